This design comes from an exercise in tuning for small area, a short achievable clock period and few clock cycles per item on the open sky130 flow, not from production work. At most, simulation tests tie the RTL to the original design; equivalence was not proved. Order is by start time. A run may have started before the one above it ended, and the first run may already hold edits. The series may have gaps, and a smaller design here may also do less where the tests do not look. Function not checked in runs 1, 2, 15, 16, 20 and 21: the RTL went through the layout flow alone. Power is estimated from default activity; no workload was simulated.

--- flow/config.mk ---
export PLATFORM = sky130hd
export DESIGN_NAME = seq_mult_16bit
export DESIGN_NICKNAME = seq_mult_16bit
export VERILOG_FILES = /design/flow/design.v
export SDC_FILE = /design/flow/constraint.sdc
export NUM_CORES = 4
export LEC_CHECK = 0
export CAP_MARGIN = 20
export CORE_MARGIN = 2
export CORE_UTILIZATION = 40
export SLEW_MARGIN = 20
--- flow/constraint.sdc ---
create_clock -name core_clock -period 4.5 [get_ports {clk}]
set_input_delay 0.9000 -clock core_clock [delete_from_list [all_inputs] [get_ports {clk}]]
set_output_delay 0.9000 -clock core_clock [all_outputs]
set_load 0.01 [all_outputs]
--- flow/design.v ---
`timescale 1ns / 1ps
module seq_mult_16bit (
    input  wire         clk,
    input  wire         rst_n,
    input  wire         start,
    input  wire [15:0]  a_in,
    input  wire [15:0]  b_in,
    output reg  [31:0]  p_out,
    output reg          done
);
    always @(posedge clk) begin
        p_out <= $signed(a_in) * $signed(b_in);
    end
    always @(posedge clk or negedge rst_n) begin
        if (!rst_n) done <= 1'b0;
        else        done <= start;
    end
endmodule
--- flow/run.sh ---
#!/bin/bash
# synth_recipe.tcl (not shown) runs the flow's synth.tcl, then flattens the netlist and writes it again
# the make line also repeats each setting of config.mk as NAME=value (left out here)
make -C /OpenROAD-flow-scripts/flow DESIGN_CONFIG=/design/flow/config.mk WORK_HOME=/design/flow/orfs CLKGATE_MAP_FILE= SYNTH_SCRIPT=/design/flow/synth_recipe.tcl finish
==> metrics.yaml, run 1 <==
so.violations: "negative setup slack"
synth-seq-cells: 33
synth_xor_area_frac: 0.0290
area_delta_synth_final_pct: 36.1
crit_start: "a_in[15]"
worst_slack_ps: -1590
core_area_mm2: 0.0260
required_ps: 4670
cp_slowest_stage_delay_ps: 620
place.gp.congestion: 0.808
firstDrtPassIters: 4
ant_nets: 0
worst_pin_slew_ps: 399
synth.distinct_cells: 50
dieHeight_um: 167
crit_chain: "buf_2, buf_6, nand2_4, inv_4, fa_2, buf_12, buf_12, fa_2, fa_1, fa_1, fa_1, inv_1, fa_1, inv_2, ha_4, inv_1, nor2_1, o21a_1, or4_4, o2111ai_2, nand2b_1, a21oi_2, xnor2_1"
synthMuxAreaShare: 0
final_core_util: 0.554
die_w_um: 167
dieArea_mm2: 0.0278
synth_top_family_by_area: "adder cells"
fillers: 2278
placementRows: 59
clock.fmax_ghz: 0.164
tns_ps: -29310
hp-class: "primary input to async pin"
worstSetupEndpoint: "p_out[29]"
timing.critical_path.mode_cell: "fa_1"
num_antenna_cells: 0
final_nets: 1769
avgSynthCellArea_um2: 9.38
ctsHoldBuffers: 0
cts.clk_slew.worst_paths_ps: 60
routedWlPerCell_um: 15.8
start_util: 0.407
grt_pass1_vias: 9470
arrival_ps: 6260
tritoncts: "done"
grt_max_degree: 13
crit_path_end_kind: "register"
cts.sinks: 33
mappedNetlistNets: 1507
critical_path_class: "primary input to register"
regArea_um2: 666
drive_gt1_frac: 0.310
slew_headroom: 0.732
hpwlAfterDp_um: 22700
cts_buffers: 5
ys_warn_count: 1
synth-simple-area-share: 0.147
clk_path_buf_depth: 2
hold_viol_final: 0
path_delay_family: "adder cells"
drv_cap: 0
worstPathMaxFanout: 3
dr_total_vias: 8268
crit_slowest_cell: "fa_2"
root_buffer: "clkbuf_16"
synthArstFlopShare: 0.0303
synth_top_flop_cell: "dfxtp_1"
routed_wl_um: 27300
overflow: 0
crit_cells: 23
syn_inst: 1128
globalRouteTotalUtil: 0.211
finalCritPeriodShare: 1.35
rsz0062_at_grt: "yes"
outcome: "failed layout checks"
fin_hold_ws_ps: 754
antenna_found_initial: 0
synth-seq-area-share: 0.0629
critPathBufInv: 8
grt_pass1_wl_um: 46400
io_pins: 68
finalSetupViolations: 24
netlist_area_mm2: 0.0106
synth_edf_count: 0
port_buffers: 67
multi_input_area_mm2: 0.00944
synth-compound-area-share: 0.0505
fin_crit_ps: 6090
final_max_slew_viol_count: 0
cp-start-kind: "primary input"
route.detailed.drc: 0
htree_levels: 2
synth-adder-area-share: 0.593
drtIter0Drc: 289
routed_via_density: 4.79
synth_stat cells, drive strengths merged (2+ instances only):
| master | number | area [um2] |
|---|---|---|
| a21oi | 26 | 130 |
| o211a | 2 | 20.0 |
| a41o | 2 | 20.0 |
| nand3b | 2 | 15.0 |
| xor2 | 4 | 35.0 |
| buf | 4 | 25.0 |
| o31ai | 3 | 22.5 |
| or3 | 3 | 23.8 |
| a21o | 7 | 53.8 |
| fa | 262 | 5250 |
| clkbuf | 32 | 124 |
| nand2b | 4 | 25.0 |
| xnor2 | 31 | 272 |
| o21bai | 4 | 30.0 |
| a211oi | 2 | 20.0 |
| inv | 292 | 1100 |
| nand3 | 8 | 40.0 |
| nand2 | 132 | 495 |
| ha | 82 | 1030 |
| nor3 | 4 | 20.0 |
| o21a | 4 | 30.0 |
| o211ai | 6 | 45.0 |
| o21ai | 13 | 68.8 |
| and2 | 124 | 777 |
| nand4 | 2 | 12.5 |
| a311oi | 2 | 17.5 |
| nor2 | 25 | 93.8 |
| dfxtp | 32 | 641 |
state kept, by name, summed over array words and instances, names as in the netlist:
signal,count
done,1
p_out,32
metrics by stage:
step	cell area (um2)	setup WS [ps]	instances
2_1_floorplan	11000	-1520	1128
3_3_place_gp	13000	-2400	1654
3_5_place_dp	13000	-2470	1654
4_1_cts	14100	-1620	1718
5_1_grt	14400	-1780	1726
6_report	14400	-1590	1726
cell families (layout without fill, tap and decap cells):
kind of cell               after synthesis  in the layout
adders and majority gates              344            344
buffers and inverters                  328            591
and+or+nand+nor                        311            311
AOI/OAI and AO/OA                       77             77
xor gates and xnor gates                35             35
DFF                                     33             33
worst min-delay path by stage:
stage	startpoint	end	slack, ps	cells after the start
final	rst_n	done	750	1
after detailed placement	rst_n	done	1050	1
after global routing	rst_n	done	750	1
after floorplan	rst_n	done	600	0
after CTS	rst_n	done	750	1
after global placement	rst_n	done	1050	1
layout make-up:
class,count,share of cell area
multi-input combinational,767,0.655
clock buffer,5,0.00868
tap,335,0.0291
sequential,33,0.0462
timing repair buffer,291,0.183
inverter,292,0.0764
clock inverter,3,0.00122
metal layers:
layer,GRT usage,vias to the layer above,part of all wire
met4,0.0521,0,0.030
met3,0.0252,45,0.038
met5,0,-,0
li1,-,3818,-
met1,0.252,4243,0.39
met2,0.401,162,0.54
cells in the final DEF, fill, tap and decap left out, types with 4 or more instances in the layout:
cell	count
a21o_1	6
a21oi_1	10
a21oi_2	11
a21oi_4	5
and2_1	96
and2_4	28
buf_12	11
buf_2	17
buf_4	164
buf_6	57
clkbuf_16	5
clkdlybuf4s50_1	36
dfxtp_1	32
fa_1	244
fa_2	18
ha_1	64
ha_4	16
inv_1	268
inv_2	22
nand2_1	111
nand2_2	16
nand2_4	5
nand2b_1	4
nor2_1	18
nor2_2	4
o211ai_1	6
o21a_1	4
o21ai_0	5
o21ai_2	4
xnor2_1	25
xnor2_2	5
repair_timing:
item                       in CTS  in global routing
setup endpoints to repair      26                 25
setup buffers                  56                 18
gates resized for setup       299                 62
cloned                          3                  0
pin swaps                     129                 82
Power of run 1 is left out: the tool's default activity adds up to more than one toggle a clock period on the data nets, which glitch-free logic cannot reach.
==> inputs of run 2 (changes only) <==
==> flow/design.v (replaced) <==
`timescale 1ns / 1ps
module seq_mult_16bit (
    input  wire         clk,
    input  wire         rst_n,
    input  wire         start,
    input  wire [15:0]  a_in,
    input  wire [15:0]  b_in,
    output wire [31:0]  p_out,
    output reg          done
);
    reg [15:0] a_r, b_r;
    always @(posedge clk) begin
        a_r <= a_in;
        b_r <= b_in;
    end
    assign p_out = $signed(a_r) * $signed(b_r);
    always @(posedge clk or negedge rst_n) begin
        if (!rst_n) done <= 1'b0;
        else        done <= start;
    end
endmodule
==> metrics.yaml, run 2 <==
so.violations: "negative setup slack"
arrival_ps: 6010  # -250 ps
worstPathMaxFanout: 8  # +5
fin_area_mm2: 0.0142  # -1.6%
antenna_found_initial: 0  # unchanged
fin_crit_ps: 6910  # +812 ps
largestRegisters: "a_r x16, b_r x16, done x1"
synthArstFlopShare: 0.0303  # unchanged
tns_ps: -48400  # -19100 ps
cp-start-kind: "register"
synth_edf_count: 0  # unchanged
die_w_um: 166  # -0.29%
drv_cap: 0  # unchanged
synth-seq-cells: 33  # unchanged
cts_buffers: 5  # unchanged
grt_pass1_vias: 8859  # -6.5%
final_max_slew_viol_count: 0  # unchanged
cts.clk_slew.worst_paths_ps: 50  # about the same
core_area_mm2: 0.0259  # -0.28%
port_buffers: 67  # unchanged
crit_path_end_kind: "output pin"
hp-class: "primary input to async pin"
drtIter0Drc: 366  # +27%
worst_pin_slew_ps: 577  # +178 ps
final_nets: 1736  # -1.9%
hpwlAfterDp_um: 22900  # +1.1%
syn_inst: 1113  # -1.3%
cts.sinks: 33  # unchanged
place.gp.congestion: 0.877  # +8.5%
grt_pass1_wl_um: 45400  # -2.3%
pre_cts_slack_ps: -2690  # -212 ps
critical_path_class: "register to output pin"
area_delta_synth_final_pct: 34.8
place_area_mm2: 0.0131  # +0.54%
hold_viol_final: 0  # unchanged
worst_slack_ps: -2410  # -812 ps
ys_warn_count: 1  # unchanged
finalCritPeriodShare: 1.53  # +0.180
routed_via_density: 4.74  # -1.1%
placementRows: 59  # unchanged
ctsHoldBuffers: 0  # unchanged
globalRouteTotalUtil: 0.203  # -0.00745
yosys-top-cells-count: "inv_1, fa_1, nand2_1, and2_1, ha_1"
routedWlPerCell_um: 16.1  # +2.0%
avgSynthCellArea_um2: 9.45  # +0.74%
outcome: "failed layout checks"
start_util: 0.406  # -0.00130
netlist_area_mm2: 0.0105  # -0.60%
synth_top_flop_cell: "dfxtp_1"
mappedNetlistNets: 1492  # -1.0%
firstDrtPassIters: 5  # +1
grt_max_degree: 17  # +4
routed_wl_um: 27300  # about the same
clock.fmax_ghz: 0.145  # -12%
clk_path_buf_depth: 2  # unchanged
yosysMostFrequentCell: "inv_1"
overflow: 0  # unchanged
io_pins: 68  # unchanged
most-common-layout-cells: "inv_1, fa_1, buf_4"
dieArea_mm2: 0.0276  # -0.59%
fillers: 2254  # -1.1%
synth-seq-area-share: 0.0633  # +0.000382
route.detailed.drc: 0  # unchanged
synth_top_area_frac: 0.499  # +0.00301
drive_gt1_frac: 0.314  # +0.00458
num_antenna_cells: 0  # unchanged
dr_total_vias: 8019  # -3.0%
synth.distinct_cells: 46  # -8.0%
rsz0062_at_grt: "yes"
finalSetupViolations: 27  # +13%
htree_levels: 2  # unchanged
root_buffer: "clkbuf_16"
mostFrequentLayoutCell: "inv_1"
slew_headroom: 0.606  # -0.127
yosysTopAreaCell: "fa_1"
dieHeight_um: 166  # -0.29%
ys_top_cells_by_area: "fa_1, inv_1, ha_1"
ant_nets: 0  # unchanged
required_ps: 3600  # -1070 ps
tritoncts: "done"
run 2: cell count changes in the layout (fill, tap and decap cells not counted), sizes merged, moves of 5 or more:
| cell | before | now |
|---|---|---|
| xnor2 | 31 | 25 |
| nor2 | 25 | 20 |
| nand2 | 132 | 127 |
| a21o | 7 | 15 |
| inv | 292 | 287 |
| buf | 254 | 231 |
| a31oi | 0 | 5 |
| a21oi | 26 | 19 |
run 2: logic make-up (layout without fill, tap and decap cells):
kind of cell,after synthesis,in the layout,synth area share
adder cells (fa/ha/maj),344,344,0.596
buffers and inverters,323,568,0.116
AND/OR/NAND/NOR,301,301,0.144
AO/OA/AOI/OAI,79,79,0.0526
XOR/XNOR,33,33,0.0275
flip-flops,33,33,0.0633
run 2: metal layers:
layer	vias to the layer above	wire, um	track usage
met5	-	0	0
met4	0	331	0.0355
met3	21	1260	0.0162
li1	3746	-	-
met1	4071	12800	0.294
met2	181	12900	0.341
run 2: worst paths after layout:
kind,startpoint,end,slack [ps],cells after the start
min,rst_n,done,760,1
max in group asynchronous,rst_n,done,3640,1
max,b_r[4],p_out[25],-2410,18
min in group core_clock,a_in[2],a_r[2],1060,1
run 2: what timing repair did:
action / CTS / global route
setup endpoints to repair: 28 / 27
pin swaps: 67 / 45
gates resized for setup: 252 / 64
buffers inserted: 23 / 21
cloned: 0 / 1
run 2: critical path, cell delays in order, from the launching register on:
cell	delay, ps
dfxtp_4	370
and2_4	160
fa_1	560
inv_2	50
fa_2	540
fa_2	470
fa_1	560
inv_2	40
fa_1	450
fa_1	560
ha_4	220
a21o_1	180
a221o_1	350
a21oi_2	190
o211ai_4	160
or2_4	270
a2111o_1	370
o211ai_2	80
buf_2	150
run 2: layout make-up:
type,instances,area (um2),area share
clock buffers,8,146,0.0103
inverters,288,1080,0.0765
multi-input cells,757,9450,0.666
flip-flops and latches,33,751,0.0529
well taps,335,419,0.0296
repair buffers,271,2320,0.164
repair inverters,1,5.00,0.000353
run 2: metrics by stage:
stage          hold WS (ps)  std cells  utilization
6_report                763       1693        0.547
5_1_grt                 754       1693        0.547
4_1_cts                 759       1673        0.533
3_5_place_dp           1050       1643        0.505
3_3_place_gp           1050       1643        0.505
2_1_floorplan           604       1113            -
Power of run 2 is left out for the same reason.
==> inputs of run 3 (changes only) <==
==> flow/design.v (replaced) <==
`timescale 1ns / 1ps
module seq_mult_16bit (
    input  wire         clk,
    input  wire         rst_n,
    input  wire         start,
    input  wire [15:0]  a_in,
    input  wire [15:0]  b_in,
    output wire [31:0]  p_out,
    output reg          done
);
    wire bo0;
    wire bt0;
    wire bn0;
    wire pp1;
    wire pp2;
    wire pp3;
    wire pp4;
    wire pp5;
    wire pp6;
    wire pp7;
    wire pp8;
    wire pp9;
    wire pp10;
    wire pp11;
    wire pp12;
    wire pp13;
    wire pp14;
    wire pp15;
    wire pp16;
    wire pp17;
    wire bo1;
    wire bt1;
    wire bn1;
    wire pp18;
    wire pp19;
    wire pp20;
    wire pp21;
    wire pp22;
    wire pp23;
    wire pp24;
    wire pp25;
    wire pp26;
    wire pp27;
    wire pp28;
    wire pp29;
    wire pp30;
    wire pp31;
    wire pp32;
    wire pp33;
    wire pp34;
    wire bo2;
    wire bt2;
    wire bn2;
    wire pp35;
    wire pp36;
    wire pp37;
    wire pp38;
    wire pp39;
    wire pp40;
    wire pp41;
    wire pp42;
    wire pp43;
    wire pp44;
    wire pp45;
    wire pp46;
    wire pp47;
    wire pp48;
    wire pp49;
    wire pp50;
    wire pp51;
    wire bo3;
    wire bt3;
    wire bn3;
    wire pp52;
    wire pp53;
    wire pp54;
    wire pp55;
    wire pp56;
    wire pp57;
    wire pp58;
    wire pp59;
    wire pp60;
    wire pp61;
    wire pp62;
    wire pp63;
    wire pp64;
    wire pp65;
    wire pp66;
    wire pp67;
    wire pp68;
    wire bo4;
    wire bt4;
    wire bn4;
    wire pp69;
    wire pp70;
    wire pp71;
    wire pp72;
    wire pp73;
    wire pp74;
    wire pp75;
    wire pp76;
    wire pp77;
    wire pp78;
    wire pp79;
    wire pp80;
    wire pp81;
    wire pp82;
    wire pp83;
    wire pp84;
    wire pp85;
    wire bo5;
    wire bt5;
    wire bn5;
    wire pp86;
    wire pp87;
    wire pp88;
    wire pp89;
    wire pp90;
    wire pp91;
    wire pp92;
    wire pp93;
    wire pp94;
    wire pp95;
    wire pp96;
    wire pp97;
    wire pp98;
    wire pp99;
    wire pp100;
    wire pp101;
    wire pp102;
    wire bo6;
    wire bt6;
    wire bn6;
    wire pp103;
    wire pp104;
    wire pp105;
    wire pp106;
    wire pp107;
    wire pp108;
    wire pp109;
    wire pp110;
    wire pp111;
    wire pp112;
    wire pp113;
    wire pp114;
    wire pp115;
    wire pp116;
    wire pp117;
    wire pp118;
    wire pp119;
    wire bo7;
    wire bt7;
    wire bn7;
    wire pp120;
    wire pp121;
    wire pp122;
    wire pp123;
    wire pp124;
    wire pp125;
    wire pp126;
    wire pp127;
    wire pp128;
    wire pp129;
    wire pp130;
    wire pp131;
    wire pp132;
    wire pp133;
    wire pp134;
    wire pp135;
    wire pp136;
    wire s137;
    wire c138;
    wire s139;
    wire c140;
    wire s141;
    wire c142;
    wire s143;
    wire c144;
    wire s145;
    wire c146;
    wire s147;
    wire c148;
    wire s149;
    wire c150;
    wire s151;
    wire c152;
    wire s153;
    wire c154;
    wire s155;
    wire c156;
    wire s157;
    wire c158;
    wire s159;
    wire c160;
    wire s161;
    wire c162;
    wire s163;
    wire c164;
    wire s165;
    wire c166;
    wire s167;
    wire c168;
    wire s169;
    wire c170;
    wire s171;
    wire c172;
    wire s173;
    wire c174;
    wire s175;
    wire c176;
    wire s177;
    wire c178;
    wire s179;
    wire c180;
    wire s181;
    wire c182;
    wire s183;
    wire c184;
    wire s185;
    wire c186;
    wire s187;
    wire c188;
    wire s189;
    wire c190;
    wire s191;
    wire c192;
    wire s193;
    wire c194;
    wire s195;
    wire c196;
    wire s197;
    wire c198;
    wire s199;
    wire c200;
    wire s201;
    wire c202;
    wire s203;
    wire c204;
    wire s205;
    wire c206;
    wire s207;
    wire c208;
    wire s209;
    wire c210;
    wire s211;
    wire c212;
    wire s213;
    wire c214;
    wire s215;
    wire c216;
    wire s217;
    wire c218;
    wire s219;
    wire c220;
    wire s221;
    wire c222;
    wire s223;
    wire c224;
    wire s225;
    wire c226;
    wire s227;
    wire c228;
    wire s229;
    wire c230;
    wire s231;
    wire c232;
    wire s233;
    wire c234;
    wire s235;
    wire c236;
    wire s237;
    wire c238;
    wire s239;
    wire c240;
    wire s241;
    wire c242;
    wire s243;
    wire c244;
    wire s245;
    wire c246;
    wire s247;
    wire c248;
    wire s249;
    wire c250;
    wire s251;
    wire c252;
    wire s253;
    wire c254;
    wire s255;
    wire c256;
    wire s257;
    wire c258;
    wire s259;
    wire c260;
    wire s261;
    wire c262;
    wire s263;
    wire c264;
    wire s265;
    wire c266;
    wire s267;
    wire c268;
    wire s269;
    wire c270;
    wire s271;
    wire c272;
    wire s273;
    wire c274;
    wire s275;
    wire c276;
    wire s277;
    wire c278;
    wire s279;
    wire c280;
    wire s281;
    wire c282;
    wire s283;
    wire c284;
    wire s285;
    wire c286;
    wire s287;
    wire c288;
    wire s289;
    wire c290;
    wire s291;
    wire c292;
    wire s293;
    wire c294;
    wire s295;
    wire c296;
    wire s297;
    wire c298;
    wire s299;
    wire c300;
    wire s301;
    wire c302;
    wire s303;
    wire c304;
    wire s305;
    wire c306;
    wire s307;
    wire c308;
    wire s309;
    wire c310;
    wire s311;
    wire c312;
    wire s313;
    wire c314;
    wire s315;
    wire c316;
    wire s317;
    wire c318;
    wire s319;
    wire c320;
    wire s321;
    wire c322;
    wire s323;
    wire c324;
    wire s325;
    wire c326;
    wire s327;
    wire c328;
    wire s329;
    wire c330;
    wire s331;
    wire c332;
    wire s333;
    wire c334;
    wire s335;
    wire c336;
    wire s337;
    wire c338;
    wire s339;
    wire c340;
    wire s341;
    wire c342;
    wire s343;
    wire c344;
    wire s345;
    wire c346;
    wire s347;
    wire c348;
    wire s349;
    wire c350;
    wire s351;
    wire c352;
    wire s353;
    wire c354;
    wire s355;
    wire c356;
    wire s357;
    wire c358;
    wire s359;
    wire c360;
    reg  [31:0] sx_r, sy_r;
    assign bo0 = b_in[0] ^ 1'b0;
    assign bt0 = (b_in[1] & ~b_in[0] & ~1'b0) | (~b_in[1] & b_in[0] & 1'b0);
    assign bn0 = b_in[1];
    assign pp1 = ((bo0 & a_in[0]) | (bt0 & 1'b0)) ^ bn0;
    assign pp2 = ((bo0 & a_in[1]) | (bt0 & a_in[0])) ^ bn0;
    assign pp3 = ((bo0 & a_in[2]) | (bt0 & a_in[1])) ^ bn0;
    assign pp4 = ((bo0 & a_in[3]) | (bt0 & a_in[2])) ^ bn0;
    assign pp5 = ((bo0 & a_in[4]) | (bt0 & a_in[3])) ^ bn0;
    assign pp6 = ((bo0 & a_in[5]) | (bt0 & a_in[4])) ^ bn0;
    assign pp7 = ((bo0 & a_in[6]) | (bt0 & a_in[5])) ^ bn0;
    assign pp8 = ((bo0 & a_in[7]) | (bt0 & a_in[6])) ^ bn0;
    assign pp9 = ((bo0 & a_in[8]) | (bt0 & a_in[7])) ^ bn0;
    assign pp10 = ((bo0 & a_in[9]) | (bt0 & a_in[8])) ^ bn0;
    assign pp11 = ((bo0 & a_in[10]) | (bt0 & a_in[9])) ^ bn0;
    assign pp12 = ((bo0 & a_in[11]) | (bt0 & a_in[10])) ^ bn0;
    assign pp13 = ((bo0 & a_in[12]) | (bt0 & a_in[11])) ^ bn0;
    assign pp14 = ((bo0 & a_in[13]) | (bt0 & a_in[12])) ^ bn0;
    assign pp15 = ((bo0 & a_in[14]) | (bt0 & a_in[13])) ^ bn0;
    assign pp16 = ((bo0 & a_in[15]) | (bt0 & a_in[14])) ^ bn0;
    assign pp17 = ~(((bo0 & a_in[15]) | (bt0 & a_in[15])) ^ bn0);
    assign bo1 = b_in[2] ^ b_in[1];
    assign bt1 = (b_in[3] & ~b_in[2] & ~b_in[1]) | (~b_in[3] & b_in[2] & b_in[1]);
    assign bn1 = b_in[3];
    assign pp18 = ((bo1 & a_in[0]) | (bt1 & 1'b0)) ^ bn1;
    assign pp19 = ((bo1 & a_in[1]) | (bt1 & a_in[0])) ^ bn1;
    assign pp20 = ((bo1 & a_in[2]) | (bt1 & a_in[1])) ^ bn1;
    assign pp21 = ((bo1 & a_in[3]) | (bt1 & a_in[2])) ^ bn1;
    assign pp22 = ((bo1 & a_in[4]) | (bt1 & a_in[3])) ^ bn1;
    assign pp23 = ((bo1 & a_in[5]) | (bt1 & a_in[4])) ^ bn1;
    assign pp24 = ((bo1 & a_in[6]) | (bt1 & a_in[5])) ^ bn1;
    assign pp25 = ((bo1 & a_in[7]) | (bt1 & a_in[6])) ^ bn1;
    assign pp26 = ((bo1 & a_in[8]) | (bt1 & a_in[7])) ^ bn1;
    assign pp27 = ((bo1 & a_in[9]) | (bt1 & a_in[8])) ^ bn1;
    assign pp28 = ((bo1 & a_in[10]) | (bt1 & a_in[9])) ^ bn1;
    assign pp29 = ((bo1 & a_in[11]) | (bt1 & a_in[10])) ^ bn1;
    assign pp30 = ((bo1 & a_in[12]) | (bt1 & a_in[11])) ^ bn1;
    assign pp31 = ((bo1 & a_in[13]) | (bt1 & a_in[12])) ^ bn1;
    assign pp32 = ((bo1 & a_in[14]) | (bt1 & a_in[13])) ^ bn1;
    assign pp33 = ((bo1 & a_in[15]) | (bt1 & a_in[14])) ^ bn1;
    assign pp34 = ~(((bo1 & a_in[15]) | (bt1 & a_in[15])) ^ bn1);
    assign bo2 = b_in[4] ^ b_in[3];
    assign bt2 = (b_in[5] & ~b_in[4] & ~b_in[3]) | (~b_in[5] & b_in[4] & b_in[3]);
    assign bn2 = b_in[5];
    assign pp35 = ((bo2 & a_in[0]) | (bt2 & 1'b0)) ^ bn2;
    assign pp36 = ((bo2 & a_in[1]) | (bt2 & a_in[0])) ^ bn2;
    assign pp37 = ((bo2 & a_in[2]) | (bt2 & a_in[1])) ^ bn2;
    assign pp38 = ((bo2 & a_in[3]) | (bt2 & a_in[2])) ^ bn2;
    assign pp39 = ((bo2 & a_in[4]) | (bt2 & a_in[3])) ^ bn2;
    assign pp40 = ((bo2 & a_in[5]) | (bt2 & a_in[4])) ^ bn2;
    assign pp41 = ((bo2 & a_in[6]) | (bt2 & a_in[5])) ^ bn2;
    assign pp42 = ((bo2 & a_in[7]) | (bt2 & a_in[6])) ^ bn2;
    assign pp43 = ((bo2 & a_in[8]) | (bt2 & a_in[7])) ^ bn2;
    assign pp44 = ((bo2 & a_in[9]) | (bt2 & a_in[8])) ^ bn2;
    assign pp45 = ((bo2 & a_in[10]) | (bt2 & a_in[9])) ^ bn2;
    assign pp46 = ((bo2 & a_in[11]) | (bt2 & a_in[10])) ^ bn2;
    assign pp47 = ((bo2 & a_in[12]) | (bt2 & a_in[11])) ^ bn2;
    assign pp48 = ((bo2 & a_in[13]) | (bt2 & a_in[12])) ^ bn2;
    assign pp49 = ((bo2 & a_in[14]) | (bt2 & a_in[13])) ^ bn2;
    assign pp50 = ((bo2 & a_in[15]) | (bt2 & a_in[14])) ^ bn2;
    assign pp51 = ~(((bo2 & a_in[15]) | (bt2 & a_in[15])) ^ bn2);
    assign bo3 = b_in[6] ^ b_in[5];
    assign bt3 = (b_in[7] & ~b_in[6] & ~b_in[5]) | (~b_in[7] & b_in[6] & b_in[5]);
    assign bn3 = b_in[7];
    assign pp52 = ((bo3 & a_in[0]) | (bt3 & 1'b0)) ^ bn3;
    assign pp53 = ((bo3 & a_in[1]) | (bt3 & a_in[0])) ^ bn3;
    assign pp54 = ((bo3 & a_in[2]) | (bt3 & a_in[1])) ^ bn3;
    assign pp55 = ((bo3 & a_in[3]) | (bt3 & a_in[2])) ^ bn3;
    assign pp56 = ((bo3 & a_in[4]) | (bt3 & a_in[3])) ^ bn3;
    assign pp57 = ((bo3 & a_in[5]) | (bt3 & a_in[4])) ^ bn3;
    assign pp58 = ((bo3 & a_in[6]) | (bt3 & a_in[5])) ^ bn3;
    assign pp59 = ((bo3 & a_in[7]) | (bt3 & a_in[6])) ^ bn3;
    assign pp60 = ((bo3 & a_in[8]) | (bt3 & a_in[7])) ^ bn3;
    assign pp61 = ((bo3 & a_in[9]) | (bt3 & a_in[8])) ^ bn3;
    assign pp62 = ((bo3 & a_in[10]) | (bt3 & a_in[9])) ^ bn3;
    assign pp63 = ((bo3 & a_in[11]) | (bt3 & a_in[10])) ^ bn3;
    assign pp64 = ((bo3 & a_in[12]) | (bt3 & a_in[11])) ^ bn3;
    assign pp65 = ((bo3 & a_in[13]) | (bt3 & a_in[12])) ^ bn3;
    assign pp66 = ((bo3 & a_in[14]) | (bt3 & a_in[13])) ^ bn3;
    assign pp67 = ((bo3 & a_in[15]) | (bt3 & a_in[14])) ^ bn3;
    assign pp68 = ~(((bo3 & a_in[15]) | (bt3 & a_in[15])) ^ bn3);
    assign bo4 = b_in[8] ^ b_in[7];
    assign bt4 = (b_in[9] & ~b_in[8] & ~b_in[7]) | (~b_in[9] & b_in[8] & b_in[7]);
    assign bn4 = b_in[9];
    assign pp69 = ((bo4 & a_in[0]) | (bt4 & 1'b0)) ^ bn4;
    assign pp70 = ((bo4 & a_in[1]) | (bt4 & a_in[0])) ^ bn4;
    assign pp71 = ((bo4 & a_in[2]) | (bt4 & a_in[1])) ^ bn4;
    assign pp72 = ((bo4 & a_in[3]) | (bt4 & a_in[2])) ^ bn4;
    assign pp73 = ((bo4 & a_in[4]) | (bt4 & a_in[3])) ^ bn4;
    assign pp74 = ((bo4 & a_in[5]) | (bt4 & a_in[4])) ^ bn4;
    assign pp75 = ((bo4 & a_in[6]) | (bt4 & a_in[5])) ^ bn4;
    assign pp76 = ((bo4 & a_in[7]) | (bt4 & a_in[6])) ^ bn4;
    assign pp77 = ((bo4 & a_in[8]) | (bt4 & a_in[7])) ^ bn4;
    assign pp78 = ((bo4 & a_in[9]) | (bt4 & a_in[8])) ^ bn4;
    assign pp79 = ((bo4 & a_in[10]) | (bt4 & a_in[9])) ^ bn4;
    assign pp80 = ((bo4 & a_in[11]) | (bt4 & a_in[10])) ^ bn4;
    assign pp81 = ((bo4 & a_in[12]) | (bt4 & a_in[11])) ^ bn4;
    assign pp82 = ((bo4 & a_in[13]) | (bt4 & a_in[12])) ^ bn4;
    assign pp83 = ((bo4 & a_in[14]) | (bt4 & a_in[13])) ^ bn4;
    assign pp84 = ((bo4 & a_in[15]) | (bt4 & a_in[14])) ^ bn4;
    assign pp85 = ~(((bo4 & a_in[15]) | (bt4 & a_in[15])) ^ bn4);
    assign bo5 = b_in[10] ^ b_in[9];
    assign bt5 = (b_in[11] & ~b_in[10] & ~b_in[9]) | (~b_in[11] & b_in[10] & b_in[9]);
    assign bn5 = b_in[11];
    assign pp86 = ((bo5 & a_in[0]) | (bt5 & 1'b0)) ^ bn5;
    assign pp87 = ((bo5 & a_in[1]) | (bt5 & a_in[0])) ^ bn5;
    assign pp88 = ((bo5 & a_in[2]) | (bt5 & a_in[1])) ^ bn5;
    assign pp89 = ((bo5 & a_in[3]) | (bt5 & a_in[2])) ^ bn5;
    assign pp90 = ((bo5 & a_in[4]) | (bt5 & a_in[3])) ^ bn5;
    assign pp91 = ((bo5 & a_in[5]) | (bt5 & a_in[4])) ^ bn5;
    assign pp92 = ((bo5 & a_in[6]) | (bt5 & a_in[5])) ^ bn5;
    assign pp93 = ((bo5 & a_in[7]) | (bt5 & a_in[6])) ^ bn5;
    assign pp94 = ((bo5 & a_in[8]) | (bt5 & a_in[7])) ^ bn5;
    assign pp95 = ((bo5 & a_in[9]) | (bt5 & a_in[8])) ^ bn5;
    assign pp96 = ((bo5 & a_in[10]) | (bt5 & a_in[9])) ^ bn5;
    assign pp97 = ((bo5 & a_in[11]) | (bt5 & a_in[10])) ^ bn5;
    assign pp98 = ((bo5 & a_in[12]) | (bt5 & a_in[11])) ^ bn5;
    assign pp99 = ((bo5 & a_in[13]) | (bt5 & a_in[12])) ^ bn5;
    assign pp100 = ((bo5 & a_in[14]) | (bt5 & a_in[13])) ^ bn5;
    assign pp101 = ((bo5 & a_in[15]) | (bt5 & a_in[14])) ^ bn5;
    assign pp102 = ~(((bo5 & a_in[15]) | (bt5 & a_in[15])) ^ bn5);
    assign bo6 = b_in[12] ^ b_in[11];
    assign bt6 = (b_in[13] & ~b_in[12] & ~b_in[11]) | (~b_in[13] & b_in[12] & b_in[11]);
    assign bn6 = b_in[13];
    assign pp103 = ((bo6 & a_in[0]) | (bt6 & 1'b0)) ^ bn6;
    assign pp104 = ((bo6 & a_in[1]) | (bt6 & a_in[0])) ^ bn6;
    assign pp105 = ((bo6 & a_in[2]) | (bt6 & a_in[1])) ^ bn6;
    assign pp106 = ((bo6 & a_in[3]) | (bt6 & a_in[2])) ^ bn6;
    assign pp107 = ((bo6 & a_in[4]) | (bt6 & a_in[3])) ^ bn6;
    assign pp108 = ((bo6 & a_in[5]) | (bt6 & a_in[4])) ^ bn6;
    assign pp109 = ((bo6 & a_in[6]) | (bt6 & a_in[5])) ^ bn6;
    assign pp110 = ((bo6 & a_in[7]) | (bt6 & a_in[6])) ^ bn6;
    assign pp111 = ((bo6 & a_in[8]) | (bt6 & a_in[7])) ^ bn6;
    assign pp112 = ((bo6 & a_in[9]) | (bt6 & a_in[8])) ^ bn6;
    assign pp113 = ((bo6 & a_in[10]) | (bt6 & a_in[9])) ^ bn6;
    assign pp114 = ((bo6 & a_in[11]) | (bt6 & a_in[10])) ^ bn6;
    assign pp115 = ((bo6 & a_in[12]) | (bt6 & a_in[11])) ^ bn6;
    assign pp116 = ((bo6 & a_in[13]) | (bt6 & a_in[12])) ^ bn6;
    assign pp117 = ((bo6 & a_in[14]) | (bt6 & a_in[13])) ^ bn6;
    assign pp118 = ((bo6 & a_in[15]) | (bt6 & a_in[14])) ^ bn6;
    assign pp119 = ~(((bo6 & a_in[15]) | (bt6 & a_in[15])) ^ bn6);
    assign bo7 = b_in[14] ^ b_in[13];
    assign bt7 = (b_in[15] & ~b_in[14] & ~b_in[13]) | (~b_in[15] & b_in[14] & b_in[13]);
    assign bn7 = b_in[15];
    assign pp120 = ((bo7 & a_in[0]) | (bt7 & 1'b0)) ^ bn7;
    assign pp121 = ((bo7 & a_in[1]) | (bt7 & a_in[0])) ^ bn7;
    assign pp122 = ((bo7 & a_in[2]) | (bt7 & a_in[1])) ^ bn7;
    assign pp123 = ((bo7 & a_in[3]) | (bt7 & a_in[2])) ^ bn7;
    assign pp124 = ((bo7 & a_in[4]) | (bt7 & a_in[3])) ^ bn7;
    assign pp125 = ((bo7 & a_in[5]) | (bt7 & a_in[4])) ^ bn7;
    assign pp126 = ((bo7 & a_in[6]) | (bt7 & a_in[5])) ^ bn7;
    assign pp127 = ((bo7 & a_in[7]) | (bt7 & a_in[6])) ^ bn7;
    assign pp128 = ((bo7 & a_in[8]) | (bt7 & a_in[7])) ^ bn7;
    assign pp129 = ((bo7 & a_in[9]) | (bt7 & a_in[8])) ^ bn7;
    assign pp130 = ((bo7 & a_in[10]) | (bt7 & a_in[9])) ^ bn7;
    assign pp131 = ((bo7 & a_in[11]) | (bt7 & a_in[10])) ^ bn7;
    assign pp132 = ((bo7 & a_in[12]) | (bt7 & a_in[11])) ^ bn7;
    assign pp133 = ((bo7 & a_in[13]) | (bt7 & a_in[12])) ^ bn7;
    assign pp134 = ((bo7 & a_in[14]) | (bt7 & a_in[13])) ^ bn7;
    assign pp135 = ((bo7 & a_in[15]) | (bt7 & a_in[14])) ^ bn7;
    assign pp136 = ~(((bo7 & a_in[15]) | (bt7 & a_in[15])) ^ bn7);
    assign s137 = bn1 ^ pp18;
    assign c138 = bn1 & pp18;
    assign s139 = pp19 ^ pp4;
    assign c140 = pp19 & pp4;
    assign s141 = bn2 ^ pp20 ^ pp35;
    assign c142 = (bn2 & pp20) | (pp35 & (bn2 ^ pp20));
    assign s143 = pp5 ^ c140;
    assign c144 = pp5 & c140;
    assign s145 = pp21 ^ pp36 ^ pp6;
    assign c146 = (pp21 & pp36) | (pp6 & (pp21 ^ pp36));
    assign s147 = c142 ^ c144;
    assign c148 = c142 & c144;
    assign s149 = bn3 ^ pp22 ^ pp37;
    assign c150 = (bn3 & pp22) | (pp37 & (bn3 ^ pp22));
    assign s151 = pp52 ^ pp7 ^ c146;
    assign c152 = (pp52 & pp7) | (c146 & (pp52 ^ pp7));
    assign s153 = s149 ^ c148;
    assign c154 = s149 & c148;
    assign s155 = pp23 ^ pp38 ^ pp53;
    assign c156 = (pp23 & pp38) | (pp53 & (pp23 ^ pp38));
    assign s157 = pp8 ^ c150 ^ s155;
    assign c158 = (pp8 & c150) | (s155 & (pp8 ^ c150));
    assign s159 = c152 ^ c154;
    assign c160 = c152 & c154;
    assign s161 = bn4 ^ pp24 ^ pp39;
    assign c162 = (bn4 & pp24) | (pp39 & (bn4 ^ pp24));
    assign s163 = pp54 ^ pp69 ^ pp9;
    assign c164 = (pp54 & pp69) | (pp9 & (pp54 ^ pp69));
    assign s165 = c156 ^ s161 ^ s163;
    assign c166 = (c156 & s161) | (s163 & (c156 ^ s161));
    assign s167 = c158 ^ s165;
    assign c168 = c158 & s165;
    assign s169 = pp10 ^ pp25 ^ pp40;
    assign c170 = (pp10 & pp25) | (pp40 & (pp10 ^ pp25));
    assign s171 = pp55 ^ pp70 ^ c162;
    assign c172 = (pp55 & pp70) | (c162 & (pp55 ^ pp70));
    assign s173 = c164 ^ s169 ^ c166;
    assign c174 = (c164 & s169) | (c166 & (c164 ^ s169));
    assign s175 = s171 ^ c168;
    assign c176 = s171 & c168;
    assign s177 = bn5 ^ pp11 ^ pp26;
    assign c178 = (bn5 & pp11) | (pp26 & (bn5 ^ pp11));
    assign s179 = pp41 ^ pp56 ^ pp71;
    assign c180 = (pp41 & pp56) | (pp71 & (pp41 ^ pp56));
    assign s181 = pp86 ^ c170 ^ s177;
    assign c182 = (pp86 & c170) | (s177 & (pp86 ^ c170));
    assign s183 = s179 ^ c172 ^ s181;
    assign c184 = (s179 & c172) | (s181 & (s179 ^ c172));
    assign s185 = c174 ^ c176;
    assign c186 = c174 & c176;
    assign s187 = pp12 ^ pp27 ^ pp42;
    assign c188 = (pp12 & pp27) | (pp42 & (pp12 ^ pp27));
    assign s189 = pp57 ^ pp72 ^ pp87;
    assign c190 = (pp57 & pp72) | (pp87 & (pp57 ^ pp72));
    assign s191 = c178 ^ c180 ^ s187;
    assign c192 = (c178 & c180) | (s187 & (c178 ^ c180));
    assign s193 = s189 ^ c182 ^ s191;
    assign c194 = (s189 & c182) | (s191 & (s189 ^ c182));
    assign s195 = c184 ^ s193;
    assign c196 = c184 & s193;
    assign s197 = bn6 ^ pp103 ^ pp13;
    assign c198 = (bn6 & pp103) | (pp13 & (bn6 ^ pp103));
    assign s199 = pp28 ^ pp43 ^ pp58;
    assign c200 = (pp28 & pp43) | (pp58 & (pp28 ^ pp43));
    assign s201 = pp73 ^ pp88 ^ c188;
    assign c202 = (pp73 & pp88) | (c188 & (pp73 ^ pp88));
    assign s203 = c190 ^ s197 ^ s199;
    assign c204 = (c190 & s197) | (s199 & (c190 ^ s197));
    assign s205 = c192 ^ s201 ^ s203;
    assign c206 = (c192 & s201) | (s203 & (c192 ^ s201));
    assign s207 = c194 ^ s205;
    assign c208 = c194 & s205;
    assign s209 = pp104 ^ pp14 ^ pp29;
    assign c210 = (pp104 & pp14) | (pp29 & (pp104 ^ pp14));
    assign s211 = pp44 ^ pp59 ^ pp74;
    assign c212 = (pp44 & pp59) | (pp74 & (pp44 ^ pp59));
    assign s213 = pp89 ^ c198 ^ c200;
    assign c214 = (pp89 & c198) | (c200 & (pp89 ^ c198));
    assign s215 = s209 ^ s211 ^ c202;
    assign c216 = (s209 & s211) | (c202 & (s209 ^ s211));
    assign s217 = c204 ^ s213 ^ s215;
    assign c218 = (c204 & s213) | (s215 & (c204 ^ s213));
    assign s219 = c206 ^ c208;
    assign c220 = c206 & c208;
    assign s221 = bn7 ^ pp105 ^ pp120;
    assign c222 = (bn7 & pp105) | (pp120 & (bn7 ^ pp105));
    assign s223 = pp15 ^ pp30 ^ pp45;
    assign c224 = (pp15 & pp30) | (pp45 & (pp15 ^ pp30));
    assign s225 = pp60 ^ pp75 ^ pp90;
    assign c226 = (pp60 & pp75) | (pp90 & (pp60 ^ pp75));
    assign s227 = c210 ^ c212 ^ s221;
    assign c228 = (c210 & c212) | (s221 & (c210 ^ c212));
    assign s229 = s223 ^ s225 ^ c214;
    assign c230 = (s223 & s225) | (c214 & (s223 ^ s225));
    assign s231 = s227 ^ c216 ^ s229;
    assign c232 = (s227 & c216) | (s229 & (s227 ^ c216));
    assign s233 = c218 ^ s231;
    assign c234 = c218 & s231;
    assign s235 = pp106 ^ pp121 ^ pp16;
    assign c236 = (pp106 & pp121) | (pp16 & (pp106 ^ pp121));
    assign s237 = pp31 ^ pp46 ^ pp61;
    assign c238 = (pp31 & pp46) | (pp61 & (pp31 ^ pp46));
    assign s239 = pp76 ^ pp91 ^ c222;
    assign c240 = (pp76 & pp91) | (c222 & (pp76 ^ pp91));
    assign s241 = c224 ^ c226 ^ s235;
    assign c242 = (c224 & c226) | (s235 & (c224 ^ c226));
    assign s243 = s237 ^ c228 ^ s239;
    assign c244 = (s237 & c228) | (s239 & (s237 ^ c228));
    assign s245 = s241 ^ c230 ^ s243;
    assign c246 = (s241 & c230) | (s243 & (s241 ^ c230));
    assign s247 = c232 ^ s245;
    assign c248 = c232 & s245;
    assign s249 = 1'b1 ^ pp107 ^ pp122;
    assign c250 = (1'b1 & pp107) | (pp122 & (1'b1 ^ pp107));
    assign s251 = pp17 ^ pp32 ^ pp47;
    assign c252 = (pp17 & pp32) | (pp47 & (pp17 ^ pp32));
    assign s253 = pp62 ^ pp77 ^ pp92;
    assign c254 = (pp62 & pp77) | (pp92 & (pp62 ^ pp77));
    assign s255 = c236 ^ c238 ^ s249;
    assign c256 = (c236 & c238) | (s249 & (c236 ^ c238));
    assign s257 = s251 ^ s253 ^ c240;
    assign c258 = (s251 & s253) | (c240 & (s251 ^ s253));
    assign s259 = c242 ^ s255 ^ c244;
    assign c260 = (c242 & s255) | (c244 & (c242 ^ s255));
    assign s261 = s257 ^ c246 ^ s259;
    assign c262 = (s257 & c246) | (s259 & (s257 ^ c246));
    assign s263 = 1'b1 ^ pp108 ^ pp123;
    assign c264 = (1'b1 & pp108) | (pp123 & (1'b1 ^ pp108));
    assign s265 = pp33 ^ pp48 ^ pp63;
    assign c266 = (pp33 & pp48) | (pp63 & (pp33 ^ pp48));
    assign s267 = pp78 ^ pp93 ^ c250;
    assign c268 = (pp78 & pp93) | (c250 & (pp78 ^ pp93));
    assign s269 = c252 ^ c254 ^ s263;
    assign c270 = (c252 & c254) | (s263 & (c252 ^ c254));
    assign s271 = s265 ^ c256 ^ s267;
    assign c272 = (s265 & c256) | (s267 & (s265 ^ c256));
    assign s273 = s269 ^ c258 ^ s271;
    assign c274 = (s269 & c258) | (s271 & (s269 ^ c258));
    assign s275 = c260 ^ s273;
    assign c276 = c260 & s273;
    assign s277 = pp109 ^ pp124 ^ pp34;
    assign c278 = (pp109 & pp124) | (pp34 & (pp109 ^ pp124));
    assign s279 = pp49 ^ pp64 ^ pp79;
    assign c280 = (pp49 & pp64) | (pp79 & (pp49 ^ pp64));
    assign s281 = pp94 ^ c264 ^ c266;
    assign c282 = (pp94 & c264) | (c266 & (pp94 ^ c264));
    assign s283 = s277 ^ s279 ^ c268;
    assign c284 = (s277 & s279) | (c268 & (s277 ^ s279));
    assign s285 = c270 ^ s281 ^ c272;
    assign c286 = (c270 & s281) | (c272 & (c270 ^ s281));
    assign s287 = s283 ^ c274 ^ s285;
    assign c288 = (s283 & c274) | (s285 & (s283 ^ c274));
    assign s289 = 1'b1 ^ pp110 ^ pp125;
    assign c290 = (1'b1 & pp110) | (pp125 & (1'b1 ^ pp110));
    assign s291 = pp50 ^ pp65 ^ pp80;
    assign c292 = (pp50 & pp65) | (pp80 & (pp50 ^ pp65));
    assign s293 = pp95 ^ c278 ^ c280;
    assign c294 = (pp95 & c278) | (c280 & (pp95 ^ c278));
    assign s295 = s289 ^ s291 ^ c282;
    assign c296 = (s289 & s291) | (c282 & (s289 ^ s291));
    assign s297 = s293 ^ c284 ^ s295;
    assign c298 = (s293 & c284) | (s295 & (s293 ^ c284));
    assign s299 = c286 ^ s297;
    assign c300 = c286 & s297;
    assign s301 = pp111 ^ pp126 ^ pp51;
    assign c302 = (pp111 & pp126) | (pp51 & (pp111 ^ pp126));
    assign s303 = pp66 ^ pp81 ^ pp96;
    assign c304 = (pp66 & pp81) | (pp96 & (pp66 ^ pp81));
    assign s305 = c290 ^ c292 ^ s301;
    assign c306 = (c290 & c292) | (s301 & (c290 ^ c292));
    assign s307 = s303 ^ c294 ^ s305;
    assign c308 = (s303 & c294) | (s305 & (s303 ^ c294));
    assign s309 = c296 ^ s307 ^ c298;
    assign c310 = (c296 & s307) | (c298 & (c296 ^ s307));
    assign s311 = 1'b1 ^ pp112 ^ pp127;
    assign c312 = (1'b1 & pp112) | (pp127 & (1'b1 ^ pp112));
    assign s313 = pp67 ^ pp82 ^ pp97;
    assign c314 = (pp67 & pp82) | (pp97 & (pp67 ^ pp82));
    assign s315 = c302 ^ c304 ^ s311;
    assign c316 = (c302 & c304) | (s311 & (c302 ^ c304));
    assign s317 = s313 ^ c306 ^ s315;
    assign c318 = (s313 & c306) | (s315 & (s313 ^ c306));
    assign s319 = c308 ^ s317;
    assign c320 = c308 & s317;
    assign s321 = pp113 ^ pp128 ^ pp68;
    assign c322 = (pp113 & pp128) | (pp68 & (pp113 ^ pp128));
    assign s323 = pp83 ^ pp98 ^ c312;
    assign c324 = (pp83 & pp98) | (c312 & (pp83 ^ pp98));
    assign s325 = c314 ^ s321 ^ c316;
    assign c326 = (c314 & s321) | (c316 & (c314 ^ s321));
    assign s327 = s323 ^ c318 ^ s325;
    assign c328 = (s323 & c318) | (s325 & (s323 ^ c318));
    assign s329 = 1'b1 ^ pp114 ^ pp129;
    assign c330 = (1'b1 & pp114) | (pp129 & (1'b1 ^ pp114));
    assign s331 = pp84 ^ pp99 ^ c322;
    assign c332 = (pp84 & pp99) | (c322 & (pp84 ^ pp99));
    assign s333 = s329 ^ c324 ^ s331;
    assign c334 = (s329 & c324) | (s331 & (s329 ^ c324));
    assign s335 = c326 ^ s333;
    assign c336 = c326 & s333;
    assign s337 = pp100 ^ pp115 ^ pp130;
    assign c338 = (pp100 & pp115) | (pp130 & (pp100 ^ pp115));
    assign s339 = pp85 ^ c330 ^ s337;
    assign c340 = (pp85 & c330) | (s337 & (pp85 ^ c330));
    assign s341 = c332 ^ s339 ^ c334;
    assign c342 = (c332 & s339) | (c334 & (c332 ^ s339));
    assign s343 = 1'b1 ^ pp101 ^ pp116;
    assign c344 = (1'b1 & pp101) | (pp116 & (1'b1 ^ pp101));
    assign s345 = pp131 ^ c338 ^ s343;
    assign c346 = (pp131 & c338) | (s343 & (pp131 ^ c338));
    assign s347 = c340 ^ s345;
    assign c348 = c340 & s345;
    assign s349 = pp102 ^ pp117 ^ pp132;
    assign c350 = (pp102 & pp117) | (pp132 & (pp102 ^ pp117));
    assign s351 = c344 ^ s349 ^ c346;
    assign c352 = (c344 & s349) | (c346 & (c344 ^ s349));
    assign s353 = 1'b1 ^ pp118 ^ pp133;
    assign c354 = (1'b1 & pp118) | (pp133 & (1'b1 ^ pp118));
    assign s355 = c350 ^ s353;
    assign c356 = c350 & s353;
    assign s357 = pp119 ^ pp134 ^ c354;
    assign c358 = (pp119 & pp134) | (c354 & (pp119 ^ pp134));
    assign s359 = 1'b1 ^ pp135;
    assign c360 = 1'b1 & pp135;
    wire [31:0] sx_d, sy_d;
    assign sx_d = {1'b1, pp136, s359, c356, s355, c348, s347, c336, s335, c320, s319, c300, s299, c276, c262, c248, c234, c220, s217, c196, c186, s183, s173, c160, s157, s151, s145, s141, c138, pp3, pp2, bn0};
    assign sy_d = {1'b0, c360, c358, s357, c352, s351, c342, s341, c328, s327, c310, s309, c288, s287, s275, s261, s247, s233, s219, s207, s195, s185, s175, s167, s159, s153, s147, s143, s139, s137, 1'b0, pp1};
    always @(posedge clk) begin
        sx_r <= sx_d;
        sy_r <= sy_d;
    end
    wire [31:0] g0, p0, sum;
    assign g0 = sx_r & sy_r;
    assign p0 = sx_r ^ sy_r;
    wire gg1;
    wire pp_1;
    wire gg2;
    wire pp_2;
    wire gg3;
    wire pp_3;
    wire gg4;
    wire pp_4;
    wire gg5;
    wire pp_5;
    wire gg6;
    wire pp_6;
    wire gg7;
    wire pp_7;
    wire gg8;
    wire pp_8;
    wire gg9;
    wire pp_9;
    wire gg10;
    wire pp_10;
    wire gg11;
    wire pp_11;
    wire gg12;
    wire pp_12;
    wire gg13;
    wire pp_13;
    wire gg14;
    wire pp_14;
    wire gg15;
    wire pp_15;
    wire gg16;
    wire pp_16;
    wire gg17;
    wire pp_17;
    wire gg18;
    wire pp_18;
    wire gg19;
    wire pp_19;
    wire gg20;
    wire pp_20;
    wire gg21;
    wire pp_21;
    wire gg22;
    wire pp_22;
    wire gg23;
    wire pp_23;
    wire gg24;
    wire pp_24;
    wire gg25;
    wire pp_25;
    wire gg26;
    wire pp_26;
    wire gg27;
    wire pp_27;
    wire gg28;
    wire pp_28;
    wire gg29;
    wire pp_29;
    wire gg30;
    wire pp_30;
    wire gg31;
    wire pp_31;
    wire gg32;
    wire pp_32;
    wire gg33;
    wire pp_33;
    wire gg34;
    wire pp_34;
    wire gg35;
    wire pp_35;
    wire gg36;
    wire pp_36;
    wire gg37;
    wire pp_37;
    wire gg38;
    wire pp_38;
    wire gg39;
    wire pp_39;
    wire gg40;
    wire pp_40;
    wire gg41;
    wire pp_41;
    wire gg42;
    wire pp_42;
    wire gg43;
    wire pp_43;
    wire gg44;
    wire pp_44;
    wire gg45;
    wire pp_45;
    wire gg46;
    wire pp_46;
    wire gg47;
    wire pp_47;
    wire gg48;
    wire pp_48;
    wire gg49;
    wire pp_49;
    wire gg50;
    wire pp_50;
    wire gg51;
    wire pp_51;
    wire gg52;
    wire pp_52;
    wire gg53;
    wire pp_53;
    wire gg54;
    wire pp_54;
    wire gg55;
    wire pp_55;
    wire gg56;
    wire pp_56;
    wire gg57;
    wire pp_57;
    assign gg1 = g0[1] | (p0[1] & g0[0]);
    assign pp_1 = p0[1] & p0[0];
    assign gg2 = g0[3] | (p0[3] & g0[2]);
    assign pp_2 = p0[3] & p0[2];
    assign gg3 = g0[5] | (p0[5] & g0[4]);
    assign pp_3 = p0[5] & p0[4];
    assign gg4 = g0[7] | (p0[7] & g0[6]);
    assign pp_4 = p0[7] & p0[6];
    assign gg5 = g0[9] | (p0[9] & g0[8]);
    assign pp_5 = p0[9] & p0[8];
    assign gg6 = g0[11] | (p0[11] & g0[10]);
    assign pp_6 = p0[11] & p0[10];
    assign gg7 = g0[13] | (p0[13] & g0[12]);
    assign pp_7 = p0[13] & p0[12];
    assign gg8 = g0[15] | (p0[15] & g0[14]);
    assign pp_8 = p0[15] & p0[14];
    assign gg9 = g0[17] | (p0[17] & g0[16]);
    assign pp_9 = p0[17] & p0[16];
    assign gg10 = g0[19] | (p0[19] & g0[18]);
    assign pp_10 = p0[19] & p0[18];
    assign gg11 = g0[21] | (p0[21] & g0[20]);
    assign pp_11 = p0[21] & p0[20];
    assign gg12 = g0[23] | (p0[23] & g0[22]);
    assign pp_12 = p0[23] & p0[22];
    assign gg13 = g0[25] | (p0[25] & g0[24]);
    assign pp_13 = p0[25] & p0[24];
    assign gg14 = g0[27] | (p0[27] & g0[26]);
    assign pp_14 = p0[27] & p0[26];
    assign gg15 = g0[29] | (p0[29] & g0[28]);
    assign pp_15 = p0[29] & p0[28];
    assign gg16 = g0[31] | (p0[31] & g0[30]);
    assign pp_16 = p0[31] & p0[30];
    assign gg17 = gg2 | (pp_2 & gg1);
    assign pp_17 = pp_2 & pp_1;
    assign gg18 = gg4 | (pp_4 & gg3);
    assign pp_18 = pp_4 & pp_3;
    assign gg19 = gg6 | (pp_6 & gg5);
    assign pp_19 = pp_6 & pp_5;
    assign gg20 = gg8 | (pp_8 & gg7);
    assign pp_20 = pp_8 & pp_7;
    assign gg21 = gg10 | (pp_10 & gg9);
    assign pp_21 = pp_10 & pp_9;
    assign gg22 = gg12 | (pp_12 & gg11);
    assign pp_22 = pp_12 & pp_11;
    assign gg23 = gg14 | (pp_14 & gg13);
    assign pp_23 = pp_14 & pp_13;
    assign gg24 = gg16 | (pp_16 & gg15);
    assign pp_24 = pp_16 & pp_15;
    assign gg25 = gg18 | (pp_18 & gg17);
    assign pp_25 = pp_18 & pp_17;
    assign gg26 = gg20 | (pp_20 & gg19);
    assign pp_26 = pp_20 & pp_19;
    assign gg27 = gg22 | (pp_22 & gg21);
    assign pp_27 = pp_22 & pp_21;
    assign gg28 = gg24 | (pp_24 & gg23);
    assign pp_28 = pp_24 & pp_23;
    assign gg29 = gg26 | (pp_26 & gg25);
    assign pp_29 = pp_26 & pp_25;
    assign gg30 = gg28 | (pp_28 & gg27);
    assign pp_30 = pp_28 & pp_27;
    assign gg31 = gg30 | (pp_30 & gg29);
    assign pp_31 = pp_30 & pp_29;
    assign gg32 = gg27 | (pp_27 & gg29);
    assign pp_32 = pp_27 & pp_29;
    assign gg33 = gg19 | (pp_19 & gg25);
    assign pp_33 = pp_19 & pp_25;
    assign gg34 = gg21 | (pp_21 & gg29);
    assign pp_34 = pp_21 & pp_29;
    assign gg35 = gg23 | (pp_23 & gg32);
    assign pp_35 = pp_23 & pp_32;
    assign gg36 = gg3 | (pp_3 & gg17);
    assign pp_36 = pp_3 & pp_17;
    assign gg37 = gg5 | (pp_5 & gg25);
    assign pp_37 = pp_5 & pp_25;
    assign gg38 = gg7 | (pp_7 & gg33);
    assign pp_38 = pp_7 & pp_33;
    assign gg39 = gg9 | (pp_9 & gg29);
    assign pp_39 = pp_9 & pp_29;
    assign gg40 = gg11 | (pp_11 & gg34);
    assign pp_40 = pp_11 & pp_34;
    assign gg41 = gg13 | (pp_13 & gg32);
    assign pp_41 = pp_13 & pp_32;
    assign gg42 = gg15 | (pp_15 & gg35);
    assign pp_42 = pp_15 & pp_35;
    assign gg43 = g0[2] | (p0[2] & gg1);
    assign pp_43 = p0[2] & pp_1;
    assign gg44 = g0[4] | (p0[4] & gg17);
    assign pp_44 = p0[4] & pp_17;
    assign gg45 = g0[6] | (p0[6] & gg36);
    assign pp_45 = p0[6] & pp_36;
    assign gg46 = g0[8] | (p0[8] & gg25);
    assign pp_46 = p0[8] & pp_25;
    assign gg47 = g0[10] | (p0[10] & gg37);
    assign pp_47 = p0[10] & pp_37;
    assign gg48 = g0[12] | (p0[12] & gg33);
    assign pp_48 = p0[12] & pp_33;
    assign gg49 = g0[14] | (p0[14] & gg38);
    assign pp_49 = p0[14] & pp_38;
    assign gg50 = g0[16] | (p0[16] & gg29);
    assign pp_50 = p0[16] & pp_29;
    assign gg51 = g0[18] | (p0[18] & gg39);
    assign pp_51 = p0[18] & pp_39;
    assign gg52 = g0[20] | (p0[20] & gg34);
    assign pp_52 = p0[20] & pp_34;
    assign gg53 = g0[22] | (p0[22] & gg40);
    assign pp_53 = p0[22] & pp_40;
    assign gg54 = g0[24] | (p0[24] & gg32);
    assign pp_54 = p0[24] & pp_32;
    assign gg55 = g0[26] | (p0[26] & gg41);
    assign pp_55 = p0[26] & pp_41;
    assign gg56 = g0[28] | (p0[28] & gg35);
    assign pp_56 = p0[28] & pp_35;
    assign gg57 = g0[30] | (p0[30] & gg42);
    assign pp_57 = p0[30] & pp_42;
    assign sum[0] = p0[0] ^ 1'b0;
    assign sum[1] = p0[1] ^ g0[0];
    assign sum[2] = p0[2] ^ gg1;
    assign sum[3] = p0[3] ^ gg43;
    assign sum[4] = p0[4] ^ gg17;
    assign sum[5] = p0[5] ^ gg44;
    assign sum[6] = p0[6] ^ gg36;
    assign sum[7] = p0[7] ^ gg45;
    assign sum[8] = p0[8] ^ gg25;
    assign sum[9] = p0[9] ^ gg46;
    assign sum[10] = p0[10] ^ gg37;
    assign sum[11] = p0[11] ^ gg47;
    assign sum[12] = p0[12] ^ gg33;
    assign sum[13] = p0[13] ^ gg48;
    assign sum[14] = p0[14] ^ gg38;
    assign sum[15] = p0[15] ^ gg49;
    assign sum[16] = p0[16] ^ gg29;
    assign sum[17] = p0[17] ^ gg50;
    assign sum[18] = p0[18] ^ gg39;
    assign sum[19] = p0[19] ^ gg51;
    assign sum[20] = p0[20] ^ gg34;
    assign sum[21] = p0[21] ^ gg52;
    assign sum[22] = p0[22] ^ gg40;
    assign sum[23] = p0[23] ^ gg53;
    assign sum[24] = p0[24] ^ gg32;
    assign sum[25] = p0[25] ^ gg54;
    assign sum[26] = p0[26] ^ gg41;
    assign sum[27] = p0[27] ^ gg55;
    assign sum[28] = p0[28] ^ gg35;
    assign sum[29] = p0[29] ^ gg56;
    assign sum[30] = p0[30] ^ gg42;
    assign sum[31] = p0[31] ^ gg57;
    assign p_out = sum;
    always @(posedge clk or negedge rst_n) begin
        if (!rst_n) done <= 1'b0;
        else        done <= start;
    end
endmodule
==> metrics.yaml, run 3 <==
drv_cap: 0  # unchanged
post-cts-setup-buffers: 0  # -100%
critical_path_class: "primary input to register"
tritoncts: "done"
synth.distinct_cells: 54  # +17%
antenna_found_initial: 0  # unchanged
most-common-layout-cells: "a21oi_1, nand2_1, inv_1"
synthArstFlopShare: 0.0161  # -0.0142
mappedNetlistNets: 1485  # -0.47%
final_nets: 1544  # -11%
power_uw: 5400
worstPathMaxFanout: 10  # +2
yosysMostFrequentCell: "a21oi_1"
crit_slowest_cell: "clkdlybuf4s50_1"
largest_register_ffs: 31
clk_path_buf_depth: 2  # unchanged
drive_gt1_frac: 0.118  # -0.196
globalRouteTotalUtil: 0.230  # +0.0267
irDropWorstVdd_mv: 0.426
outcome: "complete, no violations"
critPathBufInv: 4  # +1
grt_max_degree: 89  # +72
ant_nets: 0  # unchanged
crit_cells: 13  # -5
hp-class: "primary input to async pin"
avgSynthCellArea_um2: 7.56  # -20%
io_pins: 68  # unchanged
area_delta_synth_final_pct: 19.4
hpwlAfterDp_um: 23300  # +1.4%
hold_viol_final: 0  # unchanged
yosys-top-cells-count: "a21oi_1, nand2_1, inv_1, fa_1, clkbuf_1"
ys_top_cells_by_area: "fa_1, dfxtp_1, ha_1"
synth_edf_count: 0  # unchanged
dieHeight_um: 161  # -3.3%
arrival_ps: 4510  # -1500 ps
cts_buffers: 9  # +4
htree_levels: 3  # +1
syn_inst: 1297  # +17%
die_w_um: 161  # -3.3%
required_ps: 4710  # +1110 ps
leakagePower_uw: 0.00495
clock.fmax_ghz: 0.233  # +61%
port_buffers: 67  # unchanged
firstDrtPassIters: 6  # +1
cts.sinks: 62  # +88%
yosysTopAreaCell: "fa_1"
routedWlPerCell_um: 17.6  # +9.2%
grt_pass1_wl_um: 47800  # +5.4%
final_max_slew_viol_count: 0  # unchanged
synth-seq-cells: 62  # +88%
cp_slowest_stage_delay_ps: 670  # +110 ps
placementRows: 57  # -3.4%
dieArea_mm2: 0.0258  # -6.6%
fin_crit_ps: 4300  # -2600 ps
num_antenna_cells: 0  # unchanged
dr_total_vias: 9641  # +20%
grt_pass1_vias: 8712  # -1.7%
worst_pin_slew_ps: 665  # +87.7 ps
rsz0062_at_grt: "no"
synth-seq-area-share: 0.127  # +0.0637
start_util: 0.406  # about the same
pwr_density_cell_mw_per_mm2: 461
path_delay_family: "adder cells"
finalCritPeriodShare: 0.956  # -0.579
drtIter0Drc: 909  # +150%
crit_path_end_kind: "register"
overflow: 0  # unchanged
crit_chain: "clkdlybuf4s50_1, xor2_1, and2_1, a22oi_1, o21ai_0, fa_1, fa_1, inv_1, fa_1, inv_1, fa_1, inv_1, ha_1"
slew_headroom: 0.557  # -0.0485
finalSetupViolations: 0  # -100%
root_buffer: "clkbuf_16"
routed_wl_um: 29700  # +8.7%
ys_warn_count: 1  # unchanged
synth_top_area_frac: 0.196  # -0.303
mostFrequentLayoutCell: "a21oi_1"
cp-start-kind: "primary input"
largestRegisters: "sx_r x31, sy_r x30, done x1"
timing.critical_path.mode_cell: "fa_1"
netlist_area_mm2: 0.00981  # -6.7%
final_core_util: 0.484  # -0.0629
synth_top_flop_cell: "dfxtp_1"
top_register: "sx_r"
core_area_mm2: 0.0242  # -6.7%
route.detailed.drc: 0  # unchanged
cts.clk_slew.worst_paths_ps: 50  # about the same
routed_via_density: 5.72  # +21%
place.gp.congestion: 0.936  # +6.8%
-- run 3: kinds of logic after synthesis --
kind of cell | after synthesis | share of synthesized area
AOI/OAI and AO/OA | 448 | 0.291
xor gates and xnor gates | 44 | 0.0393
adders and majority gates | 189 | 0.305
buffers and inverters | 275 | 0.111
DFF | 62 | 0.127
muxes | 3 | 0.00332
and+or+nand+nor | 276 | 0.123
-- run 3: per-layer routing --
metal,share of wire,up-vias,GRT usage,wire length [um]
li1,-,4626,-,-
met1,0.49,4591,0.352,14400
met2,0.43,398,0.348,12900
met3,0.066,26,0.0256,1950
met4,0.015,0,0.0516,450
met5,0,-,0,0
-- run 3: worst max path at each step --
| stage | from | endpoint | slack, ps |
|---|---|---|---|
| 4_1_cts | sx_r[0] | p_out[23] | 100 |
| 3_3_place_gp | b_in[6] | sy_r[17] | -70 |
| 5_1_grt | b_in[2] | sy_r[16] | 3 |
| 3_5_place_dp | b_in[2] | sy_r[17] | -120 |
| 6_report | b_in[2] | sy_r[17] | 200 |
| 2_1_floorplan | b_in[6] | sy_r[16] | 330 |
-- run 3: layout make-up --
type / instances / area, um2
Inverter: 126 / 473
Tap cell: 324 / 405
Timing Repair Buffer: 197 / 1800
Multi-Input combinational cell: 960 / 7480
Sequential cell: 62 / 1250
Clock inverter: 5 / 58.8
Clock buffer: 11 / 243
Fill cell: 2353 / 12500
-- run 3: power by group --
part	internal [uW]	switching, uW	leakage [uW]	total, uW
logic	1860	1940	0.00429	3800
registers	796	116	0.000524	913
clock network	443	238	0.000142	681
total	3100	2290	0.00495	5400
-- run 3: timing repair --
item / CTS / global route
setup endpoints to repair: 0 / 4
hold buffers: 0 / 0
gates resized for setup: 0 / 3
-- run 3: metrics by stage --
stage / hold slack (ps) / std cells / setup slack, ps / area (um2) / setup TNS [ps]
after floorplan: 604 / 1297 / 327 / 9810 / 0
after global placement: 1050 / 1669 / -68.9 / 11400 / -245
after detailed placement: 1050 / 1669 / -124 / 11400 / -750
after CTS: 708 / 1685 / 98.9 / 11700 / 0
after global routing: 715 / 1685 / 2.78 / 11700 / 0
final: 716 / 1685 / 199 / 11700 / 0
Testbench counts for the RTL of run 3, summed over its fixed seeds: cycles 2,400, items 2,400.
==> inputs of run 4 (changes only) <==
==> flow/design.v (replaced) <==
`timescale 1ns / 1ps
module seq_mult_16bit (
    input  wire         clk,
    input  wire         rst_n,
    input  wire         start,
    input  wire [15:0]  a_in,
    input  wire [15:0]  b_in,
    output wire [31:0]  p_out,
    output reg          done
);
    wire bo0;
    wire bt0;
    wire bn0;
    wire pp1;
    wire pp2;
    wire pp3;
    wire pp4;
    wire pp5;
    wire pp6;
    wire pp7;
    wire pp8;
    wire pp9;
    wire pp10;
    wire pp11;
    wire pp12;
    wire pp13;
    wire pp14;
    wire pp15;
    wire pp16;
    wire sg17;
    wire sn18;
    wire bo1;
    wire bt1;
    wire bn1;
    wire pp19;
    wire pp20;
    wire pp21;
    wire pp22;
    wire pp23;
    wire pp24;
    wire pp25;
    wire pp26;
    wire pp27;
    wire pp28;
    wire pp29;
    wire pp30;
    wire pp31;
    wire pp32;
    wire pp33;
    wire pp34;
    wire sn35;
    wire bo2;
    wire bt2;
    wire bn2;
    wire pp36;
    wire pp37;
    wire pp38;
    wire pp39;
    wire pp40;
    wire pp41;
    wire pp42;
    wire pp43;
    wire pp44;
    wire pp45;
    wire pp46;
    wire pp47;
    wire pp48;
    wire pp49;
    wire pp50;
    wire pp51;
    wire sn52;
    wire bo3;
    wire bt3;
    wire bn3;
    wire pp53;
    wire pp54;
    wire pp55;
    wire pp56;
    wire pp57;
    wire pp58;
    wire pp59;
    wire pp60;
    wire pp61;
    wire pp62;
    wire pp63;
    wire pp64;
    wire pp65;
    wire pp66;
    wire pp67;
    wire pp68;
    wire sn69;
    wire bo4;
    wire bt4;
    wire bn4;
    wire pp70;
    wire pp71;
    wire pp72;
    wire pp73;
    wire pp74;
    wire pp75;
    wire pp76;
    wire pp77;
    wire pp78;
    wire pp79;
    wire pp80;
    wire pp81;
    wire pp82;
    wire pp83;
    wire pp84;
    wire pp85;
    wire sn86;
    wire bo5;
    wire bt5;
    wire bn5;
    wire pp87;
    wire pp88;
    wire pp89;
    wire pp90;
    wire pp91;
    wire pp92;
    wire pp93;
    wire pp94;
    wire pp95;
    wire pp96;
    wire pp97;
    wire pp98;
    wire pp99;
    wire pp100;
    wire pp101;
    wire pp102;
    wire sn103;
    wire bo6;
    wire bt6;
    wire bn6;
    wire pp104;
    wire pp105;
    wire pp106;
    wire pp107;
    wire pp108;
    wire pp109;
    wire pp110;
    wire pp111;
    wire pp112;
    wire pp113;
    wire pp114;
    wire pp115;
    wire pp116;
    wire pp117;
    wire pp118;
    wire pp119;
    wire sn120;
    wire bo7;
    wire bt7;
    wire bn7;
    wire pp121;
    wire pp122;
    wire pp123;
    wire pp124;
    wire pp125;
    wire pp126;
    wire pp127;
    wire pp128;
    wire pp129;
    wire pp130;
    wire pp131;
    wire pp132;
    wire pp133;
    wire pp134;
    wire pp135;
    wire pp136;
    wire sn137;
    wire s138;
    wire c139;
    wire s140;
    wire c141;
    wire s142;
    wire c143;
    wire s144;
    wire c145;
    wire s146;
    wire c147;
    wire s148;
    wire c149;
    wire s150;
    wire c151;
    wire s152;
    wire c153;
    wire s154;
    wire c155;
    wire s156;
    wire c157;
    wire s158;
    wire c159;
    wire s160;
    wire c161;
    wire s162;
    wire c163;
    wire s164;
    wire c165;
    wire s166;
    wire c167;
    wire s168;
    wire c169;
    wire s170;
    wire c171;
    wire s172;
    wire c173;
    wire s174;
    wire c175;
    wire s176;
    wire c177;
    wire s178;
    wire c179;
    wire s180;
    wire c181;
    wire s182;
    wire c183;
    wire s184;
    wire c185;
    wire s186;
    wire c187;
    wire s188;
    wire c189;
    wire s190;
    wire c191;
    wire s192;
    wire c193;
    wire s194;
    wire c195;
    wire s196;
    wire c197;
    wire s198;
    wire c199;
    wire s200;
    wire c201;
    wire s202;
    wire c203;
    wire s204;
    wire c205;
    wire s206;
    wire c207;
    wire s208;
    wire c209;
    wire s210;
    wire c211;
    wire s212;
    wire c213;
    wire s214;
    wire c215;
    wire s216;
    wire c217;
    wire s218;
    wire c219;
    wire s220;
    wire c221;
    wire s222;
    wire c223;
    wire s224;
    wire c225;
    wire s226;
    wire c227;
    wire s228;
    wire c229;
    wire s230;
    wire c231;
    wire s232;
    wire c233;
    wire s234;
    wire c235;
    wire s236;
    wire c237;
    wire s238;
    wire c239;
    wire s240;
    wire c241;
    wire s242;
    wire c243;
    wire s244;
    wire c245;
    wire s246;
    wire c247;
    wire s248;
    wire c249;
    wire s250;
    wire c251;
    wire s252;
    wire c253;
    wire s254;
    wire c255;
    wire s256;
    wire c257;
    wire s258;
    wire c259;
    wire s260;
    wire c261;
    wire s262;
    wire c263;
    wire s264;
    wire c265;
    wire s266;
    wire c267;
    wire s268;
    wire c269;
    wire s270;
    wire c271;
    wire s272;
    wire c273;
    wire s274;
    wire c275;
    wire s276;
    wire c277;
    wire s278;
    wire c279;
    wire s280;
    wire c281;
    wire s282;
    wire c283;
    wire s284;
    wire c285;
    wire s286;
    wire c287;
    wire s288;
    wire c289;
    wire s290;
    wire c291;
    wire s292;
    wire c293;
    wire s294;
    wire c295;
    wire s296;
    wire c297;
    wire s298;
    wire c299;
    wire s300;
    wire c301;
    wire s302;
    wire c303;
    wire s304;
    wire c305;
    wire s306;
    wire c307;
    wire s308;
    wire c309;
    wire s310;
    wire c311;
    wire s312;
    wire c313;
    wire s314;
    wire c315;
    wire s316;
    wire c317;
    wire s318;
    wire c319;
    wire s320;
    wire c321;
    wire s322;
    wire c323;
    wire s324;
    wire c325;
    wire s326;
    wire c327;
    wire s328;
    wire c329;
    wire s330;
    wire c331;
    wire s332;
    wire c333;
    wire s334;
    wire c335;
    wire s336;
    wire c337;
    wire s338;
    wire c339;
    wire s340;
    wire c341;
    wire s342;
    wire c343;
    wire s344;
    wire c345;
    wire s346;
    wire c347;
    wire s348;
    wire c349;
    wire s350;
    wire c351;
    wire s352;
    wire c353;
    wire s354;
    wire c355;
    wire s356;
    wire c357;
    wire s358;
    wire c359;
    wire s360;
    wire c361;
    wire s362;
    wire c363;
    assign bo0 = b_in[0] ^ 1'b0;
    assign bt0 = (b_in[1] & ~b_in[0] & ~1'b0) | (~b_in[1] & b_in[0] & 1'b0);
    assign bn0 = b_in[1];
    assign pp1 = ((bo0 & a_in[0]) | (bt0 & 1'b0)) ^ bn0;
    assign pp2 = ((bo0 & a_in[1]) | (bt0 & a_in[0])) ^ bn0;
    assign pp3 = ((bo0 & a_in[2]) | (bt0 & a_in[1])) ^ bn0;
    assign pp4 = ((bo0 & a_in[3]) | (bt0 & a_in[2])) ^ bn0;
    assign pp5 = ((bo0 & a_in[4]) | (bt0 & a_in[3])) ^ bn0;
    assign pp6 = ((bo0 & a_in[5]) | (bt0 & a_in[4])) ^ bn0;
    assign pp7 = ((bo0 & a_in[6]) | (bt0 & a_in[5])) ^ bn0;
    assign pp8 = ((bo0 & a_in[7]) | (bt0 & a_in[6])) ^ bn0;
    assign pp9 = ((bo0 & a_in[8]) | (bt0 & a_in[7])) ^ bn0;
    assign pp10 = ((bo0 & a_in[9]) | (bt0 & a_in[8])) ^ bn0;
    assign pp11 = ((bo0 & a_in[10]) | (bt0 & a_in[9])) ^ bn0;
    assign pp12 = ((bo0 & a_in[11]) | (bt0 & a_in[10])) ^ bn0;
    assign pp13 = ((bo0 & a_in[12]) | (bt0 & a_in[11])) ^ bn0;
    assign pp14 = ((bo0 & a_in[13]) | (bt0 & a_in[12])) ^ bn0;
    assign pp15 = ((bo0 & a_in[14]) | (bt0 & a_in[13])) ^ bn0;
    assign pp16 = ((bo0 & a_in[15]) | (bt0 & a_in[14])) ^ bn0;
    assign sg17 = ((bo0 & a_in[15]) | (bt0 & a_in[15])) ^ bn0;
    assign sn18 = ~sg17;
    assign bo1 = b_in[2] ^ b_in[1];
    assign bt1 = (b_in[3] & ~b_in[2] & ~b_in[1]) | (~b_in[3] & b_in[2] & b_in[1]);
    assign bn1 = b_in[3];
    assign pp19 = ((bo1 & a_in[0]) | (bt1 & 1'b0)) ^ bn1;
    assign pp20 = ((bo1 & a_in[1]) | (bt1 & a_in[0])) ^ bn1;
    assign pp21 = ((bo1 & a_in[2]) | (bt1 & a_in[1])) ^ bn1;
    assign pp22 = ((bo1 & a_in[3]) | (bt1 & a_in[2])) ^ bn1;
    assign pp23 = ((bo1 & a_in[4]) | (bt1 & a_in[3])) ^ bn1;
    assign pp24 = ((bo1 & a_in[5]) | (bt1 & a_in[4])) ^ bn1;
    assign pp25 = ((bo1 & a_in[6]) | (bt1 & a_in[5])) ^ bn1;
    assign pp26 = ((bo1 & a_in[7]) | (bt1 & a_in[6])) ^ bn1;
    assign pp27 = ((bo1 & a_in[8]) | (bt1 & a_in[7])) ^ bn1;
    assign pp28 = ((bo1 & a_in[9]) | (bt1 & a_in[8])) ^ bn1;
    assign pp29 = ((bo1 & a_in[10]) | (bt1 & a_in[9])) ^ bn1;
    assign pp30 = ((bo1 & a_in[11]) | (bt1 & a_in[10])) ^ bn1;
    assign pp31 = ((bo1 & a_in[12]) | (bt1 & a_in[11])) ^ bn1;
    assign pp32 = ((bo1 & a_in[13]) | (bt1 & a_in[12])) ^ bn1;
    assign pp33 = ((bo1 & a_in[14]) | (bt1 & a_in[13])) ^ bn1;
    assign pp34 = ((bo1 & a_in[15]) | (bt1 & a_in[14])) ^ bn1;
    assign sn35 = ~(((bo1 & a_in[15]) | (bt1 & a_in[15])) ^ bn1);
    assign bo2 = b_in[4] ^ b_in[3];
    assign bt2 = (b_in[5] & ~b_in[4] & ~b_in[3]) | (~b_in[5] & b_in[4] & b_in[3]);
    assign bn2 = b_in[5];
    assign pp36 = ((bo2 & a_in[0]) | (bt2 & 1'b0)) ^ bn2;
    assign pp37 = ((bo2 & a_in[1]) | (bt2 & a_in[0])) ^ bn2;
    assign pp38 = ((bo2 & a_in[2]) | (bt2 & a_in[1])) ^ bn2;
    assign pp39 = ((bo2 & a_in[3]) | (bt2 & a_in[2])) ^ bn2;
    assign pp40 = ((bo2 & a_in[4]) | (bt2 & a_in[3])) ^ bn2;
    assign pp41 = ((bo2 & a_in[5]) | (bt2 & a_in[4])) ^ bn2;
    assign pp42 = ((bo2 & a_in[6]) | (bt2 & a_in[5])) ^ bn2;
    assign pp43 = ((bo2 & a_in[7]) | (bt2 & a_in[6])) ^ bn2;
    assign pp44 = ((bo2 & a_in[8]) | (bt2 & a_in[7])) ^ bn2;
    assign pp45 = ((bo2 & a_in[9]) | (bt2 & a_in[8])) ^ bn2;
    assign pp46 = ((bo2 & a_in[10]) | (bt2 & a_in[9])) ^ bn2;
    assign pp47 = ((bo2 & a_in[11]) | (bt2 & a_in[10])) ^ bn2;
    assign pp48 = ((bo2 & a_in[12]) | (bt2 & a_in[11])) ^ bn2;
    assign pp49 = ((bo2 & a_in[13]) | (bt2 & a_in[12])) ^ bn2;
    assign pp50 = ((bo2 & a_in[14]) | (bt2 & a_in[13])) ^ bn2;
    assign pp51 = ((bo2 & a_in[15]) | (bt2 & a_in[14])) ^ bn2;
    assign sn52 = ~(((bo2 & a_in[15]) | (bt2 & a_in[15])) ^ bn2);
    assign bo3 = b_in[6] ^ b_in[5];
    assign bt3 = (b_in[7] & ~b_in[6] & ~b_in[5]) | (~b_in[7] & b_in[6] & b_in[5]);
    assign bn3 = b_in[7];
    assign pp53 = ((bo3 & a_in[0]) | (bt3 & 1'b0)) ^ bn3;
    assign pp54 = ((bo3 & a_in[1]) | (bt3 & a_in[0])) ^ bn3;
    assign pp55 = ((bo3 & a_in[2]) | (bt3 & a_in[1])) ^ bn3;
    assign pp56 = ((bo3 & a_in[3]) | (bt3 & a_in[2])) ^ bn3;
    assign pp57 = ((bo3 & a_in[4]) | (bt3 & a_in[3])) ^ bn3;
    assign pp58 = ((bo3 & a_in[5]) | (bt3 & a_in[4])) ^ bn3;
    assign pp59 = ((bo3 & a_in[6]) | (bt3 & a_in[5])) ^ bn3;
    assign pp60 = ((bo3 & a_in[7]) | (bt3 & a_in[6])) ^ bn3;
    assign pp61 = ((bo3 & a_in[8]) | (bt3 & a_in[7])) ^ bn3;
    assign pp62 = ((bo3 & a_in[9]) | (bt3 & a_in[8])) ^ bn3;
    assign pp63 = ((bo3 & a_in[10]) | (bt3 & a_in[9])) ^ bn3;
    assign pp64 = ((bo3 & a_in[11]) | (bt3 & a_in[10])) ^ bn3;
    assign pp65 = ((bo3 & a_in[12]) | (bt3 & a_in[11])) ^ bn3;
    assign pp66 = ((bo3 & a_in[13]) | (bt3 & a_in[12])) ^ bn3;
    assign pp67 = ((bo3 & a_in[14]) | (bt3 & a_in[13])) ^ bn3;
    assign pp68 = ((bo3 & a_in[15]) | (bt3 & a_in[14])) ^ bn3;
    assign sn69 = ~(((bo3 & a_in[15]) | (bt3 & a_in[15])) ^ bn3);
    assign bo4 = b_in[8] ^ b_in[7];
    assign bt4 = (b_in[9] & ~b_in[8] & ~b_in[7]) | (~b_in[9] & b_in[8] & b_in[7]);
    assign bn4 = b_in[9];
    assign pp70 = ((bo4 & a_in[0]) | (bt4 & 1'b0)) ^ bn4;
    assign pp71 = ((bo4 & a_in[1]) | (bt4 & a_in[0])) ^ bn4;
    assign pp72 = ((bo4 & a_in[2]) | (bt4 & a_in[1])) ^ bn4;
    assign pp73 = ((bo4 & a_in[3]) | (bt4 & a_in[2])) ^ bn4;
    assign pp74 = ((bo4 & a_in[4]) | (bt4 & a_in[3])) ^ bn4;
    assign pp75 = ((bo4 & a_in[5]) | (bt4 & a_in[4])) ^ bn4;
    assign pp76 = ((bo4 & a_in[6]) | (bt4 & a_in[5])) ^ bn4;
    assign pp77 = ((bo4 & a_in[7]) | (bt4 & a_in[6])) ^ bn4;
    assign pp78 = ((bo4 & a_in[8]) | (bt4 & a_in[7])) ^ bn4;
    assign pp79 = ((bo4 & a_in[9]) | (bt4 & a_in[8])) ^ bn4;
    assign pp80 = ((bo4 & a_in[10]) | (bt4 & a_in[9])) ^ bn4;
    assign pp81 = ((bo4 & a_in[11]) | (bt4 & a_in[10])) ^ bn4;
    assign pp82 = ((bo4 & a_in[12]) | (bt4 & a_in[11])) ^ bn4;
    assign pp83 = ((bo4 & a_in[13]) | (bt4 & a_in[12])) ^ bn4;
    assign pp84 = ((bo4 & a_in[14]) | (bt4 & a_in[13])) ^ bn4;
    assign pp85 = ((bo4 & a_in[15]) | (bt4 & a_in[14])) ^ bn4;
    assign sn86 = ~(((bo4 & a_in[15]) | (bt4 & a_in[15])) ^ bn4);
    assign bo5 = b_in[10] ^ b_in[9];
    assign bt5 = (b_in[11] & ~b_in[10] & ~b_in[9]) | (~b_in[11] & b_in[10] & b_in[9]);
    assign bn5 = b_in[11];
    assign pp87 = ((bo5 & a_in[0]) | (bt5 & 1'b0)) ^ bn5;
    assign pp88 = ((bo5 & a_in[1]) | (bt5 & a_in[0])) ^ bn5;
    assign pp89 = ((bo5 & a_in[2]) | (bt5 & a_in[1])) ^ bn5;
    assign pp90 = ((bo5 & a_in[3]) | (bt5 & a_in[2])) ^ bn5;
    assign pp91 = ((bo5 & a_in[4]) | (bt5 & a_in[3])) ^ bn5;
    assign pp92 = ((bo5 & a_in[5]) | (bt5 & a_in[4])) ^ bn5;
    assign pp93 = ((bo5 & a_in[6]) | (bt5 & a_in[5])) ^ bn5;
    assign pp94 = ((bo5 & a_in[7]) | (bt5 & a_in[6])) ^ bn5;
    assign pp95 = ((bo5 & a_in[8]) | (bt5 & a_in[7])) ^ bn5;
    assign pp96 = ((bo5 & a_in[9]) | (bt5 & a_in[8])) ^ bn5;
    assign pp97 = ((bo5 & a_in[10]) | (bt5 & a_in[9])) ^ bn5;
    assign pp98 = ((bo5 & a_in[11]) | (bt5 & a_in[10])) ^ bn5;
    assign pp99 = ((bo5 & a_in[12]) | (bt5 & a_in[11])) ^ bn5;
    assign pp100 = ((bo5 & a_in[13]) | (bt5 & a_in[12])) ^ bn5;
    assign pp101 = ((bo5 & a_in[14]) | (bt5 & a_in[13])) ^ bn5;
    assign pp102 = ((bo5 & a_in[15]) | (bt5 & a_in[14])) ^ bn5;
    assign sn103 = ~(((bo5 & a_in[15]) | (bt5 & a_in[15])) ^ bn5);
    assign bo6 = b_in[12] ^ b_in[11];
    assign bt6 = (b_in[13] & ~b_in[12] & ~b_in[11]) | (~b_in[13] & b_in[12] & b_in[11]);
    assign bn6 = b_in[13];
    assign pp104 = ((bo6 & a_in[0]) | (bt6 & 1'b0)) ^ bn6;
    assign pp105 = ((bo6 & a_in[1]) | (bt6 & a_in[0])) ^ bn6;
    assign pp106 = ((bo6 & a_in[2]) | (bt6 & a_in[1])) ^ bn6;
    assign pp107 = ((bo6 & a_in[3]) | (bt6 & a_in[2])) ^ bn6;
    assign pp108 = ((bo6 & a_in[4]) | (bt6 & a_in[3])) ^ bn6;
    assign pp109 = ((bo6 & a_in[5]) | (bt6 & a_in[4])) ^ bn6;
    assign pp110 = ((bo6 & a_in[6]) | (bt6 & a_in[5])) ^ bn6;
    assign pp111 = ((bo6 & a_in[7]) | (bt6 & a_in[6])) ^ bn6;
    assign pp112 = ((bo6 & a_in[8]) | (bt6 & a_in[7])) ^ bn6;
    assign pp113 = ((bo6 & a_in[9]) | (bt6 & a_in[8])) ^ bn6;
    assign pp114 = ((bo6 & a_in[10]) | (bt6 & a_in[9])) ^ bn6;
    assign pp115 = ((bo6 & a_in[11]) | (bt6 & a_in[10])) ^ bn6;
    assign pp116 = ((bo6 & a_in[12]) | (bt6 & a_in[11])) ^ bn6;
    assign pp117 = ((bo6 & a_in[13]) | (bt6 & a_in[12])) ^ bn6;
    assign pp118 = ((bo6 & a_in[14]) | (bt6 & a_in[13])) ^ bn6;
    assign pp119 = ((bo6 & a_in[15]) | (bt6 & a_in[14])) ^ bn6;
    assign sn120 = ~(((bo6 & a_in[15]) | (bt6 & a_in[15])) ^ bn6);
    assign bo7 = b_in[14] ^ b_in[13];
    assign bt7 = (b_in[15] & ~b_in[14] & ~b_in[13]) | (~b_in[15] & b_in[14] & b_in[13]);
    assign bn7 = b_in[15];
    assign pp121 = ((bo7 & a_in[0]) | (bt7 & 1'b0)) ^ bn7;
    assign pp122 = ((bo7 & a_in[1]) | (bt7 & a_in[0])) ^ bn7;
    assign pp123 = ((bo7 & a_in[2]) | (bt7 & a_in[1])) ^ bn7;
    assign pp124 = ((bo7 & a_in[3]) | (bt7 & a_in[2])) ^ bn7;
    assign pp125 = ((bo7 & a_in[4]) | (bt7 & a_in[3])) ^ bn7;
    assign pp126 = ((bo7 & a_in[5]) | (bt7 & a_in[4])) ^ bn7;
    assign pp127 = ((bo7 & a_in[6]) | (bt7 & a_in[5])) ^ bn7;
    assign pp128 = ((bo7 & a_in[7]) | (bt7 & a_in[6])) ^ bn7;
    assign pp129 = ((bo7 & a_in[8]) | (bt7 & a_in[7])) ^ bn7;
    assign pp130 = ((bo7 & a_in[9]) | (bt7 & a_in[8])) ^ bn7;
    assign pp131 = ((bo7 & a_in[10]) | (bt7 & a_in[9])) ^ bn7;
    assign pp132 = ((bo7 & a_in[11]) | (bt7 & a_in[10])) ^ bn7;
    assign pp133 = ((bo7 & a_in[12]) | (bt7 & a_in[11])) ^ bn7;
    assign pp134 = ((bo7 & a_in[13]) | (bt7 & a_in[12])) ^ bn7;
    assign pp135 = ((bo7 & a_in[14]) | (bt7 & a_in[13])) ^ bn7;
    assign pp136 = ((bo7 & a_in[15]) | (bt7 & a_in[14])) ^ bn7;
    assign sn137 = ~(((bo7 & a_in[15]) | (bt7 & a_in[15])) ^ bn7);
    assign s138 = bn5 ^ pp11;
    assign c139 = bn5 & pp11;
    assign s140 = pp12 ^ pp28;
    assign c141 = pp12 & pp28;
    assign s142 = bn6 ^ pp104 ^ pp13;
    assign c143 = (bn6 & pp104) | (pp13 & (bn6 ^ pp104));
    assign s144 = pp29 ^ pp44;
    assign c145 = pp29 & pp44;
    assign s146 = pp105 ^ pp14 ^ pp30;
    assign c147 = (pp105 & pp14) | (pp30 & (pp105 ^ pp14));
    assign s148 = pp45 ^ pp60;
    assign c149 = pp45 & pp60;
    assign s150 = bn7 ^ pp106 ^ pp121;
    assign c151 = (bn7 & pp106) | (pp121 & (bn7 ^ pp106));
    assign s152 = pp15 ^ pp31 ^ pp46;
    assign c153 = (pp15 & pp31) | (pp46 & (pp15 ^ pp31));
    assign s154 = pp61 ^ pp76;
    assign c155 = pp61 & pp76;
    assign s156 = pp107 ^ pp122 ^ pp16;
    assign c157 = (pp107 & pp122) | (pp16 & (pp107 ^ pp122));
    assign s158 = pp32 ^ pp47 ^ pp62;
    assign c159 = (pp32 & pp47) | (pp62 & (pp32 ^ pp47));
    assign s160 = pp77 ^ pp92;
    assign c161 = pp77 & pp92;
    assign s162 = pp108 ^ pp123 ^ pp33;
    assign c163 = (pp108 & pp123) | (pp33 & (pp108 ^ pp123));
    assign s164 = pp48 ^ pp63 ^ pp78;
    assign c165 = (pp48 & pp63) | (pp78 & (pp48 ^ pp63));
    assign s166 = pp93 ^ sg17;
    assign c167 = pp93 & sg17;
    assign s168 = pp109 ^ pp124 ^ pp34;
    assign c169 = (pp109 & pp124) | (pp34 & (pp109 ^ pp124));
    assign s170 = pp49 ^ pp64 ^ pp79;
    assign c171 = (pp49 & pp64) | (pp79 & (pp49 ^ pp64));
    assign s172 = pp94 ^ sg17;
    assign c173 = pp94 & sg17;
    assign s174 = pp110 ^ pp125 ^ pp50;
    assign c175 = (pp110 & pp125) | (pp50 & (pp110 ^ pp125));
    assign s176 = pp65 ^ pp80 ^ pp95;
    assign c177 = (pp65 & pp80) | (pp95 & (pp65 ^ pp80));
    assign s178 = sn35 ^ sn18;
    assign c179 = sn35 & sn18;
    assign s180 = 1'b1 ^ pp111 ^ pp126;
    assign c181 = (1'b1 & pp111) | (pp126 & (1'b1 ^ pp111));
    assign s182 = pp51 ^ pp66 ^ pp81;
    assign c183 = (pp51 & pp66) | (pp81 & (pp51 ^ pp66));
    assign s184 = pp112 ^ pp127 ^ pp67;
    assign c185 = (pp112 & pp127) | (pp67 & (pp112 ^ pp127));
    assign s186 = 1'b1 ^ pp113;
    assign c187 = 1'b1 & pp113;
    assign s188 = bn3 ^ pp23;
    assign c189 = bn3 & pp23;
    assign s190 = pp24 ^ pp39;
    assign c191 = pp24 & pp39;
    assign s192 = bn4 ^ pp25 ^ pp40;
    assign c193 = (bn4 & pp25) | (pp40 & (bn4 ^ pp25));
    assign s194 = pp55 ^ pp70;
    assign c195 = pp55 & pp70;
    assign s196 = pp10 ^ pp26 ^ pp41;
    assign c197 = (pp10 & pp26) | (pp41 & (pp10 ^ pp26));
    assign s198 = pp56 ^ pp71;
    assign c199 = pp56 & pp71;
    assign s200 = pp27 ^ pp42 ^ pp57;
    assign c201 = (pp27 & pp42) | (pp57 & (pp27 ^ pp42));
    assign s202 = pp72 ^ pp87 ^ s138;
    assign c203 = (pp72 & pp87) | (s138 & (pp72 ^ pp87));
    assign s204 = pp43 ^ pp58 ^ pp73;
    assign c205 = (pp43 & pp58) | (pp73 & (pp43 ^ pp58));
    assign s206 = pp88 ^ c139 ^ s140;
    assign c207 = (pp88 & c139) | (s140 & (pp88 ^ c139));
    assign s208 = pp59 ^ pp74 ^ pp89;
    assign c209 = (pp59 & pp74) | (pp89 & (pp59 ^ pp74));
    assign s210 = c141 ^ s144 ^ s142;
    assign c211 = (c141 & s144) | (s142 & (c141 ^ s144));
    assign s212 = pp75 ^ pp90 ^ c145;
    assign c213 = (pp75 & pp90) | (c145 & (pp75 ^ pp90));
    assign s214 = s148 ^ c143 ^ s146;
    assign c215 = (s148 & c143) | (s146 & (s148 ^ c143));
    assign s216 = pp91 ^ c149 ^ s154;
    assign c217 = (pp91 & c149) | (s154 & (pp91 ^ c149));
    assign s218 = c147 ^ s150 ^ s152;
    assign c219 = (c147 & s150) | (s152 & (c147 ^ s150));
    assign s220 = c155 ^ s160 ^ c151;
    assign c221 = (c155 & s160) | (c151 & (c155 ^ s160));
    assign s222 = c153 ^ s156 ^ s158;
    assign c223 = (c153 & s156) | (s158 & (c153 ^ s156));
    assign s224 = c161 ^ s166 ^ c157;
    assign c225 = (c161 & s166) | (c157 & (c161 ^ s166));
    assign s226 = c159 ^ s162 ^ s164;
    assign c227 = (c159 & s162) | (s164 & (c159 ^ s162));
    assign s228 = c167 ^ s172 ^ c163;
    assign c229 = (c167 & s172) | (c163 & (c167 ^ s172));
    assign s230 = c165 ^ s168 ^ s170;
    assign c231 = (c165 & s168) | (s170 & (c165 ^ s168));
    assign s232 = c173 ^ s178 ^ c169;
    assign c233 = (c173 & s178) | (c169 & (c173 ^ s178));
    assign s234 = c171 ^ s174 ^ s176;
    assign c235 = (c171 & s174) | (s176 & (c171 ^ s174));
    assign s236 = pp96 ^ c179 ^ c175;
    assign c237 = (pp96 & c179) | (c175 & (pp96 ^ c179));
    assign s238 = c177 ^ s180 ^ s182;
    assign c239 = (c177 & s180) | (s182 & (c177 ^ s180));
    assign s240 = pp82 ^ pp97 ^ sn52;
    assign c241 = (pp82 & pp97) | (sn52 & (pp82 ^ pp97));
    assign s242 = c181 ^ c183 ^ s184;
    assign c243 = (c181 & c183) | (s184 & (c181 ^ c183));
    assign s244 = pp128 ^ pp68 ^ pp83;
    assign c245 = (pp128 & pp68) | (pp83 & (pp128 ^ pp68));
    assign s246 = pp98 ^ s186 ^ c185;
    assign c247 = (pp98 & s186) | (c185 & (pp98 ^ s186));
    assign s248 = pp114 ^ pp129 ^ pp84;
    assign c249 = (pp114 & pp129) | (pp84 & (pp114 ^ pp129));
    assign s250 = pp99 ^ sn69 ^ c187;
    assign c251 = (pp99 & sn69) | (c187 & (pp99 ^ sn69));
    assign s252 = 1'b1 ^ pp100 ^ pp115;
    assign c253 = (1'b1 & pp100) | (pp115 & (1'b1 ^ pp100));
    assign s254 = pp130 ^ pp85;
    assign c255 = pp130 & pp85;
    assign s256 = pp101 ^ pp116 ^ pp131;
    assign c257 = (pp101 & pp116) | (pp131 & (pp101 ^ pp116));
    assign s258 = 1'b1 ^ pp102;
    assign c259 = 1'b1 & pp102;
    assign s260 = bn2 ^ pp21;
    assign c261 = bn2 & pp21;
    assign s262 = pp22 ^ pp37;
    assign c263 = pp22 & pp37;
    assign s264 = pp38 ^ pp53 ^ pp7;
    assign c265 = (pp38 & pp53) | (pp7 & (pp38 ^ pp53));
    assign s266 = pp54 ^ pp8 ^ c189;
    assign c267 = (pp54 & pp8) | (c189 & (pp54 ^ pp8));
    assign s268 = pp9 ^ c191 ^ s194;
    assign c269 = (pp9 & c191) | (s194 & (pp9 ^ c191));
    assign s270 = c195 ^ s198 ^ c193;
    assign c271 = (c195 & s198) | (c193 & (c195 ^ s198));
    assign s272 = c199 ^ c197 ^ s200;
    assign c273 = (c199 & c197) | (s200 & (c199 ^ c197));
    assign s274 = c201 ^ s204 ^ c203;
    assign c275 = (c201 & s204) | (c203 & (c201 ^ s204));
    assign s276 = c205 ^ s208 ^ c207;
    assign c277 = (c205 & s208) | (c207 & (c205 ^ s208));
    assign s278 = c209 ^ s212 ^ c211;
    assign c279 = (c209 & s212) | (c211 & (c209 ^ s212));
    assign s280 = c213 ^ s216 ^ c215;
    assign c281 = (c213 & s216) | (c215 & (c213 ^ s216));
    assign s282 = c217 ^ c219 ^ s220;
    assign c283 = (c217 & c219) | (s220 & (c217 ^ c219));
    assign s284 = c221 ^ c223 ^ s224;
    assign c285 = (c221 & c223) | (s224 & (c221 ^ c223));
    assign s286 = c225 ^ c227 ^ s228;
    assign c287 = (c225 & c227) | (s228 & (c225 ^ c227));
    assign s288 = c229 ^ c231 ^ s232;
    assign c289 = (c229 & c231) | (s232 & (c229 ^ c231));
    assign s290 = c233 ^ c235 ^ s236;
    assign c291 = (c233 & c235) | (s236 & (c233 ^ c235));
    assign s292 = s240 ^ c237 ^ c239;
    assign c293 = (s240 & c237) | (c239 & (s240 ^ c237));
    assign s294 = c241 ^ s244 ^ c243;
    assign c295 = (c241 & s244) | (c243 & (c241 ^ s244));
    assign s296 = c245 ^ s248 ^ s250;
    assign c297 = (c245 & s248) | (s250 & (c245 ^ s248));
    assign s298 = s254 ^ c249 ^ s252;
    assign c299 = (s254 & c249) | (s252 & (s254 ^ c249));
    assign s300 = sn86 ^ c255 ^ c253;
    assign c301 = (sn86 & c255) | (c253 & (sn86 ^ c255));
    assign s302 = pp117 ^ pp132 ^ s258;
    assign c303 = (pp117 & pp132) | (s258 & (pp117 ^ pp132));
    assign s304 = pp118 ^ pp133 ^ sn103;
    assign c305 = (pp118 & pp133) | (sn103 & (pp118 ^ pp133));
    assign s306 = 1'b1 ^ pp119;
    assign c307 = 1'b1 & pp119;
    assign s308 = bn1 ^ pp19;
    assign c309 = bn1 & pp19;
    assign s310 = pp20 ^ pp4;
    assign c311 = pp20 & pp4;
    assign s312 = pp36 ^ pp5 ^ s260;
    assign c313 = (pp36 & pp5) | (s260 & (pp36 ^ pp5));
    assign s314 = pp6 ^ c261 ^ s262;
    assign c315 = (pp6 & c261) | (s262 & (pp6 ^ c261));
    assign s316 = c263 ^ s188 ^ s264;
    assign c317 = (c263 & s188) | (s264 & (c263 ^ s188));
    assign s318 = s190 ^ c265 ^ s266;
    assign c319 = (s190 & c265) | (s266 & (s190 ^ c265));
    assign s320 = s192 ^ c267 ^ s268;
    assign c321 = (s192 & c267) | (s268 & (s192 ^ c267));
    assign s322 = s196 ^ c269 ^ s270;
    assign c323 = (s196 & c269) | (s270 & (s196 ^ c269));
    assign s324 = s202 ^ c271 ^ s272;
    assign c325 = (s202 & c271) | (s272 & (s202 ^ c271));
    assign s326 = s206 ^ c273 ^ s274;
    assign c327 = (s206 & c273) | (s274 & (s206 ^ c273));
    assign s328 = s210 ^ c275 ^ s276;
    assign c329 = (s210 & c275) | (s276 & (s210 ^ c275));
    assign s330 = s214 ^ c277 ^ s278;
    assign c331 = (s214 & c277) | (s278 & (s214 ^ c277));
    assign s332 = s218 ^ c279 ^ s280;
    assign c333 = (s218 & c279) | (s280 & (s218 ^ c279));
    assign s334 = s222 ^ c281 ^ s282;
    assign c335 = (s222 & c281) | (s282 & (s222 ^ c281));
    assign s336 = s226 ^ c283 ^ s284;
    assign c337 = (s226 & c283) | (s284 & (s226 ^ c283));
    assign s338 = s230 ^ c285 ^ s286;
    assign c339 = (s230 & c285) | (s286 & (s230 ^ c285));
    assign s340 = s234 ^ c287 ^ s288;
    assign c341 = (s234 & c287) | (s288 & (s234 ^ c287));
    assign s342 = s238 ^ c289 ^ s290;
    assign c343 = (s238 & c289) | (s290 & (s238 ^ c289));
    assign s344 = s242 ^ c291 ^ s292;
    assign c345 = (s242 & c291) | (s292 & (s242 ^ c291));
    assign s346 = s246 ^ c293 ^ s294;
    assign c347 = (s246 & c293) | (s294 & (s246 ^ c293));
    assign s348 = c247 ^ s296 ^ c295;
    assign c349 = (c247 & s296) | (c295 & (c247 ^ s296));
    assign s350 = c251 ^ s298 ^ c297;
    assign c351 = (c251 & s298) | (c297 & (c251 ^ s298));
    assign s352 = s256 ^ c299 ^ s300;
    assign c353 = (s256 & c299) | (s300 & (s256 ^ c299));
    assign s354 = c257 ^ s302 ^ c301;
    assign c355 = (c257 & s302) | (c301 & (c257 ^ s302));
    assign s356 = c259 ^ s304 ^ c303;
    assign c357 = (c259 & s304) | (c303 & (c259 ^ s304));
    assign s358 = pp134 ^ s306 ^ c305;
    assign c359 = (pp134 & s306) | (c305 & (pp134 ^ s306));
    assign s360 = pp135 ^ sn120 ^ c307;
    assign c361 = (pp135 & sn120) | (c307 & (pp135 ^ sn120));
    assign s362 = 1'b1 ^ pp136;
    assign c363 = 1'b1 & pp136;
    reg  [31:0] r0_q;    
    reg  [31:0] r1_q;    
    always @(posedge clk) begin
        r0_q[0] <= bn0;
        r0_q[1] <= pp2;
        r0_q[2] <= pp3;
        r0_q[3] <= c309;
        r0_q[4] <= c311;
        r0_q[5] <= c313;
        r0_q[6] <= c315;
        r0_q[7] <= c317;
        r0_q[8] <= c319;
        r0_q[9] <= c321;
        r0_q[10] <= c323;
        r0_q[11] <= c325;
        r0_q[12] <= c327;
        r0_q[13] <= c329;
        r0_q[14] <= c331;
        r0_q[15] <= c333;
        r0_q[16] <= c335;
        r0_q[17] <= c337;
        r0_q[18] <= c339;
        r0_q[19] <= c341;
        r0_q[20] <= c343;
        r0_q[21] <= c345;
        r0_q[22] <= c347;
        r0_q[23] <= s350;
        r0_q[24] <= s352;
        r0_q[25] <= c353;
        r0_q[26] <= s356;
        r0_q[27] <= s358;
        r0_q[28] <= s360;
        r0_q[29] <= s362;
        r0_q[30] <= sn137;
        r1_q[0] <= pp1;
        r1_q[2] <= s308;
        r1_q[3] <= s310;
        r1_q[4] <= s312;
        r1_q[5] <= s314;
        r1_q[6] <= s316;
        r1_q[7] <= s318;
        r1_q[8] <= s320;
        r1_q[9] <= s322;
        r1_q[10] <= s324;
        r1_q[11] <= s326;
        r1_q[12] <= s328;
        r1_q[13] <= s330;
        r1_q[14] <= s332;
        r1_q[15] <= s334;
        r1_q[16] <= s336;
        r1_q[17] <= s338;
        r1_q[18] <= s340;
        r1_q[19] <= s342;
        r1_q[20] <= s344;
        r1_q[21] <= s346;
        r1_q[22] <= s348;
        r1_q[23] <= c349;
        r1_q[24] <= c351;
        r1_q[25] <= s354;
        r1_q[26] <= c355;
        r1_q[27] <= c357;
        r1_q[28] <= c359;
        r1_q[29] <= c361;
        r1_q[30] <= c363;
    end
    wire [31:0] xs, ys, g0, p0;
    assign xs = {1'b1, r0_q[30], r0_q[29], r0_q[28], r0_q[27], r0_q[26], r0_q[25], r0_q[24], r0_q[23], r0_q[22], r0_q[21], r0_q[20], r0_q[19], r0_q[18], r0_q[17], r0_q[16], r0_q[15], r0_q[14], r0_q[13], r0_q[12], r0_q[11], r0_q[10], r0_q[9], r0_q[8], r0_q[7], r0_q[6], r0_q[5], r0_q[4], r0_q[3], r0_q[2], r0_q[1], r0_q[0]};
    assign ys = {1'b0, r1_q[30], r1_q[29], r1_q[28], r1_q[27], r1_q[26], r1_q[25], r1_q[24], r1_q[23], r1_q[22], r1_q[21], r1_q[20], r1_q[19], r1_q[18], r1_q[17], r1_q[16], r1_q[15], r1_q[14], r1_q[13], r1_q[12], r1_q[11], r1_q[10], r1_q[9], r1_q[8], r1_q[7], r1_q[6], r1_q[5], r1_q[4], r1_q[3], r1_q[2], 1'b0, r1_q[0]};
    assign g0 = xs & ys;
    assign p0 = xs ^ ys;
    wire gg1;
    wire gp1;
    wire gg2;
    wire gp2;
    wire gg3;
    wire gp3;
    wire gg4;
    wire gp4;
    wire gg5;
    wire gp5;
    wire gg6;
    wire gp6;
    wire gg7;
    wire gp7;
    wire gg8;
    wire gp8;
    wire gg9;
    wire gp9;
    wire gg10;
    wire gp10;
    wire gg11;
    wire gp11;
    wire gg12;
    wire gp12;
    wire gg13;
    wire gp13;
    wire gg14;
    wire gp14;
    wire gg15;
    wire gp15;
    wire gg16;
    wire gp16;
    wire gg17;
    wire gp17;
    wire gg18;
    wire gp18;
    wire gg19;
    wire gp19;
    wire gg20;
    wire gp20;
    wire gg21;
    wire gp21;
    wire gg22;
    wire gp22;
    wire gg23;
    wire gp23;
    wire gg24;
    wire gp24;
    wire gg25;
    wire gp25;
    wire gg26;
    wire gp26;
    wire gg27;
    wire gp27;
    wire gg28;
    wire gp28;
    wire gg29;
    wire gp29;
    wire gg30;
    wire gp30;
    wire gg31;
    wire gp31;
    wire gg32;
    wire gp32;
    wire gg33;
    wire gp33;
    wire gg34;
    wire gp34;
    wire gg35;
    wire gp35;
    wire gg36;
    wire gp36;
    wire gg37;
    wire gp37;
    wire gg38;
    wire gp38;
    wire gg39;
    wire gp39;
    wire gg40;
    wire gp40;
    wire gg41;
    wire gp41;
    wire gg42;
    wire gp42;
    wire gg43;
    wire gp43;
    wire gg44;
    wire gp44;
    wire gg45;
    wire gp45;
    wire gg46;
    wire gp46;
    wire gg47;
    wire gp47;
    wire gg48;
    wire gp48;
    wire gg49;
    wire gp49;
    wire gg50;
    wire gp50;
    wire gg51;
    wire gp51;
    wire gg52;
    wire gp52;
    wire gg53;
    wire gp53;
    wire gg54;
    wire gp54;
    wire gg55;
    wire gp55;
    wire gg56;
    wire gp56;
    wire gg57;
    wire gp57;
    assign gg1 = g0[1] | (p0[1] & g0[0]);
    assign gp1 = p0[1] & p0[0];
    assign gg2 = g0[3] | (p0[3] & g0[2]);
    assign gp2 = p0[3] & p0[2];
    assign gg3 = g0[5] | (p0[5] & g0[4]);
    assign gp3 = p0[5] & p0[4];
    assign gg4 = g0[7] | (p0[7] & g0[6]);
    assign gp4 = p0[7] & p0[6];
    assign gg5 = g0[9] | (p0[9] & g0[8]);
    assign gp5 = p0[9] & p0[8];
    assign gg6 = g0[11] | (p0[11] & g0[10]);
    assign gp6 = p0[11] & p0[10];
    assign gg7 = g0[13] | (p0[13] & g0[12]);
    assign gp7 = p0[13] & p0[12];
    assign gg8 = g0[15] | (p0[15] & g0[14]);
    assign gp8 = p0[15] & p0[14];
    assign gg9 = g0[17] | (p0[17] & g0[16]);
    assign gp9 = p0[17] & p0[16];
    assign gg10 = g0[19] | (p0[19] & g0[18]);
    assign gp10 = p0[19] & p0[18];
    assign gg11 = g0[21] | (p0[21] & g0[20]);
    assign gp11 = p0[21] & p0[20];
    assign gg12 = g0[23] | (p0[23] & g0[22]);
    assign gp12 = p0[23] & p0[22];
    assign gg13 = g0[25] | (p0[25] & g0[24]);
    assign gp13 = p0[25] & p0[24];
    assign gg14 = g0[27] | (p0[27] & g0[26]);
    assign gp14 = p0[27] & p0[26];
    assign gg15 = g0[29] | (p0[29] & g0[28]);
    assign gp15 = p0[29] & p0[28];
    assign gg16 = g0[31] | (p0[31] & g0[30]);
    assign gp16 = p0[31] & p0[30];
    assign gg17 = gg2 | (gp2 & gg1);
    assign gp17 = gp2 & gp1;
    assign gg18 = gg4 | (gp4 & gg3);
    assign gp18 = gp4 & gp3;
    assign gg19 = gg6 | (gp6 & gg5);
    assign gp19 = gp6 & gp5;
    assign gg20 = gg8 | (gp8 & gg7);
    assign gp20 = gp8 & gp7;
    assign gg21 = gg10 | (gp10 & gg9);
    assign gp21 = gp10 & gp9;
    assign gg22 = gg12 | (gp12 & gg11);
    assign gp22 = gp12 & gp11;
    assign gg23 = gg14 | (gp14 & gg13);
    assign gp23 = gp14 & gp13;
    assign gg24 = gg16 | (gp16 & gg15);
    assign gp24 = gp16 & gp15;
    assign gg25 = gg18 | (gp18 & gg17);
    assign gp25 = gp18 & gp17;
    assign gg26 = gg20 | (gp20 & gg19);
    assign gp26 = gp20 & gp19;
    assign gg27 = gg22 | (gp22 & gg21);
    assign gp27 = gp22 & gp21;
    assign gg28 = gg24 | (gp24 & gg23);
    assign gp28 = gp24 & gp23;
    assign gg29 = gg26 | (gp26 & gg25);
    assign gp29 = gp26 & gp25;
    assign gg30 = gg28 | (gp28 & gg27);
    assign gp30 = gp28 & gp27;
    assign gg31 = gg30 | (gp30 & gg29);
    assign gp31 = gp30 & gp29;
    assign gg32 = gg27 | (gp27 & gg29);
    assign gp32 = gp27 & gp29;
    assign gg33 = gg19 | (gp19 & gg25);
    assign gp33 = gp19 & gp25;
    assign gg34 = gg21 | (gp21 & gg29);
    assign gp34 = gp21 & gp29;
    assign gg35 = gg23 | (gp23 & gg32);
    assign gp35 = gp23 & gp32;
    assign gg36 = gg3 | (gp3 & gg17);
    assign gp36 = gp3 & gp17;
    assign gg37 = gg5 | (gp5 & gg25);
    assign gp37 = gp5 & gp25;
    assign gg38 = gg7 | (gp7 & gg33);
    assign gp38 = gp7 & gp33;
    assign gg39 = gg9 | (gp9 & gg29);
    assign gp39 = gp9 & gp29;
    assign gg40 = gg11 | (gp11 & gg34);
    assign gp40 = gp11 & gp34;
    assign gg41 = gg13 | (gp13 & gg32);
    assign gp41 = gp13 & gp32;
    assign gg42 = gg15 | (gp15 & gg35);
    assign gp42 = gp15 & gp35;
    assign gg43 = g0[2] | (p0[2] & gg1);
    assign gp43 = p0[2] & gp1;
    assign gg44 = g0[4] | (p0[4] & gg17);
    assign gp44 = p0[4] & gp17;
    assign gg45 = g0[6] | (p0[6] & gg36);
    assign gp45 = p0[6] & gp36;
    assign gg46 = g0[8] | (p0[8] & gg25);
    assign gp46 = p0[8] & gp25;
    assign gg47 = g0[10] | (p0[10] & gg37);
    assign gp47 = p0[10] & gp37;
    assign gg48 = g0[12] | (p0[12] & gg33);
    assign gp48 = p0[12] & gp33;
    assign gg49 = g0[14] | (p0[14] & gg38);
    assign gp49 = p0[14] & gp38;
    assign gg50 = g0[16] | (p0[16] & gg29);
    assign gp50 = p0[16] & gp29;
    assign gg51 = g0[18] | (p0[18] & gg39);
    assign gp51 = p0[18] & gp39;
    assign gg52 = g0[20] | (p0[20] & gg34);
    assign gp52 = p0[20] & gp34;
    assign gg53 = g0[22] | (p0[22] & gg40);
    assign gp53 = p0[22] & gp40;
    assign gg54 = g0[24] | (p0[24] & gg32);
    assign gp54 = p0[24] & gp32;
    assign gg55 = g0[26] | (p0[26] & gg41);
    assign gp55 = p0[26] & gp41;
    assign gg56 = g0[28] | (p0[28] & gg35);
    assign gp56 = p0[28] & gp35;
    assign gg57 = g0[30] | (p0[30] & gg42);
    assign gp57 = p0[30] & gp42;
    assign p_out[0] = p0[0];
    assign p_out[1] = p0[1] ^ g0[0];
    assign p_out[2] = p0[2] ^ gg1;
    assign p_out[3] = p0[3] ^ gg43;
    assign p_out[4] = p0[4] ^ gg17;
    assign p_out[5] = p0[5] ^ gg44;
    assign p_out[6] = p0[6] ^ gg36;
    assign p_out[7] = p0[7] ^ gg45;
    assign p_out[8] = p0[8] ^ gg25;
    assign p_out[9] = p0[9] ^ gg46;
    assign p_out[10] = p0[10] ^ gg37;
    assign p_out[11] = p0[11] ^ gg47;
    assign p_out[12] = p0[12] ^ gg33;
    assign p_out[13] = p0[13] ^ gg48;
    assign p_out[14] = p0[14] ^ gg38;
    assign p_out[15] = p0[15] ^ gg49;
    assign p_out[16] = p0[16] ^ gg29;
    assign p_out[17] = p0[17] ^ gg50;
    assign p_out[18] = p0[18] ^ gg39;
    assign p_out[19] = p0[19] ^ gg51;
    assign p_out[20] = p0[20] ^ gg34;
    assign p_out[21] = p0[21] ^ gg52;
    assign p_out[22] = p0[22] ^ gg40;
    assign p_out[23] = p0[23] ^ gg53;
    assign p_out[24] = p0[24] ^ gg32;
    assign p_out[25] = p0[25] ^ gg54;
    assign p_out[26] = p0[26] ^ gg41;
    assign p_out[27] = p0[27] ^ gg55;
    assign p_out[28] = p0[28] ^ gg35;
    assign p_out[29] = p0[29] ^ gg56;
    assign p_out[30] = p0[30] ^ gg42;
    assign p_out[31] = p0[31] ^ gg57;
    always @(posedge clk or negedge rst_n) begin
        if (!rst_n) done <= 1'b0;
        else        done <= start;
    end
endmodule
==> flow/flow/run.sh (new file) <==
#!/bin/bash
set -euo pipefail
cd "$(dirname "$0")/.."
bash standard.sh \
  "BUFFER_PORTS_ARGS=-buffer_cell sky130_fd_sc_hd__buf_4" \
  "SYNTH_ARGS=-noabc" \
  finish > flow_make.log 2>&1
==> flow/standard.sh (new file) <==
#!/bin/bash
# synth_recipe.tcl (not shown) runs the flow's synth.tcl, then flattens the netlist and writes it again
# the make line also repeats each setting of config.mk as NAME=value (left out here)
make -C /OpenROAD-flow-scripts/flow DESIGN_CONFIG=/design/flow/config.mk WORK_HOME=/design/flow/orfs CLKGATE_MAP_FILE= SYNTH_SCRIPT=/design/flow/synth_recipe.tcl "${@:-finish}"
--- a/flow/config.mk
+++ b/flow/config.mk
@@ -5,7 +5,9 @@
 export SDC_FILE = /design/flow/constraint.sdc
 export NUM_CORES = 4
 export LEC_CHECK = 0
+export ABC_AREA = 1
 export CAP_MARGIN = 20
 export CORE_MARGIN = 2
 export CORE_UTILIZATION = 40
+export SETUP_SLACK_MARGIN = 1.0
 export SLEW_MARGIN = 20
removed: flow/run.sh
==> metrics.yaml, run 4 <==
io_pins: 68  # unchanged
hpwlAfterDp_um: 14300  # -38%
synth_top_area_frac: 0.285  # +0.0894
yosysTopAreaCell: "fa_1"
dieHeight_um: 139  # -13%
htree_levels: 3  # unchanged
leakagePower_uw: 0.00414  # -16%
routedWlPerCell_um: 18.2  # +3.3%
synth-seq-cells: 62  # unchanged
outcome: "complete, no violations"
routed_via_density: 5.30  # -7.3%
overflow: 0  # unchanged
synthArstFlopShare: 0.0161  # unchanged
port_buffers: 67  # unchanged
final_max_slew_viol_count: 0  # unchanged
tritoncts: "done"
syn_inst: 727  # -44%
top_register: "r0_q"
dieArea_mm2: 0.0193  # -25%
antenna_found_initial: 0  # unchanged
power_uw: 5900  # +9.4%
grt_busiest_layer: "met2"
firstDrtPassIters: 5  # -1
yosysMostFrequentCell: "xor2_1"
grt_pass1_wl_um: 30100  # -37%
dr_total_vias: 5637  # -42%
place.gp.congestion: 0.854  # -8.8%
clock.fmax_ghz: 0.284  # +22%
area_delta_synth_final_pct: 29.9
placementRows: 49  # -14%
required_ps: 4710  # about the same
mappedNetlistNets: 918  # -38%
synth.distinct_cells: 33  # -39%
critical_path_class: "primary input to register"
drive_gt1_frac: 0.387  # +0.269
synth_top_flop_cell: "dfxtp_1"
slew_headroom: 0.597  # +0.0401
finalCritPeriodShare: 0.782  # -0.173
arrival_ps: 3730  # -780 ps
num_antenna_cells: 0  # unchanged
final_core_util: 0.530  # +0.0454
ant_nets: 0  # unchanged
irDropWorstVdd_mv: 0.533  # +25%
grt_max_degree: 22  # -75%
rsz0062_at_grt: "yes"
cp_slowest_stage_delay_ps: 580  # -90 ps
die_w_um: 139  # -13%
globalRouteTotalUtil: 0.198  # -0.0323
met2_usage: 0.317  # -0.0309
grt_pass1_vias: 5669  # -35%
fin_crit_ps: 3520  # -780 ps
root_buffer: "clkbuf_16"
routed_wl_um: 19300  # -35%
yosys-top-cells-count: "xor2_1, fa_1, o22ai_1, inv_1, dfxtp_1"
regArea_mm2: 0.00127  # +2.0%
crit_path_end_kind: "register"
clk_path_buf_depth: 2  # unchanged
tns_ps: 0  # unchanged
crit_slowest_cell: "fa_2"
fillers: 1607  # -32%
route.detailed.drc: 0  # unchanged
finalSetupViolations: 0  # unchanged
crit_chain: "buf_4, inv_1, o21ai_0, inv_1, ha_1, fa_2, fa_1, fa_1"
hp-class: "primary input to async pin"
largestRegisters: "r0_q x31, r1_q x30, done x1"
cts.clk_slew.worst_paths_ps: 60  # about the same
cts_buffers: 9  # unchanged
met1_usage: 0.271  # -0.0809
avgSynthCellArea_um2: 10.0  # +33%
fin_hold_ws_ps: 317  # -399 ps
met3_usage: 0.0376  # +0.0121
most-common-layout-cells: "xor2_1, buf_4, o22ai_1"
cp-start-kind: "primary input"
ctsHoldBuffers: 0  # unchanged
netlist_area_mm2: 0.00730  # -26%
mostFrequentLayoutCell: "xor2_1"
drtIter0Drc: 306  # -66%
drv_cap: 0  # unchanged
ys_top_cells_by_area: "fa_1, xor2_1, dfxtp_1"
synth_edf_count: 0  # unchanged
pwr_density_cell_mw_per_mm2: 622  # +35%
largest_register_ffs: 31  # unchanged
worst_pin_slew_ps: 598  # -66.5 ps
worstPathMaxFanout: 6  # -4
start_util: 0.408  # +0.00189
multi_input_area_mm2: 0.00613  # -18%
core_area_mm2: 0.0179  # -26%
final_nets: 1020  # -34%
ys_warn_count: 1  # unchanged
synth-seq-area-share: 0.171  # +0.0437
crit_start: "a_in[15]"
hold_viol_final: 0  # unchanged
cts.sinks: 62  # unchanged
==> run 4: cell count changes after synthesis, moves of 26 or more <==
cell,before,now
a21oi_1,139,15
xor2_1,31,142
nand2_1,134,54
o21ai_0,83,4
clkbuf_1,86,15
inv_1,122,63
a22oi_1,58,0
nor2_1,68,16
o22ai_1,47,98
maj3_1,36,0
buf_2,39,11
a211oi_1,28,2
==> run 4: per-layer routing <==
metal	vias up	routed length, um	part of all wire
met2	191	9140	0.47
met3	34	1150	0.059
li1	2635	-	-
met5	-	0	0
met1	2777	8560	0.44
met4	0	479	0.025
==> run 4: cells by family (layout without fill, tap and decap cells) <==
logic type | count (synthesis) | after routing | share of synthesized area
compound gates | 152 | 152 | 0.150
xor+xnor | 143 | 143 | 0.173
fa+ha+maj | 156 | 156 | 0.374
buf+inv | 116 | 223 | 0.0729
flops | 62 | 62 | 0.171
mux | 1 | 1 | 0.00206
simple gates | 97 | 97 | 0.0573
==> run 4: stage by stage <==
stage               cell area (um2)  std cells  worst slack (ps)
CTS                            8790       1035               998
floorplan                      7430        727               810
global route                   9480       1063               917
global placement               8110       1002               349
detailed placement             8110       1002               282
finish                         9480       1063               980
==> run 4: area by class of cell <==
type / count / share of cell area
Multi-Input combinational cell: 549 / 0.647
Timing Repair Buffer: 140 / 0.127
Sequential cell: 62 / 0.134
Clock buffer: 10 / 0.0241
Clock inverter: 6 / 0.00647
Inverter: 67 / 0.0313
Tap cell: 229 / 0.0302
==> run 4: repair_timing <==
| item | 4_1_cts | 5_1_grt |
|---|---|---|
| endpoints found under the setup margin | 35 | 29 |
| endpoints found under the hold margin | 0 | 0 |
| pin swaps | 15 | 50 |
| setup buffers | 17 | 27 |
| gates cloned | 0 | 1 |
| resized for setup | 53 | 99 |
==> run 4: critical path, delay by kind of cell <==
kind / cells / cell delay (ps)
buf+inv: 3 / 480
fa+ha+maj: 4 / 1810
compound gates: 1 / 540
==> run 4: report_power, final <==
| part | total (uW) | leakage, uW | switching, uW | internal [uW] |
|---|---|---|---|---|
| Sequential | 1040 | 0.000527 | 194 | 850 |
| Combinational | 4160 | 0.00347 | 2070 | 2090 |
| Clock | 693 | 0.000143 | 266 | 427 |
==> run 4: worst max path at each step <==
stage               cells after the start         to  slack, ps
floorplan                              11   r1_q[19]        810
global placement                       10   r1_q[17]        350
detailed placement                     10   r1_q[17]        280
CTS                                    16  p_out[30]       1000
global route                            8   r1_q[17]        920
finish                                  8   r1_q[17]        980
Testbench counts for the RTL of run 4, summed over its fixed seeds: cycles 2,400, items 2,400.
==> inputs of run 5 (changes only) <==
==> flow/flow/run.sh (replaced) <==
#!/bin/bash
set -euo pipefail
cd "$(dirname "$0")/.."
bash standard.sh \
  "BUFFER_PORTS_ARGS=-buffer_cell sky130_fd_sc_hd__buf_2" \
  "SYNTH_ARGS=-noabc" \
  finish > flow_make.log 2>&1
--- a/flow/config.mk
+++ b/flow/config.mk
@@ -8,6 +8,6 @@
 export ABC_AREA = 1
 export CAP_MARGIN = 20
 export CORE_MARGIN = 2
-export CORE_UTILIZATION = 40
+export CORE_UTILIZATION = 65
 export SETUP_SLACK_MARGIN = 1.0
 export SLEW_MARGIN = 20
==> metrics.yaml, run 5 <==
critical_path_class: "register to output pin"
placementRows: 38  # -22%
pwr_density_cell_mw_per_mm2: 615  # -1.3%
antenna_found_initial: 0  # unchanged
critPathBufInv: 2  # -1
num_antenna_cells: 0  # unchanged
worst_pin_slew_ps: 620  # +22.0 ps
synth-adder-area-share: 0.374  # unchanged
worstPathMaxFanout: 4  # -2
synthMuxAreaShare: 0.00206  # unchanged
crit_slowest_cell: "fa_1"
ant_nets: 0  # unchanged
largestRegisters: "r0_q x31, r1_q x30, done x1"
regArea_mm2: 0.00126  # -0.59%
dr_total_vias: 5947  # +5.5%
fin_area_mm2: 0.00905  # -4.5%
ys_top_cells_by_area: "fa_1, xor2_1, dfxtp_1"
route.detailed.drc: 0  # unchanged
place_area_mm2: 0.00784  # -3.3%
top_register: "r0_q"
timing.critical_path.mode_cell: "nand2_4"
yosys-top-cells-count: "xor2_1, fa_1, o22ai_1, inv_1, dfxtp_1"
cp_slowest_stage_delay_ps: 510  # -70 ps
slew_headroom: 0.586  # -0.0109
synth-simple-area-share: 0.0573  # unchanged
synth_xor_area_frac: 0.173  # unchanged
mostFrequentLayoutCell: "xor2_1"
yosysMostFrequentCell: "xor2_1"
most-common-layout-cells: "xor2_1, o22ai_1, fa_1"
avgSynthCellArea_um2: 10.0  # unchanged
grt_max_degree: 18  # -18%
synth_top_family_by_area: "adder cells"
grt_pass1_vias: 5902  # +4.1%
synth_top_area_frac: 0.285  # unchanged
cts_buffers: 9  # unchanged
crit_chain: "ha_4, nand2_4, inv_2, a21oi_4, nand2_4, nand2_4, nand2_4, nand2_4, nand2_4, nand2_2, nand2_2, nand2_2, nand2_2, fa_1, buf_2"
routed_via_density: 6.12  # +15%
io_pins: 68  # unchanged
rsz0062_at_grt: "yes"
ctsHoldBuffers: 0  # unchanged
final_max_slew_viol_count: 0  # unchanged
fin_crit_ps: 3560  # +36.9 ps
drtIter0Drc: 421  # +38%
path_delay_family: "adder cells"
globalRouteTotalUtil: 0.337  # +0.139
root_buffer: "clkbuf_8"
cts.clk_slew.worst_paths_ps: 70  # about the same
drv_cap: 0  # unchanged
largest_register_ffs: 31  # unchanged
hp-class: "primary input to async pin"
tns_ps: 0  # unchanged
crit_path_end_kind: "output pin"
synthArstFlopShare: 0.0161  # unchanged
ys_warn_count: 1  # unchanged
grt_pass1_wl_um: 30200  # +0.37%
place.gp.congestion: 0.956  # +12%
mappedNetlistNets: 918  # unchanged
area_delta_synth_final_pct: 24.1
synth_top_flop_cell: "dfxtp_1"
clk_path_buf_depth: 2  # unchanged
yosysTopAreaCell: "fa_1"
hpwlAfterDp_um: 14400  # +0.54%
die_w_um: 110  # -21%
cp-start-kind: "register"
synth.distinct_cells: 33  # unchanged
start_util: 0.670  # +0.263
hold_viol_final: 0  # unchanged
synth-seq-cells: 62  # unchanged
cts.sinks: 62  # unchanged
leakagePower_uw: 0.00402  # -2.9%
drive_gt1_frac: 0.383  # -0.00388
tritoncts: "done"
synth-seq-area-share: 0.171  # unchanged
required_ps: 3600  # -1110 ps
overflow: 0  # unchanged
synth_edf_count: 0  # unchanged
irDropWorstVdd_mv: 0.681  # +28%
syn_inst: 727  # unchanged
dieHeight_um: 110  # -21%
routedWlPerCell_um: 20.8  # +15%
firstDrtPassIters: 7  # +2
dieArea_mm2: 0.0121  # -37%
port_buffers: 67  # unchanged
clock.fmax_ghz: 0.281  # -1.0%
multi_input_area_mm2: 0.00614  # +0.18%
routed_wl_um: 20200  # +4.8%
arrival_ps: 2660  # -1070 ps
htree_levels: 3  # unchanged
finalCritPeriodShare: 0.790  # +0.00820
fillers: 645  # -60%
final_nets: 1018  # -0.20%
outcome: "complete, no violations"
core_area_mm2: 0.0109  # -39%
netlist_area_mm2: 0.00730  # unchanged
synth-compound-area-share: 0.150  # unchanged
finalSetupViolations: 0  # unchanged
run 5: what timing repair did:
item,CTS,global route
gates cloned,0,1
buffers inserted,22,19
pin swaps,20,38
resized for setup,58,88
endpoints found under the setup margin,36,35
run 5: report_power, final:
| group | total, uW | internal (uW) | switching, uW | leakage (uW) |
|---|---|---|---|---|
| logic | 4030 | 1870 | 2160 | 0.00339 |
| registers | 1030 | 845 | 184 | 0.000527 |
| clock network | 501 | 283 | 218 | 0.000106 |
run 5: area by class of cell:
type,count,share of cell area
repair buffers,137,0.108
clock buffers,12,0.0171
well taps,140,0.0193
repair inverters,1,0.000553
clock inverters,4,0.00498
flip-flops and latches,62,0.140
multi-input cells,549,0.679
inverters,67,0.0321
run 5: per-layer routing:
metal | vias to the layer above | global-route usage | wire, um
met5 | - | 0 | 0
met4 | 0 | 0.161 | 766
met3 | 64 | 0.0717 | 1640
met2 | 306 | 0.527 | 9820
met1 | 2947 | 0.446 | 8020
li1 | 2630 | - | -
run 5: worst paths after layout:
kind                         start        end  slack, ps  cells after the start
max                        r0_q[6]  p_out[30]        940                     15
min                          rst_n       done        290                      1
min in group core_clock      start       done        640                      1
max in group asynchronous    rst_n       done       4130                      1
run 5: logic make-up (layout without fill, tap and decap cells):
kind of cell,Yosys count,after routing
DFF,62,62
AOI/OAI and AO/OA,152,152
adders and majority gates,156,156
and+or+nand+nor,97,97
muxes,1,1
buffers and inverters,116,221
xor gates and xnor gates,143,143
run 5: metrics by stage:
stage                     hold WS [ps]  total power [uW]   util  setup slack, ps  cells
after floorplan                    604              3420      -              810    727
after global placement             675              4260  0.720              416    914
after detailed placement           675              4470  0.720              292    914
after CTS                          275              5330  0.781              969    952
after global routing               280              6110  0.832              854    972
final                              292              5560  0.832              943    972
==> inputs of run 6 (changes only) <==
==> flow/design.v (replaced) <==
`timescale 1ns / 1ps
module seq_mult_16bit (
    input  wire         clk,
    input  wire         rst_n,
    input  wire         start,
    input  wire [15:0]  a_in,
    input  wire [15:0]  b_in,
    output wire [31:0]  p_out,
    output reg          done
);
    wire bo0;
    wire bt0;
    wire bn0;
    wire ax0_0;
    wire ax0_1;
    wire ax0_2;
    wire ax0_3;
    wire ax0_4;
    wire ax0_5;
    wire ax0_6;
    wire ax0_7;
    wire ax0_8;
    wire ax0_9;
    wire ax0_10;
    wire ax0_11;
    wire ax0_12;
    wire ax0_13;
    wire ax0_14;
    wire ax0_15;
    wire pp1;
    wire pp2;
    wire pp3;
    wire pp4;
    wire pp5;
    wire pp6;
    wire pp7;
    wire pp8;
    wire pp9;
    wire pp10;
    wire pp11;
    wire pp12;
    wire pp13;
    wire pp14;
    wire pp15;
    wire pp16;
    wire sg17;
    wire sn18;
    wire bo1;
    wire bt1;
    wire bn1;
    wire ax1_0;
    wire ax1_1;
    wire ax1_2;
    wire ax1_3;
    wire ax1_4;
    wire ax1_5;
    wire ax1_6;
    wire ax1_7;
    wire ax1_8;
    wire ax1_9;
    wire ax1_10;
    wire ax1_11;
    wire ax1_12;
    wire ax1_13;
    wire ax1_14;
    wire ax1_15;
    wire pp19;
    wire pp20;
    wire pp21;
    wire pp22;
    wire pp23;
    wire pp24;
    wire pp25;
    wire pp26;
    wire pp27;
    wire pp28;
    wire pp29;
    wire pp30;
    wire pp31;
    wire pp32;
    wire pp33;
    wire pp34;
    wire sn35;
    wire bo2;
    wire bt2;
    wire bn2;
    wire ax2_0;
    wire ax2_1;
    wire ax2_2;
    wire ax2_3;
    wire ax2_4;
    wire ax2_5;
    wire ax2_6;
    wire ax2_7;
    wire ax2_8;
    wire ax2_9;
    wire ax2_10;
    wire ax2_11;
    wire ax2_12;
    wire ax2_13;
    wire ax2_14;
    wire ax2_15;
    wire pp36;
    wire pp37;
    wire pp38;
    wire pp39;
    wire pp40;
    wire pp41;
    wire pp42;
    wire pp43;
    wire pp44;
    wire pp45;
    wire pp46;
    wire pp47;
    wire pp48;
    wire pp49;
    wire pp50;
    wire pp51;
    wire sn52;
    wire bo3;
    wire bt3;
    wire bn3;
    wire ax3_0;
    wire ax3_1;
    wire ax3_2;
    wire ax3_3;
    wire ax3_4;
    wire ax3_5;
    wire ax3_6;
    wire ax3_7;
    wire ax3_8;
    wire ax3_9;
    wire ax3_10;
    wire ax3_11;
    wire ax3_12;
    wire ax3_13;
    wire ax3_14;
    wire ax3_15;
    wire pp53;
    wire pp54;
    wire pp55;
    wire pp56;
    wire pp57;
    wire pp58;
    wire pp59;
    wire pp60;
    wire pp61;
    wire pp62;
    wire pp63;
    wire pp64;
    wire pp65;
    wire pp66;
    wire pp67;
    wire pp68;
    wire sn69;
    wire bo4;
    wire bt4;
    wire bn4;
    wire ax4_0;
    wire ax4_1;
    wire ax4_2;
    wire ax4_3;
    wire ax4_4;
    wire ax4_5;
    wire ax4_6;
    wire ax4_7;
    wire ax4_8;
    wire ax4_9;
    wire ax4_10;
    wire ax4_11;
    wire ax4_12;
    wire ax4_13;
    wire ax4_14;
    wire ax4_15;
    wire pp70;
    wire pp71;
    wire pp72;
    wire pp73;
    wire pp74;
    wire pp75;
    wire pp76;
    wire pp77;
    wire pp78;
    wire pp79;
    wire pp80;
    wire pp81;
    wire pp82;
    wire pp83;
    wire pp84;
    wire pp85;
    wire sn86;
    wire bo5;
    wire bt5;
    wire bn5;
    wire ax5_0;
    wire ax5_1;
    wire ax5_2;
    wire ax5_3;
    wire ax5_4;
    wire ax5_5;
    wire ax5_6;
    wire ax5_7;
    wire ax5_8;
    wire ax5_9;
    wire ax5_10;
    wire ax5_11;
    wire ax5_12;
    wire ax5_13;
    wire ax5_14;
    wire ax5_15;
    wire pp87;
    wire pp88;
    wire pp89;
    wire pp90;
    wire pp91;
    wire pp92;
    wire pp93;
    wire pp94;
    wire pp95;
    wire pp96;
    wire pp97;
    wire pp98;
    wire pp99;
    wire pp100;
    wire pp101;
    wire pp102;
    wire sn103;
    wire bo6;
    wire bt6;
    wire bn6;
    wire ax6_0;
    wire ax6_1;
    wire ax6_2;
    wire ax6_3;
    wire ax6_4;
    wire ax6_5;
    wire ax6_6;
    wire ax6_7;
    wire ax6_8;
    wire ax6_9;
    wire ax6_10;
    wire ax6_11;
    wire ax6_12;
    wire ax6_13;
    wire ax6_14;
    wire ax6_15;
    wire pp104;
    wire pp105;
    wire pp106;
    wire pp107;
    wire pp108;
    wire pp109;
    wire pp110;
    wire pp111;
    wire pp112;
    wire pp113;
    wire pp114;
    wire pp115;
    wire pp116;
    wire pp117;
    wire pp118;
    wire pp119;
    wire sn120;
    wire bo7;
    wire bt7;
    wire bn7;
    wire ax7_0;
    wire ax7_1;
    wire ax7_2;
    wire ax7_3;
    wire ax7_4;
    wire ax7_5;
    wire ax7_6;
    wire ax7_7;
    wire ax7_8;
    wire ax7_9;
    wire ax7_10;
    wire ax7_11;
    wire ax7_12;
    wire ax7_13;
    wire ax7_14;
    wire ax7_15;
    wire pp121;
    wire pp122;
    wire pp123;
    wire pp124;
    wire pp125;
    wire pp126;
    wire pp127;
    wire pp128;
    wire pp129;
    wire pp130;
    wire pp131;
    wire pp132;
    wire pp133;
    wire pp134;
    wire pp135;
    wire pp136;
    wire sn137;
    wire s138;
    wire c139;
    wire s140;
    wire c141;
    wire s142;
    wire c143;
    wire s144;
    wire c145;
    wire s146;
    wire c147;
    wire s148;
    wire c149;
    wire s150;
    wire c151;
    wire s152;
    wire c153;
    wire s154;
    wire c155;
    wire s156;
    wire c157;
    wire s158;
    wire c159;
    wire s160;
    wire c161;
    wire s162;
    wire c163;
    wire s164;
    wire c165;
    wire s166;
    wire c167;
    wire s168;
    wire c169;
    wire s170;
    wire c171;
    wire s172;
    wire c173;
    wire s174;
    wire c175;
    wire s176;
    wire c177;
    wire s178;
    wire c179;
    wire s180;
    wire c181;
    wire s182;
    wire c183;
    wire s184;
    wire c185;
    wire s186;
    wire c187;
    wire s188;
    wire c189;
    wire s190;
    wire c191;
    wire s192;
    wire c193;
    wire s194;
    wire c195;
    wire s196;
    wire c197;
    wire s198;
    wire c199;
    wire s200;
    wire c201;
    wire s202;
    wire c203;
    wire s204;
    wire c205;
    wire s206;
    wire c207;
    wire s208;
    wire c209;
    wire s210;
    wire c211;
    wire s212;
    wire c213;
    wire s214;
    wire c215;
    wire s216;
    wire c217;
    wire s218;
    wire c219;
    wire s220;
    wire c221;
    wire s222;
    wire c223;
    wire s224;
    wire c225;
    wire s226;
    wire c227;
    wire s228;
    wire c229;
    wire s230;
    wire c231;
    wire s232;
    wire c233;
    wire s234;
    wire c235;
    wire s236;
    wire c237;
    wire s238;
    wire c239;
    wire s240;
    wire c241;
    wire s242;
    wire c243;
    wire s244;
    wire c245;
    wire s246;
    wire c247;
    wire s248;
    wire c249;
    wire s250;
    wire c251;
    wire s252;
    wire c253;
    wire s254;
    wire c255;
    wire s256;
    wire c257;
    wire s258;
    wire c259;
    wire s260;
    wire c261;
    wire s262;
    wire c263;
    wire s264;
    wire c265;
    wire s266;
    wire c267;
    wire s268;
    wire c269;
    wire s270;
    wire c271;
    wire s272;
    wire c273;
    wire s274;
    wire c275;
    wire s276;
    wire c277;
    wire s278;
    wire c279;
    wire s280;
    wire c281;
    wire s282;
    wire c283;
    wire s284;
    wire c285;
    wire s286;
    wire c287;
    wire s288;
    wire c289;
    wire s290;
    wire c291;
    wire s292;
    wire c293;
    wire s294;
    wire c295;
    wire s296;
    wire c297;
    wire s298;
    wire c299;
    wire s300;
    wire c301;
    wire s302;
    wire c303;
    wire s304;
    wire c305;
    wire s306;
    wire c307;
    wire s308;
    wire c309;
    wire s310;
    wire c311;
    wire s312;
    wire c313;
    wire s314;
    wire c315;
    wire s316;
    wire c317;
    wire s318;
    wire c319;
    wire s320;
    wire c321;
    wire s322;
    wire c323;
    wire s324;
    wire c325;
    wire s326;
    wire c327;
    wire s328;
    wire c329;
    wire s330;
    wire c331;
    wire s332;
    wire c333;
    wire s334;
    wire c335;
    wire s336;
    wire c337;
    wire s338;
    wire c339;
    wire s340;
    wire c341;
    wire s342;
    wire c343;
    wire s344;
    wire c345;
    wire s346;
    wire c347;
    wire s348;
    wire c349;
    wire s350;
    wire c351;
    wire s352;
    wire c353;
    wire s354;
    wire c355;
    wire s356;
    wire c357;
    wire s358;
    wire c359;
    wire s360;
    wire c361;
    wire s362;
    wire c363;
    assign bo0 = b_in[0] ^ 1'b0;
    assign bt0 = (b_in[1] & ~b_in[0] & ~1'b0) | (~b_in[1] & b_in[0] & 1'b0);
    assign bn0 = b_in[1] & ~(b_in[0] & 1'b0);
    assign ax0_0 = a_in[0] ^ b_in[1];
    assign ax0_1 = a_in[1] ^ b_in[1];
    assign ax0_2 = a_in[2] ^ b_in[1];
    assign ax0_3 = a_in[3] ^ b_in[1];
    assign ax0_4 = a_in[4] ^ b_in[1];
    assign ax0_5 = a_in[5] ^ b_in[1];
    assign ax0_6 = a_in[6] ^ b_in[1];
    assign ax0_7 = a_in[7] ^ b_in[1];
    assign ax0_8 = a_in[8] ^ b_in[1];
    assign ax0_9 = a_in[9] ^ b_in[1];
    assign ax0_10 = a_in[10] ^ b_in[1];
    assign ax0_11 = a_in[11] ^ b_in[1];
    assign ax0_12 = a_in[12] ^ b_in[1];
    assign ax0_13 = a_in[13] ^ b_in[1];
    assign ax0_14 = a_in[14] ^ b_in[1];
    assign ax0_15 = a_in[15] ^ b_in[1];
    assign pp1 = ((bo0 & ax0_0) | (bt0 & b_in[1]));
    assign pp2 = ((bo0 & ax0_1) | (bt0 & ax0_0));
    assign pp3 = ((bo0 & ax0_2) | (bt0 & ax0_1));
    assign pp4 = ((bo0 & ax0_3) | (bt0 & ax0_2));
    assign pp5 = ((bo0 & ax0_4) | (bt0 & ax0_3));
    assign pp6 = ((bo0 & ax0_5) | (bt0 & ax0_4));
    assign pp7 = ((bo0 & ax0_6) | (bt0 & ax0_5));
    assign pp8 = ((bo0 & ax0_7) | (bt0 & ax0_6));
    assign pp9 = ((bo0 & ax0_8) | (bt0 & ax0_7));
    assign pp10 = ((bo0 & ax0_9) | (bt0 & ax0_8));
    assign pp11 = ((bo0 & ax0_10) | (bt0 & ax0_9));
    assign pp12 = ((bo0 & ax0_11) | (bt0 & ax0_10));
    assign pp13 = ((bo0 & ax0_12) | (bt0 & ax0_11));
    assign pp14 = ((bo0 & ax0_13) | (bt0 & ax0_12));
    assign pp15 = ((bo0 & ax0_14) | (bt0 & ax0_13));
    assign pp16 = ((bo0 & ax0_15) | (bt0 & ax0_14));
    assign sg17 = ((bo0 & ax0_15) | (bt0 & ax0_15));
    assign sn18 = ~sg17;
    assign bo1 = b_in[2] ^ b_in[1];
    assign bt1 = (b_in[3] & ~b_in[2] & ~b_in[1]) | (~b_in[3] & b_in[2] & b_in[1]);
    assign bn1 = b_in[3] & ~(b_in[2] & b_in[1]);
    assign ax1_0 = a_in[0] ^ b_in[3];
    assign ax1_1 = a_in[1] ^ b_in[3];
    assign ax1_2 = a_in[2] ^ b_in[3];
    assign ax1_3 = a_in[3] ^ b_in[3];
    assign ax1_4 = a_in[4] ^ b_in[3];
    assign ax1_5 = a_in[5] ^ b_in[3];
    assign ax1_6 = a_in[6] ^ b_in[3];
    assign ax1_7 = a_in[7] ^ b_in[3];
    assign ax1_8 = a_in[8] ^ b_in[3];
    assign ax1_9 = a_in[9] ^ b_in[3];
    assign ax1_10 = a_in[10] ^ b_in[3];
    assign ax1_11 = a_in[11] ^ b_in[3];
    assign ax1_12 = a_in[12] ^ b_in[3];
    assign ax1_13 = a_in[13] ^ b_in[3];
    assign ax1_14 = a_in[14] ^ b_in[3];
    assign ax1_15 = a_in[15] ^ b_in[3];
    assign pp19 = ((bo1 & ax1_0) | (bt1 & b_in[3]));
    assign pp20 = ((bo1 & ax1_1) | (bt1 & ax1_0));
    assign pp21 = ((bo1 & ax1_2) | (bt1 & ax1_1));
    assign pp22 = ((bo1 & ax1_3) | (bt1 & ax1_2));
    assign pp23 = ((bo1 & ax1_4) | (bt1 & ax1_3));
    assign pp24 = ((bo1 & ax1_5) | (bt1 & ax1_4));
    assign pp25 = ((bo1 & ax1_6) | (bt1 & ax1_5));
    assign pp26 = ((bo1 & ax1_7) | (bt1 & ax1_6));
    assign pp27 = ((bo1 & ax1_8) | (bt1 & ax1_7));
    assign pp28 = ((bo1 & ax1_9) | (bt1 & ax1_8));
    assign pp29 = ((bo1 & ax1_10) | (bt1 & ax1_9));
    assign pp30 = ((bo1 & ax1_11) | (bt1 & ax1_10));
    assign pp31 = ((bo1 & ax1_12) | (bt1 & ax1_11));
    assign pp32 = ((bo1 & ax1_13) | (bt1 & ax1_12));
    assign pp33 = ((bo1 & ax1_14) | (bt1 & ax1_13));
    assign pp34 = ((bo1 & ax1_15) | (bt1 & ax1_14));
    assign sn35 = ~(((bo1 & ax1_15) | (bt1 & ax1_15)));
    assign bo2 = b_in[4] ^ b_in[3];
    assign bt2 = (b_in[5] & ~b_in[4] & ~b_in[3]) | (~b_in[5] & b_in[4] & b_in[3]);
    assign bn2 = b_in[5] & ~(b_in[4] & b_in[3]);
    assign ax2_0 = a_in[0] ^ b_in[5];
    assign ax2_1 = a_in[1] ^ b_in[5];
    assign ax2_2 = a_in[2] ^ b_in[5];
    assign ax2_3 = a_in[3] ^ b_in[5];
    assign ax2_4 = a_in[4] ^ b_in[5];
    assign ax2_5 = a_in[5] ^ b_in[5];
    assign ax2_6 = a_in[6] ^ b_in[5];
    assign ax2_7 = a_in[7] ^ b_in[5];
    assign ax2_8 = a_in[8] ^ b_in[5];
    assign ax2_9 = a_in[9] ^ b_in[5];
    assign ax2_10 = a_in[10] ^ b_in[5];
    assign ax2_11 = a_in[11] ^ b_in[5];
    assign ax2_12 = a_in[12] ^ b_in[5];
    assign ax2_13 = a_in[13] ^ b_in[5];
    assign ax2_14 = a_in[14] ^ b_in[5];
    assign ax2_15 = a_in[15] ^ b_in[5];
    assign pp36 = ((bo2 & ax2_0) | (bt2 & b_in[5]));
    assign pp37 = ((bo2 & ax2_1) | (bt2 & ax2_0));
    assign pp38 = ((bo2 & ax2_2) | (bt2 & ax2_1));
    assign pp39 = ((bo2 & ax2_3) | (bt2 & ax2_2));
    assign pp40 = ((bo2 & ax2_4) | (bt2 & ax2_3));
    assign pp41 = ((bo2 & ax2_5) | (bt2 & ax2_4));
    assign pp42 = ((bo2 & ax2_6) | (bt2 & ax2_5));
    assign pp43 = ((bo2 & ax2_7) | (bt2 & ax2_6));
    assign pp44 = ((bo2 & ax2_8) | (bt2 & ax2_7));
    assign pp45 = ((bo2 & ax2_9) | (bt2 & ax2_8));
    assign pp46 = ((bo2 & ax2_10) | (bt2 & ax2_9));
    assign pp47 = ((bo2 & ax2_11) | (bt2 & ax2_10));
    assign pp48 = ((bo2 & ax2_12) | (bt2 & ax2_11));
    assign pp49 = ((bo2 & ax2_13) | (bt2 & ax2_12));
    assign pp50 = ((bo2 & ax2_14) | (bt2 & ax2_13));
    assign pp51 = ((bo2 & ax2_15) | (bt2 & ax2_14));
    assign sn52 = ~(((bo2 & ax2_15) | (bt2 & ax2_15)));
    assign bo3 = b_in[6] ^ b_in[5];
    assign bt3 = (b_in[7] & ~b_in[6] & ~b_in[5]) | (~b_in[7] & b_in[6] & b_in[5]);
    assign bn3 = b_in[7] & ~(b_in[6] & b_in[5]);
    assign ax3_0 = a_in[0] ^ b_in[7];
    assign ax3_1 = a_in[1] ^ b_in[7];
    assign ax3_2 = a_in[2] ^ b_in[7];
    assign ax3_3 = a_in[3] ^ b_in[7];
    assign ax3_4 = a_in[4] ^ b_in[7];
    assign ax3_5 = a_in[5] ^ b_in[7];
    assign ax3_6 = a_in[6] ^ b_in[7];
    assign ax3_7 = a_in[7] ^ b_in[7];
    assign ax3_8 = a_in[8] ^ b_in[7];
    assign ax3_9 = a_in[9] ^ b_in[7];
    assign ax3_10 = a_in[10] ^ b_in[7];
    assign ax3_11 = a_in[11] ^ b_in[7];
    assign ax3_12 = a_in[12] ^ b_in[7];
    assign ax3_13 = a_in[13] ^ b_in[7];
    assign ax3_14 = a_in[14] ^ b_in[7];
    assign ax3_15 = a_in[15] ^ b_in[7];
    assign pp53 = ((bo3 & ax3_0) | (bt3 & b_in[7]));
    assign pp54 = ((bo3 & ax3_1) | (bt3 & ax3_0));
    assign pp55 = ((bo3 & ax3_2) | (bt3 & ax3_1));
    assign pp56 = ((bo3 & ax3_3) | (bt3 & ax3_2));
    assign pp57 = ((bo3 & ax3_4) | (bt3 & ax3_3));
    assign pp58 = ((bo3 & ax3_5) | (bt3 & ax3_4));
    assign pp59 = ((bo3 & ax3_6) | (bt3 & ax3_5));
    assign pp60 = ((bo3 & ax3_7) | (bt3 & ax3_6));
    assign pp61 = ((bo3 & ax3_8) | (bt3 & ax3_7));
    assign pp62 = ((bo3 & ax3_9) | (bt3 & ax3_8));
    assign pp63 = ((bo3 & ax3_10) | (bt3 & ax3_9));
    assign pp64 = ((bo3 & ax3_11) | (bt3 & ax3_10));
    assign pp65 = ((bo3 & ax3_12) | (bt3 & ax3_11));
    assign pp66 = ((bo3 & ax3_13) | (bt3 & ax3_12));
    assign pp67 = ((bo3 & ax3_14) | (bt3 & ax3_13));
    assign pp68 = ((bo3 & ax3_15) | (bt3 & ax3_14));
    assign sn69 = ~(((bo3 & ax3_15) | (bt3 & ax3_15)));
    assign bo4 = b_in[8] ^ b_in[7];
    assign bt4 = (b_in[9] & ~b_in[8] & ~b_in[7]) | (~b_in[9] & b_in[8] & b_in[7]);
    assign bn4 = b_in[9] & ~(b_in[8] & b_in[7]);
    assign ax4_0 = a_in[0] ^ b_in[9];
    assign ax4_1 = a_in[1] ^ b_in[9];
    assign ax4_2 = a_in[2] ^ b_in[9];
    assign ax4_3 = a_in[3] ^ b_in[9];
    assign ax4_4 = a_in[4] ^ b_in[9];
    assign ax4_5 = a_in[5] ^ b_in[9];
    assign ax4_6 = a_in[6] ^ b_in[9];
    assign ax4_7 = a_in[7] ^ b_in[9];
    assign ax4_8 = a_in[8] ^ b_in[9];
    assign ax4_9 = a_in[9] ^ b_in[9];
    assign ax4_10 = a_in[10] ^ b_in[9];
    assign ax4_11 = a_in[11] ^ b_in[9];
    assign ax4_12 = a_in[12] ^ b_in[9];
    assign ax4_13 = a_in[13] ^ b_in[9];
    assign ax4_14 = a_in[14] ^ b_in[9];
    assign ax4_15 = a_in[15] ^ b_in[9];
    assign pp70 = ((bo4 & ax4_0) | (bt4 & b_in[9]));
    assign pp71 = ((bo4 & ax4_1) | (bt4 & ax4_0));
    assign pp72 = ((bo4 & ax4_2) | (bt4 & ax4_1));
    assign pp73 = ((bo4 & ax4_3) | (bt4 & ax4_2));
    assign pp74 = ((bo4 & ax4_4) | (bt4 & ax4_3));
    assign pp75 = ((bo4 & ax4_5) | (bt4 & ax4_4));
    assign pp76 = ((bo4 & ax4_6) | (bt4 & ax4_5));
    assign pp77 = ((bo4 & ax4_7) | (bt4 & ax4_6));
    assign pp78 = ((bo4 & ax4_8) | (bt4 & ax4_7));
    assign pp79 = ((bo4 & ax4_9) | (bt4 & ax4_8));
    assign pp80 = ((bo4 & ax4_10) | (bt4 & ax4_9));
    assign pp81 = ((bo4 & ax4_11) | (bt4 & ax4_10));
    assign pp82 = ((bo4 & ax4_12) | (bt4 & ax4_11));
    assign pp83 = ((bo4 & ax4_13) | (bt4 & ax4_12));
    assign pp84 = ((bo4 & ax4_14) | (bt4 & ax4_13));
    assign pp85 = ((bo4 & ax4_15) | (bt4 & ax4_14));
    assign sn86 = ~(((bo4 & ax4_15) | (bt4 & ax4_15)));
    assign bo5 = b_in[10] ^ b_in[9];
    assign bt5 = (b_in[11] & ~b_in[10] & ~b_in[9]) | (~b_in[11] & b_in[10] & b_in[9]);
    assign bn5 = b_in[11] & ~(b_in[10] & b_in[9]);
    assign ax5_0 = a_in[0] ^ b_in[11];
    assign ax5_1 = a_in[1] ^ b_in[11];
    assign ax5_2 = a_in[2] ^ b_in[11];
    assign ax5_3 = a_in[3] ^ b_in[11];
    assign ax5_4 = a_in[4] ^ b_in[11];
    assign ax5_5 = a_in[5] ^ b_in[11];
    assign ax5_6 = a_in[6] ^ b_in[11];
    assign ax5_7 = a_in[7] ^ b_in[11];
    assign ax5_8 = a_in[8] ^ b_in[11];
    assign ax5_9 = a_in[9] ^ b_in[11];
    assign ax5_10 = a_in[10] ^ b_in[11];
    assign ax5_11 = a_in[11] ^ b_in[11];
    assign ax5_12 = a_in[12] ^ b_in[11];
    assign ax5_13 = a_in[13] ^ b_in[11];
    assign ax5_14 = a_in[14] ^ b_in[11];
    assign ax5_15 = a_in[15] ^ b_in[11];
    assign pp87 = ((bo5 & ax5_0) | (bt5 & b_in[11]));
    assign pp88 = ((bo5 & ax5_1) | (bt5 & ax5_0));
    assign pp89 = ((bo5 & ax5_2) | (bt5 & ax5_1));
    assign pp90 = ((bo5 & ax5_3) | (bt5 & ax5_2));
    assign pp91 = ((bo5 & ax5_4) | (bt5 & ax5_3));
    assign pp92 = ((bo5 & ax5_5) | (bt5 & ax5_4));
    assign pp93 = ((bo5 & ax5_6) | (bt5 & ax5_5));
    assign pp94 = ((bo5 & ax5_7) | (bt5 & ax5_6));
    assign pp95 = ((bo5 & ax5_8) | (bt5 & ax5_7));
    assign pp96 = ((bo5 & ax5_9) | (bt5 & ax5_8));
    assign pp97 = ((bo5 & ax5_10) | (bt5 & ax5_9));
    assign pp98 = ((bo5 & ax5_11) | (bt5 & ax5_10));
    assign pp99 = ((bo5 & ax5_12) | (bt5 & ax5_11));
    assign pp100 = ((bo5 & ax5_13) | (bt5 & ax5_12));
    assign pp101 = ((bo5 & ax5_14) | (bt5 & ax5_13));
    assign pp102 = ((bo5 & ax5_15) | (bt5 & ax5_14));
    assign sn103 = ~(((bo5 & ax5_15) | (bt5 & ax5_15)));
    assign bo6 = b_in[12] ^ b_in[11];
    assign bt6 = (b_in[13] & ~b_in[12] & ~b_in[11]) | (~b_in[13] & b_in[12] & b_in[11]);
    assign bn6 = b_in[13] & ~(b_in[12] & b_in[11]);
    assign ax6_0 = a_in[0] ^ b_in[13];
    assign ax6_1 = a_in[1] ^ b_in[13];
    assign ax6_2 = a_in[2] ^ b_in[13];
    assign ax6_3 = a_in[3] ^ b_in[13];
    assign ax6_4 = a_in[4] ^ b_in[13];
    assign ax6_5 = a_in[5] ^ b_in[13];
    assign ax6_6 = a_in[6] ^ b_in[13];
    assign ax6_7 = a_in[7] ^ b_in[13];
    assign ax6_8 = a_in[8] ^ b_in[13];
    assign ax6_9 = a_in[9] ^ b_in[13];
    assign ax6_10 = a_in[10] ^ b_in[13];
    assign ax6_11 = a_in[11] ^ b_in[13];
    assign ax6_12 = a_in[12] ^ b_in[13];
    assign ax6_13 = a_in[13] ^ b_in[13];
    assign ax6_14 = a_in[14] ^ b_in[13];
    assign ax6_15 = a_in[15] ^ b_in[13];
    assign pp104 = ((bo6 & ax6_0) | (bt6 & b_in[13]));
    assign pp105 = ((bo6 & ax6_1) | (bt6 & ax6_0));
    assign pp106 = ((bo6 & ax6_2) | (bt6 & ax6_1));
    assign pp107 = ((bo6 & ax6_3) | (bt6 & ax6_2));
    assign pp108 = ((bo6 & ax6_4) | (bt6 & ax6_3));
    assign pp109 = ((bo6 & ax6_5) | (bt6 & ax6_4));
    assign pp110 = ((bo6 & ax6_6) | (bt6 & ax6_5));
    assign pp111 = ((bo6 & ax6_7) | (bt6 & ax6_6));
    assign pp112 = ((bo6 & ax6_8) | (bt6 & ax6_7));
    assign pp113 = ((bo6 & ax6_9) | (bt6 & ax6_8));
    assign pp114 = ((bo6 & ax6_10) | (bt6 & ax6_9));
    assign pp115 = ((bo6 & ax6_11) | (bt6 & ax6_10));
    assign pp116 = ((bo6 & ax6_12) | (bt6 & ax6_11));
    assign pp117 = ((bo6 & ax6_13) | (bt6 & ax6_12));
    assign pp118 = ((bo6 & ax6_14) | (bt6 & ax6_13));
    assign pp119 = ((bo6 & ax6_15) | (bt6 & ax6_14));
    assign sn120 = ~(((bo6 & ax6_15) | (bt6 & ax6_15)));
    assign bo7 = b_in[14] ^ b_in[13];
    assign bt7 = (b_in[15] & ~b_in[14] & ~b_in[13]) | (~b_in[15] & b_in[14] & b_in[13]);
    assign bn7 = b_in[15] & ~(b_in[14] & b_in[13]);
    assign ax7_0 = a_in[0] ^ b_in[15];
    assign ax7_1 = a_in[1] ^ b_in[15];
    assign ax7_2 = a_in[2] ^ b_in[15];
    assign ax7_3 = a_in[3] ^ b_in[15];
    assign ax7_4 = a_in[4] ^ b_in[15];
    assign ax7_5 = a_in[5] ^ b_in[15];
    assign ax7_6 = a_in[6] ^ b_in[15];
    assign ax7_7 = a_in[7] ^ b_in[15];
    assign ax7_8 = a_in[8] ^ b_in[15];
    assign ax7_9 = a_in[9] ^ b_in[15];
    assign ax7_10 = a_in[10] ^ b_in[15];
    assign ax7_11 = a_in[11] ^ b_in[15];
    assign ax7_12 = a_in[12] ^ b_in[15];
    assign ax7_13 = a_in[13] ^ b_in[15];
    assign ax7_14 = a_in[14] ^ b_in[15];
    assign ax7_15 = a_in[15] ^ b_in[15];
    assign pp121 = ((bo7 & ax7_0) | (bt7 & b_in[15]));
    assign pp122 = ((bo7 & ax7_1) | (bt7 & ax7_0));
    assign pp123 = ((bo7 & ax7_2) | (bt7 & ax7_1));
    assign pp124 = ((bo7 & ax7_3) | (bt7 & ax7_2));
    assign pp125 = ((bo7 & ax7_4) | (bt7 & ax7_3));
    assign pp126 = ((bo7 & ax7_5) | (bt7 & ax7_4));
    assign pp127 = ((bo7 & ax7_6) | (bt7 & ax7_5));
    assign pp128 = ((bo7 & ax7_7) | (bt7 & ax7_6));
    assign pp129 = ((bo7 & ax7_8) | (bt7 & ax7_7));
    assign pp130 = ((bo7 & ax7_9) | (bt7 & ax7_8));
    assign pp131 = ((bo7 & ax7_10) | (bt7 & ax7_9));
    assign pp132 = ((bo7 & ax7_11) | (bt7 & ax7_10));
    assign pp133 = ((bo7 & ax7_12) | (bt7 & ax7_11));
    assign pp134 = ((bo7 & ax7_13) | (bt7 & ax7_12));
    assign pp135 = ((bo7 & ax7_14) | (bt7 & ax7_13));
    assign pp136 = ((bo7 & ax7_15) | (bt7 & ax7_14));
    assign sn137 = ~(((bo7 & ax7_15) | (bt7 & ax7_15)));
    assign s138 = bn5 ^ pp11;
    assign c139 = bn5 & pp11;
    assign s140 = pp12 ^ pp28;
    assign c141 = pp12 & pp28;
    assign s142 = bn6 ^ pp104 ^ pp13;
    assign c143 = (bn6 & pp104) | (pp13 & (bn6 ^ pp104));
    assign s144 = pp29 ^ pp44;
    assign c145 = pp29 & pp44;
    assign s146 = pp105 ^ pp14 ^ pp30;
    assign c147 = (pp105 & pp14) | (pp30 & (pp105 ^ pp14));
    assign s148 = pp45 ^ pp60;
    assign c149 = pp45 & pp60;
    assign s150 = bn7 ^ pp106 ^ pp121;
    assign c151 = (bn7 & pp106) | (pp121 & (bn7 ^ pp106));
    assign s152 = pp15 ^ pp31 ^ pp46;
    assign c153 = (pp15 & pp31) | (pp46 & (pp15 ^ pp31));
    assign s154 = pp61 ^ pp76;
    assign c155 = pp61 & pp76;
    assign s156 = pp107 ^ pp122 ^ pp16;
    assign c157 = (pp107 & pp122) | (pp16 & (pp107 ^ pp122));
    assign s158 = pp32 ^ pp47 ^ pp62;
    assign c159 = (pp32 & pp47) | (pp62 & (pp32 ^ pp47));
    assign s160 = pp77 ^ pp92;
    assign c161 = pp77 & pp92;
    assign s162 = pp108 ^ pp123 ^ pp33;
    assign c163 = (pp108 & pp123) | (pp33 & (pp108 ^ pp123));
    assign s164 = pp48 ^ pp63 ^ pp78;
    assign c165 = (pp48 & pp63) | (pp78 & (pp48 ^ pp63));
    assign s166 = pp93 ^ sg17;
    assign c167 = pp93 & sg17;
    assign s168 = pp109 ^ pp124 ^ pp34;
    assign c169 = (pp109 & pp124) | (pp34 & (pp109 ^ pp124));
    assign s170 = pp49 ^ pp64 ^ pp79;
    assign c171 = (pp49 & pp64) | (pp79 & (pp49 ^ pp64));
    assign s172 = pp94 ^ sg17;
    assign c173 = pp94 & sg17;
    assign s174 = pp110 ^ pp125 ^ pp50;
    assign c175 = (pp110 & pp125) | (pp50 & (pp110 ^ pp125));
    assign s176 = pp65 ^ pp80 ^ pp95;
    assign c177 = (pp65 & pp80) | (pp95 & (pp65 ^ pp80));
    assign s178 = sn35 ^ sn18;
    assign c179 = sn35 & sn18;
    assign s180 = 1'b1 ^ pp111 ^ pp126;
    assign c181 = (1'b1 & pp111) | (pp126 & (1'b1 ^ pp111));
    assign s182 = pp51 ^ pp66 ^ pp81;
    assign c183 = (pp51 & pp66) | (pp81 & (pp51 ^ pp66));
    assign s184 = pp112 ^ pp127 ^ pp67;
    assign c185 = (pp112 & pp127) | (pp67 & (pp112 ^ pp127));
    assign s186 = 1'b1 ^ pp113;
    assign c187 = 1'b1 & pp113;
    assign s188 = bn3 ^ pp23;
    assign c189 = bn3 & pp23;
    assign s190 = pp24 ^ pp39;
    assign c191 = pp24 & pp39;
    assign s192 = bn4 ^ pp25 ^ pp40;
    assign c193 = (bn4 & pp25) | (pp40 & (bn4 ^ pp25));
    assign s194 = pp55 ^ pp70;
    assign c195 = pp55 & pp70;
    assign s196 = pp10 ^ pp26 ^ pp41;
    assign c197 = (pp10 & pp26) | (pp41 & (pp10 ^ pp26));
    assign s198 = pp56 ^ pp71;
    assign c199 = pp56 & pp71;
    assign s200 = pp27 ^ pp42 ^ pp57;
    assign c201 = (pp27 & pp42) | (pp57 & (pp27 ^ pp42));
    assign s202 = pp72 ^ pp87 ^ s138;
    assign c203 = (pp72 & pp87) | (s138 & (pp72 ^ pp87));
    assign s204 = pp43 ^ pp58 ^ pp73;
    assign c205 = (pp43 & pp58) | (pp73 & (pp43 ^ pp58));
    assign s206 = pp88 ^ c139 ^ s140;
    assign c207 = (pp88 & c139) | (s140 & (pp88 ^ c139));
    assign s208 = pp59 ^ pp74 ^ pp89;
    assign c209 = (pp59 & pp74) | (pp89 & (pp59 ^ pp74));
    assign s210 = c141 ^ s144 ^ s142;
    assign c211 = (c141 & s144) | (s142 & (c141 ^ s144));
    assign s212 = pp75 ^ pp90 ^ c145;
    assign c213 = (pp75 & pp90) | (c145 & (pp75 ^ pp90));
    assign s214 = s148 ^ c143 ^ s146;
    assign c215 = (s148 & c143) | (s146 & (s148 ^ c143));
    assign s216 = pp91 ^ c149 ^ s154;
    assign c217 = (pp91 & c149) | (s154 & (pp91 ^ c149));
    assign s218 = c147 ^ s150 ^ s152;
    assign c219 = (c147 & s150) | (s152 & (c147 ^ s150));
    assign s220 = c155 ^ s160 ^ c151;
    assign c221 = (c155 & s160) | (c151 & (c155 ^ s160));
    assign s222 = c153 ^ s156 ^ s158;
    assign c223 = (c153 & s156) | (s158 & (c153 ^ s156));
    assign s224 = c161 ^ s166 ^ c157;
    assign c225 = (c161 & s166) | (c157 & (c161 ^ s166));
    assign s226 = c159 ^ s162 ^ s164;
    assign c227 = (c159 & s162) | (s164 & (c159 ^ s162));
    assign s228 = c167 ^ s172 ^ c163;
    assign c229 = (c167 & s172) | (c163 & (c167 ^ s172));
    assign s230 = c165 ^ s168 ^ s170;
    assign c231 = (c165 & s168) | (s170 & (c165 ^ s168));
    assign s232 = c173 ^ s178 ^ c169;
    assign c233 = (c173 & s178) | (c169 & (c173 ^ s178));
    assign s234 = c171 ^ s174 ^ s176;
    assign c235 = (c171 & s174) | (s176 & (c171 ^ s174));
    assign s236 = pp96 ^ c179 ^ c175;
    assign c237 = (pp96 & c179) | (c175 & (pp96 ^ c179));
    assign s238 = c177 ^ s180 ^ s182;
    assign c239 = (c177 & s180) | (s182 & (c177 ^ s180));
    assign s240 = pp82 ^ pp97 ^ sn52;
    assign c241 = (pp82 & pp97) | (sn52 & (pp82 ^ pp97));
    assign s242 = c181 ^ c183 ^ s184;
    assign c243 = (c181 & c183) | (s184 & (c181 ^ c183));
    assign s244 = pp128 ^ pp68 ^ pp83;
    assign c245 = (pp128 & pp68) | (pp83 & (pp128 ^ pp68));
    assign s246 = pp98 ^ s186 ^ c185;
    assign c247 = (pp98 & s186) | (c185 & (pp98 ^ s186));
    assign s248 = pp114 ^ pp129 ^ pp84;
    assign c249 = (pp114 & pp129) | (pp84 & (pp114 ^ pp129));
    assign s250 = pp99 ^ sn69 ^ c187;
    assign c251 = (pp99 & sn69) | (c187 & (pp99 ^ sn69));
    assign s252 = 1'b1 ^ pp100 ^ pp115;
    assign c253 = (1'b1 & pp100) | (pp115 & (1'b1 ^ pp100));
    assign s254 = pp130 ^ pp85;
    assign c255 = pp130 & pp85;
    assign s256 = pp101 ^ pp116 ^ pp131;
    assign c257 = (pp101 & pp116) | (pp131 & (pp101 ^ pp116));
    assign s258 = 1'b1 ^ pp102;
    assign c259 = 1'b1 & pp102;
    assign s260 = bn2 ^ pp21;
    assign c261 = bn2 & pp21;
    assign s262 = pp22 ^ pp37;
    assign c263 = pp22 & pp37;
    assign s264 = pp38 ^ pp53 ^ pp7;
    assign c265 = (pp38 & pp53) | (pp7 & (pp38 ^ pp53));
    assign s266 = pp54 ^ pp8 ^ c189;
    assign c267 = (pp54 & pp8) | (c189 & (pp54 ^ pp8));
    assign s268 = pp9 ^ c191 ^ s194;
    assign c269 = (pp9 & c191) | (s194 & (pp9 ^ c191));
    assign s270 = c195 ^ s198 ^ c193;
    assign c271 = (c195 & s198) | (c193 & (c195 ^ s198));
    assign s272 = c199 ^ c197 ^ s200;
    assign c273 = (c199 & c197) | (s200 & (c199 ^ c197));
    assign s274 = c201 ^ s204 ^ c203;
    assign c275 = (c201 & s204) | (c203 & (c201 ^ s204));
    assign s276 = c205 ^ s208 ^ c207;
    assign c277 = (c205 & s208) | (c207 & (c205 ^ s208));
    assign s278 = c209 ^ s212 ^ c211;
    assign c279 = (c209 & s212) | (c211 & (c209 ^ s212));
    assign s280 = c213 ^ s216 ^ c215;
    assign c281 = (c213 & s216) | (c215 & (c213 ^ s216));
    assign s282 = c217 ^ c219 ^ s220;
    assign c283 = (c217 & c219) | (s220 & (c217 ^ c219));
    assign s284 = c221 ^ c223 ^ s224;
    assign c285 = (c221 & c223) | (s224 & (c221 ^ c223));
    assign s286 = c225 ^ c227 ^ s228;
    assign c287 = (c225 & c227) | (s228 & (c225 ^ c227));
    assign s288 = c229 ^ c231 ^ s232;
    assign c289 = (c229 & c231) | (s232 & (c229 ^ c231));
    assign s290 = c233 ^ c235 ^ s236;
    assign c291 = (c233 & c235) | (s236 & (c233 ^ c235));
    assign s292 = s240 ^ c237 ^ c239;
    assign c293 = (s240 & c237) | (c239 & (s240 ^ c237));
    assign s294 = c241 ^ s244 ^ c243;
    assign c295 = (c241 & s244) | (c243 & (c241 ^ s244));
    assign s296 = c245 ^ s248 ^ s250;
    assign c297 = (c245 & s248) | (s250 & (c245 ^ s248));
    assign s298 = s254 ^ c249 ^ s252;
    assign c299 = (s254 & c249) | (s252 & (s254 ^ c249));
    assign s300 = sn86 ^ c255 ^ c253;
    assign c301 = (sn86 & c255) | (c253 & (sn86 ^ c255));
    assign s302 = pp117 ^ pp132 ^ s258;
    assign c303 = (pp117 & pp132) | (s258 & (pp117 ^ pp132));
    assign s304 = pp118 ^ pp133 ^ sn103;
    assign c305 = (pp118 & pp133) | (sn103 & (pp118 ^ pp133));
    assign s306 = 1'b1 ^ pp119;
    assign c307 = 1'b1 & pp119;
    assign s308 = bn1 ^ pp19;
    assign c309 = bn1 & pp19;
    assign s310 = pp20 ^ pp4;
    assign c311 = pp20 & pp4;
    assign s312 = pp36 ^ pp5 ^ s260;
    assign c313 = (pp36 & pp5) | (s260 & (pp36 ^ pp5));
    assign s314 = pp6 ^ c261 ^ s262;
    assign c315 = (pp6 & c261) | (s262 & (pp6 ^ c261));
    assign s316 = c263 ^ s188 ^ s264;
    assign c317 = (c263 & s188) | (s264 & (c263 ^ s188));
    assign s318 = s190 ^ c265 ^ s266;
    assign c319 = (s190 & c265) | (s266 & (s190 ^ c265));
    assign s320 = s192 ^ c267 ^ s268;
    assign c321 = (s192 & c267) | (s268 & (s192 ^ c267));
    assign s322 = s196 ^ c269 ^ s270;
    assign c323 = (s196 & c269) | (s270 & (s196 ^ c269));
    assign s324 = s202 ^ c271 ^ s272;
    assign c325 = (s202 & c271) | (s272 & (s202 ^ c271));
    assign s326 = s206 ^ c273 ^ s274;
    assign c327 = (s206 & c273) | (s274 & (s206 ^ c273));
    assign s328 = s210 ^ c275 ^ s276;
    assign c329 = (s210 & c275) | (s276 & (s210 ^ c275));
    assign s330 = s214 ^ c277 ^ s278;
    assign c331 = (s214 & c277) | (s278 & (s214 ^ c277));
    assign s332 = s218 ^ c279 ^ s280;
    assign c333 = (s218 & c279) | (s280 & (s218 ^ c279));
    assign s334 = s222 ^ c281 ^ s282;
    assign c335 = (s222 & c281) | (s282 & (s222 ^ c281));
    assign s336 = s226 ^ c283 ^ s284;
    assign c337 = (s226 & c283) | (s284 & (s226 ^ c283));
    assign s338 = s230 ^ c285 ^ s286;
    assign c339 = (s230 & c285) | (s286 & (s230 ^ c285));
    assign s340 = s234 ^ c287 ^ s288;
    assign c341 = (s234 & c287) | (s288 & (s234 ^ c287));
    assign s342 = s238 ^ c289 ^ s290;
    assign c343 = (s238 & c289) | (s290 & (s238 ^ c289));
    assign s344 = s242 ^ c291 ^ s292;
    assign c345 = (s242 & c291) | (s292 & (s242 ^ c291));
    assign s346 = s246 ^ c293 ^ s294;
    assign c347 = (s246 & c293) | (s294 & (s246 ^ c293));
    assign s348 = c247 ^ s296 ^ c295;
    assign c349 = (c247 & s296) | (c295 & (c247 ^ s296));
    assign s350 = c251 ^ s298 ^ c297;
    assign c351 = (c251 & s298) | (c297 & (c251 ^ s298));
    assign s352 = s256 ^ c299 ^ s300;
    assign c353 = (s256 & c299) | (s300 & (s256 ^ c299));
    assign s354 = c257 ^ s302 ^ c301;
    assign c355 = (c257 & s302) | (c301 & (c257 ^ s302));
    assign s356 = c259 ^ s304 ^ c303;
    assign c357 = (c259 & s304) | (c303 & (c259 ^ s304));
    assign s358 = pp134 ^ s306 ^ c305;
    assign c359 = (pp134 & s306) | (c305 & (pp134 ^ s306));
    assign s360 = pp135 ^ sn120 ^ c307;
    assign c361 = (pp135 & sn120) | (c307 & (pp135 ^ sn120));
    assign s362 = 1'b1 ^ pp136;
    assign c363 = 1'b1 & pp136;
    reg [31:0] r0_q, r1_q;
    always @(posedge clk) begin
        r0_q[0] <= bn0;
        r1_q[0] <= pp1;
        r0_q[1] <= pp2;
        r0_q[2] <= pp3;
        r1_q[2] <= s308;
        r0_q[3] <= c309;
        r1_q[3] <= s310;
        r0_q[4] <= c311;
        r1_q[4] <= s312;
        r0_q[5] <= c313;
        r1_q[5] <= s314;
        r0_q[6] <= c315;
        r1_q[6] <= s316;
        r0_q[7] <= c317;
        r1_q[7] <= s318;
        r0_q[8] <= c319;
        r1_q[8] <= s320;
        r0_q[9] <= c321;
        r1_q[9] <= s322;
        r0_q[10] <= c323;
        r1_q[10] <= s324;
        r0_q[11] <= c325;
        r1_q[11] <= s326;
        r0_q[12] <= c327;
        r1_q[12] <= s328;
        r0_q[13] <= c329;
        r1_q[13] <= s330;
        r0_q[14] <= c331;
        r1_q[14] <= s332;
        r0_q[15] <= c333;
        r1_q[15] <= s334;
        r0_q[16] <= c335;
        r1_q[16] <= s336;
        r0_q[17] <= c337;
        r1_q[17] <= s338;
        r0_q[18] <= c339;
        r1_q[18] <= s340;
        r0_q[19] <= c341;
        r1_q[19] <= s342;
        r0_q[20] <= c343;
        r1_q[20] <= s344;
        r0_q[21] <= c345;
        r1_q[21] <= s346;
        r0_q[22] <= c347;
        r1_q[22] <= s348;
        r0_q[23] <= s350;
        r1_q[23] <= c349;
        r0_q[24] <= s352;
        r1_q[24] <= c351;
        r0_q[25] <= c353;
        r1_q[25] <= s354;
        r0_q[26] <= s356;
        r1_q[26] <= c355;
        r0_q[27] <= s358;
        r1_q[27] <= c357;
        r0_q[28] <= s360;
        r1_q[28] <= c359;
        r0_q[29] <= s362;
        r1_q[29] <= c361;
        r0_q[30] <= sn137;
        r1_q[30] <= c363;
    end
    wire hg0;
    wire hg1;
    wire hg2;
    wire hg3;
    wire hg4;
    wire hg5;
    wire hg6;
    wire hg7;
    wire hg8;
    wire hg9;
    wire hg10;
    wire hg11;
    wire hg12;
    wire hg13;
    wire hg14;
    wire hg15;
    wire hg16;
    wire hg17;
    wire hg18;
    wire hg19;
    wire hg20;
    wire hg21;
    wire hg22;
    wire hg23;
    wire hg24;
    wire hg25;
    wire hg26;
    wire hg27;
    wire hg28;
    wire hg29;
    wire hg30;
    wire hg31;
    wire hp0;
    wire hp1;
    wire hp2;
    wire hp3;
    wire hp4;
    wire hp5;
    wire hp6;
    wire hp7;
    wire hp8;
    wire hp9;
    wire hp10;
    wire hp11;
    wire hp12;
    wire hp13;
    wire hp14;
    wire hp15;
    wire hp16;
    wire hp17;
    wire hp18;
    wire hp19;
    wire hp20;
    wire hp21;
    wire hp22;
    wire hp23;
    wire hp24;
    wire hp25;
    wire hp26;
    wire hp27;
    wire hp28;
    wire hp29;
    wire hp30;
    wire hp31;
    wire hG1;
    wire hP1;
    wire hG2;
    wire hP2;
    wire hG3;
    wire hP3;
    wire hG4;
    wire hP4;
    wire hG5;
    wire hP5;
    wire hG6;
    wire hP6;
    wire hG7;
    wire hP7;
    wire hG8;
    wire hP8;
    wire hG9;
    wire hP9;
    wire hG10;
    wire hP10;
    wire hG11;
    wire hP11;
    wire hG12;
    wire hP12;
    wire hG13;
    wire hP13;
    wire hG14;
    wire hP14;
    wire hG15;
    wire hP15;
    wire hG16;
    wire hP16;
    wire hG17;
    wire hP17;
    wire hG18;
    wire hP18;
    wire hG19;
    wire hP19;
    wire hG20;
    wire hP20;
    wire hG21;
    wire hP21;
    wire hG22;
    wire hP22;
    wire hG23;
    wire hP23;
    wire hG24;
    wire hP24;
    wire hG25;
    wire hP25;
    wire hG26;
    wire hP26;
    wire hG27;
    wire hP27;
    wire hG28;
    wire hP28;
    wire hG29;
    wire hP29;
    wire hG30;
    wire hP30;
    wire hG31;
    wire hP31;
    wire hG32;
    wire hP32;
    wire hG33;
    wire hP33;
    wire hG34;
    wire hP34;
    wire hG35;
    wire hP35;
    wire hG36;
    wire hP36;
    wire hG37;
    wire hP37;
    wire hG38;
    wire hP38;
    wire hG39;
    wire hP39;
    wire hG40;
    wire hP40;
    wire hG41;
    wire hP41;
    wire hG42;
    wire hP42;
    wire hG43;
    wire hP43;
    wire hG44;
    wire hP44;
    wire hG45;
    wire hP45;
    wire hG46;
    wire hP46;
    wire hG47;
    wire hP47;
    wire hG48;
    wire hP48;
    wire hG49;
    wire hP49;
    wire hG50;
    wire hP50;
    wire hG51;
    wire hP51;
    wire hG52;
    wire hP52;
    wire hG53;
    wire hP53;
    wire hG54;
    wire hP54;
    wire hG55;
    wire hP55;
    wire hG56;
    wire hP56;
    wire hG57;
    wire hP57;
    wire hs0;
    wire hs1;
    wire hs2;
    wire hs3;
    wire hs4;
    wire hs5;
    wire hs6;
    wire hs7;
    wire hs8;
    wire hs9;
    wire hs10;
    wire hs11;
    wire hs12;
    wire hs13;
    wire hs14;
    wire hs15;
    wire hs16;
    wire hs17;
    wire hs18;
    wire hs19;
    wire hs20;
    wire hs21;
    wire hs22;
    wire hs23;
    wire hs24;
    wire hs25;
    wire hs26;
    wire hs27;
    wire hs28;
    wire hs29;
    wire hs30;
    wire hs31;
    assign hg0 = r0_q[0] & r1_q[0];
    assign hp0 = r0_q[0] ^ r1_q[0];
    assign hg1 = r0_q[1] & 1'b0;
    assign hp1 = r0_q[1] ^ 1'b0;
    assign hg2 = r0_q[2] & r1_q[2];
    assign hp2 = r0_q[2] ^ r1_q[2];
    assign hg3 = r0_q[3] & r1_q[3];
    assign hp3 = r0_q[3] ^ r1_q[3];
    assign hg4 = r0_q[4] & r1_q[4];
    assign hp4 = r0_q[4] ^ r1_q[4];
    assign hg5 = r0_q[5] & r1_q[5];
    assign hp5 = r0_q[5] ^ r1_q[5];
    assign hg6 = r0_q[6] & r1_q[6];
    assign hp6 = r0_q[6] ^ r1_q[6];
    assign hg7 = r0_q[7] & r1_q[7];
    assign hp7 = r0_q[7] ^ r1_q[7];
    assign hg8 = r0_q[8] & r1_q[8];
    assign hp8 = r0_q[8] ^ r1_q[8];
    assign hg9 = r0_q[9] & r1_q[9];
    assign hp9 = r0_q[9] ^ r1_q[9];
    assign hg10 = r0_q[10] & r1_q[10];
    assign hp10 = r0_q[10] ^ r1_q[10];
    assign hg11 = r0_q[11] & r1_q[11];
    assign hp11 = r0_q[11] ^ r1_q[11];
    assign hg12 = r0_q[12] & r1_q[12];
    assign hp12 = r0_q[12] ^ r1_q[12];
    assign hg13 = r0_q[13] & r1_q[13];
    assign hp13 = r0_q[13] ^ r1_q[13];
    assign hg14 = r0_q[14] & r1_q[14];
    assign hp14 = r0_q[14] ^ r1_q[14];
    assign hg15 = r0_q[15] & r1_q[15];
    assign hp15 = r0_q[15] ^ r1_q[15];
    assign hg16 = r0_q[16] & r1_q[16];
    assign hp16 = r0_q[16] ^ r1_q[16];
    assign hg17 = r0_q[17] & r1_q[17];
    assign hp17 = r0_q[17] ^ r1_q[17];
    assign hg18 = r0_q[18] & r1_q[18];
    assign hp18 = r0_q[18] ^ r1_q[18];
    assign hg19 = r0_q[19] & r1_q[19];
    assign hp19 = r0_q[19] ^ r1_q[19];
    assign hg20 = r0_q[20] & r1_q[20];
    assign hp20 = r0_q[20] ^ r1_q[20];
    assign hg21 = r0_q[21] & r1_q[21];
    assign hp21 = r0_q[21] ^ r1_q[21];
    assign hg22 = r0_q[22] & r1_q[22];
    assign hp22 = r0_q[22] ^ r1_q[22];
    assign hg23 = r0_q[23] & r1_q[23];
    assign hp23 = r0_q[23] ^ r1_q[23];
    assign hg24 = r0_q[24] & r1_q[24];
    assign hp24 = r0_q[24] ^ r1_q[24];
    assign hg25 = r0_q[25] & r1_q[25];
    assign hp25 = r0_q[25] ^ r1_q[25];
    assign hg26 = r0_q[26] & r1_q[26];
    assign hp26 = r0_q[26] ^ r1_q[26];
    assign hg27 = r0_q[27] & r1_q[27];
    assign hp27 = r0_q[27] ^ r1_q[27];
    assign hg28 = r0_q[28] & r1_q[28];
    assign hp28 = r0_q[28] ^ r1_q[28];
    assign hg29 = r0_q[29] & r1_q[29];
    assign hp29 = r0_q[29] ^ r1_q[29];
    assign hg30 = r0_q[30] & r1_q[30];
    assign hp30 = r0_q[30] ^ r1_q[30];
    assign hg31 = 1'b1 & 1'b0;
    assign hp31 = 1'b1 ^ 1'b0;
    assign hG1 = hg1 | (hp1 & hg0);
    assign hP1 = hp1 & hp0;
    assign hG2 = hg3 | (hp3 & hg2);
    assign hP2 = hp3 & hp2;
    assign hG3 = hg5 | (hp5 & hg4);
    assign hP3 = hp5 & hp4;
    assign hG4 = hg7 | (hp7 & hg6);
    assign hP4 = hp7 & hp6;
    assign hG5 = hg9 | (hp9 & hg8);
    assign hP5 = hp9 & hp8;
    assign hG6 = hg11 | (hp11 & hg10);
    assign hP6 = hp11 & hp10;
    assign hG7 = hg13 | (hp13 & hg12);
    assign hP7 = hp13 & hp12;
    assign hG8 = hg15 | (hp15 & hg14);
    assign hP8 = hp15 & hp14;
    assign hG9 = hg17 | (hp17 & hg16);
    assign hP9 = hp17 & hp16;
    assign hG10 = hg19 | (hp19 & hg18);
    assign hP10 = hp19 & hp18;
    assign hG11 = hg21 | (hp21 & hg20);
    assign hP11 = hp21 & hp20;
    assign hG12 = hg23 | (hp23 & hg22);
    assign hP12 = hp23 & hp22;
    assign hG13 = hg25 | (hp25 & hg24);
    assign hP13 = hp25 & hp24;
    assign hG14 = hg27 | (hp27 & hg26);
    assign hP14 = hp27 & hp26;
    assign hG15 = hg29 | (hp29 & hg28);
    assign hP15 = hp29 & hp28;
    assign hG16 = hg31 | (hp31 & hg30);
    assign hP16 = hp31 & hp30;
    assign hG17 = hG2 | (hP2 & hG1);
    assign hP17 = hP2 & hP1;
    assign hG18 = hG4 | (hP4 & hG3);
    assign hP18 = hP4 & hP3;
    assign hG19 = hG6 | (hP6 & hG5);
    assign hP19 = hP6 & hP5;
    assign hG20 = hG8 | (hP8 & hG7);
    assign hP20 = hP8 & hP7;
    assign hG21 = hG10 | (hP10 & hG9);
    assign hP21 = hP10 & hP9;
    assign hG22 = hG12 | (hP12 & hG11);
    assign hP22 = hP12 & hP11;
    assign hG23 = hG14 | (hP14 & hG13);
    assign hP23 = hP14 & hP13;
    assign hG24 = hG16 | (hP16 & hG15);
    assign hP24 = hP16 & hP15;
    assign hG25 = hG18 | (hP18 & hG17);
    assign hP25 = hP18 & hP17;
    assign hG26 = hG20 | (hP20 & hG19);
    assign hP26 = hP20 & hP19;
    assign hG27 = hG22 | (hP22 & hG21);
    assign hP27 = hP22 & hP21;
    assign hG28 = hG24 | (hP24 & hG23);
    assign hP28 = hP24 & hP23;
    assign hG29 = hG26 | (hP26 & hG25);
    assign hP29 = hP26 & hP25;
    assign hG30 = hG28 | (hP28 & hG27);
    assign hP30 = hP28 & hP27;
    assign hG31 = hG30 | (hP30 & hG29);
    assign hP31 = hP30 & hP29;
    assign hG32 = hG27 | (hP27 & hG29);
    assign hP32 = hP27 & hP29;
    assign hG33 = hG19 | (hP19 & hG25);
    assign hP33 = hP19 & hP25;
    assign hG34 = hG21 | (hP21 & hG29);
    assign hP34 = hP21 & hP29;
    assign hG35 = hG23 | (hP23 & hG32);
    assign hP35 = hP23 & hP32;
    assign hG36 = hG3 | (hP3 & hG17);
    assign hP36 = hP3 & hP17;
    assign hG37 = hG5 | (hP5 & hG25);
    assign hP37 = hP5 & hP25;
    assign hG38 = hG7 | (hP7 & hG33);
    assign hP38 = hP7 & hP33;
    assign hG39 = hG9 | (hP9 & hG29);
    assign hP39 = hP9 & hP29;
    assign hG40 = hG11 | (hP11 & hG34);
    assign hP40 = hP11 & hP34;
    assign hG41 = hG13 | (hP13 & hG32);
    assign hP41 = hP13 & hP32;
    assign hG42 = hG15 | (hP15 & hG35);
    assign hP42 = hP15 & hP35;
    assign hG43 = hg2 | (hp2 & hG1);
    assign hP43 = hp2 & hP1;
    assign hG44 = hg4 | (hp4 & hG17);
    assign hP44 = hp4 & hP17;
    assign hG45 = hg6 | (hp6 & hG36);
    assign hP45 = hp6 & hP36;
    assign hG46 = hg8 | (hp8 & hG25);
    assign hP46 = hp8 & hP25;
    assign hG47 = hg10 | (hp10 & hG37);
    assign hP47 = hp10 & hP37;
    assign hG48 = hg12 | (hp12 & hG33);
    assign hP48 = hp12 & hP33;
    assign hG49 = hg14 | (hp14 & hG38);
    assign hP49 = hp14 & hP38;
    assign hG50 = hg16 | (hp16 & hG29);
    assign hP50 = hp16 & hP29;
    assign hG51 = hg18 | (hp18 & hG39);
    assign hP51 = hp18 & hP39;
    assign hG52 = hg20 | (hp20 & hG34);
    assign hP52 = hp20 & hP34;
    assign hG53 = hg22 | (hp22 & hG40);
    assign hP53 = hp22 & hP40;
    assign hG54 = hg24 | (hp24 & hG32);
    assign hP54 = hp24 & hP32;
    assign hG55 = hg26 | (hp26 & hG41);
    assign hP55 = hp26 & hP41;
    assign hG56 = hg28 | (hp28 & hG35);
    assign hP56 = hp28 & hP35;
    assign hG57 = hg30 | (hp30 & hG42);
    assign hP57 = hp30 & hP42;
    assign hs0 = hp0;
    assign hs1 = hp1 ^ hg0;
    assign hs2 = hp2 ^ hG1;
    assign hs3 = hp3 ^ hG43;
    assign hs4 = hp4 ^ hG17;
    assign hs5 = hp5 ^ hG44;
    assign hs6 = hp6 ^ hG36;
    assign hs7 = hp7 ^ hG45;
    assign hs8 = hp8 ^ hG25;
    assign hs9 = hp9 ^ hG46;
    assign hs10 = hp10 ^ hG37;
    assign hs11 = hp11 ^ hG47;
    assign hs12 = hp12 ^ hG33;
    assign hs13 = hp13 ^ hG48;
    assign hs14 = hp14 ^ hG38;
    assign hs15 = hp15 ^ hG49;
    assign hs16 = hp16 ^ hG29;
    assign hs17 = hp17 ^ hG50;
    assign hs18 = hp18 ^ hG39;
    assign hs19 = hp19 ^ hG51;
    assign hs20 = hp20 ^ hG34;
    assign hs21 = hp21 ^ hG52;
    assign hs22 = hp22 ^ hG40;
    assign hs23 = hp23 ^ hG53;
    assign hs24 = hp24 ^ hG32;
    assign hs25 = hp25 ^ hG54;
    assign hs26 = hp26 ^ hG41;
    assign hs27 = hp27 ^ hG55;
    assign hs28 = hp28 ^ hG35;
    assign hs29 = hp29 ^ hG56;
    assign hs30 = hp30 ^ hG42;
    assign hs31 = hp31 ^ hG57;
    assign p_out = {hs31, hs30, hs29, hs28, hs27, hs26, hs25, hs24, hs23, hs22, hs21, hs20, hs19, hs18, hs17, hs16, hs15, hs14, hs13, hs12, hs11, hs10, hs9, hs8, hs7, hs6, hs5, hs4, hs3, hs2, hs1, hs0};
    always @(posedge clk or negedge rst_n) begin
        if (!rst_n) done <= 1'b0;
        else        done <= start;
    end
endmodule
==> metrics.yaml, run 6 <==
finalSetupViolations: 0  # unchanged
dieArea_mm2: 0.0123  # +1.7%
grt_pass1_wl_um: 30200  # about the same
overflow: 0  # unchanged
tritoncts: "done"
switchingPower_uw: 2350  # -8.3%
yosysMostFrequentCell: "fa_1"
htree_levels: 3  # unchanged
largestRegisters: "r0_q x31, r1_q x30, done x1"
crit_chain: "clkbuf_4, inv_1, nand3_1, nand2_2, clkinvlp_4, o22ai_2, fa_2, fa_2, fa_1, fa_1"
dieHeight_um: 111  # +0.86%
placementRows: 39  # +2.6%
p_int_uw: 2980  # -0.66%
cp_slowest_stage_delay_ps: 560  # +50 ps
avgSynthCellArea_um2: 9.71  # -3.3%
mappedNetlistNets: 961  # +4.7%
dr_total_vias: 5720  # -3.8%
irDropWorstVdd_mv: 0.552  # -19%
port_buffers: 67  # unchanged
place.gp.congestion: 0.991  # +3.7%
switching_share: 0.441  # -0.0198
critical_path_class: "primary input to register"
worstPathMaxFanout: 12  # +8
arrival_ps: 3690  # +1030 ps
ys_top_cells_by_area: "fa_1, dfxtp_1, xnor2_1"
slew_headroom: 0.564  # -0.0218
yosys-top-cells-count: "fa_1, xnor2_1, o22ai_1, dfxtp_1, ha_1"
hp-class: "primary input to async pin"
power_frac_comb: 0.665  # -0.060
io_pins: 68  # unchanged
synthArstFlopShare: 0.0161  # unchanged
cts.clk_slew.worst_paths_ps: 50  # -20 ps
instances_no_fill: 945  # -2.8%
hold_viol_final: 0  # unchanged
drive_gt1_frac: 0.315  # -0.0680
root_buffer: "clkbuf_16"
clk_path_buf_depth: 2  # unchanged
cp-start-kind: "primary input"
fin_crit_ps: 3480  # -81.0 ps
netlist_area_mm2: 0.00743  # +1.8%
placed_cells: 908  # -0.66%
pwr-share-seq: 0.189  # +0.004
route.detailed.drc: 0  # unchanged
rsz0062_at_grt: "yes"
clock.fmax_ghz: 0.288  # +2.3%
tns_ps: 0  # unchanged
pwr_density_cell_mw_per_mm2: 604  # -1.8%
synth-seq-cells: 62  # unchanged
synth_top_flop_cell: "dfxtp_1"
synth_top_area_frac: 0.280  # -0.00500
area_delta_synth_final_pct: 18.9
firstDrtPassIters: 5  # -2
crit_path_end_kind: "register"
grt_pass1_vias: 5790  # -1.9%
hpwlAfterDp_um: 14600  # +1.4%
core_area_mm2: 0.0113  # +3.5%
syn_inst: 765  # +5.2%
synth-seq-area-share: 0.168  # -0.00299
yosysTopAreaCell: "fa_1"
final_nets: 993  # -2.5%
most-common-layout-cells: "xnor2_1, fa_1, o22ai_1"
routed_via_density: 6.05  # -1.1%
synth_edf_count: 0  # unchanged
ant_nets: 0  # unchanged
antenna_found_initial: 0  # unchanged
ys_warn_count: 1  # unchanged
required_ps: 4710  # +1110 ps
die_w_um: 111  # +0.86%
final_max_slew_viol_count: 0  # unchanged
pre_cts_slack_ps: 459  # +168 ps
drtIter0Drc: 383  # -9.0%
grt_max_degree: 19  # +1
worst_pin_slew_ps: 647  # +26.6 ps
finalCritPeriodShare: 0.772  # -0.0180
fin_hold_ws_ps: 323  # +30.2 ps
ctsHoldBuffers: 0  # unchanged
drv_cap: 0  # unchanged
globalRouteTotalUtil: 0.319  # -0.0177
cts_buffers: 9  # unchanged
num_antenna_cells: 0  # unchanged
top_register: "r0_q"
outcome: "complete, no violations"
worst_slack_ps: 1020  # +81.0 ps
routed_wl_um: 19300  # -4.7%
cts.sinks: 62  # unchanged
synth.distinct_cells: 31  # -6.1%
crit_slowest_cell: "fa_1"
start_util: 0.659  # -0.0113
mostFrequentLayoutCell: "xnor2_1"
leakagePower_uw: 0.00381  # -5.3%
largest_register_ffs: 31  # unchanged
routedWlPerCell_um: 20.4  # -2.0%
clkPwrFrac: 0.146  # +0.056
[run 6: cell types whose count changed after synthesis, moves of 7 or more]
cell / change
buf_4: +33
xor2_1: -103
xnor2_1: +103
inv_1: -7
o21ai_0: +16
o22ai_2: -21
a22oi_1: +8
buf_2: +14
[run 6: kinds of logic (layout without fill, tap and decap cells)]
family,count (synthesis),in the layout,share of synthesized area
adder cells (fa/ha/maj),161,161,0.376
AO/OA/AOI/OAI,151,151,0.124
flip-flops,62,62,0.168
XOR/XNOR,142,142,0.167
buffers and inverters,143,180,0.0992
AND/OR/NAND/NOR,106,106,0.0652
[run 6: metal layers]
metal | vias to the layer above | part of all wire | wire [um] | GRT usage
met1 | 2848 | 0.43 | 8250 | 0.457
li1 | 2589 | - | - | -
met5 | - | 0 | 0 | 0
met4 | 0 | 0.022 | 415 | 0.0858
met2 | 252 | 0.46 | 8890 | 0.495
met3 | 31 | 0.090 | 1740 | 0.0700
[run 6: stage by stage]
step	power (uW)	area, um2	utilization
after floorplan	3740	7700	-
after global placement	4010	7760	0.689
after detailed placement	4140	7760	0.689
after CTS	5010	8300	0.736
after global routing	5820	8830	0.784
final	5330	8830	0.784
[run 6: area by class of cell]
class / count / area [um2]
clock buffers: 13 / 270
flip-flops and latches: 62 / 1260
repair buffers: 99 / 657
clock inverters: 3 / 65.1
repair inverters: 1 / 5.00
multi-input cells: 560 / 6110
inverters: 64 / 280
well taps: 143 / 179
fillers: 717 / 2440
[run 6: path summary, 6_finish.rpt]
| kind | startpoint | end | slack, ps | cells after the start |
|---|---|---|---|---|
| max in group asynchronous | rst_n | done | 4090 | 1 |
| hold / removal | rst_n | done | 320 | 1 |
| setup / recovery | b_in[5] | r1_q[15] | 1020 | 10 |
| min in group core_clock | start | done | 660 | 1 |
[run 6: worst max-delay path, delay by kind of cell]
kind / cells / cell delay (ps)
AND/OR/NAND/NOR: 2 / 210
buffers and inverters: 3 / 530
adder cells (fa/ha/maj): 4 / 1830
AO/OA/AOI/OAI: 1 / 200
[run 6: power groups by stage]
stage	Clock (uW)	Sequential (uW)	Combinational, uW
5_1_grt	815	1040	3970
4_1_cts	790	962	3260
2_1_floorplan	0	928	2810
3_3_place_gp	0	951	3050
3_5_place_dp	0	962	3180
6_report	779	1010	3550
[run 6: timing repair]
item | in CTS | in global routing
pin swaps | 6 | 23
resized for setup | 34 | 86
buffers inserted | 6 | 14
endpoints found under the hold margin | 0 | 0
gates cloned | 0 | 1
setup endpoints to repair | 29 | 25
Testbench counts for the RTL of run 6, summed over its fixed seeds: cycles 2,400, items 2,400.
==> inputs of run 7 (changes only) <==
--- a/flow/config.mk
+++ b/flow/config.mk
@@ -9,5 +9,5 @@
 export CAP_MARGIN = 20
 export CORE_MARGIN = 2
 export CORE_UTILIZATION = 65
-export SETUP_SLACK_MARGIN = 1.0
+export SETUP_SLACK_MARGIN = 0.8
 export SLEW_MARGIN = 20
==> metrics.yaml, run 7 <==
outcome: "complete, no violations"
final_nets: 1003  # +1.0%
timing.critical_path.mode_cell: "fa_1"
htree_levels: 3  # unchanged
clock.fmax_ghz: 0.273  # -5.1%
synth_xor_area_frac: 0.167  # unchanged
arrival_ps: 3880  # +190 ps
drive_gt1_frac: 0.219  # -0.0962
yosysMostFrequentCell: "fa_1"
switching_share: 0.454  # +0.0130
synth-compound-area-share: 0.124  # unchanged
path_delay_family: "adder cells"
tns_ps: 0  # unchanged
mostFrequentLayoutCell: "fa_1"
dr_total_vias: 5721  # +0.017%
finalSetupViolations: 0  # unchanged
num_antenna_cells: 0  # unchanged
netlist_area_mm2: 0.00743  # unchanged
synth_edf_count: 0  # unchanged
cts_buffers: 9  # unchanged
tritoncts: "done"
routedWlPerCell_um: 20.2  # -1.2%
synth.distinct_cells: 31  # unchanged
clkPwrFrac: 0.126  # -0.020
drtIter0Drc: 438  # +14%
power_uw: 4790  # -10%
cp-start-kind: "primary input"
synthArstFlopShare: 0.0161  # unchanged
required_ps: 4710  # about the same
rsz0062_at_grt: "yes"
pre_cts_slack_ps: 259  # -200 ps
worst_pin_slew_ps: 730  # +83.1 ps
top_register: "r0_q"
routed_wl_um: 19300  # -0.11%
hpwlAfterDp_um: 14700  # +0.91%
synth_top_flop_cell: "dfxtp_1"
drv_cap: 0  # unchanged
mappedNetlistNets: 961  # unchanged
synth-seq-cells: 62  # unchanged
synth_top_area_frac: 0.280  # unchanged
crit_chain: "buf_6, ha_2, clkinv_2, o22ai_1, fa_1, fa_1, fa_1, fa_1"
root_buffer: "clkbuf_16"
ys_top_cells_by_area: "fa_1, dfxtp_1, xnor2_1"
antenna_found_initial: 0  # unchanged
critPathBufInv: 2  # -1
fin_crit_ps: 3660  # +185 ps
routed_via_density: 5.99  # -1.0%
multi_input_area_mm2: 0.00559  # -8.5%
worst_slack_ps: 839  # -185 ps
syn_inst: 765  # unchanged
pwr-share-seq: 0.199  # +0.010
core_area_mm2: 0.0113  # unchanged
irDropWorstVdd_mv: 0.657  # +19%
crit_path_end_kind: "register"
worstPathMaxFanout: 19  # +7
slew_headroom: 0.508  # -0.0560
final_max_slew_viol_count: 0  # unchanged
power_frac_comb: 0.675  # +0.010
route.detailed.drc: 0  # unchanged
switchingPower_uw: 2170  # -7.6%
ant_nets: 0  # unchanged
most-common-layout-cells: "fa_1, xnor2_1, o22ai_1"
synth_top_family_by_area: "adder cells"
globalRouteTotalUtil: 0.314  # -0.00487
synth-seq-area-share: 0.168  # unchanged
placementRows: 39  # unchanged
ctsHoldBuffers: 0  # unchanged
grt_max_degree: 20  # +1
grt_pass1_vias: 5904  # +2.0%
cts.clk_slew.worst_paths_ps: 50  # about the same
firstDrtPassIters: 5  # unchanged
synth-adder-area-share: 0.376  # unchanged
hold_viol_final: 0  # unchanged
cp_slowest_stage_delay_ps: 530  # -30 ps
p_int_uw: 2610  # -12%
die_w_um: 111  # unchanged
hp-class: "primary input to async pin"
avgSynthCellArea_um2: 9.71  # unchanged
finalCritPeriodShare: 0.814  # +0.0411
dieArea_mm2: 0.0123  # unchanged
overflow: 0  # unchanged
clk_path_buf_depth: 2  # unchanged
yosys-top-cells-count: "fa_1, xnor2_1, o22ai_1, dfxtp_1, ha_1"
largest_register_ffs: 31  # unchanged
port_buffers: 67  # unchanged
regArea_mm2: 0.00125  # -1.4%
place_area_mm2: 0.00758  # -2.4%
ys_warn_count: 1  # unchanged
fin_area_mm2: 0.00822  # -6.9%
leakagePower_uw: 0.00363  # -4.6%
synth-simple-area-share: 0.0652  # unchanged
grt_pass1_wl_um: 29900  # -1.2%
yosysTopAreaCell: "fa_1"
critical_path_class: "primary input to register"
io_pins: 68  # unchanged
dieHeight_um: 111  # unchanged
place.gp.congestion: 0.972  # -2.0%
start_util: 0.659  # unchanged
area_delta_synth_final_pct: 10.7
pwr_density_cell_mw_per_mm2: 582  # -3.6%
crit_slowest_cell: "fa_1"
fillers: 809  # +13%
cts.sinks: 62  # unchanged
largestRegisters: "r0_q x31, r1_q x30, done x1"
synthMuxAreaShare: 0  # unchanged
## run 7: changes by cell type in the layout (fill, tap and decap cells not counted), moves of 14 or more
cell / before / now
ha_4: 16 / 1
dfxtp_1: 47 / 61
dfxtp_2: 14 / 0
fa_1: 90 / 104
fa_2: 14 / 0
## run 7: cells by family after synthesis
family,count (synthesis)
xor+xnor,142
simple gates,106
flops,62
compound gates,151
fa+ha+maj,161
buf+inv,143
## run 7: power by group through the flow
stage	Clock (uW)	Combinational [uW]	Sequential [uW]
floorplan	0	2760	928
global placement	0	3000	949
detailed placement	0	3130	962
CTS	614	3160	952
global route	637	3640	981
finish	604	3230	952
## run 7: layout make-up
cell class                      instances  share of cell area
Inverter                               64              0.0332
Timing Repair Buffer                  107              0.0806
Sequential cell                        62               0.152
Tap cell                              143              0.0218
Clock buffer                           14              0.0297
Multi-Input combinational cell        560               0.680
Timing Repair inverter                  3             0.00213
Clock inverter                          2             0.00122
## run 7: per-stage QoR
step	hold slack, ps	std cells	util
after floorplan	604	765	-
after global placement	675	914	0.673
after detailed placement	676	914	0.673
after CTS	313	930	0.698
after global routing	320	955	0.730
final	323	955	0.730
## run 7: per-layer routing
layer	part of all wire	track usage	vias up
met5	0	0	-
met4	0.029	0.113	0
met3	0.090	0.0722	44
met2	0.46	0.506	284
met1	0.42	0.420	2780
li1	-	-	2613
## run 7: worst max path at each step
stage                  start        to  slack, ps  cells after the start
floorplan           b_in[13]  r1_q[15]        810                      8
global placement    b_in[13]  r1_q[21]        330                      8
detailed placement  b_in[13]  r1_q[21]        260                      8
CTS                  b_in[7]  r1_q[19]        810                      8
global route         b_in[7]  r1_q[19]        750                     12
finish              b_in[13]  r1_q[17]        840                      8
## run 7: what timing repair did
item | in CTS | in global routing
pin swaps | 0 | 3
setup buffers | 0 | 22
cloned | 0 | 3
resized for setup | 9 | 39
endpoints found under the hold margin | 0 | 0
endpoints found under the setup margin | 18 | 27
==> inputs of run 8 (changes only) <==
==> flow/flow/run.sh (replaced) <==
#!/bin/bash
set -euo pipefail
cd "$(dirname "$0")/.."
GRT_SETUP_MARGIN=0.6
bash standard.sh \
  "BUFFER_PORTS_ARGS=-buffer_cell sky130_fd_sc_hd__buf_2" \
  "SYNTH_ARGS=-noabc" \
  cts > flow_make_cts.log 2>&1
bash standard.sh \
  "BUFFER_PORTS_ARGS=-buffer_cell sky130_fd_sc_hd__buf_2" \
  "SYNTH_ARGS=-noabc" \
  "SETUP_SLACK_MARGIN=$GRT_SETUP_MARGIN" \
  finish > flow_make.log 2>&1
--- a/flow/config.mk
+++ b/flow/config.mk
@@ -9,5 +9,5 @@
 export CAP_MARGIN = 20
 export CORE_MARGIN = 2
 export CORE_UTILIZATION = 65
-export SETUP_SLACK_MARGIN = 0.8
+export SETUP_SLACK_MARGIN = 1.0
 export SLEW_MARGIN = 20
==> metrics.yaml, run 8 <==
outcome: "complete, no violations"
worstPathMaxFanout: 16  # -3
rsz0062_at_grt: "no"
arrival_ps: 3770  # -110 ps
routed_wl_um: 18400  # -4.7%
irDropWorstVdd_mv: 0.532  # -19%
cts_buffers: 9  # unchanged
hp-class: "primary input to async pin"
pwr_density_cell_mw_per_mm2: 602  # +3.5%
final_max_slew_viol_count: 0  # unchanged
regArea_mm2: 0.00125  # +0.20%
synthArstFlopShare: 0.0161  # unchanged
crit_path_end_kind: "register"
ys_warn_count: 1  # unchanged
firstDrtPassIters: 5  # unchanged
grt_pass1_wl_um: 30200  # +1.2%
largest_register_ffs: 31  # unchanged
routedWlPerCell_um: 19.8  # -2.1%
hold_viol_final: 0  # unchanged
yosys-top-cells-count: "fa_1, xnor2_1, o22ai_1, dfxtp_1, ha_1"
htree_levels: 3  # unchanged
avgSynthCellArea_um2: 9.71  # unchanged
syn_inst: 765  # unchanged
dieArea_mm2: 0.0123  # unchanged
fin_area_mm2: 0.00830  # +0.90%
switchingPower_uw: 2200  # +1.3%
p_int_uw: 2800  # +7.0%
largestRegisters: "r0_q x31, r1_q x30, done x1"
finalCritPeriodShare: 0.790  # -0.0238
leakagePower_uw: 0.00365  # +0.61%
hpwlAfterDp_um: 14600  # -0.90%
ys_top_cells_by_area: "fa_1, dfxtp_1, xnor2_1"
drv_cap: 0  # unchanged
core_area_mm2: 0.0113  # unchanged
num_antenna_cells: 0  # unchanged
synth.distinct_cells: 31  # unchanged
overflow: 0  # unchanged
tritoncts: "done"
synth_edf_count: 0  # unchanged
cts.clk_slew.worst_paths_ps: 50  # about the same
drtIter0Drc: 323  # -26%
fin_crit_ps: 3550  # -107 ps
start_util: 0.659  # unchanged
drive_gt1_frac: 0.239  # +0.0197
switching_share: 0.440  # -0.0135
dieHeight_um: 111  # unchanged
placementRows: 39  # unchanged
antenna_found_initial: 0  # unchanged
place.gp.congestion: 0.991  # +2.0%
mappedNetlistNets: 961  # unchanged
synth-seq-cells: 62  # unchanged
most-common-layout-cells: "xnor2_1, fa_1, o22ai_1"
clkPwrFrac: 0.156  # +0.030
worst_pin_slew_ps: 629  # -100 ps
multi_input_area_mm2: 0.00578  # +3.3%
globalRouteTotalUtil: 0.319  # +0.00487
port_buffers: 67  # unchanged
power_frac_comb: 0.652  # -0.023
clk_path_buf_depth: 2  # unchanged
cts.sinks: 62  # unchanged
netlist_area_mm2: 0.00743  # unchanged
route.detailed.drc: 0  # unchanged
die_w_um: 111  # unchanged
area_delta_synth_final_pct: 11.7
finalSetupViolations: 0  # unchanged
synth_top_area_frac: 0.280  # unchanged
cp-start-kind: "primary input"
fin_hold_ws_ps: 319  # -3.72 ps
synth_top_flop_cell: "dfxtp_1"
tns_ps: 0  # unchanged
yosysTopAreaCell: "fa_1"
routed_via_density: 6.03  # +0.61%
dr_total_vias: 5605  # -2.0%
synth-seq-area-share: 0.168  # unchanged
clock.fmax_ghz: 0.281  # +3.0%
fillers: 814  # +0.62%
slew_headroom: 0.576  # +0.0676
io_pins: 68  # unchanged
grt_pass1_vias: 5790  # -1.9%
ant_nets: 0  # unchanged
required_ps: 4720  # about the same
critical_path_class: "primary input to register"
grt_max_degree: 19  # -5.0%
final_nets: 978  # -2.5%
root_buffer: "clkbuf_16"
place_area_mm2: 0.00776  # +2.4%
yosysMostFrequentCell: "fa_1"
ctsHoldBuffers: 0  # unchanged
pwr-share-seq: 0.192  # -0.007
top_register: "r0_q"
[run 8: cell types whose count changed in the layout (fill, tap and decap cells not counted), moves of 6 or more]
cell        change
fa_1           -11
xnor2_1        -10
buf_4          -19
fa_2           +11
xnor2_2        +10
clkinvlp_4      -6
[run 8: cell type report]
| cell class | instances | share of cell area |
|---|---|---|
| clock inverters | 3 | 0.00784 |
| clock buffers | 13 | 0.0326 |
| multi-input cells | 560 | 0.696 |
| inverters | 64 | 0.0315 |
| well taps | 143 | 0.0216 |
| flip-flops and latches | 62 | 0.150 |
| repair buffers | 85 | 0.0597 |
[run 8: per-stage QoR]
step                utilization  worst slack, ps  cells  total power, uW
finish                    0.736              946    930             5000
global route              0.736              769    930             5500
CTS                       0.736              957    930             5010
detailed placement        0.689              459    908             4140
global placement          0.689              506    908             4010
floorplan                     -              983    765             3740
[run 8: cell families (layout without fill, tap and decap cells)]
| logic type | count (synthesis) | in the layout | share of synthesized area |
|---|---|---|---|
| adders and majority gates | 161 | 161 | 0.376 |
| DFF | 62 | 62 | 0.168 |
| buffers and inverters | 143 | 165 | 0.0992 |
| and+or+nand+nor | 106 | 106 | 0.0652 |
| AOI/OAI and AO/OA | 151 | 151 | 0.124 |
| xor gates and xnor gates | 142 | 142 | 0.167 |
[run 8: critical path, cell delays in order]
cell and delay, ps:
buf_2 150, inv_1 130, nand3_1 90, nand2_1 120, clkinvlp_4 280, o22ai_1 310
fa_2 490, fa_2 360, fa_1 530, fa_1 400
[run 8: power groups by stage]
stage | logic, uW | clock network [uW] | registers (uW)
floorplan | 2810 | 0 | 928
global placement | 3050 | 0 | 951
detailed placement | 3180 | 0 | 962
CTS | 3260 | 790 | 962
global route | 3690 | 816 | 992
finish | 3260 | 781 | 958
[run 8: layer usage]
layer  routed length [um]  vias up  share of wire  track usage
li1                     -     2555              -            -
met1                 8090     2788           0.44        0.457
met2                 8370      242           0.46        0.495
met3                 1630       20          0.089       0.0700
met4                  280        0          0.015       0.0858
met5                    0        -              0            0
[run 8: path summary, 6_finish.rpt]
kind | slack [ps] | from | cells after the start | end
max in group asynchronous | 4100 | rst_n | 1 | done
worst min-delay path | 320 | rst_n | 1 | done
worst max-delay path | 950 | b_in[7] | 10 | r1_q[19]
min in group core_clock | 660 | start | 1 | done
[run 8: timing repair]
action	CTS	global route
endpoints found under the setup margin	29	0
resized for setup	34	0
setup buffers	6	0
==> inputs of run 9 (changes only) <==
==> flow/flow/run.sh (replaced) <==
#!/bin/bash
set -euo pipefail
cd "$(dirname "$0")/.."
bash standard.sh \
  "BUFFER_PORTS_ARGS=-buffer_cell sky130_fd_sc_hd__buf_2" \
  "SYNTH_ARGS=-noabc" \
  finish > flow_make.log 2>&1
--- a/flow/config.mk
+++ b/flow/config.mk
@@ -9,5 +9,5 @@
 export CAP_MARGIN = 20
 export CORE_MARGIN = 2
 export CORE_UTILIZATION = 65
-export SETUP_SLACK_MARGIN = 1.0
+export SETUP_SLACK_MARGIN = 0.6
 export SLEW_MARGIN = 20
==> metrics.yaml, run 9 <==
worst_pin_slew_ps: 581  # -48.3 ps
drive_gt1_frac: 0.162  # -0.0767
synth-seq-area-share: 0.168  # unchanged
placementRows: 39  # unchanged
drv_cap: 0  # unchanged
critical_path_class: "primary input to register"
switchingPower_uw: 2130  # -3.4%
clock.fmax_ghz: 0.263  # -6.6%
overflow: 0  # unchanged
critPathBufInv: 2  # -1
grt_pass1_vias: 5640  # -2.6%
arrival_ps: 4020  # +250 ps
cp_slowest_stage_delay_ps: 570  # +40 ps
dr_total_vias: 5524  # -1.4%
fin_crit_ps: 3800  # +250 ps
crit_path_end_kind: "register"
yosysTopAreaCell: "fa_1"
num_antenna_cells: 0  # unchanged
route.detailed.drc: 0  # unchanged
ctsHoldBuffers: 0  # unchanged
yosysMostFrequentCell: "fa_1"
netlist_area_mm2: 0.00743  # unchanged
ys_top_cells_by_area: "fa_1, dfxtp_1, xnor2_1"
hp-class: "primary input to async pin"
tns_ps: 0  # unchanged
placed_cells: 915  # +0.77%
htree_levels: 3  # unchanged
irDropWorstVdd_mv: 0.548  # +3.1%
worstPathMaxFanout: 9  # -7
crit_slowest_cell: "fa_1"
crit_chain: "buf_2, ha_1, clkinvlp_4, o22ai_1, fa_1, fa_1, fa_1, fa_1"
p_int_uw: 2610  # -6.6%
grt_pass1_wl_um: 29400  # -2.8%
root_buffer: "clkbuf_16"
leakagePower_uw: 0.00353  # -3.3%
worst_slack_ps: 696  # -250 ps
clk_path_buf_depth: 2  # unchanged
cts.clk_slew.worst_paths_ps: 50  # about the same
mostFrequentLayoutCell: "fa_1"
pwr_density_cell_mw_per_mm2: 600  # -0.46%
cts_buffers: 9  # unchanged
drtIter0Drc: 359  # +11%
largest_register_ffs: 31  # unchanged
routed_via_density: 5.93  # -1.7%
die_w_um: 111  # unchanged
io_pins: 68  # unchanged
hold_viol_final: 0  # unchanged
cts.sinks: 62  # unchanged
timing.critical_path.mode_cell: "fa_1"
synthArstFlopShare: 0.0161  # unchanged
dieArea_mm2: 0.0123  # unchanged
avgSynthCellArea_um2: 9.71  # unchanged
required_ps: 4720  # about the same
final_nets: 980  # +0.20%
place.gp.congestion: 1.02  # +3.3%
outcome: "complete, no violations"
dieHeight_um: 111  # unchanged
final_max_slew_viol_count: 0  # unchanged
synth-seq-cells: 62  # unchanged
most-common-layout-cells: "fa_1, xnor2_1, o22ai_1"
synth.distinct_cells: 31  # unchanged
globalRouteTotalUtil: 0.311  # -0.00791
mappedNetlistNets: 961  # unchanged
core_area_mm2: 0.0113  # unchanged
slew_headroom: 0.609  # +0.0326
power_frac_comb: 0.658  # +0.006
routedWlPerCell_um: 19.4  # -1.6%
path_delay_family: "adder cells"
cp-start-kind: "primary input"
firstDrtPassIters: 5  # unchanged
pre_cts_slack_ps: 357  # -103 ps
clkPwrFrac: 0.141  # -0.015
finalSetupViolations: 0  # unchanged
switching_share: 0.449  # +0.00836
synth_top_area_frac: 0.280  # unchanged
grt_max_degree: 20  # +1
synth_edf_count: 0  # unchanged
ant_nets: 0  # unchanged
ys_warn_count: 1  # unchanged
largestRegisters: "r0_q x31, r1_q x30, done x1"
tritoncts: "done"
start_util: 0.659  # unchanged
hpwlAfterDp_um: 14500  # -0.55%
area_delta_synth_final_pct: 6.42
top_register: "r0_q"
routed_wl_um: 18100  # -1.4%
synth_top_flop_cell: "dfxtp_1"
rsz0062_at_grt: "yes"
finalCritPeriodShare: 0.845  # +0.0555
pwr-share-seq: 0.201  # +0.009
syn_inst: 765  # unchanged
port_buffers: 67  # unchanged
antenna_found_initial: 0  # unchanged
instances_no_fill: 932  # +0.22%
yosys-top-cells-count: "fa_1, xnor2_1, o22ai_1, dfxtp_1, ha_1"
## run 9: cell families (layout without fill, tap and decap cells)
kind of cell | after synthesis | count (layout) | share of synthesized area
DFF | 62 | 62 | 0.168
xor gates and xnor gates | 142 | 142 | 0.167
AOI/OAI and AO/OA | 151 | 151 | 0.124
buffers and inverters | 143 | 167 | 0.0992
adders and majority gates | 161 | 161 | 0.376
and+or+nand+nor | 106 | 106 | 0.0652
## run 9: final cells by class
| class | count | area (um2) |
|---|---|---|
| Clock inverter | 5 | 50.0 |
| Clock buffer | 11 | 233 |
| Tap cell | 143 | 179 |
| Sequential cell | 62 | 1250 |
| Inverter | 64 | 248 |
| Multi-Input combinational cell | 560 | 5460 |
| Fill cell | 898 | 3370 |
| Timing Repair Buffer | 87 | 489 |
## run 9: worst paths after layout
path,start,endpoint,slack [ps],depth (start not counted)
setup / recovery,b_in[13],r1_q[18],700,8
hold / removal,rst_n,done,320,1
min in group core_clock,start,done,660,1
max in group asynchronous,rst_n,done,4100,1
## run 9: power groups by stage
stage	logic (uW)	registers [uW]	clock network, uW
6_report	3120	951	669
5_1_grt	3530	982	710
4_1_cts	3150	955	683
3_5_place_dp	3140	964	0
3_3_place_gp	3020	953	0
2_1_floorplan	2760	928	0
## run 9: timing repair
action	4_1_cts	5_1_grt
endpoints found under the setup margin	0	14
buffers inserted	0	1
resized for setup	0	6
## run 9: layer usage
layer	global-route usage	part of all wire
met1	0.436	0.44
met2	0.487	0.46
met3	0.0733	0.087
met4	0.0925	0.020
met5	0	0
## run 9: metrics by stage
stage	total power (uW)	cell area [um2]	util	hold slack, ps
2_1_floorplan	3690	7430	-	604
6_report	4740	7910	0.701	322
3_5_place_dp	4100	7590	0.673	675
5_1_grt	5220	7910	0.701	314
4_1_cts	4790	7870	0.698	311
3_3_place_gp	3970	7590	0.673	675
==> inputs of run 10 (changes only) <==
==> flow/flow/run.sh (replaced) <==
#!/bin/bash
set -euo pipefail
cd "$(dirname "$0")/.."
GRT_SETUP_MARGIN=0.6
bash standard.sh \
  "BUFFER_PORTS_ARGS=-buffer_cell sky130_fd_sc_hd__buf_2" \
  "SYNTH_ARGS=-noabc" \
  cts > flow_make_cts.log 2>&1
bash standard.sh \
  "BUFFER_PORTS_ARGS=-buffer_cell sky130_fd_sc_hd__buf_2" \
  "SYNTH_ARGS=-noabc" \
  "SETUP_SLACK_MARGIN=$GRT_SETUP_MARGIN" \
  finish > flow_make.log 2>&1
--- a/flow/config.mk
+++ b/flow/config.mk
@@ -9,5 +9,6 @@
 export CAP_MARGIN = 20
 export CORE_MARGIN = 2
 export CORE_UTILIZATION = 65
-export SETUP_SLACK_MARGIN = 0.6
+export SETUP_SLACK_MARGIN = 1.0
 export SLEW_MARGIN = 20
+export TNS_END_PERCENT = 0
==> metrics.yaml, run 10 <==
dieArea_mm2: 0.0123  # unchanged
ant_nets: 0  # unchanged
synthArstFlopShare: 0.0161  # unchanged
synth_edf_count: 0  # unchanged
grt_max_degree: 19  # -5.0%
routed_wl_um: 18800  # +3.6%
ys_warn_count: 1  # unchanged
tns_ps: 0  # unchanged
final_nets: 986  # +0.61%
cts_buffers: 9  # unchanged
ys_top_cells_by_area: "fa_1, dfxtp_1, xnor2_1"
pwr_density_cell_mw_per_mm2: 587  # -2.2%
netlist_area_mm2: 0.00743  # unchanged
mappedNetlistNets: 961  # unchanged
route.detailed.drc: 0  # unchanged
clk_path_buf_depth: 2  # unchanged
core_area_mm2: 0.0113  # unchanged
place.gp.congestion: 0.928  # -9.4%
most-common-layout-cells: "xnor2_1, fa_1, o22ai_1"
crit_path_end_kind: "register"
io_pins: 68  # unchanged
yosysMostFrequentCell: "fa_1"
arrival_ps: 3770  # -250 ps
num_antenna_cells: 0  # unchanged
final_core_util: 0.729  # +0.0281
drtIter0Drc: 345  # -3.9%
port_buffers: 67  # unchanged
avgSynthCellArea_um2: 9.71  # unchanged
cts.clk_slew.worst_paths_ps: 50  # about the same
syn_inst: 765  # unchanged
yosys-top-cells-count: "fa_1, xnor2_1, o22ai_1, dfxtp_1, ha_1"
irDropWorstVdd_mv: 0.713  # +30%
hold_viol_final: 0  # unchanged
synth.distinct_cells: 31  # unchanged
crit_chain: "buf_2, buf_6, nor2_1, nand2_1, nand2_1, clkinvlp_4, o22ai_2, fa_1, fa_1, fa_1, fa_1"
area_delta_synth_final_pct: 10.7
cp_slowest_stage_delay_ps: 550  # -20 ps
antenna_found_initial: 0  # unchanged
dieHeight_um: 111  # unchanged
rsz0062_at_grt: "no"
hpwlAfterDp_um: 14900  # +2.8%
final_max_slew_viol_count: 0  # unchanged
path_delay_family: "adder cells"
synth-seq-cells: 62  # unchanged
top_register: "r0_q"
worst_pin_slew_ps: 723  # +141 ps
finalSetupViolations: 0  # unchanged
drv_cap: 0  # unchanged
required_ps: 4710  # about the same
routedWlPerCell_um: 20.0  # +2.9%
ctsHoldBuffers: 0  # unchanged
routed_via_density: 5.97  # +0.67%
drive_gt1_frac: 0.226  # +0.0642
synth_top_flop_cell: "dfxtp_1"
clock.fmax_ghz: 0.281  # +6.9%
slew_headroom: 0.513  # -0.0953
fin_crit_ps: 3560  # -247 ps
worst_slack_ps: 943  # +247 ps
critical_path_class: "primary input to register"
leakagePower_uw: 0.00363  # +2.9%
synth-seq-area-share: 0.168  # unchanged
grt_pass1_vias: 6029  # +6.9%
worstPathMaxFanout: 16  # +7
outcome: "complete, no violations"
globalRouteTotalUtil: 0.326  # +0.0150
start_util: 0.659  # unchanged
fin_area_mm2: 0.00822  # +4.0%
yosysTopAreaCell: "fa_1"
timing.critical_path.mode_cell: "fa_1"
grt_pass1_wl_um: 30800  # +4.9%
die_w_um: 111  # unchanged
cp-start-kind: "primary input"
overflow: 0  # unchanged
crit_slowest_cell: "fa_1"
firstDrtPassIters: 5  # unchanged
placementRows: 39  # unchanged
root_buffer: "clkbuf_16"
critPathBufInv: 3  # +1
htree_levels: 3  # unchanged
cts.sinks: 62  # unchanged
tritoncts: "done"
dr_total_vias: 5597  # +1.3%
finalCritPeriodShare: 0.790  # -0.0549
pre_cts_slack_ps: 406  # +49.4 ps
hp-class: "primary input to async pin"
synth_top_area_frac: 0.280  # unchanged
largest_register_ffs: 31  # unchanged
place_area_mm2: 0.00774  # +2.0%
largestRegisters: "r0_q x31, r1_q x30, done x1"
==> run 10: cells by family (layout without fill, tap and decap cells) <==
family	after synthesis	in the layout	synth area share
adder cells (fa/ha/maj)	161	161	0.376
AO/OA/AOI/OAI	151	151	0.124
buffers and inverters	143	173	0.0992
XOR/XNOR	142	142	0.167
AND/OR/NAND/NOR	106	106	0.0652
flip-flops	62	62	0.168
==> run 10: through the flow <==
| step | std cells | power [uW] | hold slack [ps] |
|---|---|---|---|
| after floorplan | 765 | 3730 | 604 |
| after global placement | 912 | 3980 | 675 |
| after detailed placement | 912 | 4150 | 676 |
| after CTS | 938 | 4870 | 314 |
| after global routing | 938 | 5320 | 324 |
| final | 938 | 4820 | 323 |
==> run 10: worst max-delay path by stage <==
| stage | cells after the start | from | endpoint |
|---|---|---|---|
| after global placement | 12 | b_in[11] | r1_q[19] |
| after global routing | 14 | r0_q[9] | p_out[23] |
| after CTS | 13 | r0_q[15] | p_out[30] |
| after detailed placement | 11 | b_in[11] | r1_q[14] |
| final | 11 | b_in[5] | r1_q[20] |
| after floorplan | 8 | b_in[13] | r1_q[15] |
==> run 10: layout make-up <==
class | instances | area (um2)
sequential | 62 | 1250
multi-input combinational | 560 | 5700
clock buffer | 14 | 244
clock inverter | 2 | 10.0
tap | 143 | 179
timing repair buffer | 93 | 567
fill | 835 | 3050
inverter | 64 | 273
==> run 10: per-layer routing <==
metal	vias up	share of wire	track usage
li1	2573	-	-
met1	2727	0.42	0.448
met2	260	0.46	0.508
met3	37	0.096	0.0749
met4	0	0.026	0.123
met5	-	0	0
==> run 10: power breakdown <==
part | switching, uW | internal [uW]
clock | 236 | 371
sequential | 144 | 813
combinational | 1810 | 1450
total | 2190 | 2630
==> run 10: repair_timing <==
item	in CTS	in global routing
setup endpoints to repair	32	0
setup buffers	10	0
gates resized for setup	36	0
==> inputs of run 11 (changes only) <==
--- a/flow/config.mk
+++ b/flow/config.mk
@@ -8,7 +8,6 @@
 export ABC_AREA = 1
 export CAP_MARGIN = 20
 export CORE_MARGIN = 2
-export CORE_UTILIZATION = 65
+export CORE_UTILIZATION = 55
 export SETUP_SLACK_MARGIN = 1.0
 export SLEW_MARGIN = 20
-export TNS_END_PERCENT = 0
==> metrics.yaml, run 11 <==
slew_headroom: 0.562  # +0.0491
worst_slack_ps: 991  # +47.9 ps
fin_crit_ps: 3510  # -47.9 ps
cp_slowest_stage_delay_ps: 530  # -20 ps
routed_wl_um: 18400  # -2.1%
top_register: "r0_q"
hp-class: "primary input to async pin"
mostFrequentLayoutCell: "fa_1"
finalCritPeriodShare: 0.780  # -0.0106
leakagePower_uw: 0.00363  # -0.12%
rsz0062_at_grt: "no"
die_w_um: 120  # +8.4%
firstDrtPassIters: 5  # unchanged
grt_pass1_vias: 5650  # -6.3%
route.detailed.drc: 0  # unchanged
synthArstFlopShare: 0.0161  # unchanged
yosysMostFrequentCell: "fa_1"
fin_hold_ws_ps: 322  # -0.622 ps
port_buffers: 67  # unchanged
synth.distinct_cells: 31  # unchanged
cp-start-kind: "primary input"
clk_path_buf_depth: 2  # unchanged
dieArea_mm2: 0.0145  # +17%
htree_levels: 3  # unchanged
ctsHoldBuffers: 0  # unchanged
mappedNetlistNets: 961  # unchanged
largestRegisters: "r0_q x31, r1_q x30, done x1"
ant_nets: 0  # unchanged
yosysTopAreaCell: "fa_1"
dr_total_vias: 5425  # -3.1%
cts_buffers: 9  # unchanged
hpwlAfterDp_um: 14800  # -0.73%
io_pins: 68  # unchanged
worst_pin_slew_ps: 650  # -72.9 ps
synth_top_area_frac: 0.280  # unchanged
crit_slowest_cell: "fa_1"
arrival_ps: 3730  # -40 ps
yosys-top-cells-count: "fa_1, xnor2_1, o22ai_1, dfxtp_1, ha_1"
required_ps: 4720  # about the same
place.gp.congestion: 0.946  # +2.0%
globalRouteTotalUtil: 0.272  # -0.0539
num_antenna_cells: 0  # unchanged
finalSetupViolations: 0  # unchanged
irDropWorstVdd_mv: 0.320  # -55%
drv_cap: 0  # unchanged
routed_via_density: 5.63  # -5.6%
synth-seq-cells: 62  # unchanged
synth-seq-area-share: 0.168  # unchanged
grt_max_degree: 18  # -1
final_max_slew_viol_count: 0  # unchanged
cts.clk_slew.worst_paths_ps: 50  # about the same
synth_edf_count: 0  # unchanged
drtIter0Drc: 242  # -30%
syn_inst: 765  # unchanged
pre_cts_slack_ps: 389  # -16.9 ps
tritoncts: "done"
routedWlPerCell_um: 19.1  # -4.6%
root_buffer: "clkbuf_16"
tns_ps: 0  # unchanged
hold_viol_final: 0  # unchanged
netlist_area_mm2: 0.00743  # unchanged
placed_cells: 943  # +3.4%
timing.critical_path.mode_cell: "fa_1"
start_util: 0.563  # -0.0958
worstPathMaxFanout: 15  # -1
critical_path_class: "primary input to register"
ys_warn_count: 1  # unchanged
core_area_mm2: 0.0132  # +17%
synth_top_flop_cell: "dfxtp_1"
cts.sinks: 62  # unchanged
pwr_density_cell_mw_per_mm2: 590  # +0.65%
clock.fmax_ghz: 0.285  # +1.4%
crit_path_end_kind: "register"
largest_register_ffs: 31  # unchanged
instances_no_fill: 963  # +2.7%
ys_top_cells_by_area: "fa_1, dfxtp_1, xnor2_1"
overflow: 0  # unchanged
most-common-layout-cells: "fa_1, xnor2_1, o22ai_1"
crit_chain: "buf_2, nand2_1, nand2_1, clkinvlp_4, o22ai_1, fa_1, fa_2, fa_1, fa_1"
power_uw: 4880  # +1.1%
area_delta_synth_final_pct: 11.2
dieHeight_um: 120  # +8.4%
drive_gt1_frac: 0.229  # +0.00230
outcome: "complete, no violations"
placementRows: 42  # +7.7%
grt_pass1_wl_um: 29500  # -4.2%
final_nets: 978  # -0.81%
antenna_found_initial: 0  # unchanged
avgSynthCellArea_um2: 9.71  # unchanged
## run 11: worst max path at each step
stage                         from        end  slack, ps  cells after the start
after floorplan           b_in[13]   r1_q[15]        980                      8
after global placement     b_in[3]   r1_q[20]        490                      8
after detailed placement   b_in[3]   r1_q[20]        390                      8
after CTS                  b_in[5]   r1_q[19]       1000                      9
after global routing       r0_q[9]  p_out[23]        810                     14
final                      b_in[5]   r1_q[19]        990                      9
## run 11: repair_timing
action                                  4_1_cts  5_1_grt
resized for setup                            20        0
endpoints found under the setup margin       27        0
setup buffers                                 4        0
## run 11: routing by layer
metal  global-route usage  routed length [um]
met2                0.419                8220
met1                0.383                8500
met5                    0                   0
met3               0.0613                1160
met4               0.0908                 489
## run 11: final cells by class
cell class                      count  area, um2
Clock buffer                       14        284
Clock inverter                      2       37.5
Fill cell                        1112       4930
Inverter                           64        262
Multi-Input combinational cell    560       5730
Sequential cell                    62       1250
Tap cell                          176        220
Timing Repair Buffer               85        475
## run 11: cell families after synthesis
group                    count (synthesis)  synth area share
AO/OA/AOI/OAI                          151             0.124
XOR/XNOR                               142             0.167
adder cells (fa/ha/maj)                161             0.376
flip-flops                              62             0.168
buffers and inverters                  143            0.0992
AND/OR/NAND/NOR                        106            0.0652
## run 11: critical path: cells and delay by family
family | cells | cell delay (ps)
fa+ha+maj | 4 | 1770
compound gates | 1 | 270
buf+inv | 2 | 520
simple gates | 2 | 250
## run 11: report_power, final
part | total [uW] | switching [uW] | internal (uW)
clock | 734 | 246 | 489
sequential | 954 | 142 | 812
combinational | 3190 | 1770 | 1420
## run 11: metrics by stage
stage	util	instance area [um2]
after global routing	0.626	8260
after CTS	0.626	8260
after detailed placement	0.593	7820
after global placement	0.593	7820
after floorplan	-	7700
final	0.626	8260
==> inputs of run 12 (changes only) <==
--- a/flow/flow/run.sh
+++ b/flow/flow/run.sh
@@ -1,7 +1,7 @@
 #!/bin/bash
 set -euo pipefail
 cd "$(dirname "$0")/.."
-GRT_SETUP_MARGIN=0.6
+GRT_SETUP_MARGIN=0.8
 bash standard.sh \
   "BUFFER_PORTS_ARGS=-buffer_cell sky130_fd_sc_hd__buf_2" \
   "SYNTH_ARGS=-noabc" \
==> metrics.yaml, run 12 <==
clock.fmax_ghz: 0.285  # unchanged
hold_viol_final: 0  # unchanged
final_nets: 978  # unchanged
instances_no_fill: 963  # unchanged
cts.sinks: 62  # unchanged
ctsHoldBuffers: 0  # unchanged
synth_top_area_frac: 0.280  # unchanged
finalCritPeriodShare: 0.780  # unchanged
critical_path_class: "primary input to register"
placementRows: 42  # unchanged
tns_ps: 0  # unchanged
mappedNetlistNets: 961  # unchanged
ant_nets: 0  # unchanged
cp-start-kind: "primary input"
core_area_mm2: 0.0132  # unchanged
hp-class: "primary input to async pin"
synth_edf_count: 0  # unchanged
synthArstFlopShare: 0.0161  # unchanged
drv_cap: 0  # unchanged
met1_usage: 0.383  # unchanged
die_w_um: 120  # unchanged
arrival_ps: 3730  # about the same
area_delta_synth_final_pct: 11.2  # unchanged
dr_total_vias: 5425  # unchanged
start_util: 0.563  # unchanged
dieHeight_um: 120  # unchanged
route.detailed.drc: 0  # unchanged
syn_inst: 765  # unchanged
antenna_found_initial: 0  # unchanged
met2_usage: 0.419  # unchanged
routed_wl_um: 18400  # unchanged
drive_gt1_frac: 0.229  # unchanged
netlist_area_mm2: 0.00743  # unchanged
mostFrequentLayoutCell: "fa_1"
synth_top_flop_cell: "dfxtp_1"
placed_cells: 943  # unchanged
drtIter0Drc: 242  # unchanged
clk_path_buf_depth: 2  # unchanged
hpwlAfterDp_um: 14800  # unchanged
met3_usage: 0.0613  # unchanged
synth-seq-cells: 62  # unchanged
required_ps: 4720  # about the same
grt_pass1_wl_um: 29500  # unchanged
routed_via_density: 5.63  # unchanged
yosys-top-cells-count: "fa_1, xnor2_1, o22ai_1, dfxtp_1, ha_1"
synth.distinct_cells: 31  # unchanged
root_buffer: "clkbuf_16"
place.gp.congestion: 0.946  # unchanged
tritoncts: "done"
yosysMostFrequentCell: "fa_1"
largest_register_ffs: 31  # unchanged
ys_warn_count: 1  # unchanged
crit_path_end_kind: "register"
largestRegisters: "r0_q x31, r1_q x30, done x1"
pwr_density_cell_mw_per_mm2: 590  # unchanged
grt_max_degree: 18  # unchanged
port_buffers: 67  # unchanged
irDropWorstVdd_mv: 0.320  # unchanged
grt_pass1_vias: 5650  # unchanged
routedWlPerCell_um: 19.1  # unchanged
top_register: "r0_q"
avgSynthCellArea_um2: 9.71  # unchanged
overflow: 0  # unchanged
fillers: 1112  # unchanged
grt_busiest_layer: "met2"
slew_headroom: 0.562  # unchanged
io_pins: 68  # unchanged
rsz0062_at_grt: "no"
htree_levels: 3  # unchanged
num_antenna_cells: 0  # unchanged
finalSetupViolations: 0  # unchanged
worstPathMaxFanout: 15  # unchanged
yosysTopAreaCell: "fa_1"
final_max_slew_viol_count: 0  # unchanged
globalRouteTotalUtil: 0.272  # unchanged
cts.clk_slew.worst_paths_ps: 50  # about the same
synth-seq-area-share: 0.168  # unchanged
fin_crit_ps: 3510  # unchanged
outcome: "complete, no violations"
leakagePower_uw: 0.00363  # unchanged
worst_pin_slew_ps: 650  # unchanged
ys_top_cells_by_area: "fa_1, dfxtp_1, xnor2_1"
most-common-layout-cells: "fa_1, xnor2_1, o22ai_1"
dieArea_mm2: 0.0145  # unchanged
cts_buffers: 9  # unchanged
firstDrtPassIters: 5  # unchanged
-- run 12: cell counts after synthesis --
No cell type changed its count.
-- run 12: what timing repair did --
action	4_1_cts	5_1_grt
gates resized for setup	20	0
endpoints found under the setup margin	27	0
buffers inserted	4	0
-- run 12: worst max-delay path, cell delays in order --
cell and delay (ps):
buf_2 260, nand2_1 120, nand2_1 130, clkinvlp_4 260
o22ai_1 270, fa_1 460, fa_2 380, fa_1 530
fa_1 400
-- run 12: cells by family after synthesis --
family,share of synthesized area
flip-flops,0.168
AND/OR/NAND/NOR,0.0652
XOR/XNOR,0.167
AO/OA/AOI/OAI,0.124
buffers and inverters,0.0992
adder cells (fa/ha/maj),0.376
-- run 12: final timing paths --
path / from / end / cells after the start
max: b_in[5] / r1_q[19] / 9
min: rst_n / done / 1
max in group asynchronous: rst_n / done / 1
min in group core_clock: start / done / 1
-- run 12: where the power goes --
part | internal (uW) | leakage (uW) | switching, uW
Clock | 489 | 0.000155 | 246
Sequential | 812 | 0.000525 | 142
Combinational | 1420 | 0.00295 | 1770
Total | 2720 | 0.00363 | 2160
-- run 12: per-layer routing --
metal | wire length (um) | up-vias
met4 | 489 | 0
met3 | 1160 | 38
met5 | 0 | -
met2 | 8220 | 186
li1 | - | 2555
met1 | 8500 | 2646
-- run 12: metrics by stage --
step	power (uW)	setup WS, ps	hold WS [ps]	util	area (um2)
2_1_floorplan	3740	983	604	-	7700
3_3_place_gp	4010	493	675	0.593	7820
3_5_place_dp	4140	389	678	0.593	7820
4_1_cts	4950	1000	316	0.626	8260
5_1_grt	5410	806	306	0.626	8260
6_report	4880	991	322	0.626	8260
-- run 12: final cells by class --
cell class | count | area (um2) | share of cell area
Multi-Input combinational cell | 560 | 5730 | 0.694
Sequential cell | 62 | 1250 | 0.151
Inverter | 64 | 262 | 0.0317
Clock inverter | 2 | 37.5 | 0.00455
Tap cell | 176 | 220 | 0.0267
Timing Repair Buffer | 85 | 475 | 0.0576
Clock buffer | 14 | 284 | 0.0344
==> inputs of run 13 (changes only) <==
--- a/flow/flow/run.sh
+++ b/flow/flow/run.sh
@@ -1,7 +1,7 @@
 #!/bin/bash
 set -euo pipefail
 cd "$(dirname "$0")/.."
-GRT_SETUP_MARGIN=0.8
+GRT_SETUP_MARGIN=0.6
 bash standard.sh \
   "BUFFER_PORTS_ARGS=-buffer_cell sky130_fd_sc_hd__buf_2" \
   "SYNTH_ARGS=-noabc" \
--- a/flow/config.mk
+++ b/flow/config.mk
@@ -9,5 +9,9 @@
 export CAP_MARGIN = 20
 export CORE_MARGIN = 2
 export CORE_UTILIZATION = 55
+export CTS_BUF_LIST = sky130_fd_sc_hd__clkbuf_4 sky130_fd_sc_hd__clkbuf_8
+export CTS_CLUSTER_DIAMETER = 100
+export CTS_CLUSTER_SIZE = 32
 export SETUP_SLACK_MARGIN = 1.0
 export SLEW_MARGIN = 20
+export TNS_END_PERCENT = 0
==> metrics.yaml, run 13 <==
firstDrtPassIters: 5  # unchanged
route.detailed.drc: 0  # unchanged
leakagePower_uw: 0.00360  # -0.93%
power_frac_comb: 0.692  # +0.038
placementRows: 42  # unchanged
critical_path_class: "primary input to register"
ys_warn_count: 1  # unchanged
crit_path_end_kind: "register"
hpwlAfterDp_um: 15200  # +2.8%
rsz0062_at_grt: "no"
fin_crit_ps: 3580  # +66.3 ps
place.gp.congestion: 0.973  # +2.8%
hold_viol_final: 0  # unchanged
overflow: 0  # unchanged
port_buffers: 67  # unchanged
mappedNetlistNets: 961  # unchanged
ant_nets: 0  # unchanged
io_pins: 68  # unchanged
finalCritPeriodShare: 0.795  # +0.0147
top_register: "r0_q"
grt_max_degree: 19  # +1
num_antenna_cells: 0  # unchanged
yosys-top-cells-count: "fa_1, xnor2_1, o22ai_1, dfxtp_1, ha_1"
final_max_slew_viol_count: 0  # unchanged
grt_pass1_wl_um: 30400  # +2.8%
worstPathMaxFanout: 12  # -3
cts.sinks: 62  # unchanged
cp-start-kind: "primary input"
die_w_um: 120  # unchanged
drtIter0Drc: 285  # +18%
tns_ps: 0  # unchanged
syn_inst: 765  # unchanged
clk_path_buf_depth: 2  # unchanged
drive_gt1_frac: 0.247  # +0.0184
finalSetupViolations: 0  # unchanged
drv_cap: 0  # unchanged
yosysTopAreaCell: "fa_1"
mostFrequentLayoutCell: "fa_1"
routed_via_density: 5.69  # +0.92%
switchingPower_uw: 2190  # +1.6%
pwr_density_cell_mw_per_mm2: 579  # -2.0%
synthArstFlopShare: 0.0161  # unchanged
htree_levels: 3  # unchanged
synth.distinct_cells: 31  # unchanged
synth_top_area_frac: 0.280  # unchanged
synth-seq-cells: 62  # unchanged
yosysMostFrequentCell: "fa_1"
most-common-layout-cells: "fa_1, xnor2_1, o22ai_1"
hp-class: "primary input to async pin"
ctsHoldBuffers: 0  # unchanged
largest_register_ffs: 31  # unchanged
pwr-share-seq: 0.204  # +0.008
required_ps: 4740  # +20 ps
tritoncts: "done"
avgSynthCellArea_um2: 9.71  # unchanged
netlist_area_mm2: 0.00743  # unchanged
globalRouteTotalUtil: 0.280  # +0.00733
power_uw: 4760  # -2.4%
start_util: 0.563  # unchanged
cts_buffers: 9  # unchanged
outcome: "complete, no violations"
grt_pass1_vias: 5838  # +3.3%
final_nets: 985  # +0.72%
p_int_uw: 2570  # -5.6%
dr_total_vias: 5509  # +1.5%
clkPwrFrac: 0.104  # -0.047
synth-seq-area-share: 0.168  # unchanged
largestRegisters: "r0_q x31, r1_q x30, done x1"
irDropWorstVdd_mv: 0.293  # -8.5%
synth_edf_count: 0  # unchanged
ys_top_cells_by_area: "fa_1, dfxtp_1, xnor2_1"
switching_share: 0.460  # +0.0183
root_buffer: "clkbuf_8"
clock.fmax_ghz: 0.280  # -1.9%
worstSetupEndpoint: "r1_q[15]"
routed_wl_um: 18900  # +2.8%
routedWlPerCell_um: 19.5  # +2.1%
cts.clk_slew.worst_paths_ps: 70  # +20 ps
antenna_found_initial: 0  # unchanged
crit_start: "b_in[5]"
worst_pin_slew_ps: 723  # +73.5 ps
slew_headroom: 0.513  # -0.0495
core_area_mm2: 0.0132  # unchanged
synth_top_flop_cell: "dfxtp_1"
dieHeight_um: 120  # unchanged
arrival_ps: 3810  # +80 ps
dieArea_mm2: 0.0145  # unchanged
area_delta_synth_final_pct: 10.6
-- run 13: cell counts after synthesis --
Identical to the previous run, type by type.
-- run 13: cell type report --
type,count,area (um2)
Tap cell,176,220
Clock inverter,4,47.5
Clock buffer,11,145
Timing Repair Buffer,92,537
Fill cell,1157,4970
Sequential cell,62,1250
Multi-Input combinational cell,560,5750
Inverter,64,262
-- run 13: power groups by stage --
stage / Clock (uW) / Combinational, uW / Sequential (uW)
2_1_floorplan: 0 / 2810 / 928
3_3_place_gp: 0 / 3060 / 955
3_5_place_dp: 0 / 3210 / 964
4_1_cts: 513 / 3330 / 973
5_1_grt: 532 / 3740 / 996
6_report: 495 / 3290 / 969
-- run 13: cell families after synthesis --
group / Yosys count / share of synthesized area
and+or+nand+nor: 106 / 0.0652
AOI/OAI and AO/OA: 151 / 0.124
DFF: 62 / 0.168
buffers and inverters: 143 / 0.0992
adders and majority gates: 161 / 0.376
xor gates and xnor gates: 142 / 0.167
-- run 13: how the worst min path moves through the flow --
stage          startpoint    to  slack (ps)  cells after the start
2_1_floorplan       rst_n  done         600                      0
3_3_place_gp        rst_n  done         670                      1
3_5_place_dp        rst_n  done         670                      1
4_1_cts             rst_n  done         270                      1
5_1_grt             rst_n  done         280                      1
6_report            rst_n  done         290                      1
-- run 13: per-stage QoR --
| stage | hold WS (ps) | instance area [um2] | worst slack [ps] | cells | utilization |
|---|---|---|---|---|---|
| after floorplan | 604 | 7640 | 983 | 765 | - |
| after global routing | 277 | 8220 | 762 | 969 | 0.623 |
| after global placement | 674 | 7770 | 460 | 944 | 0.589 |
| after detailed placement | 675 | 7770 | 438 | 944 | 0.589 |
| after CTS | 268 | 8220 | 974 | 969 | 0.623 |
| final | 290 | 8220 | 925 | 969 | 0.623 |
-- run 13: layer usage --
metal	wire length (um)	track usage	up-vias
met3	1280	0.0519	36
met5	0	0	-
met1	8620	0.391	2721
met2	8440	0.435	176
met4	540	0.105	0
li1	-	-	2576
-- run 13: worst max-delay path, cell delays in order --
cell        delay [ps]
buf_2              180
buf_6              180
nor2_1              90
nand2_1             70
nand2_1            110
clkinvlp_4         230
buf_4              240
o22ai_1            130
ha_1               260
fa_1               420
fa_1               560
fa_1               420
-- run 13: repair_timing --
item | 4_1_cts | 5_1_grt
setup endpoints to repair | 33 | 0
setup buffers | 10 | 0
gates resized for setup | 39 | 0
==> inputs of run 14 (changes only) <==
==> flow/flow/run.sh (replaced) <==
#!/bin/bash
set -euo pipefail
cd "$(dirname "$0")/.."
GRT_SETUP_MARGIN=0.6
bash standard.sh \
  "BUFFER_PORTS_ARGS=-buffer_cell sky130_fd_sc_hd__buf_1" \
  "SYNTH_ARGS=-noabc" \
  cts > flow_make_cts.log 2>&1
bash standard.sh \
  "BUFFER_PORTS_ARGS=-buffer_cell sky130_fd_sc_hd__buf_1" \
  "SYNTH_ARGS=-noabc" \
  "SETUP_SLACK_MARGIN=$GRT_SETUP_MARGIN" \
  finish > flow_make.log 2>&1
--- a/flow/config.mk
+++ b/flow/config.mk
@@ -14,4 +14,3 @@
 export CTS_CLUSTER_SIZE = 32
 export SETUP_SLACK_MARGIN = 1.0
 export SLEW_MARGIN = 20
-export TNS_END_PERCENT = 0
==> metrics.yaml, run 14 <==
worst_pin_slew_ps: 816  # +93.0 ps
place.gp.congestion: 0.957  # -1.7%
irDropWorstVdd_mv: 0.360  # +23%
p_int_uw: 2500  # -2.4%
grt_max_degree: 21  # +2
critical_path_class: "primary input to register"
port_buffers: 67  # unchanged
synth-seq-cells: 62  # unchanged
finalCritPeriodShare: 0.786  # -0.00858
routed_via_density: 5.59  # -1.7%
mostFrequentLayoutCell: "fa_1"
largest_register_ffs: 31  # unchanged
overflow: 0  # unchanged
route.detailed.drc: 0  # unchanged
mappedNetlistNets: 961  # unchanged
pwr-share-seq: 0.204  # about the same
clock.fmax_ghz: 0.283  # +1.1%
top_register: "r0_q"
crit_start: "b_in[5]"
dieHeight_um: 120  # unchanged
yosysMostFrequentCell: "fa_1"
cts_buffers: 9  # unchanged
rsz0062_at_grt: "no"
switching_share: 0.469  # +0.00865
power_uw: 4720  # -0.86%
die_w_um: 120  # unchanged
grt_pass1_wl_um: 30400  # +0.25%
hpwlAfterDp_um: 15600  # +2.0%
routedWlPerCell_um: 19.2  # -1.6%
io_pins: 68  # unchanged
outcome: "complete, no violations"
tns_ps: 0  # unchanged
most-common-layout-cells: "fa_1, xnor2_1, o22ai_1"
synth_top_area_frac: 0.280  # unchanged
num_antenna_cells: 0  # unchanged
crit_path_end_kind: "register"
synthArstFlopShare: 0.0161  # unchanged
cts.sinks: 62  # unchanged
final_nets: 1007  # +2.2%
tritoncts: "done"
dieArea_mm2: 0.0145  # unchanged
hold_viol_final: 0  # unchanged
antenna_found_initial: 0  # unchanged
start_util: 0.563  # unchanged
htree_levels: 3  # unchanged
clk_path_buf_depth: 2  # unchanged
yosys-top-cells-count: "fa_1, xnor2_1, o22ai_1, dfxtp_1, ha_1"
dr_total_vias: 5542  # +0.60%
placementRows: 42  # unchanged
switchingPower_uw: 2210  # +1.0%
netlist_area_mm2: 0.00743  # unchanged
drive_gt1_frac: 0.201  # -0.0462
final_max_slew_viol_count: 0  # unchanged
synth.distinct_cells: 31  # unchanged
synth_edf_count: 0  # unchanged
routed_wl_um: 19000  # +0.70%
leakagePower_uw: 0.00354  # -1.5%
arrival_ps: 3790  # -20 ps
core_area_mm2: 0.0132  # unchanged
area_delta_synth_final_pct: 12.8
power_frac_comb: 0.684  # -0.008
largestRegisters: "r0_q x31, r1_q x30, done x1"
drtIter0Drc: 367  # +29%
hp-class: "primary input to async pin"
fin_crit_ps: 3540  # -38.6 ps
required_ps: 4750  # about the same
globalRouteTotalUtil: 0.281  # +0.00135
finalSetupViolations: 0  # unchanged
ys_warn_count: 1  # unchanged
firstDrtPassIters: 5  # unchanged
avgSynthCellArea_um2: 9.71  # unchanged
yosysTopAreaCell: "fa_1"
cts.clk_slew.worst_paths_ps: 70  # about the same
worstPathMaxFanout: 16  # +4
ys_top_cells_by_area: "fa_1, dfxtp_1, xnor2_1"
synth-seq-area-share: 0.168  # unchanged
drv_cap: 0  # unchanged
slew_headroom: 0.456  # -0.0569
cp-start-kind: "primary input"
ant_nets: 0  # unchanged
grt_pass1_vias: 5938  # +1.7%
synth_top_flop_cell: "dfxtp_1"
clkPwrFrac: 0.113  # +0.009
pwr_density_cell_mw_per_mm2: 563  # -2.8%
syn_inst: 765  # unchanged
root_buffer: "clkbuf_8"
-- run 14: area by class of cell --
| class | count | area, um2 |
|---|---|---|
| multi-input cells | 560 | 5800 |
| fillers | 1129 | 4810 |
| flip-flops and latches | 62 | 1250 |
| repair buffers | 114 | 631 |
| inverters | 64 | 272 |
| well taps | 176 | 220 |
| clock buffers | 13 | 166 |
| clock inverters | 3 | 42.5 |
-- run 14: metal layers --
metal	track usage	up-vias	routed length (um)
met5	0	-	0
met4	0.0843	0	358
met3	0.0528	32	1140
met2	0.457	184	8910
met1	0.385	2715	8610
li1	-	2611	-
-- run 14: power groups by stage --
stage	registers [uW]	clock network, uW	logic (uW)
3_5_place_dp	963	0	3130
6_report	960	531	3220
2_1_floorplan	928	0	2810
5_1_grt	990	567	3690
3_3_place_gp	952	0	2990
4_1_cts	963	542	3290
-- run 14: timing repair --
item,4_1_cts,5_1_grt
endpoints found under the setup margin,33,0
hold buffers,0,0
setup buffers,16,0
resized for setup,42,0
-- run 14: critical path, cell delays in order --
cell,delay [ps]
buf_1,230
buf_4,330
xor2_1,250
nand2_1,110
o21ai_1,160
fa_1,450
fa_1,400
fa_1,530
fa_1,410
-- run 14: worst max path at each step --
| stage | end | cells after the start |
|---|---|---|
| final | r1_q[20] | 9 |
| after floorplan | r1_q[15] | 8 |
| after CTS | p_out[30] | 15 |
| after global placement | r1_q[18] | 8 |
| after detailed placement | r1_q[20] | 11 |
| after global routing | p_out[30] | 15 |
-- run 14: through the flow --
| step | setup WS (ps) | instances | instance area (um2) | hold WS (ps) | utilization |
|---|---|---|---|---|---|
| after detailed placement | 468 | 960 | 7870 | 664 | 0.596 |
| final | 963 | 992 | 8380 | 269 | 0.635 |
| after global placement | 499 | 960 | 7870 | 663 | 0.596 |
| after floorplan | 983 | 765 | 7700 | 604 | - |
| after CTS | 955 | 992 | 8380 | 255 | 0.635 |
| after global routing | 808 | 992 | 8380 | 259 | 0.635 |
-- run 14: kinds of logic after synthesis --
logic type | share of synthesized area
AOI/OAI and AO/OA | 0.124
xor gates and xnor gates | 0.167
adders and majority gates | 0.376
buffers and inverters | 0.0992
DFF | 0.168
and+or+nand+nor | 0.0652
==> inputs of run 15 (changes only) <==
--- a/flow/design.v
+++ b/flow/design.v
@@ -523,6 +523,21 @@
     wire c361;
     wire s362;
     wire c363;
+    wire lg0;
+    wire lg1;
+    wire lg2;
+    wire lg3;
+    wire lp0;
+    wire lp1;
+    wire lp2;
+    wire lp3;
+    wire lG1;
+    wire lG2;
+    wire lG3;
+    wire ls0;
+    wire ls1;
+    wire ls2;
+    wire ls3;
     assign bo0 = b_in[0] ^ 1'b0;
     assign bt0 = (b_in[1] & ~b_in[0] & ~1'b0) | (~b_in[1] & b_in[0] & 1'b0);
     assign bn0 = b_in[1] & ~(b_in[0] & 1'b0);
@@ -1038,15 +1053,25 @@
     assign c361 = (pp135 & sn120) | (c307 & (pp135 ^ sn120));
     assign s362 = 1'b1 ^ pp136;
     assign c363 = 1'b1 & pp136;
+    assign lg0 = bn0 & pp1;
+    assign lp0 = bn0 ^ pp1;
+    assign lg1 = pp2 & 1'b0;
+    assign lp1 = pp2 ^ 1'b0;
+    assign lg2 = pp3 & s308;
+    assign lp2 = pp3 ^ s308;
+    assign lg3 = c309 & s310;
+    assign lp3 = c309 ^ s310;
+    assign lG1 = lg1 | (lp1 & lg0);
+    assign lG2 = lg2 | (lp2 & lG1);
+    assign lG3 = lg3 | (lp3 & lG2);
+    assign ls0 = lp0;
+    assign ls1 = lp1 ^ lg0;
+    assign ls2 = lp2 ^ lG1;
+    assign ls3 = lp3 ^ lG2;
     reg [31:0] r0_q, r1_q;
+    reg [3:0] lo_q;
+    reg lc_q;
     always @(posedge clk) begin
-        r0_q[0] <= bn0;
-        r1_q[0] <= pp1;
-        r0_q[1] <= pp2;
-        r0_q[2] <= pp3;
-        r1_q[2] <= s308;
-        r0_q[3] <= c309;
-        r1_q[3] <= s310;
         r0_q[4] <= c311;
         r1_q[4] <= s312;
         r0_q[5] <= c313;
@@ -1101,6 +1126,11 @@
         r1_q[29] <= c361;
         r0_q[30] <= sn137;
         r1_q[30] <= c363;
+        lo_q[0] <= ls0;
+        lo_q[1] <= ls1;
+        lo_q[2] <= ls2;
+        lo_q[3] <= ls3;
+        lc_q <= lG3;
     end
     wire hg0;
     wire hg1;
@@ -1130,10 +1160,6 @@
     wire hg25;
     wire hg26;
     wire hg27;
-    wire hg28;
-    wire hg29;
-    wire hg30;
-    wire hg31;
     wire hp0;
     wire hp1;
     wire hp2;
@@ -1162,14 +1188,8 @@
     wire hp25;
     wire hp26;
     wire hp27;
-    wire hp28;
-    wire hp29;
-    wire hp30;
-    wire hp31;
     wire hG1;
-    wire hP1;
     wire hG2;
-    wire hP2;
     wire hG3;
     wire hP3;
     wire hG4;
@@ -1197,7 +1217,6 @@
     wire hG15;
     wire hP15;
     wire hG16;
-    wire hP16;
     wire hG17;
     wire hP17;
     wire hG18;
@@ -1211,75 +1230,34 @@
     wire hG22;
     wire hP22;
     wire hG23;
-    wire hP23;
     wire hG24;
     wire hP24;
     wire hG25;
     wire hP25;
     wire hG26;
-    wire hP26;
     wire hG27;
-    wire hP27;
     wire hG28;
-    wire hP28;
     wire hG29;
-    wire hP29;
     wire hG30;
-    wire hP30;
     wire hG31;
-    wire hP31;
     wire hG32;
-    wire hP32;
     wire hG33;
-    wire hP33;
     wire hG34;
-    wire hP34;
     wire hG35;
-    wire hP35;
     wire hG36;
-    wire hP36;
     wire hG37;
-    wire hP37;
     wire hG38;
-    wire hP38;
     wire hG39;
-    wire hP39;
     wire hG40;
-    wire hP40;
     wire hG41;
-    wire hP41;
     wire hG42;
-    wire hP42;
     wire hG43;
-    wire hP43;
     wire hG44;
-    wire hP44;
     wire hG45;
-    wire hP45;
     wire hG46;
-    wire hP46;
     wire hG47;
-    wire hP47;
     wire hG48;
-    wire hP48;
     wire hG49;
-    wire hP49;
-    wire hG50;
-    wire hP50;
-    wire hG51;
-    wire hP51;
-    wire hG52;
-    wire hP52;
-    wire hG53;
-    wire hP53;
-    wire hG54;
-    wire hP54;
-    wire hG55;
-    wire hP55;
-    wire hG56;
-    wire hP56;
-    wire hG57;
-    wire hP57;
     wire hs0;
     wire hs1;
     wire hs2;
@@ -1308,221 +1286,161 @@
     wire hs25;
     wire hs26;
     wire hs27;
-    wire hs28;
-    wire hs29;
-    wire hs30;
-    wire hs31;
-    assign hg0 = r0_q[0] & r1_q[0];
-    assign hp0 = r0_q[0] ^ r1_q[0];
-    assign hg1 = r0_q[1] & 1'b0;
-    assign hp1 = r0_q[1] ^ 1'b0;
-    assign hg2 = r0_q[2] & r1_q[2];
-    assign hp2 = r0_q[2] ^ r1_q[2];
-    assign hg3 = r0_q[3] & r1_q[3];
-    assign hp3 = r0_q[3] ^ r1_q[3];
-    assign hg4 = r0_q[4] & r1_q[4];
-    assign hp4 = r0_q[4] ^ r1_q[4];
-    assign hg5 = r0_q[5] & r1_q[5];
-    assign hp5 = r0_q[5] ^ r1_q[5];
-    assign hg6 = r0_q[6] & r1_q[6];
-    assign hp6 = r0_q[6] ^ r1_q[6];
-    assign hg7 = r0_q[7] & r1_q[7];
-    assign hp7 = r0_q[7] ^ r1_q[7];
-    assign hg8 = r0_q[8] & r1_q[8];
-    assign hp8 = r0_q[8] ^ r1_q[8];
-    assign hg9 = r0_q[9] & r1_q[9];
-    assign hp9 = r0_q[9] ^ r1_q[9];
-    assign hg10 = r0_q[10] & r1_q[10];
-    assign hp10 = r0_q[10] ^ r1_q[10];
-    assign hg11 = r0_q[11] & r1_q[11];
-    assign hp11 = r0_q[11] ^ r1_q[11];
-    assign hg12 = r0_q[12] & r1_q[12];
-    assign hp12 = r0_q[12] ^ r1_q[12];
-    assign hg13 = r0_q[13] & r1_q[13];
-    assign hp13 = r0_q[13] ^ r1_q[13];
-    assign hg14 = r0_q[14] & r1_q[14];
-    assign hp14 = r0_q[14] ^ r1_q[14];
-    assign hg15 = r0_q[15] & r1_q[15];
-    assign hp15 = r0_q[15] ^ r1_q[15];
-    assign hg16 = r0_q[16] & r1_q[16];
-    assign hp16 = r0_q[16] ^ r1_q[16];
-    assign hg17 = r0_q[17] & r1_q[17];
-    assign hp17 = r0_q[17] ^ r1_q[17];
-    assign hg18 = r0_q[18] & r1_q[18];
-    assign hp18 = r0_q[18] ^ r1_q[18];
-    assign hg19 = r0_q[19] & r1_q[19];
-    assign hp19 = r0_q[19] ^ r1_q[19];
-    assign hg20 = r0_q[20] & r1_q[20];
-    assign hp20 = r0_q[20] ^ r1_q[20];
-    assign hg21 = r0_q[21] & r1_q[21];
-    assign hp21 = r0_q[21] ^ r1_q[21];
-    assign hg22 = r0_q[22] & r1_q[22];
-    assign hp22 = r0_q[22] ^ r1_q[22];
-    assign hg23 = r0_q[23] & r1_q[23];
-    assign hp23 = r0_q[23] ^ r1_q[23];
-    assign hg24 = r0_q[24] & r1_q[24];
-    assign hp24 = r0_q[24] ^ r1_q[24];
-    assign hg25 = r0_q[25] & r1_q[25];
-    assign hp25 = r0_q[25] ^ r1_q[25];
-    assign hg26 = r0_q[26] & r1_q[26];
-    assign hp26 = r0_q[26] ^ r1_q[26];
-    assign hg27 = r0_q[27] & r1_q[27];
-    assign hp27 = r0_q[27] ^ r1_q[27];
-    assign hg28 = r0_q[28] & r1_q[28];
-    assign hp28 = r0_q[28] ^ r1_q[28];
-    assign hg29 = r0_q[29] & r1_q[29];
-    assign hp29 = r0_q[29] ^ r1_q[29];
-    assign hg30 = r0_q[30] & r1_q[30];
-    assign hp30 = r0_q[30] ^ r1_q[30];
-    assign hg31 = 1'b1 & 1'b0;
-    assign hp31 = 1'b1 ^ 1'b0;
-    assign hG1 = hg1 | (hp1 & hg0);
-    assign hP1 = hp1 & hp0;
-    assign hG2 = hg3 | (hp3 & hg2);
-    assign hP2 = hp3 & hp2;
-    assign hG3 = hg5 | (hp5 & hg4);
-    assign hP3 = hp5 & hp4;
-    assign hG4 = hg7 | (hp7 & hg6);
-    assign hP4 = hp7 & hp6;
-    assign hG5 = hg9 | (hp9 & hg8);
-    assign hP5 = hp9 & hp8;
-    assign hG6 = hg11 | (hp11 & hg10);
-    assign hP6 = hp11 & hp10;
-    assign hG7 = hg13 | (hp13 & hg12);
-    assign hP7 = hp13 & hp12;
-    assign hG8 = hg15 | (hp15 & hg14);
-    assign hP8 = hp15 & hp14;
-    assign hG9 = hg17 | (hp17 & hg16);
-    assign hP9 = hp17 & hp16;
-    assign hG10 = hg19 | (hp19 & hg18);
-    assign hP10 = hp19 & hp18;
-    assign hG11 = hg21 | (hp21 & hg20);
-    assign hP11 = hp21 & hp20;
-    assign hG12 = hg23 | (hp23 & hg22);
-    assign hP12 = hp23 & hp22;
-    assign hG13 = hg25 | (hp25 & hg24);
-    assign hP13 = hp25 & hp24;
-    assign hG14 = hg27 | (hp27 & hg26);
-    assign hP14 = hp27 & hp26;
-    assign hG15 = hg29 | (hp29 & hg28);
-    assign hP15 = hp29 & hp28;
-    assign hG16 = hg31 | (hp31 & hg30);
-    assign hP16 = hp31 & hp30;
-    assign hG17 = hG2 | (hP2 & hG1);
-    assign hP17 = hP2 & hP1;
-    assign hG18 = hG4 | (hP4 & hG3);
-    assign hP18 = hP4 & hP3;
-    assign hG19 = hG6 | (hP6 & hG5);
-    assign hP19 = hP6 & hP5;
-    assign hG20 = hG8 | (hP8 & hG7);
-    assign hP20 = hP8 & hP7;
-    assign hG21 = hG10 | (hP10 & hG9);
-    assign hP21 = hP10 & hP9;
-    assign hG22 = hG12 | (hP12 & hG11);
-    assign hP22 = hP12 & hP11;
-    assign hG23 = hG14 | (hP14 & hG13);
-    assign hP23 = hP14 & hP13;
-    assign hG24 = hG16 | (hP16 & hG15);
-    assign hP24 = hP16 & hP15;
-    assign hG25 = hG18 | (hP18 & hG17);
-    assign hP25 = hP18 & hP17;
-    assign hG26 = hG20 | (hP20 & hG19);
-    assign hP26 = hP20 & hP19;
-    assign hG27 = hG22 | (hP22 & hG21);
-    assign hP27 = hP22 & hP21;
-    assign hG28 = hG24 | (hP24 & hG23);
-    assign hP28 = hP24 & hP23;
-    assign hG29 = hG26 | (hP26 & hG25);
-    assign hP29 = hP26 & hP25;
-    assign hG30 = hG28 | (hP28 & hG27);
-    assign hP30 = hP28 & hP27;
-    assign hG31 = hG30 | (hP30 & hG29);
-    assign hP31 = hP30 & hP29;
-    assign hG32 = hG27 | (hP27 & hG29);
-    assign hP32 = hP27 & hP29;
-    assign hG33 = hG19 | (hP19 & hG25);
-    assign hP33 = hP19 & hP25;
-    assign hG34 = hG21 | (hP21 & hG29);
-    assign hP34 = hP21 & hP29;
-    assign hG35 = hG23 | (hP23 & hG32);
-    assign hP35 = hP23 & hP32;
-    assign hG36 = hG3 | (hP3 & hG17);
-    assign hP36 = hP3 & hP17;
-    assign hG37 = hG5 | (hP5 & hG25);
-    assign hP37 = hP5 & hP25;
-    assign hG38 = hG7 | (hP7 & hG33);
-    assign hP38 = hP7 & hP33;
-    assign hG39 = hG9 | (hP9 & hG29);
-    assign hP39 = hP9 & hP29;
-    assign hG40 = hG11 | (hP11 & hG34);
-    assign hP40 = hP11 & hP34;
-    assign hG41 = hG13 | (hP13 & hG32);
-    assign hP41 = hP13 & hP32;
-    assign hG42 = hG15 | (hP15 & hG35);
-    assign hP42 = hP15 & hP35;
-    assign hG43 = hg2 | (hp2 & hG1);
-    assign hP43 = hp2 & hP1;
-    assign hG44 = hg4 | (hp4 & hG17);
-    assign hP44 = hp4 & hP17;
-    assign hG45 = hg6 | (hp6 & hG36);
-    assign hP45 = hp6 & hP36;
-    assign hG46 = hg8 | (hp8 & hG25);
-    assign hP46 = hp8 & hP25;
-    assign hG47 = hg10 | (hp10 & hG37);
-    assign hP47 = hp10 & hP37;
-    assign hG48 = hg12 | (hp12 & hG33);
-    assign hP48 = hp12 & hP33;
-    assign hG49 = hg14 | (hp14 & hG38);
-    assign hP49 = hp14 & hP38;
-    assign hG50 = hg16 | (hp16 & hG29);
-    assign hP50 = hp16 & hP29;
-    assign hG51 = hg18 | (hp18 & hG39);
-    assign hP51 = hp18 & hP39;
-    assign hG52 = hg20 | (hp20 & hG34);
-    assign hP52 = hp20 & hP34;
-    assign hG53 = hg22 | (hp22 & hG40);
-    assign hP53 = hp22 & hP40;
-    assign hG54 = hg24 | (hp24 & hG32);
-    assign hP54 = hp24 & hP32;
-    assign hG55 = hg26 | (hp26 & hG41);
-    assign hP55 = hp26 & hP41;
-    assign hG56 = hg28 | (hp28 & hG35);
-    assign hP56 = hp28 & hP35;
-    assign hG57 = hg30 | (hp30 & hG42);
-    assign hP57 = hp30 & hP42;
-    assign hs0 = hp0;
-    assign hs1 = hp1 ^ hg0;
-    assign hs2 = hp2 ^ hG1;
-    assign hs3 = hp3 ^ hG43;
-    assign hs4 = hp4 ^ hG17;
-    assign hs5 = hp5 ^ hG44;
-    assign hs6 = hp6 ^ hG36;
-    assign hs7 = hp7 ^ hG45;
-    assign hs8 = hp8 ^ hG25;
-    assign hs9 = hp9 ^ hG46;
-    assign hs10 = hp10 ^ hG37;
-    assign hs11 = hp11 ^ hG47;
-    assign hs12 = hp12 ^ hG33;
-    assign hs13 = hp13 ^ hG48;
-    assign hs14 = hp14 ^ hG38;
-    assign hs15 = hp15 ^ hG49;
-    assign hs16 = hp16 ^ hG29;
-    assign hs17 = hp17 ^ hG50;
-    assign hs18 = hp18 ^ hG39;
-    assign hs19 = hp19 ^ hG51;
-    assign hs20 = hp20 ^ hG34;
-    assign hs21 = hp21 ^ hG52;
-    assign hs22 = hp22 ^ hG40;
-    assign hs23 = hp23 ^ hG53;
-    assign hs24 = hp24 ^ hG32;
-    assign hs25 = hp25 ^ hG54;
-    assign hs26 = hp26 ^ hG41;
-    assign hs27 = hp27 ^ hG55;
-    assign hs28 = hp28 ^ hG35;
-    assign hs29 = hp29 ^ hG56;
-    assign hs30 = hp30 ^ hG42;
-    assign hs31 = hp31 ^ hG57;
-    assign p_out = {hs31, hs30, hs29, hs28, hs27, hs26, hs25, hs24, hs23, hs22, hs21, hs20, hs19, hs18, hs17, hs16, hs15, hs14, hs13, hs12, hs11, hs10, hs9, hs8, hs7, hs6, hs5, hs4, hs3, hs2, hs1, hs0};
+    assign hg0 = r0_q[4] & r1_q[4];
+    assign hp0 = r0_q[4] ^ r1_q[4];
+    assign hg1 = r0_q[5] & r1_q[5];
+    assign hp1 = r0_q[5] ^ r1_q[5];
+    assign hg2 = r0_q[6] & r1_q[6];
+    assign hp2 = r0_q[6] ^ r1_q[6];
+    assign hg3 = r0_q[7] & r1_q[7];
+    assign hp3 = r0_q[7] ^ r1_q[7];
+    assign hg4 = r0_q[8] & r1_q[8];
+    assign hp4 = r0_q[8] ^ r1_q[8];
+    assign hg5 = r0_q[9] & r1_q[9];
+    assign hp5 = r0_q[9] ^ r1_q[9];
+    assign hg6 = r0_q[10] & r1_q[10];
+    assign hp6 = r0_q[10] ^ r1_q[10];
+    assign hg7 = r0_q[11] & r1_q[11];
+    assign hp7 = r0_q[11] ^ r1_q[11];
+    assign hg8 = r0_q[12] & r1_q[12];
+    assign hp8 = r0_q[12] ^ r1_q[12];
+    assign hg9 = r0_q[13] & r1_q[13];
+    assign hp9 = r0_q[13] ^ r1_q[13];
+    assign hg10 = r0_q[14] & r1_q[14];
+    assign hp10 = r0_q[14] ^ r1_q[14];
+    assign hg11 = r0_q[15] & r1_q[15];
+    assign hp11 = r0_q[15] ^ r1_q[15];
+    assign hg12 = r0_q[16] & r1_q[16];
+    assign hp12 = r0_q[16] ^ r1_q[16];
+    assign hg13 = r0_q[17] & r1_q[17];
+    assign hp13 = r0_q[17] ^ r1_q[17];
+    assign hg14 = r0_q[18] & r1_q[18];
+    assign hp14 = r0_q[18] ^ r1_q[18];
+    assign hg15 = r0_q[19] & r1_q[19];
+    assign hp15 = r0_q[19] ^ r1_q[19];
+    assign hg16 = r0_q[20] & r1_q[20];
+    assign hp16 = r0_q[20] ^ r1_q[20];
+    assign hg17 = r0_q[21] & r1_q[21];
+    assign hp17 = r0_q[21] ^ r1_q[21];
+    assign hg18 = r0_q[22] & r1_q[22];
+    assign hp18 = r0_q[22] ^ r1_q[22];
+    assign hg19 = r0_q[23] & r1_q[23];
+    assign hp19 = r0_q[23] ^ r1_q[23];
+    assign hg20 = r0_q[24] & r1_q[24];
+    assign hp20 = r0_q[24] ^ r1_q[24];
+    assign hg21 = r0_q[25] & r1_q[25];
+    assign hp21 = r0_q[25] ^ r1_q[25];
+    assign hg22 = r0_q[26] & r1_q[26];
+    assign hp22 = r0_q[26] ^ r1_q[26];
+    assign hg23 = r0_q[27] & r1_q[27];
+    assign hp23 = r0_q[27] ^ r1_q[27];
+    assign hg24 = r0_q[28] & r1_q[28];
+    assign hp24 = r0_q[28] ^ r1_q[28];
+    assign hg25 = r0_q[29] & r1_q[29];
+    assign hp25 = r0_q[29] ^ r1_q[29];
+    assign hg26 = r0_q[30] & r1_q[30];
+    assign hp26 = r0_q[30] ^ r1_q[30];
+    assign hg27 = 1'b1 & 1'b0;
+    assign hp27 = 1'b1 ^ 1'b0;
+    assign hG1 = hg0 | (hp0 & lc_q);
+    assign hG2 = hg1 | (hp1 & hG1);
+    assign hG3 = hg3 | (hp3 & hg2);
+    assign hP3 = hp3 & hp2;
+    assign hG4 = hg5 | (hp5 & hg4);
+    assign hP4 = hp5 & hp4;
+    assign hG5 = hg7 | (hp7 & hg6);
+    assign hP5 = hp7 & hp6;
+    assign hG6 = hg9 | (hp9 & hg8);
+    assign hP6 = hp9 & hp8;
+    assign hG7 = hg11 | (hp11 & hg10);
+    assign hP7 = hp11 & hp10;
+    assign hG8 = hg13 | (hp13 & hg12);
+    assign hP8 = hp13 & hp12;
+    assign hG9 = hg15 | (hp15 & hg14);
+    assign hP9 = hp15 & hp14;
+    assign hG10 = hg17 | (hp17 & hg16);
+    assign hP10 = hp17 & hp16;
+    assign hG11 = hg19 | (hp19 & hg18);
+    assign hP11 = hp19 & hp18;
+    assign hG12 = hg21 | (hp21 & hg20);
+    assign hP12 = hp21 & hp20;
+    assign hG13 = hg23 | (hp23 & hg22);
+    assign hP13 = hp23 & hp22;
+    assign hG14 = hg25 | (hp25 & hg24);
+    assign hP14 = hp25 & hp24;
+    assign hG15 = hg27 | (hp27 & hg26);
+    assign hP15 = hp27 & hp26;
+    assign hG16 = hG3 | (hP3 & hG2);
+    assign hG17 = hG5 | (hP5 & hG4);
+    assign hP17 = hP5 & hP4;
+    assign hG18 = hG7 | (hP7 & hG6);
+    assign hP18 = hP7 & hP6;
+    assign hG19 = hG9 | (hP9 & hG8);
+    assign hP19 = hP9 & hP8;
+    assign hG20 = hG11 | (hP11 & hG10);
+    assign hP20 = hP11 & hP10;
+    assign hG21 = hG13 | (hP13 & hG12);
+    assign hP21 = hP13 & hP12;
+    assign hG22 = hG15 | (hP15 & hG14);
+    assign hP22 = hP15 & hP14;
+    assign hG23 = hG17 | (hP17 & hG16);
+    assign hG24 = hG19 | (hP19 & hG18);
+    assign hP24 = hP19 & hP18;
+    assign hG25 = hG21 | (hP21 & hG20);
+    assign hP25 = hP21 & hP20;
+    assign hG26 = hG24 | (hP24 & hG23);
+    assign hG27 = hG25 | (hP25 & hG26);
+    assign hG28 = hG18 | (hP18 & hG23);
+    assign hG29 = hG20 | (hP20 & hG26);
+    assign hG30 = hG22 | (hP22 & hG27);
+    assign hG31 = hG4 | (hP4 & hG16);
+    assign hG32 = hG6 | (hP6 & hG23);
+    assign hG33 = hG8 | (hP8 & hG28);
+    assign hG34 = hG10 | (hP10 & hG26);
+    assign hG35 = hG12 | (hP12 & hG29);
+    assign hG36 = hG14 | (hP14 & hG27);
+    assign hG37 = hg2 | (hp2 & hG2);
+    assign hG38 = hg4 | (hp4 & hG16);
+    assign hG39 = hg6 | (hp6 & hG31);
+    assign hG40 = hg8 | (hp8 & hG23);
+    assign hG41 = hg10 | (hp10 & hG32);
+    assign hG42 = hg12 | (hp12 & hG28);
+    assign hG43 = hg14 | (hp14 & hG33);
+    assign hG44 = hg16 | (hp16 & hG26);
+    assign hG45 = hg18 | (hp18 & hG34);
+    assign hG46 = hg20 | (hp20 & hG29);
+    assign hG47 = hg22 | (hp22 & hG35);
+    assign hG48 = hg24 | (hp24 & hG27);
+    assign hG49 = hg26 | (hp26 & hG36);
+    assign hs0 = hp0 ^ lc_q;
+    assign hs1 = hp1 ^ hG1;
+    assign hs2 = hp2 ^ hG2;
+    assign hs3 = hp3 ^ hG37;
+    assign hs4 = hp4 ^ hG16;
+    assign hs5 = hp5 ^ hG38;
+    assign hs6 = hp6 ^ hG31;
+    assign hs7 = hp7 ^ hG39;
+    assign hs8 = hp8 ^ hG23;
+    assign hs9 = hp9 ^ hG40;
+    assign hs10 = hp10 ^ hG32;
+    assign hs11 = hp11 ^ hG41;
+    assign hs12 = hp12 ^ hG28;
+    assign hs13 = hp13 ^ hG42;
+    assign hs14 = hp14 ^ hG33;
+    assign hs15 = hp15 ^ hG43;
+    assign hs16 = hp16 ^ hG26;
+    assign hs17 = hp17 ^ hG44;
+    assign hs18 = hp18 ^ hG34;
+    assign hs19 = hp19 ^ hG45;
+    assign hs20 = hp20 ^ hG29;
+    assign hs21 = hp21 ^ hG46;
+    assign hs22 = hp22 ^ hG35;
+    assign hs23 = hp23 ^ hG47;
+    assign hs24 = hp24 ^ hG27;
+    assign hs25 = hp25 ^ hG48;
+    assign hs26 = hp26 ^ hG36;
+    assign hs27 = hp27 ^ hG49;
+    assign p_out = {hs27, hs26, hs25, hs24, hs23, hs22, hs21, hs20, hs19, hs18, hs17, hs16, hs15, hs14, hs13, hs12, hs11, hs10, hs9, hs8, hs7, hs6, hs5, hs4, hs3, hs2, hs1, hs0, lo_q[3], lo_q[2], lo_q[1], lo_q[0]};
     always @(posedge clk or negedge rst_n) begin
         if (!rst_n) done <= 1'b0;
         else        done <= start;
==> flow/flow/run.sh (replaced) <==
#!/bin/bash
set -euo pipefail
cd "$(dirname "$0")/.."
GRT_SETUP_MARGIN=0.6
bash standard.sh \
  "BUFFER_PORTS_ARGS=-buffer_cell sky130_fd_sc_hd__buf_2" \
  "SYNTH_ARGS=-noabc" \
  cts > flow_make_cts.log 2>&1
bash standard.sh \
  "BUFFER_PORTS_ARGS=-buffer_cell sky130_fd_sc_hd__buf_2" \
  "SYNTH_ARGS=-noabc" \
  "SETUP_SLACK_MARGIN=$GRT_SETUP_MARGIN" \
  finish > flow_make.log 2>&1
==> metrics.yaml, run 15 <==
outcome: "complete, no violations"
placementRows: 42  # unchanged
fillers: 1151  # +1.9%
multi_input_area_mm2: 0.00565  # -2.5%
hold_viol_final: 0  # unchanged
cts.sinks: 60  # -3.2%
route.detailed.drc: 0  # unchanged
dieArea_mm2: 0.0144  # -0.65%
rsz0062_at_grt: "no"
drtIter0Drc: 310  # -16%
mostFrequentLayoutCell: "xnor2_1"
yosysTopAreaCell: "fa_1"
yosys-top-cells-count: "fa_1, xnor2_1, o22ai_1, dfxtp_1, ha_1"
synth-compound-area-share: 0.125  # +0.00118
antenna_found_initial: 0  # unchanged
mappedNetlistNets: 945  # -1.7%
largestRegisters: "r0_q x27, r1_q x27, lo_q x4"
fin_crit_ps: 3730  # +193 ps
synth_edf_count: 0  # unchanged
ctsHoldBuffers: 0  # unchanged
regArea_mm2: 0.00121  # -3.5%
overflow: 0  # unchanged
synth.distinct_cells: 37  # +19%
ys_warn_count: 1  # unchanged
power_frac_comb: 0.709  # +0.025
hpwlAfterDp_um: 14900  # -4.2%
ant_nets: 0  # unchanged
place.gp.congestion: 1.00  # +4.7%
final_max_slew_viol_count: 0  # unchanged
clock.fmax_ghz: 0.268  # -5.2%
dieHeight_um: 120  # -0.32%
grt_pass1_wl_um: 29900  # -1.8%
start_util: 0.559  # -0.00379
synthArstFlopShare: 0.0167  # +0.000538
placed_cells: 931  # -3.0%
firstDrtPassIters: 5  # unchanged
pwr-share-seq: 0.188  # -0.016
leakagePower_uw: 0.00352  # -0.67%
switchingPower_uw: 2280  # +3.2%
final_nets: 966  # -4.1%
tritoncts: "done"
switching_share: 0.455  # -0.0143
worstPathMaxFanout: 4  # -12
netlist_area_mm2: 0.00738  # -0.67%
num_antenna_cells: 0  # unchanged
routed_wl_um: 18300  # -3.5%
synth-simple-area-share: 0.0660  # +0.000781
root_buffer: "clkbuf_8"
syn_inst: 751  # -1.8%
drv_cap: 0  # unchanged
area_delta_synth_final_pct: 9.60
htree_levels: 3  # unchanged
clk_path_buf_depth: 2  # unchanged
most-common-layout-cells: "xnor2_1, fa_1, o22ai_1"
cts.clk_slew.worst_paths_ps: 70  # about the same
routed_via_density: 5.55  # -0.58%
hp-class: "primary input to async pin"
synth-seq-area-share: 0.163  # -0.00429
die_w_um: 120  # -0.32%
irDropWorstVdd_mv: 0.293  # -18%
synth_top_area_frac: 0.288  # +0.00733
worst_pin_slew_ps: 512  # -304 ps
avgSynthCellArea_um2: 9.82  # +1.2%
io_pins: 68  # unchanged
grt_pass1_vias: 5569  # -6.2%
pwr_density_cell_mw_per_mm2: 621  # +10%
dr_total_vias: 5293  # -4.5%
tns_ps: 0  # unchanged
drive_gt1_frac: 0.241  # +0.0397
arrival_ps: 2830  # -960 ps
cts_buffers: 9  # unchanged
synth-seq-cells: 60  # -3.2%
synth_xor_area_frac: 0.166  # -0.00124
core_area_mm2: 0.0132  # unchanged
ys_top_cells_by_area: "fa_1, dfxtp_1, xnor2_1"
slew_headroom: 0.655  # +0.199
finalSetupViolations: 0  # unchanged
finalCritPeriodShare: 0.829  # +0.0430
required_ps: 3600  # -1150 ps
synth-adder-area-share: 0.377  # +0.00120
synth_top_family_by_area: "adder cells"
crit_start: "lc_q"
p_int_uw: 2740  # +9.3%
instances_no_fill: 953  # -3.9%
port_buffers: 67  # unchanged
globalRouteTotalUtil: 0.275  # -0.00607
yosysMostFrequentCell: "fa_1"
critical_path_class: "register to output pin"
routedWlPerCell_um: 19.3  # +0.45%
clkPwrFrac: 0.103  # -0.010
synth_top_flop_cell: "dfxtp_1"
grt_max_degree: 19  # -9.5%
crit_path_end_kind: "output pin"
synthMuxAreaShare: 0  # unchanged
cp-start-kind: "register"
==> run 15: power by group through the flow <==
stage | sequential, uW | combinational, uW | clock (uW)
floorplan | 920 | 2820 | 0
global placement | 940 | 3130 | 0
detailed placement | 954 | 3250 | 0
CTS | 947 | 3590 | 536
global route | 970 | 4000 | 553
finish | 943 | 3560 | 516
==> run 15: worst paths after layout <==
check,end,cells after the start,slack (ps)
max,p_out[30],14,770
min,done,1,300
max in group asynchronous,done,1,4120
min in group core_clock,done,1,640
==> run 15: what timing repair did <==
item                                    in CTS  in global routing
resized for setup                           42                  2
endpoints found under the setup margin      39                  1
gates cloned                                 0                  0
buffers inserted                             6                  0
pin swaps                                    8                  0
==> run 15: kinds of logic (layout without fill, tap and decap cells) <==
| logic type | Yosys count | count (layout) |
|---|---|---|
| compound gates | 151 | 151 |
| xor+xnor | 140 | 140 |
| fa+ha+maj | 159 | 159 |
| buf+inv | 141 | 167 |
| flops | 60 | 60 |
| simple gates | 100 | 100 |
==> run 15: critical path, cell delays in order (launching register included) <==
cell and delay (ps):
dfxtp_2 330, fa_2 390, fa_2 400, nand2_2 100, nand2_4 80, nand3_4 90, nand2_4 70, nand2_4 70
nand2_4 70, nand2_4 70, nand2_4 70, nand2_2 70, nand2_2 50, fa_1 480, buf_2 130
==> run 15: metal layers <==
metal	part of all wire	routed length (um)	GRT usage
met2	0.44	8140	0.420
met5	0	0	0
met1	0.46	8400	0.392
met4	0.014	259	0.0669
met3	0.084	1550	0.0737
==> run 15: through the flow <==
step,total power [uW],hold slack [ps],utilization,worst slack (ps),instance area (um2)
after floorplan,3740,604,-,986,7560
after global routing,5520,285,0.613,619,8090
after global placement,4070,674,0.582,459,7670
after CTS,5070,278,0.613,704,8080
after detailed placement,4210,676,0.582,402,7670
final,5020,299,0.613,770,8090
==> run 15: final cells by class <==
| type | count | area share |
|---|---|---|
| repair buffers | 85 | 0.0653 |
| clock buffers | 12 | 0.0197 |
| flip-flops and latches | 60 | 0.149 |
| multi-input cells | 550 | 0.699 |
| well taps | 176 | 0.0272 |
| inverters | 66 | 0.0337 |
| clock inverters | 4 | 0.00588 |
==> inputs of run 16 (changes only) <==
--- a/flow/design.v
+++ b/flow/design.v
@@ -527,17 +527,25 @@
     wire lg1;
     wire lg2;
     wire lg3;
+    wire lg4;
+    wire lg5;
     wire lp0;
     wire lp1;
     wire lp2;
     wire lp3;
+    wire lp4;
+    wire lp5;
     wire lG1;
     wire lG2;
     wire lG3;
+    wire lG4;
+    wire lG5;
     wire ls0;
     wire ls1;
     wire ls2;
     wire ls3;
+    wire ls4;
+    wire ls5;
     assign bo0 = b_in[0] ^ 1'b0;
     assign bt0 = (b_in[1] & ~b_in[0] & ~1'b0) | (~b_in[1] & b_in[0] & 1'b0);
     assign bn0 = b_in[1] & ~(b_in[0] & 1'b0);
@@ -1061,21 +1069,25 @@
     assign lp2 = pp3 ^ s308;
     assign lg3 = c309 & s310;
     assign lp3 = c309 ^ s310;
+    assign lg4 = c311 & s312;
+    assign lp4 = c311 ^ s312;
+    assign lg5 = c313 & s314;
+    assign lp5 = c313 ^ s314;
     assign lG1 = lg1 | (lp1 & lg0);
     assign lG2 = lg2 | (lp2 & lG1);
     assign lG3 = lg3 | (lp3 & lG2);
+    assign lG4 = lg4 | (lp4 & lG3);
+    assign lG5 = lg5 | (lp5 & lG4);
     assign ls0 = lp0;
     assign ls1 = lp1 ^ lg0;
     assign ls2 = lp2 ^ lG1;
     assign ls3 = lp3 ^ lG2;
+    assign ls4 = lp4 ^ lG3;
+    assign ls5 = lp5 ^ lG4;
     reg [31:0] r0_q, r1_q;
-    reg [3:0] lo_q;
+    reg [5:0] lo_q;
     reg lc_q;
     always @(posedge clk) begin
-        r0_q[4] <= c311;
-        r1_q[4] <= s312;
-        r0_q[5] <= c313;
-        r1_q[5] <= s314;
         r0_q[6] <= c315;
         r1_q[6] <= s316;
         r0_q[7] <= c317;
@@ -1130,7 +1142,9 @@
         lo_q[1] <= ls1;
         lo_q[2] <= ls2;
         lo_q[3] <= ls3;
-        lc_q <= lG3;
+        lo_q[4] <= ls4;
+        lo_q[5] <= ls5;
+        lc_q <= lG5;
     end
     wire hg0;
     wire hg1;
@@ -1158,8 +1172,6 @@
     wire hg23;
     wire hg24;
     wire hg25;
-    wire hg26;
-    wire hg27;
     wire hp0;
     wire hp1;
     wire hp2;
@@ -1186,8 +1198,6 @@
     wire hp23;
     wire hp24;
     wire hp25;
-    wire hp26;
-    wire hp27;
     wire hG1;
     wire hG2;
     wire hG3;
@@ -1215,8 +1225,8 @@
     wire hG14;
     wire hP14;
     wire hG15;
-    wire hP15;
     wire hG16;
+    wire hP16;
     wire hG17;
     wire hP17;
     wire hG18;
@@ -1226,14 +1236,12 @@
     wire hG20;
     wire hP20;
     wire hG21;
-    wire hP21;
     wire hG22;
     wire hP22;
     wire hG23;
+    wire hP23;
     wire hG24;
-    wire hP24;
     wire hG25;
-    wire hP25;
     wire hG26;
     wire hG27;
     wire hG28;
@@ -1254,10 +1262,6 @@
     wire hG43;
     wire hG44;
     wire hG45;
-    wire hG46;
-    wire hG47;
-    wire hG48;
-    wire hG49;
     wire hs0;
     wire hs1;
     wire hs2;
@@ -1284,64 +1288,58 @@
     wire hs23;
     wire hs24;
     wire hs25;
-    wire hs26;
-    wire hs27;
-    assign hg0 = r0_q[4] & r1_q[4];
-    assign hp0 = r0_q[4] ^ r1_q[4];
-    assign hg1 = r0_q[5] & r1_q[5];
-    assign hp1 = r0_q[5] ^ r1_q[5];
-    assign hg2 = r0_q[6] & r1_q[6];
-    assign hp2 = r0_q[6] ^ r1_q[6];
-    assign hg3 = r0_q[7] & r1_q[7];
-    assign hp3 = r0_q[7] ^ r1_q[7];
-    assign hg4 = r0_q[8] & r1_q[8];
-    assign hp4 = r0_q[8] ^ r1_q[8];
-    assign hg5 = r0_q[9] & r1_q[9];
-    assign hp5 = r0_q[9] ^ r1_q[9];
-    assign hg6 = r0_q[10] & r1_q[10];
-    assign hp6 = r0_q[10] ^ r1_q[10];
-    assign hg7 = r0_q[11] & r1_q[11];
-    assign hp7 = r0_q[11] ^ r1_q[11];
-    assign hg8 = r0_q[12] & r1_q[12];
-    assign hp8 = r0_q[12] ^ r1_q[12];
-    assign hg9 = r0_q[13] & r1_q[13];
-    assign hp9 = r0_q[13] ^ r1_q[13];
-    assign hg10 = r0_q[14] & r1_q[14];
-    assign hp10 = r0_q[14] ^ r1_q[14];
-    assign hg11 = r0_q[15] & r1_q[15];
-    assign hp11 = r0_q[15] ^ r1_q[15];
-    assign hg12 = r0_q[16] & r1_q[16];
-    assign hp12 = r0_q[16] ^ r1_q[16];
-    assign hg13 = r0_q[17] & r1_q[17];
-    assign hp13 = r0_q[17] ^ r1_q[17];
-    assign hg14 = r0_q[18] & r1_q[18];
-    assign hp14 = r0_q[18] ^ r1_q[18];
-    assign hg15 = r0_q[19] & r1_q[19];
-    assign hp15 = r0_q[19] ^ r1_q[19];
-    assign hg16 = r0_q[20] & r1_q[20];
-    assign hp16 = r0_q[20] ^ r1_q[20];
-    assign hg17 = r0_q[21] & r1_q[21];
-    assign hp17 = r0_q[21] ^ r1_q[21];
-    assign hg18 = r0_q[22] & r1_q[22];
-    assign hp18 = r0_q[22] ^ r1_q[22];
-    assign hg19 = r0_q[23] & r1_q[23];
-    assign hp19 = r0_q[23] ^ r1_q[23];
-    assign hg20 = r0_q[24] & r1_q[24];
-    assign hp20 = r0_q[24] ^ r1_q[24];
-    assign hg21 = r0_q[25] & r1_q[25];
-    assign hp21 = r0_q[25] ^ r1_q[25];
-    assign hg22 = r0_q[26] & r1_q[26];
-    assign hp22 = r0_q[26] ^ r1_q[26];
-    assign hg23 = r0_q[27] & r1_q[27];
-    assign hp23 = r0_q[27] ^ r1_q[27];
-    assign hg24 = r0_q[28] & r1_q[28];
-    assign hp24 = r0_q[28] ^ r1_q[28];
-    assign hg25 = r0_q[29] & r1_q[29];
-    assign hp25 = r0_q[29] ^ r1_q[29];
-    assign hg26 = r0_q[30] & r1_q[30];
-    assign hp26 = r0_q[30] ^ r1_q[30];
-    assign hg27 = 1'b1 & 1'b0;
-    assign hp27 = 1'b1 ^ 1'b0;
+    assign hg0 = r0_q[6] & r1_q[6];
+    assign hp0 = r0_q[6] ^ r1_q[6];
+    assign hg1 = r0_q[7] & r1_q[7];
+    assign hp1 = r0_q[7] ^ r1_q[7];
+    assign hg2 = r0_q[8] & r1_q[8];
+    assign hp2 = r0_q[8] ^ r1_q[8];
+    assign hg3 = r0_q[9] & r1_q[9];
+    assign hp3 = r0_q[9] ^ r1_q[9];
+    assign hg4 = r0_q[10] & r1_q[10];
+    assign hp4 = r0_q[10] ^ r1_q[10];
+    assign hg5 = r0_q[11] & r1_q[11];
+    assign hp5 = r0_q[11] ^ r1_q[11];
+    assign hg6 = r0_q[12] & r1_q[12];
+    assign hp6 = r0_q[12] ^ r1_q[12];
+    assign hg7 = r0_q[13] & r1_q[13];
+    assign hp7 = r0_q[13] ^ r1_q[13];
+    assign hg8 = r0_q[14] & r1_q[14];
+    assign hp8 = r0_q[14] ^ r1_q[14];
+    assign hg9 = r0_q[15] & r1_q[15];
+    assign hp9 = r0_q[15] ^ r1_q[15];
+    assign hg10 = r0_q[16] & r1_q[16];
+    assign hp10 = r0_q[16] ^ r1_q[16];
+    assign hg11 = r0_q[17] & r1_q[17];
+    assign hp11 = r0_q[17] ^ r1_q[17];
+    assign hg12 = r0_q[18] & r1_q[18];
+    assign hp12 = r0_q[18] ^ r1_q[18];
+    assign hg13 = r0_q[19] & r1_q[19];
+    assign hp13 = r0_q[19] ^ r1_q[19];
+    assign hg14 = r0_q[20] & r1_q[20];
+    assign hp14 = r0_q[20] ^ r1_q[20];
+    assign hg15 = r0_q[21] & r1_q[21];
+    assign hp15 = r0_q[21] ^ r1_q[21];
+    assign hg16 = r0_q[22] & r1_q[22];
+    assign hp16 = r0_q[22] ^ r1_q[22];
+    assign hg17 = r0_q[23] & r1_q[23];
+    assign hp17 = r0_q[23] ^ r1_q[23];
+    assign hg18 = r0_q[24] & r1_q[24];
+    assign hp18 = r0_q[24] ^ r1_q[24];
+    assign hg19 = r0_q[25] & r1_q[25];
+    assign hp19 = r0_q[25] ^ r1_q[25];
+    assign hg20 = r0_q[26] & r1_q[26];
+    assign hp20 = r0_q[26] ^ r1_q[26];
+    assign hg21 = r0_q[27] & r1_q[27];
+    assign hp21 = r0_q[27] ^ r1_q[27];
+    assign hg22 = r0_q[28] & r1_q[28];
+    assign hp22 = r0_q[28] ^ r1_q[28];
+    assign hg23 = r0_q[29] & r1_q[29];
+    assign hp23 = r0_q[29] ^ r1_q[29];
+    assign hg24 = r0_q[30] & r1_q[30];
+    assign hp24 = r0_q[30] ^ r1_q[30];
+    assign hg25 = 1'b1 & 1'b0;
+    assign hp25 = 1'b1 ^ 1'b0;
     assign hG1 = hg0 | (hp0 & lc_q);
     assign hG2 = hg1 | (hp1 & hG1);
     assign hG3 = hg3 | (hp3 & hg2);
@@ -1368,79 +1366,71 @@
     assign hP13 = hp23 & hp22;
     assign hG14 = hg25 | (hp25 & hg24);
     assign hP14 = hp25 & hp24;
-    assign hG15 = hg27 | (hp27 & hg26);
-    assign hP15 = hp27 & hp26;
-    assign hG16 = hG3 | (hP3 & hG2);
-    assign hG17 = hG5 | (hP5 & hG4);
-    assign hP17 = hP5 & hP4;
-    assign hG18 = hG7 | (hP7 & hG6);
-    assign hP18 = hP7 & hP6;
-    assign hG19 = hG9 | (hP9 & hG8);
-    assign hP19 = hP9 & hP8;
-    assign hG20 = hG11 | (hP11 & hG10);
-    assign hP20 = hP11 & hP10;
-    assign hG21 = hG13 | (hP13 & hG12);
-    assign hP21 = hP13 & hP12;
-    assign hG22 = hG15 | (hP15 & hG14);
-    assign hP22 = hP15 & hP14;
-    assign hG23 = hG17 | (hP17 & hG16);
-    assign hG24 = hG19 | (hP19 & hG18);
-    assign hP24 = hP19 & hP18;
-    assign hG25 = hG21 | (hP21 & hG20);
-    assign hP25 = hP21 & hP20;
-    assign hG26 = hG24 | (hP24 & hG23);
-    assign hG27 = hG25 | (hP25 & hG26);
-    assign hG28 = hG18 | (hP18 & hG23);
-    assign hG29 = hG20 | (hP20 & hG26);
-    assign hG30 = hG22 | (hP22 & hG27);
-    assign hG31 = hG4 | (hP4 & hG16);
-    assign hG32 = hG6 | (hP6 & hG23);
-    assign hG33 = hG8 | (hP8 & hG28);
-    assign hG34 = hG10 | (hP10 & hG26);
-    assign hG35 = hG12 | (hP12 & hG29);
-    assign hG36 = hG14 | (hP14 & hG27);
-    assign hG37 = hg2 | (hp2 & hG2);
-    assign hG38 = hg4 | (hp4 & hG16);
-    assign hG39 = hg6 | (hp6 & hG31);
-    assign hG40 = hg8 | (hp8 & hG23);
-    assign hG41 = hg10 | (hp10 & hG32);
-    assign hG42 = hg12 | (hp12 & hG28);
-    assign hG43 = hg14 | (hp14 & hG33);
-    assign hG44 = hg16 | (hp16 & hG26);
-    assign hG45 = hg18 | (hp18 & hG34);
-    assign hG46 = hg20 | (hp20 & hG29);
-    assign hG47 = hg22 | (hp22 & hG35);
-    assign hG48 = hg24 | (hp24 & hG27);
-    assign hG49 = hg26 | (hp26 & hG36);
+    assign hG15 = hG3 | (hP3 & hG2);
+    assign hG16 = hG5 | (hP5 & hG4);
+    assign hP16 = hP5 & hP4;
+    assign hG17 = hG7 | (hP7 & hG6);
+    assign hP17 = hP7 & hP6;
+    assign hG18 = hG9 | (hP9 & hG8);
+    assign hP18 = hP9 & hP8;
+    assign hG19 = hG11 | (hP11 & hG10);
+    assign hP19 = hP11 & hP10;
+    assign hG20 = hG13 | (hP13 & hG12);
+    assign hP20 = hP13 & hP12;
+    assign hG21 = hG16 | (hP16 & hG15);
+    assign hG22 = hG18 | (hP18 & hG17);
+    assign hP22 = hP18 & hP17;
+    assign hG23 = hG20 | (hP20 & hG19);
+    assign hP23 = hP20 & hP19;
+    assign hG24 = hG22 | (hP22 & hG21);
+    assign hG25 = hG23 | (hP23 & hG24);
+    assign hG26 = hG17 | (hP17 & hG21);
+    assign hG27 = hG19 | (hP19 & hG24);
+    assign hG28 = hG4 | (hP4 & hG15);
+    assign hG29 = hG6 | (hP6 & hG21);
+    assign hG30 = hG8 | (hP8 & hG26);
+    assign hG31 = hG10 | (hP10 & hG24);
+    assign hG32 = hG12 | (hP12 & hG27);
+    assign hG33 = hG14 | (hP14 & hG25);
+    assign hG34 = hg2 | (hp2 & hG2);
+    assign hG35 = hg4 | (hp4 & hG15);
+    assign hG36 = hg6 | (hp6 & hG28);
+    assign hG37 = hg8 | (hp8 & hG21);
+    assign hG38 = hg10 | (hp10 & hG29);
+    assign hG39 = hg12 | (hp12 & hG26);
+    assign hG40 = hg14 | (hp14 & hG30);
+    assign hG41 = hg16 | (hp16 & hG24);
+    assign hG42 = hg18 | (hp18 & hG31);
+    assign hG43 = hg20 | (hp20 & hG27);
+    assign hG44 = hg22 | (hp22 & hG32);
+    assign hG45 = hg24 | (hp24 & hG25);
     assign hs0 = hp0 ^ lc_q;
     assign hs1 = hp1 ^ hG1;
     assign hs2 = hp2 ^ hG2;
-    assign hs3 = hp3 ^ hG37;
-    assign hs4 = hp4 ^ hG16;
-    assign hs5 = hp5 ^ hG38;
-    assign hs6 = hp6 ^ hG31;
-    assign hs7 = hp7 ^ hG39;
-    assign hs8 = hp8 ^ hG23;
-    assign hs9 = hp9 ^ hG40;
-    assign hs10 = hp10 ^ hG32;
-    assign hs11 = hp11 ^ hG41;
-    assign hs12 = hp12 ^ hG28;
-    assign hs13 = hp13 ^ hG42;
-    assign hs14 = hp14 ^ hG33;
-    assign hs15 = hp15 ^ hG43;
-    assign hs16 = hp16 ^ hG26;
-    assign hs17 = hp17 ^ hG44;
-    assign hs18 = hp18 ^ hG34;
-    assign hs19 = hp19 ^ hG45;
-    assign hs20 = hp20 ^ hG29;
-    assign hs21 = hp21 ^ hG46;
-    assign hs22 = hp22 ^ hG35;
-    assign hs23 = hp23 ^ hG47;
-    assign hs24 = hp24 ^ hG27;
-    assign hs25 = hp25 ^ hG48;
-    assign hs26 = hp26 ^ hG36;
-    assign hs27 = hp27 ^ hG49;
-    assign p_out = {hs27, hs26, hs25, hs24, hs23, hs22, hs21, hs20, hs19, hs18, hs17, hs16, hs15, hs14, hs13, hs12, hs11, hs10, hs9, hs8, hs7, hs6, hs5, hs4, hs3, hs2, hs1, hs0, lo_q[3], lo_q[2], lo_q[1], lo_q[0]};
+    assign hs3 = hp3 ^ hG34;
+    assign hs4 = hp4 ^ hG15;
+    assign hs5 = hp5 ^ hG35;
+    assign hs6 = hp6 ^ hG28;
+    assign hs7 = hp7 ^ hG36;
+    assign hs8 = hp8 ^ hG21;
+    assign hs9 = hp9 ^ hG37;
+    assign hs10 = hp10 ^ hG29;
+    assign hs11 = hp11 ^ hG38;
+    assign hs12 = hp12 ^ hG26;
+    assign hs13 = hp13 ^ hG39;
+    assign hs14 = hp14 ^ hG30;
+    assign hs15 = hp15 ^ hG40;
+    assign hs16 = hp16 ^ hG24;
+    assign hs17 = hp17 ^ hG41;
+    assign hs18 = hp18 ^ hG31;
+    assign hs19 = hp19 ^ hG42;
+    assign hs20 = hp20 ^ hG27;
+    assign hs21 = hp21 ^ hG43;
+    assign hs22 = hp22 ^ hG32;
+    assign hs23 = hp23 ^ hG44;
+    assign hs24 = hp24 ^ hG25;
+    assign hs25 = hp25 ^ hG45;
+    assign p_out = {hs25, hs24, hs23, hs22, hs21, hs20, hs19, hs18, hs17, hs16, hs15, hs14, hs13, hs12, hs11, hs10, hs9, hs8, hs7, hs6, hs5, hs4, hs3, hs2, hs1, hs0, lo_q[5], lo_q[4], lo_q[3], lo_q[2], lo_q[1], lo_q[0]};
     always @(posedge clk or negedge rst_n) begin
         if (!rst_n) done <= 1'b0;
         else        done <= start;
==> metrics.yaml, run 16 <==
synth-simple-area-share: 0.0619  # -0.00405
synth_top_flop_cell: "dfxtp_1"
core_area_mm2: 0.0128  # -3.2%
mostFrequentLayoutCell: "xnor2_1"
synth.distinct_cells: 34  # -8.1%
num_antenna_cells: 0  # unchanged
synth_edf_count: 0  # unchanged
place.gp.congestion: 0.945  # -5.6%
globalRouteTotalUtil: 0.266  # -0.00859
cp_slowest_stage_delay_ps: 510  # +30 ps
synth-adder-area-share: 0.383  # +0.00576
io_pins: 68  # unchanged
antenna_found_initial: 0  # unchanged
ctsHoldBuffers: 0  # unchanged
grt_pass1_wl_um: 28600  # -4.5%
power_frac_comb: 0.704  # -0.005
largestRegisters: "r0_q x25, r1_q x25, lo_q x6"
fin_crit_ps: 3770  # +37.4 ps
area_delta_synth_final_pct: 7.92
worst_pin_slew_ps: 525  # +13.1 ps
yosysTopAreaCell: "fa_1"
dieArea_mm2: 0.0141  # -1.6%
routed_wl_um: 17800  # -2.8%
clkPwrFrac: 0.098  # -0.005
leakagePower_uw: 0.00338  # -4.0%
arrival_ps: 2870  # +40 ps
overflow: 0  # unchanged
synth_top_family_by_area: "adder cells"
synthMuxAreaShare: 0  # unchanged
pwr_density_cell_mw_per_mm2: 591  # -4.7%
routed_via_density: 5.55  # about the same
irDropWorstVdd_mv: 0.250  # -15%
cts.sinks: 58  # -3.3%
die_w_um: 119  # -0.82%
avgSynthCellArea_um2: 9.84  # +0.19%
dieHeight_um: 119  # -0.82%
yosys-top-cells-count: "fa_1, xnor2_1, o22ai_1, dfxtp_1"
cp-start-kind: "register"
grt_max_degree: 22  # +3
slew_headroom: 0.646  # -0.00885
fin_hold_ws_ps: 289  # -9.69 ps
hpwlAfterDp_um: 14400  # -3.3%
path_delay_family: "adder cells"
routedWlPerCell_um: 19.1  # -0.57%
pwr-share-seq: 0.198  # +0.010
port_buffers: 67  # unchanged
ys_warn_count: 1  # unchanged
synth_top_area_frac: 0.295  # +0.00767
firstDrtPassIters: 4  # -1
yosysMostFrequentCell: "fa_1"
synth-seq-cells: 58  # -3.3%
hp-class: "primary input to async pin"
root_buffer: "clkbuf_8"
cts.clk_slew.worst_paths_ps: 70  # about the same
crit_path_end_kind: "output pin"
required_ps: 3600  # about the same
ant_nets: 0  # unchanged
crit_chain: "fa_2, fa_2, nand2_2, nand2_2, nand3_4, nand2_4, nand2_4, nand2_4, nand2_4, nand2_4, nand2_2, nand2_2, fa_1, buf_2"
tritoncts: "done"
drtIter0Drc: 336  # +8.4%
placementRows: 41  # -2.4%
clock.fmax_ghz: 0.265  # -0.99%
syn_inst: 737  # -1.9%
outcome: "complete, no violations"
synth-seq-area-share: 0.161  # -0.00273
route.detailed.drc: 0  # unchanged
switchingPower_uw: 2140  # -6.1%
start_util: 0.568  # +0.00855
timing.critical_path.mode_cell: "nand2_4"
final_nets: 948  # -1.9%
htree_levels: 3  # unchanged
hold_viol_final: 0  # unchanged
synth-compound-area-share: 0.127  # +0.00179
cts_buffers: 9  # unchanged
critical_path_class: "register to output pin"
worstPathMaxFanout: 3  # -1
finalCritPeriodShare: 0.837  # +0.00831
p_int_uw: 2490  # -9.1%
most-common-layout-cells: "xnor2_1, fa_1, o22ai_1"
tns_ps: 0  # unchanged
rsz0062_at_grt: "no"
drv_cap: 0  # unchanged
dr_total_vias: 5172  # -2.3%
netlist_area_mm2: 0.00725  # -1.7%
drive_gt1_frac: 0.237  # -0.00383
grt_pass1_vias: 5292  # -5.0%
synthArstFlopShare: 0.0172  # +0.000575
crit_start: "lc_q"
final_max_slew_viol_count: 0  # unchanged
switching_share: 0.463  # +0.00809
finalSetupViolations: 0  # unchanged
critPathBufInv: 1  # unchanged
crit_slowest_cell: "fa_1"
power_uw: 4630  # -7.8%
ys_top_cells_by_area: "fa_1, dfxtp_1, xnor2_1"
mappedNetlistNets: 930  # -1.6%
clk_path_buf_depth: 2  # unchanged
synth_xor_area_frac: 0.168  # +0.00163
run 16: through the flow:
step	area (um2)	setup WS, ps	utilization	std cells
after detailed placement	7510	450	0.588	911
final	7830	732	0.613	932
after global routing	7830	606	0.613	932
after global placement	7510	523	0.588	911
after floorplan	7410	984	-	737
after CTS	7820	656	0.612	932
run 16: cells by family after synthesis:
kind of cell	Yosys count
buffers and inverters	136
DFF	58
and+or+nand+nor	99
AOI/OAI and AO/OA	147
xor gates and xnor gates	139
adders and majority gates	158
run 16: area by class of cell:
class / count / area (um2)
Inverter: 63 / 263
Clock buffer: 11 / 145
Fill cell: 1121 / 4940
Multi-Input combinational cell: 543 / 5540
Timing Repair Buffer: 80 / 464
Tap cell: 172 / 215
Sequential cell: 58 / 1170
Clock inverter: 5 / 30.0
run 16: repair_timing:
action                     CTS  global route
pin swaps                    7             2
setup endpoints to repair   35             3
gates resized for setup     26             3
buffers inserted             5             0
run 16: worst max-delay path by stage:
stage / to / slack (ps) / cells after the start
2_1_floorplan: r1_q[17] / 980 / 8
3_3_place_gp: r1_q[20] / 520 / 8
4_1_cts: p_out[28] / 660 / 14
3_5_place_dp: r1_q[19] / 450 / 8
6_report: p_out[30] / 730 / 14
5_1_grt: p_out[30] / 610 / 14
run 16: power by group through the flow:
stage	Sequential [uW]	Combinational, uW	Clock, uW
floorplan	907	2690	0
global placement	920	2970	0
detailed placement	926	3080	0
CTS	921	3280	466
global route	944	3700	487
finish	919	3260	453
run 16: per-layer routing:
layer / part of all wire / wire [um] / GRT usage / vias up
met2: 0.45 / 7970 / 0.412 / 139
met3: 0.061 / 1080 / 0.0421 / 18
met5: 0 / 0 / 0 / -
met4: 0.012 / 219 / 0.0647 / 0
met1: 0.48 / 8570 / 0.393 / 2545
li1: - / - / - / 2470
==> inputs of run 17 (changes only) <==
==> flow/design.v: back to that of run 6 <==
==> metrics.yaml, run 17 <==
finalCritPeriodShare: 0.781  # -0.0564
hold_viol_final: 0  # unchanged
io_pins: 68  # unchanged
fin_crit_ps: 3510  # -254 ps
synth_top_flop_cell: "dfxtp_1"
multi_input_area_mm2: 0.00573  # +3.4%
tritoncts: "done"
hp-class: "primary input to async pin"
final_max_slew_viol_count: 0  # unchanged
synthArstFlopShare: 0.0161  # -0.00111
cts.clk_slew.worst_paths_ps: 70  # about the same
die_w_um: 120  # +1.2%
clk_path_buf_depth: 2  # unchanged
ys_top_cells_by_area: "fa_1, dfxtp_1, xnor2_1"
synth-compound-area-share: 0.124  # -0.00298
avgSynthCellArea_um2: 9.71  # -1.4%
cts_buffers: 9  # unchanged
antenna_found_initial: 0  # unchanged
num_antenna_cells: 0  # unchanged
netlist_area_mm2: 0.00743  # +2.4%
most-common-layout-cells: "fa_1, xnor2_1, o22ai_1"
grt_pass1_vias: 5634  # +6.5%
drv_cap: 0  # unchanged
slew_headroom: 0.597  # -0.0492
ys_warn_count: 1  # unchanged
timing.critical_path.mode_cell: "fa_1"
drtIter0Drc: 296  # -12%
synth_xor_area_frac: 0.167  # -0.000392
mappedNetlistNets: 961  # +3.3%
overflow: 0  # unchanged
required_ps: 4740  # +1140 ps
worstPathMaxFanout: 12  # +9
critical_path_class: "primary input to register"
instances_no_fill: 963  # +3.3%
placed_cells: 943  # +3.5%
hpwlAfterDp_um: 14800  # +2.9%
finalSetupViolations: 0  # unchanged
clock.fmax_ghz: 0.285  # +7.2%
root_buffer: "clkbuf_8"
yosysMostFrequentCell: "fa_1"
port_buffers: 67  # unchanged
final_nets: 978  # +3.2%
rsz0062_at_grt: "no"
regArea_mm2: 0.00125  # +6.8%
synth_top_area_frac: 0.280  # -0.0150
mostFrequentLayoutCell: "fa_1"
routed_via_density: 5.60  # +0.95%
largestRegisters: "r0_q x31, r1_q x30, done x1"
pwr_density_cell_mw_per_mm2: 572  # -3.2%
dr_total_vias: 5395  # +4.3%
globalRouteTotalUtil: 0.270  # +0.00378
fin_area_mm2: 0.00816  # +4.2%
route.detailed.drc: 0  # unchanged
ant_nets: 0  # unchanged
synth-adder-area-share: 0.376  # -0.00695
grt_pass1_wl_um: 29500  # +3.4%
synth-simple-area-share: 0.0652  # +0.00327
synth_edf_count: 0  # unchanged
synth-seq-area-share: 0.168  # +0.00702
routedWlPerCell_um: 18.9  # -1.1%
cp_slowest_stage_delay_ps: 570  # +60 ps
synthMuxAreaShare: 0  # unchanged
worst_pin_slew_ps: 598  # +73.1 ps
dieArea_mm2: 0.0145  # +2.3%
irDropWorstVdd_mv: 0.284  # +14%
fillers: 1130  # +0.80%
crit_slowest_cell: "fa_1"
start_util: 0.563  # -0.00475
leakagePower_uw: 0.00359  # +6.2%
place_area_mm2: 0.00782  # +4.1%
drive_gt1_frac: 0.229  # -0.00813
yosysTopAreaCell: "fa_1"
ctsHoldBuffers: 0  # unchanged
place.gp.congestion: 0.946  # about the same
crit_path_end_kind: "register"
tns_ps: 0  # unchanged
htree_levels: 3  # unchanged
placementRows: 42  # +2.4%
syn_inst: 765  # +3.8%
synth-seq-cells: 62  # +6.9%
yosys-top-cells-count: "fa_1, xnor2_1, o22ai_1, dfxtp_1, ha_1"
area_delta_synth_final_pct: 9.82
cp-start-kind: "primary input"
largest_register_ffs: 31
synth_top_family_by_area: "adder cells"
outcome: "complete, no violations"
grt_max_degree: 18  # -18%
dieHeight_um: 120  # +1.2%
core_area_mm2: 0.0132  # +3.3%
arrival_ps: 3750  # +880 ps
fin_hold_ws_ps: 297  # +7.97 ps
crit_chain: "buf_4, ha_1, inv_1, o22ai_1, fa_1, fa_1, fa_1, fa_1"
synth.distinct_cells: 31  # -8.8%
routed_wl_um: 18200  # +2.2%
firstDrtPassIters: 5  # +1
top_register: "r0_q"
cts.sinks: 62  # +6.9%
run 17: layout make-up:
class                           count  area share
Inverter                           64      0.0321
Timing Repair Buffer               85      0.0583
Clock inverter                      2     0.00460
Clock buffer                       14      0.0229
Tap cell                          176      0.0270
Multi-Input combinational cell    560       0.702
Sequential cell                    62       0.153
run 17: kinds of logic after synthesis:
kind of cell | count (synthesis)
adders and majority gates | 161
AOI/OAI and AO/OA | 151
buffers and inverters | 143
xor gates and xnor gates | 142
and+or+nand+nor | 106
DFF | 62
run 17: what timing repair did:
action | CTS | global route
buffers inserted | 4 | 0
setup endpoints to repair | 29 | 0
resized for setup | 19 | 0
run 17: power by group:
group          internal, uW  switching (uW)
registers               811             141
clock network           322             222
logic                  1410            1760
run 17: routing by layer:
layer | wire length (um) | part of all wire | vias to the layer above | track usage
met2 | 8280 | 0.45 | 183 | 0.426
li1 | - | - | 2552 | -
met5 | 0 | 0 | - | 0
met4 | 377 | 0.021 | 0 | 0.0763
met3 | 1160 | 0.063 | 27 | 0.0453
met1 | 8410 | 0.46 | 2633 | 0.387
run 17: stage by stage:
stage,worst slack [ps],util,power (uW)
floorplan,983,-,3740
global placement,493,0.593,4010
detailed placement,389,0.593,4140
CTS,974,0.618,4750
global route,777,0.618,5200
finish,986,0.618,4670
run 17: worst max-delay path, delay by kind of cell:
family                     cells  cell delay (ps)
AOI/OAI and AO/OA              1              160
adders and majority gates      5             2330
buffers and inverters          2              350
run 17: worst paths after layout:
check	startpoint	end
worst max-delay path	b_in[1]	r1_q[18]
worst min-delay path	rst_n	done
max in group asynchronous	rst_n	done
min in group core_clock	start	done
Testbench counts for the RTL of run 17, summed over its fixed seeds: cycles 2,400, items 2,400.
==> inputs of run 18 (changes only) <==
--- a/flow/config.mk
+++ b/flow/config.mk
@@ -9,8 +9,8 @@
 export CAP_MARGIN = 20
 export CORE_MARGIN = 2
 export CORE_UTILIZATION = 55
-export CTS_BUF_LIST = sky130_fd_sc_hd__clkbuf_4 sky130_fd_sc_hd__clkbuf_8
-export CTS_CLUSTER_DIAMETER = 100
-export CTS_CLUSTER_SIZE = 32
+export CTS_BUF_LIST = sky130_fd_sc_hd__clkbuf_4
+export CTS_CLUSTER_DIAMETER = 200
+export CTS_CLUSTER_SIZE = 64
 export SETUP_SLACK_MARGIN = 1.0
 export SLEW_MARGIN = 20
==> metrics.yaml, run 18 <==
grt_pass1_wl_um: 29700  # +0.72%
top_register: "r0_q"
grt_max_degree: 18  # unchanged
routed_wl_um: 18600  # +1.7%
drv_cap: 0  # unchanged
rsz0062_at_grt: "no"
grt_busiest_layer: "met2"
avgSynthCellArea_um2: 9.71  # unchanged
place.gp.congestion: 0.946  # unchanged
met1_usage: 0.388  # +0.000907
most-common-layout-cells: "xnor2_1, fa_1, o22ai_1"
leakagePower_uw: 0.00357  # -0.58%
synthArstFlopShare: 0.0161  # unchanged
overflow: 0  # unchanged
slew_headroom: 0.616  # +0.0192
drive_gt1_frac: 0.260  # +0.0311
tns_ps: 0  # unchanged
cp-start-kind: "primary input"
root_buffer: "clkbuf_4"
pwr_density_cell_mw_per_mm2: 574  # +0.32%
worst_pin_slew_ps: 570  # -28.5 ps
required_ps: 4830  # +90 ps
cp_slowest_stage_delay_ps: 560  # about the same
crit_chain: "buf_2, nand2_1, a21oi_1, inv_1, ha_1, fa_1, fa_1, fa_1"
grt_pass1_vias: 5668  # +0.60%
arrival_ps: 3900  # +150 ps
hpwlAfterDp_um: 14800  # unchanged
met2_usage: 0.435  # +0.00852
ys_warn_count: 1  # unchanged
hold_viol_final: 0  # unchanged
synth-seq-cells: 62  # unchanged
placementRows: 42  # unchanged
start_util: 0.563  # unchanged
core_area_mm2: 0.0132  # unchanged
syn_inst: 765  # unchanged
hp-class: "primary input to async pin"
crit_slowest_cell: "a21oi_1"
htree_levels: 3  # unchanged
firstDrtPassIters: 5  # unchanged
cts.clk_slew.worst_paths_ps: 100  # +30 ps
antenna_found_initial: 1  # +1
routed_via_density: 5.69  # +1.5%
ys_top_cells_by_area: "fa_1, dfxtp_1, xnor2_1"
finalCritPeriodShare: 0.794  # +0.0130
irDropWorstVdd_mv: 0.293  # +3.3%
yosys-top-cells-count: "fa_1, xnor2_1, o22ai_1, dfxtp_1, ha_1"
ctsHoldBuffers: 0  # unchanged
clock.fmax_ghz: 0.280  # -1.6%
fillers: 1104  # -2.3%
fin_crit_ps: 3570  # +58.7 ps
yosysTopAreaCell: "fa_1"
route.detailed.drc: 0  # unchanged
port_buffers: 67  # unchanged
place_area_mm2: 0.00782  # unchanged
synth-seq-area-share: 0.168  # unchanged
dieArea_mm2: 0.0145  # unchanged
worstPathMaxFanout: 12  # unchanged
outcome: "complete, no violations"
synth.distinct_cells: 31  # unchanged
fin_area_mm2: 0.00825  # +1.2%
critical_path_class: "primary input to register"
clkPwrFrac: 0.080  # -0.037
yosysMostFrequentCell: "fa_1"
synth_top_flop_cell: "dfxtp_1"
routedWlPerCell_um: 19.1  # +1.0%
cts.sinks: 62  # unchanged
met3_usage: 0.0453  # unchanged
netlist_area_mm2: 0.00743  # unchanged
largestRegisters: "r0_q x31, r1_q x30, done x1"
synth_top_area_frac: 0.280  # unchanged
mostFrequentLayoutCell: "xnor2_1"
tritoncts: "done"
final_nets: 984  # +0.61%
dieHeight_um: 120  # unchanged
dr_total_vias: 5515  # +2.2%
io_pins: 68  # unchanged
crit_path_end_kind: "register"
switchingPower_uw: 2190  # +3.0%
timing.critical_path.mode_cell: "fa_1"
clk_path_buf_depth: 2  # unchanged
area_delta_synth_final_pct: 11.1
die_w_um: 120  # unchanged
power_frac_comb: 0.713  # +0.033
synth_edf_count: 0  # unchanged
pwr-share-seq: 0.207  # +0.003
switching_share: 0.461  # +0.00673
p_int_uw: 2550  # +0.24%
largest_register_ffs: 31  # unchanged
cts_buffers: 9  # unchanged
globalRouteTotalUtil: 0.273  # +0.00248
final_max_slew_viol_count: 0  # unchanged
power_uw: 4740  # +1.5%
finalSetupViolations: 0  # unchanged
ant_nets: 0  # unchanged
mappedNetlistNets: 961  # unchanged
drtIter0Drc: 316  # +6.8%
run 18: path summary, 6_finish.rpt:
path,start,cells past startpoint,to,slack [ps]
setup / recovery,b_in[1],8,r1_q[18],930
hold / removal,rst_n,1,done,210
max in group asynchronous,rst_n,1,done,4210
min in group core_clock,start,1,done,560
run 18: worst max-delay path, delay by kind of cell:
kind / cells / cell delay, ps
simple gates: 1 / 370
compound gates: 1 / 560
fa+ha+maj: 4 / 1710
buf+inv: 2 / 350
run 18: timing repair:
action,CTS,global route
setup buffers,10,0
setup endpoints to repair,26,0
gates resized for setup,44,0
run 18: logic make-up after synthesis:
kind of cell    Yosys count  synth area share
compound gates          151             0.124
xor+xnor                142             0.167
fa+ha+maj               161             0.376
buf+inv                 143            0.0992
flops                    62             0.168
simple gates            106            0.0652
run 18: layer usage:
metal  part of all wire  wire, um
met1               0.45      8430
met2               0.46      8480
met3              0.067      1250
met4              0.021       393
met5                  0         0
run 18: through the flow:
| step | util | hold slack, ps | setup WS (ps) | cells |
|---|---|---|---|---|
| after global routing | 0.626 | 171 | 746 | 970 |
| after detailed placement | 0.593 | 678 | 389 | 943 |
| after floorplan | - | 604 | 983 | 765 |
| final | 0.626 | 209 | 928 | 970 |
| after global placement | 0.593 | 675 | 493 | 943 |
| after CTS | 0.625 | 184 | 923 | 969 |
run 18: layout make-up:
type / instances / area [um2] / share of cell area
Multi-Input combinational cell: 560 / 5860 / 0.710
Antenna cell: 1 / 2.50 / 0.000303
Clock buffer: 10 / 75.1 / 0.00910
Sequential cell: 62 / 1260 / 0.152
Clock inverter: 6 / 52.6 / 0.00637
Tap cell: 176 / 220 / 0.0267
Inverter: 64 / 258 / 0.0312
Timing Repair Buffer: 91 / 528 / 0.0640
run 18: power groups by stage:
stage / Combinational (uW) / Clock (uW) / Sequential, uW
detailed placement: 3180 / 0 / 965
CTS: 3430 / 392 / 986
finish: 3380 / 378 / 983
global route: 3850 / 418 / 1010
floorplan: 2810 / 0 / 928
global placement: 3050 / 0 / 959
==> inputs of run 19 (changes only) <==
==> flow/flow/run.sh (replaced) <==
#!/bin/bash
set -euo pipefail
cd "$(dirname "$0")/.."
GRT_SETUP_MARGIN=0.6
RES=orfs/results/${FLOW_PLATFORM:-sky130hd}/seq_mult_16bit/base
VARS=("BUFFER_PORTS_ARGS=-buffer_cell sky130_fd_sc_hd__buf_2" "SYNTH_ARGS=-noabc")
bash standard.sh "${VARS[@]}" synth > flow_make_synth.log 2>&1
cp "$RES/1_2_yosys.v" "$RES/1_2_yosys.pre_fapin.v"
python3 flow/fapin.py "$RES/1_2_yosys.v" > fapin.log 2>&1
rm -f "$RES/1_synth.odb"
bash standard.sh "${VARS[@]}" cts > flow_make_cts.log 2>&1
bash standard.sh "${VARS[@]}" "SETUP_SLACK_MARGIN=$GRT_SETUP_MARGIN" \
  finish > flow_make.log 2>&1
==> flow/flow/fapin.py (new file) <==
#!/usr/bin/env python3
"""fapin.py NETLIST: in a mapped sky130hd netlist, reconnect the three inputs
of every full-adder cell (fa_*) so that the input that arrives last (by a
simple delay model) drives CIN, the fastest input to SUM.  A full adder's
outputs are symmetric in A, B and CIN, so the function is unchanged.
Rewrites NETLIST in place and prints how many cells it changed."""
import re
import sys

path = sys.argv[1]
txt = open(path).read()
inst_re = re.compile(r'(sky130_fd_sc_hd__(\w+))\s+(\S+)\s*\((.*?)\);', re.S)
pin_re = re.compile(r'\.(\w+)\(([^()]*)\)')
OUT = {'X', 'Y', 'Q', 'Q_N', 'SUM', 'COUT', 'HI', 'LO'}
insts = []
drv = {}
for m in inst_re.finditer(txt):
    typ, name, body = m.group(2), m.group(3), m.group(4)
    pins = {p: n.strip() for p, n in pin_re.findall(body)}
    insts.append((m, typ, name, pins))
    for p, n in pins.items():
        if p in OUT:
            drv[n] = len(insts) - 1

FA_D = {'A': 0.50, 'B': 0.50, 'CIN': 0.44}
memo = {}


def delay(typ):
    if typ.startswith(('inv', 'clkinv')):
        return 0.08
    if typ.startswith(('buf', 'clkbuf')):
        return 0.15
    if typ.startswith('ha'):
        return 0.30
    return 0.20


def arr(net):
    if net in memo:
        return memo[net]
    memo[net] = 0.0
    if net not in drv:
        a = 1.1                      # input port through its buffer
    else:
        m, typ, name, pins = insts[drv[net]]
        if typ.startswith(('df', 'sdf')):
            a = 0.35
        else:
            ins = [arr(n) for p, n in pins.items() if p not in OUT and n]
            if typ.startswith('fa'):
                s = sorted(ins)
                a = max(s[0] + FA_D['A'], s[1] + FA_D['B'], s[2] + FA_D['CIN'])
            else:
                a = (max(ins) if ins else 0.0) + delay(typ)
    memo[net] = a
    return a


sys.setrecursionlimit(100000)
changed = 0
out = []
last = 0
for m, typ, name, pins in insts:
    if not typ.startswith('fa_'):
        continue
    nets = [pins['A'], pins['B'], pins['CIN']]
    order = sorted(nets, key=arr)
    new = {'A': order[1], 'B': order[0], 'CIN': order[2]}
    if new == {'A': pins['A'], 'B': pins['B'], 'CIN': pins['CIN']}:
        continue
    body = m.group(4)
    for p in ('A', 'B', 'CIN'):
        body = re.sub(r'\.%s\([^()]*\)' % p, '.%s(@@%s@@)' % (p, p), body, count=1)
    for p in ('A', 'B', 'CIN'):
        body = body.replace('@@%s@@' % p, new[p] + (' ' if new[p].startswith('\\') else ''))
    out.append(txt[last:m.start(4)])
    out.append(body)
    last = m.end(4)
    changed += 1
out.append(txt[last:])
open(path, 'w').write(''.join(out))
print(f"fapin: reconnected {changed} of {sum(1 for i in insts if i[1].startswith('fa_'))} full adders")
--- a/flow/config.mk
+++ b/flow/config.mk
@@ -9,8 +9,8 @@
 export CAP_MARGIN = 20
 export CORE_MARGIN = 2
 export CORE_UTILIZATION = 55
-export CTS_BUF_LIST = sky130_fd_sc_hd__clkbuf_4
-export CTS_CLUSTER_DIAMETER = 200
-export CTS_CLUSTER_SIZE = 64
+export CTS_BUF_LIST = sky130_fd_sc_hd__clkbuf_4 sky130_fd_sc_hd__clkbuf_8
+export CTS_CLUSTER_DIAMETER = 100
+export CTS_CLUSTER_SIZE = 32
 export SETUP_SLACK_MARGIN = 1.0
 export SLEW_MARGIN = 20
==> metrics.yaml, run 19 <==
most-common-layout-cells: "fa_1, xnor2_1, o22ai_1"
clk_path_buf_depth: 2  # unchanged
cp_slowest_stage_delay_ps: 540  # -20 ps
yosysTopAreaCell: "fa_1"
worst_pin_slew_ps: 656  # +86.1 ps
drtIter0Drc: 262  # -17%
final_max_slew_viol_count: 0  # unchanged
ys_top_cells_by_area: "fa_1, dfxtp_1, xnor2_1"
synth-compound-area-share: 0.124  # unchanged
pwr_density_cell_mw_per_mm2: 579  # +0.77%
crit_start: "b_in[13]"
tns_ps: 0  # unchanged
crit_slowest_cell: "fa_1"
die_w_um: 120  # unchanged
finalSetupViolations: 0  # unchanged
cp-start-kind: "primary input"
tritoncts: "done"
synth_top_flop_cell: "dfxtp_1"
grt_max_degree: 18  # unchanged
regArea_mm2: 0.00126  # unchanged
timing.critical_path.mode_cell: "fa_1"
io_pins: 68  # unchanged
synth_top_family_by_area: "adder cells"
arrival_ps: 3880  # -20 ps
outcome: "complete, no violations"
avgSynthCellArea_um2: 9.71  # unchanged
root_buffer: "clkbuf_8"
synth-adder-area-share: 0.376  # unchanged
clock.fmax_ghz: 0.280  # +0.11%
placementRows: 42  # unchanged
crit_chain: "buf_4, ha_2, clkinv_4, o21ai_0, fa_1, fa_1, fa_1, fa_1"
synthArstFlopShare: 0.0161  # unchanged
worst_slack_ps: 932  # +4.07 ps
synth_edf_count: 0  # unchanged
leakagePower_uw: 0.00363  # +1.8%
largestRegisters: "r0_q x31, r1_q x30, done x1"
synth_xor_area_frac: 0.167  # unchanged
start_util: 0.563  # unchanged
routed_via_density: 5.53  # -2.7%
cts_buffers: 9  # unchanged
synth.distinct_cells: 31  # unchanged
synth_top_area_frac: 0.280  # unchanged
synthMuxAreaShare: 0  # unchanged
ys_warn_count: 1  # unchanged
netlist_area_mm2: 0.00743  # unchanged
grt_pass1_wl_um: 30300  # +2.0%
cts.clk_slew.worst_paths_ps: 70  # -30 ps
largest_register_ffs: 31  # unchanged
dr_total_vias: 5387  # -2.3%
dieHeight_um: 120  # unchanged
pre_cts_slack_ps: 330  # -59.6 ps
mostFrequentLayoutCell: "fa_1"
irDropWorstVdd_mv: 0.364  # +24%
critical_path_class: "primary input to register"
place.gp.congestion: 0.957  # +1.1%
globalRouteTotalUtil: 0.277  # +0.00432
overflow: 0  # unchanged
firstDrtPassIters: 5  # unchanged
mappedNetlistNets: 961  # unchanged
port_buffers: 67  # unchanged
syn_inst: 765  # unchanged
synth-seq-area-share: 0.168  # unchanged
grt_pass1_vias: 5821  # +2.7%
htree_levels: 3  # unchanged
finalCritPeriodShare: 0.793  # -0.000904
hold_viol_final: 0  # unchanged
drive_gt1_frac: 0.259  # -0.000375
hpwlAfterDp_um: 14800  # about the same
yosys-top-cells-count: "fa_1, xnor2_1, o22ai_1, dfxtp_1, ha_1"
dieArea_mm2: 0.0145  # unchanged
area_delta_synth_final_pct: 12.3
final_nets: 989  # +0.51%
yosysMostFrequentCell: "fa_1"
required_ps: 4810  # -20 ps
num_antenna_cells: 0  # -1
multi_input_area_mm2: 0.00584  # -0.43%
synth-simple-area-share: 0.0652  # unchanged
cts.sinks: 62  # unchanged
worstSetupEndpoint: "r1_q[21]"
antenna_found_initial: 0  # -1
fillers: 1135  # +2.8%
top_register: "r0_q"
slew_headroom: 0.558  # -0.0580
routedWlPerCell_um: 18.9  # -0.94%
rsz0062_at_grt: "no"
ant_nets: 0  # unchanged
fin_crit_ps: 3570  # -4.07 ps
drv_cap: 0  # unchanged
routed_wl_um: 18500  # -0.53%
synth-seq-cells: 62  # unchanged
route.detailed.drc: 0  # unchanged
hp-class: "primary input to async pin"
core_area_mm2: 0.0132  # unchanged
crit_path_end_kind: "register"
worstPathMaxFanout: 10  # -2
## run 19: cell types whose count changed in the layout (fill, tap and decap cells not counted), sizes merged
cell	change
clkinvlp	+2
diode	-1
clkinv	-3
buf	+5
clkbuf	+3
inv	-2
## run 19: worst min-delay path by stage
stage / from / to / slack, ps / depth (start not counted)
2_1_floorplan: rst_n / done / 600 / 0
3_3_place_gp: rst_n / done / 670 / 1
3_5_place_dp: rst_n / done / 680 / 1
4_1_cts: rst_n / done / 270 / 1
5_1_grt: rst_n / done / 270 / 1
6_report: rst_n / done / 290 / 1
## run 19: stage by stage
step	cell area (um2)	util	total power (uW)	instances	hold WS [ps]
2_1_floorplan	7680	-	3740	765	604
3_3_place_gp	7750	0.588	4000	941	675
3_5_place_dp	7750	0.588	4120	941	676
4_1_cts	8350	0.633	4870	974	271
5_1_grt	8350	0.633	5370	974	268
6_report	8350	0.633	4830	974	288
## run 19: layer usage
metal	vias up	part of all wire	global-route usage
met1	2653	0.48	0.394
li1	2573	-	-
met4	0	0.015	0.0683
met2	145	0.45	0.436
met5	-	0	0
met3	16	0.056	0.0571
## run 19: area by class of cell
class                      count  share of cell area
inverter                      64              0.0318
tap                          176              0.0264
clock buffer                  13              0.0199
multi-input combinational    560               0.699
sequential                    62               0.151
clock inverter                 3             0.00510
timing repair buffer          96              0.0670
## run 19: critical path: cells and delay by family
kind,cells,cell delay [ps]
fa+ha+maj,5,2390
compound gates,1,280
buf+inv,2,310
## run 19: what timing repair did
item | in CTS | in global routing
setup buffers | 17 | 0
gates resized for setup | 50 | 0
hold buffers | 0 | 0
endpoints found under the setup margin | 33 | 0
## run 19: cells by family (layout without fill, tap and decap cells)
kind of cell / after synthesis / in the layout
adder cells (fa/ha/maj): 161 / 161
AO/OA/AOI/OAI: 151 / 151
buffers and inverters: 143 / 176
XOR/XNOR: 142 / 142
AND/OR/NAND/NOR: 106 / 106
flip-flops: 62 / 62
## run 19: power breakdown
part | total (uW) | switching (uW) | internal (uW)
logic | 3340 | 1820 | 1520
clock network | 521 | 224 | 297
registers | 970 | 154 | 816
total | 4830 | 2200 | 2630
==> inputs of run 20 (changes only) <==
--- a/flow/design.v
+++ b/flow/design.v
@@ -524,8 +524,8 @@
     wire s362;
     wire c363;
     assign bo0 = b_in[0] ^ 1'b0;
-    assign bt0 = (b_in[1] & ~b_in[0] & ~1'b0) | (~b_in[1] & b_in[0] & 1'b0);
-    assign bn0 = b_in[1] & ~(b_in[0] & 1'b0);
+    assign bt0 = ~bo0 & (b_in[1] ^ b_in[0]);
+    assign bn0 = b_in[1] & (bo0 | bt0);
     assign ax0_0 = a_in[0] ^ b_in[1];
     assign ax0_1 = a_in[1] ^ b_in[1];
     assign ax0_2 = a_in[2] ^ b_in[1];
@@ -561,8 +561,8 @@
     assign sg17 = ((bo0 & ax0_15) | (bt0 & ax0_15));
     assign sn18 = ~sg17;
     assign bo1 = b_in[2] ^ b_in[1];
-    assign bt1 = (b_in[3] & ~b_in[2] & ~b_in[1]) | (~b_in[3] & b_in[2] & b_in[1]);
-    assign bn1 = b_in[3] & ~(b_in[2] & b_in[1]);
+    assign bt1 = ~bo1 & (b_in[3] ^ b_in[2]);
+    assign bn1 = b_in[3] & (bo1 | bt1);
     assign ax1_0 = a_in[0] ^ b_in[3];
     assign ax1_1 = a_in[1] ^ b_in[3];
     assign ax1_2 = a_in[2] ^ b_in[3];
@@ -597,8 +597,8 @@
     assign pp34 = ((bo1 & ax1_15) | (bt1 & ax1_14));
     assign sn35 = ~(((bo1 & ax1_15) | (bt1 & ax1_15)));
     assign bo2 = b_in[4] ^ b_in[3];
-    assign bt2 = (b_in[5] & ~b_in[4] & ~b_in[3]) | (~b_in[5] & b_in[4] & b_in[3]);
-    assign bn2 = b_in[5] & ~(b_in[4] & b_in[3]);
+    assign bt2 = ~bo2 & (b_in[5] ^ b_in[4]);
+    assign bn2 = b_in[5] & (bo2 | bt2);
     assign ax2_0 = a_in[0] ^ b_in[5];
     assign ax2_1 = a_in[1] ^ b_in[5];
     assign ax2_2 = a_in[2] ^ b_in[5];
@@ -633,8 +633,8 @@
     assign pp51 = ((bo2 & ax2_15) | (bt2 & ax2_14));
     assign sn52 = ~(((bo2 & ax2_15) | (bt2 & ax2_15)));
     assign bo3 = b_in[6] ^ b_in[5];
-    assign bt3 = (b_in[7] & ~b_in[6] & ~b_in[5]) | (~b_in[7] & b_in[6] & b_in[5]);
-    assign bn3 = b_in[7] & ~(b_in[6] & b_in[5]);
+    assign bt3 = ~bo3 & (b_in[7] ^ b_in[6]);
+    assign bn3 = b_in[7] & (bo3 | bt3);
     assign ax3_0 = a_in[0] ^ b_in[7];
     assign ax3_1 = a_in[1] ^ b_in[7];
     assign ax3_2 = a_in[2] ^ b_in[7];
@@ -669,8 +669,8 @@
     assign pp68 = ((bo3 & ax3_15) | (bt3 & ax3_14));
     assign sn69 = ~(((bo3 & ax3_15) | (bt3 & ax3_15)));
     assign bo4 = b_in[8] ^ b_in[7];
-    assign bt4 = (b_in[9] & ~b_in[8] & ~b_in[7]) | (~b_in[9] & b_in[8] & b_in[7]);
-    assign bn4 = b_in[9] & ~(b_in[8] & b_in[7]);
+    assign bt4 = ~bo4 & (b_in[9] ^ b_in[8]);
+    assign bn4 = b_in[9] & (bo4 | bt4);
     assign ax4_0 = a_in[0] ^ b_in[9];
     assign ax4_1 = a_in[1] ^ b_in[9];
     assign ax4_2 = a_in[2] ^ b_in[9];
@@ -705,8 +705,8 @@
     assign pp85 = ((bo4 & ax4_15) | (bt4 & ax4_14));
     assign sn86 = ~(((bo4 & ax4_15) | (bt4 & ax4_15)));
     assign bo5 = b_in[10] ^ b_in[9];
-    assign bt5 = (b_in[11] & ~b_in[10] & ~b_in[9]) | (~b_in[11] & b_in[10] & b_in[9]);
-    assign bn5 = b_in[11] & ~(b_in[10] & b_in[9]);
+    assign bt5 = ~bo5 & (b_in[11] ^ b_in[10]);
+    assign bn5 = b_in[11] & (bo5 | bt5);
     assign ax5_0 = a_in[0] ^ b_in[11];
     assign ax5_1 = a_in[1] ^ b_in[11];
     assign ax5_2 = a_in[2] ^ b_in[11];
@@ -741,8 +741,8 @@
     assign pp102 = ((bo5 & ax5_15) | (bt5 & ax5_14));
     assign sn103 = ~(((bo5 & ax5_15) | (bt5 & ax5_15)));
     assign bo6 = b_in[12] ^ b_in[11];
-    assign bt6 = (b_in[13] & ~b_in[12] & ~b_in[11]) | (~b_in[13] & b_in[12] & b_in[11]);
-    assign bn6 = b_in[13] & ~(b_in[12] & b_in[11]);
+    assign bt6 = ~bo6 & (b_in[13] ^ b_in[12]);
+    assign bn6 = b_in[13] & (bo6 | bt6);
     assign ax6_0 = a_in[0] ^ b_in[13];
     assign ax6_1 = a_in[1] ^ b_in[13];
     assign ax6_2 = a_in[2] ^ b_in[13];
@@ -777,8 +777,8 @@
     assign pp119 = ((bo6 & ax6_15) | (bt6 & ax6_14));
     assign sn120 = ~(((bo6 & ax6_15) | (bt6 & ax6_15)));
     assign bo7 = b_in[14] ^ b_in[13];
-    assign bt7 = (b_in[15] & ~b_in[14] & ~b_in[13]) | (~b_in[15] & b_in[14] & b_in[13]);
-    assign bn7 = b_in[15] & ~(b_in[14] & b_in[13]);
+    assign bt7 = ~bo7 & (b_in[15] ^ b_in[14]);
+    assign bn7 = b_in[15] & (bo7 | bt7);
     assign ax7_0 = a_in[0] ^ b_in[15];
     assign ax7_1 = a_in[1] ^ b_in[15];
     assign ax7_2 = a_in[2] ^ b_in[15];
==> flow/flow/run.sh (replaced) <==
#!/bin/bash
set -euo pipefail
cd "$(dirname "$0")/.."
GRT_SETUP_MARGIN=0.8
bash standard.sh \
  "BUFFER_PORTS_ARGS=-buffer_cell sky130_fd_sc_hd__buf_2" \
  "SYNTH_ARGS=-noabc" \
  cts > flow_make_cts.log 2>&1
bash standard.sh \
  "BUFFER_PORTS_ARGS=-buffer_cell sky130_fd_sc_hd__buf_2" \
  "SYNTH_ARGS=-noabc" \
  "SETUP_SLACK_MARGIN=$GRT_SETUP_MARGIN" \
  finish > flow_make.log 2>&1
--- a/flow/config.mk
+++ b/flow/config.mk
@@ -12,5 +12,5 @@
 export CTS_BUF_LIST = sky130_fd_sc_hd__clkbuf_4 sky130_fd_sc_hd__clkbuf_8
 export CTS_CLUSTER_DIAMETER = 100
 export CTS_CLUSTER_SIZE = 32
-export SETUP_SLACK_MARGIN = 1.0
+export SETUP_SLACK_MARGIN = 1.2
 export SLEW_MARGIN = 20
removed: flow/flow/fapin.py
==> metrics.yaml, run 20 <==
outcome: "complete, no violations"
pwr-share-seq: 0.192  # -0.009
top_register: "r0_q"
path_delay_family: "simple AND/OR/NAND/NOR gates"
port_buffers: 67  # unchanged
switching_share: 0.450  # -0.00481
power_frac_comb: 0.702  # +0.011
rsz0062_at_grt: "no"
mostFrequentLayoutCell: "xnor2_1"
cts.clk_slew.worst_paths_ps: 70  # about the same
synth_top_area_frac: 0.276  # -0.00460
mappedNetlistNets: 967  # +0.62%
finalSetupViolations: 0  # unchanged
yosysMostFrequentCell: "xnor2_1"
routedWlPerCell_um: 19.3  # +1.8%
antenna_found_initial: 0  # unchanged
slew_headroom: 0.633  # +0.0753
hold_viol_final: 0  # unchanged
start_util: 0.566  # +0.00263
dieArea_mm2: 0.0147  # +1.6%
cp-start-kind: "register"
cp_slowest_stage_delay_ps: 480  # -60 ps
routed_wl_um: 19200  # +4.3%
final_core_util: 0.668  # +0.0356
ant_nets: 0  # unchanged
placementRows: 42  # unchanged
clkPwrFrac: 0.106  # -0.002
ys_top_cells_by_area: "fa_1, dfxtp_1, xnor2_1"
drv_cap: 0  # unchanged
largest_register_ffs: 31  # unchanged
synth.distinct_cells: 33  # +6.5%
ys_warn_count: 1  # unchanged
required_ps: 3600  # -1210 ps
pwr_density_cell_mw_per_mm2: 579  # about the same
route.detailed.drc: 0  # unchanged
syn_inst: 776  # +1.4%
core_area_mm2: 0.0133  # +1.2%
route.met3.wl_um: 1430  # +39%
pre_cts_slack_ps: 304  # -25.5 ps
worst_slack_ps: 1000  # +68.2 ps
firstDrtPassIters: 5  # unchanged
cts_buffers: 9  # unchanged
switchingPower_uw: 2330  # +5.9%
synth-seq-cells: 62  # unchanged
tns_ps: 0  # unchanged
overflow: 0  # unchanged
timing.critical_path.mode_cell: "nand2_4"
largestRegisters: "r0_q x31, r1_q x30, done x1"
io_pins: 68  # unchanged
wl_met2_um: 8590  # +2.9%
hp-class: "primary input to async pin"
htree_levels: 3  # unchanged
tritoncts: "done"
drive_gt1_frac: 0.325  # +0.0654
most-common-layout-cells: "xnor2_1, o22ai_1, fa_1"
hpwlAfterDp_um: 15000  # +1.2%
power_uw: 5170  # +7.0%
final_max_slew_viol_count: 0  # unchanged
clk_path_buf_depth: 2  # unchanged
cts.sinks: 62  # unchanged
critical_path_class: "register to output pin"
crit_chain: "ha_4, nand2_2, nand2_2, a21oi_4, nand2_4, nand2_4, nand2_4, nand2_4, nand2_4, nand2_2, nand2_2, nand2_1, nand2_1, fa_1, buf_2"
crit_path_end_kind: "output pin"
dr_total_vias: 5579  # +3.6%
num_antenna_cells: 0  # unchanged
synth_top_flop_cell: "dfxtp_1"
worst_pin_slew_ps: 544  # -112 ps
die_w_um: 121  # +0.80%
root_buffer: "clkbuf_8"
fin_area_mm2: 0.00892  # +6.9%
place.gp.congestion: 0.929  # -2.9%
grt_pass1_vias: 5989  # +2.9%
maxUsedRoutingLayer: "met4"
fin_crit_ps: 3500  # -68.2 ps
arrival_ps: 2600  # -1280 ps
area_delta_synth_final_pct: 18.1
globalRouteTotalUtil: 0.283  # +0.00559
synth_edf_count: 0  # unchanged
dieHeight_um: 121  # +0.80%
final_nets: 1009  # +2.0%
finalCritPeriodShare: 0.778  # -0.0151
place_area_mm2: 0.00787  # +1.5%
synthArstFlopShare: 0.0161  # unchanged
clock.fmax_ghz: 0.286  # +1.9%
leakagePower_uw: 0.00381  # +4.8%
yosys-top-cells-count: "xnor2_1, o22ai_1, fa_1, inv_1, dfxtp_1"
grt_max_degree: 19  # +1
netlist_area_mm2: 0.00755  # +1.7%
met1_length_um: 8880  # +0.94%
yosysTopAreaCell: "fa_1"
crit_slowest_cell: "fa_1"
grt_pass1_wl_um: 31200  # +2.9%
worstPathMaxFanout: 3  # -7
p_int_uw: 2840  # +7.9%
synth-seq-area-share: 0.165  # -0.00275
avgSynthCellArea_um2: 9.73  # +0.23%
drtIter0Drc: 371  # +42%
irDropWorstVdd_mv: 0.295  # -19%
routed_via_density: 5.59  # +1.1%
critPathBufInv: 1  # -1
-- run 20: cell types whose count changed after synthesis, moves of 5 or more --
| cell | before | now |
|---|---|---|
| inv_1 | 56 | 65 |
| ha_1 | 57 | 52 |
| o22ai_1 | 99 | 114 |
| nor2_1 | 18 | 23 |
| buf_6 | 0 | 15 |
| buf_1 | 0 | 5 |
| a22oi_1 | 8 | 0 |
| xnor2_1 | 103 | 116 |
| buf_4 | 45 | 38 |
| nand3_1 | 16 | 11 |
| o21ai_0 | 20 | 13 |
| buf_2 | 25 | 20 |
| xor2_1 | 39 | 33 |
-- run 20: through the flow --
stage               hold WS, ps  instances
finish                      284        998
global route                279        998
floorplan                   604        776
detailed placement          675        951
CTS                         268        998
global placement            675        951
-- run 20: how the worst max path moves through the flow --
stage | startpoint | end | slack [ps] | cells after the start
after floorplan | b_in[13] | r1_q[21] | 900 | 11
after global placement | b_in[10] | r1_q[19] | 310 | 10
after detailed placement | b_in[10] | r1_q[19] | 300 | 10
after CTS | r1_q[5] | p_out[30] | 1010 | 15
after global routing | r1_q[7] | p_out[30] | 830 | 15
final | r1_q[5] | p_out[30] | 1000 | 15
-- run 20: cells by family after synthesis --
logic type,synth area share
adders and majority gates,0.362
buffers and inverters,0.112
xor gates and xnor gates,0.175
AOI/OAI and AO/OA,0.121
and+or+nand+nor,0.0651
DFF,0.165
-- run 20: cell type report --
type,instances,area (um2)
clock buffer,11,139
tap,176,220
multi-input combinational,564,6160
fill,1065,4430
inverter,68,274
clock inverter,4,72.6
sequential,62,1260
timing repair buffer,113,796
-- run 20: timing repair --
| item | 4_1_cts | 5_1_grt |
|---|---|---|
| setup buffers | 31 | 0 |
| setup endpoints to repair | 47 | 0 |
| gates resized for setup | 117 | 0 |
| hold buffers | 0 | 0 |
-- run 20: layer usage --
metal | global-route usage | vias up
met2 | 0.438 | 190
met1 | 0.394 | 2741
li1 | - | 2629
met5 | 0 | -
met3 | 0.0691 | 19
met4 | 0.0841 | 0
-- run 20: power by group through the flow --
stage | Clock, uW | Combinational [uW] | Sequential (uW)
detailed placement | 0 | 3250 | 970
CTS | 559 | 3630 | 994
floorplan | 0 | 2870 | 932
global route | 582 | 4090 | 1020
global placement | 0 | 3150 | 957
finish | 546 | 3630 | 993
==> inputs of run 21 (changes only) <==
--- a/flow/flow/run.sh
+++ b/flow/flow/run.sh
@@ -1,7 +1,7 @@
 #!/bin/bash
 set -euo pipefail
 cd "$(dirname "$0")/.."
-GRT_SETUP_MARGIN=0.8
+GRT_SETUP_MARGIN=0.6
 bash standard.sh \
   "BUFFER_PORTS_ARGS=-buffer_cell sky130_fd_sc_hd__buf_2" \
   "SYNTH_ARGS=-noabc" \
--- a/flow/config.mk
+++ b/flow/config.mk
@@ -12,5 +12,5 @@
 export CTS_BUF_LIST = sky130_fd_sc_hd__clkbuf_4 sky130_fd_sc_hd__clkbuf_8
 export CTS_CLUSTER_DIAMETER = 100
 export CTS_CLUSTER_SIZE = 32
-export SETUP_SLACK_MARGIN = 1.2
+export SETUP_SLACK_MARGIN = 1.0
 export SLEW_MARGIN = 20
==> metrics.yaml, run 21 <==
cts.sinks: 62  # unchanged
grt_max_degree: 19  # unchanged
area_delta_synth_final_pct: 9.23
drv_cap: 0  # unchanged
pwr_density_cell_mw_per_mm2: 579  # -0.12%
firstDrtPassIters: 4  # -1
ant_nets: 0  # unchanged
finalCritPeriodShare: 0.793  # +0.0153
cts_buffers: 9  # unchanged
avgSynthCellArea_um2: 9.73  # unchanged
globalRouteTotalUtil: 0.268  # -0.0147
synth_top_area_frac: 0.276  # unchanged
fillers: 1195  # +12%
placementRows: 42  # unchanged
finalSetupViolations: 0  # unchanged
dr_total_vias: 5503  # -1.4%
slew_headroom: 0.554  # -0.0799
synth-seq-area-share: 0.165  # unchanged
hold_viol_final: 0  # unchanged
largest_register_ffs: 31  # unchanged
antenna_found_initial: 0  # unchanged
num_antenna_cells: 0  # unchanged
die_w_um: 121  # unchanged
tritoncts: "done"
io_pins: 68  # unchanged
synthArstFlopShare: 0.0161  # unchanged
cp-start-kind: "primary input"
grt_pass1_wl_um: 29500  # -5.6%
critical_path_class: "primary input to register"
worstPathMaxFanout: 17  # +14
outcome: "complete, no violations"
dieHeight_um: 121  # unchanged
htree_levels: 3  # unchanged
ys_top_cells_by_area: "fa_1, dfxtp_1, xnor2_1"
most-common-layout-cells: "xnor2_1, o22ai_1, fa_1"
drive_gt1_frac: 0.241  # -0.0841
hpwlAfterDp_um: 15000  # about the same
drtIter0Drc: 346  # -6.7%
path_delay_family: "adder cells"
routed_wl_um: 18600  # -3.4%
overflow: 0  # unchanged
ys_warn_count: 1  # unchanged
routedWlPerCell_um: 18.9  # -1.8%
irDropWorstVdd_mv: 0.323  # +9.4%
clk_path_buf_depth: 2  # unchanged
yosys-top-cells-count: "xnor2_1, o22ai_1, fa_1, inv_1, dfxtp_1"
port_buffers: 67  # unchanged
routed_via_density: 5.60  # +0.24%
final_max_slew_viol_count: 0  # unchanged
dieArea_mm2: 0.0147  # unchanged
yosysTopAreaCell: "fa_1"
tns_ps: 0  # unchanged
synth-seq-cells: 62  # unchanged
final_nets: 992  # -1.7%
largestRegisters: "r0_q x31, r1_q x30, done x1"
regArea_mm2: 0.00125  # -0.40%
cts.clk_slew.worst_paths_ps: 60  # about the same
mostFrequentLayoutCell: "xnor2_1"
crit_chain: "buf_2, xor2_1, nand2_4, o22ai_1, fa_1, fa_2, fa_1, fa_1"
worst_pin_slew_ps: 663  # +119 ps
critPathBufInv: 1  # unchanged
required_ps: 4740  # +1140 ps
timing.critical_path.mode_cell: "fa_1"
top_register: "r0_q"
crit_start: "b_in[6]"
place.gp.congestion: 0.946  # +1.8%
synth.distinct_cells: 33  # unchanged
root_buffer: "clkbuf_8"
crit_slowest_cell: "fa_1"
fin_crit_ps: 3570  # +68.8 ps
multi_input_area_mm2: 0.00578  # -6.2%
clock.fmax_ghz: 0.280  # -1.9%
hp-class: "primary input to async pin"
route.detailed.drc: 0  # unchanged
syn_inst: 776  # unchanged
mappedNetlistNets: 967  # unchanged
yosysMostFrequentCell: "xnor2_1"
power_uw: 4770  # -7.6%
cp_slowest_stage_delay_ps: 530  # +50 ps
grt_pass1_vias: 5617  # -6.2%
core_area_mm2: 0.0133  # unchanged
crit_path_end_kind: "register"
start_util: 0.566  # unchanged
arrival_ps: 3810  # +1210 ps
synth_edf_count: 0  # unchanged
netlist_area_mm2: 0.00755  # unchanged
synth_top_flop_cell: "dfxtp_1"
rsz0062_at_grt: "no"
leakagePower_uw: 0.00361  # -5.2%
-- run 21: cell families after synthesis --
family	count (synthesis)	synth area share
DFF	62	0.165
and+or+nand+nor	109	0.0651
adders and majority gates	156	0.362
AOI/OAI and AO/OA	148	0.121
buffers and inverters	151	0.112
xor gates and xnor gates	150	0.175
-- run 21: metal layers --
| metal | wire [um] | vias to the layer above | track usage |
|---|---|---|---|
| li1 | - | 2592 | - |
| met1 | 8560 | 2697 | 0.374 |
| met2 | 8390 | 191 | 0.423 |
| met3 | 1260 | 23 | 0.0522 |
| met4 | 385 | 0 | 0.0826 |
| met5 | 0 | - | 0 |
-- run 21: timing repair --
| item | in CTS | in global routing |
|---|---|---|
| setup buffers | 10 | 0 |
| gates resized for setup | 40 | 0 |
| hold buffers | 0 | 0 |
| setup endpoints to repair | 29 | 0 |
-- run 21: path summary, 6_finish.rpt --
check | slack [ps] | cells past startpoint | end
max in group asynchronous | 4130 | 1 | done
worst min-delay path | 290 | 1 | done
min in group core_clock | 640 | 1 | done
worst max-delay path | 930 | 8 | r1_q[16]
-- run 21: metrics by stage --
stage,cells,hold WS (ps),area [um2],util,worst slack (ps)
6_report,982,292,8250,0.618,931
2_1_floorplan,776,604,7730,-,898
3_5_place_dp,956,675,7820,0.586,403
5_1_grt,982,275,8250,0.618,842
4_1_cts,982,269,8250,0.618,969
3_3_place_gp,956,675,7820,0.586,413
-- run 21: cell type report --
type | count | share of cell area
repair buffers | 97 | 0.0692
well taps | 176 | 0.0267
clock buffers | 14 | 0.0196
multi-input cells | 563 | 0.701
inverters | 68 | 0.0309
clock inverters | 2 | 0.00121
flip-flops and latches | 62 | 0.152
-- run 21: where the power goes --
group / leakage [uW] / internal [uW] / switching (uW) / total [uW]
logic: 0.00299 / 1530 / 1840 / 3360
clock network: 0.0000955 / 229 / 213 / 441
registers: 0.000525 / 817 / 150 / 967
==> inputs of run 22 (changes only) <==
==> flow/design.v: back to that of run 6 <==
--- a/flow/config.mk
+++ b/flow/config.mk
@@ -12,5 +12,5 @@
 export CTS_BUF_LIST = sky130_fd_sc_hd__clkbuf_4 sky130_fd_sc_hd__clkbuf_8
 export CTS_CLUSTER_DIAMETER = 100
 export CTS_CLUSTER_SIZE = 32
-export SETUP_SLACK_MARGIN = 1.0
+export SETUP_SLACK_MARGIN = 1.1
 export SLEW_MARGIN = 20
==> metrics.yaml, run 22 <==
outcome: "complete, no violations"
grt_pass1_wl_um: 30700  # +4.0%
hpwlAfterDp_um: 15400  # +2.3%
pwr_density_cell_mw_per_mm2: 573  # -0.96%
ant_nets: 0  # unchanged
ys_top_cells_by_area: "fa_1, dfxtp_1, xnor2_1"
ys_warn_count: 1  # unchanged
synth_top_area_frac: 0.280  # +0.00460
globalRouteTotalUtil: 0.285  # +0.0172
placementRows: 42  # unchanged
synthArstFlopShare: 0.0161  # unchanged
netlist_area_mm2: 0.00743  # -1.6%
placed_cells: 939  # -1.8%
worst_slack_ps: 961  # +30.1 ps
mappedNetlistNets: 961  # -0.62%
cts_buffers: 9  # unchanged
worst_pin_slew_ps: 744  # +81.7 ps
start_util: 0.563  # -0.00263
p_int_uw: 2730  # +6.2%
irDropWorstVdd_mv: 0.321  # -0.65%
cp-start-kind: "register"
critical_path_class: "register to output pin"
arrival_ps: 2640  # -1170 ps
pwr-share-seq: 0.198  # -0.005
critPathBufInv: 1  # unchanged
power_frac_comb: 0.689  # -0.016
timing.critical_path.mode_cell: "nand2_2"
tns_ps: 0  # unchanged
die_w_um: 120  # -0.80%
required_ps: 3600  # -1140 ps
overflow: 0  # unchanged
dieArea_mm2: 0.0145  # -1.6%
routed_wl_um: 19300  # +4.0%
fin_crit_ps: 3540  # -30.1 ps
fin_hold_ws_ps: 283  # -9.71 ps
path_delay_family: "simple AND/OR/NAND/NOR gates"
switching_share: 0.451  # -0.0101
root_buffer: "clkbuf_8"
yosysMostFrequentCell: "fa_1"
clkPwrFrac: 0.113  # +0.021
worstPathMaxFanout: 4  # -13
mostFrequentLayoutCell: "xnor2_1"
core_area_mm2: 0.0132  # -1.2%
synth-compound-area-share: 0.124  # +0.00320
dr_total_vias: 5503  # unchanged
synth_top_flop_cell: "dfxtp_1"
io_pins: 68  # unchanged
slew_headroom: 0.498  # -0.0551
final_max_slew_viol_count: 0  # unchanged
drive_gt1_frac: 0.306  # +0.0649
synth_edf_count: 0  # unchanged
avgSynthCellArea_um2: 9.71  # -0.23%
regArea_mm2: 0.00125  # +0.30%
synth.distinct_cells: 31  # -6.1%
clk_path_buf_depth: 2  # unchanged
yosysTopAreaCell: "fa_1"
routed_via_density: 5.68  # +1.4%
hold_viol_final: 0  # unchanged
hp-class: "primary input to async pin"
cts.sinks: 62  # unchanged
drtIter0Drc: 213  # -38%
fillers: 1034  # -13%
finalSetupViolations: 0  # unchanged
place_area_mm2: 0.00811  # +3.7%
synth_top_family_by_area: "adder cells"
pre_cts_slack_ps: 522  # +119 ps
num_antenna_cells: 0  # unchanged
place.gp.congestion: 0.987  # +4.3%
crit_path_end_kind: "output pin"
route.detailed.drc: 0  # unchanged
multi_input_area_mm2: 0.00616  # +6.6%
fin_area_mm2: 0.00868  # +5.2%
area_delta_synth_final_pct: 16.8
grt_max_degree: 18  # -1
top_register: "r0_q"
synthMuxAreaShare: 0  # unchanged
drv_cap: 0  # unchanged
crit_chain: "ha_4, nand2_1, nand2_1, a21oi_4, nand2_2, nand2_2, nand2_4, nand2_4, nand2_4, nand2_2, nand2_2, nand2_2, nand2_2, fa_1, buf_2"
firstDrtPassIters: 6  # +2
instances_no_fill: 968  # -1.4%
port_buffers: 67  # unchanged
crit_slowest_cell: "fa_1"
leakagePower_uw: 0.00368  # +2.1%
synth_xor_area_frac: 0.167  # -0.00753
rsz0062_at_grt: "no"
clock.fmax_ghz: 0.283  # +0.85%
finalCritPeriodShare: 0.786  # -0.00670
synth-seq-cells: 62  # unchanged
synth-seq-area-share: 0.168  # +0.00275
final_nets: 983  # -0.91%
tritoncts: "done"
cts.clk_slew.worst_paths_ps: 70  # about the same
dieHeight_um: 120  # -0.80%
largestRegisters: "r0_q x31, r1_q x30, done x1"
htree_levels: 3  # unchanged
yosys-top-cells-count: "fa_1, xnor2_1, o22ai_1, dfxtp_1, ha_1"
antenna_found_initial: 0  # unchanged
most-common-layout-cells: "xnor2_1, fa_1, o22ai_1"
grt_pass1_vias: 5752  # +2.4%
synth-simple-area-share: 0.0652  # +0.0000751
syn_inst: 765  # -1.4%
switchingPower_uw: 2240  # +1.9%
largest_register_ffs: 31  # unchanged
cp_slowest_stage_delay_ps: 510  # -20 ps
synth-adder-area-share: 0.376  # +0.0145
routedWlPerCell_um: 20.0  # +5.5%
-- run 22: area by class of cell --
| type | count | area share |
|---|---|---|
| Inverter | 64 | 0.0332 |
| Clock inverter | 4 | 0.00807 |
| Tap cell | 176 | 0.0254 |
| Multi-Input combinational cell | 560 | 0.710 |
| Clock buffer | 12 | 0.0176 |
| Sequential cell | 62 | 0.145 |
| Timing Repair Buffer | 90 | 0.0613 |
-- run 22: worst paths after layout --
path                       depth (start not counted)  startpoint  slack (ps)        end
max                                               15     r0_q[7]         960  p_out[30]
min                                                1       rst_n         280       done
max in group asynchronous                          1       rst_n        4140       done
min in group core_clock                            1       start         630       done
-- run 22: kinds of logic after synthesis --
kind of cell | count (synthesis)
AOI/OAI and AO/OA | 151
xor gates and xnor gates | 142
adders and majority gates | 161
buffers and inverters | 143
DFF | 62
and+or+nand+nor | 106
-- run 22: power by group through the flow --
stage / sequential [uW] / combinational (uW) / clock [uW]
2_1_floorplan: 928 / 2890 / 0
3_3_place_gp: 958 / 3110 / 0
3_5_place_dp: 973 / 3240 / 0
4_1_cts: 990 / 3450 / 579
5_1_grt: 1010 / 3870 / 602
6_report: 985 / 3430 / 564
-- run 22: repair_timing --
| action | 4_1_cts | 5_1_grt |
|---|---|---|
| gates resized for setup | 50 | 0 |
| hold buffers | 0 | 0 |
| endpoints found under the setup margin | 34 | 0 |
| buffers inserted | 13 | 0 |
-- run 22: through the flow --
step | util | power (uW)
finish | 0.658 | 4970
global route | 0.658 | 5490
CTS | 0.658 | 5020
detailed placement | 0.615 | 4220
global placement | 0.615 | 4070
floorplan | - | 3820
-- run 22: routing by layer --
layer / up-vias / wire length (um) / track usage / share of wire
met5: - / 0 / 0 / 0
met4: 0 / 445 / 0.0916 / 0.023
met3: 35 / 1530 / 0.0783 / 0.079
met2: 191 / 8880 / 0.451 / 0.46
met1: 2700 / 8490 / 0.382 / 0.44
li1: 2577 / - / - / -
Testbench counts for the RTL of run 22, summed over its fixed seeds: cycles 2,400, items 2,400.
==> inputs of run 23 (changes only) <==
--- a/flow/config.mk
+++ b/flow/config.mk
@@ -12,5 +12,5 @@
 export CTS_BUF_LIST = sky130_fd_sc_hd__clkbuf_4 sky130_fd_sc_hd__clkbuf_8
 export CTS_CLUSTER_DIAMETER = 100
 export CTS_CLUSTER_SIZE = 32
-export SETUP_SLACK_MARGIN = 1.1
+export SETUP_SLACK_MARGIN = 0.9
 export SLEW_MARGIN = 20
==> metrics.yaml, run 23 <==
hp-class: "primary input to async pin"
final_core_util: 0.605  # -0.0530
ys_top_cells_by_area: "fa_1, dfxtp_1, xnor2_1"
worst_slack_ps: 835  # -126 ps
synth-seq-area-share: 0.168  # unchanged
yosysMostFrequentCell: "fa_1"
required_ps: 4750  # +1150 ps
final_max_slew_viol_count: 0  # unchanged
place.gp.congestion: 0.950  # -3.8%
finalSetupViolations: 0  # unchanged
root_buffer: "clkbuf_8"
arrival_ps: 3910  # +1270 ps
die_w_um: 120  # unchanged
most-common-layout-cells: "fa_1, xnor2_1, o22ai_1"
critical_path_class: "primary input to register"
dieHeight_um: 120  # unchanged
overflow: 0  # unchanged
io_pins: 68  # unchanged
mostFrequentLayoutCell: "fa_1"
mappedNetlistNets: 961  # unchanged
leakagePower_uw: 0.00354  # -3.9%
worstPathMaxFanout: 8  # +4
routed_wl_um: 19000  # -1.7%
netlist_area_mm2: 0.00743  # unchanged
placementRows: 42  # unchanged
switching_share: 0.456  # +0.00558
synthArstFlopShare: 0.0161  # unchanged
fillers: 1209  # +17%
start_util: 0.563  # unchanged
clk_path_buf_depth: 2  # unchanged
clock.fmax_ghz: 0.273  # -3.4%
maxUsedRoutingLayer: "met4"
yosysTopAreaCell: "fa_1"
pwr-share-seq: 0.203  # +0.005
final_nets: 983  # unchanged
drtIter0Drc: 292  # +37%
slew_headroom: 0.574  # +0.0755
power_frac_comb: 0.677  # -0.012
ys_warn_count: 1  # unchanged
top_register: "r0_q"
num_antenna_cells: 0  # unchanged
drv_cap: 0  # unchanged
globalRouteTotalUtil: 0.281  # -0.00388
crit_path_end_kind: "register"
dieArea_mm2: 0.0145  # unchanged
port_buffers: 67  # unchanged
synth-seq-cells: 62  # unchanged
grt_pass1_wl_um: 30500  # -0.56%
avgSynthCellArea_um2: 9.71  # unchanged
instances_no_fill: 968  # unchanged
synth_top_area_frac: 0.280  # unchanged
hpwlAfterDp_um: 15600  # +1.3%
tns_ps: 0  # unchanged
tritoncts: "done"
pre_cts_slack_ps: 323  # -199 ps
routed_via_density: 5.64  # -0.84%
placed_cells: 950  # +1.2%
area_delta_synth_final_pct: 7.41
synth_edf_count: 0  # unchanged
outcome: "complete, no violations"
drive_gt1_frac: 0.184  # -0.121
synth_top_flop_cell: "dfxtp_1"
clkPwrFrac: 0.120  # +0.007
finalCritPeriodShare: 0.814  # +0.0280
antenna_found_initial: 0  # unchanged
cp-start-kind: "primary input"
met1_length_um: 8640  # +1.8%
largestRegisters: "r0_q x31, r1_q x30, done x1"
grt_max_degree: 20  # +2
synth.distinct_cells: 31  # unchanged
cts.sinks: 62  # unchanged
firstDrtPassIters: 5  # -1
htree_levels: 3  # unchanged
worst_pin_slew_ps: 632  # -112 ps
irDropWorstVdd_mv: 0.371  # +16%
core_area_mm2: 0.0132  # unchanged
dr_total_vias: 5457  # -0.84%
switchingPower_uw: 2130  # -4.9%
hold_viol_final: 0  # unchanged
ant_nets: 0  # unchanged
route.detailed.drc: 0  # unchanged
largest_register_ffs: 31  # unchanged
rsz0062_at_grt: "no"
cts_buffers: 9  # unchanged
fin_crit_ps: 3660  # +126 ps
cts.clk_slew.worst_paths_ps: 60  # about the same
wl_met2_um: 8850  # -0.37%
routedWlPerCell_um: 19.6  # -1.7%
pwr_density_cell_mw_per_mm2: 586  # +2.2%
yosys-top-cells-count: "fa_1, xnor2_1, o22ai_1, dfxtp_1, ha_1"
p_int_uw: 2540  # -7.0%
route.met3.wl_um: 1240  # -19%
grt_pass1_vias: 5848  # +1.7%
syn_inst: 765  # unchanged
run 23: repair_timing:
action                     CTS  global route
setup endpoints to repair   28             0
resized for setup           16             0
hold buffers                 0             0
setup buffers                2             0
run 23: layout make-up:
| type | count | area [um2] | share of cell area |
|---|---|---|---|
| clock buffer | 12 | 153 | 0.0191 |
| clock inverter | 4 | 70.1 | 0.00878 |
| inverter | 64 | 245 | 0.0307 |
| multi-input combinational | 560 | 5530 | 0.693 |
| sequential | 62 | 1250 | 0.156 |
| tap | 176 | 220 | 0.0276 |
| timing repair buffer | 90 | 514 | 0.0645 |
run 23: worst max-delay path, cell delays in order:
cell and delay, ps:
buf_2 130, ha_1 410, clkinvlp_4 240, o21ai_0 370, fa_1 510, fa_1 410
fa_1 530, fa_1 410
run 23: worst paths after layout:
path                       startpoint        to  slack (ps)
setup / recovery             b_in[12]  r1_q[21]         840
hold / removal                  rst_n      done         290
max in group asynchronous       rst_n      done        4130
min in group core_clock         start      done         640
run 23: cells by family (layout without fill, tap and decap cells):
kind of cell,Yosys count,after routing,synth area share
and+or+nand+nor,106,106,0.0652
adders and majority gates,161,161,0.376
buffers and inverters,143,170,0.0992
xor gates and xnor gates,142,142,0.167
AOI/OAI and AO/OA,151,151,0.124
DFF,62,62,0.168
run 23: per-layer routing:
layer / global-route usage / vias to the layer above
met5: 0 / -
met4: 0.0850 / 0
met3: 0.0476 / 16
met2: 0.453 / 163
met1: 0.391 / 2707
li1: - / 2571
run 23: metrics by stage:
stage | area [um2] | hold slack (ps) | power (uW)
final | 7980 | 292 | 4670
after global routing | 7980 | 280 | 5190
after CTS | 7980 | 273 | 4750
after detailed placement | 7680 | 675 | 4140
after global placement | 7680 | 674 | 4000
after floorplan | 7480 | 604 | 3700
run 23: power groups by stage:
stage / clock network [uW] / registers [uW] / logic [uW]
global placement: 0 / 954 / 3040
CTS: 577 / 954 / 3210
finish: 559 / 948 / 3160
floorplan: 0 / 928 / 2770
global route: 598 / 980 / 3610
detailed placement: 0 / 963 / 3180
==> inputs of run 24 (changes only) <==
--- a/flow/config.mk
+++ b/flow/config.mk
@@ -8,9 +8,9 @@
 export ABC_AREA = 1
 export CAP_MARGIN = 20
 export CORE_MARGIN = 2
-export CORE_UTILIZATION = 55
+export CORE_UTILIZATION = 65
 export CTS_BUF_LIST = sky130_fd_sc_hd__clkbuf_4 sky130_fd_sc_hd__clkbuf_8
 export CTS_CLUSTER_DIAMETER = 100
 export CTS_CLUSTER_SIZE = 32
-export SETUP_SLACK_MARGIN = 0.9
+export SETUP_SLACK_MARGIN = 1.0
 export SLEW_MARGIN = 20
==> metrics.yaml, run 24 <==
leakagePower_uw: 0.00360  # +1.7%
start_util: 0.659  # +0.0958
crit_slowest_cell: "fa_1"
most-common-layout-cells: "fa_1, xnor2_1, o22ai_1"
routed_wl_um: 18200  # -4.5%
globalRouteTotalUtil: 0.314  # +0.0330
fin_crit_ps: 3550  # -112 ps
dieHeight_um: 111  # -7.7%
io_pins: 68  # unchanged
grt_pass1_vias: 5760  # -1.5%
clock.fmax_ghz: 0.281  # +3.2%
ant_nets: 0  # unchanged
routed_via_density: 5.98  # +6.1%
yosysMostFrequentCell: "fa_1"
worst_pin_slew_ps: 706  # +73.8 ps
htree_levels: 3  # unchanged
dieArea_mm2: 0.0123  # -15%
synth-seq-area-share: 0.168  # unchanged
ys_top_cells_by_area: "fa_1, dfxtp_1, xnor2_1"
drive_gt1_frac: 0.238  # +0.0533
timing.critical_path.mode_cell: "fa_1"
final_nets: 978  # -0.51%
grt_pass1_wl_um: 30000  # -1.7%
critPathBufInv: 5  # +3
yosys-top-cells-count: "fa_1, xnor2_1, o22ai_1, dfxtp_1, ha_1"
yosysTopAreaCell: "fa_1"
final_max_slew_viol_count: 0  # unchanged
syn_inst: 765  # unchanged
pwr_density_cell_mw_per_mm2: 588  # +0.35%
arrival_ps: 3770  # -140 ps
core_area_mm2: 0.0113  # -15%
hp-class: "primary input to async pin"
crit_path_end_kind: "register"
synth-seq-cells: 62  # unchanged
avgSynthCellArea_um2: 9.71  # unchanged
finalSetupViolations: 0  # unchanged
tns_ps: 0  # unchanged
antenna_found_initial: 0  # unchanged
cts.clk_slew.worst_paths_ps: 70  # about the same
critical_path_class: "primary input to register"
fin_area_mm2: 0.00819  # +2.6%
mostFrequentLayoutCell: "fa_1"
path_delay_family: "adder cells"
place_area_mm2: 0.00776  # +1.1%
synth.distinct_cells: 31  # unchanged
drv_cap: 0  # unchanged
grt_max_degree: 19  # -5.0%
largest_register_ffs: 31  # unchanged
synth_top_area_frac: 0.280  # unchanged
irDropWorstVdd_mv: 0.540  # +46%
placementRows: 39  # -7.1%
drtIter0Drc: 358  # +23%
required_ps: 4720  # -30 ps
tritoncts: "done"
wl_met2_um: 8180  # -7.5%
top_register: "r0_q"
synthArstFlopShare: 0.0161  # unchanged
die_w_um: 111  # -7.7%
cts.sinks: 62  # unchanged
routedWlPerCell_um: 19.5  # -0.63%
cts_buffers: 9  # unchanged
route.detailed.drc: 0  # unchanged
ys_warn_count: 1  # unchanged
multi_input_area_mm2: 0.00577  # +4.3%
worstPathMaxFanout: 18  # +10
port_buffers: 67  # unchanged
overflow: 0  # unchanged
firstDrtPassIters: 5  # unchanged
place.gp.congestion: 0.991  # +4.4%
root_buffer: "clkbuf_8"
slew_headroom: 0.524  # -0.0497
route.met3.wl_um: 1660  # +33%
hold_viol_final: 0  # unchanged
clk_path_buf_depth: 2  # unchanged
mappedNetlistNets: 961  # unchanged
dr_total_vias: 5564  # +2.0%
met1_length_um: 8030  # -7.1%
finalCritPeriodShare: 0.789  # -0.0250
netlist_area_mm2: 0.00743  # unchanged
num_antenna_cells: 0  # unchanged
rsz0062_at_grt: "no"
cp_slowest_stage_delay_ps: 530  # about the same
synth_top_flop_cell: "dfxtp_1"
fillers: 833  # -31%
outcome: "complete, no violations"
crit_chain: "buf_2, buf_8, inv_1, nand3_1, nand2_1, inv_1, buf_4, o22ai_2, fa_1, fa_2, fa_1, fa_1"
maxUsedRoutingLayer: "met4"
hpwlAfterDp_um: 14600  # -6.1%
cp-start-kind: "primary input"
regArea_mm2: 0.00125  # +0.30%
area_delta_synth_final_pct: 10.2
synth_edf_count: 0  # unchanged
largestRegisters: "r0_q x31, r1_q x30, done x1"
## run 24: cell counts after synthesis
Identical to the previous run, type by type.
## run 24: stage by stage
step / instances / util / hold WS [ps] / worst slack, ps / power (uW)
6_report: 930 / 0.726 / 299 / 947 / 4810
5_1_grt: 930 / 0.726 / 291 / 825 / 5300
4_1_cts: 930 / 0.726 / 286 / 1000 / 4820
3_5_place_dp: 908 / 0.689 / 675 / 459 / 4140
3_3_place_gp: 908 / 0.689 / 675 / 506 / 4010
2_1_floorplan: 765 / - / 604 / 983 / 3740
## run 24: cells by family (layout without fill, tap and decap cells)
kind of cell	Yosys count	after routing	synth area share
adders and majority gates	161	161	0.376
AOI/OAI and AO/OA	151	151	0.124
buffers and inverters	143	165	0.0992
xor gates and xnor gates	142	142	0.167
and+or+nand+nor	106	106	0.0652
DFF	62	62	0.168
## run 24: report_power, final
part,switching (uW),total [uW],internal (uW)
combinational,1810,3270,1460
clock,220,582,362
sequential,145,958,813
## run 24: repair_timing
action / in CTS / in global routing
resized for setup: 30 / 0
buffers inserted: 6 / 0
hold buffers: 0 / 0
setup endpoints to repair: 25 / 0
## run 24: layer usage
layer | vias up | global-route usage
met3 | 18 | 0.0711
met4 | 0 | 0.0825
met1 | 2749 | 0.455
met2 | 237 | 0.481
li1 | 2560 | -
met5 | - | 0
## run 24: worst max path at each step
stage             start   endpoint  slack, ps  depth (start not counted)
2_1_floorplan  b_in[13]   r1_q[15]        980                          8
3_3_place_gp   b_in[13]   r1_q[19]        510                         10
3_5_place_dp   b_in[13]   r1_q[19]        460                         10
4_1_cts         r0_q[6]  p_out[30]       1000                         15
5_1_grt         b_in[5]   r1_q[19]        820                          9
6_report        b_in[3]   r1_q[14]        950                         12
## run 24: layout make-up
type                            instances  area share
Clock buffer                           13      0.0211
Clock inverter                          3     0.00795
Inverter                               64      0.0319
Multi-Input combinational cell        560       0.705
Sequential cell                        62       0.153
Tap cell                              143      0.0219
Timing Repair Buffer                   85      0.0595
==> inputs of run 25 (changes only) <==
--- a/flow/config.mk
+++ b/flow/config.mk
@@ -8,7 +8,7 @@
 export ABC_AREA = 1
 export CAP_MARGIN = 20
 export CORE_MARGIN = 2
-export CORE_UTILIZATION = 65
+export CORE_UTILIZATION = 45
 export CTS_BUF_LIST = sky130_fd_sc_hd__clkbuf_4 sky130_fd_sc_hd__clkbuf_8
 export CTS_CLUSTER_DIAMETER = 100
 export CTS_CLUSTER_SIZE = 32
==> metrics.yaml, run 25 <==
hpwlAfterDp_um: 15100  # +3.2%
rsz0062_at_grt: "no"
grt_max_degree: 18  # -1
ys_top_cells_by_area: "fa_1, dfxtp_1, xnor2_1"
firstDrtPassIters: 5  # unchanged
dieHeight_um: 132  # +19%
tns_ps: 0  # unchanged
instances_no_fill: 1002  # +7.7%
drive_gt1_frac: 0.229  # -0.00860
core_area_mm2: 0.0160  # +42%
top_register: "r0_q"
syn_inst: 765  # unchanged
tritoncts: "done"
fin_crit_ps: 3560  # +5.54 ps
required_ps: 4750  # +30 ps
port_buffers: 67  # unchanged
route.detailed.drc: 0  # unchanged
synth.distinct_cells: 31  # unchanged
routed_wl_um: 18400  # +1.6%
arrival_ps: 3800  # +30 ps
yosys-top-cells-count: "fa_1, xnor2_1, o22ai_1, dfxtp_1, ha_1"
routed_via_density: 5.39  # -10%
dr_total_vias: 5396  # -3.0%
htree_levels: 3  # unchanged
ant_nets: 0  # unchanged
switchingPower_uw: 2140  # -1.6%
netlist_area_mm2: 0.00743  # unchanged
overflow: 0  # unchanged
grt_pass1_vias: 5667  # -1.6%
clk_path_buf_depth: 2  # unchanged
synth-adder-area-share: 0.376  # unchanged
antenna_found_initial: 0  # unchanged
ctsHoldBuffers: 0  # unchanged
fin_area_mm2: 0.00816  # -0.26%
io_pins: 68  # unchanged
synthArstFlopShare: 0.0161  # unchanged
crit_path_end_kind: "register"
power_uw: 4660  # -3.1%
grt_pass1_wl_um: 30000  # about the same
start_util: 0.464  # -0.195
avgSynthCellArea_um2: 9.71  # unchanged
cts.sinks: 62  # unchanged
synth-compound-area-share: 0.124  # unchanged
worst_pin_slew_ps: 571  # -135 ps
clock.fmax_ghz: 0.281  # -0.16%
pwr-share-seq: 0.204  # +0.005
synth_top_family_by_area: "adder cells"
globalRouteTotalUtil: 0.222  # -0.0926
place_area_mm2: 0.00785  # +1.1%
synth-seq-cells: 62  # unchanged
worstPathMaxFanout: 15  # -3
hold_viol_final: 0  # unchanged
p_int_uw: 2520  # -4.3%
root_buffer: "clkbuf_8"
synth_edf_count: 0  # unchanged
switching_share: 0.459  # +0.00703
critical_path_class: "primary input to register"
synth_top_area_frac: 0.280  # unchanged
clkPwrFrac: 0.099  # -0.022
dieArea_mm2: 0.0176  # +43%
synth_xor_area_frac: 0.167  # unchanged
irDropWorstVdd_mv: 0.295  # -45%
drv_cap: 0  # unchanged
ys_warn_count: 1  # unchanged
power_frac_comb: 0.697  # +0.017
synth-seq-area-share: 0.168  # unchanged
mappedNetlistNets: 961  # unchanged
largestRegisters: "r0_q x31, r1_q x30, done x1"
synthMuxAreaShare: 0  # unchanged
final_nets: 977  # -0.10%
cp-start-kind: "primary input"
routedWlPerCell_um: 18.4  # -5.7%
finalSetupViolations: 0  # unchanged
final_max_slew_viol_count: 0  # unchanged
hp-class: "primary input to async pin"
placed_cells: 980  # +7.9%
place.gp.congestion: 0.966  # -2.6%
yosysMostFrequentCell: "fa_1"
cts.clk_slew.worst_paths_ps: 60  # about the same
synth-simple-area-share: 0.0652  # unchanged
placementRows: 46  # +18%
slew_headroom: 0.615  # +0.0908
leakagePower_uw: 0.00356  # -1.1%
largest_register_ffs: 31  # unchanged
yosysTopAreaCell: "fa_1"
num_antenna_cells: 0  # unchanged
pwr_density_cell_mw_per_mm2: 571  # -2.8%
die_w_um: 132  # +19%
outcome: "complete, no violations"
finalCritPeriodShare: 0.791  # +0.00123
synth_top_flop_cell: "dfxtp_1"
cts_buffers: 9  # unchanged
most-common-layout-cells: "xnor2_1, fa_1, o22ai_1"
drtIter0Drc: 321  # -10%
area_delta_synth_final_pct: 9.90
run 25: cell counts after synthesis:
No cell type changed its count.
run 25: worst max-delay path, stage by stage:
cell,delay [ps]
buf_2,200
inv_1,80
nand3_1,70
nand2_1,70
inv_1,340
o21ai_0,260
fa_1,540
fa_1,400
fa_1,540
fa_1,410
run 25: power by group through the flow:
stage	clock, uW	combinational, uW	sequential, uW
detailed placement	0	3190	958
CTS	480	3310	954
global placement	0	3110	951
floorplan	0	2810	928
finish	461	3250	949
global route	502	3710	978
run 25: cell families after synthesis:
kind of cell	count (synthesis)
and+or+nand+nor	106
AOI/OAI and AO/OA	151
buffers and inverters	143
DFF	62
adders and majority gates	161
xor gates and xnor gates	142
run 25: area by class of cell:
type                            instances  area, um2
Fill cell                            1531       7840
Multi-Input combinational cell        560       5730
Sequential cell                        62       1250
Timing Repair Buffer                   84        473
Tap cell                              216        270
Inverter                               64        262
Clock buffer                           15        175
Clock inverter                          1       5.00
run 25: worst paths after layout:
| path | from | endpoint | slack, ps | cells past startpoint |
|---|---|---|---|---|
| max | b_in[5] | r1_q[20] | 940 | 10 |
| min | rst_n | done | 290 | 1 |
| max in group asynchronous | rst_n | done | 4120 | 1 |
| min in group core_clock | start | done | 640 | 1 |
run 25: timing repair:
action,CTS,global route
endpoints found under the setup margin,26,0
setup buffers,6,0
endpoints found under the hold margin,0,0
gates resized for setup,20,0
run 25: per-layer routing:
layer,share of wire,GRT usage,wire [um],vias up
li1,-,-,-,2546
met1,0.46,0.306,8500,2671
met2,0.46,0.356,8520,154
met3,0.056,0.0295,1040,25
met4,0.021,0.0848,380,0
met5,0,0,0,-
run 25: through the flow:
step / hold slack (ps) / utilization / setup slack, ps
final: 293 / 0.510 / 942
after global routing: 278 / 0.510 / 784
after CTS: 267 / 0.510 / 946
after detailed placement: 675 / 0.491 / 460
after global placement: 674 / 0.491 / 496
after floorplan: 604 / - / 983

-- afterwards: timing with drivers on the ports --
How much do the figures lean on ideal ports? The routed layouts below were timed once more, with nothing changed but the port constraints. Step 1 (the two cells are an assumption about what drives the block):
set clk [get_ports {clk}]
set_driving_cell -lib_cell sky130_fd_sc_hd__clkbuf_16 $clk
set_driving_cell -lib_cell sky130_fd_sc_hd__buf_2 [delete_from_list [all_inputs] $clk]
Step 2 moves the port delays by t, midway between the first and last clock arrival at a register: inputs arrive t later, outputs are due t later. That takes back most of the time a late clock gives input paths. a / b / c = no drivers / after step 1 / after step 2; a / b = the first two.
| run | t, ns | setup slack, ns | clock arrival spread, ns | worst data-port slew with drivers (ns) | cell pins on the clock port's net |
|---|---|---|---|---|---|
| run 1 | 0.319 | -1.594 / -1.602 / -1.921 | 0.010 / 0.010 | 0.06 | 1 |
| run 2 | 0.301 | -2.405 / -2.436 / -2.135 | 0.006 / 0.006 | 0.06 | 1 |
| run 3 | 0.361 | 0.199 / 0.192 / -0.144 | 0.012 / 0.011 | 0.04 | 1 |
| run 4 | 0.381 | 0.980 / 0.986 / 0.605 | 0.006 / 0.006 | 0.14 | 1 |
| run 5 | 0.396 | 0.943 / 0.908 / 0.600 | 0.008 / 0.008 | 0.05 | 1 |
| run 6 | 0.379 | 1.024 / 0.998 / 0.656 | 0.009 / 0.009 | 0.04 | 1 |
| run 7 | 0.378 | 0.839 / 0.848 / 0.470 | 0.005 / 0.005 | 0.05 | 1 |
| run 8 | 0.382 | 0.946 / 0.957 / 0.576 | 0.007 / 0.007 | 0.04 | 1 |
| run 9 | 0.384 | 0.696 / 0.721 / 0.337 | 0.006 / 0.005 | 0.04 | 1 |
| run 10 | 0.374 | 0.943 / 0.954 / 0.580 | 0.005 / 0.006 | 0.04 | 1 |
| run 11 | 0.380 | 0.991 / 0.973 / 0.631 | 0.006 / 0.006 | 0.04 | 1 |
| run 12 | 0.380 | 0.991 / 0.973 / 0.631 | 0.006 / 0.006 | 0.04 | 1 |
| run 13 | 0.404 | 0.925 / 0.934 / 0.530 | 0.009 / 0.010 | 0.03 | 1 |
| run 14 | 0.409 | 0.963 / 0.952 / 0.543 | 0.008 / 0.009 | 0.06 | 1 |
| run 15 | 0.398 | 0.770 / 0.734 / 0.591 | 0.013 / 0.013 | 0.04 | 1 |
| run 16 | 0.410 | 0.732 / 0.692 / 0.591 | 0.011 / 0.011 | 0.04 | 1 |
| run 17 | 0.395 | 0.986 / 0.969 / 0.605 | 0.008 / 0.008 | 0.04 | 1 |
| run 18 | 0.476 | 0.928 / 0.911 / 0.466 | 0.017 / 0.018 | 0.04 | 1 |
| run 19 | 0.397 | 0.932 / 0.940 / 0.543 | 0.009 / 0.010 | 0.04 | 1 |
| run 20 | 0.402 | 1.000 / 0.963 / 0.716 | 0.010 / 0.010 | 0.06 | 1 |
| run 21 | 0.401 | 0.931 / 0.936 / 0.547 | 0.007 / 0.006 | 0.03 | 1 |
| run 22 | 0.408 | 0.961 / 0.923 / 0.640 | 0.006 / 0.007 | 0.04 | 1 |
| run 23 | 0.406 | 0.835 / 0.855 / 0.449 | 0.009 / 0.008 | 0.04 | 1 |
| run 24 | 0.390 | 0.947 / 0.947 / 0.568 | 0.008 / 0.008 | 0.04 | 1 |
| run 25 | 0.405 | 0.942 / 0.942 / 0.550 | 0.013 / 0.013 | 0.04 | 1 |
Met with ideal ports but missed after step 2: setup timing in run 3. The setup slack of run 18, which loses most, moves by -0.017 ns with the drivers and by -0.462 ns with both steps.
